This is an optimization exercise on Yosys and OpenROAD, whose aim is a short achievable clock period and few clock cycles, not a production implementation.
Where RTL was checked, it was by simulation tests only, not by an equivalence proof against the original.
The runs stand in the order in which they began. Some may have run side by side, so a run need not build on the results above it, and the first need not be the original design.
The series may have gaps, and a smaller design here may also do less where the tests do not look.
Function not checked in run 2: the RTL went through the layout flow alone.

**design/flow/config.mk**
```make
export PLATFORM = sky130hd
export DESIGN_NAME = TourLogic
export DESIGN_NICKNAME = TourLogic
export VERILOG_FILES = /design/flow/design.v
export SDC_FILE = /design/flow/constraint.sdc
export NUM_CORES = 4
export LEC_CHECK = 0
export CAP_MARGIN = 20
export CORE_MARGIN = 2
export CORE_UTILIZATION = 40
export SLEW_MARGIN = 20
```
**design/flow/constraint.sdc**
```tcl
create_clock -name core_clock -period 10.0 [get_ports {clk}]
set_input_delay 2.0000 -clock core_clock [delete_from_list [all_inputs] [get_ports {clk}]]
set_output_delay 2.0000 -clock core_clock [all_outputs]
set_load 0.01 [all_outputs]
```
**design/flow/run.sh**
```bash
#!/bin/bash
# synth_recipe.tcl (not shown) runs the flow's synth.tcl, then flattens the netlist and writes it again
# the make line also repeats each setting of config.mk as NAME=value (left out here)
make -C /OpenROAD-flow-scripts/flow DESIGN_CONFIG=/design/flow/config.mk WORK_HOME=/design/flow/orfs CLKGATE_MAP_FILE= SYNTH_SCRIPT=/design/flow/synth_recipe.tcl finish
```
**design/flow/design.v**
```verilog
module TourLogic(clk,rst_n,x_start,y_start,go,done,indx,move);
  input clk,rst_n;
  input [2:0] x_start, y_start;
  input logic go;
  input [4:0] indx;
  output logic done;
  output logic [7:0] move;
  logic        busy;           
  logic [24:0] vis;            
  logic [24:0] cur;            
  logic [4:0]  depth;          
  logic [7:0]  mask;           
  logic [7:0]  stk [0:23];     
  assign done = busy & (depth == 5'd24);
  assign move = stk[5'd23 - indx];
  wire [24:0] unv = ~vis;
  logic [24:0] f0, f1, f2;
  wire cz1 = ~(unv[7]) & ~(unv[11]);
  wire co1 = (~(unv[7]) & (unv[11])) | ((unv[7]) & ~(unv[11]));
  wire ct1 = (~(unv[7]) & 1'b0) | ((unv[7]) & (unv[11])) | (1'b0 & ~(unv[11]));
  assign f0[0] = cz1; assign f1[0] = co1; assign f2[0] = ct1;
  wire cz2 = ~(unv[8]) & ~(unv[10]);
  wire co2 = (~(unv[8]) & (unv[10])) | ((unv[8]) & ~(unv[10]));
  wire ct2 = (~(unv[8]) & 1'b0) | ((unv[8]) & (unv[10])) | (1'b0 & ~(unv[10]));
  wire cz3 = cz2 & ~(unv[12]);
  wire co3 = (cz2 & (unv[12])) | (co2 & ~(unv[12]));
  wire ct3 = (cz2 & 1'b0) | (co2 & (unv[12])) | (ct2 & ~(unv[12]));
  assign f0[1] = cz3; assign f1[1] = co3; assign f2[1] = ct3;
  wire cz4 = ~(unv[9]) & ~(unv[5]);
  wire co4 = (~(unv[9]) & (unv[5])) | ((unv[9]) & ~(unv[5]));
  wire ct4 = (~(unv[9]) & 1'b0) | ((unv[9]) & (unv[5])) | (1'b0 & ~(unv[5]));
  wire cz5 = ~(unv[11]) & ~(unv[13]);
  wire co5 = (~(unv[11]) & (unv[13])) | ((unv[11]) & ~(unv[13]));
  wire ct5 = (~(unv[11]) & 1'b0) | ((unv[11]) & (unv[13])) | (1'b0 & ~(unv[13]));
  wire cz6 = cz4 & cz5;
  wire co6 = (cz4 & co5) | (co4 & cz5);
  wire ct6 = (cz4 & ct5) | (co4 & co5) | (ct4 & cz5);
  assign f0[2] = cz6; assign f1[2] = co6; assign f2[2] = ct6;
  wire cz7 = ~(unv[6]) & ~(unv[12]);
  wire co7 = (~(unv[6]) & (unv[12])) | ((unv[6]) & ~(unv[12]));
  wire ct7 = (~(unv[6]) & 1'b0) | ((unv[6]) & (unv[12])) | (1'b0 & ~(unv[12]));
  wire cz8 = cz7 & ~(unv[14]);
  wire co8 = (cz7 & (unv[14])) | (co7 & ~(unv[14]));
  wire ct8 = (cz7 & 1'b0) | (co7 & (unv[14])) | (ct7 & ~(unv[14]));
  assign f0[3] = cz8; assign f1[3] = co8; assign f2[3] = ct8;
  wire cz9 = ~(unv[7]) & ~(unv[13]);
  wire co9 = (~(unv[7]) & (unv[13])) | ((unv[7]) & ~(unv[13]));
  wire ct9 = (~(unv[7]) & 1'b0) | ((unv[7]) & (unv[13])) | (1'b0 & ~(unv[13]));
  assign f0[4] = cz9; assign f1[4] = co9; assign f2[4] = ct9;
  wire cz10 = ~(unv[12]) & ~(unv[2]);
  wire co10 = (~(unv[12]) & (unv[2])) | ((unv[12]) & ~(unv[2]));
  wire ct10 = (~(unv[12]) & 1'b0) | ((unv[12]) & (unv[2])) | (1'b0 & ~(unv[2]));
  wire cz11 = cz10 & ~(unv[16]);
  wire co11 = (cz10 & (unv[16])) | (co10 & ~(unv[16]));
  wire ct11 = (cz10 & 1'b0) | (co10 & (unv[16])) | (ct10 & ~(unv[16]));
  assign f0[5] = cz11; assign f1[5] = co11; assign f2[5] = ct11;
  wire cz12 = ~(unv[13]) & ~(unv[3]);
  wire co12 = (~(unv[13]) & (unv[3])) | ((unv[13]) & ~(unv[3]));
  wire ct12 = (~(unv[13]) & 1'b0) | ((unv[13]) & (unv[3])) | (1'b0 & ~(unv[3]));
  wire cz13 = ~(unv[15]) & ~(unv[17]);
  wire co13 = (~(unv[15]) & (unv[17])) | ((unv[15]) & ~(unv[17]));
  wire ct13 = (~(unv[15]) & 1'b0) | ((unv[15]) & (unv[17])) | (1'b0 & ~(unv[17]));
  wire cz14 = cz12 & cz13;
  wire co14 = (cz12 & co13) | (co12 & cz13);
  wire ct14 = (cz12 & ct13) | (co12 & co13) | (ct12 & cz13);
  assign f0[6] = cz14; assign f1[6] = co14; assign f2[6] = ct14;
  wire cz15 = ~(unv[14]) & ~(unv[4]);
  wire co15 = (~(unv[14]) & (unv[4])) | ((unv[14]) & ~(unv[4]));
  wire ct15 = (~(unv[14]) & 1'b0) | ((unv[14]) & (unv[4])) | (1'b0 & ~(unv[4]));
  wire cz16 = ~(unv[0]) & ~(unv[10]);
  wire co16 = (~(unv[0]) & (unv[10])) | ((unv[0]) & ~(unv[10]));
  wire ct16 = (~(unv[0]) & 1'b0) | ((unv[0]) & (unv[10])) | (1'b0 & ~(unv[10]));
  wire cz17 = ~(unv[16]) & ~(unv[18]);
  wire co17 = (~(unv[16]) & (unv[18])) | ((unv[16]) & ~(unv[18]));
  wire ct17 = (~(unv[16]) & 1'b0) | ((unv[16]) & (unv[18])) | (1'b0 & ~(unv[18]));
  wire cz18 = cz15 & cz16;
  wire co18 = (cz15 & co16) | (co15 & cz16);
  wire ct18 = (cz15 & ct16) | (co15 & co16) | (ct15 & cz16);
  wire cz19 = cz18 & cz17;
  wire co19 = (cz18 & co17) | (co18 & cz17);
  wire ct19 = (cz18 & ct17) | (co18 & co17) | (ct18 & cz17);
  assign f0[7] = cz19; assign f1[7] = co19; assign f2[7] = ct19;
  wire cz20 = ~(unv[1]) & ~(unv[11]);
  wire co20 = (~(unv[1]) & (unv[11])) | ((unv[1]) & ~(unv[11]));
  wire ct20 = (~(unv[1]) & 1'b0) | ((unv[1]) & (unv[11])) | (1'b0 & ~(unv[11]));
  wire cz21 = ~(unv[17]) & ~(unv[19]);
  wire co21 = (~(unv[17]) & (unv[19])) | ((unv[17]) & ~(unv[19]));
  wire ct21 = (~(unv[17]) & 1'b0) | ((unv[17]) & (unv[19])) | (1'b0 & ~(unv[19]));
  wire cz22 = cz20 & cz21;
  wire co22 = (cz20 & co21) | (co20 & cz21);
  wire ct22 = (cz20 & ct21) | (co20 & co21) | (ct20 & cz21);
  assign f0[8] = cz22; assign f1[8] = co22; assign f2[8] = ct22;
  wire cz23 = ~(unv[2]) & ~(unv[12]);
  wire co23 = (~(unv[2]) & (unv[12])) | ((unv[2]) & ~(unv[12]));
  wire ct23 = (~(unv[2]) & 1'b0) | ((unv[2]) & (unv[12])) | (1'b0 & ~(unv[12]));
  wire cz24 = cz23 & ~(unv[18]);
  wire co24 = (cz23 & (unv[18])) | (co23 & ~(unv[18]));
  wire ct24 = (cz23 & 1'b0) | (co23 & (unv[18])) | (ct23 & ~(unv[18]));
  assign f0[9] = cz24; assign f1[9] = co24; assign f2[9] = ct24;
  wire cz25 = ~(unv[17]) & ~(unv[7]);
  wire co25 = (~(unv[17]) & (unv[7])) | ((unv[17]) & ~(unv[7]));
  wire ct25 = (~(unv[17]) & 1'b0) | ((unv[17]) & (unv[7])) | (1'b0 & ~(unv[7]));
  wire cz26 = ~(unv[1]) & ~(unv[21]);
  wire co26 = (~(unv[1]) & (unv[21])) | ((unv[1]) & ~(unv[21]));
  wire ct26 = (~(unv[1]) & 1'b0) | ((unv[1]) & (unv[21])) | (1'b0 & ~(unv[21]));
  wire cz27 = cz25 & cz26;
  wire co27 = (cz25 & co26) | (co25 & cz26);
  wire ct27 = (cz25 & ct26) | (co25 & co26) | (ct25 & cz26);
  assign f0[10] = cz27; assign f1[10] = co27; assign f2[10] = ct27;
  wire cz28 = ~(unv[18]) & ~(unv[8]);
  wire co28 = (~(unv[18]) & (unv[8])) | ((unv[18]) & ~(unv[8]));
  wire ct28 = (~(unv[18]) & 1'b0) | ((unv[18]) & (unv[8])) | (1'b0 & ~(unv[8]));
  wire cz29 = ~(unv[2]) & ~(unv[0]);
  wire co29 = (~(unv[2]) & (unv[0])) | ((unv[2]) & ~(unv[0]));
  wire ct29 = (~(unv[2]) & 1'b0) | ((unv[2]) & (unv[0])) | (1'b0 & ~(unv[0]));
  wire cz30 = ~(unv[20]) & ~(unv[22]);
  wire co30 = (~(unv[20]) & (unv[22])) | ((unv[20]) & ~(unv[22]));
  wire ct30 = (~(unv[20]) & 1'b0) | ((unv[20]) & (unv[22])) | (1'b0 & ~(unv[22]));
  wire cz31 = cz28 & cz29;
  wire co31 = (cz28 & co29) | (co28 & cz29);
  wire ct31 = (cz28 & ct29) | (co28 & co29) | (ct28 & cz29);
  wire cz32 = cz31 & cz30;
  wire co32 = (cz31 & co30) | (co31 & cz30);
  wire ct32 = (cz31 & ct30) | (co31 & co30) | (ct31 & cz30);
  assign f0[11] = cz32; assign f1[11] = co32; assign f2[11] = ct32;
  wire cz33 = ~(unv[19]) & ~(unv[9]);
  wire co33 = (~(unv[19]) & (unv[9])) | ((unv[19]) & ~(unv[9]));
  wire ct33 = (~(unv[19]) & 1'b0) | ((unv[19]) & (unv[9])) | (1'b0 & ~(unv[9]));
  wire cz34 = ~(unv[3]) & ~(unv[1]);
  wire co34 = (~(unv[3]) & (unv[1])) | ((unv[3]) & ~(unv[1]));
  wire ct34 = (~(unv[3]) & 1'b0) | ((unv[3]) & (unv[1])) | (1'b0 & ~(unv[1]));
  wire cz35 = ~(unv[5]) & ~(unv[15]);
  wire co35 = (~(unv[5]) & (unv[15])) | ((unv[5]) & ~(unv[15]));
  wire ct35 = (~(unv[5]) & 1'b0) | ((unv[5]) & (unv[15])) | (1'b0 & ~(unv[15]));
  wire cz36 = ~(unv[21]) & ~(unv[23]);
  wire co36 = (~(unv[21]) & (unv[23])) | ((unv[21]) & ~(unv[23]));
  wire ct36 = (~(unv[21]) & 1'b0) | ((unv[21]) & (unv[23])) | (1'b0 & ~(unv[23]));
  wire cz37 = cz33 & cz34;
  wire co37 = (cz33 & co34) | (co33 & cz34);
  wire ct37 = (cz33 & ct34) | (co33 & co34) | (ct33 & cz34);
  wire cz38 = cz35 & cz36;
  wire co38 = (cz35 & co36) | (co35 & cz36);
  wire ct38 = (cz35 & ct36) | (co35 & co36) | (ct35 & cz36);
  wire cz39 = cz37 & cz38;
  wire co39 = (cz37 & co38) | (co37 & cz38);
  wire ct39 = (cz37 & ct38) | (co37 & co38) | (ct37 & cz38);
  assign f0[12] = cz39; assign f1[12] = co39; assign f2[12] = ct39;
  wire cz40 = ~(unv[4]) & ~(unv[2]);
  wire co40 = (~(unv[4]) & (unv[2])) | ((unv[4]) & ~(unv[2]));
  wire ct40 = (~(unv[4]) & 1'b0) | ((unv[4]) & (unv[2])) | (1'b0 & ~(unv[2]));
  wire cz41 = ~(unv[6]) & ~(unv[16]);
  wire co41 = (~(unv[6]) & (unv[16])) | ((unv[6]) & ~(unv[16]));
  wire ct41 = (~(unv[6]) & 1'b0) | ((unv[6]) & (unv[16])) | (1'b0 & ~(unv[16]));
  wire cz42 = ~(unv[22]) & ~(unv[24]);
  wire co42 = (~(unv[22]) & (unv[24])) | ((unv[22]) & ~(unv[24]));
  wire ct42 = (~(unv[22]) & 1'b0) | ((unv[22]) & (unv[24])) | (1'b0 & ~(unv[24]));
  wire cz43 = cz40 & cz41;
  wire co43 = (cz40 & co41) | (co40 & cz41);
  wire ct43 = (cz40 & ct41) | (co40 & co41) | (ct40 & cz41);
  wire cz44 = cz43 & cz42;
  wire co44 = (cz43 & co42) | (co43 & cz42);
  wire ct44 = (cz43 & ct42) | (co43 & co42) | (ct43 & cz42);
  assign f0[13] = cz44; assign f1[13] = co44; assign f2[13] = ct44;
  wire cz45 = ~(unv[3]) & ~(unv[7]);
  wire co45 = (~(unv[3]) & (unv[7])) | ((unv[3]) & ~(unv[7]));
  wire ct45 = (~(unv[3]) & 1'b0) | ((unv[3]) & (unv[7])) | (1'b0 & ~(unv[7]));
  wire cz46 = ~(unv[17]) & ~(unv[23]);
  wire co46 = (~(unv[17]) & (unv[23])) | ((unv[17]) & ~(unv[23]));
  wire ct46 = (~(unv[17]) & 1'b0) | ((unv[17]) & (unv[23])) | (1'b0 & ~(unv[23]));
  wire cz47 = cz45 & cz46;
  wire co47 = (cz45 & co46) | (co45 & cz46);
  wire ct47 = (cz45 & ct46) | (co45 & co46) | (ct45 & cz46);
  assign f0[14] = cz47; assign f1[14] = co47; assign f2[14] = ct47;
  wire cz48 = ~(unv[22]) & ~(unv[12]);
  wire co48 = (~(unv[22]) & (unv[12])) | ((unv[22]) & ~(unv[12]));
  wire ct48 = (~(unv[22]) & 1'b0) | ((unv[22]) & (unv[12])) | (1'b0 & ~(unv[12]));
  wire cz49 = cz48 & ~(unv[6]);
  wire co49 = (cz48 & (unv[6])) | (co48 & ~(unv[6]));
  wire ct49 = (cz48 & 1'b0) | (co48 & (unv[6])) | (ct48 & ~(unv[6]));
  assign f0[15] = cz49; assign f1[15] = co49; assign f2[15] = ct49;
  wire cz50 = ~(unv[23]) & ~(unv[13]);
  wire co50 = (~(unv[23]) & (unv[13])) | ((unv[23]) & ~(unv[13]));
  wire ct50 = (~(unv[23]) & 1'b0) | ((unv[23]) & (unv[13])) | (1'b0 & ~(unv[13]));
  wire cz51 = ~(unv[7]) & ~(unv[5]);
  wire co51 = (~(unv[7]) & (unv[5])) | ((unv[7]) & ~(unv[5]));
  wire ct51 = (~(unv[7]) & 1'b0) | ((unv[7]) & (unv[5])) | (1'b0 & ~(unv[5]));
  wire cz52 = cz50 & cz51;
  wire co52 = (cz50 & co51) | (co50 & cz51);
  wire ct52 = (cz50 & ct51) | (co50 & co51) | (ct50 & cz51);
  assign f0[16] = cz52; assign f1[16] = co52; assign f2[16] = ct52;
  wire cz53 = ~(unv[24]) & ~(unv[14]);
  wire co53 = (~(unv[24]) & (unv[14])) | ((unv[24]) & ~(unv[14]));
  wire ct53 = (~(unv[24]) & 1'b0) | ((unv[24]) & (unv[14])) | (1'b0 & ~(unv[14]));
  wire cz54 = ~(unv[8]) & ~(unv[6]);
  wire co54 = (~(unv[8]) & (unv[6])) | ((unv[8]) & ~(unv[6]));
  wire ct54 = (~(unv[8]) & 1'b0) | ((unv[8]) & (unv[6])) | (1'b0 & ~(unv[6]));
  wire cz55 = ~(unv[10]) & ~(unv[20]);
  wire co55 = (~(unv[10]) & (unv[20])) | ((unv[10]) & ~(unv[20]));
  wire ct55 = (~(unv[10]) & 1'b0) | ((unv[10]) & (unv[20])) | (1'b0 & ~(unv[20]));
  wire cz56 = cz53 & cz54;
  wire co56 = (cz53 & co54) | (co53 & cz54);
  wire ct56 = (cz53 & ct54) | (co53 & co54) | (ct53 & cz54);
  wire cz57 = cz56 & cz55;
  wire co57 = (cz56 & co55) | (co56 & cz55);
  wire ct57 = (cz56 & ct55) | (co56 & co55) | (ct56 & cz55);
  assign f0[17] = cz57; assign f1[17] = co57; assign f2[17] = ct57;
  wire cz58 = ~(unv[9]) & ~(unv[7]);
  wire co58 = (~(unv[9]) & (unv[7])) | ((unv[9]) & ~(unv[7]));
  wire ct58 = (~(unv[9]) & 1'b0) | ((unv[9]) & (unv[7])) | (1'b0 & ~(unv[7]));
  wire cz59 = ~(unv[11]) & ~(unv[21]);
  wire co59 = (~(unv[11]) & (unv[21])) | ((unv[11]) & ~(unv[21]));
  wire ct59 = (~(unv[11]) & 1'b0) | ((unv[11]) & (unv[21])) | (1'b0 & ~(unv[21]));
  wire cz60 = cz58 & cz59;
  wire co60 = (cz58 & co59) | (co58 & cz59);
  wire ct60 = (cz58 & ct59) | (co58 & co59) | (ct58 & cz59);
  assign f0[18] = cz60; assign f1[18] = co60; assign f2[18] = ct60;
  wire cz61 = ~(unv[8]) & ~(unv[12]);
  wire co61 = (~(unv[8]) & (unv[12])) | ((unv[8]) & ~(unv[12]));
  wire ct61 = (~(unv[8]) & 1'b0) | ((unv[8]) & (unv[12])) | (1'b0 & ~(unv[12]));
  wire cz62 = cz61 & ~(unv[22]);
  wire co62 = (cz61 & (unv[22])) | (co61 & ~(unv[22]));
  wire ct62 = (cz61 & 1'b0) | (co61 & (unv[22])) | (ct61 & ~(unv[22]));
  assign f0[19] = cz62; assign f1[19] = co62; assign f2[19] = ct62;
  wire cz63 = ~(unv[17]) & ~(unv[11]);
  wire co63 = (~(unv[17]) & (unv[11])) | ((unv[17]) & ~(unv[11]));
  wire ct63 = (~(unv[17]) & 1'b0) | ((unv[17]) & (unv[11])) | (1'b0 & ~(unv[11]));
  assign f0[20] = cz63; assign f1[20] = co63; assign f2[20] = ct63;
  wire cz64 = ~(unv[18]) & ~(unv[12]);
  wire co64 = (~(unv[18]) & (unv[12])) | ((unv[18]) & ~(unv[12]));
  wire ct64 = (~(unv[18]) & 1'b0) | ((unv[18]) & (unv[12])) | (1'b0 & ~(unv[12]));
  wire cz65 = cz64 & ~(unv[10]);
  wire co65 = (cz64 & (unv[10])) | (co64 & ~(unv[10]));
  wire ct65 = (cz64 & 1'b0) | (co64 & (unv[10])) | (ct64 & ~(unv[10]));
  assign f0[21] = cz65; assign f1[21] = co65; assign f2[21] = ct65;
  wire cz66 = ~(unv[19]) & ~(unv[13]);
  wire co66 = (~(unv[19]) & (unv[13])) | ((unv[19]) & ~(unv[13]));
  wire ct66 = (~(unv[19]) & 1'b0) | ((unv[19]) & (unv[13])) | (1'b0 & ~(unv[13]));
  wire cz67 = ~(unv[11]) & ~(unv[15]);
  wire co67 = (~(unv[11]) & (unv[15])) | ((unv[11]) & ~(unv[15]));
  wire ct67 = (~(unv[11]) & 1'b0) | ((unv[11]) & (unv[15])) | (1'b0 & ~(unv[15]));
  wire cz68 = cz66 & cz67;
  wire co68 = (cz66 & co67) | (co66 & cz67);
  wire ct68 = (cz66 & ct67) | (co66 & co67) | (ct66 & cz67);
  assign f0[22] = cz68; assign f1[22] = co68; assign f2[22] = ct68;
  wire cz69 = ~(unv[14]) & ~(unv[12]);
  wire co69 = (~(unv[14]) & (unv[12])) | ((unv[14]) & ~(unv[12]));
  wire ct69 = (~(unv[14]) & 1'b0) | ((unv[14]) & (unv[12])) | (1'b0 & ~(unv[12]));
  wire cz70 = cz69 & ~(unv[16]);
  wire co70 = (cz69 & (unv[16])) | (co69 & ~(unv[16]));
  wire ct70 = (cz69 & 1'b0) | (co69 & (unv[16])) | (ct69 & ~(unv[16]));
  assign f0[23] = cz70; assign f1[23] = co70; assign f2[23] = ct70;
  wire cz71 = ~(unv[13]) & ~(unv[17]);
  wire co71 = (~(unv[13]) & (unv[17])) | ((unv[13]) & ~(unv[17]));
  wire ct71 = (~(unv[13]) & 1'b0) | ((unv[13]) & (unv[17])) | (1'b0 & ~(unv[17]));
  assign f0[24] = cz71; assign f1[24] = co71; assign f2[24] = ct71;
  wire [24:0] A  = unv & (f0 | f1);    
  wire [24:0] Zg = unv & f0;           
  wire [24:0] U1 = unv & f1;
  wire [24:0] U2 = unv & f2;
  wire cz72 = ~(A[0]) & ~(A[1]);
  wire co72 = (~(A[0]) & (A[1])) | ((A[0]) & ~(A[1]));
  wire ct72 = (~(A[0]) & 1'b0) | ((A[0]) & (A[1])) | (1'b0 & ~(A[1]));
  wire cz73 = ~(A[2]) & ~(A[3]);
  wire co73 = (~(A[2]) & (A[3])) | ((A[2]) & ~(A[3]));
  wire ct73 = (~(A[2]) & 1'b0) | ((A[2]) & (A[3])) | (1'b0 & ~(A[3]));
  wire cz74 = ~(A[4]) & ~(A[5]);
  wire co74 = (~(A[4]) & (A[5])) | ((A[4]) & ~(A[5]));
  wire ct74 = (~(A[4]) & 1'b0) | ((A[4]) & (A[5])) | (1'b0 & ~(A[5]));
  wire cz75 = ~(A[6]) & ~(A[7]);
  wire co75 = (~(A[6]) & (A[7])) | ((A[6]) & ~(A[7]));
  wire ct75 = (~(A[6]) & 1'b0) | ((A[6]) & (A[7])) | (1'b0 & ~(A[7]));
  wire cz76 = ~(A[8]) & ~(A[9]);
  wire co76 = (~(A[8]) & (A[9])) | ((A[8]) & ~(A[9]));
  wire ct76 = (~(A[8]) & 1'b0) | ((A[8]) & (A[9])) | (1'b0 & ~(A[9]));
  wire cz77 = ~(A[10]) & ~(A[11]);
  wire co77 = (~(A[10]) & (A[11])) | ((A[10]) & ~(A[11]));
  wire ct77 = (~(A[10]) & 1'b0) | ((A[10]) & (A[11])) | (1'b0 & ~(A[11]));
  wire cz78 = ~(A[12]) & ~(A[13]);
  wire co78 = (~(A[12]) & (A[13])) | ((A[12]) & ~(A[13]));
  wire ct78 = (~(A[12]) & 1'b0) | ((A[12]) & (A[13])) | (1'b0 & ~(A[13]));
  wire cz79 = ~(A[14]) & ~(A[15]);
  wire co79 = (~(A[14]) & (A[15])) | ((A[14]) & ~(A[15]));
  wire ct79 = (~(A[14]) & 1'b0) | ((A[14]) & (A[15])) | (1'b0 & ~(A[15]));
  wire cz80 = ~(A[16]) & ~(A[17]);
  wire co80 = (~(A[16]) & (A[17])) | ((A[16]) & ~(A[17]));
  wire ct80 = (~(A[16]) & 1'b0) | ((A[16]) & (A[17])) | (1'b0 & ~(A[17]));
  wire cz81 = ~(A[18]) & ~(A[19]);
  wire co81 = (~(A[18]) & (A[19])) | ((A[18]) & ~(A[19]));
  wire ct81 = (~(A[18]) & 1'b0) | ((A[18]) & (A[19])) | (1'b0 & ~(A[19]));
  wire cz82 = ~(A[20]) & ~(A[21]);
  wire co82 = (~(A[20]) & (A[21])) | ((A[20]) & ~(A[21]));
  wire ct82 = (~(A[20]) & 1'b0) | ((A[20]) & (A[21])) | (1'b0 & ~(A[21]));
  wire cz83 = ~(A[22]) & ~(A[23]);
  wire co83 = (~(A[22]) & (A[23])) | ((A[22]) & ~(A[23]));
  wire ct83 = (~(A[22]) & 1'b0) | ((A[22]) & (A[23])) | (1'b0 & ~(A[23]));
  wire cz84 = cz72 & cz73;
  wire co84 = (cz72 & co73) | (co72 & cz73);
  wire ct84 = (cz72 & ct73) | (co72 & co73) | (ct72 & cz73);
  wire cz85 = cz74 & cz75;
  wire co85 = (cz74 & co75) | (co74 & cz75);
  wire ct85 = (cz74 & ct75) | (co74 & co75) | (ct74 & cz75);
  wire cz86 = cz76 & cz77;
  wire co86 = (cz76 & co77) | (co76 & cz77);
  wire ct86 = (cz76 & ct77) | (co76 & co77) | (ct76 & cz77);
  wire cz87 = cz78 & cz79;
  wire co87 = (cz78 & co79) | (co78 & cz79);
  wire ct87 = (cz78 & ct79) | (co78 & co79) | (ct78 & cz79);
  wire cz88 = cz80 & cz81;
  wire co88 = (cz80 & co81) | (co80 & cz81);
  wire ct88 = (cz80 & ct81) | (co80 & co81) | (ct80 & cz81);
  wire cz89 = cz82 & cz83;
  wire co89 = (cz82 & co83) | (co82 & cz83);
  wire ct89 = (cz82 & ct83) | (co82 & co83) | (ct82 & cz83);
  wire cz90 = cz84 & cz85;
  wire co90 = (cz84 & co85) | (co84 & cz85);
  wire ct90 = (cz84 & ct85) | (co84 & co85) | (ct84 & cz85);
  wire cz91 = cz86 & cz87;
  wire co91 = (cz86 & co87) | (co86 & cz87);
  wire ct91 = (cz86 & ct87) | (co86 & co87) | (ct86 & cz87);
  wire cz92 = cz88 & cz89;
  wire co92 = (cz88 & co89) | (co88 & cz89);
  wire ct92 = (cz88 & ct89) | (co88 & co89) | (ct88 & cz89);
  wire cz93 = cz90 & cz91;
  wire co93 = (cz90 & co91) | (co90 & cz91);
  wire ct93 = (cz90 & ct91) | (co90 & co91) | (ct90 & cz91);
  wire cz94 = cz92 & ~(A[24]);
  wire co94 = (cz92 & (A[24])) | (co92 & ~(A[24]));
  wire ct94 = (cz92 & 1'b0) | (co92 & (A[24])) | (ct92 & ~(A[24]));
  wire cz95 = cz93 & cz94;
  wire co95 = (cz93 & co94) | (co93 & cz94);
  wire ct95 = (cz93 & ct94) | (co93 & co94) | (ct93 & cz94);
  wire cz96 = ~(Zg[0]) & ~(Zg[1]);
  wire co96 = (~(Zg[0]) & (Zg[1])) | ((Zg[0]) & ~(Zg[1]));
  wire ct96 = (~(Zg[0]) & 1'b0) | ((Zg[0]) & (Zg[1])) | (1'b0 & ~(Zg[1]));
  wire cz97 = ~(Zg[2]) & ~(Zg[3]);
  wire co97 = (~(Zg[2]) & (Zg[3])) | ((Zg[2]) & ~(Zg[3]));
  wire ct97 = (~(Zg[2]) & 1'b0) | ((Zg[2]) & (Zg[3])) | (1'b0 & ~(Zg[3]));
  wire cz98 = ~(Zg[4]) & ~(Zg[5]);
  wire co98 = (~(Zg[4]) & (Zg[5])) | ((Zg[4]) & ~(Zg[5]));
  wire ct98 = (~(Zg[4]) & 1'b0) | ((Zg[4]) & (Zg[5])) | (1'b0 & ~(Zg[5]));
  wire cz99 = ~(Zg[6]) & ~(Zg[7]);
  wire co99 = (~(Zg[6]) & (Zg[7])) | ((Zg[6]) & ~(Zg[7]));
  wire ct99 = (~(Zg[6]) & 1'b0) | ((Zg[6]) & (Zg[7])) | (1'b0 & ~(Zg[7]));
  wire cz100 = ~(Zg[8]) & ~(Zg[9]);
  wire co100 = (~(Zg[8]) & (Zg[9])) | ((Zg[8]) & ~(Zg[9]));
  wire ct100 = (~(Zg[8]) & 1'b0) | ((Zg[8]) & (Zg[9])) | (1'b0 & ~(Zg[9]));
  wire cz101 = ~(Zg[10]) & ~(Zg[11]);
  wire co101 = (~(Zg[10]) & (Zg[11])) | ((Zg[10]) & ~(Zg[11]));
  wire ct101 = (~(Zg[10]) & 1'b0) | ((Zg[10]) & (Zg[11])) | (1'b0 & ~(Zg[11]));
  wire cz102 = ~(Zg[12]) & ~(Zg[13]);
  wire co102 = (~(Zg[12]) & (Zg[13])) | ((Zg[12]) & ~(Zg[13]));
  wire ct102 = (~(Zg[12]) & 1'b0) | ((Zg[12]) & (Zg[13])) | (1'b0 & ~(Zg[13]));
  wire cz103 = ~(Zg[14]) & ~(Zg[15]);
  wire co103 = (~(Zg[14]) & (Zg[15])) | ((Zg[14]) & ~(Zg[15]));
  wire ct103 = (~(Zg[14]) & 1'b0) | ((Zg[14]) & (Zg[15])) | (1'b0 & ~(Zg[15]));
  wire cz104 = ~(Zg[16]) & ~(Zg[17]);
  wire co104 = (~(Zg[16]) & (Zg[17])) | ((Zg[16]) & ~(Zg[17]));
  wire ct104 = (~(Zg[16]) & 1'b0) | ((Zg[16]) & (Zg[17])) | (1'b0 & ~(Zg[17]));
  wire cz105 = ~(Zg[18]) & ~(Zg[19]);
  wire co105 = (~(Zg[18]) & (Zg[19])) | ((Zg[18]) & ~(Zg[19]));
  wire ct105 = (~(Zg[18]) & 1'b0) | ((Zg[18]) & (Zg[19])) | (1'b0 & ~(Zg[19]));
  wire cz106 = ~(Zg[20]) & ~(Zg[21]);
  wire co106 = (~(Zg[20]) & (Zg[21])) | ((Zg[20]) & ~(Zg[21]));
  wire ct106 = (~(Zg[20]) & 1'b0) | ((Zg[20]) & (Zg[21])) | (1'b0 & ~(Zg[21]));
  wire cz107 = ~(Zg[22]) & ~(Zg[23]);
  wire co107 = (~(Zg[22]) & (Zg[23])) | ((Zg[22]) & ~(Zg[23]));
  wire ct107 = (~(Zg[22]) & 1'b0) | ((Zg[22]) & (Zg[23])) | (1'b0 & ~(Zg[23]));
  wire cz108 = cz96 & cz97;
  wire co108 = (cz96 & co97) | (co96 & cz97);
  wire ct108 = (cz96 & ct97) | (co96 & co97) | (ct96 & cz97);
  wire cz109 = cz98 & cz99;
  wire co109 = (cz98 & co99) | (co98 & cz99);
  wire ct109 = (cz98 & ct99) | (co98 & co99) | (ct98 & cz99);
  wire cz110 = cz100 & cz101;
  wire co110 = (cz100 & co101) | (co100 & cz101);
  wire ct110 = (cz100 & ct101) | (co100 & co101) | (ct100 & cz101);
  wire cz111 = cz102 & cz103;
  wire co111 = (cz102 & co103) | (co102 & cz103);
  wire ct111 = (cz102 & ct103) | (co102 & co103) | (ct102 & cz103);
  wire cz112 = cz104 & cz105;
  wire co112 = (cz104 & co105) | (co104 & cz105);
  wire ct112 = (cz104 & ct105) | (co104 & co105) | (ct104 & cz105);
  wire cz113 = cz106 & cz107;
  wire co113 = (cz106 & co107) | (co106 & cz107);
  wire ct113 = (cz106 & ct107) | (co106 & co107) | (ct106 & cz107);
  wire cz114 = cz108 & cz109;
  wire co114 = (cz108 & co109) | (co108 & cz109);
  wire ct114 = (cz108 & ct109) | (co108 & co109) | (ct108 & cz109);
  wire cz115 = cz110 & cz111;
  wire co115 = (cz110 & co111) | (co110 & cz111);
  wire ct115 = (cz110 & ct111) | (co110 & co111) | (ct110 & cz111);
  wire cz116 = cz112 & cz113;
  wire co116 = (cz112 & co113) | (co112 & cz113);
  wire ct116 = (cz112 & ct113) | (co112 & co113) | (ct112 & cz113);
  wire cz117 = cz114 & cz115;
  wire co117 = (cz114 & co115) | (co114 & cz115);
  wire ct117 = (cz114 & ct115) | (co114 & co115) | (ct114 & cz115);
  wire cz118 = cz116 & ~(Zg[24]);
  wire co118 = (cz116 & (Zg[24])) | (co116 & ~(Zg[24]));
  wire ct118 = (cz116 & 1'b0) | (co116 & (Zg[24])) | (ct116 & ~(Zg[24]));
  wire cz119 = cz117 & cz118;
  wire co119 = (cz117 & co118) | (co117 & cz118);
  wire ct119 = (cz117 & ct118) | (co117 & co118) | (ct117 & cz118);
  wire a0 = cz95, a1 = co95, a2 = ct95;
  wire z0 = cz119, z1 = co119;
  wire rem0 = (depth == 5'd23);
  wire rem1 = (depth == 5'd22);
  logic [24:0] ok;
  wire cz120 = ~(U2[7]) & ~(U2[11]);
  wire co120 = (~(U2[7]) & (U2[11])) | ((U2[7]) & ~(U2[11]));
  wire ct120 = (~(U2[7]) & 1'b0) | ((U2[7]) & (U2[11])) | (1'b0 & ~(U2[11]));
  wire ble1_0 = cz120 | co120;
  wire ble2_0 = cz120 | co120 | ct120;
  wire zo0 = ~(z0 | (z1 & Zg[0]));
  wire an0_0 = a0 | (a1 & A[0]);
  wire an1_0 = (a1 & ~A[0]) | (a2 & A[0]);
  wire r2_0 = ~zo0 & ~(U1[7] | U1[11]) & ~f0[0] & ((an0_0 & ble2_0) | (an1_0 & ble1_0));
  assign ok[0] = unv[0] & (rem0 | (rem1 & ~zo0) | (~rem0 & ~rem1 & r2_0));
  wire cz121 = ~(U2[8]) & ~(U2[10]);
  wire co121 = (~(U2[8]) & (U2[10])) | ((U2[8]) & ~(U2[10]));
  wire ct121 = (~(U2[8]) & 1'b0) | ((U2[8]) & (U2[10])) | (1'b0 & ~(U2[10]));
  wire cz122 = cz121 & ~(U2[12]);
  wire co122 = (cz121 & (U2[12])) | (co121 & ~(U2[12]));
  wire ct122 = (cz121 & 1'b0) | (co121 & (U2[12])) | (ct121 & ~(U2[12]));
  wire ble1_1 = cz122 | co122;
  wire ble2_1 = cz122 | co122 | ct122;
  wire zo1 = ~(z0 | (z1 & Zg[1]));
  wire an0_1 = a0 | (a1 & A[1]);
  wire an1_1 = (a1 & ~A[1]) | (a2 & A[1]);
  wire r2_1 = ~zo1 & ~(U1[8] | U1[10] | U1[12]) & ~f0[1] & ((an0_1 & ble2_1) | (an1_1 & ble1_1));
  assign ok[1] = unv[1] & (rem0 | (rem1 & ~zo1) | (~rem0 & ~rem1 & r2_1));
  wire cz123 = ~(U2[9]) & ~(U2[5]);
  wire co123 = (~(U2[9]) & (U2[5])) | ((U2[9]) & ~(U2[5]));
  wire ct123 = (~(U2[9]) & 1'b0) | ((U2[9]) & (U2[5])) | (1'b0 & ~(U2[5]));
  wire cz124 = ~(U2[11]) & ~(U2[13]);
  wire co124 = (~(U2[11]) & (U2[13])) | ((U2[11]) & ~(U2[13]));
  wire ct124 = (~(U2[11]) & 1'b0) | ((U2[11]) & (U2[13])) | (1'b0 & ~(U2[13]));
  wire cz125 = cz123 & cz124;
  wire co125 = (cz123 & co124) | (co123 & cz124);
  wire ct125 = (cz123 & ct124) | (co123 & co124) | (ct123 & cz124);
  wire ble1_2 = cz125 | co125;
  wire ble2_2 = cz125 | co125 | ct125;
  wire zo2 = ~(z0 | (z1 & Zg[2]));
  wire an0_2 = a0 | (a1 & A[2]);
  wire an1_2 = (a1 & ~A[2]) | (a2 & A[2]);
  wire r2_2 = ~zo2 & ~(U1[9] | U1[5] | U1[11] | U1[13]) & ~f0[2] & ((an0_2 & ble2_2) | (an1_2 & ble1_2));
  assign ok[2] = unv[2] & (rem0 | (rem1 & ~zo2) | (~rem0 & ~rem1 & r2_2));
  wire cz126 = ~(U2[6]) & ~(U2[12]);
  wire co126 = (~(U2[6]) & (U2[12])) | ((U2[6]) & ~(U2[12]));
  wire ct126 = (~(U2[6]) & 1'b0) | ((U2[6]) & (U2[12])) | (1'b0 & ~(U2[12]));
  wire cz127 = cz126 & ~(U2[14]);
  wire co127 = (cz126 & (U2[14])) | (co126 & ~(U2[14]));
  wire ct127 = (cz126 & 1'b0) | (co126 & (U2[14])) | (ct126 & ~(U2[14]));
  wire ble1_3 = cz127 | co127;
  wire ble2_3 = cz127 | co127 | ct127;
  wire zo3 = ~(z0 | (z1 & Zg[3]));
  wire an0_3 = a0 | (a1 & A[3]);
  wire an1_3 = (a1 & ~A[3]) | (a2 & A[3]);
  wire r2_3 = ~zo3 & ~(U1[6] | U1[12] | U1[14]) & ~f0[3] & ((an0_3 & ble2_3) | (an1_3 & ble1_3));
  assign ok[3] = unv[3] & (rem0 | (rem1 & ~zo3) | (~rem0 & ~rem1 & r2_3));
  wire cz128 = ~(U2[7]) & ~(U2[13]);
  wire co128 = (~(U2[7]) & (U2[13])) | ((U2[7]) & ~(U2[13]));
  wire ct128 = (~(U2[7]) & 1'b0) | ((U2[7]) & (U2[13])) | (1'b0 & ~(U2[13]));
  wire ble1_4 = cz128 | co128;
  wire ble2_4 = cz128 | co128 | ct128;
  wire zo4 = ~(z0 | (z1 & Zg[4]));
  wire an0_4 = a0 | (a1 & A[4]);
  wire an1_4 = (a1 & ~A[4]) | (a2 & A[4]);
  wire r2_4 = ~zo4 & ~(U1[7] | U1[13]) & ~f0[4] & ((an0_4 & ble2_4) | (an1_4 & ble1_4));
  assign ok[4] = unv[4] & (rem0 | (rem1 & ~zo4) | (~rem0 & ~rem1 & r2_4));
  wire cz129 = ~(U2[12]) & ~(U2[2]);
  wire co129 = (~(U2[12]) & (U2[2])) | ((U2[12]) & ~(U2[2]));
  wire ct129 = (~(U2[12]) & 1'b0) | ((U2[12]) & (U2[2])) | (1'b0 & ~(U2[2]));
  wire cz130 = cz129 & ~(U2[16]);
  wire co130 = (cz129 & (U2[16])) | (co129 & ~(U2[16]));
  wire ct130 = (cz129 & 1'b0) | (co129 & (U2[16])) | (ct129 & ~(U2[16]));
  wire ble1_5 = cz130 | co130;
  wire ble2_5 = cz130 | co130 | ct130;
  wire zo5 = ~(z0 | (z1 & Zg[5]));
  wire an0_5 = a0 | (a1 & A[5]);
  wire an1_5 = (a1 & ~A[5]) | (a2 & A[5]);
  wire r2_5 = ~zo5 & ~(U1[12] | U1[2] | U1[16]) & ~f0[5] & ((an0_5 & ble2_5) | (an1_5 & ble1_5));
  assign ok[5] = unv[5] & (rem0 | (rem1 & ~zo5) | (~rem0 & ~rem1 & r2_5));
  wire cz131 = ~(U2[13]) & ~(U2[3]);
  wire co131 = (~(U2[13]) & (U2[3])) | ((U2[13]) & ~(U2[3]));
  wire ct131 = (~(U2[13]) & 1'b0) | ((U2[13]) & (U2[3])) | (1'b0 & ~(U2[3]));
  wire cz132 = ~(U2[15]) & ~(U2[17]);
  wire co132 = (~(U2[15]) & (U2[17])) | ((U2[15]) & ~(U2[17]));
  wire ct132 = (~(U2[15]) & 1'b0) | ((U2[15]) & (U2[17])) | (1'b0 & ~(U2[17]));
  wire cz133 = cz131 & cz132;
  wire co133 = (cz131 & co132) | (co131 & cz132);
  wire ct133 = (cz131 & ct132) | (co131 & co132) | (ct131 & cz132);
  wire ble1_6 = cz133 | co133;
  wire ble2_6 = cz133 | co133 | ct133;
  wire zo6 = ~(z0 | (z1 & Zg[6]));
  wire an0_6 = a0 | (a1 & A[6]);
  wire an1_6 = (a1 & ~A[6]) | (a2 & A[6]);
  wire r2_6 = ~zo6 & ~(U1[13] | U1[3] | U1[15] | U1[17]) & ~f0[6] & ((an0_6 & ble2_6) | (an1_6 & ble1_6));
  assign ok[6] = unv[6] & (rem0 | (rem1 & ~zo6) | (~rem0 & ~rem1 & r2_6));
  wire cz134 = ~(U2[14]) & ~(U2[4]);
  wire co134 = (~(U2[14]) & (U2[4])) | ((U2[14]) & ~(U2[4]));
  wire ct134 = (~(U2[14]) & 1'b0) | ((U2[14]) & (U2[4])) | (1'b0 & ~(U2[4]));
  wire cz135 = ~(U2[0]) & ~(U2[10]);
  wire co135 = (~(U2[0]) & (U2[10])) | ((U2[0]) & ~(U2[10]));
  wire ct135 = (~(U2[0]) & 1'b0) | ((U2[0]) & (U2[10])) | (1'b0 & ~(U2[10]));
  wire cz136 = ~(U2[16]) & ~(U2[18]);
  wire co136 = (~(U2[16]) & (U2[18])) | ((U2[16]) & ~(U2[18]));
  wire ct136 = (~(U2[16]) & 1'b0) | ((U2[16]) & (U2[18])) | (1'b0 & ~(U2[18]));
  wire cz137 = cz134 & cz135;
  wire co137 = (cz134 & co135) | (co134 & cz135);
  wire ct137 = (cz134 & ct135) | (co134 & co135) | (ct134 & cz135);
  wire cz138 = cz137 & cz136;
  wire co138 = (cz137 & co136) | (co137 & cz136);
  wire ct138 = (cz137 & ct136) | (co137 & co136) | (ct137 & cz136);
  wire ble1_7 = cz138 | co138;
  wire ble2_7 = cz138 | co138 | ct138;
  wire zo7 = ~(z0 | (z1 & Zg[7]));
  wire an0_7 = a0 | (a1 & A[7]);
  wire an1_7 = (a1 & ~A[7]) | (a2 & A[7]);
  wire r2_7 = ~zo7 & ~(U1[14] | U1[4] | U1[0] | U1[10] | U1[16] | U1[18]) & ~f0[7] & ((an0_7 & ble2_7) | (an1_7 & ble1_7));
  assign ok[7] = unv[7] & (rem0 | (rem1 & ~zo7) | (~rem0 & ~rem1 & r2_7));
  wire cz139 = ~(U2[1]) & ~(U2[11]);
  wire co139 = (~(U2[1]) & (U2[11])) | ((U2[1]) & ~(U2[11]));
  wire ct139 = (~(U2[1]) & 1'b0) | ((U2[1]) & (U2[11])) | (1'b0 & ~(U2[11]));
  wire cz140 = ~(U2[17]) & ~(U2[19]);
  wire co140 = (~(U2[17]) & (U2[19])) | ((U2[17]) & ~(U2[19]));
  wire ct140 = (~(U2[17]) & 1'b0) | ((U2[17]) & (U2[19])) | (1'b0 & ~(U2[19]));
  wire cz141 = cz139 & cz140;
  wire co141 = (cz139 & co140) | (co139 & cz140);
  wire ct141 = (cz139 & ct140) | (co139 & co140) | (ct139 & cz140);
  wire ble1_8 = cz141 | co141;
  wire ble2_8 = cz141 | co141 | ct141;
  wire zo8 = ~(z0 | (z1 & Zg[8]));
  wire an0_8 = a0 | (a1 & A[8]);
  wire an1_8 = (a1 & ~A[8]) | (a2 & A[8]);
  wire r2_8 = ~zo8 & ~(U1[1] | U1[11] | U1[17] | U1[19]) & ~f0[8] & ((an0_8 & ble2_8) | (an1_8 & ble1_8));
  assign ok[8] = unv[8] & (rem0 | (rem1 & ~zo8) | (~rem0 & ~rem1 & r2_8));
  wire cz142 = ~(U2[2]) & ~(U2[12]);
  wire co142 = (~(U2[2]) & (U2[12])) | ((U2[2]) & ~(U2[12]));
  wire ct142 = (~(U2[2]) & 1'b0) | ((U2[2]) & (U2[12])) | (1'b0 & ~(U2[12]));
  wire cz143 = cz142 & ~(U2[18]);
  wire co143 = (cz142 & (U2[18])) | (co142 & ~(U2[18]));
  wire ct143 = (cz142 & 1'b0) | (co142 & (U2[18])) | (ct142 & ~(U2[18]));
  wire ble1_9 = cz143 | co143;
  wire ble2_9 = cz143 | co143 | ct143;
  wire zo9 = ~(z0 | (z1 & Zg[9]));
  wire an0_9 = a0 | (a1 & A[9]);
  wire an1_9 = (a1 & ~A[9]) | (a2 & A[9]);
  wire r2_9 = ~zo9 & ~(U1[2] | U1[12] | U1[18]) & ~f0[9] & ((an0_9 & ble2_9) | (an1_9 & ble1_9));
  assign ok[9] = unv[9] & (rem0 | (rem1 & ~zo9) | (~rem0 & ~rem1 & r2_9));
  wire cz144 = ~(U2[17]) & ~(U2[7]);
  wire co144 = (~(U2[17]) & (U2[7])) | ((U2[17]) & ~(U2[7]));
  wire ct144 = (~(U2[17]) & 1'b0) | ((U2[17]) & (U2[7])) | (1'b0 & ~(U2[7]));
  wire cz145 = ~(U2[1]) & ~(U2[21]);
  wire co145 = (~(U2[1]) & (U2[21])) | ((U2[1]) & ~(U2[21]));
  wire ct145 = (~(U2[1]) & 1'b0) | ((U2[1]) & (U2[21])) | (1'b0 & ~(U2[21]));
  wire cz146 = cz144 & cz145;
  wire co146 = (cz144 & co145) | (co144 & cz145);
  wire ct146 = (cz144 & ct145) | (co144 & co145) | (ct144 & cz145);
  wire ble1_10 = cz146 | co146;
  wire ble2_10 = cz146 | co146 | ct146;
  wire zo10 = ~(z0 | (z1 & Zg[10]));
  wire an0_10 = a0 | (a1 & A[10]);
  wire an1_10 = (a1 & ~A[10]) | (a2 & A[10]);
  wire r2_10 = ~zo10 & ~(U1[17] | U1[7] | U1[1] | U1[21]) & ~f0[10] & ((an0_10 & ble2_10) | (an1_10 & ble1_10));
  assign ok[10] = unv[10] & (rem0 | (rem1 & ~zo10) | (~rem0 & ~rem1 & r2_10));
  wire cz147 = ~(U2[18]) & ~(U2[8]);
  wire co147 = (~(U2[18]) & (U2[8])) | ((U2[18]) & ~(U2[8]));
  wire ct147 = (~(U2[18]) & 1'b0) | ((U2[18]) & (U2[8])) | (1'b0 & ~(U2[8]));
  wire cz148 = ~(U2[2]) & ~(U2[0]);
  wire co148 = (~(U2[2]) & (U2[0])) | ((U2[2]) & ~(U2[0]));
  wire ct148 = (~(U2[2]) & 1'b0) | ((U2[2]) & (U2[0])) | (1'b0 & ~(U2[0]));
  wire cz149 = ~(U2[20]) & ~(U2[22]);
  wire co149 = (~(U2[20]) & (U2[22])) | ((U2[20]) & ~(U2[22]));
  wire ct149 = (~(U2[20]) & 1'b0) | ((U2[20]) & (U2[22])) | (1'b0 & ~(U2[22]));
  wire cz150 = cz147 & cz148;
  wire co150 = (cz147 & co148) | (co147 & cz148);
  wire ct150 = (cz147 & ct148) | (co147 & co148) | (ct147 & cz148);
  wire cz151 = cz150 & cz149;
  wire co151 = (cz150 & co149) | (co150 & cz149);
  wire ct151 = (cz150 & ct149) | (co150 & co149) | (ct150 & cz149);
  wire ble1_11 = cz151 | co151;
  wire ble2_11 = cz151 | co151 | ct151;
  wire zo11 = ~(z0 | (z1 & Zg[11]));
  wire an0_11 = a0 | (a1 & A[11]);
  wire an1_11 = (a1 & ~A[11]) | (a2 & A[11]);
  wire r2_11 = ~zo11 & ~(U1[18] | U1[8] | U1[2] | U1[0] | U1[20] | U1[22]) & ~f0[11] & ((an0_11 & ble2_11) | (an1_11 & ble1_11));
  assign ok[11] = unv[11] & (rem0 | (rem1 & ~zo11) | (~rem0 & ~rem1 & r2_11));
  wire cz152 = ~(U2[19]) & ~(U2[9]);
  wire co152 = (~(U2[19]) & (U2[9])) | ((U2[19]) & ~(U2[9]));
  wire ct152 = (~(U2[19]) & 1'b0) | ((U2[19]) & (U2[9])) | (1'b0 & ~(U2[9]));
  wire cz153 = ~(U2[3]) & ~(U2[1]);
  wire co153 = (~(U2[3]) & (U2[1])) | ((U2[3]) & ~(U2[1]));
  wire ct153 = (~(U2[3]) & 1'b0) | ((U2[3]) & (U2[1])) | (1'b0 & ~(U2[1]));
  wire cz154 = ~(U2[5]) & ~(U2[15]);
  wire co154 = (~(U2[5]) & (U2[15])) | ((U2[5]) & ~(U2[15]));
  wire ct154 = (~(U2[5]) & 1'b0) | ((U2[5]) & (U2[15])) | (1'b0 & ~(U2[15]));
  wire cz155 = ~(U2[21]) & ~(U2[23]);
  wire co155 = (~(U2[21]) & (U2[23])) | ((U2[21]) & ~(U2[23]));
  wire ct155 = (~(U2[21]) & 1'b0) | ((U2[21]) & (U2[23])) | (1'b0 & ~(U2[23]));
  wire cz156 = cz152 & cz153;
  wire co156 = (cz152 & co153) | (co152 & cz153);
  wire ct156 = (cz152 & ct153) | (co152 & co153) | (ct152 & cz153);
  wire cz157 = cz154 & cz155;
  wire co157 = (cz154 & co155) | (co154 & cz155);
  wire ct157 = (cz154 & ct155) | (co154 & co155) | (ct154 & cz155);
  wire cz158 = cz156 & cz157;
  wire co158 = (cz156 & co157) | (co156 & cz157);
  wire ct158 = (cz156 & ct157) | (co156 & co157) | (ct156 & cz157);
  wire ble1_12 = cz158 | co158;
  wire ble2_12 = cz158 | co158 | ct158;
  wire zo12 = ~(z0 | (z1 & Zg[12]));
  wire an0_12 = a0 | (a1 & A[12]);
  wire an1_12 = (a1 & ~A[12]) | (a2 & A[12]);
  wire r2_12 = ~zo12 & ~(U1[19] | U1[9] | U1[3] | U1[1] | U1[5] | U1[15] | U1[21] | U1[23]) & ~f0[12] & ((an0_12 & ble2_12) | (an1_12 & ble1_12));
  assign ok[12] = unv[12] & (rem0 | (rem1 & ~zo12) | (~rem0 & ~rem1 & r2_12));
  wire cz159 = ~(U2[4]) & ~(U2[2]);
  wire co159 = (~(U2[4]) & (U2[2])) | ((U2[4]) & ~(U2[2]));
  wire ct159 = (~(U2[4]) & 1'b0) | ((U2[4]) & (U2[2])) | (1'b0 & ~(U2[2]));
  wire cz160 = ~(U2[6]) & ~(U2[16]);
  wire co160 = (~(U2[6]) & (U2[16])) | ((U2[6]) & ~(U2[16]));
  wire ct160 = (~(U2[6]) & 1'b0) | ((U2[6]) & (U2[16])) | (1'b0 & ~(U2[16]));
  wire cz161 = ~(U2[22]) & ~(U2[24]);
  wire co161 = (~(U2[22]) & (U2[24])) | ((U2[22]) & ~(U2[24]));
  wire ct161 = (~(U2[22]) & 1'b0) | ((U2[22]) & (U2[24])) | (1'b0 & ~(U2[24]));
  wire cz162 = cz159 & cz160;
  wire co162 = (cz159 & co160) | (co159 & cz160);
  wire ct162 = (cz159 & ct160) | (co159 & co160) | (ct159 & cz160);
  wire cz163 = cz162 & cz161;
  wire co163 = (cz162 & co161) | (co162 & cz161);
  wire ct163 = (cz162 & ct161) | (co162 & co161) | (ct162 & cz161);
  wire ble1_13 = cz163 | co163;
  wire ble2_13 = cz163 | co163 | ct163;
  wire zo13 = ~(z0 | (z1 & Zg[13]));
  wire an0_13 = a0 | (a1 & A[13]);
  wire an1_13 = (a1 & ~A[13]) | (a2 & A[13]);
  wire r2_13 = ~zo13 & ~(U1[4] | U1[2] | U1[6] | U1[16] | U1[22] | U1[24]) & ~f0[13] & ((an0_13 & ble2_13) | (an1_13 & ble1_13));
  assign ok[13] = unv[13] & (rem0 | (rem1 & ~zo13) | (~rem0 & ~rem1 & r2_13));
  wire cz164 = ~(U2[3]) & ~(U2[7]);
  wire co164 = (~(U2[3]) & (U2[7])) | ((U2[3]) & ~(U2[7]));
  wire ct164 = (~(U2[3]) & 1'b0) | ((U2[3]) & (U2[7])) | (1'b0 & ~(U2[7]));
  wire cz165 = ~(U2[17]) & ~(U2[23]);
  wire co165 = (~(U2[17]) & (U2[23])) | ((U2[17]) & ~(U2[23]));
  wire ct165 = (~(U2[17]) & 1'b0) | ((U2[17]) & (U2[23])) | (1'b0 & ~(U2[23]));
  wire cz166 = cz164 & cz165;
  wire co166 = (cz164 & co165) | (co164 & cz165);
  wire ct166 = (cz164 & ct165) | (co164 & co165) | (ct164 & cz165);
  wire ble1_14 = cz166 | co166;
  wire ble2_14 = cz166 | co166 | ct166;
  wire zo14 = ~(z0 | (z1 & Zg[14]));
  wire an0_14 = a0 | (a1 & A[14]);
  wire an1_14 = (a1 & ~A[14]) | (a2 & A[14]);
  wire r2_14 = ~zo14 & ~(U1[3] | U1[7] | U1[17] | U1[23]) & ~f0[14] & ((an0_14 & ble2_14) | (an1_14 & ble1_14));
  assign ok[14] = unv[14] & (rem0 | (rem1 & ~zo14) | (~rem0 & ~rem1 & r2_14));
  wire cz167 = ~(U2[22]) & ~(U2[12]);
  wire co167 = (~(U2[22]) & (U2[12])) | ((U2[22]) & ~(U2[12]));
  wire ct167 = (~(U2[22]) & 1'b0) | ((U2[22]) & (U2[12])) | (1'b0 & ~(U2[12]));
  wire cz168 = cz167 & ~(U2[6]);
  wire co168 = (cz167 & (U2[6])) | (co167 & ~(U2[6]));
  wire ct168 = (cz167 & 1'b0) | (co167 & (U2[6])) | (ct167 & ~(U2[6]));
  wire ble1_15 = cz168 | co168;
  wire ble2_15 = cz168 | co168 | ct168;
  wire zo15 = ~(z0 | (z1 & Zg[15]));
  wire an0_15 = a0 | (a1 & A[15]);
  wire an1_15 = (a1 & ~A[15]) | (a2 & A[15]);
  wire r2_15 = ~zo15 & ~(U1[22] | U1[12] | U1[6]) & ~f0[15] & ((an0_15 & ble2_15) | (an1_15 & ble1_15));
  assign ok[15] = unv[15] & (rem0 | (rem1 & ~zo15) | (~rem0 & ~rem1 & r2_15));
  wire cz169 = ~(U2[23]) & ~(U2[13]);
  wire co169 = (~(U2[23]) & (U2[13])) | ((U2[23]) & ~(U2[13]));
  wire ct169 = (~(U2[23]) & 1'b0) | ((U2[23]) & (U2[13])) | (1'b0 & ~(U2[13]));
  wire cz170 = ~(U2[7]) & ~(U2[5]);
  wire co170 = (~(U2[7]) & (U2[5])) | ((U2[7]) & ~(U2[5]));
  wire ct170 = (~(U2[7]) & 1'b0) | ((U2[7]) & (U2[5])) | (1'b0 & ~(U2[5]));
  wire cz171 = cz169 & cz170;
  wire co171 = (cz169 & co170) | (co169 & cz170);
  wire ct171 = (cz169 & ct170) | (co169 & co170) | (ct169 & cz170);
  wire ble1_16 = cz171 | co171;
  wire ble2_16 = cz171 | co171 | ct171;
  wire zo16 = ~(z0 | (z1 & Zg[16]));
  wire an0_16 = a0 | (a1 & A[16]);
  wire an1_16 = (a1 & ~A[16]) | (a2 & A[16]);
  wire r2_16 = ~zo16 & ~(U1[23] | U1[13] | U1[7] | U1[5]) & ~f0[16] & ((an0_16 & ble2_16) | (an1_16 & ble1_16));
  assign ok[16] = unv[16] & (rem0 | (rem1 & ~zo16) | (~rem0 & ~rem1 & r2_16));
  wire cz172 = ~(U2[24]) & ~(U2[14]);
  wire co172 = (~(U2[24]) & (U2[14])) | ((U2[24]) & ~(U2[14]));
  wire ct172 = (~(U2[24]) & 1'b0) | ((U2[24]) & (U2[14])) | (1'b0 & ~(U2[14]));
  wire cz173 = ~(U2[8]) & ~(U2[6]);
  wire co173 = (~(U2[8]) & (U2[6])) | ((U2[8]) & ~(U2[6]));
  wire ct173 = (~(U2[8]) & 1'b0) | ((U2[8]) & (U2[6])) | (1'b0 & ~(U2[6]));
  wire cz174 = ~(U2[10]) & ~(U2[20]);
  wire co174 = (~(U2[10]) & (U2[20])) | ((U2[10]) & ~(U2[20]));
  wire ct174 = (~(U2[10]) & 1'b0) | ((U2[10]) & (U2[20])) | (1'b0 & ~(U2[20]));
  wire cz175 = cz172 & cz173;
  wire co175 = (cz172 & co173) | (co172 & cz173);
  wire ct175 = (cz172 & ct173) | (co172 & co173) | (ct172 & cz173);
  wire cz176 = cz175 & cz174;
  wire co176 = (cz175 & co174) | (co175 & cz174);
  wire ct176 = (cz175 & ct174) | (co175 & co174) | (ct175 & cz174);
  wire ble1_17 = cz176 | co176;
  wire ble2_17 = cz176 | co176 | ct176;
  wire zo17 = ~(z0 | (z1 & Zg[17]));
  wire an0_17 = a0 | (a1 & A[17]);
  wire an1_17 = (a1 & ~A[17]) | (a2 & A[17]);
  wire r2_17 = ~zo17 & ~(U1[24] | U1[14] | U1[8] | U1[6] | U1[10] | U1[20]) & ~f0[17] & ((an0_17 & ble2_17) | (an1_17 & ble1_17));
  assign ok[17] = unv[17] & (rem0 | (rem1 & ~zo17) | (~rem0 & ~rem1 & r2_17));
  wire cz177 = ~(U2[9]) & ~(U2[7]);
  wire co177 = (~(U2[9]) & (U2[7])) | ((U2[9]) & ~(U2[7]));
  wire ct177 = (~(U2[9]) & 1'b0) | ((U2[9]) & (U2[7])) | (1'b0 & ~(U2[7]));
  wire cz178 = ~(U2[11]) & ~(U2[21]);
  wire co178 = (~(U2[11]) & (U2[21])) | ((U2[11]) & ~(U2[21]));
  wire ct178 = (~(U2[11]) & 1'b0) | ((U2[11]) & (U2[21])) | (1'b0 & ~(U2[21]));
  wire cz179 = cz177 & cz178;
  wire co179 = (cz177 & co178) | (co177 & cz178);
  wire ct179 = (cz177 & ct178) | (co177 & co178) | (ct177 & cz178);
  wire ble1_18 = cz179 | co179;
  wire ble2_18 = cz179 | co179 | ct179;
  wire zo18 = ~(z0 | (z1 & Zg[18]));
  wire an0_18 = a0 | (a1 & A[18]);
  wire an1_18 = (a1 & ~A[18]) | (a2 & A[18]);
  wire r2_18 = ~zo18 & ~(U1[9] | U1[7] | U1[11] | U1[21]) & ~f0[18] & ((an0_18 & ble2_18) | (an1_18 & ble1_18));
  assign ok[18] = unv[18] & (rem0 | (rem1 & ~zo18) | (~rem0 & ~rem1 & r2_18));
  wire cz180 = ~(U2[8]) & ~(U2[12]);
  wire co180 = (~(U2[8]) & (U2[12])) | ((U2[8]) & ~(U2[12]));
  wire ct180 = (~(U2[8]) & 1'b0) | ((U2[8]) & (U2[12])) | (1'b0 & ~(U2[12]));
  wire cz181 = cz180 & ~(U2[22]);
  wire co181 = (cz180 & (U2[22])) | (co180 & ~(U2[22]));
  wire ct181 = (cz180 & 1'b0) | (co180 & (U2[22])) | (ct180 & ~(U2[22]));
  wire ble1_19 = cz181 | co181;
  wire ble2_19 = cz181 | co181 | ct181;
  wire zo19 = ~(z0 | (z1 & Zg[19]));
  wire an0_19 = a0 | (a1 & A[19]);
  wire an1_19 = (a1 & ~A[19]) | (a2 & A[19]);
  wire r2_19 = ~zo19 & ~(U1[8] | U1[12] | U1[22]) & ~f0[19] & ((an0_19 & ble2_19) | (an1_19 & ble1_19));
  assign ok[19] = unv[19] & (rem0 | (rem1 & ~zo19) | (~rem0 & ~rem1 & r2_19));
  wire cz182 = ~(U2[17]) & ~(U2[11]);
  wire co182 = (~(U2[17]) & (U2[11])) | ((U2[17]) & ~(U2[11]));
  wire ct182 = (~(U2[17]) & 1'b0) | ((U2[17]) & (U2[11])) | (1'b0 & ~(U2[11]));
  wire ble1_20 = cz182 | co182;
  wire ble2_20 = cz182 | co182 | ct182;
  wire zo20 = ~(z0 | (z1 & Zg[20]));
  wire an0_20 = a0 | (a1 & A[20]);
  wire an1_20 = (a1 & ~A[20]) | (a2 & A[20]);
  wire r2_20 = ~zo20 & ~(U1[17] | U1[11]) & ~f0[20] & ((an0_20 & ble2_20) | (an1_20 & ble1_20));
  assign ok[20] = unv[20] & (rem0 | (rem1 & ~zo20) | (~rem0 & ~rem1 & r2_20));
  wire cz183 = ~(U2[18]) & ~(U2[12]);
  wire co183 = (~(U2[18]) & (U2[12])) | ((U2[18]) & ~(U2[12]));
  wire ct183 = (~(U2[18]) & 1'b0) | ((U2[18]) & (U2[12])) | (1'b0 & ~(U2[12]));
  wire cz184 = cz183 & ~(U2[10]);
  wire co184 = (cz183 & (U2[10])) | (co183 & ~(U2[10]));
  wire ct184 = (cz183 & 1'b0) | (co183 & (U2[10])) | (ct183 & ~(U2[10]));
  wire ble1_21 = cz184 | co184;
  wire ble2_21 = cz184 | co184 | ct184;
  wire zo21 = ~(z0 | (z1 & Zg[21]));
  wire an0_21 = a0 | (a1 & A[21]);
  wire an1_21 = (a1 & ~A[21]) | (a2 & A[21]);
  wire r2_21 = ~zo21 & ~(U1[18] | U1[12] | U1[10]) & ~f0[21] & ((an0_21 & ble2_21) | (an1_21 & ble1_21));
  assign ok[21] = unv[21] & (rem0 | (rem1 & ~zo21) | (~rem0 & ~rem1 & r2_21));
  wire cz185 = ~(U2[19]) & ~(U2[13]);
  wire co185 = (~(U2[19]) & (U2[13])) | ((U2[19]) & ~(U2[13]));
  wire ct185 = (~(U2[19]) & 1'b0) | ((U2[19]) & (U2[13])) | (1'b0 & ~(U2[13]));
  wire cz186 = ~(U2[11]) & ~(U2[15]);
  wire co186 = (~(U2[11]) & (U2[15])) | ((U2[11]) & ~(U2[15]));
  wire ct186 = (~(U2[11]) & 1'b0) | ((U2[11]) & (U2[15])) | (1'b0 & ~(U2[15]));
  wire cz187 = cz185 & cz186;
  wire co187 = (cz185 & co186) | (co185 & cz186);
  wire ct187 = (cz185 & ct186) | (co185 & co186) | (ct185 & cz186);
  wire ble1_22 = cz187 | co187;
  wire ble2_22 = cz187 | co187 | ct187;
  wire zo22 = ~(z0 | (z1 & Zg[22]));
  wire an0_22 = a0 | (a1 & A[22]);
  wire an1_22 = (a1 & ~A[22]) | (a2 & A[22]);
  wire r2_22 = ~zo22 & ~(U1[19] | U1[13] | U1[11] | U1[15]) & ~f0[22] & ((an0_22 & ble2_22) | (an1_22 & ble1_22));
  assign ok[22] = unv[22] & (rem0 | (rem1 & ~zo22) | (~rem0 & ~rem1 & r2_22));
  wire cz188 = ~(U2[14]) & ~(U2[12]);
  wire co188 = (~(U2[14]) & (U2[12])) | ((U2[14]) & ~(U2[12]));
  wire ct188 = (~(U2[14]) & 1'b0) | ((U2[14]) & (U2[12])) | (1'b0 & ~(U2[12]));
  wire cz189 = cz188 & ~(U2[16]);
  wire co189 = (cz188 & (U2[16])) | (co188 & ~(U2[16]));
  wire ct189 = (cz188 & 1'b0) | (co188 & (U2[16])) | (ct188 & ~(U2[16]));
  wire ble1_23 = cz189 | co189;
  wire ble2_23 = cz189 | co189 | ct189;
  wire zo23 = ~(z0 | (z1 & Zg[23]));
  wire an0_23 = a0 | (a1 & A[23]);
  wire an1_23 = (a1 & ~A[23]) | (a2 & A[23]);
  wire r2_23 = ~zo23 & ~(U1[14] | U1[12] | U1[16]) & ~f0[23] & ((an0_23 & ble2_23) | (an1_23 & ble1_23));
  assign ok[23] = unv[23] & (rem0 | (rem1 & ~zo23) | (~rem0 & ~rem1 & r2_23));
  wire cz190 = ~(U2[13]) & ~(U2[17]);
  wire co190 = (~(U2[13]) & (U2[17])) | ((U2[13]) & ~(U2[17]));
  wire ct190 = (~(U2[13]) & 1'b0) | ((U2[13]) & (U2[17])) | (1'b0 & ~(U2[17]));
  wire ble1_24 = cz190 | co190;
  wire ble2_24 = cz190 | co190 | ct190;
  wire zo24 = ~(z0 | (z1 & Zg[24]));
  wire an0_24 = a0 | (a1 & A[24]);
  wire an1_24 = (a1 & ~A[24]) | (a2 & A[24]);
  wire r2_24 = ~zo24 & ~(U1[13] | U1[17]) & ~f0[24] & ((an0_24 & ble2_24) | (an1_24 & ble1_24));
  assign ok[24] = unv[24] & (rem0 | (rem1 & ~zo24) | (~rem0 & ~rem1 & r2_24));
  logic [7:0] valid;
  assign valid[0] = mask[0] & ((cur[0] & ok[7]) | (cur[1] & ok[8]) | (cur[2] & ok[9]) | (cur[5] & ok[12]) | (cur[6] & ok[13]) | (cur[7] & ok[14]) | (cur[10] & ok[17]) | (cur[11] & ok[18]) | (cur[12] & ok[19]) | (cur[15] & ok[22]) | (cur[16] & ok[23]) | (cur[17] & ok[24]));
  assign valid[1] = mask[1] & ((cur[5] & ok[2]) | (cur[6] & ok[3]) | (cur[7] & ok[4]) | (cur[10] & ok[7]) | (cur[11] & ok[8]) | (cur[12] & ok[9]) | (cur[15] & ok[12]) | (cur[16] & ok[13]) | (cur[17] & ok[14]) | (cur[20] & ok[17]) | (cur[21] & ok[18]) | (cur[22] & ok[19]));
  assign valid[2] = mask[2] & ((cur[10] & ok[1]) | (cur[11] & ok[2]) | (cur[12] & ok[3]) | (cur[13] & ok[4]) | (cur[15] & ok[6]) | (cur[16] & ok[7]) | (cur[17] & ok[8]) | (cur[18] & ok[9]) | (cur[20] & ok[11]) | (cur[21] & ok[12]) | (cur[22] & ok[13]) | (cur[23] & ok[14]));
  assign valid[3] = mask[3] & ((cur[11] & ok[0]) | (cur[12] & ok[1]) | (cur[13] & ok[2]) | (cur[14] & ok[3]) | (cur[16] & ok[5]) | (cur[17] & ok[6]) | (cur[18] & ok[7]) | (cur[19] & ok[8]) | (cur[21] & ok[10]) | (cur[22] & ok[11]) | (cur[23] & ok[12]) | (cur[24] & ok[13]));
  assign valid[4] = mask[4] & ((cur[7] & ok[0]) | (cur[8] & ok[1]) | (cur[9] & ok[2]) | (cur[12] & ok[5]) | (cur[13] & ok[6]) | (cur[14] & ok[7]) | (cur[17] & ok[10]) | (cur[18] & ok[11]) | (cur[19] & ok[12]) | (cur[22] & ok[15]) | (cur[23] & ok[16]) | (cur[24] & ok[17]));
  assign valid[5] = mask[5] & ((cur[2] & ok[5]) | (cur[3] & ok[6]) | (cur[4] & ok[7]) | (cur[7] & ok[10]) | (cur[8] & ok[11]) | (cur[9] & ok[12]) | (cur[12] & ok[15]) | (cur[13] & ok[16]) | (cur[14] & ok[17]) | (cur[17] & ok[20]) | (cur[18] & ok[21]) | (cur[19] & ok[22]));
  assign valid[6] = mask[6] & ((cur[1] & ok[10]) | (cur[2] & ok[11]) | (cur[3] & ok[12]) | (cur[4] & ok[13]) | (cur[6] & ok[15]) | (cur[7] & ok[16]) | (cur[8] & ok[17]) | (cur[9] & ok[18]) | (cur[11] & ok[20]) | (cur[12] & ok[21]) | (cur[13] & ok[22]) | (cur[14] & ok[23]));
  assign valid[7] = mask[7] & ((cur[0] & ok[11]) | (cur[1] & ok[12]) | (cur[2] & ok[13]) | (cur[3] & ok[14]) | (cur[5] & ok[16]) | (cur[6] & ok[17]) | (cur[7] & ok[18]) | (cur[8] & ok[19]) | (cur[10] & ok[21]) | (cur[11] & ok[22]) | (cur[12] & ok[23]) | (cur[13] & ok[24]));
  wire [7:0] sel = valid & ~(valid - 8'd1);    
  wire       adv = |valid;
  logic [24:0] ncur;    
  logic [24:0] par;     
  wire  [7:0] t = stk[0];
  assign ncur[0] = (cur[7] & sel[4]) | (cur[11] & sel[3]);
  assign ncur[1] = (cur[8] & sel[4]) | (cur[10] & sel[2]) | (cur[12] & sel[3]);
  assign ncur[2] = (cur[5] & sel[1]) | (cur[9] & sel[4]) | (cur[11] & sel[2]) | (cur[13] & sel[3]);
  assign ncur[3] = (cur[6] & sel[1]) | (cur[12] & sel[2]) | (cur[14] & sel[3]);
  assign ncur[4] = (cur[7] & sel[1]) | (cur[13] & sel[2]);
  assign ncur[5] = (cur[2] & sel[5]) | (cur[12] & sel[4]) | (cur[16] & sel[3]);
  assign ncur[6] = (cur[3] & sel[5]) | (cur[13] & sel[4]) | (cur[15] & sel[2]) | (cur[17] & sel[3]);
  assign ncur[7] = (cur[0] & sel[0]) | (cur[4] & sel[5]) | (cur[10] & sel[1]) | (cur[14] & sel[4]) | (cur[16] & sel[2]) | (cur[18] & sel[3]);
  assign ncur[8] = (cur[1] & sel[0]) | (cur[11] & sel[1]) | (cur[17] & sel[2]) | (cur[19] & sel[3]);
  assign ncur[9] = (cur[2] & sel[0]) | (cur[12] & sel[1]) | (cur[18] & sel[2]);
  assign ncur[10] = (cur[1] & sel[6]) | (cur[7] & sel[5]) | (cur[17] & sel[4]) | (cur[21] & sel[3]);
  assign ncur[11] = (cur[0] & sel[7]) | (cur[2] & sel[6]) | (cur[8] & sel[5]) | (cur[18] & sel[4]) | (cur[20] & sel[2]) | (cur[22] & sel[3]);
  assign ncur[12] = (cur[1] & sel[7]) | (cur[3] & sel[6]) | (cur[5] & sel[0]) | (cur[9] & sel[5]) | (cur[15] & sel[1]) | (cur[19] & sel[4]) | (cur[21] & sel[2]) | (cur[23] & sel[3]);
  assign ncur[13] = (cur[2] & sel[7]) | (cur[4] & sel[6]) | (cur[6] & sel[0]) | (cur[16] & sel[1]) | (cur[22] & sel[2]) | (cur[24] & sel[3]);
  assign ncur[14] = (cur[3] & sel[7]) | (cur[7] & sel[0]) | (cur[17] & sel[1]) | (cur[23] & sel[2]);
  assign ncur[15] = (cur[6] & sel[6]) | (cur[12] & sel[5]) | (cur[22] & sel[4]);
  assign ncur[16] = (cur[5] & sel[7]) | (cur[7] & sel[6]) | (cur[13] & sel[5]) | (cur[23] & sel[4]);
  assign ncur[17] = (cur[6] & sel[7]) | (cur[8] & sel[6]) | (cur[10] & sel[0]) | (cur[14] & sel[5]) | (cur[20] & sel[1]) | (cur[24] & sel[4]);
  assign ncur[18] = (cur[7] & sel[7]) | (cur[9] & sel[6]) | (cur[11] & sel[0]) | (cur[21] & sel[1]);
  assign ncur[19] = (cur[8] & sel[7]) | (cur[12] & sel[0]) | (cur[22] & sel[1]);
  assign ncur[20] = (cur[11] & sel[6]) | (cur[17] & sel[5]);
  assign ncur[21] = (cur[10] & sel[7]) | (cur[12] & sel[6]) | (cur[18] & sel[5]);
  assign ncur[22] = (cur[11] & sel[7]) | (cur[13] & sel[6]) | (cur[15] & sel[0]) | (cur[19] & sel[5]);
  assign ncur[23] = (cur[12] & sel[7]) | (cur[14] & sel[6]) | (cur[16] & sel[0]);
  assign ncur[24] = (cur[13] & sel[7]) | (cur[17] & sel[0]);
  assign par[0] = (t[0] & cur[7]) | (t[7] & cur[11]);
  assign par[1] = (t[0] & cur[8]) | (t[6] & cur[10]) | (t[7] & cur[12]);
  assign par[2] = (t[0] & cur[9]) | (t[5] & cur[5]) | (t[6] & cur[11]) | (t[7] & cur[13]);
  assign par[3] = (t[5] & cur[6]) | (t[6] & cur[12]) | (t[7] & cur[14]);
  assign par[4] = (t[5] & cur[7]) | (t[6] & cur[13]);
  assign par[5] = (t[0] & cur[12]) | (t[1] & cur[2]) | (t[7] & cur[16]);
  assign par[6] = (t[0] & cur[13]) | (t[1] & cur[3]) | (t[6] & cur[15]) | (t[7] & cur[17]);
  assign par[7] = (t[0] & cur[14]) | (t[1] & cur[4]) | (t[4] & cur[0]) | (t[5] & cur[10]) | (t[6] & cur[16]) | (t[7] & cur[18]);
  assign par[8] = (t[4] & cur[1]) | (t[5] & cur[11]) | (t[6] & cur[17]) | (t[7] & cur[19]);
  assign par[9] = (t[4] & cur[2]) | (t[5] & cur[12]) | (t[6] & cur[18]);
  assign par[10] = (t[0] & cur[17]) | (t[1] & cur[7]) | (t[2] & cur[1]) | (t[7] & cur[21]);
  assign par[11] = (t[0] & cur[18]) | (t[1] & cur[8]) | (t[2] & cur[2]) | (t[3] & cur[0]) | (t[6] & cur[20]) | (t[7] & cur[22]);
  assign par[12] = (t[0] & cur[19]) | (t[1] & cur[9]) | (t[2] & cur[3]) | (t[3] & cur[1]) | (t[4] & cur[5]) | (t[5] & cur[15]) | (t[6] & cur[21]) | (t[7] & cur[23]);
  assign par[13] = (t[2] & cur[4]) | (t[3] & cur[2]) | (t[4] & cur[6]) | (t[5] & cur[16]) | (t[6] & cur[22]) | (t[7] & cur[24]);
  assign par[14] = (t[3] & cur[3]) | (t[4] & cur[7]) | (t[5] & cur[17]) | (t[6] & cur[23]);
  assign par[15] = (t[0] & cur[22]) | (t[1] & cur[12]) | (t[2] & cur[6]);
  assign par[16] = (t[0] & cur[23]) | (t[1] & cur[13]) | (t[2] & cur[7]) | (t[3] & cur[5]);
  assign par[17] = (t[0] & cur[24]) | (t[1] & cur[14]) | (t[2] & cur[8]) | (t[3] & cur[6]) | (t[4] & cur[10]) | (t[5] & cur[20]);
  assign par[18] = (t[2] & cur[9]) | (t[3] & cur[7]) | (t[4] & cur[11]) | (t[5] & cur[21]);
  assign par[19] = (t[3] & cur[8]) | (t[4] & cur[12]) | (t[5] & cur[22]);
  assign par[20] = (t[1] & cur[17]) | (t[2] & cur[11]);
  assign par[21] = (t[1] & cur[18]) | (t[2] & cur[12]) | (t[3] & cur[10]);
  assign par[22] = (t[1] & cur[19]) | (t[2] & cur[13]) | (t[3] & cur[11]) | (t[4] & cur[15]);
  assign par[23] = (t[2] & cur[14]) | (t[3] & cur[12]) | (t[4] & cur[16]);
  assign par[24] = (t[3] & cur[13]) | (t[4] & cur[17]);
  wire [7:0] after = {|t[6:0], |t[5:0], |t[4:0], |t[3:0], |t[2:0], |t[1:0], t[0], 1'b0};
  wire [2:0] xs = x_start, ys = y_start;
  wire [4:0] sidx = xs * 3'd5 + ys;
  wire [24:0] s1h = 25'd1 << sidx;
  always_ff @(posedge clk, negedge rst_n)
    if (!rst_n) busy <= 1'b0;
    else if (!busy) busy <= go;
    else if (done) busy <= 1'b0;
  always_ff @(posedge clk) begin
    if (!busy) begin
      if (go) begin
        vis   <= s1h;
        cur   <= s1h;
        depth <= 5'd0;
        mask  <= 8'hff;
      end
    end else if (!done) begin
      if (adv) begin
        vis   <= vis | ncur;
        cur   <= ncur;
        depth <= depth + 5'd1;
        mask  <= 8'hff;
        stk[0] <= sel;
        for (int i = 1; i < 24; i++) stk[i] <= stk[i-1];
      end else begin
        vis   <= vis & ~cur;
        cur   <= par;
        depth <= depth - 5'd1;
        mask  <= after;
        for (int i = 0; i < 23; i++) stk[i] <= stk[i+1];
        stk[23] <= 8'h00;
      end
    end
  end
endmodule
```
==> results of run 1 <==
cell families after synthesis:
family,synth area share (%)
AO/OA/AOI/OAI,25.4
XOR/XNOR,0.275
adder cells (fa/ha/maj),12.3
buffers and inverters,4.48
flip-flops,34.4
multiplexers,9.70
AND/OR/NAND/NOR,13.4
per-layer routing:
layer / vias to the layer above / share of wire [%] / track usage, %
met1: 10700 / 41 / 46.3
met5: - / 0 / 0
met2: 1543 / 43 / 49.8
li1: 9057 / - / -
met3: 355 / 11 / 6.80
met4: 0 / 5.4 / 15.7
stage by stage:
stage | std cells | setup WS [ps] | instance area (um2) | utilization, % | hold WS, ps
5_1_grt | 3039 | 771 | 24400 | 44.3 | 594
3_5_place_dp | 2989 | 1560 | 23500 | 42.7 | 573
4_1_cts | 3037 | 1510 | 24400 | 44.2 | 582
3_3_place_gp | 2989 | 1420 | 23500 | 42.7 | 561
6_report | 3039 | 1070 | 24400 | 44.3 | 579
2_1_floorplan | 2271 | 413 | 22300 | - | 541
worst min-delay path by stage:
stage	from	slack [ps]	cells past startpoint	end
finish	stk[23][5]$_SDFFCE_PP0P_	580	1	stk[22][5]$_DFFE_PP_
global route	stk[13][4]$_DFFE_PP_	590	1	stk[12][4]$_DFFE_PP_
CTS	stk[12][1]$_DFFE_PP_	580	1	stk[11][1]$_DFFE_PP_
detailed placement	stk[23][5]$_SDFFCE_PP0P_	570	1	stk[22][5]$_DFFE_PP_
global placement	stk[2][4]$_DFFE_PP_	560	1	stk[1][4]$_DFFE_PP_
floorplan	stk[1][1]$_DFFE_PP_	540	1	stk[0][1]$_DFFE_PP_
sequential cells by signal, indices dropped and copies added (netlist names):
| name | flops |
|---|---|
| mask | 8 |
| busy | 1 |
| stk | 192 |
| vis | 25 |
| depth | 5 |
| cur | 25 |
placed cells by master (no fill, tap or decap), types with 14 or more instances in the layout:
master / instances
sky130_fd_sc_hd__and2_1: 27
sky130_fd_sc_hd__o21ai_0: 79
sky130_fd_sc_hd__nor3_1: 25
sky130_fd_sc_hd__o31ai_1: 16
sky130_fd_sc_hd__o211ai_1: 53
sky130_fd_sc_hd__a221oi_1: 52
sky130_fd_sc_hd__ha_1: 215
sky130_fd_sc_hd__mux2i_1: 18
sky130_fd_sc_hd__nand2_1: 154
sky130_fd_sc_hd__a2111oi_0: 16
sky130_fd_sc_hd__a22o_1: 54
sky130_fd_sc_hd__a222oi_1: 41
sky130_fd_sc_hd__o221ai_1: 16
sky130_fd_sc_hd__a211oi_1: 22
sky130_fd_sc_hd__nor4_1: 23
sky130_fd_sc_hd__edfxtp_1: 255
sky130_fd_sc_hd__mux2_1: 100
sky130_fd_sc_hd__a31oi_1: 14
sky130_fd_sc_hd__o22ai_1: 25
sky130_fd_sc_hd__mux2_2: 76
sky130_fd_sc_hd__o21ai_1: 15
sky130_fd_sc_hd__nand4_1: 42
sky130_fd_sc_hd__nand3_1: 64
sky130_fd_sc_hd__inv_1: 124
sky130_fd_sc_hd__a21oi_1: 97
sky130_fd_sc_hd__clkdlybuf4s50_1: 22
sky130_fd_sc_hd__a22oi_1: 83
sky130_fd_sc_hd__nor2_1: 140
sky130_fd_sc_hd__or2_2: 26
sky130_fd_sc_hd__buf_4: 65
sky130_fd_sc_hd__a21o_1: 21
sky130_fd_sc_hd__clkbuf_16: 26
layout make-up:
type,count,area (um2),share of cell area [%]
clock buffer,29,662,2.71
clock inverter,19,200,0.821
inverter,124,465,1.91
multi-input combinational,1772,13700,56.1
sequential,256,7680,31.5
tap,748,936,3.84
timing repair buffer,91,767,3.14
worst max-delay path, delay by kind of cell, from the launching register on:
kind / cells / cell delay (ps)
xor+xnor: 2 / 320
flops: 1 / 840
buf+inv: 6 / 1470
fa+ha+maj: 3 / 1080
compound gates: 10 / 3460
simple gates: 7 / 1470
==> parameters.txt, run 1 <==
Parameter                              Value

Yosys
  Cell count after synthesis ... 2271
  Most common flop cell mapped by yosys ... sky130_fd_sc_hd__edfxtp_1
  Number of register bits inferred by synthesis ... 256
  Portion of the post-synthesis area used by sequential elements ... 34.4%
  Most area-hungry cell type in the Yosys netlist ... sky130_fd_sc_hd__edfxtp_1
  Number of enable flip-flop cells after synthesis ... 255
  Dominant cell by count in the synthesized netlist ... sky130_fd_sc_hd__edfxtp_1
  Async S/R FF share, synth ... 0.391%
  Top cells by instance count after synthesis ... 255 x sky130_fd_sc_hd__edfxtp_1, 215 x sky130_fd_sc_hd__ha_1, 154 x sky130_fd_sc_hd__nand2_1, 145 x sky130_fd_sc_hd__nor2_1, 124 x sky130_fd_sc_hd__inv_1
  YS warnings ... 2
  Number of distinct library cells after synthesis ... 97
  Top area cells in the synthesized netlist ... sky130_fd_sc_hd__edfxtp_1 34%, sky130_fd_sc_hd__ha_1 12%, sky130_fd_sc_hd__mux2_1 5.0%, sky130_fd_sc_hd__mux2_2 3.8%, sky130_fd_sc_hd__a22oi_1 2.8%
  Share of the synthesized area in the top cell type ... 34.3%
  Average instance area after synthesis ... 9.82 um2
  Synth Cell Area ... 22300 um2

Finish
  Diodes inserted ... 0
  Final #Nets ... 2502
  P&R area growth vs syn ... 9.40%
  Share of post-route cells with drive strength above 1 ... 10.9%
  Count of filler cells inserted in the layout ... 5345

Setup path
  Critical path capture point ... depth[4]$_SDFFCE_PN0P_
  Cell repeated most along the worst path ... sky130_fd_sc_hd__nor2_1
  Critical R2R Launch ... vis[2]$_DFFE_PP_
  Data arrival time of the critical path ... 9230 ps
  Data required time at the worst endpoint ... 10300 ps
  Startpoint types ... flop
  Library cell contributing the largest single delay on the critical path ... sky130_fd_sc_hd__a221oi_1
  Longest individual stage delay on the worst path ... 1000 ps
  Internal reg-to-reg setup slack ... 1070 ps
  Critical path type ... flop to flop
  Depth of the worst register-to-register path ... 28
  CP endpoint kind ... flop
  Critical path launch point ... vis[2]$_DFFE_PP_
  Capture point of the worst reg-to-reg path ... depth[4]$_SDFFCE_PN0P_
  Worst-path maximum fanout ... 14

Route
  Via count normalized by instance count ... 7.11
  First-pass iteration count of the detailed router ... 9
  Detailed-route DRC error count ... 0
  Wirelength per Cell ... 32.5 um
  Vias ... 21600
  Total Routed Length ... 98700 um
  Number of DRC markers in iteration 0 ... 3367
  Routed Antenna Nets ... 0

STA
  Worst-margin pin slew ... 1330 ps
  Final setup viols ... 0
  Share of the clock period used by the worst path after layout ... 89.3%
  Peak Freq ... 112 MHz
  Total count of hold-check failures in the final report ... 0
  Setup Skew ... 30.2 ps
  Unrepaired setup endpoints after global routing ... no
  Fin. max-slew vios ... 0
  Summed negative setup slack over all endpoints ... 0 ps
  Worst-case headroom to the max-slew limit ... 11.3%
  Post-route minimum period ... 8930 ps

Clock network
  Buffers from clock root to sink, at most ... 3
  Cts bufs inserted ... 26
  Post-CTS repair timing setup buffer count ... 0
  # clock sinks ... 256
  Clock tree from TritonCTS ... built
  Hold buffers post-CTS ... 0
  Buffer type at the clock tree root ... sky130_fd_sc_hd__clkbuf_16
  Post-cts gate resize count ... 0
  Clock edge transition at the registers on the reported setup and hold paths ... 70 ps
  H-Tree Level Count ... 1
  Source-to-sink clock delay at the later pin of the worst-skew pair ... 580 ps

Min path
  Kind of path behind the tightest hold check ... flop to flop

GRT
  Number of antenna violations at the first check in global routing ... 0
  Number of global-route vias before repair ... 20400
  Wire length of the first global-routing pass ... 141000 um
  Pin count of the biggest net entering global routing ... 207
  Tot GR Track Use ... 33.4%
  Overflow left after global routing ... 0

Floorplanning
  Ports placed on the boundary ... 23
  Die width ... 240 um
  Placement row count ... 86
  Die ar. ... 57700 um2
  Die extent in y ... 240 um
  Core Footprint ... 55100 um2
  Effective utilization at floorplan ... 40.5%

Job
  Maximum Capacitance Violations ... 0

Placement
  Routability congestion estimate from global placement ... 1.07
  HPWL Detailed ... 72600 um
  Port Buffers ... 22

Outcome
  Status ... complete, no violations
Testbench counts, summed over its fixed seeds: cycles 3,993.
Power of run 1 is left out: the tool's default activity adds up to more than one toggle a clock period on the data nets, which glitch-free logic cannot reach.
==> run 2: too many edits to list; what changed since run 1 <==
design/flow/design.v: 895 -> 2893 lines; modules unchanged: 0
  TourLogic: edited, 895 -> 2893 lines, shown in part
==> module TourLogic as of run 2, first 34 of 2893 lines <==
module TourLogic(clk,rst_n,x_start,y_start,go,done,indx,move);
  input clk,rst_n;
  input [2:0] x_start, y_start;
  input logic go;
  input [4:0] indx;
  output logic done;
  output logic [7:0] move;
  logic        busy;           
  logic [24:0] vis;            
  logic [24:0] cur;            
  logic [4:0]  depth;          
  logic [7:0]  mask;           
  logic [7:0]  stk [0:23];     
  assign done = busy & (depth == 5'd24);
  assign move = stk[5'd23 - indx];
  wire [24:0] unv = ~vis;
  logic [24:0] F1, F2, F3;
  assign F1[0] = (~(unv[7]) & (unv[11])) | ((unv[7]) & ~(unv[11]));
  assign F2[0] = (~(unv[7]) & 1'b0) | ((unv[7]) & (unv[11])) | (1'b0 & ~(unv[11]));
  assign F3[0] = ((unv[7]) & 1'b0) | (1'b0 & (unv[11])) | (~(unv[7]) & ~~(unv[11]) & ~(unv[11]) & ~1'b0) | (~~(unv[7]) & ~(unv[7]) & ~1'b0 & ~(unv[11]));
  wire cz1 = ~(unv[10]) & ~(unv[12]);
  wire co1 = (~(unv[10]) & (unv[12])) | ((unv[10]) & ~(unv[12]));
  wire ct1 = (~(unv[10]) & 1'b0) | ((unv[10]) & (unv[12])) | (1'b0 & ~(unv[12]));
  assign F1[1] = (~(unv[8]) & co1) | ((unv[8]) & cz1);
  assign F2[1] = (~(unv[8]) & ct1) | ((unv[8]) & co1) | (1'b0 & cz1);
  assign F3[1] = ((unv[8]) & ct1) | (1'b0 & co1) | (~(unv[8]) & ~cz1 & ~co1 & ~ct1) | (~~(unv[8]) & ~(unv[8]) & ~1'b0 & cz1);
  wire cz2 = ~(unv[9]) & ~(unv[5]);
  wire co2 = (~(unv[9]) & (unv[5])) | ((unv[9]) & ~(unv[5]));
  wire ct2 = (~(unv[9]) & 1'b0) | ((unv[9]) & (unv[5])) | (1'b0 & ~(unv[5]));
  wire cz3 = ~(unv[11]) & ~(unv[13]);
  wire co3 = (~(unv[11]) & (unv[13])) | ((unv[11]) & ~(unv[13]));
  wire ct3 = (~(unv[11]) & 1'b0) | ((unv[11]) & (unv[13])) | (1'b0 & ~(unv[13]));
  assign F1[2] = (cz2 & co3) | (co2 & cz3);
  assign F2[2] = (cz2 & ct3) | (co2 & co3) | (ct2 & cz3);
--- a/design/flow/config.mk
+++ b/design/flow/config.mk
@@ -7,2 +7,3 @@
 export LEC_CHECK = 0
+export ABC_CLOCK_PERIOD_IN_PS = 4000
 export CAP_MARGIN = 20
@@ -10,2 +11,3 @@
 export CORE_UTILIZATION = 40
+export SETUP_SLACK_MARGIN = 5
 export SLEW_MARGIN = 20
==> run 2 against run 1 <==
The flow now stops in global routing; area after synthesis up 80%; synthesized cell count rose to 2.5 times the previous value.
==> parameters.txt, run 2 <==
Parameter                              Value

Yosys
  Top area cells in the synthesized netlist ... sky130_fd_sc_hd__edfxtp_1 19%, sky130_fd_sc_hd__nand2_1 10%, sky130_fd_sc_hd__ha_1 8.1%, sky130_fd_sc_hd__nor2_1 4.9%, sky130_fd_sc_hd__a31oi_1 4.8% (was sky130_fd_sc_hd__edfxtp_1 34%, sky130_fd_sc_hd__ha_1 12%, sky130_fd_sc_hd__mux2_1 5.0%, sky130_fd_sc_hd__mux2_2 3.8%, sky130_fd_sc_hd__a22oi_1 2.8%)
  Synth Cell Area ... 40000 um2 (was 22300 um2)
  Top cells by instance count after synthesis ... 1115 x sky130_fd_sc_hd__nand2_1, 523 x sky130_fd_sc_hd__nor2_1, 353 x sky130_fd_sc_hd__clkbuf_1, 339 x sky130_fd_sc_hd__a21oi_1, 309 x sky130_fd_sc_hd__a31oi_1 (was 255 x sky130_fd_sc_hd__edfxtp_1, 215 x sky130_fd_sc_hd__ha_1, 154 x sky130_fd_sc_hd__nand2_1, 145 x sky130_fd_sc_hd__nor2_1, 124 x sky130_fd_sc_hd__inv_1)
  Most area-hungry cell type in the Yosys netlist ... sky130_fd_sc_hd__edfxtp_1 (unchanged)
  Cell count after synthesis ... 5734 (was 2271)
  Portion of the post-synthesis area used by sequential elements ... 19.2% (was 34.4%)
  Number of distinct library cells after synthesis ... 112 (was 97)
  YS warnings ... 2 (unchanged)
  Async S/R FF share, synth ... 0.391% (unchanged)
  Share of the synthesized area in the top cell type ... 19.1% (was 34.3%)
  Number of enable flip-flop cells after synthesis ... 255 (unchanged)
  Average instance area after synthesis ... 6.98 um2 (was 9.82 um2)
  Dominant cell by count in the synthesized netlist ... sky130_fd_sc_hd__nand2_1 (was sky130_fd_sc_hd__edfxtp_1)
  Most common flop cell mapped by yosys ... sky130_fd_sc_hd__edfxtp_1 (unchanged)
  Number of register bits inferred by synthesis ... 256 (unchanged)

Outcome
  Stage where the flow stopped ... global routing
  Status ... stopped before the end (was complete, no violations)
  Error Message ... [ERROR GRT-0232] Routing congestion too high. Check the congestion heatmap in the GUI.

Placement
  HPWL Detailed ... 240000 um (was 72600 um)
  Number of placed cells counting well taps ... 7142 (was 2989)
  Port Buffers ... 22 (unchanged)
  Routability congestion estimate from global placement ... 1.22 (was 1.07)

STA
  Worst Endpoint after GRT Repair ... depth[4]$_SDFFCE_PN0P_/D
  Kind of pin the worst path terminates on ... sequential cell input

Clock network
  Hold buffers post-CTS ... 0 (unchanged)
  Buffers from clock root to sink, at most ... 3 (unchanged)
  Buffer type at the clock tree root ... sky130_fd_sc_hd__clkbuf_16 (unchanged)
  H-Tree Level Count ... 1 (unchanged)
  Cts bufs inserted ... 26 (unchanged)
  # clock sinks ... 256 (unchanged)

GRT
  Pin count of the biggest net entering global routing ... 208

Floorplanning
  Placement row count ... 116 (was 86)
  Effective utilization at floorplan ... 40.2% (was 40.5%)
  Die extent in y ... 320 um (was 240 um)
  Ports placed on the boundary ... 23 (unchanged)
  Die width ... 320 um (was 240 um)
## run 2: cell families after synthesis
kind of cell	count (synthesis)	synth area share [%]
buffers and inverters	605	6.09
muxes	56	1.46
AOI/OAI and AO/OA	2082	37.2
and+or+nand+nor	2474	27.9
DFF	256	19.2
adders and majority gates	258	8.06
xor gates and xnor gates	3	0.0656
## run 2: through the flow
step	hold slack, ps	worst slack, ps	instance area (um2)
floorplan	568	2900	40900
global placement	607	-98.6	45100
detailed placement	623	138	45200
CTS	665	2400	54100
## run 2: how the worst max path moves through the flow
| stage | slack [ps] | end | cells past startpoint | start |
|---|---|---|---|---|
| after detailed placement | 140 | vis[20]$_DFFE_PP_ | 24 | vis[19]$_DFFE_PP_ |
| after CTS | 2400 | stk[11][4]$_DFFE_PP_ | 33 | vis[17]$_DFFE_PP_ |
| after floorplan | 2900 | mask[7]$_SDFFCE_PP1P_ | 30 | vis[14]$_DFFE_PP_ |
| after global placement | -100 | vis[23]$_DFFE_PP_ | 30 | vis[19]$_DFFE_PP_ |
## run 2: what timing repair did
action	in CTS
setup buffers	321
pin swaps	278
setup endpoints to repair	263
gates cloned	50
resized for setup	919
==> inputs of run 3 (changes only) <==
==> design/flow/design.v: back to that of run 1 <==
==> run 3 against run 2 <==
Now clean on timing, DRC and antenna; synthesized cell count down 60%; area after synthesis down 44%.
==> parameters.txt, run 3 <==
Parameter                              Value

Yosys
  Synth Cell Area ... 22300 um2 (was 40000 um2)
  YS warnings ... 2 (unchanged)
  Top area cells in the synthesized netlist ... sky130_fd_sc_hd__edfxtp_1 34%, sky130_fd_sc_hd__ha_1 12%, sky130_fd_sc_hd__mux2_1 5.0%, sky130_fd_sc_hd__mux2_2 3.8%, sky130_fd_sc_hd__a22oi_1 2.8% (was sky130_fd_sc_hd__edfxtp_1 19%, sky130_fd_sc_hd__nand2_1 10%, sky130_fd_sc_hd__ha_1 8.1%, sky130_fd_sc_hd__nor2_1 4.9%, sky130_fd_sc_hd__a31oi_1 4.8%)
  Cell count after synthesis ... 2271 (was 5734)
  Portion of the post-synthesis area used by sequential elements ... 34.4% (was 19.2%)
  Number of register bits inferred by synthesis ... 256 (unchanged)
  Share of synthesized area spent on multiplexers ... 9.70% (was 1.46%)
  Area fraction in compound gates after synthesis ... 25.4% (was 37.2%)
  Async S/R FF share, synth ... 0.391% (unchanged)
  Average instance area after synthesis ... 9.82 um2 (was 6.98 um2)
  Top cells by instance count after synthesis ... 255 x sky130_fd_sc_hd__edfxtp_1, 215 x sky130_fd_sc_hd__ha_1, 154 x sky130_fd_sc_hd__nand2_1, 145 x sky130_fd_sc_hd__nor2_1, 124 x sky130_fd_sc_hd__inv_1 (was 1115 x sky130_fd_sc_hd__nand2_1, 523 x sky130_fd_sc_hd__nor2_1, 353 x sky130_fd_sc_hd__clkbuf_1, 339 x sky130_fd_sc_hd__a21oi_1, 309 x sky130_fd_sc_hd__a31oi_1)
  Number of enable flip-flop cells after synthesis ... 255 (unchanged)
  Dominant cell by count in the synthesized netlist ... sky130_fd_sc_hd__edfxtp_1 (was sky130_fd_sc_hd__nand2_1)
  Adder-cell area share of the yosys netlist ... 12.3% (was 8.06%)
  Number of distinct library cells after synthesis ... 97 (was 112)
  Most common flop cell mapped by yosys ... sky130_fd_sc_hd__edfxtp_1 (unchanged)
  Share of the synthesized area in the top cell type ... 34.3% (was 19.1%)
  Share of synthesized cell area in and, or, nand and nor gates ... 13.4% (was 27.9%)
  Main combinational cell family by area after synthesis ... compound AO/OA/AOI/OAI gates (unchanged)
  Parity-gate share of the synthesized area counting xor and xnor cells ... 0.275% (was 0.0656%)
  Most area-hungry cell type in the Yosys netlist ... sky130_fd_sc_hd__edfxtp_1 (unchanged)

Min path
  Launch instance of the worst min-delay path ... stk[23][4]$_SDFFCE_PP0P_
  Worst Hold End ... stk[22][4]$_DFFE_PP_
  Kind of path behind the tightest hold check ... flop to flop
  Worst Hold Path Cells ... 1

Route
  Total Routed Length ... 115000 um
  Detailed-route DRC error count ... 0
  Wirelength per Cell ... 33.9 um
  Number of DRC markers in iteration 0 ... 4062
  Vias ... 24100
  First-pass iteration count of the detailed router ... 9
  Routed Antenna Nets ... 0
  Via count normalized by instance count ... 7.10

Floorplanning
  Core Footprint ... 55100 um2
  Placement row count ... 86 (was 116)
  Die ar. ... 57700 um2
  Die width ... 240 um (was 320 um)
  Effective utilization at floorplan ... 40.5% (was 40.2%)
  Ports placed on the boundary ... 23 (unchanged)
  Die extent in y ... 240 um (was 320 um)

Setup path
  Worst-path maximum fanout ... 13
  CP endpoint kind ... flop
  Data arrival time of the critical path ... 6800 ps
  Data required time at the worst endpoint ... 10290 ps
  Critical R2R Launch ... vis[21]$_DFFE_PP_
  Internal reg-to-reg setup slack ... 3490 ps
  Critical path type ... flop to flop
  Depth of the worst register-to-register path ... 29
  Library cell contributing the largest single delay on the critical path ... sky130_fd_sc_hd__a21oi_4
  Longest individual stage delay on the worst path ... 440 ps
  Capture point of the worst reg-to-reg path ... vis[22]$_DFFE_PP_
  Startpoint types ... flop

Placement
  Routability congestion estimate from global placement ... 1.09 (was 1.22)
  Placed cell areas ... 24100 um2 (was 45200 um2)
  HPWL Detailed ... 74600 um (was 240000 um)
  Port Buffers ... 22 (unchanged)

Finish
  Final core area utilization ... 55.6%
  Final #Nets ... 2853
  Share of post-route cells with drive strength above 1 ... 36.3%
  P&R area growth vs syn ... 37.5%
  Top Registers ... stk: 192 flops, cur: 25 flops, vis: 25 flops
  Most common library cell in the layout ignoring fill and taps ... sky130_fd_sc_hd__buf_4
  Count of filler cells inserted in the layout ... 4780
  Summed area of non-filler cells in the final layout ... 30700 um2
  Largest register FFs ... 192
  Register ranked first by flip-flop count ... stk
  Most frequent cells in the layout ... 291 x sky130_fd_sc_hd__buf_4, 255 x sky130_fd_sc_hd__edfxtp_1, 174 x sky130_fd_sc_hd__ha_1

STA
  Worst-case headroom to the max-slew limit ... 21.8%
  Worst-margin pin slew ... 1160 ps
  Share of the clock period used by the worst path after layout ... 65.1%
  Total count of hold-check failures in the final report ... 0
  Peak Freq ... 154 MHz
  Post-route minimum period ... 6510 ps
  Fin. max-slew vios ... 0
  Final setup viols ... 0
  Summed negative setup slack over all endpoints ... 0 ps
  Unrepaired setup endpoints after global routing ... yes
  Setup Skew ... 16.2 ps

Outcome
  Status ... complete, no violations (was stopped before the end)

Clock network
  Buffers from clock root to sink, at most ... 3 (unchanged)
  Source-to-sink clock delay at the later pin of the worst-skew pair ... 580 ps
  Hold buffers post-CTS ... 0 (unchanged)
  # clock sinks ... 256 (unchanged)
  Buffer type at the clock tree root ... sky130_fd_sc_hd__clkbuf_16 (unchanged)
  Clock tree from TritonCTS ... built
  Clock edge transition at the registers on the reported setup and hold paths ... 70 ps
  Cts bufs inserted ... 27 (was 26)
  H-Tree Level Count ... 1 (unchanged)

GRT
  Met1 demand-to-capacity share in global routing ... 50.8%
  Tot GR Track Use ... 37.6%
  GR Util met3 ... 8.60%
  Pin count of the biggest net entering global routing ... 193
  Met2 Use GR ... 55.9%
  Number of antenna violations at the first check in global routing ... 1
  Wire length of the first global-routing pass ... 158000 um
  Overflow left after global routing ... 0
  Most congested layer reported by global routing ... met2
  Number of global-route vias before repair ... 22700

Job
  Maximum Capacitance Violations ... 0
## run 3: changes by cell type after synthesis, moves of 57 or more
cell,previous run,this run
sky130_fd_sc_hd__buf_2,75,18
sky130_fd_sc_hd__nor2_1,523,145
sky130_fd_sc_hd__o21ai_0,241,79
sky130_fd_sc_hd__a211oi_1,88,22
sky130_fd_sc_hd__nand3_1,221,65
sky130_fd_sc_hd__a21oi_1,339,97
sky130_fd_sc_hd__nand2_1,1115,154
sky130_fd_sc_hd__mux2_2,19,76
sky130_fd_sc_hd__mux2_1,0,100
sky130_fd_sc_hd__clkbuf_1,353,75
sky130_fd_sc_hd__a22oi_1,144,83
sky130_fd_sc_hd__nor3_1,138,25
sky130_fd_sc_hd__nand4_1,121,42
sky130_fd_sc_hd__a31oi_1,309,14
## run 3: what timing repair did
action | 4_1_cts | 5_1_grt
cloned | 9 | 17
hold endpoints to repair | 0 | 0
buffers inserted | 279 | 55
gates resized for setup | 494 | 78
setup endpoints to repair | 262 | 262
pin swaps | 159 | 63
## run 3: cell families (layout without fill, tap and decap cells)
| family | Yosys count | after routing |
|---|---|---|
| AO/OA/AOI/OAI | 753 | 753 |
| XOR/XNOR | 7 | 7 |
| adder cells (fa/ha/maj) | 218 | 218 |
| buffers and inverters | 243 | 612 |
| flip-flops | 256 | 256 |
| multiplexers | 194 | 194 |
| other | 0 | 1 |
| AND/OR/NAND/NOR | 600 | 603 |
## run 3: area by class of cell
type	instances	area [um2]	share of cell area, %
well taps	748	936	3.05
clock inverters	17	125	0.408
diodes	1	2.50	0.00816
repair buffers	438	4440	14.5
clock buffers	33	698	2.28
flip-flops and latches	256	7680	25.1
inverters	124	561	1.83
multi-input cells	1775	16200	52.9
## run 3: metrics by stage
step | hold WS, ps | setup WS (ps) | std cells
after floorplan | 541 | 4070 | 2271
after global placement | 561 | 1460 | 2981
after detailed placement | 568 | 1510 | 2981
after CTS | 583 | 3720 | 3319
after global routing | 615 | 3400 | 3391
final | 581 | 3490 | 3392
## run 3: worst max-delay path by stage
stage	to	start	cells after the start
2_1_floorplan	depth[4]$_SDFFCE_PN0P_	vis[12]$_DFFE_PP_	29
3_3_place_gp	depth[4]$_SDFFCE_PN0P_	vis[11]$_DFFE_PP_	26
3_5_place_dp	depth[4]$_SDFFCE_PN0P_	vis[11]$_DFFE_PP_	26
4_1_cts	mask[7]$_SDFFCE_PP1P_	vis[16]$_DFFE_PP_	23
5_1_grt	vis[22]$_DFFE_PP_	vis[21]$_DFFE_PP_	29
6_report	vis[22]$_DFFE_PP_	vis[21]$_DFFE_PP_	29
## run 3: layer usage
layer	vias up	part of all wire [%]
met5	-	0.0070
met4	2	6.9
met3	545	12
met2	1925	42
met1	11800	39
li1	9834	-
## run 3: worst max-delay path: cells and delay by family, from the launching register on
kind / cells / cell delay [ps]
AO/OA/AOI/OAI: 9 / 2350
buffers and inverters: 12 / 2010
AND/OR/NAND/NOR: 6 / 880
adder cells (fa/ha/maj): 2 / 570
flip-flops: 1 / 400
Testbench counts for the RTL of run 3, summed over its fixed seeds: cycles 3,993.
Power of run 3 is left out for the same reason.
==> inputs of run 4 (changes only) <==
==> design/flow/design.v (replaced) <==
module TourLogic(clk,rst_n,x_start,y_start,go,done,indx,move);
  input clk,rst_n;
  input [2:0] x_start, y_start;
  input logic go;
  input [4:0] indx;
  output logic done;
  output logic [7:0] move;
  logic        busy;           
  logic [24:0] vis;            
  logic [24:0] cur;            
  logic [4:0]  depth;          
  logic [7:0]  mask;           
  logic [7:0]  stk [0:23];     
  logic [2:0]  acls;           
  logic [2:0]  acstk [0:23];   
  logic [2:0] nc0;    
  logic [3:0] nc1;    
  logic [4:0] nc2;    
  logic [3:0] nc3;    
  logic [2:0] nc4;    
  logic [3:0] nc5;    
  logic [4:0] nc6;    
  logic [6:0] nc7;    
  logic [4:0] nc8;    
  logic [3:0] nc9;    
  logic [4:0] nc10;    
  logic [6:0] nc11;    
  logic [8:0] nc12;    
  logic [6:0] nc13;    
  logic [4:0] nc14;    
  logic [3:0] nc15;    
  logic [4:0] nc16;    
  logic [6:0] nc17;    
  logic [4:0] nc18;    
  logic [3:0] nc19;    
  logic [2:0] nc20;    
  logic [3:0] nc21;    
  logic [4:0] nc22;    
  logic [3:0] nc23;    
  logic [2:0] nc24;    
  assign done = busy & (depth == 5'd24);
  assign move = stk[indx];
  wire [24:0] unv = ~vis;
  logic [24:0] A, U2, U3;    
  assign A[0] = unv[0] & nc0[1]; assign U2[0] = unv[0] & nc0[2]; assign U3[0] = 1'b0;
  assign A[1] = unv[1] & nc1[1]; assign U2[1] = unv[1] & nc1[2]; assign U3[1] = unv[1] & nc1[3];
  assign A[2] = unv[2] & nc2[1]; assign U2[2] = unv[2] & nc2[2]; assign U3[2] = unv[2] & nc2[3];
  assign A[3] = unv[3] & nc3[1]; assign U2[3] = unv[3] & nc3[2]; assign U3[3] = unv[3] & nc3[3];
  assign A[4] = unv[4] & nc4[1]; assign U2[4] = unv[4] & nc4[2]; assign U3[4] = 1'b0;
  assign A[5] = unv[5] & nc5[1]; assign U2[5] = unv[5] & nc5[2]; assign U3[5] = unv[5] & nc5[3];
  assign A[6] = unv[6] & nc6[1]; assign U2[6] = unv[6] & nc6[2]; assign U3[6] = unv[6] & nc6[3];
  assign A[7] = unv[7] & nc7[1]; assign U2[7] = unv[7] & nc7[2]; assign U3[7] = unv[7] & nc7[3];
  assign A[8] = unv[8] & nc8[1]; assign U2[8] = unv[8] & nc8[2]; assign U3[8] = unv[8] & nc8[3];
  assign A[9] = unv[9] & nc9[1]; assign U2[9] = unv[9] & nc9[2]; assign U3[9] = unv[9] & nc9[3];
  assign A[10] = unv[10] & nc10[1]; assign U2[10] = unv[10] & nc10[2]; assign U3[10] = unv[10] & nc10[3];
  assign A[11] = unv[11] & nc11[1]; assign U2[11] = unv[11] & nc11[2]; assign U3[11] = unv[11] & nc11[3];
  assign A[12] = unv[12] & nc12[1]; assign U2[12] = unv[12] & nc12[2]; assign U3[12] = unv[12] & nc12[3];
  assign A[13] = unv[13] & nc13[1]; assign U2[13] = unv[13] & nc13[2]; assign U3[13] = unv[13] & nc13[3];
  assign A[14] = unv[14] & nc14[1]; assign U2[14] = unv[14] & nc14[2]; assign U3[14] = unv[14] & nc14[3];
  assign A[15] = unv[15] & nc15[1]; assign U2[15] = unv[15] & nc15[2]; assign U3[15] = unv[15] & nc15[3];
  assign A[16] = unv[16] & nc16[1]; assign U2[16] = unv[16] & nc16[2]; assign U3[16] = unv[16] & nc16[3];
  assign A[17] = unv[17] & nc17[1]; assign U2[17] = unv[17] & nc17[2]; assign U3[17] = unv[17] & nc17[3];
  assign A[18] = unv[18] & nc18[1]; assign U2[18] = unv[18] & nc18[2]; assign U3[18] = unv[18] & nc18[3];
  assign A[19] = unv[19] & nc19[1]; assign U2[19] = unv[19] & nc19[2]; assign U3[19] = unv[19] & nc19[3];
  assign A[20] = unv[20] & nc20[1]; assign U2[20] = unv[20] & nc20[2]; assign U3[20] = 1'b0;
  assign A[21] = unv[21] & nc21[1]; assign U2[21] = unv[21] & nc21[2]; assign U3[21] = unv[21] & nc21[3];
  assign A[22] = unv[22] & nc22[1]; assign U2[22] = unv[22] & nc22[2]; assign U3[22] = unv[22] & nc22[3];
  assign A[23] = unv[23] & nc23[1]; assign U2[23] = unv[23] & nc23[2]; assign U3[23] = unv[23] & nc23[3];
  assign A[24] = unv[24] & nc24[1]; assign U2[24] = unv[24] & nc24[2]; assign U3[24] = 1'b0;
  wire a0 = acls[0], a1 = acls[1], a2 = acls[2];
  wire d_lt21 = (depth < 5'd21);    
  wire d_lt22 = (depth < 5'd22);    
  logic [24:0] ok1, G;
  logic [24:0] c0, c1, c2;          
  wire cz1 = ~U2[7] & ~U2[11];
  wire co1 = (~U2[7] & U2[11]) | (U2[7] & ~U2[11]);
  wire ct1 = (~U2[7] & 1'b0) | (U2[7] & U2[11]) | (1'b0 & ~U2[11]);
  wire an0_0 = a0 | (a1 & A[0]);
  wire an1_0 = (a1 & ~A[0]) | (a2 & A[0]);
  wire an2_0 = a2 & ~A[0];
  wire r1_0 = ~(A[7] | A[11]) & ((an0_0 & (cz1 | co1 | ct1)) | (an1_0 & (cz1 | co1)));
  assign ok1[0] = unv[0] & (~d_lt22 | r1_0);
  assign c0[0] = an0_0 & cz1;
  assign c1[0] = (an0_0 & co1) | (an1_0 & cz1);
  assign c2[0] = (an0_0 & ct1) | (an1_0 & co1) | (an2_0 & cz1);
  wire cz2 = ~U2[8] & ~U2[10];
  wire co2 = (~U2[8] & U2[10]) | (U2[8] & ~U2[10]);
  wire ct2 = (~U2[8] & 1'b0) | (U2[8] & U2[10]) | (1'b0 & ~U2[10]);
  wire cz3 = cz2 & ~U2[12];
  wire co3 = (cz2 & U2[12]) | (co2 & ~U2[12]);
  wire ct3 = (cz2 & 1'b0) | (co2 & U2[12]) | (ct2 & ~U2[12]);
  wire an0_1 = a0 | (a1 & A[1]);
  wire an1_1 = (a1 & ~A[1]) | (a2 & A[1]);
  wire an2_1 = a2 & ~A[1];
  wire r1_1 = ~(A[8] | A[10] | A[12]) & ((an0_1 & (cz3 | co3 | ct3)) | (an1_1 & (cz3 | co3)));
  assign ok1[1] = unv[1] & (~d_lt22 | r1_1);
  assign c0[1] = an0_1 & cz3;
  assign c1[1] = (an0_1 & co3) | (an1_1 & cz3);
  assign c2[1] = (an0_1 & ct3) | (an1_1 & co3) | (an2_1 & cz3);
  wire cz4 = ~U2[9] & ~U2[5];
  wire co4 = (~U2[9] & U2[5]) | (U2[9] & ~U2[5]);
  wire ct4 = (~U2[9] & 1'b0) | (U2[9] & U2[5]) | (1'b0 & ~U2[5]);
  wire cz5 = ~U2[11] & ~U2[13];
  wire co5 = (~U2[11] & U2[13]) | (U2[11] & ~U2[13]);
  wire ct5 = (~U2[11] & 1'b0) | (U2[11] & U2[13]) | (1'b0 & ~U2[13]);
  wire cz6 = cz4 & cz5;
  wire co6 = (cz4 & co5) | (co4 & cz5);
  wire ct6 = (cz4 & ct5) | (co4 & co5) | (ct4 & cz5);
  wire an0_2 = a0 | (a1 & A[2]);
  wire an1_2 = (a1 & ~A[2]) | (a2 & A[2]);
  wire an2_2 = a2 & ~A[2];
  wire r1_2 = ~(A[9] | A[5] | A[11] | A[13]) & ((an0_2 & (cz6 | co6 | ct6)) | (an1_2 & (cz6 | co6)));
  assign ok1[2] = unv[2] & (~d_lt22 | r1_2);
  assign c0[2] = an0_2 & cz6;
  assign c1[2] = (an0_2 & co6) | (an1_2 & cz6);
  assign c2[2] = (an0_2 & ct6) | (an1_2 & co6) | (an2_2 & cz6);
  wire cz7 = ~U2[6] & ~U2[12];
  wire co7 = (~U2[6] & U2[12]) | (U2[6] & ~U2[12]);
  wire ct7 = (~U2[6] & 1'b0) | (U2[6] & U2[12]) | (1'b0 & ~U2[12]);
  wire cz8 = cz7 & ~U2[14];
  wire co8 = (cz7 & U2[14]) | (co7 & ~U2[14]);
  wire ct8 = (cz7 & 1'b0) | (co7 & U2[14]) | (ct7 & ~U2[14]);
  wire an0_3 = a0 | (a1 & A[3]);
  wire an1_3 = (a1 & ~A[3]) | (a2 & A[3]);
  wire an2_3 = a2 & ~A[3];
  wire r1_3 = ~(A[6] | A[12] | A[14]) & ((an0_3 & (cz8 | co8 | ct8)) | (an1_3 & (cz8 | co8)));
  assign ok1[3] = unv[3] & (~d_lt22 | r1_3);
  assign c0[3] = an0_3 & cz8;
  assign c1[3] = (an0_3 & co8) | (an1_3 & cz8);
  assign c2[3] = (an0_3 & ct8) | (an1_3 & co8) | (an2_3 & cz8);
  wire cz9 = ~U2[7] & ~U2[13];
  wire co9 = (~U2[7] & U2[13]) | (U2[7] & ~U2[13]);
  wire ct9 = (~U2[7] & 1'b0) | (U2[7] & U2[13]) | (1'b0 & ~U2[13]);
  wire an0_4 = a0 | (a1 & A[4]);
  wire an1_4 = (a1 & ~A[4]) | (a2 & A[4]);
  wire an2_4 = a2 & ~A[4];
  wire r1_4 = ~(A[7] | A[13]) & ((an0_4 & (cz9 | co9 | ct9)) | (an1_4 & (cz9 | co9)));
  assign ok1[4] = unv[4] & (~d_lt22 | r1_4);
  assign c0[4] = an0_4 & cz9;
  assign c1[4] = (an0_4 & co9) | (an1_4 & cz9);
  assign c2[4] = (an0_4 & ct9) | (an1_4 & co9) | (an2_4 & cz9);
  wire cz10 = ~U2[12] & ~U2[2];
  wire co10 = (~U2[12] & U2[2]) | (U2[12] & ~U2[2]);
  wire ct10 = (~U2[12] & 1'b0) | (U2[12] & U2[2]) | (1'b0 & ~U2[2]);
  wire cz11 = cz10 & ~U2[16];
  wire co11 = (cz10 & U2[16]) | (co10 & ~U2[16]);
  wire ct11 = (cz10 & 1'b0) | (co10 & U2[16]) | (ct10 & ~U2[16]);
  wire an0_5 = a0 | (a1 & A[5]);
  wire an1_5 = (a1 & ~A[5]) | (a2 & A[5]);
  wire an2_5 = a2 & ~A[5];
  wire r1_5 = ~(A[12] | A[2] | A[16]) & ((an0_5 & (cz11 | co11 | ct11)) | (an1_5 & (cz11 | co11)));
  assign ok1[5] = unv[5] & (~d_lt22 | r1_5);
  assign c0[5] = an0_5 & cz11;
  assign c1[5] = (an0_5 & co11) | (an1_5 & cz11);
  assign c2[5] = (an0_5 & ct11) | (an1_5 & co11) | (an2_5 & cz11);
  wire cz12 = ~U2[13] & ~U2[3];
  wire co12 = (~U2[13] & U2[3]) | (U2[13] & ~U2[3]);
  wire ct12 = (~U2[13] & 1'b0) | (U2[13] & U2[3]) | (1'b0 & ~U2[3]);
  wire cz13 = ~U2[15] & ~U2[17];
  wire co13 = (~U2[15] & U2[17]) | (U2[15] & ~U2[17]);
  wire ct13 = (~U2[15] & 1'b0) | (U2[15] & U2[17]) | (1'b0 & ~U2[17]);
  wire cz14 = cz12 & cz13;
  wire co14 = (cz12 & co13) | (co12 & cz13);
  wire ct14 = (cz12 & ct13) | (co12 & co13) | (ct12 & cz13);
  wire an0_6 = a0 | (a1 & A[6]);
  wire an1_6 = (a1 & ~A[6]) | (a2 & A[6]);
  wire an2_6 = a2 & ~A[6];
  wire r1_6 = ~(A[13] | A[3] | A[15] | A[17]) & ((an0_6 & (cz14 | co14 | ct14)) | (an1_6 & (cz14 | co14)));
  assign ok1[6] = unv[6] & (~d_lt22 | r1_6);
  assign c0[6] = an0_6 & cz14;
  assign c1[6] = (an0_6 & co14) | (an1_6 & cz14);
  assign c2[6] = (an0_6 & ct14) | (an1_6 & co14) | (an2_6 & cz14);
  wire cz15 = ~U2[14] & ~U2[4];
  wire co15 = (~U2[14] & U2[4]) | (U2[14] & ~U2[4]);
  wire ct15 = (~U2[14] & 1'b0) | (U2[14] & U2[4]) | (1'b0 & ~U2[4]);
  wire cz16 = ~U2[0] & ~U2[10];
  wire co16 = (~U2[0] & U2[10]) | (U2[0] & ~U2[10]);
  wire ct16 = (~U2[0] & 1'b0) | (U2[0] & U2[10]) | (1'b0 & ~U2[10]);
  wire cz17 = ~U2[16] & ~U2[18];
  wire co17 = (~U2[16] & U2[18]) | (U2[16] & ~U2[18]);
  wire ct17 = (~U2[16] & 1'b0) | (U2[16] & U2[18]) | (1'b0 & ~U2[18]);
  wire cz18 = cz15 & cz16;
  wire co18 = (cz15 & co16) | (co15 & cz16);
  wire ct18 = (cz15 & ct16) | (co15 & co16) | (ct15 & cz16);
  wire cz19 = cz18 & cz17;
  wire co19 = (cz18 & co17) | (co18 & cz17);
  wire ct19 = (cz18 & ct17) | (co18 & co17) | (ct18 & cz17);
  wire an0_7 = a0 | (a1 & A[7]);
  wire an1_7 = (a1 & ~A[7]) | (a2 & A[7]);
  wire an2_7 = a2 & ~A[7];
  wire r1_7 = ~(A[14] | A[4] | A[0] | A[10] | A[16] | A[18]) & ((an0_7 & (cz19 | co19 | ct19)) | (an1_7 & (cz19 | co19)));
  assign ok1[7] = unv[7] & (~d_lt22 | r1_7);
  assign c0[7] = an0_7 & cz19;
  assign c1[7] = (an0_7 & co19) | (an1_7 & cz19);
  assign c2[7] = (an0_7 & ct19) | (an1_7 & co19) | (an2_7 & cz19);
  wire cz20 = ~U2[1] & ~U2[11];
  wire co20 = (~U2[1] & U2[11]) | (U2[1] & ~U2[11]);
  wire ct20 = (~U2[1] & 1'b0) | (U2[1] & U2[11]) | (1'b0 & ~U2[11]);
  wire cz21 = ~U2[17] & ~U2[19];
  wire co21 = (~U2[17] & U2[19]) | (U2[17] & ~U2[19]);
  wire ct21 = (~U2[17] & 1'b0) | (U2[17] & U2[19]) | (1'b0 & ~U2[19]);
  wire cz22 = cz20 & cz21;
  wire co22 = (cz20 & co21) | (co20 & cz21);
  wire ct22 = (cz20 & ct21) | (co20 & co21) | (ct20 & cz21);
  wire an0_8 = a0 | (a1 & A[8]);
  wire an1_8 = (a1 & ~A[8]) | (a2 & A[8]);
  wire an2_8 = a2 & ~A[8];
  wire r1_8 = ~(A[1] | A[11] | A[17] | A[19]) & ((an0_8 & (cz22 | co22 | ct22)) | (an1_8 & (cz22 | co22)));
  assign ok1[8] = unv[8] & (~d_lt22 | r1_8);
  assign c0[8] = an0_8 & cz22;
  assign c1[8] = (an0_8 & co22) | (an1_8 & cz22);
  assign c2[8] = (an0_8 & ct22) | (an1_8 & co22) | (an2_8 & cz22);
  wire cz23 = ~U2[2] & ~U2[12];
  wire co23 = (~U2[2] & U2[12]) | (U2[2] & ~U2[12]);
  wire ct23 = (~U2[2] & 1'b0) | (U2[2] & U2[12]) | (1'b0 & ~U2[12]);
  wire cz24 = cz23 & ~U2[18];
  wire co24 = (cz23 & U2[18]) | (co23 & ~U2[18]);
  wire ct24 = (cz23 & 1'b0) | (co23 & U2[18]) | (ct23 & ~U2[18]);
  wire an0_9 = a0 | (a1 & A[9]);
  wire an1_9 = (a1 & ~A[9]) | (a2 & A[9]);
  wire an2_9 = a2 & ~A[9];
  wire r1_9 = ~(A[2] | A[12] | A[18]) & ((an0_9 & (cz24 | co24 | ct24)) | (an1_9 & (cz24 | co24)));
  assign ok1[9] = unv[9] & (~d_lt22 | r1_9);
  assign c0[9] = an0_9 & cz24;
  assign c1[9] = (an0_9 & co24) | (an1_9 & cz24);
  assign c2[9] = (an0_9 & ct24) | (an1_9 & co24) | (an2_9 & cz24);
  wire cz25 = ~U2[17] & ~U2[7];
  wire co25 = (~U2[17] & U2[7]) | (U2[17] & ~U2[7]);
  wire ct25 = (~U2[17] & 1'b0) | (U2[17] & U2[7]) | (1'b0 & ~U2[7]);
  wire cz26 = ~U2[1] & ~U2[21];
  wire co26 = (~U2[1] & U2[21]) | (U2[1] & ~U2[21]);
  wire ct26 = (~U2[1] & 1'b0) | (U2[1] & U2[21]) | (1'b0 & ~U2[21]);
  wire cz27 = cz25 & cz26;
  wire co27 = (cz25 & co26) | (co25 & cz26);
  wire ct27 = (cz25 & ct26) | (co25 & co26) | (ct25 & cz26);
  wire an0_10 = a0 | (a1 & A[10]);
  wire an1_10 = (a1 & ~A[10]) | (a2 & A[10]);
  wire an2_10 = a2 & ~A[10];
  wire r1_10 = ~(A[17] | A[7] | A[1] | A[21]) & ((an0_10 & (cz27 | co27 | ct27)) | (an1_10 & (cz27 | co27)));
  assign ok1[10] = unv[10] & (~d_lt22 | r1_10);
  assign c0[10] = an0_10 & cz27;
  assign c1[10] = (an0_10 & co27) | (an1_10 & cz27);
  assign c2[10] = (an0_10 & ct27) | (an1_10 & co27) | (an2_10 & cz27);
  wire cz28 = ~U2[18] & ~U2[8];
  wire co28 = (~U2[18] & U2[8]) | (U2[18] & ~U2[8]);
  wire ct28 = (~U2[18] & 1'b0) | (U2[18] & U2[8]) | (1'b0 & ~U2[8]);
  wire cz29 = ~U2[2] & ~U2[0];
  wire co29 = (~U2[2] & U2[0]) | (U2[2] & ~U2[0]);
  wire ct29 = (~U2[2] & 1'b0) | (U2[2] & U2[0]) | (1'b0 & ~U2[0]);
  wire cz30 = ~U2[20] & ~U2[22];
  wire co30 = (~U2[20] & U2[22]) | (U2[20] & ~U2[22]);
  wire ct30 = (~U2[20] & 1'b0) | (U2[20] & U2[22]) | (1'b0 & ~U2[22]);
  wire cz31 = cz28 & cz29;
  wire co31 = (cz28 & co29) | (co28 & cz29);
  wire ct31 = (cz28 & ct29) | (co28 & co29) | (ct28 & cz29);
  wire cz32 = cz31 & cz30;
  wire co32 = (cz31 & co30) | (co31 & cz30);
  wire ct32 = (cz31 & ct30) | (co31 & co30) | (ct31 & cz30);
  wire an0_11 = a0 | (a1 & A[11]);
  wire an1_11 = (a1 & ~A[11]) | (a2 & A[11]);
  wire an2_11 = a2 & ~A[11];
  wire r1_11 = ~(A[18] | A[8] | A[2] | A[0] | A[20] | A[22]) & ((an0_11 & (cz32 | co32 | ct32)) | (an1_11 & (cz32 | co32)));
  assign ok1[11] = unv[11] & (~d_lt22 | r1_11);
  assign c0[11] = an0_11 & cz32;
  assign c1[11] = (an0_11 & co32) | (an1_11 & cz32);
  assign c2[11] = (an0_11 & ct32) | (an1_11 & co32) | (an2_11 & cz32);
  wire cz33 = ~U2[19] & ~U2[9];
  wire co33 = (~U2[19] & U2[9]) | (U2[19] & ~U2[9]);
  wire ct33 = (~U2[19] & 1'b0) | (U2[19] & U2[9]) | (1'b0 & ~U2[9]);
  wire cz34 = ~U2[3] & ~U2[1];
  wire co34 = (~U2[3] & U2[1]) | (U2[3] & ~U2[1]);
  wire ct34 = (~U2[3] & 1'b0) | (U2[3] & U2[1]) | (1'b0 & ~U2[1]);
  wire cz35 = ~U2[5] & ~U2[15];
  wire co35 = (~U2[5] & U2[15]) | (U2[5] & ~U2[15]);
  wire ct35 = (~U2[5] & 1'b0) | (U2[5] & U2[15]) | (1'b0 & ~U2[15]);
  wire cz36 = ~U2[21] & ~U2[23];
  wire co36 = (~U2[21] & U2[23]) | (U2[21] & ~U2[23]);
  wire ct36 = (~U2[21] & 1'b0) | (U2[21] & U2[23]) | (1'b0 & ~U2[23]);
  wire cz37 = cz33 & cz34;
  wire co37 = (cz33 & co34) | (co33 & cz34);
  wire ct37 = (cz33 & ct34) | (co33 & co34) | (ct33 & cz34);
  wire cz38 = cz35 & cz36;
  wire co38 = (cz35 & co36) | (co35 & cz36);
  wire ct38 = (cz35 & ct36) | (co35 & co36) | (ct35 & cz36);
  wire cz39 = cz37 & cz38;
  wire co39 = (cz37 & co38) | (co37 & cz38);
  wire ct39 = (cz37 & ct38) | (co37 & co38) | (ct37 & cz38);
  wire an0_12 = a0 | (a1 & A[12]);
  wire an1_12 = (a1 & ~A[12]) | (a2 & A[12]);
  wire an2_12 = a2 & ~A[12];
  wire r1_12 = ~(A[19] | A[9] | A[3] | A[1] | A[5] | A[15] | A[21] | A[23]) & ((an0_12 & (cz39 | co39 | ct39)) | (an1_12 & (cz39 | co39)));
  assign ok1[12] = unv[12] & (~d_lt22 | r1_12);
  assign c0[12] = an0_12 & cz39;
  assign c1[12] = (an0_12 & co39) | (an1_12 & cz39);
  assign c2[12] = (an0_12 & ct39) | (an1_12 & co39) | (an2_12 & cz39);
  wire cz40 = ~U2[4] & ~U2[2];
  wire co40 = (~U2[4] & U2[2]) | (U2[4] & ~U2[2]);
  wire ct40 = (~U2[4] & 1'b0) | (U2[4] & U2[2]) | (1'b0 & ~U2[2]);
  wire cz41 = ~U2[6] & ~U2[16];
  wire co41 = (~U2[6] & U2[16]) | (U2[6] & ~U2[16]);
  wire ct41 = (~U2[6] & 1'b0) | (U2[6] & U2[16]) | (1'b0 & ~U2[16]);
  wire cz42 = ~U2[22] & ~U2[24];
  wire co42 = (~U2[22] & U2[24]) | (U2[22] & ~U2[24]);
  wire ct42 = (~U2[22] & 1'b0) | (U2[22] & U2[24]) | (1'b0 & ~U2[24]);
  wire cz43 = cz40 & cz41;
  wire co43 = (cz40 & co41) | (co40 & cz41);
  wire ct43 = (cz40 & ct41) | (co40 & co41) | (ct40 & cz41);
  wire cz44 = cz43 & cz42;
  wire co44 = (cz43 & co42) | (co43 & cz42);
  wire ct44 = (cz43 & ct42) | (co43 & co42) | (ct43 & cz42);
  wire an0_13 = a0 | (a1 & A[13]);
  wire an1_13 = (a1 & ~A[13]) | (a2 & A[13]);
  wire an2_13 = a2 & ~A[13];
  wire r1_13 = ~(A[4] | A[2] | A[6] | A[16] | A[22] | A[24]) & ((an0_13 & (cz44 | co44 | ct44)) | (an1_13 & (cz44 | co44)));
  assign ok1[13] = unv[13] & (~d_lt22 | r1_13);
  assign c0[13] = an0_13 & cz44;
  assign c1[13] = (an0_13 & co44) | (an1_13 & cz44);
  assign c2[13] = (an0_13 & ct44) | (an1_13 & co44) | (an2_13 & cz44);
  wire cz45 = ~U2[3] & ~U2[7];
  wire co45 = (~U2[3] & U2[7]) | (U2[3] & ~U2[7]);
  wire ct45 = (~U2[3] & 1'b0) | (U2[3] & U2[7]) | (1'b0 & ~U2[7]);
  wire cz46 = ~U2[17] & ~U2[23];
  wire co46 = (~U2[17] & U2[23]) | (U2[17] & ~U2[23]);
  wire ct46 = (~U2[17] & 1'b0) | (U2[17] & U2[23]) | (1'b0 & ~U2[23]);
  wire cz47 = cz45 & cz46;
  wire co47 = (cz45 & co46) | (co45 & cz46);
  wire ct47 = (cz45 & ct46) | (co45 & co46) | (ct45 & cz46);
  wire an0_14 = a0 | (a1 & A[14]);
  wire an1_14 = (a1 & ~A[14]) | (a2 & A[14]);
  wire an2_14 = a2 & ~A[14];
  wire r1_14 = ~(A[3] | A[7] | A[17] | A[23]) & ((an0_14 & (cz47 | co47 | ct47)) | (an1_14 & (cz47 | co47)));
  assign ok1[14] = unv[14] & (~d_lt22 | r1_14);
  assign c0[14] = an0_14 & cz47;
  assign c1[14] = (an0_14 & co47) | (an1_14 & cz47);
  assign c2[14] = (an0_14 & ct47) | (an1_14 & co47) | (an2_14 & cz47);
  wire cz48 = ~U2[22] & ~U2[12];
  wire co48 = (~U2[22] & U2[12]) | (U2[22] & ~U2[12]);
  wire ct48 = (~U2[22] & 1'b0) | (U2[22] & U2[12]) | (1'b0 & ~U2[12]);
  wire cz49 = cz48 & ~U2[6];
  wire co49 = (cz48 & U2[6]) | (co48 & ~U2[6]);
  wire ct49 = (cz48 & 1'b0) | (co48 & U2[6]) | (ct48 & ~U2[6]);
  wire an0_15 = a0 | (a1 & A[15]);
  wire an1_15 = (a1 & ~A[15]) | (a2 & A[15]);
  wire an2_15 = a2 & ~A[15];
  wire r1_15 = ~(A[22] | A[12] | A[6]) & ((an0_15 & (cz49 | co49 | ct49)) | (an1_15 & (cz49 | co49)));
  assign ok1[15] = unv[15] & (~d_lt22 | r1_15);
  assign c0[15] = an0_15 & cz49;
  assign c1[15] = (an0_15 & co49) | (an1_15 & cz49);
  assign c2[15] = (an0_15 & ct49) | (an1_15 & co49) | (an2_15 & cz49);
  wire cz50 = ~U2[23] & ~U2[13];
  wire co50 = (~U2[23] & U2[13]) | (U2[23] & ~U2[13]);
  wire ct50 = (~U2[23] & 1'b0) | (U2[23] & U2[13]) | (1'b0 & ~U2[13]);
  wire cz51 = ~U2[7] & ~U2[5];
  wire co51 = (~U2[7] & U2[5]) | (U2[7] & ~U2[5]);
  wire ct51 = (~U2[7] & 1'b0) | (U2[7] & U2[5]) | (1'b0 & ~U2[5]);
  wire cz52 = cz50 & cz51;
  wire co52 = (cz50 & co51) | (co50 & cz51);
  wire ct52 = (cz50 & ct51) | (co50 & co51) | (ct50 & cz51);
  wire an0_16 = a0 | (a1 & A[16]);
  wire an1_16 = (a1 & ~A[16]) | (a2 & A[16]);
  wire an2_16 = a2 & ~A[16];
  wire r1_16 = ~(A[23] | A[13] | A[7] | A[5]) & ((an0_16 & (cz52 | co52 | ct52)) | (an1_16 & (cz52 | co52)));
  assign ok1[16] = unv[16] & (~d_lt22 | r1_16);
  assign c0[16] = an0_16 & cz52;
  assign c1[16] = (an0_16 & co52) | (an1_16 & cz52);
  assign c2[16] = (an0_16 & ct52) | (an1_16 & co52) | (an2_16 & cz52);
  wire cz53 = ~U2[24] & ~U2[14];
  wire co53 = (~U2[24] & U2[14]) | (U2[24] & ~U2[14]);
  wire ct53 = (~U2[24] & 1'b0) | (U2[24] & U2[14]) | (1'b0 & ~U2[14]);
  wire cz54 = ~U2[8] & ~U2[6];
  wire co54 = (~U2[8] & U2[6]) | (U2[8] & ~U2[6]);
  wire ct54 = (~U2[8] & 1'b0) | (U2[8] & U2[6]) | (1'b0 & ~U2[6]);
  wire cz55 = ~U2[10] & ~U2[20];
  wire co55 = (~U2[10] & U2[20]) | (U2[10] & ~U2[20]);
  wire ct55 = (~U2[10] & 1'b0) | (U2[10] & U2[20]) | (1'b0 & ~U2[20]);
  wire cz56 = cz53 & cz54;
  wire co56 = (cz53 & co54) | (co53 & cz54);
  wire ct56 = (cz53 & ct54) | (co53 & co54) | (ct53 & cz54);
  wire cz57 = cz56 & cz55;
  wire co57 = (cz56 & co55) | (co56 & cz55);
  wire ct57 = (cz56 & ct55) | (co56 & co55) | (ct56 & cz55);
  wire an0_17 = a0 | (a1 & A[17]);
  wire an1_17 = (a1 & ~A[17]) | (a2 & A[17]);
  wire an2_17 = a2 & ~A[17];
  wire r1_17 = ~(A[24] | A[14] | A[8] | A[6] | A[10] | A[20]) & ((an0_17 & (cz57 | co57 | ct57)) | (an1_17 & (cz57 | co57)));
  assign ok1[17] = unv[17] & (~d_lt22 | r1_17);
  assign c0[17] = an0_17 & cz57;
  assign c1[17] = (an0_17 & co57) | (an1_17 & cz57);
  assign c2[17] = (an0_17 & ct57) | (an1_17 & co57) | (an2_17 & cz57);
  wire cz58 = ~U2[9] & ~U2[7];
  wire co58 = (~U2[9] & U2[7]) | (U2[9] & ~U2[7]);
  wire ct58 = (~U2[9] & 1'b0) | (U2[9] & U2[7]) | (1'b0 & ~U2[7]);
  wire cz59 = ~U2[11] & ~U2[21];
  wire co59 = (~U2[11] & U2[21]) | (U2[11] & ~U2[21]);
  wire ct59 = (~U2[11] & 1'b0) | (U2[11] & U2[21]) | (1'b0 & ~U2[21]);
  wire cz60 = cz58 & cz59;
  wire co60 = (cz58 & co59) | (co58 & cz59);
  wire ct60 = (cz58 & ct59) | (co58 & co59) | (ct58 & cz59);
  wire an0_18 = a0 | (a1 & A[18]);
  wire an1_18 = (a1 & ~A[18]) | (a2 & A[18]);
  wire an2_18 = a2 & ~A[18];
  wire r1_18 = ~(A[9] | A[7] | A[11] | A[21]) & ((an0_18 & (cz60 | co60 | ct60)) | (an1_18 & (cz60 | co60)));
  assign ok1[18] = unv[18] & (~d_lt22 | r1_18);
  assign c0[18] = an0_18 & cz60;
  assign c1[18] = (an0_18 & co60) | (an1_18 & cz60);
  assign c2[18] = (an0_18 & ct60) | (an1_18 & co60) | (an2_18 & cz60);
  wire cz61 = ~U2[8] & ~U2[12];
  wire co61 = (~U2[8] & U2[12]) | (U2[8] & ~U2[12]);
  wire ct61 = (~U2[8] & 1'b0) | (U2[8] & U2[12]) | (1'b0 & ~U2[12]);
  wire cz62 = cz61 & ~U2[22];
  wire co62 = (cz61 & U2[22]) | (co61 & ~U2[22]);
  wire ct62 = (cz61 & 1'b0) | (co61 & U2[22]) | (ct61 & ~U2[22]);
  wire an0_19 = a0 | (a1 & A[19]);
  wire an1_19 = (a1 & ~A[19]) | (a2 & A[19]);
  wire an2_19 = a2 & ~A[19];
  wire r1_19 = ~(A[8] | A[12] | A[22]) & ((an0_19 & (cz62 | co62 | ct62)) | (an1_19 & (cz62 | co62)));
  assign ok1[19] = unv[19] & (~d_lt22 | r1_19);
  assign c0[19] = an0_19 & cz62;
  assign c1[19] = (an0_19 & co62) | (an1_19 & cz62);
  assign c2[19] = (an0_19 & ct62) | (an1_19 & co62) | (an2_19 & cz62);
  wire cz63 = ~U2[17] & ~U2[11];
  wire co63 = (~U2[17] & U2[11]) | (U2[17] & ~U2[11]);
  wire ct63 = (~U2[17] & 1'b0) | (U2[17] & U2[11]) | (1'b0 & ~U2[11]);
  wire an0_20 = a0 | (a1 & A[20]);
  wire an1_20 = (a1 & ~A[20]) | (a2 & A[20]);
  wire an2_20 = a2 & ~A[20];
  wire r1_20 = ~(A[17] | A[11]) & ((an0_20 & (cz63 | co63 | ct63)) | (an1_20 & (cz63 | co63)));
  assign ok1[20] = unv[20] & (~d_lt22 | r1_20);
  assign c0[20] = an0_20 & cz63;
  assign c1[20] = (an0_20 & co63) | (an1_20 & cz63);
  assign c2[20] = (an0_20 & ct63) | (an1_20 & co63) | (an2_20 & cz63);
  wire cz64 = ~U2[18] & ~U2[12];
  wire co64 = (~U2[18] & U2[12]) | (U2[18] & ~U2[12]);
  wire ct64 = (~U2[18] & 1'b0) | (U2[18] & U2[12]) | (1'b0 & ~U2[12]);
  wire cz65 = cz64 & ~U2[10];
  wire co65 = (cz64 & U2[10]) | (co64 & ~U2[10]);
  wire ct65 = (cz64 & 1'b0) | (co64 & U2[10]) | (ct64 & ~U2[10]);
  wire an0_21 = a0 | (a1 & A[21]);
  wire an1_21 = (a1 & ~A[21]) | (a2 & A[21]);
  wire an2_21 = a2 & ~A[21];
  wire r1_21 = ~(A[18] | A[12] | A[10]) & ((an0_21 & (cz65 | co65 | ct65)) | (an1_21 & (cz65 | co65)));
  assign ok1[21] = unv[21] & (~d_lt22 | r1_21);
  assign c0[21] = an0_21 & cz65;
  assign c1[21] = (an0_21 & co65) | (an1_21 & cz65);
  assign c2[21] = (an0_21 & ct65) | (an1_21 & co65) | (an2_21 & cz65);
  wire cz66 = ~U2[19] & ~U2[13];
  wire co66 = (~U2[19] & U2[13]) | (U2[19] & ~U2[13]);
  wire ct66 = (~U2[19] & 1'b0) | (U2[19] & U2[13]) | (1'b0 & ~U2[13]);
  wire cz67 = ~U2[11] & ~U2[15];
  wire co67 = (~U2[11] & U2[15]) | (U2[11] & ~U2[15]);
  wire ct67 = (~U2[11] & 1'b0) | (U2[11] & U2[15]) | (1'b0 & ~U2[15]);
  wire cz68 = cz66 & cz67;
  wire co68 = (cz66 & co67) | (co66 & cz67);
  wire ct68 = (cz66 & ct67) | (co66 & co67) | (ct66 & cz67);
  wire an0_22 = a0 | (a1 & A[22]);
  wire an1_22 = (a1 & ~A[22]) | (a2 & A[22]);
  wire an2_22 = a2 & ~A[22];
  wire r1_22 = ~(A[19] | A[13] | A[11] | A[15]) & ((an0_22 & (cz68 | co68 | ct68)) | (an1_22 & (cz68 | co68)));
  assign ok1[22] = unv[22] & (~d_lt22 | r1_22);
  assign c0[22] = an0_22 & cz68;
  assign c1[22] = (an0_22 & co68) | (an1_22 & cz68);
  assign c2[22] = (an0_22 & ct68) | (an1_22 & co68) | (an2_22 & cz68);
  wire cz69 = ~U2[14] & ~U2[12];
  wire co69 = (~U2[14] & U2[12]) | (U2[14] & ~U2[12]);
  wire ct69 = (~U2[14] & 1'b0) | (U2[14] & U2[12]) | (1'b0 & ~U2[12]);
  wire cz70 = cz69 & ~U2[16];
  wire co70 = (cz69 & U2[16]) | (co69 & ~U2[16]);
  wire ct70 = (cz69 & 1'b0) | (co69 & U2[16]) | (ct69 & ~U2[16]);
  wire an0_23 = a0 | (a1 & A[23]);
  wire an1_23 = (a1 & ~A[23]) | (a2 & A[23]);
  wire an2_23 = a2 & ~A[23];
  wire r1_23 = ~(A[14] | A[12] | A[16]) & ((an0_23 & (cz70 | co70 | ct70)) | (an1_23 & (cz70 | co70)));
  assign ok1[23] = unv[23] & (~d_lt22 | r1_23);
  assign c0[23] = an0_23 & cz70;
  assign c1[23] = (an0_23 & co70) | (an1_23 & cz70);
  assign c2[23] = (an0_23 & ct70) | (an1_23 & co70) | (an2_23 & cz70);
  wire cz71 = ~U2[13] & ~U2[17];
  wire co71 = (~U2[13] & U2[17]) | (U2[13] & ~U2[17]);
  wire ct71 = (~U2[13] & 1'b0) | (U2[13] & U2[17]) | (1'b0 & ~U2[17]);
  wire an0_24 = a0 | (a1 & A[24]);
  wire an1_24 = (a1 & ~A[24]) | (a2 & A[24]);
  wire an2_24 = a2 & ~A[24];
  wire r1_24 = ~(A[13] | A[17]) & ((an0_24 & (cz71 | co71 | ct71)) | (an1_24 & (cz71 | co71)));
  assign ok1[24] = unv[24] & (~d_lt22 | r1_24);
  assign c0[24] = an0_24 & cz71;
  assign c1[24] = (an0_24 & co71) | (an1_24 & cz71);
  assign c2[24] = (an0_24 & ct71) | (an1_24 & co71) | (an2_24 & cz71);
  assign G = ok1;
  logic [7:0] valid, sel;
  assign valid[0] = mask[0] & ((cur[0] & G[7]) | (cur[1] & G[8]) | (cur[2] & G[9]) | (cur[5] & G[12]) | (cur[6] & G[13]) | (cur[7] & G[14]) | (cur[10] & G[17]) | (cur[11] & G[18]) | (cur[12] & G[19]) | (cur[15] & G[22]) | (cur[16] & G[23]) | (cur[17] & G[24]));
  assign valid[1] = mask[1] & ((cur[5] & G[2]) | (cur[6] & G[3]) | (cur[7] & G[4]) | (cur[10] & G[7]) | (cur[11] & G[8]) | (cur[12] & G[9]) | (cur[15] & G[12]) | (cur[16] & G[13]) | (cur[17] & G[14]) | (cur[20] & G[17]) | (cur[21] & G[18]) | (cur[22] & G[19]));
  assign valid[2] = mask[2] & ((cur[10] & G[1]) | (cur[11] & G[2]) | (cur[12] & G[3]) | (cur[13] & G[4]) | (cur[15] & G[6]) | (cur[16] & G[7]) | (cur[17] & G[8]) | (cur[18] & G[9]) | (cur[20] & G[11]) | (cur[21] & G[12]) | (cur[22] & G[13]) | (cur[23] & G[14]));
  assign valid[3] = mask[3] & ((cur[11] & G[0]) | (cur[12] & G[1]) | (cur[13] & G[2]) | (cur[14] & G[3]) | (cur[16] & G[5]) | (cur[17] & G[6]) | (cur[18] & G[7]) | (cur[19] & G[8]) | (cur[21] & G[10]) | (cur[22] & G[11]) | (cur[23] & G[12]) | (cur[24] & G[13]));
  assign valid[4] = mask[4] & ((cur[7] & G[0]) | (cur[8] & G[1]) | (cur[9] & G[2]) | (cur[12] & G[5]) | (cur[13] & G[6]) | (cur[14] & G[7]) | (cur[17] & G[10]) | (cur[18] & G[11]) | (cur[19] & G[12]) | (cur[22] & G[15]) | (cur[23] & G[16]) | (cur[24] & G[17]));
  assign valid[5] = mask[5] & ((cur[2] & G[5]) | (cur[3] & G[6]) | (cur[4] & G[7]) | (cur[7] & G[10]) | (cur[8] & G[11]) | (cur[9] & G[12]) | (cur[12] & G[15]) | (cur[13] & G[16]) | (cur[14] & G[17]) | (cur[17] & G[20]) | (cur[18] & G[21]) | (cur[19] & G[22]));
  assign valid[6] = mask[6] & ((cur[1] & G[10]) | (cur[2] & G[11]) | (cur[3] & G[12]) | (cur[4] & G[13]) | (cur[6] & G[15]) | (cur[7] & G[16]) | (cur[8] & G[17]) | (cur[9] & G[18]) | (cur[11] & G[20]) | (cur[12] & G[21]) | (cur[13] & G[22]) | (cur[14] & G[23]));
  assign valid[7] = mask[7] & ((cur[0] & G[11]) | (cur[1] & G[12]) | (cur[2] & G[13]) | (cur[3] & G[14]) | (cur[5] & G[16]) | (cur[6] & G[17]) | (cur[7] & G[18]) | (cur[8] & G[19]) | (cur[10] & G[21]) | (cur[11] & G[22]) | (cur[12] & G[23]) | (cur[13] & G[24]));
  assign sel[0] = valid[0];
  assign sel[1] = valid[1] & ~valid[0];
  assign sel[2] = valid[2] & ~valid[0] & ~valid[1];
  assign sel[3] = valid[3] & ~valid[0] & ~valid[1] & ~valid[2];
  assign sel[4] = valid[4] & ~valid[0] & ~valid[1] & ~valid[2] & ~valid[3];
  assign sel[5] = valid[5] & ~valid[0] & ~valid[1] & ~valid[2] & ~valid[3] & ~valid[4];
  assign sel[6] = valid[6] & ~valid[0] & ~valid[1] & ~valid[2] & ~valid[3] & ~valid[4] & ~valid[5];
  assign sel[7] = valid[7] & ~valid[0] & ~valid[1] & ~valid[2] & ~valid[3] & ~valid[4] & ~valid[5] & ~valid[6];
  wire adv = |valid;
  logic [24:0] n1h, d1;
  assign n1h[0] = ((cur[7] & sel[4]) | (cur[11] & sel[3]));
  assign n1h[1] = ((cur[8] & sel[4]) | (cur[10] & sel[2]) | (cur[12] & sel[3]));
  assign n1h[2] = ((cur[5] & sel[1]) | (cur[9] & sel[4]) | (cur[11] & sel[2]) | (cur[13] & sel[3]));
  assign n1h[3] = ((cur[6] & sel[1]) | (cur[12] & sel[2]) | (cur[14] & sel[3]));
  assign n1h[4] = ((cur[7] & sel[1]) | (cur[13] & sel[2]));
  assign n1h[5] = ((cur[2] & sel[5]) | (cur[12] & sel[4]) | (cur[16] & sel[3]));
  assign n1h[6] = ((cur[3] & sel[5]) | (cur[13] & sel[4]) | (cur[15] & sel[2]) | (cur[17] & sel[3]));
  assign n1h[7] = ((cur[0] & sel[0]) | (cur[4] & sel[5]) | (cur[10] & sel[1]) | (cur[14] & sel[4]) | (cur[16] & sel[2]) | (cur[18] & sel[3]));
  assign n1h[8] = ((cur[1] & sel[0]) | (cur[11] & sel[1]) | (cur[17] & sel[2]) | (cur[19] & sel[3]));
  assign n1h[9] = ((cur[2] & sel[0]) | (cur[12] & sel[1]) | (cur[18] & sel[2]));
  assign n1h[10] = ((cur[1] & sel[6]) | (cur[7] & sel[5]) | (cur[17] & sel[4]) | (cur[21] & sel[3]));
  assign n1h[11] = ((cur[0] & sel[7]) | (cur[2] & sel[6]) | (cur[8] & sel[5]) | (cur[18] & sel[4]) | (cur[20] & sel[2]) | (cur[22] & sel[3]));
  assign n1h[12] = ((cur[1] & sel[7]) | (cur[3] & sel[6]) | (cur[5] & sel[0]) | (cur[9] & sel[5]) | (cur[15] & sel[1]) | (cur[19] & sel[4]) | (cur[21] & sel[2]) | (cur[23] & sel[3]));
  assign n1h[13] = ((cur[2] & sel[7]) | (cur[4] & sel[6]) | (cur[6] & sel[0]) | (cur[16] & sel[1]) | (cur[22] & sel[2]) | (cur[24] & sel[3]));
  assign n1h[14] = ((cur[3] & sel[7]) | (cur[7] & sel[0]) | (cur[17] & sel[1]) | (cur[23] & sel[2]));
  assign n1h[15] = ((cur[6] & sel[6]) | (cur[12] & sel[5]) | (cur[22] & sel[4]));
  assign n1h[16] = ((cur[5] & sel[7]) | (cur[7] & sel[6]) | (cur[13] & sel[5]) | (cur[23] & sel[4]));
  assign n1h[17] = ((cur[6] & sel[7]) | (cur[8] & sel[6]) | (cur[10] & sel[0]) | (cur[14] & sel[5]) | (cur[20] & sel[1]) | (cur[24] & sel[4]));
  assign n1h[18] = ((cur[7] & sel[7]) | (cur[9] & sel[6]) | (cur[11] & sel[0]) | (cur[21] & sel[1]));
  assign n1h[19] = ((cur[8] & sel[7]) | (cur[12] & sel[0]) | (cur[22] & sel[1]));
  assign n1h[20] = ((cur[11] & sel[6]) | (cur[17] & sel[5]));
  assign n1h[21] = ((cur[10] & sel[7]) | (cur[12] & sel[6]) | (cur[18] & sel[5]));
  assign n1h[22] = ((cur[11] & sel[7]) | (cur[13] & sel[6]) | (cur[15] & sel[0]) | (cur[19] & sel[5]));
  assign n1h[23] = ((cur[12] & sel[7]) | (cur[14] & sel[6]) | (cur[16] & sel[0]));
  assign n1h[24] = ((cur[13] & sel[7]) | (cur[17] & sel[0]));
  assign d1[0] = (n1h[7] | n1h[11]);
  assign d1[1] = (n1h[8] | n1h[10] | n1h[12]);
  assign d1[2] = (n1h[9] | n1h[5] | n1h[11] | n1h[13]);
  assign d1[3] = (n1h[6] | n1h[12] | n1h[14]);
  assign d1[4] = (n1h[7] | n1h[13]);
  assign d1[5] = (n1h[12] | n1h[2] | n1h[16]);
  assign d1[6] = (n1h[13] | n1h[3] | n1h[15] | n1h[17]);
  assign d1[7] = (n1h[14] | n1h[4] | n1h[0] | n1h[10] | n1h[16] | n1h[18]);
  assign d1[8] = (n1h[1] | n1h[11] | n1h[17] | n1h[19]);
  assign d1[9] = (n1h[2] | n1h[12] | n1h[18]);
  assign d1[10] = (n1h[17] | n1h[7] | n1h[1] | n1h[21]);
  assign d1[11] = (n1h[18] | n1h[8] | n1h[2] | n1h[0] | n1h[20] | n1h[22]);
  assign d1[12] = (n1h[19] | n1h[9] | n1h[3] | n1h[1] | n1h[5] | n1h[15] | n1h[21] | n1h[23]);
  assign d1[13] = (n1h[4] | n1h[2] | n1h[6] | n1h[16] | n1h[22] | n1h[24]);
  assign d1[14] = (n1h[3] | n1h[7] | n1h[17] | n1h[23]);
  assign d1[15] = (n1h[22] | n1h[12] | n1h[6]);
  assign d1[16] = (n1h[23] | n1h[13] | n1h[7] | n1h[5]);
  assign d1[17] = (n1h[24] | n1h[14] | n1h[8] | n1h[6] | n1h[10] | n1h[20]);
  assign d1[18] = (n1h[9] | n1h[7] | n1h[11] | n1h[21]);
  assign d1[19] = (n1h[8] | n1h[12] | n1h[22]);
  assign d1[20] = (n1h[17] | n1h[11]);
  assign d1[21] = (n1h[18] | n1h[12] | n1h[10]);
  assign d1[22] = (n1h[19] | n1h[13] | n1h[11] | n1h[15]);
  assign d1[23] = (n1h[14] | n1h[12] | n1h[16]);
  assign d1[24] = (n1h[13] | n1h[17]);
  wire [2:0] ac1 = ({3{n1h[0]}} & {c2[0], c1[0], c0[0]}) | ({3{n1h[1]}} & {c2[1], c1[1], c0[1]}) | ({3{n1h[2]}} & {c2[2], c1[2], c0[2]}) | ({3{n1h[3]}} & {c2[3], c1[3], c0[3]}) | ({3{n1h[4]}} & {c2[4], c1[4], c0[4]}) | ({3{n1h[5]}} & {c2[5], c1[5], c0[5]}) | ({3{n1h[6]}} & {c2[6], c1[6], c0[6]}) | ({3{n1h[7]}} & {c2[7], c1[7], c0[7]}) | ({3{n1h[8]}} & {c2[8], c1[8], c0[8]}) | ({3{n1h[9]}} & {c2[9], c1[9], c0[9]}) | ({3{n1h[10]}} & {c2[10], c1[10], c0[10]}) | ({3{n1h[11]}} & {c2[11], c1[11], c0[11]}) | ({3{n1h[12]}} & {c2[12], c1[12], c0[12]}) | ({3{n1h[13]}} & {c2[13], c1[13], c0[13]}) | ({3{n1h[14]}} & {c2[14], c1[14], c0[14]}) | ({3{n1h[15]}} & {c2[15], c1[15], c0[15]}) | ({3{n1h[16]}} & {c2[16], c1[16], c0[16]}) | ({3{n1h[17]}} & {c2[17], c1[17], c0[17]}) | ({3{n1h[18]}} & {c2[18], c1[18], c0[18]}) | ({3{n1h[19]}} & {c2[19], c1[19], c0[19]}) | ({3{n1h[20]}} & {c2[20], c1[20], c0[20]}) | ({3{n1h[21]}} & {c2[21], c1[21], c0[21]}) | ({3{n1h[22]}} & {c2[22], c1[22], c0[22]}) | ({3{n1h[23]}} & {c2[23], c1[23], c0[23]}) | ({3{n1h[24]}} & {c2[24], c1[24], c0[24]});
  wire [4:0] dm1 = depth - 5'd1;
  wire [7:0] t = stk[dm1];
  logic [24:0] par, up;
  assign par[0] = ((t[0] & cur[7]) | (t[7] & cur[11]));
  assign up[0] = (cur[7] | cur[11]);
  assign par[1] = ((t[0] & cur[8]) | (t[6] & cur[10]) | (t[7] & cur[12]));
  assign up[1] = (cur[8] | cur[10] | cur[12]);
  assign par[2] = ((t[0] & cur[9]) | (t[5] & cur[5]) | (t[6] & cur[11]) | (t[7] & cur[13]));
  assign up[2] = (cur[9] | cur[5] | cur[11] | cur[13]);
  assign par[3] = ((t[5] & cur[6]) | (t[6] & cur[12]) | (t[7] & cur[14]));
  assign up[3] = (cur[6] | cur[12] | cur[14]);
  assign par[4] = ((t[5] & cur[7]) | (t[6] & cur[13]));
  assign up[4] = (cur[7] | cur[13]);
  assign par[5] = ((t[0] & cur[12]) | (t[1] & cur[2]) | (t[7] & cur[16]));
  assign up[5] = (cur[12] | cur[2] | cur[16]);
  assign par[6] = ((t[0] & cur[13]) | (t[1] & cur[3]) | (t[6] & cur[15]) | (t[7] & cur[17]));
  assign up[6] = (cur[13] | cur[3] | cur[15] | cur[17]);
  assign par[7] = ((t[0] & cur[14]) | (t[1] & cur[4]) | (t[4] & cur[0]) | (t[5] & cur[10]) | (t[6] & cur[16]) | (t[7] & cur[18]));
  assign up[7] = (cur[14] | cur[4] | cur[0] | cur[10] | cur[16] | cur[18]);
  assign par[8] = ((t[4] & cur[1]) | (t[5] & cur[11]) | (t[6] & cur[17]) | (t[7] & cur[19]));
  assign up[8] = (cur[1] | cur[11] | cur[17] | cur[19]);
  assign par[9] = ((t[4] & cur[2]) | (t[5] & cur[12]) | (t[6] & cur[18]));
  assign up[9] = (cur[2] | cur[12] | cur[18]);
  assign par[10] = ((t[0] & cur[17]) | (t[1] & cur[7]) | (t[2] & cur[1]) | (t[7] & cur[21]));
  assign up[10] = (cur[17] | cur[7] | cur[1] | cur[21]);
  assign par[11] = ((t[0] & cur[18]) | (t[1] & cur[8]) | (t[2] & cur[2]) | (t[3] & cur[0]) | (t[6] & cur[20]) | (t[7] & cur[22]));
  assign up[11] = (cur[18] | cur[8] | cur[2] | cur[0] | cur[20] | cur[22]);
  assign par[12] = ((t[0] & cur[19]) | (t[1] & cur[9]) | (t[2] & cur[3]) | (t[3] & cur[1]) | (t[4] & cur[5]) | (t[5] & cur[15]) | (t[6] & cur[21]) | (t[7] & cur[23]));
  assign up[12] = (cur[19] | cur[9] | cur[3] | cur[1] | cur[5] | cur[15] | cur[21] | cur[23]);
  assign par[13] = ((t[2] & cur[4]) | (t[3] & cur[2]) | (t[4] & cur[6]) | (t[5] & cur[16]) | (t[6] & cur[22]) | (t[7] & cur[24]));
  assign up[13] = (cur[4] | cur[2] | cur[6] | cur[16] | cur[22] | cur[24]);
  assign par[14] = ((t[3] & cur[3]) | (t[4] & cur[7]) | (t[5] & cur[17]) | (t[6] & cur[23]));
  assign up[14] = (cur[3] | cur[7] | cur[17] | cur[23]);
  assign par[15] = ((t[0] & cur[22]) | (t[1] & cur[12]) | (t[2] & cur[6]));
  assign up[15] = (cur[22] | cur[12] | cur[6]);
  assign par[16] = ((t[0] & cur[23]) | (t[1] & cur[13]) | (t[2] & cur[7]) | (t[3] & cur[5]));
  assign up[16] = (cur[23] | cur[13] | cur[7] | cur[5]);
  assign par[17] = ((t[0] & cur[24]) | (t[1] & cur[14]) | (t[2] & cur[8]) | (t[3] & cur[6]) | (t[4] & cur[10]) | (t[5] & cur[20]));
  assign up[17] = (cur[24] | cur[14] | cur[8] | cur[6] | cur[10] | cur[20]);
  assign par[18] = ((t[2] & cur[9]) | (t[3] & cur[7]) | (t[4] & cur[11]) | (t[5] & cur[21]));
  assign up[18] = (cur[9] | cur[7] | cur[11] | cur[21]);
  assign par[19] = ((t[3] & cur[8]) | (t[4] & cur[12]) | (t[5] & cur[22]));
  assign up[19] = (cur[8] | cur[12] | cur[22]);
  assign par[20] = ((t[1] & cur[17]) | (t[2] & cur[11]));
  assign up[20] = (cur[17] | cur[11]);
  assign par[21] = ((t[1] & cur[18]) | (t[2] & cur[12]) | (t[3] & cur[10]));
  assign up[21] = (cur[18] | cur[12] | cur[10]);
  assign par[22] = ((t[1] & cur[19]) | (t[2] & cur[13]) | (t[3] & cur[11]) | (t[4] & cur[15]));
  assign up[22] = (cur[19] | cur[13] | cur[11] | cur[15]);
  assign par[23] = ((t[2] & cur[14]) | (t[3] & cur[12]) | (t[4] & cur[16]));
  assign up[23] = (cur[14] | cur[12] | cur[16]);
  assign par[24] = ((t[3] & cur[13]) | (t[4] & cur[17]));
  assign up[24] = (cur[13] | cur[17]);
  wire [7:0] after = {|t[6:0], |t[5:0], |t[4:0], |t[3:0], |t[2:0], |t[1:0], t[0], 1'b0};
  logic [24:0] s1h, s1n;    
  always_comb
    for (int i = 0; i < 5; i++)
      for (int j = 0; j < 5; j++)
        s1h[i*5+j] = (x_start == i) && (y_start == j);
  assign s1n[0] = (s1h[7] | s1h[11]);
  assign s1n[1] = (s1h[8] | s1h[10] | s1h[12]);
  assign s1n[2] = (s1h[9] | s1h[5] | s1h[11] | s1h[13]);
  assign s1n[3] = (s1h[6] | s1h[12] | s1h[14]);
  assign s1n[4] = (s1h[7] | s1h[13]);
  assign s1n[5] = (s1h[12] | s1h[2] | s1h[16]);
  assign s1n[6] = (s1h[13] | s1h[3] | s1h[15] | s1h[17]);
  assign s1n[7] = (s1h[14] | s1h[4] | s1h[0] | s1h[10] | s1h[16] | s1h[18]);
  assign s1n[8] = (s1h[1] | s1h[11] | s1h[17] | s1h[19]);
  assign s1n[9] = (s1h[2] | s1h[12] | s1h[18]);
  assign s1n[10] = (s1h[17] | s1h[7] | s1h[1] | s1h[21]);
  assign s1n[11] = (s1h[18] | s1h[8] | s1h[2] | s1h[0] | s1h[20] | s1h[22]);
  assign s1n[12] = (s1h[19] | s1h[9] | s1h[3] | s1h[1] | s1h[5] | s1h[15] | s1h[21] | s1h[23]);
  assign s1n[13] = (s1h[4] | s1h[2] | s1h[6] | s1h[16] | s1h[22] | s1h[24]);
  assign s1n[14] = (s1h[3] | s1h[7] | s1h[17] | s1h[23]);
  assign s1n[15] = (s1h[22] | s1h[12] | s1h[6]);
  assign s1n[16] = (s1h[23] | s1h[13] | s1h[7] | s1h[5]);
  assign s1n[17] = (s1h[24] | s1h[14] | s1h[8] | s1h[6] | s1h[10] | s1h[20]);
  assign s1n[18] = (s1h[9] | s1h[7] | s1h[11] | s1h[21]);
  assign s1n[19] = (s1h[8] | s1h[12] | s1h[22]);
  assign s1n[20] = (s1h[17] | s1h[11]);
  assign s1n[21] = (s1h[18] | s1h[12] | s1h[10]);
  assign s1n[22] = (s1h[19] | s1h[13] | s1h[11] | s1h[15]);
  assign s1n[23] = (s1h[14] | s1h[12] | s1h[16]);
  assign s1n[24] = (s1h[13] | s1h[17]);
  wire cz72 = ~s1n[0] & ~s1n[4];
  wire co72 = (~s1n[0] & s1n[4]) | (s1n[0] & ~s1n[4]);
  wire ct72 = (~s1n[0] & 1'b0) | (s1n[0] & s1n[4]) | (1'b0 & ~s1n[4]);
  wire cz73 = ~s1n[20] & ~s1n[24];
  wire co73 = (~s1n[20] & s1n[24]) | (s1n[20] & ~s1n[24]);
  wire ct73 = (~s1n[20] & 1'b0) | (s1n[20] & s1n[24]) | (1'b0 & ~s1n[24]);
  wire cz74 = cz72 & cz73;
  wire co74 = (cz72 & co73) | (co72 & cz73);
  wire ct74 = (cz72 & ct73) | (co72 & co73) | (ct72 & cz73);
  wire [2:0] acl0 = {ct74, co74, cz74};
  always_ff @(posedge clk, negedge rst_n)
    if (!rst_n) busy <= 1'b0;
    else if (!busy) busy <= go;
    else if (done) busy <= 1'b0;
  wire init = !busy & go;
  wire step = busy & !done;
  always_ff @(posedge clk) begin
    if (init) begin
      vis   <= s1h;
      cur   <= s1h;
      depth <= 5'd0;
      mask  <= 8'hff;
      acls  <= acl0;
    end else if (step) begin
      if (adv) begin
        mask <= 8'hff;
        vis   <= vis | n1h;
        cur   <= n1h;
        depth <= depth + 5'd1;
        acls  <= ac1;
        stk[depth] <= sel;
        acstk[depth] <= acls;
      end else begin
        vis   <= vis & ~cur;
        cur   <= par;
        depth <= dm1;
        mask  <= after;
        acls  <= acstk[dm1];
      end
    end
  end
  always_ff @(posedge clk) begin
    if (init) begin
      nc0 <= s1n[0] ? 3'd2 : 3'd4;
      nc1 <= s1n[1] ? 4'd4 : 4'd8;
      nc2 <= s1n[2] ? 5'd8 : 5'd16;
      nc3 <= s1n[3] ? 4'd4 : 4'd8;
      nc4 <= s1n[4] ? 3'd2 : 3'd4;
      nc5 <= s1n[5] ? 4'd4 : 4'd8;
      nc6 <= s1n[6] ? 5'd8 : 5'd16;
      nc7 <= s1n[7] ? 7'd32 : 7'd64;
      nc8 <= s1n[8] ? 5'd8 : 5'd16;
      nc9 <= s1n[9] ? 4'd4 : 4'd8;
      nc10 <= s1n[10] ? 5'd8 : 5'd16;
      nc11 <= s1n[11] ? 7'd32 : 7'd64;
      nc12 <= s1n[12] ? 9'd128 : 9'd256;
      nc13 <= s1n[13] ? 7'd32 : 7'd64;
      nc14 <= s1n[14] ? 5'd8 : 5'd16;
      nc15 <= s1n[15] ? 4'd4 : 4'd8;
      nc16 <= s1n[16] ? 5'd8 : 5'd16;
      nc17 <= s1n[17] ? 7'd32 : 7'd64;
      nc18 <= s1n[18] ? 5'd8 : 5'd16;
      nc19 <= s1n[19] ? 4'd4 : 4'd8;
      nc20 <= s1n[20] ? 3'd2 : 3'd4;
      nc21 <= s1n[21] ? 4'd4 : 4'd8;
      nc22 <= s1n[22] ? 5'd8 : 5'd16;
      nc23 <= s1n[23] ? 4'd4 : 4'd8;
      nc24 <= s1n[24] ? 3'd2 : 3'd4;
    end else if (step) begin
      if (adv) begin
        if (d1[0]) nc0 <= nc0 >> 1;
        if (d1[1]) nc1 <= nc1 >> 1;
        if (d1[2]) nc2 <= nc2 >> 1;
        if (d1[3]) nc3 <= nc3 >> 1;
        if (d1[4]) nc4 <= nc4 >> 1;
        if (d1[5]) nc5 <= nc5 >> 1;
        if (d1[6]) nc6 <= nc6 >> 1;
        if (d1[7]) nc7 <= nc7 >> 1;
        if (d1[8]) nc8 <= nc8 >> 1;
        if (d1[9]) nc9 <= nc9 >> 1;
        if (d1[10]) nc10 <= nc10 >> 1;
        if (d1[11]) nc11 <= nc11 >> 1;
        if (d1[12]) nc12 <= nc12 >> 1;
        if (d1[13]) nc13 <= nc13 >> 1;
        if (d1[14]) nc14 <= nc14 >> 1;
        if (d1[15]) nc15 <= nc15 >> 1;
        if (d1[16]) nc16 <= nc16 >> 1;
        if (d1[17]) nc17 <= nc17 >> 1;
        if (d1[18]) nc18 <= nc18 >> 1;
        if (d1[19]) nc19 <= nc19 >> 1;
        if (d1[20]) nc20 <= nc20 >> 1;
        if (d1[21]) nc21 <= nc21 >> 1;
        if (d1[22]) nc22 <= nc22 >> 1;
        if (d1[23]) nc23 <= nc23 >> 1;
        if (d1[24]) nc24 <= nc24 >> 1;
      end else begin
        if (up[0]) nc0 <= nc0 << 1;
        if (up[1]) nc1 <= nc1 << 1;
        if (up[2]) nc2 <= nc2 << 1;
        if (up[3]) nc3 <= nc3 << 1;
        if (up[4]) nc4 <= nc4 << 1;
        if (up[5]) nc5 <= nc5 << 1;
        if (up[6]) nc6 <= nc6 << 1;
        if (up[7]) nc7 <= nc7 << 1;
        if (up[8]) nc8 <= nc8 << 1;
        if (up[9]) nc9 <= nc9 << 1;
        if (up[10]) nc10 <= nc10 << 1;
        if (up[11]) nc11 <= nc11 << 1;
        if (up[12]) nc12 <= nc12 << 1;
        if (up[13]) nc13 <= nc13 << 1;
        if (up[14]) nc14 <= nc14 << 1;
        if (up[15]) nc15 <= nc15 << 1;
        if (up[16]) nc16 <= nc16 << 1;
        if (up[17]) nc17 <= nc17 << 1;
        if (up[18]) nc18 <= nc18 << 1;
        if (up[19]) nc19 <= nc19 << 1;
        if (up[20]) nc20 <= nc20 << 1;
        if (up[21]) nc21 <= nc21 << 1;
        if (up[22]) nc22 <= nc22 << 1;
        if (up[23]) nc23 <= nc23 << 1;
        if (up[24]) nc24 <= nc24 << 1;
      end
    end
  end
endmodule
--- a/design/flow/config.mk
+++ b/design/flow/config.mk
@@ -10,3 +10,3 @@
 export CORE_MARGIN = 2
-export CORE_UTILIZATION = 40
+export CORE_UTILIZATION = 35
 export SETUP_SLACK_MARGIN = 5
==> run 4 against run 3 <==
Still clean on timing, DRC and antenna; final cell count up 18%; core utilization down 11 points; critical path depth up 13; die area up 47%; global-route usage down 5.7 points; first-iteration DRC count up 0.91%; area after synthesis up 29%; clock skew up 33 ps; sequential share of layout area up 12 points; fmax up 11%; routed wire length up 23%; critical path type unchanged; largest cell class unchanged; highest routed layer unchanged.
==> parameters.txt, run 4 <==
Parameter                              Value

Finish
  Largest register FFs ... 192 (unchanged)
  Most common library cell in the layout ignoring fill and taps ... sky130_fd_sc_hd__edfxtp_1 (was sky130_fd_sc_hd__buf_4)
  Count of filler cells inserted in the layout ... 7413 (was 4780)
  Register cell area after layout ... 13400 um2 (was 7680 um2)
  Share of post-route cells with drive strength above 1 ... 29.8% (was 36.3%)
  Final #Nets ... 2989 (was 2853)
  Count of non-filler cells in the finished layout ... 4012 (was 3392)
  Register ranked first by flip-flop count ... stk (unchanged)
  Summed area of non-filler cells in the final layout ... 36400 um2 (was 30700 um2)
  P&R area growth vs syn ... 26.3% (was 37.5%)
  Final core area utilization ... 44.5% (was 55.6%)
  Multi-input logic area ... 15900 um2 (was 16200 um2)
  Most frequent cells in the layout ... 438 x sky130_fd_sc_hd__edfxtp_1, 373 x sky130_fd_sc_hd__nand2_1, 250 x sky130_fd_sc_hd__buf_4 (was 291 x sky130_fd_sc_hd__buf_4, 255 x sky130_fd_sc_hd__edfxtp_1, 174 x sky130_fd_sc_hd__ha_1)
  Top Registers ... stk: 192 flops, acstk: 72 flops (was stk: 192 flops, cur: 25 flops, vis: 25 flops)

Setup path
  CP endpoint kind ... flop (unchanged)
  Depth of the worst register-to-register path ... 42 (was 29)
  Critical path type ... flop to flop (unchanged)
  Data arrival time of the critical path ... 6280 ps (was 6800 ps)
  Data required time at the worst endpoint ... 10440 ps (was 10290 ps)
  Cell repeated most along the worst path ... sky130_fd_sc_hd__buf_6
  Kind of cell adding the most delay to the critical path ... buffers and inverters (was compound AO/OA/AOI/OAI gates)
  Critical Path Stages ... 42 (was 29)
  Critical path buffer and inverter count ... 34 (was 12)
  Library cell contributing the largest single delay on the critical path ... sky130_fd_sc_hd__edfxtp_1 (was sky130_fd_sc_hd__a21oi_4)
  Startpoint types ... flop (unchanged)
  Worst-path maximum fanout ... 4 (was 13)
  Longest individual stage delay on the worst path ... 510 ps (was 440 ps)

Min path
  Kind of path behind the tightest hold check ... flop to flop (unchanged)
  Worst Hold Path Cells ... 1 (unchanged)

Route
  First-pass iteration count of the detailed router ... 11 (was 9)
  Vias ... 27200 (was 24100)
  Total Routed Length ... 141000 um (was 115000 um)
  Via count normalized by instance count ... 6.78 (was 7.10)
  Routed Antenna Nets ... 0 (unchanged)
  Wirelength per Cell ... 35.2 um (was 33.9 um)
  Detailed-route DRC error count ... 0 (unchanged)
  Number of DRC markers in iteration 0 ... 4099 (was 4062)

Clock network
  Clock tree from TritonCTS ... built (unchanged)
  Cts bufs inserted ... 47 (was 27)
  H-Tree Level Count ... 2 (was 1)
  # clock sinks ... 452 (was 256)
  Clock edge transition at the registers on the reported setup and hold paths ... 60 ps (was 70 ps)
  Buffers from clock root to sink, at most ... 3 (unchanged)
  Source-to-sink clock delay at the later pin of the worst-skew pair ... 640 ps (was 580 ps)
  Buffer type at the clock tree root ... sky130_fd_sc_hd__clkbuf_16 (unchanged)

STA
  Unrepaired setup endpoints after global routing ... yes (unchanged)
  Peak Freq ... 171 MHz (was 154 MHz)
  Worst-margin pin slew ... 1190 ps (was 1160 ps)
  Worst-case headroom to the max-slew limit ... 20.2% (was 21.8%)
  Share of the clock period used by the worst path after layout ... 58.4% (was 65.1%)
  Setup Skew ... 49.4 ps (was 16.2 ps)
  Final setup viols ... 0 (unchanged)
  Post-route minimum period ... 5840 ps (was 6510 ps)
  Total count of hold-check failures in the final report ... 0 (unchanged)
  Summed negative setup slack over all endpoints ... 0 ps (unchanged)
  Fin. max-slew vios ... 0 (unchanged)

GRT
  Overflow left after global routing ... 0 (unchanged)
  Number of global-route vias before repair ... 25100 (was 22700)
  Number of antenna violations at the first check in global routing ... 4 (was 1)
  Tot GR Track Use ... 32.0% (was 37.6%)
  Wire length of the first global-routing pass ... 193000 um (was 158000 um)
  Pin count of the biggest net entering global routing ... 78 (was 193)

Yosys
  Most common flop cell mapped by yosys ... sky130_fd_sc_hd__edfxtp_1 (unchanged)
  Share of the synthesized area in the top cell type ... 45.6% (was 34.3%)
  Synth Cell Area ... 28800 um2 (was 22300 um2)
  Cell count after synthesis ... 2675 (was 2271)
  Number of enable flip-flop cells after synthesis ... 438 (was 255)
  Number of register bits inferred by synthesis ... 452 (was 256)
  Async S/R FF share, synth ... 0.221% (was 0.391%)
  YS warnings ... 1 (was 2)
  Top area cells in the synthesized netlist ... sky130_fd_sc_hd__edfxtp_1 46%, sky130_fd_sc_hd__mux4_2 10%, sky130_fd_sc_hd__nand2_1 5.1%, sky130_fd_sc_hd__a21oi_1 4.0%, sky130_fd_sc_hd__ha_1 3.2% (was sky130_fd_sc_hd__edfxtp_1 34%, sky130_fd_sc_hd__ha_1 12%, sky130_fd_sc_hd__mux2_1 5.0%, sky130_fd_sc_hd__mux2_2 3.8%, sky130_fd_sc_hd__a22oi_1 2.8%)
  Top cells by instance count after synthesis ... 438 x sky130_fd_sc_hd__edfxtp_1, 389 x sky130_fd_sc_hd__nand2_1, 229 x sky130_fd_sc_hd__a21oi_1, 161 x sky130_fd_sc_hd__nor2_1, 146 x sky130_fd_sc_hd__clkbuf_1 (was 255 x sky130_fd_sc_hd__edfxtp_1, 215 x sky130_fd_sc_hd__ha_1, 154 x sky130_fd_sc_hd__nand2_1, 145 x sky130_fd_sc_hd__nor2_1, 124 x sky130_fd_sc_hd__inv_1)
  Dominant cell by count in the synthesized netlist ... sky130_fd_sc_hd__edfxtp_1 (unchanged)
  Most area-hungry cell type in the Yosys netlist ... sky130_fd_sc_hd__edfxtp_1 (unchanged)
  Number of distinct library cells after synthesis ... 112 (was 97)
  Portion of the post-synthesis area used by sequential elements ... 46.6% (was 34.4%)
  Average instance area after synthesis ... 10.8 um2 (was 9.82 um2)

Floorplanning
  Core Footprint ... 81800 um2 (was 55100 um2)
  Effective utilization at floorplan ... 35.2% (was 40.5%)
  Die ar. ... 84700 um2 (was 57700 um2)
  Die width ... 291 um (was 240 um)
  Ports placed on the boundary ... 23 (unchanged)
  Die extent in y ... 291 um (was 240 um)
  Placement row count ... 105 (was 86)

Placement
  Routability congestion estimate from global placement ... 1.05 (was 1.09)
  Placed cell areas ... 30400 um2 (was 24100 um2)
  Number of placed cells counting well taps ... 3649 (was 2981)
  HPWL Detailed ... 93500 um (was 74600 um)
  Port Buffers ... 22 (unchanged)

Job
  Maximum Capacitance Violations ... 0 (unchanged)

Outcome
  Status ... complete, no violations (unchanged)
-- run 4: final cells by class --
type | count | share of cell area, %
multi-input cells | 1950 | 43.6
clock buffers | 55 | 3.37
well taps | 1070 | 3.68
inverters | 67 | 0.821
flip-flops and latches | 452 | 36.9
repair buffers | 382 | 10.6
diodes | 2 | 0.0137
repair inverters | 1 | 0.0241
clock inverters | 33 | 0.931
-- run 4: metrics by stage --
step	hold slack, ps	worst slack (ps)
finish	553	4160
global route	579	4150
CTS	559	4370
detailed placement	537	2360
global placement	534	2510
floorplan	440	4610
-- run 4: kinds of logic after synthesis --
family | Yosys count | synth area share (%)
muxes | 186 | 12.3
buffers and inverters | 281 | 4.04
and+or+nand+nor | 900 | 14.9
DFF | 452 | 46.6
AOI/OAI and AO/OA | 769 | 18.5
xor gates and xnor gates | 12 | 0.365
adders and majority gates | 75 | 3.25
-- run 4: worst paths after layout --
| check | endpoint | slack (ps) | startpoint |
|---|---|---|---|
| min in group asynchronous | busy$_DFF_PN0_ | 1600 | rst_n |
| max in group asynchronous | busy$_DFF_PN0_ | 8230 | rst_n |
| setup / recovery | acls[2]$_DFFE_PP_ | 4160 | nc17[2]$_SDFFCE_PP0P_ |
| hold reg to reg | nc13[6]$_DFFE_PP_ | 550 | nc13[5]$_DFFE_PP_ |
| hold / removal | nc13[6]$_DFFE_PP_ | 550 | nc13[5]$_DFFE_PP_ |
| setup reg to reg | acls[2]$_DFFE_PP_ | 4160 | nc17[2]$_SDFFCE_PP0P_ |
-- run 4: per-layer routing --
layer | share of wire (%) | wire (um) | vias to the layer above | GRT usage (%)
met1 | 39 | 54900 | 13500 | 43.9
li1 | - | - | 10900 | -
met3 | 13 | 18300 | 510 | 8.70
met4 | 6.6 | 9260 | 8 | 16.5
met2 | 42 | 58700 | 2245 | 46.1
met5 | 0.042 | 60 | - | 0
-- run 4: worst reg2reg max path, delay by kind of cell (launching register included) --
| family | cells | cell delay (ps) |
|---|---|---|
| and+or+nand+nor | 2 | 490 |
| buffers and inverters | 34 | 3660 |
| AOI/OAI and AO/OA | 5 | 750 |
| DFF | 1 | 510 |
| adders and majority gates | 1 | 270 |
-- run 4: repair_timing --
item | CTS | global route
hold buffers | 0 | 0
buffers inserted | 181 | 68
pin swaps | 76 | 56
setup endpoints to repair | 747 | 516
gates resized for setup | 332 | 147
gates cloned | 19 | 5
Testbench counts for the RTL of run 4, summed over its fixed seeds: cycles 3,993.
Power of run 4 is left out for the same reason.
==> inputs of run 5 (changes only) <==
--- a/design/flow/design.v
+++ b/design/flow/design.v
@@ -70,3 +70,2 @@
   wire a0 = acls[0], a1 = acls[1], a2 = acls[2];
-  wire d_lt21 = (depth < 5'd21);    
   wire d_lt22 = (depth < 5'd22);    
@@ -506,54 +505,429 @@
   wire adv = |valid;
-  logic [24:0] n1h, d1;
-  assign n1h[0] = ((cur[7] & sel[4]) | (cur[11] & sel[3]));
-  assign n1h[1] = ((cur[8] & sel[4]) | (cur[10] & sel[2]) | (cur[12] & sel[3]));
-  assign n1h[2] = ((cur[5] & sel[1]) | (cur[9] & sel[4]) | (cur[11] & sel[2]) | (cur[13] & sel[3]));
-  assign n1h[3] = ((cur[6] & sel[1]) | (cur[12] & sel[2]) | (cur[14] & sel[3]));
-  assign n1h[4] = ((cur[7] & sel[1]) | (cur[13] & sel[2]));
-  assign n1h[5] = ((cur[2] & sel[5]) | (cur[12] & sel[4]) | (cur[16] & sel[3]));
-  assign n1h[6] = ((cur[3] & sel[5]) | (cur[13] & sel[4]) | (cur[15] & sel[2]) | (cur[17] & sel[3]));
-  assign n1h[7] = ((cur[0] & sel[0]) | (cur[4] & sel[5]) | (cur[10] & sel[1]) | (cur[14] & sel[4]) | (cur[16] & sel[2]) | (cur[18] & sel[3]));
-  assign n1h[8] = ((cur[1] & sel[0]) | (cur[11] & sel[1]) | (cur[17] & sel[2]) | (cur[19] & sel[3]));
-  assign n1h[9] = ((cur[2] & sel[0]) | (cur[12] & sel[1]) | (cur[18] & sel[2]));
-  assign n1h[10] = ((cur[1] & sel[6]) | (cur[7] & sel[5]) | (cur[17] & sel[4]) | (cur[21] & sel[3]));
-  assign n1h[11] = ((cur[0] & sel[7]) | (cur[2] & sel[6]) | (cur[8] & sel[5]) | (cur[18] & sel[4]) | (cur[20] & sel[2]) | (cur[22] & sel[3]));
-  assign n1h[12] = ((cur[1] & sel[7]) | (cur[3] & sel[6]) | (cur[5] & sel[0]) | (cur[9] & sel[5]) | (cur[15] & sel[1]) | (cur[19] & sel[4]) | (cur[21] & sel[2]) | (cur[23] & sel[3]));
-  assign n1h[13] = ((cur[2] & sel[7]) | (cur[4] & sel[6]) | (cur[6] & sel[0]) | (cur[16] & sel[1]) | (cur[22] & sel[2]) | (cur[24] & sel[3]));
-  assign n1h[14] = ((cur[3] & sel[7]) | (cur[7] & sel[0]) | (cur[17] & sel[1]) | (cur[23] & sel[2]));
-  assign n1h[15] = ((cur[6] & sel[6]) | (cur[12] & sel[5]) | (cur[22] & sel[4]));
-  assign n1h[16] = ((cur[5] & sel[7]) | (cur[7] & sel[6]) | (cur[13] & sel[5]) | (cur[23] & sel[4]));
-  assign n1h[17] = ((cur[6] & sel[7]) | (cur[8] & sel[6]) | (cur[10] & sel[0]) | (cur[14] & sel[5]) | (cur[20] & sel[1]) | (cur[24] & sel[4]));
-  assign n1h[18] = ((cur[7] & sel[7]) | (cur[9] & sel[6]) | (cur[11] & sel[0]) | (cur[21] & sel[1]));
-  assign n1h[19] = ((cur[8] & sel[7]) | (cur[12] & sel[0]) | (cur[22] & sel[1]));
-  assign n1h[20] = ((cur[11] & sel[6]) | (cur[17] & sel[5]));
-  assign n1h[21] = ((cur[10] & sel[7]) | (cur[12] & sel[6]) | (cur[18] & sel[5]));
-  assign n1h[22] = ((cur[11] & sel[7]) | (cur[13] & sel[6]) | (cur[15] & sel[0]) | (cur[19] & sel[5]));
-  assign n1h[23] = ((cur[12] & sel[7]) | (cur[14] & sel[6]) | (cur[16] & sel[0]));
-  assign n1h[24] = ((cur[13] & sel[7]) | (cur[17] & sel[0]));
-  assign d1[0] = (n1h[7] | n1h[11]);
-  assign d1[1] = (n1h[8] | n1h[10] | n1h[12]);
-  assign d1[2] = (n1h[9] | n1h[5] | n1h[11] | n1h[13]);
-  assign d1[3] = (n1h[6] | n1h[12] | n1h[14]);
-  assign d1[4] = (n1h[7] | n1h[13]);
-  assign d1[5] = (n1h[12] | n1h[2] | n1h[16]);
-  assign d1[6] = (n1h[13] | n1h[3] | n1h[15] | n1h[17]);
-  assign d1[7] = (n1h[14] | n1h[4] | n1h[0] | n1h[10] | n1h[16] | n1h[18]);
-  assign d1[8] = (n1h[1] | n1h[11] | n1h[17] | n1h[19]);
-  assign d1[9] = (n1h[2] | n1h[12] | n1h[18]);
-  assign d1[10] = (n1h[17] | n1h[7] | n1h[1] | n1h[21]);
-  assign d1[11] = (n1h[18] | n1h[8] | n1h[2] | n1h[0] | n1h[20] | n1h[22]);
-  assign d1[12] = (n1h[19] | n1h[9] | n1h[3] | n1h[1] | n1h[5] | n1h[15] | n1h[21] | n1h[23]);
-  assign d1[13] = (n1h[4] | n1h[2] | n1h[6] | n1h[16] | n1h[22] | n1h[24]);
-  assign d1[14] = (n1h[3] | n1h[7] | n1h[17] | n1h[23]);
-  assign d1[15] = (n1h[22] | n1h[12] | n1h[6]);
-  assign d1[16] = (n1h[23] | n1h[13] | n1h[7] | n1h[5]);
-  assign d1[17] = (n1h[24] | n1h[14] | n1h[8] | n1h[6] | n1h[10] | n1h[20]);
-  assign d1[18] = (n1h[9] | n1h[7] | n1h[11] | n1h[21]);
-  assign d1[19] = (n1h[8] | n1h[12] | n1h[22]);
-  assign d1[20] = (n1h[17] | n1h[11]);
-  assign d1[21] = (n1h[18] | n1h[12] | n1h[10]);
-  assign d1[22] = (n1h[19] | n1h[13] | n1h[11] | n1h[15]);
-  assign d1[23] = (n1h[14] | n1h[12] | n1h[16]);
-  assign d1[24] = (n1h[13] | n1h[17]);
-  wire [2:0] ac1 = ({3{n1h[0]}} & {c2[0], c1[0], c0[0]}) | ({3{n1h[1]}} & {c2[1], c1[1], c0[1]}) | ({3{n1h[2]}} & {c2[2], c1[2], c0[2]}) | ({3{n1h[3]}} & {c2[3], c1[3], c0[3]}) | ({3{n1h[4]}} & {c2[4], c1[4], c0[4]}) | ({3{n1h[5]}} & {c2[5], c1[5], c0[5]}) | ({3{n1h[6]}} & {c2[6], c1[6], c0[6]}) | ({3{n1h[7]}} & {c2[7], c1[7], c0[7]}) | ({3{n1h[8]}} & {c2[8], c1[8], c0[8]}) | ({3{n1h[9]}} & {c2[9], c1[9], c0[9]}) | ({3{n1h[10]}} & {c2[10], c1[10], c0[10]}) | ({3{n1h[11]}} & {c2[11], c1[11], c0[11]}) | ({3{n1h[12]}} & {c2[12], c1[12], c0[12]}) | ({3{n1h[13]}} & {c2[13], c1[13], c0[13]}) | ({3{n1h[14]}} & {c2[14], c1[14], c0[14]}) | ({3{n1h[15]}} & {c2[15], c1[15], c0[15]}) | ({3{n1h[16]}} & {c2[16], c1[16], c0[16]}) | ({3{n1h[17]}} & {c2[17], c1[17], c0[17]}) | ({3{n1h[18]}} & {c2[18], c1[18], c0[18]}) | ({3{n1h[19]}} & {c2[19], c1[19], c0[19]}) | ({3{n1h[20]}} & {c2[20], c1[20], c0[20]}) | ({3{n1h[21]}} & {c2[21], c1[21], c0[21]}) | ({3{n1h[22]}} & {c2[22], c1[22], c0[22]}) | ({3{n1h[23]}} & {c2[23], c1[23], c0[23]}) | ({3{n1h[24]}} & {c2[24], c1[24], c0[24]});
+  logic [24:0] N1_0, D1_0;
+  logic [2:0] C1_0;
+  assign N1_0[0] = 1'b0;
+  assign D1_0[0] = (cur[0]);
+  assign N1_0[1] = 1'b0;
+  assign D1_0[1] = (cur[1] | cur[5]);
+  assign N1_0[2] = 1'b0;
+  assign D1_0[2] = (cur[2] | cur[6]);
+  assign N1_0[3] = 1'b0;
+  assign D1_0[3] = (cur[5] | cur[7]);
+  assign N1_0[4] = 1'b0;
+  assign D1_0[4] = (cur[0] | cur[6]);
+  assign N1_0[5] = 1'b0;
+  assign D1_0[5] = (cur[5]);
+  assign N1_0[6] = 1'b0;
+  assign D1_0[6] = (cur[6] | cur[10]);
+  assign N1_0[7] = (cur[0]);
+  assign D1_0[7] = (cur[7] | cur[11]);
+  assign N1_0[8] = (cur[1]);
+  assign D1_0[8] = (cur[10] | cur[12]);
+  assign N1_0[9] = (cur[2]);
+  assign D1_0[9] = (cur[5] | cur[11]);
+  assign N1_0[10] = 1'b0;
+  assign D1_0[10] = (cur[0] | cur[10]);
+  assign N1_0[11] = 1'b0;
+  assign D1_0[11] = (cur[1] | cur[11] | cur[15]);
+  assign N1_0[12] = (cur[5]);
+  assign D1_0[12] = (cur[2] | cur[12] | cur[16]);
+  assign N1_0[13] = (cur[6]);
+  assign D1_0[13] = (cur[15] | cur[17]);
+  assign N1_0[14] = (cur[7]);
+  assign D1_0[14] = (cur[0] | cur[10] | cur[16]);
+  assign N1_0[15] = 1'b0;
+  assign D1_0[15] = (cur[5] | cur[15]);
+  assign N1_0[16] = 1'b0;
+  assign D1_0[16] = (cur[0] | cur[6] | cur[16]);
+  assign N1_0[17] = (cur[10]);
+  assign D1_0[17] = (cur[1] | cur[7] | cur[17]);
+  assign N1_0[18] = (cur[11]);
+  assign D1_0[18] = (cur[0] | cur[2]);
+  assign N1_0[19] = (cur[12]);
+  assign D1_0[19] = (cur[1] | cur[5] | cur[15]);
+  assign N1_0[20] = 1'b0;
+  assign D1_0[20] = (cur[10]);
+  assign N1_0[21] = 1'b0;
+  assign D1_0[21] = (cur[5] | cur[11]);
+  assign N1_0[22] = (cur[15]);
+  assign D1_0[22] = (cur[6] | cur[12]);
+  assign N1_0[23] = (cur[16]);
+  assign D1_0[23] = (cur[5] | cur[7]);
+  assign N1_0[24] = (cur[17]);
+  assign D1_0[24] = (cur[6] | cur[10]);
+  assign C1_0 = ({3{cur[0]}} & {c2[7], c1[7], c0[7]}) | ({3{cur[1]}} & {c2[8], c1[8], c0[8]}) | ({3{cur[2]}} & {c2[9], c1[9], c0[9]}) | ({3{cur[5]}} & {c2[12], c1[12], c0[12]}) | ({3{cur[6]}} & {c2[13], c1[13], c0[13]}) | ({3{cur[7]}} & {c2[14], c1[14], c0[14]}) | ({3{cur[10]}} & {c2[17], c1[17], c0[17]}) | ({3{cur[11]}} & {c2[18], c1[18], c0[18]}) | ({3{cur[12]}} & {c2[19], c1[19], c0[19]}) | ({3{cur[15]}} & {c2[22], c1[22], c0[22]}) | ({3{cur[16]}} & {c2[23], c1[23], c0[23]}) | ({3{cur[17]}} & {c2[24], c1[24], c0[24]});
+  logic [24:0] N1_1, D1_1;
+  logic [2:0] C1_1;
+  assign N1_1[0] = 1'b0;
+  assign D1_1[0] = (cur[10]);
+  assign N1_1[1] = 1'b0;
+  assign D1_1[1] = (cur[11] | cur[15]);
+  assign N1_1[2] = (cur[5]);
+  assign D1_1[2] = (cur[12] | cur[16]);
+  assign N1_1[3] = (cur[6]);
+  assign D1_1[3] = (cur[15] | cur[17]);
+  assign N1_1[4] = (cur[7]);
+  assign D1_1[4] = (cur[10] | cur[16]);
+  assign N1_1[5] = 1'b0;
+  assign D1_1[5] = (cur[5] | cur[15]);
+  assign N1_1[6] = 1'b0;
+  assign D1_1[6] = (cur[6] | cur[16] | cur[20]);
+  assign N1_1[7] = (cur[10]);
+  assign D1_1[7] = (cur[7] | cur[17] | cur[21]);
+  assign N1_1[8] = (cur[11]);
+  assign D1_1[8] = (cur[20] | cur[22]);
+  assign N1_1[9] = (cur[12]);
+  assign D1_1[9] = (cur[5] | cur[15] | cur[21]);
+  assign N1_1[10] = 1'b0;
+  assign D1_1[10] = (cur[10] | cur[20]);
+  assign N1_1[11] = 1'b0;
+  assign D1_1[11] = (cur[5] | cur[11] | cur[21]);
+  assign N1_1[12] = (cur[15]);
+  assign D1_1[12] = (cur[6] | cur[12] | cur[22]);
+  assign N1_1[13] = (cur[16]);
+  assign D1_1[13] = (cur[5] | cur[7]);
+  assign N1_1[14] = (cur[17]);
+  assign D1_1[14] = (cur[6] | cur[10] | cur[20]);
+  assign N1_1[15] = 1'b0;
+  assign D1_1[15] = (cur[15]);
+  assign N1_1[16] = 1'b0;
+  assign D1_1[16] = (cur[10] | cur[16]);
+  assign N1_1[17] = (cur[20]);
+  assign D1_1[17] = (cur[11] | cur[17]);
+  assign N1_1[18] = (cur[21]);
+  assign D1_1[18] = (cur[10] | cur[12]);
+  assign N1_1[19] = (cur[22]);
+  assign D1_1[19] = (cur[11] | cur[15]);
+  assign N1_1[20] = 1'b0;
+  assign D1_1[20] = (cur[20]);
+  assign N1_1[21] = 1'b0;
+  assign D1_1[21] = (cur[15] | cur[21]);
+  assign N1_1[22] = 1'b0;
+  assign D1_1[22] = (cur[16] | cur[22]);
+  assign N1_1[23] = 1'b0;
+  assign D1_1[23] = (cur[15] | cur[17]);
+  assign N1_1[24] = 1'b0;
+  assign D1_1[24] = (cur[16] | cur[20]);
+  assign C1_1 = ({3{cur[5]}} & {c2[2], c1[2], c0[2]}) | ({3{cur[6]}} & {c2[3], c1[3], c0[3]}) | ({3{cur[7]}} & {c2[4], c1[4], c0[4]}) | ({3{cur[10]}} & {c2[7], c1[7], c0[7]}) | ({3{cur[11]}} & {c2[8], c1[8], c0[8]}) | ({3{cur[12]}} & {c2[9], c1[9], c0[9]}) | ({3{cur[15]}} & {c2[12], c1[12], c0[12]}) | ({3{cur[16]}} & {c2[13], c1[13], c0[13]}) | ({3{cur[17]}} & {c2[14], c1[14], c0[14]}) | ({3{cur[20]}} & {c2[17], c1[17], c0[17]}) | ({3{cur[21]}} & {c2[18], c1[18], c0[18]}) | ({3{cur[22]}} & {c2[19], c1[19], c0[19]});
+  logic [24:0] N1_2, D1_2;
+  logic [2:0] C1_2;
+  assign N1_2[0] = 1'b0;
+  assign D1_2[0] = (cur[16] | cur[20]);
+  assign N1_2[1] = (cur[10]);
+  assign D1_2[1] = (cur[17] | cur[21]);
+  assign N1_2[2] = (cur[11]);
+  assign D1_2[2] = (cur[18] | cur[20] | cur[22]);
+  assign N1_2[3] = (cur[12]);
+  assign D1_2[3] = (cur[15] | cur[21] | cur[23]);
+  assign N1_2[4] = (cur[13]);
+  assign D1_2[4] = (cur[16] | cur[22]);
+  assign N1_2[5] = 1'b0;
+  assign D1_2[5] = (cur[11] | cur[21]);
+  assign N1_2[6] = (cur[15]);
+  assign D1_2[6] = (cur[12] | cur[22]);
+  assign N1_2[7] = (cur[16]);
+  assign D1_2[7] = (cur[13] | cur[23]);
+  assign N1_2[8] = (cur[17]);
+  assign D1_2[8] = (cur[10] | cur[20]);
+  assign N1_2[9] = (cur[18]);
+  assign D1_2[9] = (cur[11] | cur[21]);
+  assign N1_2[10] = 1'b0;
+  assign D1_2[10] = (cur[10] | cur[16]);
+  assign N1_2[11] = (cur[20]);
+  assign D1_2[11] = (cur[11] | cur[17]);
+  assign N1_2[12] = (cur[21]);
+  assign D1_2[12] = (cur[10] | cur[12] | cur[18]);
+  assign N1_2[13] = (cur[22]);
+  assign D1_2[13] = (cur[11] | cur[13] | cur[15]);
+  assign N1_2[14] = (cur[23]);
+  assign D1_2[14] = (cur[12] | cur[16]);
+  assign N1_2[15] = 1'b0;
+  assign D1_2[15] = (cur[15] | cur[21]);
+  assign N1_2[16] = 1'b0;
+  assign D1_2[16] = (cur[16] | cur[22]);
+  assign N1_2[17] = 1'b0;
+  assign D1_2[17] = (cur[15] | cur[17] | cur[23]);
+  assign N1_2[18] = 1'b0;
+  assign D1_2[18] = (cur[16] | cur[18] | cur[20]);
+  assign N1_2[19] = 1'b0;
+  assign D1_2[19] = (cur[17] | cur[21]);
+  assign N1_2[20] = 1'b0;
+  assign D1_2[20] = (cur[20]);
+  assign N1_2[21] = 1'b0;
+  assign D1_2[21] = (cur[21]);
+  assign N1_2[22] = 1'b0;
+  assign D1_2[22] = (cur[20] | cur[22]);
+  assign N1_2[23] = 1'b0;
+  assign D1_2[23] = (cur[21] | cur[23]);
+  assign N1_2[24] = 1'b0;
+  assign D1_2[24] = (cur[22]);
+  assign C1_2 = ({3{cur[10]}} & {c2[1], c1[1], c0[1]}) | ({3{cur[11]}} & {c2[2], c1[2], c0[2]}) | ({3{cur[12]}} & {c2[3], c1[3], c0[3]}) | ({3{cur[13]}} & {c2[4], c1[4], c0[4]}) | ({3{cur[15]}} & {c2[6], c1[6], c0[6]}) | ({3{cur[16]}} & {c2[7], c1[7], c0[7]}) | ({3{cur[17]}} & {c2[8], c1[8], c0[8]}) | ({3{cur[18]}} & {c2[9], c1[9], c0[9]}) | ({3{cur[20]}} & {c2[11], c1[11], c0[11]}) | ({3{cur[21]}} & {c2[12], c1[12], c0[12]}) | ({3{cur[22]}} & {c2[13], c1[13], c0[13]}) | ({3{cur[23]}} & {c2[14], c1[14], c0[14]});
+  logic [24:0] N1_3, D1_3;
+  logic [2:0] C1_3;
+  assign N1_3[0] = (cur[11]);
+  assign D1_3[0] = (cur[18] | cur[22]);
+  assign N1_3[1] = (cur[12]);
+  assign D1_3[1] = (cur[19] | cur[21] | cur[23]);
+  assign N1_3[2] = (cur[13]);
+  assign D1_3[2] = (cur[16] | cur[22] | cur[24]);
+  assign N1_3[3] = (cur[14]);
+  assign D1_3[3] = (cur[17] | cur[23]);
+  assign N1_3[4] = 1'b0;
+  assign D1_3[4] = (cur[18] | cur[24]);
+  assign N1_3[5] = (cur[16]);
+  assign D1_3[5] = (cur[13] | cur[23]);
+  assign N1_3[6] = (cur[17]);
+  assign D1_3[6] = (cur[14] | cur[24]);
+  assign N1_3[7] = (cur[18]);
+  assign D1_3[7] = (cur[11] | cur[21]);
+  assign N1_3[8] = (cur[19]);
+  assign D1_3[8] = (cur[12] | cur[22]);
+  assign N1_3[9] = 1'b0;
+  assign D1_3[9] = (cur[13] | cur[23]);
+  assign N1_3[10] = (cur[21]);
+  assign D1_3[10] = (cur[12] | cur[18]);
+  assign N1_3[11] = (cur[22]);
+  assign D1_3[11] = (cur[11] | cur[13] | cur[19]);
+  assign N1_3[12] = (cur[23]);
+  assign D1_3[12] = (cur[12] | cur[14] | cur[16]);
+  assign N1_3[13] = (cur[24]);
+  assign D1_3[13] = (cur[13] | cur[17]);
+  assign N1_3[14] = 1'b0;
+  assign D1_3[14] = (cur[14] | cur[18]);
+  assign N1_3[15] = 1'b0;
+  assign D1_3[15] = (cur[17] | cur[23]);
+  assign N1_3[16] = 1'b0;
+  assign D1_3[16] = (cur[16] | cur[18] | cur[24]);
+  assign N1_3[17] = 1'b0;
+  assign D1_3[17] = (cur[17] | cur[19] | cur[21]);
+  assign N1_3[18] = 1'b0;
+  assign D1_3[18] = (cur[18] | cur[22]);
+  assign N1_3[19] = 1'b0;
+  assign D1_3[19] = (cur[19] | cur[23]);
+  assign N1_3[20] = 1'b0;
+  assign D1_3[20] = (cur[22]);
+  assign N1_3[21] = 1'b0;
+  assign D1_3[21] = (cur[21] | cur[23]);
+  assign N1_3[22] = 1'b0;
+  assign D1_3[22] = (cur[22] | cur[24]);
+  assign N1_3[23] = 1'b0;
+  assign D1_3[23] = (cur[23]);
+  assign N1_3[24] = 1'b0;
+  assign D1_3[24] = (cur[24]);
+  assign C1_3 = ({3{cur[11]}} & {c2[0], c1[0], c0[0]}) | ({3{cur[12]}} & {c2[1], c1[1], c0[1]}) | ({3{cur[13]}} & {c2[2], c1[2], c0[2]}) | ({3{cur[14]}} & {c2[3], c1[3], c0[3]}) | ({3{cur[16]}} & {c2[5], c1[5], c0[5]}) | ({3{cur[17]}} & {c2[6], c1[6], c0[6]}) | ({3{cur[18]}} & {c2[7], c1[7], c0[7]}) | ({3{cur[19]}} & {c2[8], c1[8], c0[8]}) | ({3{cur[21]}} & {c2[10], c1[10], c0[10]}) | ({3{cur[22]}} & {c2[11], c1[11], c0[11]}) | ({3{cur[23]}} & {c2[12], c1[12], c0[12]}) | ({3{cur[24]}} & {c2[13], c1[13], c0[13]});
+  logic [24:0] N1_4, D1_4;
+  logic [2:0] C1_4;
+  assign N1_4[0] = (cur[7]);
+  assign D1_4[0] = (cur[14] | cur[18]);
+  assign N1_4[1] = (cur[8]);
+  assign D1_4[1] = (cur[17] | cur[19]);
+  assign N1_4[2] = (cur[9]);
+  assign D1_4[2] = (cur[12] | cur[18]);
+  assign N1_4[3] = 1'b0;
+  assign D1_4[3] = (cur[13] | cur[19]);
+  assign N1_4[4] = 1'b0;
+  assign D1_4[4] = (cur[14]);
+  assign N1_4[5] = (cur[12]);
+  assign D1_4[5] = (cur[9] | cur[19] | cur[23]);
+  assign N1_4[6] = (cur[13]);
+  assign D1_4[6] = (cur[22] | cur[24]);
+  assign N1_4[7] = (cur[14]);
+  assign D1_4[7] = (cur[7] | cur[17] | cur[23]);
+  assign N1_4[8] = 1'b0;
+  assign D1_4[8] = (cur[8] | cur[18] | cur[24]);
+  assign N1_4[9] = 1'b0;
+  assign D1_4[9] = (cur[9] | cur[19]);
+  assign N1_4[10] = (cur[17]);
+  assign D1_4[10] = (cur[8] | cur[14] | cur[24]);
+  assign N1_4[11] = (cur[18]);
+  assign D1_4[11] = (cur[7] | cur[9]);
+  assign N1_4[12] = (cur[19]);
+  assign D1_4[12] = (cur[8] | cur[12] | cur[22]);
+  assign N1_4[13] = 1'b0;
+  assign D1_4[13] = (cur[9] | cur[13] | cur[23]);
+  assign N1_4[14] = 1'b0;
+  assign D1_4[14] = (cur[14] | cur[24]);
+  assign N1_4[15] = (cur[22]);
+  assign D1_4[15] = (cur[13] | cur[19]);
+  assign N1_4[16] = (cur[23]);
+  assign D1_4[16] = (cur[12] | cur[14]);
+  assign N1_4[17] = (cur[24]);
+  assign D1_4[17] = (cur[13] | cur[17]);
+  assign N1_4[18] = 1'b0;
+  assign D1_4[18] = (cur[14] | cur[18]);
+  assign N1_4[19] = 1'b0;
+  assign D1_4[19] = (cur[19]);
+  assign N1_4[20] = 1'b0;
+  assign D1_4[20] = (cur[18] | cur[24]);
+  assign N1_4[21] = 1'b0;
+  assign D1_4[21] = (cur[17] | cur[19]);
+  assign N1_4[22] = 1'b0;
+  assign D1_4[22] = (cur[18] | cur[22]);
+  assign N1_4[23] = 1'b0;
+  assign D1_4[23] = (cur[19] | cur[23]);
+  assign N1_4[24] = 1'b0;
+  assign D1_4[24] = (cur[24]);
+  assign C1_4 = ({3{cur[7]}} & {c2[0], c1[0], c0[0]}) | ({3{cur[8]}} & {c2[1], c1[1], c0[1]}) | ({3{cur[9]}} & {c2[2], c1[2], c0[2]}) | ({3{cur[12]}} & {c2[5], c1[5], c0[5]}) | ({3{cur[13]}} & {c2[6], c1[6], c0[6]}) | ({3{cur[14]}} & {c2[7], c1[7], c0[7]}) | ({3{cur[17]}} & {c2[10], c1[10], c0[10]}) | ({3{cur[18]}} & {c2[11], c1[11], c0[11]}) | ({3{cur[19]}} & {c2[12], c1[12], c0[12]}) | ({3{cur[22]}} & {c2[15], c1[15], c0[15]}) | ({3{cur[23]}} & {c2[16], c1[16], c0[16]}) | ({3{cur[24]}} & {c2[17], c1[17], c0[17]});
+  logic [24:0] N1_5, D1_5;
+  logic [2:0] C1_5;
+  assign N1_5[0] = 1'b0;
+  assign D1_5[0] = (cur[4] | cur[8]);
+  assign N1_5[1] = 1'b0;
+  assign D1_5[1] = (cur[7] | cur[9]);
+  assign N1_5[2] = 1'b0;
+  assign D1_5[2] = (cur[2] | cur[8]);
+  assign N1_5[3] = 1'b0;
+  assign D1_5[3] = (cur[3] | cur[9]);
+  assign N1_5[4] = 1'b0;
+  assign D1_5[4] = (cur[4]);
+  assign N1_5[5] = (cur[2]);
+  assign D1_5[5] = (cur[9] | cur[13]);
+  assign N1_5[6] = (cur[3]);
+  assign D1_5[6] = (cur[12] | cur[14]);
+  assign N1_5[7] = (cur[4]);
+  assign D1_5[7] = (cur[7] | cur[13]);
+  assign N1_5[8] = 1'b0;
+  assign D1_5[8] = (cur[8] | cur[14]);
+  assign N1_5[9] = 1'b0;
+  assign D1_5[9] = (cur[9]);
+  assign N1_5[10] = (cur[7]);
+  assign D1_5[10] = (cur[4] | cur[14] | cur[18]);
+  assign N1_5[11] = (cur[8]);
+  assign D1_5[11] = (cur[17] | cur[19]);
+  assign N1_5[12] = (cur[9]);
+  assign D1_5[12] = (cur[2] | cur[12] | cur[18]);
+  assign N1_5[13] = 1'b0;
+  assign D1_5[13] = (cur[3] | cur[13] | cur[19]);
+  assign N1_5[14] = 1'b0;
+  assign D1_5[14] = (cur[4] | cur[14]);
+  assign N1_5[15] = (cur[12]);
+  assign D1_5[15] = (cur[3] | cur[9] | cur[19]);
+  assign N1_5[16] = (cur[13]);
+  assign D1_5[16] = (cur[2] | cur[4]);
+  assign N1_5[17] = (cur[14]);
+  assign D1_5[17] = (cur[3] | cur[7] | cur[17]);
+  assign N1_5[18] = 1'b0;
+  assign D1_5[18] = (cur[4] | cur[8] | cur[18]);
+  assign N1_5[19] = 1'b0;
+  assign D1_5[19] = (cur[9] | cur[19]);
+  assign N1_5[20] = (cur[17]);
+  assign D1_5[20] = (cur[8] | cur[14]);
+  assign N1_5[21] = (cur[18]);
+  assign D1_5[21] = (cur[7] | cur[9]);
+  assign N1_5[22] = (cur[19]);
+  assign D1_5[22] = (cur[8] | cur[12]);
+  assign N1_5[23] = 1'b0;
+  assign D1_5[23] = (cur[9] | cur[13]);
+  assign N1_5[24] = 1'b0;
+  assign D1_5[24] = (cur[14]);
+  assign C1_5 = ({3{cur[2]}} & {c2[5], c1[5], c0[5]}) | ({3{cur[3]}} & {c2[6], c1[6], c0[6]}) | ({3{cur[4]}} & {c2[7], c1[7], c0[7]}) | ({3{cur[7]}} & {c2[10], c1[10], c0[10]}) | ({3{cur[8]}} & {c2[11], c1[11], c0[11]}) | ({3{cur[9]}} & {c2[12], c1[12], c0[12]}) | ({3{cur[12]}} & {c2[15], c1[15], c0[15]}) | ({3{cur[13]}} & {c2[16], c1[16], c0[16]}) | ({3{cur[14]}} & {c2[17], c1[17], c0[17]}) | ({3{cur[17]}} & {c2[20], c1[20], c0[20]}) | ({3{cur[18]}} & {c2[21], c1[21], c0[21]}) | ({3{cur[19]}} & {c2[22], c1[22], c0[22]});
+  logic [24:0] N1_6, D1_6;
+  logic [2:0] C1_6;
+  assign N1_6[0] = 1'b0;
+  assign D1_6[0] = (cur[2]);
+  assign N1_6[1] = 1'b0;
+  assign D1_6[1] = (cur[1] | cur[3]);
+  assign N1_6[2] = 1'b0;
+  assign D1_6[2] = (cur[2] | cur[4]);
+  assign N1_6[3] = 1'b0;
+  assign D1_6[3] = (cur[3]);
+  assign N1_6[4] = 1'b0;
+  assign D1_6[4] = (cur[4]);
+  assign N1_6[5] = 1'b0;
+  assign D1_6[5] = (cur[3] | cur[7]);
+  assign N1_6[6] = 1'b0;
+  assign D1_6[6] = (cur[4] | cur[6] | cur[8]);
+  assign N1_6[7] = 1'b0;
+  assign D1_6[7] = (cur[1] | cur[7] | cur[9]);
+  assign N1_6[8] = 1'b0;
+  assign D1_6[8] = (cur[2] | cur[8]);
+  assign N1_6[9] = 1'b0;
+  assign D1_6[9] = (cur[3] | cur[9]);
+  assign N1_6[10] = (cur[1]);
+  assign D1_6[10] = (cur[8] | cur[12]);
+  assign N1_6[11] = (cur[2]);
+  assign D1_6[11] = (cur[9] | cur[11] | cur[13]);
+  assign N1_6[12] = (cur[3]);
+  assign D1_6[12] = (cur[6] | cur[12] | cur[14]);
+  assign N1_6[13] = (cur[4]);
+  assign D1_6[13] = (cur[7] | cur[13]);
+  assign N1_6[14] = 1'b0;
+  assign D1_6[14] = (cur[8] | cur[14]);
+  assign N1_6[15] = (cur[6]);
+  assign D1_6[15] = (cur[3] | cur[13]);
+  assign N1_6[16] = (cur[7]);
+  assign D1_6[16] = (cur[4] | cur[14]);
+  assign N1_6[17] = (cur[8]);
+  assign D1_6[17] = (cur[1] | cur[11]);
+  assign N1_6[18] = (cur[9]);
+  assign D1_6[18] = (cur[2] | cur[12]);
+  assign N1_6[19] = 1'b0;
+  assign D1_6[19] = (cur[3] | cur[13]);
+  assign N1_6[20] = (cur[11]);
+  assign D1_6[20] = (cur[2] | cur[8]);
+  assign N1_6[21] = (cur[12]);
+  assign D1_6[21] = (cur[1] | cur[3] | cur[9]);
+  assign N1_6[22] = (cur[13]);
+  assign D1_6[22] = (cur[2] | cur[4] | cur[6]);
+  assign N1_6[23] = (cur[14]);
+  assign D1_6[23] = (cur[3] | cur[7]);
+  assign N1_6[24] = 1'b0;
+  assign D1_6[24] = (cur[4] | cur[8]);
+  assign C1_6 = ({3{cur[1]}} & {c2[10], c1[10], c0[10]}) | ({3{cur[2]}} & {c2[11], c1[11], c0[11]}) | ({3{cur[3]}} & {c2[12], c1[12], c0[12]}) | ({3{cur[4]}} & {c2[13], c1[13], c0[13]}) | ({3{cur[6]}} & {c2[15], c1[15], c0[15]}) | ({3{cur[7]}} & {c2[16], c1[16], c0[16]}) | ({3{cur[8]}} & {c2[17], c1[17], c0[17]}) | ({3{cur[9]}} & {c2[18], c1[18], c0[18]}) | ({3{cur[11]}} & {c2[20], c1[20], c0[20]}) | ({3{cur[12]}} & {c2[21], c1[21], c0[21]}) | ({3{cur[13]}} & {c2[22], c1[22], c0[22]}) | ({3{cur[14]}} & {c2[23], c1[23], c0[23]});
+  logic [24:0] N1_7, D1_7;
+  logic [2:0] C1_7;
+  assign N1_7[0] = 1'b0;
+  assign D1_7[0] = (cur[0]);
+  assign N1_7[1] = 1'b0;
+  assign D1_7[1] = (cur[1]);
+  assign N1_7[2] = 1'b0;
+  assign D1_7[2] = (cur[0] | cur[2]);
+  assign N1_7[3] = 1'b0;
+  assign D1_7[3] = (cur[1] | cur[3]);
+  assign N1_7[4] = 1'b0;
+  assign D1_7[4] = (cur[2]);
+  assign N1_7[5] = 1'b0;
+  assign D1_7[5] = (cur[1] | cur[5]);
+  assign N1_7[6] = 1'b0;
+  assign D1_7[6] = (cur[2] | cur[6]);
+  assign N1_7[7] = 1'b0;
+  assign D1_7[7] = (cur[3] | cur[5] | cur[7]);
+  assign N1_7[8] = 1'b0;
+  assign D1_7[8] = (cur[0] | cur[6] | cur[8]);
+  assign N1_7[9] = 1'b0;
+  assign D1_7[9] = (cur[1] | cur[7]);
+  assign N1_7[10] = 1'b0;
+  assign D1_7[10] = (cur[6] | cur[10]);
+  assign N1_7[11] = (cur[0]);
+  assign D1_7[11] = (cur[7] | cur[11]);
+  assign N1_7[12] = (cur[1]);
+  assign D1_7[12] = (cur[8] | cur[10] | cur[12]);
+  assign N1_7[13] = (cur[2]);
+  assign D1_7[13] = (cur[5] | cur[11] | cur[13]);
+  assign N1_7[14] = (cur[3]);
+  assign D1_7[14] = (cur[6] | cur[12]);
+  assign N1_7[15] = 1'b0;
+  assign D1_7[15] = (cur[1] | cur[11]);
+  assign N1_7[16] = (cur[5]);
+  assign D1_7[16] = (cur[2] | cur[12]);
+  assign N1_7[17] = (cur[6]);
+  assign D1_7[17] = (cur[3] | cur[13]);
+  assign N1_7[18] = (cur[7]);
+  assign D1_7[18] = (cur[0] | cur[10]);
+  assign N1_7[19] = (cur[8]);
+  assign D1_7[19] = (cur[1] | cur[11]);
+  assign N1_7[20] = 1'b0;
+  assign D1_7[20] = (cur[0] | cur[6]);
+  assign N1_7[21] = (cur[10]);
+  assign D1_7[21] = (cur[1] | cur[7]);
+  assign N1_7[22] = (cur[11]);
+  assign D1_7[22] = (cur[0] | cur[2] | cur[8]);
+  assign N1_7[23] = (cur[12]);
+  assign D1_7[23] = (cur[1] | cur[3] | cur[5]);
+  assign N1_7[24] = (cur[13]);
+  assign D1_7[24] = (cur[2] | cur[6]);
+  assign C1_7 = ({3{cur[0]}} & {c2[11], c1[11], c0[11]}) | ({3{cur[1]}} & {c2[12], c1[12], c0[12]}) | ({3{cur[2]}} & {c2[13], c1[13], c0[13]}) | ({3{cur[3]}} & {c2[14], c1[14], c0[14]}) | ({3{cur[5]}} & {c2[16], c1[16], c0[16]}) | ({3{cur[6]}} & {c2[17], c1[17], c0[17]}) | ({3{cur[7]}} & {c2[18], c1[18], c0[18]}) | ({3{cur[8]}} & {c2[19], c1[19], c0[19]}) | ({3{cur[10]}} & {c2[21], c1[21], c0[21]}) | ({3{cur[11]}} & {c2[22], c1[22], c0[22]}) | ({3{cur[12]}} & {c2[23], c1[23], c0[23]}) | ({3{cur[13]}} & {c2[24], c1[24], c0[24]});
+  wire [24:0] n1h = ({25{sel[0]}} & N1_0) | ({25{sel[1]}} & N1_1) | ({25{sel[2]}} & N1_2) | ({25{sel[3]}} & N1_3) | ({25{sel[4]}} & N1_4) | ({25{sel[5]}} & N1_5) | ({25{sel[6]}} & N1_6) | ({25{sel[7]}} & N1_7);    
+  wire [24:0] d1  = ({25{sel[0]}} & D1_0) | ({25{sel[1]}} & D1_1) | ({25{sel[2]}} & D1_2) | ({25{sel[3]}} & D1_3) | ({25{sel[4]}} & D1_4) | ({25{sel[5]}} & D1_5) | ({25{sel[6]}} & D1_6) | ({25{sel[7]}} & D1_7);    
+  wire [2:0]  ac1 = ({3{sel[0]}} & C1_0) | ({3{sel[1]}} & C1_1) | ({3{sel[2]}} & C1_2) | ({3{sel[3]}} & C1_3) | ({3{sel[4]}} & C1_4) | ({3{sel[5]}} & C1_5) | ({3{sel[6]}} & C1_6) | ({3{sel[7]}} & C1_7);
   wire [4:0] dm1 = depth - 5'd1;
==> run 5 against run 4 <==
Die area rose by 8.5%; non-clock buffer count rose by 126; hold slack got worse by 4.4 ps; global-route usage increased by 1.1 points; core utilization up 2.0 points; clock skew down 21 ps; sequential share of layout area down 4.3 points; critical endpoint is now move[0]; critical path depth is 35 lower; design area increased by 13%; register-to-register slack improved by 260 ps; flip-flop and latch count unchanged; routed wire length rose by 16%.
==> parameters.txt, run 5 <==
Parameter                              Value

Route
  Routed Antenna Nets ... 0 (unchanged)
  Vias ... 32900 (was 27200)
  First-pass iteration count of the detailed router ... 17 (was 11)
  Wirelength per Cell ... 35.9 um (was 35.2 um)
  Via count normalized by instance count ... 7.21 (was 6.78)
  Total Routed Length ... 164000 um (was 141000 um)
  Detailed-route DRC error count ... 0 (unchanged)
  Number of DRC markers in iteration 0 ... 6775 (was 4099)

Setup path
  Library cell contributing the largest single delay on the critical path ... sky130_fd_sc_hd__mux4_2 (was sky130_fd_sc_hd__edfxtp_1)
  CP cell instances ... buf_12 -> bufbuf_16 -> mux4_2 -> mux4_2 -> nor2_1 -> a21oi_2 -> buf_2
  Longest individual stage delay on the worst path ... 500 ps (was 510 ps)
  Cell repeated most along the worst path ... sky130_fd_sc_hd__mux4_2 (was sky130_fd_sc_hd__buf_6)
  Critical path buffer and inverter count ... 3 (was 34)
  Critical path type ... input port to primary output (was flop to flop)
  CP endpoint kind ... primary output (was flop)
  Data arrival time of the critical path ... 3600 ps (was 6280 ps)
  Worst-path maximum fanout ... 5 (was 4)
  Kind of cell adding the most delay to the critical path ... multiplexers (was buffers and inverters)
  Data required time at the worst endpoint ... 8000 ps (was 10440 ps)
  Startpoint types ... input port (was flop)

Clock network
  H-Tree Level Count ... 2 (unchanged)
  Buffers from clock root to sink, at most ... 3 (unchanged)
  Cts bufs inserted ... 44 (was 47)
  Clock edge transition at the registers on the reported setup and hold paths ... 60 ps (about the same)
  Clock tree from TritonCTS ... built (unchanged)
  # clock sinks ... 452 (unchanged)
  Buffer type at the clock tree root ... sky130_fd_sc_hd__clkbuf_16 (unchanged)
  Hold buffers post-CTS ... 0 (unchanged)
  Source-to-sink clock delay at the later pin of the worst-skew pair ... 620 ps (was 640 ps)

Floorplanning
  Ports placed on the boundary ... 23 (unchanged)
  Die extent in y ... 303 um (was 291 um)
  Core Footprint ... 88500 um2 (was 81800 um2)
  Die width ... 303 um (was 291 um)
  Effective utilization at floorplan ... 35.4% (was 35.2%)
  Die ar. ... 91900 um2 (was 84700 um2)
  Placement row count ... 109 (was 105)

Finish
  Final #Nets ... 3432 (was 2989)
  Register cell area after layout ... 13400 um2 (about the same)
  Register ranked first by flip-flop count ... stk (unchanged)
  Most frequent cells in the layout ... 438 x sky130_fd_sc_hd__edfxtp_1, 366 x sky130_fd_sc_hd__nand2_1, 312 x sky130_fd_sc_hd__buf_4 (was 438 x sky130_fd_sc_hd__edfxtp_1, 373 x sky130_fd_sc_hd__nand2_1, 250 x sky130_fd_sc_hd__buf_4)
  P&R area growth vs syn ... 31.5% (was 26.3%)
  Count of filler cells inserted in the layout ... 7813 (was 7413)
  Most common library cell in the layout ignoring fill and taps ... sky130_fd_sc_hd__edfxtp_1 (unchanged)
  Largest register FFs ... 192 (unchanged)
  Share of post-route cells with drive strength above 1 ... 32.1% (was 29.8%)
  Top Registers ... stk: 192 flops, acstk: 72 flops (unchanged)
  Multi-input logic area ... 18900 um2 (was 15900 um2)

Placement
  HPWL Detailed ... 99600 um (was 93500 um)
  Port Buffers ... 22 (unchanged)
  Routability congestion estimate from global placement ... 1.12 (was 1.05)

Yosys
  Area fraction in compound gates after synthesis ... 22.1% (was 18.5%)
  Number of register bits inferred by synthesis ... 452 (unchanged)
  Main combinational cell family by area after synthesis ... compound AO/OA/AOI/OAI gates (unchanged)
  Parity-gate share of the synthesized area counting xor and xnor cells ... 0.496% (was 0.365%)
  Average instance area after synthesis ... 10.2 um2 (was 10.8 um2)
  Number of enable flip-flop cells after synthesis ... 438 (unchanged)
  Async S/R FF share, synth ... 0.221% (unchanged)
  Top area cells in the synthesized netlist ... sky130_fd_sc_hd__edfxtp_1 42%, sky130_fd_sc_hd__mux4_2 9.6%, sky130_fd_sc_hd__nand2_1 4.6%, sky130_fd_sc_hd__a21oi_1 3.5%, sky130_fd_sc_hd__nor2_1 2.3% (was sky130_fd_sc_hd__edfxtp_1 46%, sky130_fd_sc_hd__mux4_2 10%, sky130_fd_sc_hd__nand2_1 5.1%, sky130_fd_sc_hd__a21oi_1 4.0%, sky130_fd_sc_hd__ha_1 3.2%)
  Share of synthesized cell area in and, or, nand and nor gates ... 16.2% (was 14.9%)
  YS warnings ... 1 (unchanged)
  Number of distinct library cells after synthesis ... 107 (was 112)
  Portion of the post-synthesis area used by sequential elements ... 42.9% (was 46.6%)
  Share of synthesized area spent on multiplexers ... 11.2% (was 12.3%)
  Share of the synthesized area in the top cell type ... 42.0% (was 45.6%)
  Dominant cell by count in the synthesized netlist ... sky130_fd_sc_hd__edfxtp_1 (unchanged)
  Synth Cell Area ... 31300 um2 (was 28800 um2)
  Top cells by instance count after synthesis ... 438 x sky130_fd_sc_hd__edfxtp_1, 382 x sky130_fd_sc_hd__nand2_1, 217 x sky130_fd_sc_hd__a21oi_1, 196 x sky130_fd_sc_hd__nor2_1, 180 x sky130_fd_sc_hd__clkbuf_1 (was 438 x sky130_fd_sc_hd__edfxtp_1, 389 x sky130_fd_sc_hd__nand2_1, 229 x sky130_fd_sc_hd__a21oi_1, 161 x sky130_fd_sc_hd__nor2_1, 146 x sky130_fd_sc_hd__clkbuf_1)
  Most area-hungry cell type in the Yosys netlist ... sky130_fd_sc_hd__edfxtp_1 (unchanged)
  Most common flop cell mapped by yosys ... sky130_fd_sc_hd__edfxtp_1 (unchanged)
  Cell count after synthesis ... 3074 (was 2675)
  Adder-cell area share of the yosys netlist ... 2.28% (was 3.25%)

STA
  Worst-margin pin slew ... 1220 ps (was 1190 ps)
  Share of the clock period used by the worst path after layout ... 56.0% (was 58.4%)
  Total count of hold-check failures in the final report ... 0 (unchanged)
  Final setup viols ... 0 (unchanged)
  Setup Skew ... 28.5 ps (was 49.4 ps)
  Peak Freq ... 179 MHz (was 171 MHz)
  Fin. max-slew vios ... 0 (unchanged)
  Unrepaired setup endpoints after global routing ... yes (unchanged)
  Post-route minimum period ... 5600 ps (was 5840 ps)
  Worst-case headroom to the max-slew limit ... 18.2% (was 20.2%)
  Summed negative setup slack over all endpoints ... 0 ps (unchanged)

GRT
  Wire length of the first global-routing pass ... 218000 um (was 193000 um)
  Number of global-route vias before repair ... 29000 (was 25100)
  Overflow left after global routing ... 0 (unchanged)
  Number of antenna violations at the first check in global routing ... 10 (was 4)
  Pin count of the biggest net entering global routing ... 95 (was 78)
  Tot GR Track Use ... 33.1% (was 32.0%)

Outcome
  Status ... complete, no violations (unchanged)

Job
  Maximum Capacitance Violations ... 0 (unchanged)

Min path
  Kind of path behind the tightest hold check ... flop to flop (unchanged)
-- run 5: logic make-up after synthesis --
logic type	Yosys count
flip-flops	452
buffers and inverters	358
multiplexers	184
XOR/XNOR	16
AO/OA/AOI/OAI	967
AND/OR/NAND/NOR	1040
adder cells (fa/ha/maj)	57
-- run 5: worst paths after layout --
path	depth (start not counted)	end	from	slack (ps)
setup / recovery	7	move[0]	indx[0]	4400
hold reg to reg	2	mask[7]$_SDFFE_PP1P_	mask[7]$_SDFFE_PP1P_	550
setup reg to reg	17	cur[12]$_DFFE_PP_	vis[24]$_DFFE_PP_	4420
hold / removal	2	mask[7]$_SDFFE_PP1P_	mask[7]$_SDFFE_PP1P_	550
max in group asynchronous	1	busy$_DFF_PN0_	rst_n	8260
min in group asynchronous	1	busy$_DFF_PN0_	rst_n	1580
-- run 5: per-layer routing --
layer / track usage [%] / vias up / share of wire (%)
met5: 0 / - / 0.19
met4: 19.4 / 12 / 8.8
met3: 13.8 / 894 / 16
met2: 45.4 / 3265 / 39
met1: 43.3 / 15900 / 36
li1: - / 12800 / -
-- run 5: repair_timing --
action | in CTS | in global routing
cloned | 18 | 31
pin swaps | 68 | 130
buffers inserted | 190 | 138
endpoints found under the setup margin | 771 | 569
resized for setup | 333 | 385
-- run 5: layout make-up --
| cell class | count | share of cell area, % |
|---|---|---|
| antenna | 6 | 0.0365 |
| clock buffer | 46 | 2.69 |
| clock inverter | 36 | 1.06 |
| inverter | 84 | 0.990 |
| multi-input combinational | 2270 | 45.9 |
| sequential | 452 | 32.6 |
| tap | 1165 | 3.54 |
| timing repair buffer | 508 | 13.2 |
| timing repair inverter | 1 | 0.0213 |
-- run 5: through the flow --
stage                     worst slack [ps]  utilization, %  hold slack, ps  cell area, um2  std cells
after floorplan                       4620               -             452           31400       3074
after global placement                2350            37.1             512           32900       4102
after detailed placement              2060            37.1             517           32900       4102
after CTS                             4420            42.8             533           37900       4392
after global routing                  4300            46.5             575           41200       4563
final                                 4400            46.5             549           41200       4568
-- run 5: worst min-delay path, delay by kind of cell, from the launching register on --
family,cells,cell delay [ps]
AO/OA/AOI/OAI,1,120
buffers and inverters,1,80
flip-flops,1,310
Testbench counts for the RTL of run 5, summed over its fixed seeds: cycles 3,993.
Power of run 5 is left out for the same reason.
==> inputs of run 6 (changes only) <==
--- a/design/flow/design.v
+++ b/design/flow/design.v
@@ -70,2 +70,3 @@
   wire a0 = acls[0], a1 = acls[1], a2 = acls[2];
+  wire d_lt21 = (depth < 5'd21);    
   wire d_lt22 = (depth < 5'd22);    
@@ -486,3 +487,1132 @@
   assign c2[24] = (an0_24 & ct71) | (an1_24 & co71) | (an2_24 & cz71);
-  assign G = ok1;
+  wire cz72 = ~U2[4] & ~U2[10];
+  wire co72 = (~U2[4] & U2[10]) | (U2[4] & ~U2[10]);
+  wire ct72 = (~U2[4] & 1'b0) | (U2[4] & U2[10]) | (1'b0 & ~U2[10]);
+  wire cz73 = ~U2[14] & ~U2[16];
+  wire co73 = (~U2[14] & U2[16]) | (U2[14] & ~U2[16]);
+  wire ct73 = (~U2[14] & 1'b0) | (U2[14] & U2[16]) | (1'b0 & ~U2[16]);
+  wire cz74 = cz72 & cz73;
+  wire co74 = (cz72 & co73) | (co72 & cz73);
+  wire ct74 = (cz72 & ct73) | (co72 & co73) | (ct72 & cz73);
+  wire cz75 = cz74 & ~U2[18];
+  wire co75 = (cz74 & U2[18]) | (co74 & ~U2[18]);
+  wire ct75 = (cz74 & 1'b0) | (co74 & U2[18]) | (ct74 & ~U2[18]);
+  wire in_0_0 = A[7] | U2[7];
+  wire e0_0_0 = c0[0] | (c1[0] & in_0_0);
+  wire e1_0_0 = (c1[0] & ~in_0_0) | (c2[0] & in_0_0);
+  wire ok2_0_0 = unv[7] & (~d_lt21 | (~(A[4] | A[10] | A[14] | A[16] | A[18]) & ((e0_0_0 & (cz75 | co75 | ct75)) | (e1_0_0 & (cz75 | co75)))));
+  wire cz76 = ~U2[2] & ~U2[8];
+  wire co76 = (~U2[2] & U2[8]) | (U2[2] & ~U2[8]);
+  wire ct76 = (~U2[2] & 1'b0) | (U2[2] & U2[8]) | (1'b0 & ~U2[8]);
+  wire cz77 = ~U2[18] & ~U2[20];
+  wire co77 = (~U2[18] & U2[20]) | (U2[18] & ~U2[20]);
+  wire ct77 = (~U2[18] & 1'b0) | (U2[18] & U2[20]) | (1'b0 & ~U2[20]);
+  wire cz78 = cz76 & cz77;
+  wire co78 = (cz76 & co77) | (co76 & cz77);
+  wire ct78 = (cz76 & ct77) | (co76 & co77) | (ct76 & cz77);
+  wire cz79 = cz78 & ~U2[22];
+  wire co79 = (cz78 & U2[22]) | (co78 & ~U2[22]);
+  wire ct79 = (cz78 & 1'b0) | (co78 & U2[22]) | (ct78 & ~U2[22]);
+  wire in_0_7 = A[11] | U2[11];
+  wire e0_0_7 = c0[0] | (c1[0] & in_0_7);
+  wire e1_0_7 = (c1[0] & ~in_0_7) | (c2[0] & in_0_7);
+  wire ok2_0_7 = unv[11] & (~d_lt21 | (~(A[2] | A[8] | A[18] | A[20] | A[22]) & ((e0_0_7 & (cz79 | co79 | ct79)) | (e1_0_7 & (cz79 | co79)))));
+  wire [7:0] v2_0 = {ok2_0_7, 1'b0, 1'b0, 1'b0, 1'b0, 1'b0, 1'b0, ok2_0_0};
+  assign G[0] = ok1[0] & (~d_lt22 | (|v2_0));
+  wire cz80 = ~U2[11] & ~U2[17];
+  wire co80 = (~U2[11] & U2[17]) | (U2[11] & ~U2[17]);
+  wire ct80 = (~U2[11] & 1'b0) | (U2[11] & U2[17]) | (1'b0 & ~U2[17]);
+  wire cz81 = cz80 & ~U2[19];
+  wire co81 = (cz80 & U2[19]) | (co80 & ~U2[19]);
+  wire ct81 = (cz80 & 1'b0) | (co80 & U2[19]) | (ct80 & ~U2[19]);
+  wire in_1_0 = A[8] | U2[8];
+  wire e0_1_0 = c0[1] | (c1[1] & in_1_0);
+  wire e1_1_0 = (c1[1] & ~in_1_0) | (c2[1] & in_1_0);
+  wire ok2_1_0 = unv[8] & (~d_lt21 | (~(A[11] | A[17] | A[19]) & ((e0_1_0 & (cz81 | co81 | ct81)) | (e1_1_0 & (cz81 | co81)))));
+  wire cz82 = ~U2[7] & ~U2[17];
+  wire co82 = (~U2[7] & U2[17]) | (U2[7] & ~U2[17]);
+  wire ct82 = (~U2[7] & 1'b0) | (U2[7] & U2[17]) | (1'b0 & ~U2[17]);
+  wire cz83 = cz82 & ~U2[21];
+  wire co83 = (cz82 & U2[21]) | (co82 & ~U2[21]);
+  wire ct83 = (cz82 & 1'b0) | (co82 & U2[21]) | (ct82 & ~U2[21]);
+  wire in_1_6 = A[10] | U2[10];
+  wire e0_1_6 = c0[1] | (c1[1] & in_1_6);
+  wire e1_1_6 = (c1[1] & ~in_1_6) | (c2[1] & in_1_6);
+  wire ok2_1_6 = unv[10] & (~d_lt21 | (~(A[7] | A[17] | A[21]) & ((e0_1_6 & (cz83 | co83 | ct83)) | (e1_1_6 & (cz83 | co83)))));
+  wire cz84 = ~U2[3] & ~U2[5];
+  wire co84 = (~U2[3] & U2[5]) | (U2[3] & ~U2[5]);
+  wire ct84 = (~U2[3] & 1'b0) | (U2[3] & U2[5]) | (1'b0 & ~U2[5]);
+  wire cz85 = ~U2[9] & ~U2[15];
+  wire co85 = (~U2[9] & U2[15]) | (U2[9] & ~U2[15]);
+  wire ct85 = (~U2[9] & 1'b0) | (U2[9] & U2[15]) | (1'b0 & ~U2[15]);
+  wire cz86 = ~U2[19] & ~U2[21];
+  wire co86 = (~U2[19] & U2[21]) | (U2[19] & ~U2[21]);
+  wire ct86 = (~U2[19] & 1'b0) | (U2[19] & U2[21]) | (1'b0 & ~U2[21]);
+  wire cz87 = cz84 & cz85;
+  wire co87 = (cz84 & co85) | (co84 & cz85);
+  wire ct87 = (cz84 & ct85) | (co84 & co85) | (ct84 & cz85);
+  wire cz88 = cz86 & ~U2[23];
+  wire co88 = (cz86 & U2[23]) | (co86 & ~U2[23]);
+  wire ct88 = (cz86 & 1'b0) | (co86 & U2[23]) | (ct86 & ~U2[23]);
+  wire cz89 = cz87 & cz88;
+  wire co89 = (cz87 & co88) | (co87 & cz88);
+  wire ct89 = (cz87 & ct88) | (co87 & co88) | (ct87 & cz88);
+  wire in_1_7 = A[12] | U2[12];
+  wire e0_1_7 = c0[1] | (c1[1] & in_1_7);
+  wire e1_1_7 = (c1[1] & ~in_1_7) | (c2[1] & in_1_7);
+  wire ok2_1_7 = unv[12] & (~d_lt21 | (~(A[3] | A[5] | A[9] | A[15] | A[19] | A[21] | A[23]) & ((e0_1_7 & (cz89 | co89 | ct89)) | (e1_1_7 & (cz89 | co89)))));
+  wire [7:0] v2_1 = {ok2_1_7, ok2_1_6, 1'b0, 1'b0, 1'b0, 1'b0, 1'b0, ok2_1_0};
+  assign G[1] = ok1[1] & (~d_lt22 | (|v2_1));
+  wire cz90 = ~U2[12] & ~U2[18];
+  wire co90 = (~U2[12] & U2[18]) | (U2[12] & ~U2[18]);
+  wire ct90 = (~U2[12] & 1'b0) | (U2[12] & U2[18]) | (1'b0 & ~U2[18]);
+  wire in_2_0 = A[9] | U2[9];
+  wire e0_2_0 = c0[2] | (c1[2] & in_2_0);
+  wire e1_2_0 = (c1[2] & ~in_2_0) | (c2[2] & in_2_0);
+  wire ok2_2_0 = unv[9] & (~d_lt21 | (~(A[12] | A[18]) & ((e0_2_0 & (cz90 | co90 | ct90)) | (e1_2_0 & (cz90 | co90)))));
+  wire cz91 = ~U2[12] & ~U2[16];
+  wire co91 = (~U2[12] & U2[16]) | (U2[12] & ~U2[16]);
+  wire ct91 = (~U2[12] & 1'b0) | (U2[12] & U2[16]) | (1'b0 & ~U2[16]);
+  wire in_2_5 = A[5] | U2[5];
+  wire e0_2_5 = c0[2] | (c1[2] & in_2_5);
+  wire e1_2_5 = (c1[2] & ~in_2_5) | (c2[2] & in_2_5);
+  wire ok2_2_5 = unv[5] & (~d_lt21 | (~(A[12] | A[16]) & ((e0_2_5 & (cz91 | co91 | ct91)) | (e1_2_5 & (cz91 | co91)))));
+  wire cz92 = ~U2[0] & ~U2[8];
+  wire co92 = (~U2[0] & U2[8]) | (U2[0] & ~U2[8]);
+  wire ct92 = (~U2[0] & 1'b0) | (U2[0] & U2[8]) | (1'b0 & ~U2[8]);
+  wire cz93 = ~U2[18] & ~U2[20];
+  wire co93 = (~U2[18] & U2[20]) | (U2[18] & ~U2[20]);
+  wire ct93 = (~U2[18] & 1'b0) | (U2[18] & U2[20]) | (1'b0 & ~U2[20]);
+  wire cz94 = cz92 & cz93;
+  wire co94 = (cz92 & co93) | (co92 & cz93);
+  wire ct94 = (cz92 & ct93) | (co92 & co93) | (ct92 & cz93);
+  wire cz95 = cz94 & ~U2[22];
+  wire co95 = (cz94 & U2[22]) | (co94 & ~U2[22]);
+  wire ct95 = (cz94 & 1'b0) | (co94 & U2[22]) | (ct94 & ~U2[22]);
+  wire in_2_6 = A[11] | U2[11];
+  wire e0_2_6 = c0[2] | (c1[2] & in_2_6);
+  wire e1_2_6 = (c1[2] & ~in_2_6) | (c2[2] & in_2_6);
+  wire ok2_2_6 = unv[11] & (~d_lt21 | (~(A[0] | A[8] | A[18] | A[20] | A[22]) & ((e0_2_6 & (cz95 | co95 | ct95)) | (e1_2_6 & (cz95 | co95)))));
+  wire cz96 = ~U2[4] & ~U2[6];
+  wire co96 = (~U2[4] & U2[6]) | (U2[4] & ~U2[6]);
+  wire ct96 = (~U2[4] & 1'b0) | (U2[4] & U2[6]) | (1'b0 & ~U2[6]);
+  wire cz97 = ~U2[16] & ~U2[22];
+  wire co97 = (~U2[16] & U2[22]) | (U2[16] & ~U2[22]);
+  wire ct97 = (~U2[16] & 1'b0) | (U2[16] & U2[22]) | (1'b0 & ~U2[22]);
+  wire cz98 = cz96 & cz97;
+  wire co98 = (cz96 & co97) | (co96 & cz97);
+  wire ct98 = (cz96 & ct97) | (co96 & co97) | (ct96 & cz97);
+  wire cz99 = cz98 & ~U2[24];
+  wire co99 = (cz98 & U2[24]) | (co98 & ~U2[24]);
+  wire ct99 = (cz98 & 1'b0) | (co98 & U2[24]) | (ct98 & ~U2[24]);
+  wire in_2_7 = A[13] | U2[13];
+  wire e0_2_7 = c0[2] | (c1[2] & in_2_7);
+  wire e1_2_7 = (c1[2] & ~in_2_7) | (c2[2] & in_2_7);
+  wire ok2_2_7 = unv[13] & (~d_lt21 | (~(A[4] | A[6] | A[16] | A[22] | A[24]) & ((e0_2_7 & (cz99 | co99 | ct99)) | (e1_2_7 & (cz99 | co99)))));
+  wire [7:0] v2_2 = {ok2_2_7, ok2_2_6, ok2_2_5, 1'b0, 1'b0, 1'b0, 1'b0, ok2_2_0};
+  assign G[2] = ok1[2] & (~d_lt22 | (|v2_2));
+  wire cz100 = ~U2[13] & ~U2[15];
+  wire co100 = (~U2[13] & U2[15]) | (U2[13] & ~U2[15]);
+  wire ct100 = (~U2[13] & 1'b0) | (U2[13] & U2[15]) | (1'b0 & ~U2[15]);
+  wire cz101 = cz100 & ~U2[17];
+  wire co101 = (cz100 & U2[17]) | (co100 & ~U2[17]);
+  wire ct101 = (cz100 & 1'b0) | (co100 & U2[17]) | (ct100 & ~U2[17]);
+  wire in_3_5 = A[6] | U2[6];
+  wire e0_3_5 = c0[3] | (c1[3] & in_3_5);
+  wire e1_3_5 = (c1[3] & ~in_3_5) | (c2[3] & in_3_5);
+  wire ok2_3_5 = unv[6] & (~d_lt21 | (~(A[13] | A[15] | A[17]) & ((e0_3_5 & (cz101 | co101 | ct101)) | (e1_3_5 & (cz101 | co101)))));
+  wire cz102 = ~U2[1] & ~U2[5];
+  wire co102 = (~U2[1] & U2[5]) | (U2[1] & ~U2[5]);
+  wire ct102 = (~U2[1] & 1'b0) | (U2[1] & U2[5]) | (1'b0 & ~U2[5]);
+  wire cz103 = ~U2[9] & ~U2[15];
+  wire co103 = (~U2[9] & U2[15]) | (U2[9] & ~U2[15]);
+  wire ct103 = (~U2[9] & 1'b0) | (U2[9] & U2[15]) | (1'b0 & ~U2[15]);
+  wire cz104 = ~U2[19] & ~U2[21];
+  wire co104 = (~U2[19] & U2[21]) | (U2[19] & ~U2[21]);
+  wire ct104 = (~U2[19] & 1'b0) | (U2[19] & U2[21]) | (1'b0 & ~U2[21]);
+  wire cz105 = cz102 & cz103;
+  wire co105 = (cz102 & co103) | (co102 & cz103);
+  wire ct105 = (cz102 & ct103) | (co102 & co103) | (ct102 & cz103);
+  wire cz106 = cz104 & ~U2[23];
+  wire co106 = (cz104 & U2[23]) | (co104 & ~U2[23]);
+  wire ct106 = (cz104 & 1'b0) | (co104 & U2[23]) | (ct104 & ~U2[23]);
+  wire cz107 = cz105 & cz106;
+  wire co107 = (cz105 & co106) | (co105 & cz106);
+  wire ct107 = (cz105 & ct106) | (co105 & co106) | (ct105 & cz106);
+  wire in_3_6 = A[12] | U2[12];
+  wire e0_3_6 = c0[3] | (c1[3] & in_3_6);
+  wire e1_3_6 = (c1[3] & ~in_3_6) | (c2[3] & in_3_6);
+  wire ok2_3_6 = unv[12] & (~d_lt21 | (~(A[1] | A[5] | A[9] | A[15] | A[19] | A[21] | A[23]) & ((e0_3_6 & (cz107 | co107 | ct107)) | (e1_3_6 & (cz107 | co107)))));
+  wire cz108 = ~U2[7] & ~U2[17];
+  wire co108 = (~U2[7] & U2[17]) | (U2[7] & ~U2[17]);
+  wire ct108 = (~U2[7] & 1'b0) | (U2[7] & U2[17]) | (1'b0 & ~U2[17]);
+  wire cz109 = cz108 & ~U2[23];
+  wire co109 = (cz108 & U2[23]) | (co108 & ~U2[23]);
+  wire ct109 = (cz108 & 1'b0) | (co108 & U2[23]) | (ct108 & ~U2[23]);
+  wire in_3_7 = A[14] | U2[14];
+  wire e0_3_7 = c0[3] | (c1[3] & in_3_7);
+  wire e1_3_7 = (c1[3] & ~in_3_7) | (c2[3] & in_3_7);
+  wire ok2_3_7 = unv[14] & (~d_lt21 | (~(A[7] | A[17] | A[23]) & ((e0_3_7 & (cz109 | co109 | ct109)) | (e1_3_7 & (cz109 | co109)))));
+  wire [7:0] v2_3 = {ok2_3_7, ok2_3_6, ok2_3_5, 1'b0, 1'b0, 1'b0, 1'b0, 1'b0};
+  assign G[3] = ok1[3] & (~d_lt22 | (|v2_3));
+  wire cz110 = ~U2[0] & ~U2[10];
+  wire co110 = (~U2[0] & U2[10]) | (U2[0] & ~U2[10]);
+  wire ct110 = (~U2[0] & 1'b0) | (U2[0] & U2[10]) | (1'b0 & ~U2[10]);
+  wire cz111 = ~U2[14] & ~U2[16];
+  wire co111 = (~U2[14] & U2[16]) | (U2[14] & ~U2[16]);
+  wire ct111 = (~U2[14] & 1'b0) | (U2[14] & U2[16]) | (1'b0 & ~U2[16]);
+  wire cz112 = cz110 & cz111;
+  wire co112 = (cz110 & co111) | (co110 & cz111);
+  wire ct112 = (cz110 & ct111) | (co110 & co111) | (ct110 & cz111);
+  wire cz113 = cz112 & ~U2[18];
+  wire co113 = (cz112 & U2[18]) | (co112 & ~U2[18]);
+  wire ct113 = (cz112 & 1'b0) | (co112 & U2[18]) | (ct112 & ~U2[18]);
+  wire in_4_5 = A[7] | U2[7];
+  wire e0_4_5 = c0[4] | (c1[4] & in_4_5);
+  wire e1_4_5 = (c1[4] & ~in_4_5) | (c2[4] & in_4_5);
+  wire ok2_4_5 = unv[7] & (~d_lt21 | (~(A[0] | A[10] | A[14] | A[16] | A[18]) & ((e0_4_5 & (cz113 | co113 | ct113)) | (e1_4_5 & (cz113 | co113)))));
+  wire cz114 = ~U2[2] & ~U2[6];
+  wire co114 = (~U2[2] & U2[6]) | (U2[2] & ~U2[6]);
+  wire ct114 = (~U2[2] & 1'b0) | (U2[2] & U2[6]) | (1'b0 & ~U2[6]);
+  wire cz115 = ~U2[16] & ~U2[22];
+  wire co115 = (~U2[16] & U2[22]) | (U2[16] & ~U2[22]);
+  wire ct115 = (~U2[16] & 1'b0) | (U2[16] & U2[22]) | (1'b0 & ~U2[22]);
+  wire cz116 = cz114 & cz115;
+  wire co116 = (cz114 & co115) | (co114 & cz115);
+  wire ct116 = (cz114 & ct115) | (co114 & co115) | (ct114 & cz115);
+  wire cz117 = cz116 & ~U2[24];
+  wire co117 = (cz116 & U2[24]) | (co116 & ~U2[24]);
+  wire ct117 = (cz116 & 1'b0) | (co116 & U2[24]) | (ct116 & ~U2[24]);
+  wire in_4_6 = A[13] | U2[13];
+  wire e0_4_6 = c0[4] | (c1[4] & in_4_6);
+  wire e1_4_6 = (c1[4] & ~in_4_6) | (c2[4] & in_4_6);
+  wire ok2_4_6 = unv[13] & (~d_lt21 | (~(A[2] | A[6] | A[16] | A[22] | A[24]) & ((e0_4_6 & (cz117 | co117 | ct117)) | (e1_4_6 & (cz117 | co117)))));
+  wire [7:0] v2_4 = {1'b0, ok2_4_6, ok2_4_5, 1'b0, 1'b0, 1'b0, 1'b0, 1'b0};
+  assign G[4] = ok1[4] & (~d_lt22 | (|v2_4));
+  wire cz118 = ~U2[1] & ~U2[3];
+  wire co118 = (~U2[1] & U2[3]) | (U2[1] & ~U2[3]);
+  wire ct118 = (~U2[1] & 1'b0) | (U2[1] & U2[3]) | (1'b0 & ~U2[3]);
+  wire cz119 = ~U2[9] & ~U2[15];
+  wire co119 = (~U2[9] & U2[15]) | (U2[9] & ~U2[15]);
+  wire ct119 = (~U2[9] & 1'b0) | (U2[9] & U2[15]) | (1'b0 & ~U2[15]);
+  wire cz120 = ~U2[19] & ~U2[21];
+  wire co120 = (~U2[19] & U2[21]) | (U2[19] & ~U2[21]);
+  wire ct120 = (~U2[19] & 1'b0) | (U2[19] & U2[21]) | (1'b0 & ~U2[21]);
+  wire cz121 = cz118 & cz119;
+  wire co121 = (cz118 & co119) | (co118 & cz119);
+  wire ct121 = (cz118 & ct119) | (co118 & co119) | (ct118 & cz119);
+  wire cz122 = cz120 & ~U2[23];
+  wire co122 = (cz120 & U2[23]) | (co120 & ~U2[23]);
+  wire ct122 = (cz120 & 1'b0) | (co120 & U2[23]) | (ct120 & ~U2[23]);
+  wire cz123 = cz121 & cz122;
+  wire co123 = (cz121 & co122) | (co121 & cz122);
+  wire ct123 = (cz121 & ct122) | (co121 & co122) | (ct121 & cz122);
+  wire in_5_0 = A[12] | U2[12];
+  wire e0_5_0 = c0[5] | (c1[5] & in_5_0);
+  wire e1_5_0 = (c1[5] & ~in_5_0) | (c2[5] & in_5_0);
+  wire ok2_5_0 = unv[12] & (~d_lt21 | (~(A[1] | A[3] | A[9] | A[15] | A[19] | A[21] | A[23]) & ((e0_5_0 & (cz123 | co123 | ct123)) | (e1_5_0 & (cz123 | co123)))));
+  wire cz124 = ~U2[9] & ~U2[11];
+  wire co124 = (~U2[9] & U2[11]) | (U2[9] & ~U2[11]);
+  wire ct124 = (~U2[9] & 1'b0) | (U2[9] & U2[11]) | (1'b0 & ~U2[11]);
+  wire cz125 = cz124 & ~U2[13];
+  wire co125 = (cz124 & U2[13]) | (co124 & ~U2[13]);
+  wire ct125 = (cz124 & 1'b0) | (co124 & U2[13]) | (ct124 & ~U2[13]);
+  wire in_5_1 = A[2] | U2[2];
+  wire e0_5_1 = c0[5] | (c1[5] & in_5_1);
+  wire e1_5_1 = (c1[5] & ~in_5_1) | (c2[5] & in_5_1);
+  wire ok2_5_1 = unv[2] & (~d_lt21 | (~(A[9] | A[11] | A[13]) & ((e0_5_1 & (cz125 | co125 | ct125)) | (e1_5_1 & (cz125 | co125)))));
+  wire cz126 = ~U2[7] & ~U2[13];
+  wire co126 = (~U2[7] & U2[13]) | (U2[7] & ~U2[13]);
+  wire ct126 = (~U2[7] & 1'b0) | (U2[7] & U2[13]) | (1'b0 & ~U2[13]);
+  wire cz127 = cz126 & ~U2[23];
+  wire co127 = (cz126 & U2[23]) | (co126 & ~U2[23]);
+  wire ct127 = (cz126 & 1'b0) | (co126 & U2[23]) | (ct126 & ~U2[23]);
+  wire in_5_7 = A[16] | U2[16];
+  wire e0_5_7 = c0[5] | (c1[5] & in_5_7);
+  wire e1_5_7 = (c1[5] & ~in_5_7) | (c2[5] & in_5_7);
+  wire ok2_5_7 = unv[16] & (~d_lt21 | (~(A[7] | A[13] | A[23]) & ((e0_5_7 & (cz127 | co127 | ct127)) | (e1_5_7 & (cz127 | co127)))));
+  wire [7:0] v2_5 = {ok2_5_7, 1'b0, 1'b0, 1'b0, 1'b0, 1'b0, ok2_5_1, ok2_5_0};
+  assign G[5] = ok1[5] & (~d_lt22 | (|v2_5));
+  wire cz128 = ~U2[2] & ~U2[4];
+  wire co128 = (~U2[2] & U2[4]) | (U2[2] & ~U2[4]);
+  wire ct128 = (~U2[2] & 1'b0) | (U2[2] & U2[4]) | (1'b0 & ~U2[4]);
+  wire cz129 = ~U2[16] & ~U2[22];
+  wire co129 = (~U2[16] & U2[22]) | (U2[16] & ~U2[22]);
+  wire ct129 = (~U2[16] & 1'b0) | (U2[16] & U2[22]) | (1'b0 & ~U2[22]);
+  wire cz130 = cz128 & cz129;
+  wire co130 = (cz128 & co129) | (co128 & cz129);
+  wire ct130 = (cz128 & ct129) | (co128 & co129) | (ct128 & cz129);
+  wire cz131 = cz130 & ~U2[24];
+  wire co131 = (cz130 & U2[24]) | (co130 & ~U2[24]);
+  wire ct131 = (cz130 & 1'b0) | (co130 & U2[24]) | (ct130 & ~U2[24]);
+  wire in_6_0 = A[13] | U2[13];
+  wire e0_6_0 = c0[6] | (c1[6] & in_6_0);
+  wire e1_6_0 = (c1[6] & ~in_6_0) | (c2[6] & in_6_0);
+  wire ok2_6_0 = unv[13] & (~d_lt21 | (~(A[2] | A[4] | A[16] | A[22] | A[24]) & ((e0_6_0 & (cz131 | co131 | ct131)) | (e1_6_0 & (cz131 | co131)))));
+  wire cz132 = ~U2[12] & ~U2[14];
+  wire co132 = (~U2[12] & U2[14]) | (U2[12] & ~U2[14]);
+  wire ct132 = (~U2[12] & 1'b0) | (U2[12] & U2[14]) | (1'b0 & ~U2[14]);
+  wire in_6_1 = A[3] | U2[3];
+  wire e0_6_1 = c0[6] | (c1[6] & in_6_1);
+  wire e1_6_1 = (c1[6] & ~in_6_1) | (c2[6] & in_6_1);
+  wire ok2_6_1 = unv[3] & (~d_lt21 | (~(A[12] | A[14]) & ((e0_6_1 & (cz132 | co132 | ct132)) | (e1_6_1 & (cz132 | co132)))));
+  wire cz133 = ~U2[12] & ~U2[22];
+  wire co133 = (~U2[12] & U2[22]) | (U2[12] & ~U2[22]);
+  wire ct133 = (~U2[12] & 1'b0) | (U2[12] & U2[22]) | (1'b0 & ~U2[22]);
+  wire in_6_6 = A[15] | U2[15];
+  wire e0_6_6 = c0[6] | (c1[6] & in_6_6);
+  wire e1_6_6 = (c1[6] & ~in_6_6) | (c2[6] & in_6_6);
+  wire ok2_6_6 = unv[15] & (~d_lt21 | (~(A[12] | A[22]) & ((e0_6_6 & (cz133 | co133 | ct133)) | (e1_6_6 & (cz133 | co133)))));
+  wire cz134 = ~U2[8] & ~U2[10];
+  wire co134 = (~U2[8] & U2[10]) | (U2[8] & ~U2[10]);
+  wire ct134 = (~U2[8] & 1'b0) | (U2[8] & U2[10]) | (1'b0 & ~U2[10]);
+  wire cz135 = ~U2[14] & ~U2[20];
+  wire co135 = (~U2[14] & U2[20]) | (U2[14] & ~U2[20]);
+  wire ct135 = (~U2[14] & 1'b0) | (U2[14] & U2[20]) | (1'b0 & ~U2[20]);
+  wire cz136 = cz134 & cz135;
+  wire co136 = (cz134 & co135) | (co134 & cz135);
+  wire ct136 = (cz134 & ct135) | (co134 & co135) | (ct134 & cz135);
+  wire cz137 = cz136 & ~U2[24];
+  wire co137 = (cz136 & U2[24]) | (co136 & ~U2[24]);
+  wire ct137 = (cz136 & 1'b0) | (co136 & U2[24]) | (ct136 & ~U2[24]);
+  wire in_6_7 = A[17] | U2[17];
+  wire e0_6_7 = c0[6] | (c1[6] & in_6_7);
+  wire e1_6_7 = (c1[6] & ~in_6_7) | (c2[6] & in_6_7);
+  wire ok2_6_7 = unv[17] & (~d_lt21 | (~(A[8] | A[10] | A[14] | A[20] | A[24]) & ((e0_6_7 & (cz137 | co137 | ct137)) | (e1_6_7 & (cz137 | co137)))));
+  wire [7:0] v2_6 = {ok2_6_7, ok2_6_6, 1'b0, 1'b0, 1'b0, 1'b0, ok2_6_1, ok2_6_0};
+  assign G[6] = ok1[6] & (~d_lt22 | (|v2_6));
+  wire cz138 = ~U2[3] & ~U2[17];
+  wire co138 = (~U2[3] & U2[17]) | (U2[3] & ~U2[17]);
+  wire ct138 = (~U2[3] & 1'b0) | (U2[3] & U2[17]) | (1'b0 & ~U2[17]);
+  wire cz139 = cz138 & ~U2[23];
+  wire co139 = (cz138 & U2[23]) | (co138 & ~U2[23]);
+  wire ct139 = (cz138 & 1'b0) | (co138 & U2[23]) | (ct138 & ~U2[23]);
+  wire in_7_0 = A[14] | U2[14];
+  wire e0_7_0 = c0[7] | (c1[7] & in_7_0);
+  wire e1_7_0 = (c1[7] & ~in_7_0) | (c2[7] & in_7_0);
+  wire ok2_7_0 = unv[14] & (~d_lt21 | (~(A[3] | A[17] | A[23]) & ((e0_7_0 & (cz139 | co139 | ct139)) | (e1_7_0 & (cz139 | co139)))));
+  wire in_7_1 = A[4] | U2[4];
+  wire e0_7_1 = c0[7] | (c1[7] & in_7_1);
+  wire e1_7_1 = (c1[7] & ~in_7_1) | (c2[7] & in_7_1);
+  wire ok2_7_1 = unv[4] & (~d_lt21 | (~(A[13]) & ((e0_7_1 & (~U2[13] | U2[13] | 1'b0)) | (e1_7_1 & (~U2[13] | U2[13])))));
+  wire in_7_4 = A[0] | U2[0];
+  wire e0_7_4 = c0[7] | (c1[7] & in_7_4);
+  wire e1_7_4 = (c1[7] & ~in_7_4) | (c2[7] & in_7_4);
+  wire ok2_7_4 = unv[0] & (~d_lt21 | (~(A[11]) & ((e0_7_4 & (~U2[11] | U2[11] | 1'b0)) | (e1_7_4 & (~U2[11] | U2[11])))));
+  wire cz140 = ~U2[1] & ~U2[17];
+  wire co140 = (~U2[1] & U2[17]) | (U2[1] & ~U2[17]);
+  wire ct140 = (~U2[1] & 1'b0) | (U2[1] & U2[17]) | (1'b0 & ~U2[17]);
+  wire cz141 = cz140 & ~U2[21];
+  wire co141 = (cz140 & U2[21]) | (co140 & ~U2[21]);
+  wire ct141 = (cz140 & 1'b0) | (co140 & U2[21]) | (ct140 & ~U2[21]);
+  wire in_7_5 = A[10] | U2[10];
+  wire e0_7_5 = c0[7] | (c1[7] & in_7_5);
+  wire e1_7_5 = (c1[7] & ~in_7_5) | (c2[7] & in_7_5);
+  wire ok2_7_5 = unv[10] & (~d_lt21 | (~(A[1] | A[17] | A[21]) & ((e0_7_5 & (cz141 | co141 | ct141)) | (e1_7_5 & (cz141 | co141)))));
+  wire cz142 = ~U2[5] & ~U2[13];
+  wire co142 = (~U2[5] & U2[13]) | (U2[5] & ~U2[13]);
+  wire ct142 = (~U2[5] & 1'b0) | (U2[5] & U2[13]) | (1'b0 & ~U2[13]);
+  wire cz143 = cz142 & ~U2[23];
+  wire co143 = (cz142 & U2[23]) | (co142 & ~U2[23]);
+  wire ct143 = (cz142 & 1'b0) | (co142 & U2[23]) | (ct142 & ~U2[23]);
+  wire in_7_6 = A[16] | U2[16];
+  wire e0_7_6 = c0[7] | (c1[7] & in_7_6);
+  wire e1_7_6 = (c1[7] & ~in_7_6) | (c2[7] & in_7_6);
+  wire ok2_7_6 = unv[16] & (~d_lt21 | (~(A[5] | A[13] | A[23]) & ((e0_7_6 & (cz143 | co143 | ct143)) | (e1_7_6 & (cz143 | co143)))));
+  wire cz144 = ~U2[9] & ~U2[11];
+  wire co144 = (~U2[9] & U2[11]) | (U2[9] & ~U2[11]);
+  wire ct144 = (~U2[9] & 1'b0) | (U2[9] & U2[11]) | (1'b0 & ~U2[11]);
+  wire cz145 = cz144 & ~U2[21];
+  wire co145 = (cz144 & U2[21]) | (co144 & ~U2[21]);
+  wire ct145 = (cz144 & 1'b0) | (co144 & U2[21]) | (ct144 & ~U2[21]);
+  wire in_7_7 = A[18] | U2[18];
+  wire e0_7_7 = c0[7] | (c1[7] & in_7_7);
+  wire e1_7_7 = (c1[7] & ~in_7_7) | (c2[7] & in_7_7);
+  wire ok2_7_7 = unv[18] & (~d_lt21 | (~(A[9] | A[11] | A[21]) & ((e0_7_7 & (cz145 | co145 | ct145)) | (e1_7_7 & (cz145 | co145)))));
+  wire [7:0] v2_7 = {ok2_7_7, ok2_7_6, ok2_7_5, ok2_7_4, 1'b0, 1'b0, ok2_7_1, ok2_7_0};
+  assign G[7] = ok1[7] & (~d_lt22 | (|v2_7));
+  wire cz146 = ~U2[10] & ~U2[12];
+  wire co146 = (~U2[10] & U2[12]) | (U2[10] & ~U2[12]);
+  wire ct146 = (~U2[10] & 1'b0) | (U2[10] & U2[12]) | (1'b0 & ~U2[12]);
+  wire in_8_4 = A[1] | U2[1];
+  wire e0_8_4 = c0[8] | (c1[8] & in_8_4);
+  wire e1_8_4 = (c1[8] & ~in_8_4) | (c2[8] & in_8_4);
+  wire ok2_8_4 = unv[1] & (~d_lt21 | (~(A[10] | A[12]) & ((e0_8_4 & (cz146 | co146 | ct146)) | (e1_8_4 & (cz146 | co146)))));
+  wire cz147 = ~U2[0] & ~U2[2];
+  wire co147 = (~U2[0] & U2[2]) | (U2[0] & ~U2[2]);
+  wire ct147 = (~U2[0] & 1'b0) | (U2[0] & U2[2]) | (1'b0 & ~U2[2]);
+  wire cz148 = ~U2[18] & ~U2[20];
+  wire co148 = (~U2[18] & U2[20]) | (U2[18] & ~U2[20]);
+  wire ct148 = (~U2[18] & 1'b0) | (U2[18] & U2[20]) | (1'b0 & ~U2[20]);
+  wire cz149 = cz147 & cz148;
+  wire co149 = (cz147 & co148) | (co147 & cz148);
+  wire ct149 = (cz147 & ct148) | (co147 & co148) | (ct147 & cz148);
+  wire cz150 = cz149 & ~U2[22];
+  wire co150 = (cz149 & U2[22]) | (co149 & ~U2[22]);
+  wire ct150 = (cz149 & 1'b0) | (co149 & U2[22]) | (ct149 & ~U2[22]);
+  wire in_8_5 = A[11] | U2[11];
+  wire e0_8_5 = c0[8] | (c1[8] & in_8_5);
+  wire e1_8_5 = (c1[8] & ~in_8_5) | (c2[8] & in_8_5);
+  wire ok2_8_5 = unv[11] & (~d_lt21 | (~(A[0] | A[2] | A[18] | A[20] | A[22]) & ((e0_8_5 & (cz150 | co150 | ct150)) | (e1_8_5 & (cz150 | co150)))));
+  wire cz151 = ~U2[6] & ~U2[10];
+  wire co151 = (~U2[6] & U2[10]) | (U2[6] & ~U2[10]);
+  wire ct151 = (~U2[6] & 1'b0) | (U2[6] & U2[10]) | (1'b0 & ~U2[10]);
+  wire cz152 = ~U2[14] & ~U2[20];
+  wire co152 = (~U2[14] & U2[20]) | (U2[14] & ~U2[20]);
+  wire ct152 = (~U2[14] & 1'b0) | (U2[14] & U2[20]) | (1'b0 & ~U2[20]);
+  wire cz153 = cz151 & cz152;
+  wire co153 = (cz151 & co152) | (co151 & cz152);
+  wire ct153 = (cz151 & ct152) | (co151 & co152) | (ct151 & cz152);
+  wire cz154 = cz153 & ~U2[24];
+  wire co154 = (cz153 & U2[24]) | (co153 & ~U2[24]);
+  wire ct154 = (cz153 & 1'b0) | (co153 & U2[24]) | (ct153 & ~U2[24]);
+  wire in_8_6 = A[17] | U2[17];
+  wire e0_8_6 = c0[8] | (c1[8] & in_8_6);
+  wire e1_8_6 = (c1[8] & ~in_8_6) | (c2[8] & in_8_6);
+  wire ok2_8_6 = unv[17] & (~d_lt21 | (~(A[6] | A[10] | A[14] | A[20] | A[24]) & ((e0_8_6 & (cz154 | co154 | ct154)) | (e1_8_6 & (cz154 | co154)))));
+  wire cz155 = ~U2[12] & ~U2[22];
+  wire co155 = (~U2[12] & U2[22]) | (U2[12] & ~U2[22]);
+  wire ct155 = (~U2[12] & 1'b0) | (U2[12] & U2[22]) | (1'b0 & ~U2[22]);
+  wire in_8_7 = A[19] | U2[19];
+  wire e0_8_7 = c0[8] | (c1[8] & in_8_7);
+  wire e1_8_7 = (c1[8] & ~in_8_7) | (c2[8] & in_8_7);
+  wire ok2_8_7 = unv[19] & (~d_lt21 | (~(A[12] | A[22]) & ((e0_8_7 & (cz155 | co155 | ct155)) | (e1_8_7 & (cz155 | co155)))));
+  wire [7:0] v2_8 = {ok2_8_7, ok2_8_6, ok2_8_5, ok2_8_4, 1'b0, 1'b0, 1'b0, 1'b0};
+  assign G[8] = ok1[8] & (~d_lt22 | (|v2_8));
+  wire cz156 = ~U2[5] & ~U2[11];
+  wire co156 = (~U2[5] & U2[11]) | (U2[5] & ~U2[11]);
+  wire ct156 = (~U2[5] & 1'b0) | (U2[5] & U2[11]) | (1'b0 & ~U2[11]);
+  wire cz157 = cz156 & ~U2[13];
+  wire co157 = (cz156 & U2[13]) | (co156 & ~U2[13]);
+  wire ct157 = (cz156 & 1'b0) | (co156 & U2[13]) | (ct156 & ~U2[13]);
+  wire in_9_4 = A[2] | U2[2];
+  wire e0_9_4 = c0[9] | (c1[9] & in_9_4);
+  wire e1_9_4 = (c1[9] & ~in_9_4) | (c2[9] & in_9_4);
+  wire ok2_9_4 = unv[2] & (~d_lt21 | (~(A[5] | A[11] | A[13]) & ((e0_9_4 & (cz157 | co157 | ct157)) | (e1_9_4 & (cz157 | co157)))));
+  wire cz158 = ~U2[1] & ~U2[3];
+  wire co158 = (~U2[1] & U2[3]) | (U2[1] & ~U2[3]);
+  wire ct158 = (~U2[1] & 1'b0) | (U2[1] & U2[3]) | (1'b0 & ~U2[3]);
+  wire cz159 = ~U2[5] & ~U2[15];
+  wire co159 = (~U2[5] & U2[15]) | (U2[5] & ~U2[15]);
+  wire ct159 = (~U2[5] & 1'b0) | (U2[5] & U2[15]) | (1'b0 & ~U2[15]);
+  wire cz160 = ~U2[19] & ~U2[21];
+  wire co160 = (~U2[19] & U2[21]) | (U2[19] & ~U2[21]);
+  wire ct160 = (~U2[19] & 1'b0) | (U2[19] & U2[21]) | (1'b0 & ~U2[21]);
+  wire cz161 = cz158 & cz159;
+  wire co161 = (cz158 & co159) | (co158 & cz159);
+  wire ct161 = (cz158 & ct159) | (co158 & co159) | (ct158 & cz159);
+  wire cz162 = cz160 & ~U2[23];
+  wire co162 = (cz160 & U2[23]) | (co160 & ~U2[23]);
+  wire ct162 = (cz160 & 1'b0) | (co160 & U2[23]) | (ct160 & ~U2[23]);
+  wire cz163 = cz161 & cz162;
+  wire co163 = (cz161 & co162) | (co161 & cz162);
+  wire ct163 = (cz161 & ct162) | (co161 & co162) | (ct161 & cz162);
+  wire in_9_5 = A[12] | U2[12];
+  wire e0_9_5 = c0[9] | (c1[9] & in_9_5);
+  wire e1_9_5 = (c1[9] & ~in_9_5) | (c2[9] & in_9_5);
+  wire ok2_9_5 = unv[12] & (~d_lt21 | (~(A[1] | A[3] | A[5] | A[15] | A[19] | A[21] | A[23]) & ((e0_9_5 & (cz163 | co163 | ct163)) | (e1_9_5 & (cz163 | co163)))));
+  wire cz164 = ~U2[7] & ~U2[11];
+  wire co164 = (~U2[7] & U2[11]) | (U2[7] & ~U2[11]);
+  wire ct164 = (~U2[7] & 1'b0) | (U2[7] & U2[11]) | (1'b0 & ~U2[11]);
+  wire cz165 = cz164 & ~U2[21];
+  wire co165 = (cz164 & U2[21]) | (co164 & ~U2[21]);
+  wire ct165 = (cz164 & 1'b0) | (co164 & U2[21]) | (ct164 & ~U2[21]);
+  wire in_9_6 = A[18] | U2[18];
+  wire e0_9_6 = c0[9] | (c1[9] & in_9_6);
+  wire e1_9_6 = (c1[9] & ~in_9_6) | (c2[9] & in_9_6);
+  wire ok2_9_6 = unv[18] & (~d_lt21 | (~(A[7] | A[11] | A[21]) & ((e0_9_6 & (cz165 | co165 | ct165)) | (e1_9_6 & (cz165 | co165)))));
+  wire [7:0] v2_9 = {1'b0, ok2_9_6, ok2_9_5, ok2_9_4, 1'b0, 1'b0, 1'b0, 1'b0};
+  assign G[9] = ok1[9] & (~d_lt22 | (|v2_9));
+  wire cz166 = ~U2[6] & ~U2[8];
+  wire co166 = (~U2[6] & U2[8]) | (U2[6] & ~U2[8]);
+  wire ct166 = (~U2[6] & 1'b0) | (U2[6] & U2[8]) | (1'b0 & ~U2[8]);
+  wire cz167 = ~U2[14] & ~U2[20];
+  wire co167 = (~U2[14] & U2[20]) | (U2[14] & ~U2[20]);
+  wire ct167 = (~U2[14] & 1'b0) | (U2[14] & U2[20]) | (1'b0 & ~U2[20]);
+  wire cz168 = cz166 & cz167;
+  wire co168 = (cz166 & co167) | (co166 & cz167);
+  wire ct168 = (cz166 & ct167) | (co166 & co167) | (ct166 & cz167);
+  wire cz169 = cz168 & ~U2[24];
+  wire co169 = (cz168 & U2[24]) | (co168 & ~U2[24]);
+  wire ct169 = (cz168 & 1'b0) | (co168 & U2[24]) | (ct168 & ~U2[24]);
+  wire in_10_0 = A[17] | U2[17];
+  wire e0_10_0 = c0[10] | (c1[10] & in_10_0);
+  wire e1_10_0 = (c1[10] & ~in_10_0) | (c2[10] & in_10_0);
+  wire ok2_10_0 = unv[17] & (~d_lt21 | (~(A[6] | A[8] | A[14] | A[20] | A[24]) & ((e0_10_0 & (cz169 | co169 | ct169)) | (e1_10_0 & (cz169 | co169)))));
+  wire cz170 = ~U2[0] & ~U2[4];
+  wire co170 = (~U2[0] & U2[4]) | (U2[0] & ~U2[4]);
+  wire ct170 = (~U2[0] & 1'b0) | (U2[0] & U2[4]) | (1'b0 & ~U2[4]);
+  wire cz171 = ~U2[14] & ~U2[16];
+  wire co171 = (~U2[14] & U2[16]) | (U2[14] & ~U2[16]);
+  wire ct171 = (~U2[14] & 1'b0) | (U2[14] & U2[16]) | (1'b0 & ~U2[16]);
+  wire cz172 = cz170 & cz171;
+  wire co172 = (cz170 & co171) | (co170 & cz171);
+  wire ct172 = (cz170 & ct171) | (co170 & co171) | (ct170 & cz171);
+  wire cz173 = cz172 & ~U2[18];
+  wire co173 = (cz172 & U2[18]) | (co172 & ~U2[18]);
+  wire ct173 = (cz172 & 1'b0) | (co172 & U2[18]) | (ct172 & ~U2[18]);
+  wire in_10_1 = A[7] | U2[7];
+  wire e0_10_1 = c0[10] | (c1[10] & in_10_1);
+  wire e1_10_1 = (c1[10] & ~in_10_1) | (c2[10] & in_10_1);
+  wire ok2_10_1 = unv[7] & (~d_lt21 | (~(A[0] | A[4] | A[14] | A[16] | A[18]) & ((e0_10_1 & (cz173 | co173 | ct173)) | (e1_10_1 & (cz173 | co173)))));
+  wire cz174 = ~U2[8] & ~U2[12];
+  wire co174 = (~U2[8] & U2[12]) | (U2[8] & ~U2[12]);
+  wire ct174 = (~U2[8] & 1'b0) | (U2[8] & U2[12]) | (1'b0 & ~U2[12]);
+  wire in_10_2 = A[1] | U2[1];
+  wire e0_10_2 = c0[10] | (c1[10] & in_10_2);
+  wire e1_10_2 = (c1[10] & ~in_10_2) | (c2[10] & in_10_2);
+  wire ok2_10_2 = unv[1] & (~d_lt21 | (~(A[8] | A[12]) & ((e0_10_2 & (cz174 | co174 | ct174)) | (e1_10_2 & (cz174 | co174)))));
+  wire cz175 = ~U2[12] & ~U2[18];
+  wire co175 = (~U2[12] & U2[18]) | (U2[12] & ~U2[18]);
+  wire ct175 = (~U2[12] & 1'b0) | (U2[12] & U2[18]) | (1'b0 & ~U2[18]);
+  wire in_10_7 = A[21] | U2[21];
+  wire e0_10_7 = c0[10] | (c1[10] & in_10_7);
+  wire e1_10_7 = (c1[10] & ~in_10_7) | (c2[10] & in_10_7);
+  wire ok2_10_7 = unv[21] & (~d_lt21 | (~(A[12] | A[18]) & ((e0_10_7 & (cz175 | co175 | ct175)) | (e1_10_7 & (cz175 | co175)))));
+  wire [7:0] v2_10 = {ok2_10_7, 1'b0, 1'b0, 1'b0, 1'b0, ok2_10_2, ok2_10_1, ok2_10_0};
+  assign G[10] = ok1[10] & (~d_lt22 | (|v2_10));
+  wire cz176 = ~U2[7] & ~U2[9];
+  wire co176 = (~U2[7] & U2[9]) | (U2[7] & ~U2[9]);
+  wire ct176 = (~U2[7] & 1'b0) | (U2[7] & U2[9]) | (1'b0 & ~U2[9]);
+  wire cz177 = cz176 & ~U2[21];
+  wire co177 = (cz176 & U2[21]) | (co176 & ~U2[21]);
+  wire ct177 = (cz176 & 1'b0) | (co176 & U2[21]) | (ct176 & ~U2[21]);
+  wire in_11_0 = A[18] | U2[18];
+  wire e0_11_0 = c0[11] | (c1[11] & in_11_0);
+  wire e1_11_0 = (c1[11] & ~in_11_0) | (c2[11] & in_11_0);
+  wire ok2_11_0 = unv[18] & (~d_lt21 | (~(A[7] | A[9] | A[21]) & ((e0_11_0 & (cz177 | co177 | ct177)) | (e1_11_0 & (cz177 | co177)))));
+  wire cz178 = ~U2[1] & ~U2[17];
+  wire co178 = (~U2[1] & U2[17]) | (U2[1] & ~U2[17]);
+  wire ct178 = (~U2[1] & 1'b0) | (U2[1] & U2[17]) | (1'b0 & ~U2[17]);
+  wire cz179 = cz178 & ~U2[19];
+  wire co179 = (cz178 & U2[19]) | (co178 & ~U2[19]);
+  wire ct179 = (cz178 & 1'b0) | (co178 & U2[19]) | (ct178 & ~U2[19]);
+  wire in_11_1 = A[8] | U2[8];
+  wire e0_11_1 = c0[11] | (c1[11] & in_11_1);
+  wire e1_11_1 = (c1[11] & ~in_11_1) | (c2[11] & in_11_1);
+  wire ok2_11_1 = unv[8] & (~d_lt21 | (~(A[1] | A[17] | A[19]) & ((e0_11_1 & (cz179 | co179 | ct179)) | (e1_11_1 & (cz179 | co179)))));
+  wire cz180 = ~U2[5] & ~U2[9];
+  wire co180 = (~U2[5] & U2[9]) | (U2[5] & ~U2[9]);
+  wire ct180 = (~U2[5] & 1'b0) | (U2[5] & U2[9]) | (1'b0 & ~U2[9]);
+  wire cz181 = cz180 & ~U2[13];
+  wire co181 = (cz180 & U2[13]) | (co180 & ~U2[13]);
+  wire ct181 = (cz180 & 1'b0) | (co180 & U2[13]) | (ct180 & ~U2[13]);
+  wire in_11_2 = A[2] | U2[2];
+  wire e0_11_2 = c0[11] | (c1[11] & in_11_2);
+  wire e1_11_2 = (c1[11] & ~in_11_2) | (c2[11] & in_11_2);
+  wire ok2_11_2 = unv[2] & (~d_lt21 | (~(A[5] | A[9] | A[13]) & ((e0_11_2 & (cz181 | co181 | ct181)) | (e1_11_2 & (cz181 | co181)))));
+  wire in_11_3 = A[0] | U2[0];
+  wire e0_11_3 = c0[11] | (c1[11] & in_11_3);
+  wire e1_11_3 = (c1[11] & ~in_11_3) | (c2[11] & in_11_3);
+  wire ok2_11_3 = unv[0] & (~d_lt21 | (~(A[7]) & ((e0_11_3 & (~U2[7] | U2[7] | 1'b0)) | (e1_11_3 & (~U2[7] | U2[7])))));
+  wire in_11_6 = A[20] | U2[20];
+  wire e0_11_6 = c0[11] | (c1[11] & in_11_6);
+  wire e1_11_6 = (c1[11] & ~in_11_6) | (c2[11] & in_11_6);
+  wire ok2_11_6 = unv[20] & (~d_lt21 | (~(A[17]) & ((e0_11_6 & (~U2[17] | U2[17] | 1'b0)) | (e1_11_6 & (~U2[17] | U2[17])))));
+  wire cz182 = ~U2[13] & ~U2[15];
+  wire co182 = (~U2[13] & U2[15]) | (U2[13] & ~U2[15]);
+  wire ct182 = (~U2[13] & 1'b0) | (U2[13] & U2[15]) | (1'b0 & ~U2[15]);
+  wire cz183 = cz182 & ~U2[19];
+  wire co183 = (cz182 & U2[19]) | (co182 & ~U2[19]);
+  wire ct183 = (cz182 & 1'b0) | (co182 & U2[19]) | (ct182 & ~U2[19]);
+  wire in_11_7 = A[22] | U2[22];
+  wire e0_11_7 = c0[11] | (c1[11] & in_11_7);
+  wire e1_11_7 = (c1[11] & ~in_11_7) | (c2[11] & in_11_7);
+  wire ok2_11_7 = unv[22] & (~d_lt21 | (~(A[13] | A[15] | A[19]) & ((e0_11_7 & (cz183 | co183 | ct183)) | (e1_11_7 & (cz183 | co183)))));
+  wire [7:0] v2_11 = {ok2_11_7, ok2_11_6, 1'b0, 1'b0, ok2_11_3, ok2_11_2, ok2_11_1, ok2_11_0};
+  assign G[11] = ok1[11] & (~d_lt22 | (|v2_11));
+  wire cz184 = ~U2[8] & ~U2[22];
+  wire co184 = (~U2[8] & U2[22]) | (U2[8] & ~U2[22]);
+  wire ct184 = (~U2[8] & 1'b0) | (U2[8] & U2[22]) | (1'b0 & ~U2[22]);
+  wire in_12_0 = A[19] | U2[19];
+  wire e0_12_0 = c0[12] | (c1[12] & in_12_0);
+  wire e1_12_0 = (c1[12] & ~in_12_0) | (c2[12] & in_12_0);
+  wire ok2_12_0 = unv[19] & (~d_lt21 | (~(A[8] | A[22]) & ((e0_12_0 & (cz184 | co184 | ct184)) | (e1_12_0 & (cz184 | co184)))));
+  wire cz185 = ~U2[2] & ~U2[18];
+  wire co185 = (~U2[2] & U2[18]) | (U2[2] & ~U2[18]);
+  wire ct185 = (~U2[2] & 1'b0) | (U2[2] & U2[18]) | (1'b0 & ~U2[18]);
+  wire in_12_1 = A[9] | U2[9];
+  wire e0_12_1 = c0[12] | (c1[12] & in_12_1);
+  wire e1_12_1 = (c1[12] & ~in_12_1) | (c2[12] & in_12_1);
+  wire ok2_12_1 = unv[9] & (~d_lt21 | (~(A[2] | A[18]) & ((e0_12_1 & (cz185 | co185 | ct185)) | (e1_12_1 & (cz185 | co185)))));
+  wire cz186 = ~U2[6] & ~U2[14];
+  wire co186 = (~U2[6] & U2[14]) | (U2[6] & ~U2[14]);
+  wire ct186 = (~U2[6] & 1'b0) | (U2[6] & U2[14]) | (1'b0 & ~U2[14]);
+  wire in_12_2 = A[3] | U2[3];
+  wire e0_12_2 = c0[12] | (c1[12] & in_12_2);
+  wire e1_12_2 = (c1[12] & ~in_12_2) | (c2[12] & in_12_2);
+  wire ok2_12_2 = unv[3] & (~d_lt21 | (~(A[6] | A[14]) & ((e0_12_2 & (cz186 | co186 | ct186)) | (e1_12_2 & (cz186 | co186)))));
+  wire cz187 = ~U2[8] & ~U2[10];
+  wire co187 = (~U2[8] & U2[10]) | (U2[8] & ~U2[10]);
+  wire ct187 = (~U2[8] & 1'b0) | (U2[8] & U2[10]) | (1'b0 & ~U2[10]);
+  wire in_12_3 = A[1] | U2[1];
+  wire e0_12_3 = c0[12] | (c1[12] & in_12_3);
+  wire e1_12_3 = (c1[12] & ~in_12_3) | (c2[12] & in_12_3);
+  wire ok2_12_3 = unv[1] & (~d_lt21 | (~(A[8] | A[10]) & ((e0_12_3 & (cz187 | co187 | ct187)) | (e1_12_3 & (cz187 | co187)))));
+  wire cz188 = ~U2[2] & ~U2[16];
+  wire co188 = (~U2[2] & U2[16]) | (U2[2] & ~U2[16]);
+  wire ct188 = (~U2[2] & 1'b0) | (U2[2] & U2[16]) | (1'b0 & ~U2[16]);
+  wire in_12_4 = A[5] | U2[5];
+  wire e0_12_4 = c0[12] | (c1[12] & in_12_4);
+  wire e1_12_4 = (c1[12] & ~in_12_4) | (c2[12] & in_12_4);
+  wire ok2_12_4 = unv[5] & (~d_lt21 | (~(A[2] | A[16]) & ((e0_12_4 & (cz188 | co188 | ct188)) | (e1_12_4 & (cz188 | co188)))));
+  wire cz189 = ~U2[6] & ~U2[22];
+  wire co189 = (~U2[6] & U2[22]) | (U2[6] & ~U2[22]);
+  wire ct189 = (~U2[6] & 1'b0) | (U2[6] & U2[22]) | (1'b0 & ~U2[22]);
+  wire in_12_5 = A[15] | U2[15];
+  wire e0_12_5 = c0[12] | (c1[12] & in_12_5);
+  wire e1_12_5 = (c1[12] & ~in_12_5) | (c2[12] & in_12_5);
+  wire ok2_12_5 = unv[15] & (~d_lt21 | (~(A[6] | A[22]) & ((e0_12_5 & (cz189 | co189 | ct189)) | (e1_12_5 & (cz189 | co189)))));
+  wire cz190 = ~U2[10] & ~U2[18];
+  wire co190 = (~U2[10] & U2[18]) | (U2[10] & ~U2[18]);
+  wire ct190 = (~U2[10] & 1'b0) | (U2[10] & U2[18]) | (1'b0 & ~U2[18]);
+  wire in_12_6 = A[21] | U2[21];
+  wire e0_12_6 = c0[12] | (c1[12] & in_12_6);
+  wire e1_12_6 = (c1[12] & ~in_12_6) | (c2[12] & in_12_6);
+  wire ok2_12_6 = unv[21] & (~d_lt21 | (~(A[10] | A[18]) & ((e0_12_6 & (cz190 | co190 | ct190)) | (e1_12_6 & (cz190 | co190)))));
+  wire cz191 = ~U2[14] & ~U2[16];
+  wire co191 = (~U2[14] & U2[16]) | (U2[14] & ~U2[16]);
+  wire ct191 = (~U2[14] & 1'b0) | (U2[14] & U2[16]) | (1'b0 & ~U2[16]);
+  wire in_12_7 = A[23] | U2[23];
+  wire e0_12_7 = c0[12] | (c1[12] & in_12_7);
+  wire e1_12_7 = (c1[12] & ~in_12_7) | (c2[12] & in_12_7);
+  wire ok2_12_7 = unv[23] & (~d_lt21 | (~(A[14] | A[16]) & ((e0_12_7 & (cz191 | co191 | ct191)) | (e1_12_7 & (cz191 | co191)))));
+  wire [7:0] v2_12 = {ok2_12_7, ok2_12_6, ok2_12_5, ok2_12_4, ok2_12_3, ok2_12_2, ok2_12_1, ok2_12_0};
+  assign G[12] = ok1[12] & (~d_lt22 | (|v2_12));
+  wire in_13_2 = A[4] | U2[4];
+  wire e0_13_2 = c0[13] | (c1[13] & in_13_2);
+  wire e1_13_2 = (c1[13] & ~in_13_2) | (c2[13] & in_13_2);
+  wire ok2_13_2 = unv[4] & (~d_lt21 | (~(A[7]) & ((e0_13_2 & (~U2[7] | U2[7] | 1'b0)) | (e1_13_2 & (~U2[7] | U2[7])))));
+  wire cz192 = ~U2[5] & ~U2[9];
+  wire co192 = (~U2[5] & U2[9]) | (U2[5] & ~U2[9]);
+  wire ct192 = (~U2[5] & 1'b0) | (U2[5] & U2[9]) | (1'b0 & ~U2[9]);
+  wire cz193 = cz192 & ~U2[11];
+  wire co193 = (cz192 & U2[11]) | (co192 & ~U2[11]);
+  wire ct193 = (cz192 & 1'b0) | (co192 & U2[11]) | (ct192 & ~U2[11]);
+  wire in_13_3 = A[2] | U2[2];
+  wire e0_13_3 = c0[13] | (c1[13] & in_13_3);
+  wire e1_13_3 = (c1[13] & ~in_13_3) | (c2[13] & in_13_3);
+  wire ok2_13_3 = unv[2] & (~d_lt21 | (~(A[5] | A[9] | A[11]) & ((e0_13_3 & (cz193 | co193 | ct193)) | (e1_13_3 & (cz193 | co193)))));
+  wire cz194 = ~U2[3] & ~U2[15];
+  wire co194 = (~U2[3] & U2[15]) | (U2[3] & ~U2[15]);
+  wire ct194 = (~U2[3] & 1'b0) | (U2[3] & U2[15]) | (1'b0 & ~U2[15]);
+  wire cz195 = cz194 & ~U2[17];
+  wire co195 = (cz194 & U2[17]) | (co194 & ~U2[17]);
+  wire ct195 = (cz194 & 1'b0) | (co194 & U2[17]) | (ct194 & ~U2[17]);
+  wire in_13_4 = A[6] | U2[6];
+  wire e0_13_4 = c0[13] | (c1[13] & in_13_4);
+  wire e1_13_4 = (c1[13] & ~in_13_4) | (c2[13] & in_13_4);
+  wire ok2_13_4 = unv[6] & (~d_lt21 | (~(A[3] | A[15] | A[17]) & ((e0_13_4 & (cz195 | co195 | ct195)) | (e1_13_4 & (cz195 | co195)))));
+  wire cz196 = ~U2[5] & ~U2[7];
+  wire co196 = (~U2[5] & U2[7]) | (U2[5] & ~U2[7]);
+  wire ct196 = (~U2[5] & 1'b0) | (U2[5] & U2[7]) | (1'b0 & ~U2[7]);
+  wire cz197 = cz196 & ~U2[23];
+  wire co197 = (cz196 & U2[23]) | (co196 & ~U2[23]);
+  wire ct197 = (cz196 & 1'b0) | (co196 & U2[23]) | (ct196 & ~U2[23]);
+  wire in_13_5 = A[16] | U2[16];
+  wire e0_13_5 = c0[13] | (c1[13] & in_13_5);
+  wire e1_13_5 = (c1[13] & ~in_13_5) | (c2[13] & in_13_5);
+  wire ok2_13_5 = unv[16] & (~d_lt21 | (~(A[5] | A[7] | A[23]) & ((e0_13_5 & (cz197 | co197 | ct197)) | (e1_13_5 & (cz197 | co197)))));
+  wire cz198 = ~U2[11] & ~U2[15];
+  wire co198 = (~U2[11] & U2[15]) | (U2[11] & ~U2[15]);
+  wire ct198 = (~U2[11] & 1'b0) | (U2[11] & U2[15]) | (1'b0 & ~U2[15]);
+  wire cz199 = cz198 & ~U2[19];
+  wire co199 = (cz198 & U2[19]) | (co198 & ~U2[19]);
+  wire ct199 = (cz198 & 1'b0) | (co198 & U2[19]) | (ct198 & ~U2[19]);
+  wire in_13_6 = A[22] | U2[22];
+  wire e0_13_6 = c0[13] | (c1[13] & in_13_6);
+  wire e1_13_6 = (c1[13] & ~in_13_6) | (c2[13] & in_13_6);
+  wire ok2_13_6 = unv[22] & (~d_lt21 | (~(A[11] | A[15] | A[19]) & ((e0_13_6 & (cz199 | co199 | ct199)) | (e1_13_6 & (cz199 | co199)))));
+  wire in_13_7 = A[24] | U2[24];
+  wire e0_13_7 = c0[13] | (c1[13] & in_13_7);
+  wire e1_13_7 = (c1[13] & ~in_13_7) | (c2[13] & in_13_7);
+  wire ok2_13_7 = unv[24] & (~d_lt21 | (~(A[17]) & ((e0_13_7 & (~U2[17] | U2[17] | 1'b0)) | (e1_13_7 & (~U2[17] | U2[17])))));
+  wire [7:0] v2_13 = {ok2_13_7, ok2_13_6, ok2_13_5, ok2_13_4, ok2_13_3, ok2_13_2, 1'b0, 1'b0};
+  assign G[13] = ok1[13] & (~d_lt22 | (|v2_13));
+  wire cz200 = ~U2[6] & ~U2[12];
+  wire co200 = (~U2[6] & U2[12]) | (U2[6] & ~U2[12]);
+  wire ct200 = (~U2[6] & 1'b0) | (U2[6] & U2[12]) | (1'b0 & ~U2[12]);
+  wire in_14_3 = A[3] | U2[3];
+  wire e0_14_3 = c0[14] | (c1[14] & in_14_3);
+  wire e1_14_3 = (c1[14] & ~in_14_3) | (c2[14] & in_14_3);
+  wire ok2_14_3 = unv[3] & (~d_lt21 | (~(A[6] | A[12]) & ((e0_14_3 & (cz200 | co200 | ct200)) | (e1_14_3 & (cz200 | co200)))));
+  wire cz201 = ~U2[0] & ~U2[4];
+  wire co201 = (~U2[0] & U2[4]) | (U2[0] & ~U2[4]);
+  wire ct201 = (~U2[0] & 1'b0) | (U2[0] & U2[4]) | (1'b0 & ~U2[4]);
+  wire cz202 = ~U2[10] & ~U2[16];
+  wire co202 = (~U2[10] & U2[16]) | (U2[10] & ~U2[16]);
+  wire ct202 = (~U2[10] & 1'b0) | (U2[10] & U2[16]) | (1'b0 & ~U2[16]);
+  wire cz203 = cz201 & cz202;
+  wire co203 = (cz201 & co202) | (co201 & cz202);
+  wire ct203 = (cz201 & ct202) | (co201 & co202) | (ct201 & cz202);
+  wire cz204 = cz203 & ~U2[18];
+  wire co204 = (cz203 & U2[18]) | (co203 & ~U2[18]);
+  wire ct204 = (cz203 & 1'b0) | (co203 & U2[18]) | (ct203 & ~U2[18]);
+  wire in_14_4 = A[7] | U2[7];
+  wire e0_14_4 = c0[14] | (c1[14] & in_14_4);
+  wire e1_14_4 = (c1[14] & ~in_14_4) | (c2[14] & in_14_4);
+  wire ok2_14_4 = unv[7] & (~d_lt21 | (~(A[0] | A[4] | A[10] | A[16] | A[18]) & ((e0_14_4 & (cz204 | co204 | ct204)) | (e1_14_4 & (cz204 | co204)))));
+  wire cz205 = ~U2[6] & ~U2[8];
+  wire co205 = (~U2[6] & U2[8]) | (U2[6] & ~U2[8]);
+  wire ct205 = (~U2[6] & 1'b0) | (U2[6] & U2[8]) | (1'b0 & ~U2[8]);
+  wire cz206 = ~U2[10] & ~U2[20];
+  wire co206 = (~U2[10] & U2[20]) | (U2[10] & ~U2[20]);
+  wire ct206 = (~U2[10] & 1'b0) | (U2[10] & U2[20]) | (1'b0 & ~U2[20]);
+  wire cz207 = cz205 & cz206;
+  wire co207 = (cz205 & co206) | (co205 & cz206);
+  wire ct207 = (cz205 & ct206) | (co205 & co206) | (ct205 & cz206);
+  wire cz208 = cz207 & ~U2[24];
+  wire co208 = (cz207 & U2[24]) | (co207 & ~U2[24]);
+  wire ct208 = (cz207 & 1'b0) | (co207 & U2[24]) | (ct207 & ~U2[24]);
+  wire in_14_5 = A[17] | U2[17];
+  wire e0_14_5 = c0[14] | (c1[14] & in_14_5);
+  wire e1_14_5 = (c1[14] & ~in_14_5) | (c2[14] & in_14_5);
+  wire ok2_14_5 = unv[17] & (~d_lt21 | (~(A[6] | A[8] | A[10] | A[20] | A[24]) & ((e0_14_5 & (cz208 | co208 | ct208)) | (e1_14_5 & (cz208 | co208)))));
+  wire cz209 = ~U2[12] & ~U2[16];
+  wire co209 = (~U2[12] & U2[16]) | (U2[12] & ~U2[16]);
+  wire ct209 = (~U2[12] & 1'b0) | (U2[12] & U2[16]) | (1'b0 & ~U2[16]);
+  wire in_14_6 = A[23] | U2[23];
+  wire e0_14_6 = c0[14] | (c1[14] & in_14_6);
+  wire e1_14_6 = (c1[14] & ~in_14_6) | (c2[14] & in_14_6);
+  wire ok2_14_6 = unv[23] & (~d_lt21 | (~(A[12] | A[16]) & ((e0_14_6 & (cz209 | co209 | ct209)) | (e1_14_6 & (cz209 | co209)))));
+  wire [7:0] v2_14 = {1'b0, ok2_14_6, ok2_14_5, ok2_14_4, ok2_14_3, 1'b0, 1'b0, 1'b0};
+  assign G[14] = ok1[14] & (~d_lt22 | (|v2_14));
+  wire cz210 = ~U2[11] & ~U2[13];
+  wire co210 = (~U2[11] & U2[13]) | (U2[11] & ~U2[13]);
+  wire ct210 = (~U2[11] & 1'b0) | (U2[11] & U2[13]) | (1'b0 & ~U2[13]);
+  wire cz211 = cz210 & ~U2[19];
+  wire co211 = (cz210 & U2[19]) | (co210 & ~U2[19]);
+  wire ct211 = (cz210 & 1'b0) | (co210 & U2[19]) | (ct210 & ~U2[19]);
+  wire in_15_0 = A[22] | U2[22];
+  wire e0_15_0 = c0[15] | (c1[15] & in_15_0);
+  wire e1_15_0 = (c1[15] & ~in_15_0) | (c2[15] & in_15_0);
+  wire ok2_15_0 = unv[22] & (~d_lt21 | (~(A[11] | A[13] | A[19]) & ((e0_15_0 & (cz211 | co211 | ct211)) | (e1_15_0 & (cz211 | co211)))));
+  wire cz212 = ~U2[1] & ~U2[3];
+  wire co212 = (~U2[1] & U2[3]) | (U2[1] & ~U2[3]);
+  wire ct212 = (~U2[1] & 1'b0) | (U2[1] & U2[3]) | (1'b0 & ~U2[3]);
+  wire cz213 = ~U2[5] & ~U2[9];
+  wire co213 = (~U2[5] & U2[9]) | (U2[5] & ~U2[9]);
+  wire ct213 = (~U2[5] & 1'b0) | (U2[5] & U2[9]) | (1'b0 & ~U2[9]);
+  wire cz214 = ~U2[19] & ~U2[21];
+  wire co214 = (~U2[19] & U2[21]) | (U2[19] & ~U2[21]);
+  wire ct214 = (~U2[19] & 1'b0) | (U2[19] & U2[21]) | (1'b0 & ~U2[21]);
+  wire cz215 = cz212 & cz213;
+  wire co215 = (cz212 & co213) | (co212 & cz213);
+  wire ct215 = (cz212 & ct213) | (co212 & co213) | (ct212 & cz213);
+  wire cz216 = cz214 & ~U2[23];
+  wire co216 = (cz214 & U2[23]) | (co214 & ~U2[23]);
+  wire ct216 = (cz214 & 1'b0) | (co214 & U2[23]) | (ct214 & ~U2[23]);
+  wire cz217 = cz215 & cz216;
+  wire co217 = (cz215 & co216) | (co215 & cz216);
+  wire ct217 = (cz215 & ct216) | (co215 & co216) | (ct215 & cz216);
+  wire in_15_1 = A[12] | U2[12];
+  wire e0_15_1 = c0[15] | (c1[15] & in_15_1);
+  wire e1_15_1 = (c1[15] & ~in_15_1) | (c2[15] & in_15_1);
+  wire ok2_15_1 = unv[12] & (~d_lt21 | (~(A[1] | A[3] | A[5] | A[9] | A[19] | A[21] | A[23]) & ((e0_15_1 & (cz217 | co217 | ct217)) | (e1_15_1 & (cz217 | co217)))));
+  wire cz218 = ~U2[3] & ~U2[13];
+  wire co218 = (~U2[3] & U2[13]) | (U2[3] & ~U2[13]);
+  wire ct218 = (~U2[3] & 1'b0) | (U2[3] & U2[13]) | (1'b0 & ~U2[13]);
+  wire cz219 = cz218 & ~U2[17];
+  wire co219 = (cz218 & U2[17]) | (co218 & ~U2[17]);
+  wire ct219 = (cz218 & 1'b0) | (co218 & U2[17]) | (ct218 & ~U2[17]);
+  wire in_15_2 = A[6] | U2[6];
+  wire e0_15_2 = c0[15] | (c1[15] & in_15_2);
+  wire e1_15_2 = (c1[15] & ~in_15_2) | (c2[15] & in_15_2);
+  wire ok2_15_2 = unv[6] & (~d_lt21 | (~(A[3] | A[13] | A[17]) & ((e0_15_2 & (cz219 | co219 | ct219)) | (e1_15_2 & (cz219 | co219)))));
+  wire [7:0] v2_15 = {1'b0, 1'b0, 1'b0, 1'b0, 1'b0, ok2_15_2, ok2_15_1, ok2_15_0};
+  assign G[15] = ok1[15] & (~d_lt22 | (|v2_15));
+  wire cz220 = ~U2[12] & ~U2[14];
+  wire co220 = (~U2[12] & U2[14]) | (U2[12] & ~U2[14]);
+  wire ct220 = (~U2[12] & 1'b0) | (U2[12] & U2[14]) | (1'b0 & ~U2[14]);
+  wire in_16_0 = A[23] | U2[23];
+  wire e0_16_0 = c0[16] | (c1[16] & in_16_0);
+  wire e1_16_0 = (c1[16] & ~in_16_0) | (c2[16] & in_16_0);
+  wire ok2_16_0 = unv[23] & (~d_lt21 | (~(A[12] | A[14]) & ((e0_16_0 & (cz220 | co220 | ct220)) | (e1_16_0 & (cz220 | co220)))));
+  wire cz221 = ~U2[2] & ~U2[4];
+  wire co221 = (~U2[2] & U2[4]) | (U2[2] & ~U2[4]);
+  wire ct221 = (~U2[2] & 1'b0) | (U2[2] & U2[4]) | (1'b0 & ~U2[4]);
+  wire cz222 = ~U2[6] & ~U2[22];
+  wire co222 = (~U2[6] & U2[22]) | (U2[6] & ~U2[22]);
+  wire ct222 = (~U2[6] & 1'b0) | (U2[6] & U2[22]) | (1'b0 & ~U2[22]);
+  wire cz223 = cz221 & cz222;
+  wire co223 = (cz221 & co222) | (co221 & cz222);
+  wire ct223 = (cz221 & ct222) | (co221 & co222) | (ct221 & cz222);
+  wire cz224 = cz223 & ~U2[24];
+  wire co224 = (cz223 & U2[24]) | (co223 & ~U2[24]);
+  wire ct224 = (cz223 & 1'b0) | (co223 & U2[24]) | (ct223 & ~U2[24]);
+  wire in_16_1 = A[13] | U2[13];
+  wire e0_16_1 = c0[16] | (c1[16] & in_16_1);
+  wire e1_16_1 = (c1[16] & ~in_16_1) | (c2[16] & in_16_1);
+  wire ok2_16_1 = unv[13] & (~d_lt21 | (~(A[2] | A[4] | A[6] | A[22] | A[24]) & ((e0_16_1 & (cz224 | co224 | ct224)) | (e1_16_1 & (cz224 | co224)))));
+  wire cz225 = ~U2[0] & ~U2[4];
+  wire co225 = (~U2[0] & U2[4]) | (U2[0] & ~U2[4]);
+  wire ct225 = (~U2[0] & 1'b0) | (U2[0] & U2[4]) | (1'b0 & ~U2[4]);
+  wire cz226 = ~U2[10] & ~U2[14];
+  wire co226 = (~U2[10] & U2[14]) | (U2[10] & ~U2[14]);
+  wire ct226 = (~U2[10] & 1'b0) | (U2[10] & U2[14]) | (1'b0 & ~U2[14]);
+  wire cz227 = cz225 & cz226;
+  wire co227 = (cz225 & co226) | (co225 & cz226);
+  wire ct227 = (cz225 & ct226) | (co225 & co226) | (ct225 & cz226);
+  wire cz228 = cz227 & ~U2[18];
+  wire co228 = (cz227 & U2[18]) | (co227 & ~U2[18]);
+  wire ct228 = (cz227 & 1'b0) | (co227 & U2[18]) | (ct227 & ~U2[18]);
+  wire in_16_2 = A[7] | U2[7];
+  wire e0_16_2 = c0[16] | (c1[16] & in_16_2);
+  wire e1_16_2 = (c1[16] & ~in_16_2) | (c2[16] & in_16_2);
+  wire ok2_16_2 = unv[7] & (~d_lt21 | (~(A[0] | A[4] | A[10] | A[14] | A[18]) & ((e0_16_2 & (cz228 | co228 | ct228)) | (e1_16_2 & (cz228 | co228)))));
+  wire cz229 = ~U2[2] & ~U2[12];
+  wire co229 = (~U2[2] & U2[12]) | (U2[2] & ~U2[12]);
+  wire ct229 = (~U2[2] & 1'b0) | (U2[2] & U2[12]) | (1'b0 & ~U2[12]);
+  wire in_16_3 = A[5] | U2[5];
+  wire e0_16_3 = c0[16] | (c1[16] & in_16_3);
+  wire e1_16_3 = (c1[16] & ~in_16_3) | (c2[16] & in_16_3);
+  wire ok2_16_3 = unv[5] & (~d_lt21 | (~(A[2] | A[12]) & ((e0_16_3 & (cz229 | co229 | ct229)) | (e1_16_3 & (cz229 | co229)))));
+  wire [7:0] v2_16 = {1'b0, 1'b0, 1'b0, 1'b0, ok2_16_3, ok2_16_2, ok2_16_1, ok2_16_0};
+  assign G[16] = ok1[16] & (~d_lt22 | (|v2_16));
+  wire in_17_0 = A[24] | U2[24];
+  wire e0_17_0 = c0[17] | (c1[17] & in_17_0);
+  wire e1_17_0 = (c1[17] & ~in_17_0) | (c2[17] & in_17_0);
+  wire ok2_17_0 = unv[24] & (~d_lt21 | (~(A[13]) & ((e0_17_0 & (~U2[13] | U2[13] | 1'b0)) | (e1_17_0 & (~U2[13] | U2[13])))));
+  wire cz230 = ~U2[3] & ~U2[7];
+  wire co230 = (~U2[3] & U2[7]) | (U2[3] & ~U2[7]);
+  wire ct230 = (~U2[3] & 1'b0) | (U2[3] & U2[7]) | (1'b0 & ~U2[7]);
+  wire cz231 = cz230 & ~U2[23];
+  wire co231 = (cz230 & U2[23]) | (co230 & ~U2[23]);
+  wire ct231 = (cz230 & 1'b0) | (co230 & U2[23]) | (ct230 & ~U2[23]);
+  wire in_17_1 = A[14] | U2[14];
+  wire e0_17_1 = c0[17] | (c1[17] & in_17_1);
+  wire e1_17_1 = (c1[17] & ~in_17_1) | (c2[17] & in_17_1);
+  wire ok2_17_1 = unv[14] & (~d_lt21 | (~(A[3] | A[7] | A[23]) & ((e0_17_1 & (cz231 | co231 | ct231)) | (e1_17_1 & (cz231 | co231)))));
+  wire cz232 = ~U2[1] & ~U2[11];
+  wire co232 = (~U2[1] & U2[11]) | (U2[1] & ~U2[11]);
+  wire ct232 = (~U2[1] & 1'b0) | (U2[1] & U2[11]) | (1'b0 & ~U2[11]);
+  wire cz233 = cz232 & ~U2[19];
+  wire co233 = (cz232 & U2[19]) | (co232 & ~U2[19]);
+  wire ct233 = (cz232 & 1'b0) | (co232 & U2[19]) | (ct232 & ~U2[19]);
+  wire in_17_2 = A[8] | U2[8];
+  wire e0_17_2 = c0[17] | (c1[17] & in_17_2);
+  wire e1_17_2 = (c1[17] & ~in_17_2) | (c2[17] & in_17_2);
+  wire ok2_17_2 = unv[8] & (~d_lt21 | (~(A[1] | A[11] | A[19]) & ((e0_17_2 & (cz233 | co233 | ct233)) | (e1_17_2 & (cz233 | co233)))));
+  wire cz234 = ~U2[3] & ~U2[13];
+  wire co234 = (~U2[3] & U2[13]) | (U2[3] & ~U2[13]);
+  wire ct234 = (~U2[3] & 1'b0) | (U2[3] & U2[13]) | (1'b0 & ~U2[13]);
+  wire cz235 = cz234 & ~U2[15];
+  wire co235 = (cz234 & U2[15]) | (co234 & ~U2[15]);
+  wire ct235 = (cz234 & 1'b0) | (co234 & U2[15]) | (ct234 & ~U2[15]);
+  wire in_17_3 = A[6] | U2[6];
+  wire e0_17_3 = c0[17] | (c1[17] & in_17_3);
+  wire e1_17_3 = (c1[17] & ~in_17_3) | (c2[17] & in_17_3);
+  wire ok2_17_3 = unv[6] & (~d_lt21 | (~(A[3] | A[13] | A[15]) & ((e0_17_3 & (cz235 | co235 | ct235)) | (e1_17_3 & (cz235 | co235)))));
+  wire cz236 = ~U2[1] & ~U2[7];
+  wire co236 = (~U2[1] & U2[7]) | (U2[1] & ~U2[7]);
+  wire ct236 = (~U2[1] & 1'b0) | (U2[1] & U2[7]) | (1'b0 & ~U2[7]);
+  wire cz237 = cz236 & ~U2[21];
+  wire co237 = (cz236 & U2[21]) | (co236 & ~U2[21]);
+  wire ct237 = (cz236 & 1'b0) | (co236 & U2[21]) | (ct236 & ~U2[21]);
+  wire in_17_4 = A[10] | U2[10];
+  wire e0_17_4 = c0[17] | (c1[17] & in_17_4);
+  wire e1_17_4 = (c1[17] & ~in_17_4) | (c2[17] & in_17_4);
+  wire ok2_17_4 = unv[10] & (~d_lt21 | (~(A[1] | A[7] | A[21]) & ((e0_17_4 & (cz237 | co237 | ct237)) | (e1_17_4 & (cz237 | co237)))));
+  wire in_17_5 = A[20] | U2[20];
+  wire e0_17_5 = c0[17] | (c1[17] & in_17_5);
+  wire e1_17_5 = (c1[17] & ~in_17_5) | (c2[17] & in_17_5);
+  wire ok2_17_5 = unv[20] & (~d_lt21 | (~(A[11]) & ((e0_17_5 & (~U2[11] | U2[11] | 1'b0)) | (e1_17_5 & (~U2[11] | U2[11])))));
+  wire [7:0] v2_17 = {1'b0, 1'b0, ok2_17_5, ok2_17_4, ok2_17_3, ok2_17_2, ok2_17_1, ok2_17_0};
+  assign G[17] = ok1[17] & (~d_lt22 | (|v2_17));
+  wire cz238 = ~U2[2] & ~U2[12];
+  wire co238 = (~U2[2] & U2[12]) | (U2[2] & ~U2[12]);
+  wire ct238 = (~U2[2] & 1'b0) | (U2[2] & U2[12]) | (1'b0 & ~U2[12]);
+  wire in_18_2 = A[9] | U2[9];
+  wire e0_18_2 = c0[18] | (c1[18] & in_18_2);
+  wire e1_18_2 = (c1[18] & ~in_18_2) | (c2[18] & in_18_2);
+  wire ok2_18_2 = unv[9] & (~d_lt21 | (~(A[2] | A[12]) & ((e0_18_2 & (cz238 | co238 | ct238)) | (e1_18_2 & (cz238 | co238)))));
+  wire cz239 = ~U2[0] & ~U2[4];
+  wire co239 = (~U2[0] & U2[4]) | (U2[0] & ~U2[4]);
+  wire ct239 = (~U2[0] & 1'b0) | (U2[0] & U2[4]) | (1'b0 & ~U2[4]);
+  wire cz240 = ~U2[10] & ~U2[14];
+  wire co240 = (~U2[10] & U2[14]) | (U2[10] & ~U2[14]);
+  wire ct240 = (~U2[10] & 1'b0) | (U2[10] & U2[14]) | (1'b0 & ~U2[14]);
+  wire cz241 = cz239 & cz240;
+  wire co241 = (cz239 & co240) | (co239 & cz240);
+  wire ct241 = (cz239 & ct240) | (co239 & co240) | (ct239 & cz240);
+  wire cz242 = cz241 & ~U2[16];
+  wire co242 = (cz241 & U2[16]) | (co241 & ~U2[16]);
+  wire ct242 = (cz241 & 1'b0) | (co241 & U2[16]) | (ct241 & ~U2[16]);
+  wire in_18_3 = A[7] | U2[7];
+  wire e0_18_3 = c0[18] | (c1[18] & in_18_3);
+  wire e1_18_3 = (c1[18] & ~in_18_3) | (c2[18] & in_18_3);
+  wire ok2_18_3 = unv[7] & (~d_lt21 | (~(A[0] | A[4] | A[10] | A[14] | A[16]) & ((e0_18_3 & (cz242 | co242 | ct242)) | (e1_18_3 & (cz242 | co242)))));
+  wire cz243 = ~U2[0] & ~U2[2];
+  wire co243 = (~U2[0] & U2[2]) | (U2[0] & ~U2[2]);
+  wire ct243 = (~U2[0] & 1'b0) | (U2[0] & U2[2]) | (1'b0 & ~U2[2]);
+  wire cz244 = ~U2[8] & ~U2[20];
+  wire co244 = (~U2[8] & U2[20]) | (U2[8] & ~U2[20]);
+  wire ct244 = (~U2[8] & 1'b0) | (U2[8] & U2[20]) | (1'b0 & ~U2[20]);
+  wire cz245 = cz243 & cz244;
+  wire co245 = (cz243 & co244) | (co243 & cz244);
+  wire ct245 = (cz243 & ct244) | (co243 & co244) | (ct243 & cz244);
+  wire cz246 = cz245 & ~U2[22];
+  wire co246 = (cz245 & U2[22]) | (co245 & ~U2[22]);
+  wire ct246 = (cz245 & 1'b0) | (co245 & U2[22]) | (ct245 & ~U2[22]);
+  wire in_18_4 = A[11] | U2[11];
+  wire e0_18_4 = c0[18] | (c1[18] & in_18_4);
+  wire e1_18_4 = (c1[18] & ~in_18_4) | (c2[18] & in_18_4);
+  wire ok2_18_4 = unv[11] & (~d_lt21 | (~(A[0] | A[2] | A[8] | A[20] | A[22]) & ((e0_18_4 & (cz246 | co246 | ct246)) | (e1_18_4 & (cz246 | co246)))));
+  wire cz247 = ~U2[10] & ~U2[12];
+  wire co247 = (~U2[10] & U2[12]) | (U2[10] & ~U2[12]);
+  wire ct247 = (~U2[10] & 1'b0) | (U2[10] & U2[12]) | (1'b0 & ~U2[12]);
+  wire in_18_5 = A[21] | U2[21];
+  wire e0_18_5 = c0[18] | (c1[18] & in_18_5);
+  wire e1_18_5 = (c1[18] & ~in_18_5) | (c2[18] & in_18_5);
+  wire ok2_18_5 = unv[21] & (~d_lt21 | (~(A[10] | A[12]) & ((e0_18_5 & (cz247 | co247 | ct247)) | (e1_18_5 & (cz247 | co247)))));
+  wire [7:0] v2_18 = {1'b0, 1'b0, ok2_18_5, ok2_18_4, ok2_18_3, ok2_18_2, 1'b0, 1'b0};
+  assign G[18] = ok1[18] & (~d_lt22 | (|v2_18));
+  wire cz248 = ~U2[1] & ~U2[11];
+  wire co248 = (~U2[1] & U2[11]) | (U2[1] & ~U2[11]);
+  wire ct248 = (~U2[1] & 1'b0) | (U2[1] & U2[11]) | (1'b0 & ~U2[11]);
+  wire cz249 = cz248 & ~U2[17];
+  wire co249 = (cz248 & U2[17]) | (co248 & ~U2[17]);
+  wire ct249 = (cz248 & 1'b0) | (co248 & U2[17]) | (ct248 & ~U2[17]);
+  wire in_19_3 = A[8] | U2[8];
+  wire e0_19_3 = c0[19] | (c1[19] & in_19_3);
+  wire e1_19_3 = (c1[19] & ~in_19_3) | (c2[19] & in_19_3);
+  wire ok2_19_3 = unv[8] & (~d_lt21 | (~(A[1] | A[11] | A[17]) & ((e0_19_3 & (cz249 | co249 | ct249)) | (e1_19_3 & (cz249 | co249)))));
+  wire cz250 = ~U2[1] & ~U2[3];
+  wire co250 = (~U2[1] & U2[3]) | (U2[1] & ~U2[3]);
+  wire ct250 = (~U2[1] & 1'b0) | (U2[1] & U2[3]) | (1'b0 & ~U2[3]);
+  wire cz251 = ~U2[5] & ~U2[9];
+  wire co251 = (~U2[5] & U2[9]) | (U2[5] & ~U2[9]);
+  wire ct251 = (~U2[5] & 1'b0) | (U2[5] & U2[9]) | (1'b0 & ~U2[9]);
+  wire cz252 = ~U2[15] & ~U2[21];
+  wire co252 = (~U2[15] & U2[21]) | (U2[15] & ~U2[21]);
+  wire ct252 = (~U2[15] & 1'b0) | (U2[15] & U2[21]) | (1'b0 & ~U2[21]);
+  wire cz253 = cz250 & cz251;
+  wire co253 = (cz250 & co251) | (co250 & cz251);
+  wire ct253 = (cz250 & ct251) | (co250 & co251) | (ct250 & cz251);
+  wire cz254 = cz252 & ~U2[23];
+  wire co254 = (cz252 & U2[23]) | (co252 & ~U2[23]);
+  wire ct254 = (cz252 & 1'b0) | (co252 & U2[23]) | (ct252 & ~U2[23]);
+  wire cz255 = cz253 & cz254;
+  wire co255 = (cz253 & co254) | (co253 & cz254);
+  wire ct255 = (cz253 & ct254) | (co253 & co254) | (ct253 & cz254);
+  wire in_19_4 = A[12] | U2[12];
+  wire e0_19_4 = c0[19] | (c1[19] & in_19_4);
+  wire e1_19_4 = (c1[19] & ~in_19_4) | (c2[19] & in_19_4);
+  wire ok2_19_4 = unv[12] & (~d_lt21 | (~(A[1] | A[3] | A[5] | A[9] | A[15] | A[21] | A[23]) & ((e0_19_4 & (cz255 | co255 | ct255)) | (e1_19_4 & (cz255 | co255)))));
+  wire cz256 = ~U2[11] & ~U2[13];
+  wire co256 = (~U2[11] & U2[13]) | (U2[11] & ~U2[13]);
+  wire ct256 = (~U2[11] & 1'b0) | (U2[11] & U2[13]) | (1'b0 & ~U2[13]);
+  wire cz257 = cz256 & ~U2[15];
+  wire co257 = (cz256 & U2[15]) | (co256 & ~U2[15]);
+  wire ct257 = (cz256 & 1'b0) | (co256 & U2[15]) | (ct256 & ~U2[15]);
+  wire in_19_5 = A[22] | U2[22];
+  wire e0_19_5 = c0[19] | (c1[19] & in_19_5);
+  wire e1_19_5 = (c1[19] & ~in_19_5) | (c2[19] & in_19_5);
+  wire ok2_19_5 = unv[22] & (~d_lt21 | (~(A[11] | A[13] | A[15]) & ((e0_19_5 & (cz257 | co257 | ct257)) | (e1_19_5 & (cz257 | co257)))));
+  wire [7:0] v2_19 = {1'b0, 1'b0, ok2_19_5, ok2_19_4, ok2_19_3, 1'b0, 1'b0, 1'b0};
+  assign G[19] = ok1[19] & (~d_lt22 | (|v2_19));
+  wire cz258 = ~U2[6] & ~U2[8];
+  wire co258 = (~U2[6] & U2[8]) | (U2[6] & ~U2[8]);
+  wire ct258 = (~U2[6] & 1'b0) | (U2[6] & U2[8]) | (1'b0 & ~U2[8]);
+  wire cz259 = ~U2[10] & ~U2[14];
+  wire co259 = (~U2[10] & U2[14]) | (U2[10] & ~U2[14]);
+  wire ct259 = (~U2[10] & 1'b0) | (U2[10] & U2[14]) | (1'b0 & ~U2[14]);
+  wire cz260 = cz258 & cz259;
+  wire co260 = (cz258 & co259) | (co258 & cz259);
+  wire ct260 = (cz258 & ct259) | (co258 & co259) | (ct258 & cz259);
+  wire cz261 = cz260 & ~U2[24];
+  wire co261 = (cz260 & U2[24]) | (co260 & ~U2[24]);
+  wire ct261 = (cz260 & 1'b0) | (co260 & U2[24]) | (ct260 & ~U2[24]);
+  wire in_20_1 = A[17] | U2[17];
+  wire e0_20_1 = c0[20] | (c1[20] & in_20_1);
+  wire e1_20_1 = (c1[20] & ~in_20_1) | (c2[20] & in_20_1);
+  wire ok2_20_1 = unv[17] & (~d_lt21 | (~(A[6] | A[8] | A[10] | A[14] | A[24]) & ((e0_20_1 & (cz261 | co261 | ct261)) | (e1_20_1 & (cz261 | co261)))));
+  wire cz262 = ~U2[0] & ~U2[2];
+  wire co262 = (~U2[0] & U2[2]) | (U2[0] & ~U2[2]);
+  wire ct262 = (~U2[0] & 1'b0) | (U2[0] & U2[2]) | (1'b0 & ~U2[2]);
+  wire cz263 = ~U2[8] & ~U2[18];
+  wire co263 = (~U2[8] & U2[18]) | (U2[8] & ~U2[18]);
+  wire ct263 = (~U2[8] & 1'b0) | (U2[8] & U2[18]) | (1'b0 & ~U2[18]);
+  wire cz264 = cz262 & cz263;
+  wire co264 = (cz262 & co263) | (co262 & cz263);
+  wire ct264 = (cz262 & ct263) | (co262 & co263) | (ct262 & cz263);
+  wire cz265 = cz264 & ~U2[22];
+  wire co265 = (cz264 & U2[22]) | (co264 & ~U2[22]);
+  wire ct265 = (cz264 & 1'b0) | (co264 & U2[22]) | (ct264 & ~U2[22]);
+  wire in_20_2 = A[11] | U2[11];
+  wire e0_20_2 = c0[20] | (c1[20] & in_20_2);
+  wire e1_20_2 = (c1[20] & ~in_20_2) | (c2[20] & in_20_2);
+  wire ok2_20_2 = unv[11] & (~d_lt21 | (~(A[0] | A[2] | A[8] | A[18] | A[22]) & ((e0_20_2 & (cz265 | co265 | ct265)) | (e1_20_2 & (cz265 | co265)))));
+  wire [7:0] v2_20 = {1'b0, 1'b0, 1'b0, 1'b0, 1'b0, ok2_20_2, ok2_20_1, 1'b0};
+  assign G[20] = ok1[20] & (~d_lt22 | (|v2_20));
+  wire cz266 = ~U2[7] & ~U2[9];
+  wire co266 = (~U2[7] & U2[9]) | (U2[7] & ~U2[9]);
+  wire ct266 = (~U2[7] & 1'b0) | (U2[7] & U2[9]) | (1'b0 & ~U2[9]);
+  wire cz267 = cz266 & ~U2[11];
+  wire co267 = (cz266 & U2[11]) | (co266 & ~U2[11]);
+  wire ct267 = (cz266 & 1'b0) | (co266 & U2[11]) | (ct266 & ~U2[11]);
+  wire in_21_1 = A[18] | U2[18];
+  wire e0_21_1 = c0[21] | (c1[21] & in_21_1);
+  wire e1_21_1 = (c1[21] & ~in_21_1) | (c2[21] & in_21_1);
+  wire ok2_21_1 = unv[18] & (~d_lt21 | (~(A[7] | A[9] | A[11]) & ((e0_21_1 & (cz267 | co267 | ct267)) | (e1_21_1 & (cz267 | co267)))));
+  wire cz268 = ~U2[1] & ~U2[3];
+  wire co268 = (~U2[1] & U2[3]) | (U2[1] & ~U2[3]);
+  wire ct268 = (~U2[1] & 1'b0) | (U2[1] & U2[3]) | (1'b0 & ~U2[3]);
+  wire cz269 = ~U2[5] & ~U2[9];
+  wire co269 = (~U2[5] & U2[9]) | (U2[5] & ~U2[9]);
+  wire ct269 = (~U2[5] & 1'b0) | (U2[5] & U2[9]) | (1'b0 & ~U2[9]);
+  wire cz270 = ~U2[15] & ~U2[19];
+  wire co270 = (~U2[15] & U2[19]) | (U2[15] & ~U2[19]);
+  wire ct270 = (~U2[15] & 1'b0) | (U2[15] & U2[19]) | (1'b0 & ~U2[19]);
+  wire cz271 = cz268 & cz269;
+  wire co271 = (cz268 & co269) | (co268 & cz269);
+  wire ct271 = (cz268 & ct269) | (co268 & co269) | (ct268 & cz269);
+  wire cz272 = cz270 & ~U2[23];
+  wire co272 = (cz270 & U2[23]) | (co270 & ~U2[23]);
+  wire ct272 = (cz270 & 1'b0) | (co270 & U2[23]) | (ct270 & ~U2[23]);
+  wire cz273 = cz271 & cz272;
+  wire co273 = (cz271 & co272) | (co271 & cz272);
+  wire ct273 = (cz271 & ct272) | (co271 & co272) | (ct271 & cz272);
+  wire in_21_2 = A[12] | U2[12];
+  wire e0_21_2 = c0[21] | (c1[21] & in_21_2);
+  wire e1_21_2 = (c1[21] & ~in_21_2) | (c2[21] & in_21_2);
+  wire ok2_21_2 = unv[12] & (~d_lt21 | (~(A[1] | A[3] | A[5] | A[9] | A[15] | A[19] | A[23]) & ((e0_21_2 & (cz273 | co273 | ct273)) | (e1_21_2 & (cz273 | co273)))));
+  wire cz274 = ~U2[1] & ~U2[7];
+  wire co274 = (~U2[1] & U2[7]) | (U2[1] & ~U2[7]);
+  wire ct274 = (~U2[1] & 1'b0) | (U2[1] & U2[7]) | (1'b0 & ~U2[7]);
+  wire cz275 = cz274 & ~U2[17];
+  wire co275 = (cz274 & U2[17]) | (co274 & ~U2[17]);
+  wire ct275 = (cz274 & 1'b0) | (co274 & U2[17]) | (ct274 & ~U2[17]);
+  wire in_21_3 = A[10] | U2[10];
+  wire e0_21_3 = c0[21] | (c1[21] & in_21_3);
+  wire e1_21_3 = (c1[21] & ~in_21_3) | (c2[21] & in_21_3);
+  wire ok2_21_3 = unv[10] & (~d_lt21 | (~(A[1] | A[7] | A[17]) & ((e0_21_3 & (cz275 | co275 | ct275)) | (e1_21_3 & (cz275 | co275)))));
+  wire [7:0] v2_21 = {1'b0, 1'b0, 1'b0, 1'b0, ok2_21_3, ok2_21_2, ok2_21_1, 1'b0};
+  assign G[21] = ok1[21] & (~d_lt22 | (|v2_21));
+  wire cz276 = ~U2[8] & ~U2[12];
+  wire co276 = (~U2[8] & U2[12]) | (U2[8] & ~U2[12]);
+  wire ct276 = (~U2[8] & 1'b0) | (U2[8] & U2[12]) | (1'b0 & ~U2[12]);
+  wire in_22_1 = A[19] | U2[19];
+  wire e0_22_1 = c0[22] | (c1[22] & in_22_1);
+  wire e1_22_1 = (c1[22] & ~in_22_1) | (c2[22] & in_22_1);
+  wire ok2_22_1 = unv[19] & (~d_lt21 | (~(A[8] | A[12]) & ((e0_22_1 & (cz276 | co276 | ct276)) | (e1_22_1 & (cz276 | co276)))));
+  wire cz277 = ~U2[2] & ~U2[4];
+  wire co277 = (~U2[2] & U2[4]) | (U2[2] & ~U2[4]);
+  wire ct277 = (~U2[2] & 1'b0) | (U2[2] & U2[4]) | (1'b0 & ~U2[4]);
+  wire cz278 = ~U2[6] & ~U2[16];
+  wire co278 = (~U2[6] & U2[16]) | (U2[6] & ~U2[16]);
+  wire ct278 = (~U2[6] & 1'b0) | (U2[6] & U2[16]) | (1'b0 & ~U2[16]);
+  wire cz279 = cz277 & cz278;
+  wire co279 = (cz277 & co278) | (co277 & cz278);
+  wire ct279 = (cz277 & ct278) | (co277 & co278) | (ct277 & cz278);
+  wire cz280 = cz279 & ~U2[24];
+  wire co280 = (cz279 & U2[24]) | (co279 & ~U2[24]);
+  wire ct280 = (cz279 & 1'b0) | (co279 & U2[24]) | (ct279 & ~U2[24]);
+  wire in_22_2 = A[13] | U2[13];
+  wire e0_22_2 = c0[22] | (c1[22] & in_22_2);
+  wire e1_22_2 = (c1[22] & ~in_22_2) | (c2[22] & in_22_2);
+  wire ok2_22_2 = unv[13] & (~d_lt21 | (~(A[2] | A[4] | A[6] | A[16] | A[24]) & ((e0_22_2 & (cz280 | co280 | ct280)) | (e1_22_2 & (cz280 | co280)))));
+  wire cz281 = ~U2[0] & ~U2[2];
+  wire co281 = (~U2[0] & U2[2]) | (U2[0] & ~U2[2]);
+  wire ct281 = (~U2[0] & 1'b0) | (U2[0] & U2[2]) | (1'b0 & ~U2[2]);
+  wire cz282 = ~U2[8] & ~U2[18];
+  wire co282 = (~U2[8] & U2[18]) | (U2[8] & ~U2[18]);
+  wire ct282 = (~U2[8] & 1'b0) | (U2[8] & U2[18]) | (1'b0 & ~U2[18]);
+  wire cz283 = cz281 & cz282;
+  wire co283 = (cz281 & co282) | (co281 & cz282);
+  wire ct283 = (cz281 & ct282) | (co281 & co282) | (ct281 & cz282);
+  wire cz284 = cz283 & ~U2[20];
+  wire co284 = (cz283 & U2[20]) | (co283 & ~U2[20]);
+  wire ct284 = (cz283 & 1'b0) | (co283 & U2[20]) | (ct283 & ~U2[20]);
+  wire in_22_3 = A[11] | U2[11];
+  wire e0_22_3 = c0[22] | (c1[22] & in_22_3);
+  wire e1_22_3 = (c1[22] & ~in_22_3) | (c2[22] & in_22_3);
+  wire ok2_22_3 = unv[11] & (~d_lt21 | (~(A[0] | A[2] | A[8] | A[18] | A[20]) & ((e0_22_3 & (cz284 | co284 | ct284)) | (e1_22_3 & (cz284 | co284)))));
+  wire cz285 = ~U2[6] & ~U2[12];
+  wire co285 = (~U2[6] & U2[12]) | (U2[6] & ~U2[12]);
+  wire ct285 = (~U2[6] & 1'b0) | (U2[6] & U2[12]) | (1'b0 & ~U2[12]);
+  wire in_22_4 = A[15] | U2[15];
+  wire e0_22_4 = c0[22] | (c1[22] & in_22_4);
+  wire e1_22_4 = (c1[22] & ~in_22_4) | (c2[22] & in_22_4);
+  wire ok2_22_4 = unv[15] & (~d_lt21 | (~(A[6] | A[12]) & ((e0_22_4 & (cz285 | co285 | ct285)) | (e1_22_4 & (cz285 | co285)))));
+  wire [7:0] v2_22 = {1'b0, 1'b0, 1'b0, ok2_22_4, ok2_22_3, ok2_22_2, ok2_22_1, 1'b0};
+  assign G[22] = ok1[22] & (~d_lt22 | (|v2_22));
+  wire cz286 = ~U2[3] & ~U2[7];
+  wire co286 = (~U2[3] & U2[7]) | (U2[3] & ~U2[7]);
+  wire ct286 = (~U2[3] & 1'b0) | (U2[3] & U2[7]) | (1'b0 & ~U2[7]);
+  wire cz287 = cz286 & ~U2[17];
+  wire co287 = (cz286 & U2[17]) | (co286 & ~U2[17]);
+  wire ct287 = (cz286 & 1'b0) | (co286 & U2[17]) | (ct286 & ~U2[17]);
+  wire in_23_2 = A[14] | U2[14];
+  wire e0_23_2 = c0[23] | (c1[23] & in_23_2);
+  wire e1_23_2 = (c1[23] & ~in_23_2) | (c2[23] & in_23_2);
+  wire ok2_23_2 = unv[14] & (~d_lt21 | (~(A[3] | A[7] | A[17]) & ((e0_23_2 & (cz287 | co287 | ct287)) | (e1_23_2 & (cz287 | co287)))));
+  wire cz288 = ~U2[1] & ~U2[3];
+  wire co288 = (~U2[1] & U2[3]) | (U2[1] & ~U2[3]);
+  wire ct288 = (~U2[1] & 1'b0) | (U2[1] & U2[3]) | (1'b0 & ~U2[3]);
+  wire cz289 = ~U2[5] & ~U2[9];
+  wire co289 = (~U2[5] & U2[9]) | (U2[5] & ~U2[9]);
+  wire ct289 = (~U2[5] & 1'b0) | (U2[5] & U2[9]) | (1'b0 & ~U2[9]);
+  wire cz290 = ~U2[15] & ~U2[19];
+  wire co290 = (~U2[15] & U2[19]) | (U2[15] & ~U2[19]);
+  wire ct290 = (~U2[15] & 1'b0) | (U2[15] & U2[19]) | (1'b0 & ~U2[19]);
+  wire cz291 = cz288 & cz289;
+  wire co291 = (cz288 & co289) | (co288 & cz289);
+  wire ct291 = (cz288 & ct289) | (co288 & co289) | (ct288 & cz289);
+  wire cz292 = cz290 & ~U2[21];
+  wire co292 = (cz290 & U2[21]) | (co290 & ~U2[21]);
+  wire ct292 = (cz290 & 1'b0) | (co290 & U2[21]) | (ct290 & ~U2[21]);
+  wire cz293 = cz291 & cz292;
+  wire co293 = (cz291 & co292) | (co291 & cz292);
+  wire ct293 = (cz291 & ct292) | (co291 & co292) | (ct291 & cz292);
+  wire in_23_3 = A[12] | U2[12];
+  wire e0_23_3 = c0[23] | (c1[23] & in_23_3);
+  wire e1_23_3 = (c1[23] & ~in_23_3) | (c2[23] & in_23_3);
+  wire ok2_23_3 = unv[12] & (~d_lt21 | (~(A[1] | A[3] | A[5] | A[9] | A[15] | A[19] | A[21]) & ((e0_23_3 & (cz293 | co293 | ct293)) | (e1_23_3 & (cz293 | co293)))));
+  wire cz294 = ~U2[5] & ~U2[7];
+  wire co294 = (~U2[5] & U2[7]) | (U2[5] & ~U2[7]);
+  wire ct294 = (~U2[5] & 1'b0) | (U2[5] & U2[7]) | (1'b0 & ~U2[7]);
+  wire cz295 = cz294 & ~U2[13];
+  wire co295 = (cz294 & U2[13]) | (co294 & ~U2[13]);
+  wire ct295 = (cz294 & 1'b0) | (co294 & U2[13]) | (ct294 & ~U2[13]);
+  wire in_23_4 = A[16] | U2[16];
+  wire e0_23_4 = c0[23] | (c1[23] & in_23_4);
+  wire e1_23_4 = (c1[23] & ~in_23_4) | (c2[23] & in_23_4);
+  wire ok2_23_4 = unv[16] & (~d_lt21 | (~(A[5] | A[7] | A[13]) & ((e0_23_4 & (cz295 | co295 | ct295)) | (e1_23_4 & (cz295 | co295)))));
+  wire [7:0] v2_23 = {1'b0, 1'b0, 1'b0, ok2_23_4, ok2_23_3, ok2_23_2, 1'b0, 1'b0};
+  assign G[23] = ok1[23] & (~d_lt22 | (|v2_23));
+  wire cz296 = ~U2[2] & ~U2[4];
+  wire co296 = (~U2[2] & U2[4]) | (U2[2] & ~U2[4]);
+  wire ct296 = (~U2[2] & 1'b0) | (U2[2] & U2[4]) | (1'b0 & ~U2[4]);
+  wire cz297 = ~U2[6] & ~U2[16];
+  wire co297 = (~U2[6] & U2[16]) | (U2[6] & ~U2[16]);
+  wire ct297 = (~U2[6] & 1'b0) | (U2[6] & U2[16]) | (1'b0 & ~U2[16]);
+  wire cz298 = cz296 & cz297;
+  wire co298 = (cz296 & co297) | (co296 & cz297);
+  wire ct298 = (cz296 & ct297) | (co296 & co297) | (ct296 & cz297);
+  wire cz299 = cz298 & ~U2[22];
+  wire co299 = (cz298 & U2[22]) | (co298 & ~U2[22]);
+  wire ct299 = (cz298 & 1'b0) | (co298 & U2[22]) | (ct298 & ~U2[22]);
+  wire in_24_3 = A[13] | U2[13];
+  wire e0_24_3 = c0[24] | (c1[24] & in_24_3);
+  wire e1_24_3 = (c1[24] & ~in_24_3) | (c2[24] & in_24_3);
+  wire ok2_24_3 = unv[13] & (~d_lt21 | (~(A[2] | A[4] | A[6] | A[16] | A[22]) & ((e0_24_3 & (cz299 | co299 | ct299)) | (e1_24_3 & (cz299 | co299)))));
+  wire cz300 = ~U2[6] & ~U2[8];
+  wire co300 = (~U2[6] & U2[8]) | (U2[6] & ~U2[8]);
+  wire ct300 = (~U2[6] & 1'b0) | (U2[6] & U2[8]) | (1'b0 & ~U2[8]);
+  wire cz301 = ~U2[10] & ~U2[14];
+  wire co301 = (~U2[10] & U2[14]) | (U2[10] & ~U2[14]);
+  wire ct301 = (~U2[10] & 1'b0) | (U2[10] & U2[14]) | (1'b0 & ~U2[14]);
+  wire cz302 = cz300 & cz301;
+  wire co302 = (cz300 & co301) | (co300 & cz301);
+  wire ct302 = (cz300 & ct301) | (co300 & co301) | (ct300 & cz301);
+  wire cz303 = cz302 & ~U2[20];
+  wire co303 = (cz302 & U2[20]) | (co302 & ~U2[20]);
+  wire ct303 = (cz302 & 1'b0) | (co302 & U2[20]) | (ct302 & ~U2[20]);
+  wire in_24_4 = A[17] | U2[17];
+  wire e0_24_4 = c0[24] | (c1[24] & in_24_4);
+  wire e1_24_4 = (c1[24] & ~in_24_4) | (c2[24] & in_24_4);
+  wire ok2_24_4 = unv[17] & (~d_lt21 | (~(A[6] | A[8] | A[10] | A[14] | A[20]) & ((e0_24_4 & (cz303 | co303 | ct303)) | (e1_24_4 & (cz303 | co303)))));
+  wire [7:0] v2_24 = {1'b0, 1'b0, 1'b0, ok2_24_4, ok2_24_3, 1'b0, 1'b0, 1'b0};
+  assign G[24] = ok1[24] & (~d_lt22 | (|v2_24));
   logic [7:0] valid, sel;
@@ -1016,12 +2146,12 @@
   assign s1n[24] = (s1h[13] | s1h[17]);
-  wire cz72 = ~s1n[0] & ~s1n[4];
-  wire co72 = (~s1n[0] & s1n[4]) | (s1n[0] & ~s1n[4]);
-  wire ct72 = (~s1n[0] & 1'b0) | (s1n[0] & s1n[4]) | (1'b0 & ~s1n[4]);
-  wire cz73 = ~s1n[20] & ~s1n[24];
-  wire co73 = (~s1n[20] & s1n[24]) | (s1n[20] & ~s1n[24]);
-  wire ct73 = (~s1n[20] & 1'b0) | (s1n[20] & s1n[24]) | (1'b0 & ~s1n[24]);
-  wire cz74 = cz72 & cz73;
-  wire co74 = (cz72 & co73) | (co72 & cz73);
-  wire ct74 = (cz72 & ct73) | (co72 & co73) | (ct72 & cz73);
-  wire [2:0] acl0 = {ct74, co74, cz74};
+  wire cz304 = ~s1n[0] & ~s1n[4];
+  wire co304 = (~s1n[0] & s1n[4]) | (s1n[0] & ~s1n[4]);
+  wire ct304 = (~s1n[0] & 1'b0) | (s1n[0] & s1n[4]) | (1'b0 & ~s1n[4]);
+  wire cz305 = ~s1n[20] & ~s1n[24];
+  wire co305 = (~s1n[20] & s1n[24]) | (s1n[20] & ~s1n[24]);
+  wire ct305 = (~s1n[20] & 1'b0) | (s1n[20] & s1n[24]) | (1'b0 & ~s1n[24]);
+  wire cz306 = cz304 & cz305;
+  wire co306 = (cz304 & co305) | (co304 & cz305);
+  wire ct306 = (cz304 & ct305) | (co304 & co305) | (ct304 & cz305);
+  wire [2:0] acl0 = {ct306, co306, cz306};
   always_ff @(posedge clk, negedge rst_n)
--- a/design/flow/config.mk
+++ b/design/flow/config.mk
@@ -10,3 +10,4 @@
 export CORE_MARGIN = 2
-export CORE_UTILIZATION = 35
+export CORE_UTILIZATION = 25
+export PLACE_DENSITY = 0.45
 export SETUP_SLACK_MARGIN = 5
==> run 6 against run 5 <==
Largest cell class unchanged; flip-flop and latch count is the same; routed wire length grew 71%; clock skew grew 19 ps; synthesized cell count grew 44%.
==> parameters.txt, run 6 <==
Parameter                              Value

Placement
  Port Buffers ... 22 (unchanged)
  HPWL Detailed ... 182000 um (was 99600 um)
  Routability congestion estimate from global placement ... 1.09 (was 1.12)

GRT
  Number of global-route vias before repair ... 43900 (was 29000)
  Number of antenna violations at the first check in global routing ... 18 (was 10)
  Most congested layer reported by global routing ... met2 (unchanged)
  Overflow left after global routing ... 0 (unchanged)
  GR Util met3 ... 12.7% (was 13.8%)
  Pin count of the biggest net entering global routing ... 71 (was 95)
  Met1 demand-to-capacity share in global routing ... 40.5% (was 43.3%)
  Met2 Use GR ... 45.5% (was 45.4%)
  Tot GR Track Use ... 32.6% (was 33.1%)
  Wire length of the first global-routing pass ... 371000 um (was 218000 um)

Yosys
  YS warnings ... 1 (unchanged)
  Cell count after synthesis ... 4421 (was 3074)
  Top area cells in the synthesized netlist ... sky130_fd_sc_hd__edfxtp_1 33%, sky130_fd_sc_hd__mux4_2 7.6%, sky130_fd_sc_hd__a21oi_1 4.5%, sky130_fd_sc_hd__nand2_1 4.2%, sky130_fd_sc_hd__o21ai_0 3.4% (was sky130_fd_sc_hd__edfxtp_1 42%, sky130_fd_sc_hd__mux4_2 9.6%, sky130_fd_sc_hd__nand2_1 4.6%, sky130_fd_sc_hd__a21oi_1 3.5%, sky130_fd_sc_hd__nor2_1 2.3%)
  Async S/R FF share, synth ... 0.221% (unchanged)
  Number of register bits inferred by synthesis ... 452 (unchanged)
  Most area-hungry cell type in the Yosys netlist ... sky130_fd_sc_hd__edfxtp_1 (unchanged)
  Portion of the post-synthesis area used by sequential elements ... 34.0% (was 42.9%)
  Average instance area after synthesis ... 8.94 um2 (was 10.2 um2)
  Synth Cell Area ... 39500 um2 (was 31300 um2)
  Most common flop cell mapped by yosys ... sky130_fd_sc_hd__edfxtp_1 (unchanged)
  Top cells by instance count after synthesis ... 445 x sky130_fd_sc_hd__nand2_1, 438 x sky130_fd_sc_hd__edfxtp_1, 352 x sky130_fd_sc_hd__a21oi_1, 312 x sky130_fd_sc_hd__nor2_1, 286 x sky130_fd_sc_hd__clkbuf_1 (was 438 x sky130_fd_sc_hd__edfxtp_1, 382 x sky130_fd_sc_hd__nand2_1, 217 x sky130_fd_sc_hd__a21oi_1, 196 x sky130_fd_sc_hd__nor2_1, 180 x sky130_fd_sc_hd__clkbuf_1)
  Share of the synthesized area in the top cell type ... 33.3% (was 42.0%)
  Number of distinct library cells after synthesis ... 117 (was 107)
  Dominant cell by count in the synthesized netlist ... sky130_fd_sc_hd__nand2_1 (was sky130_fd_sc_hd__edfxtp_1)
  Number of enable flip-flop cells after synthesis ... 438 (unchanged)

STA
  Setup Skew ... 47.9 ps (was 28.5 ps)
  Post-route minimum period ... 6150 ps (was 5600 ps)
  Peak Freq ... 163 MHz (was 179 MHz)
  Unrepaired setup endpoints after global routing ... yes (unchanged)
  Final setup viols ... 0 (unchanged)
  Worst-margin pin slew ... 1350 ps (was 1220 ps)
  Fin. max-slew vios ... 0 (unchanged)
  Share of the clock period used by the worst path after layout ... 61.5% (was 56.0%)
  Total count of hold-check failures in the final report ... 0 (unchanged)
  Summed negative setup slack over all endpoints ... 0 ps (unchanged)
  Worst-case headroom to the max-slew limit ... 10.3% (was 18.2%)

Floorplanning
  Ports placed on the boundary ... 23 (unchanged)
  Die width ... 402 um (was 303 um)
  Die extent in y ... 402 um (was 303 um)
  Placement row count ... 145 (was 109)
  Core Footprint ... 157000 um2 (was 88500 um2)
  Effective utilization at floorplan ... 25.2% (was 35.4%)
  Die ar. ... 161000 um2 (was 91900 um2)

Finish
  Final #Nets ... 4969 (was 3432)
  Register ranked first by flip-flop count ... stk (unchanged)
  Most common library cell in the layout ignoring fill and taps ... sky130_fd_sc_hd__buf_4 (was sky130_fd_sc_hd__edfxtp_1)
  P&R area growth vs syn ... 44.7% (was 31.5%)
  Most frequent cells in the layout ... 461 x sky130_fd_sc_hd__buf_4, 438 x sky130_fd_sc_hd__edfxtp_1, 316 x sky130_fd_sc_hd__nand2_1 (was 438 x sky130_fd_sc_hd__edfxtp_1, 366 x sky130_fd_sc_hd__nand2_1, 312 x sky130_fd_sc_hd__buf_4)
  Share of post-route cells with drive strength above 1 ... 38.8% (was 32.1%)
  Largest register FFs ... 192 (unchanged)
  Top Registers ... stk: 192 flops, acstk: 72 flops (unchanged)

Route
  Number of DRC markers in iteration 0 ... 9362 (was 6775)
  Routed Antenna Nets ... 0 (unchanged)
  Via count normalized by instance count ... 6.89 (was 7.21)
  Vias ... 48000 (was 32900)
  Total Routed Length ... 280000 um (was 164000 um)
  Wirelength per Cell ... 40.3 um (was 35.9 um)
  Detailed-route DRC error count ... 0 (unchanged)
  First-pass iteration count of the detailed router ... 17 (unchanged)

Setup path
  Longest individual stage delay on the worst path ... 740 ps (was 500 ps)
  Critical path type ... flop to flop (was input port to primary output)
  Worst-path maximum fanout ... 70 (was 5)
  Cell repeated most along the worst path ... sky130_fd_sc_hd__buf_6 (was sky130_fd_sc_hd__mux4_2)
  Startpoint types ... flop (was input port)
  CP endpoint kind ... flop (was primary output)
  Library cell contributing the largest single delay on the critical path ... sky130_fd_sc_hd__a2111oi_4 (was sky130_fd_sc_hd__mux4_2)
  Data arrival time of the critical path ... 6510 ps (was 3600 ps)
  Critical path buffer and inverter count ... 5 (was 3)
  Internal reg-to-reg setup slack ... 3850 ps (was 4420 ps)
  CP cell instances ... buf_12 -> or2_4 -> a21oi_1 -> o221ai_4 -> o31ai_4 -> nand4_1 -> a2111oi_4 -> buf_4 -> nor3b_4 -> a221oi_2 -> nand4_1 -> buf_6 -> o41ai_4 -> nor2_4 -> nand3_4 -> buf_6 -> o21ai_4 -> a2111oi_4 -> a21oi_2 -> buf_6 (was buf_12 -> bufbuf_16 -> mux4_2 -> mux4_2 -> nor2_1 -> a21oi_2 -> buf_2)
  Data required time at the worst endpoint ... 10360 ps (was 8000 ps)
  Kind of cell adding the most delay to the critical path ... compound AO/OA/AOI/OAI gates (was multiplexers)

Job
  Maximum Capacitance Violations ... 0 (unchanged)

Clock network
  Clock edge transition at the registers on the reported setup and hold paths ... 60 ps (about the same)
  H-Tree Level Count ... 2 (unchanged)
  Hold buffers post-CTS ... 0 (unchanged)
  Buffer type at the clock tree root ... sky130_fd_sc_hd__clkbuf_16 (unchanged)
  Cts bufs inserted ... 44 (unchanged)
  Clock tree from TritonCTS ... built (unchanged)
  Source-to-sink clock delay at the later pin of the worst-skew pair ... 640 ps (was 620 ps)
  Buffers from clock root to sink, at most ... 3 (unchanged)
  # clock sinks ... 452 (unchanged)

Min path
  Kind of path behind the tightest hold check ... flop to flop (unchanged)

Outcome
  Status ... complete, no violations (unchanged)
run 6: cell types whose count changed after synthesis, sizes merged, moves of 37 or more:
cell	change
a211oi	+48
a21oi	+135
a22oi	+51
and2	+38
buf	+53
clkbuf	+106
ha	+40
inv	+37
nand2	+65
nand3	+59
nor2	+117
nor3	+63
o21ai	+157
o22ai	+47
run 6: final timing paths:
check                      depth (start not counted)                   from               endpoint
setup / recovery                                  20      acls[0]$_DFFE_PP_       nc7[5]$_DFFE_PP_
hold / removal                                     2  depth[0]$_SDFFE_PP0P_  depth[0]$_SDFFE_PP0P_
setup reg to reg                                  20      acls[0]$_DFFE_PP_       nc7[5]$_DFFE_PP_
hold reg to reg                                    2  depth[0]$_SDFFE_PP0P_  depth[0]$_SDFFE_PP0P_
max in group asynchronous                          1                  rst_n         busy$_DFF_PN0_
min in group asynchronous                          1                  rst_n         busy$_DFF_PN0_
run 6: through the flow:
step	utilization [%]	setup WS (ps)	instances	hold WS [ps]	area, um2
2_1_floorplan	-	4720	4421	431	40600
3_3_place_gp	27.5	1610	6291	527	43100
3_5_place_dp	27.5	1560	6291	534	43100
4_1_cts	34.4	4280	6820	558	53900
5_1_grt	36.5	3980	6948	599	57200
6_report	36.5	3850	6959	566	57200
run 6: cell type report:
type / instances / area [um2]
inverter: 120 / 612
antenna: 11 / 27.5
clock buffer: 53 / 1130
tap: 2058 / 2570
clock inverter: 25 / 304
timing repair inverter: 2 / 17.5
multi-input combinational: 3419 / 29500
fill: 15400 / 99400
timing repair buffer: 819 / 9610
sequential: 452 / 13400
run 6: layer usage:
metal | part of all wire [%] | wire [um]
met5 | 0.017 | 49
met4 | 9.4 | 26300
met3 | 15 | 41600
met2 | 39 | 111000
met1 | 36 | 102000
run 6: what timing repair did:
item | in CTS | in global routing
cloned | 64 | 14
resized for setup | 1105 | 431
setup endpoints to repair | 771 | 747
setup buffers | 387 | 114
pin swaps | 325 | 194
run 6: logic make-up (layout without fill, tap and decap cells):
| group | count (synthesis) | count (layout) | synth area share [%] |
|---|---|---|---|
| buffers and inverters | 553 | 1019 | 5.75 |
| multiplexers | 197 | 197 | 9.22 |
| other | 0 | 11 | 0 |
| AO/OA/AOI/OAI | 1657 | 1657 | 29.5 |
| adder cells (fa/ha/maj) | 112 | 112 | 3.46 |
| flip-flops | 452 | 452 | 34.0 |
| XOR/XNOR | 18 | 18 | 0.399 |
| AND/OR/NAND/NOR | 1432 | 1435 | 17.7 |
run 6: worst reg2reg max path, delay by kind of cell, from the launching register on:
| family | cells | cell delay, ps |
|---|---|---|
| AO/OA/AOI/OAI | 9 | 3040 |
| buffers and inverters | 5 | 900 |
| flip-flops | 1 | 450 |
| AND/OR/NAND/NOR | 6 | 1510 |
Testbench counts for the RTL of run 6, summed over its fixed seeds: cycles 3,615.
Power of run 6 is left out for the same reason.
==> inputs of run 7 (changes only) <==
--- a/design/flow/design.v
+++ b/design/flow/design.v
@@ -41,30 +41,39 @@
   assign done = busy & (depth == 5'd24);
-  assign move = stk[indx];
+  logic [3:0] rlo;
+  logic [5:0] rhi;
+  always_comb begin
+    for (int l = 0; l < 4; l++) rlo[l] = (indx[1:0] == l);
+    for (int h = 0; h < 6; h++) rhi[h] = (indx[4:2] == h);
+    move = 8'h00;
+    for (int h = 0; h < 6; h++)
+      move = move | ({8{rhi[h]}} & (({8{rlo[0]}} & stk[4*h]) | ({8{rlo[1]}} & stk[4*h+1]) |
+                                    ({8{rlo[2]}} & stk[4*h+2]) | ({8{rlo[3]}} & stk[4*h+3])));
+  end
   wire [24:0] unv = ~vis;
   logic [24:0] A, U2, U3;    
-  assign A[0] = unv[0] & nc0[1]; assign U2[0] = unv[0] & nc0[2]; assign U3[0] = 1'b0;
-  assign A[1] = unv[1] & nc1[1]; assign U2[1] = unv[1] & nc1[2]; assign U3[1] = unv[1] & nc1[3];
-  assign A[2] = unv[2] & nc2[1]; assign U2[2] = unv[2] & nc2[2]; assign U3[2] = unv[2] & nc2[3];
-  assign A[3] = unv[3] & nc3[1]; assign U2[3] = unv[3] & nc3[2]; assign U3[3] = unv[3] & nc3[3];
-  assign A[4] = unv[4] & nc4[1]; assign U2[4] = unv[4] & nc4[2]; assign U3[4] = 1'b0;
-  assign A[5] = unv[5] & nc5[1]; assign U2[5] = unv[5] & nc5[2]; assign U3[5] = unv[5] & nc5[3];
-  assign A[6] = unv[6] & nc6[1]; assign U2[6] = unv[6] & nc6[2]; assign U3[6] = unv[6] & nc6[3];
-  assign A[7] = unv[7] & nc7[1]; assign U2[7] = unv[7] & nc7[2]; assign U3[7] = unv[7] & nc7[3];
-  assign A[8] = unv[8] & nc8[1]; assign U2[8] = unv[8] & nc8[2]; assign U3[8] = unv[8] & nc8[3];
-  assign A[9] = unv[9] & nc9[1]; assign U2[9] = unv[9] & nc9[2]; assign U3[9] = unv[9] & nc9[3];
-  assign A[10] = unv[10] & nc10[1]; assign U2[10] = unv[10] & nc10[2]; assign U3[10] = unv[10] & nc10[3];
-  assign A[11] = unv[11] & nc11[1]; assign U2[11] = unv[11] & nc11[2]; assign U3[11] = unv[11] & nc11[3];
-  assign A[12] = unv[12] & nc12[1]; assign U2[12] = unv[12] & nc12[2]; assign U3[12] = unv[12] & nc12[3];
-  assign A[13] = unv[13] & nc13[1]; assign U2[13] = unv[13] & nc13[2]; assign U3[13] = unv[13] & nc13[3];
-  assign A[14] = unv[14] & nc14[1]; assign U2[14] = unv[14] & nc14[2]; assign U3[14] = unv[14] & nc14[3];
-  assign A[15] = unv[15] & nc15[1]; assign U2[15] = unv[15] & nc15[2]; assign U3[15] = unv[15] & nc15[3];
-  assign A[16] = unv[16] & nc16[1]; assign U2[16] = unv[16] & nc16[2]; assign U3[16] = unv[16] & nc16[3];
-  assign A[17] = unv[17] & nc17[1]; assign U2[17] = unv[17] & nc17[2]; assign U3[17] = unv[17] & nc17[3];
-  assign A[18] = unv[18] & nc18[1]; assign U2[18] = unv[18] & nc18[2]; assign U3[18] = unv[18] & nc18[3];
-  assign A[19] = unv[19] & nc19[1]; assign U2[19] = unv[19] & nc19[2]; assign U3[19] = unv[19] & nc19[3];
-  assign A[20] = unv[20] & nc20[1]; assign U2[20] = unv[20] & nc20[2]; assign U3[20] = 1'b0;
-  assign A[21] = unv[21] & nc21[1]; assign U2[21] = unv[21] & nc21[2]; assign U3[21] = unv[21] & nc21[3];
-  assign A[22] = unv[22] & nc22[1]; assign U2[22] = unv[22] & nc22[2]; assign U3[22] = unv[22] & nc22[3];
-  assign A[23] = unv[23] & nc23[1]; assign U2[23] = unv[23] & nc23[2]; assign U3[23] = unv[23] & nc23[3];
-  assign A[24] = unv[24] & nc24[1]; assign U2[24] = unv[24] & nc24[2]; assign U3[24] = 1'b0;
+  assign A[0] = nc0[1]; assign U2[0] = nc0[2]; assign U3[0] = 1'b0;
+  assign A[1] = nc1[1]; assign U2[1] = nc1[2]; assign U3[1] = nc1[3];
+  assign A[2] = nc2[1]; assign U2[2] = nc2[2]; assign U3[2] = nc2[3];
+  assign A[3] = nc3[1]; assign U2[3] = nc3[2]; assign U3[3] = nc3[3];
+  assign A[4] = nc4[1]; assign U2[4] = nc4[2]; assign U3[4] = 1'b0;
+  assign A[5] = nc5[1]; assign U2[5] = nc5[2]; assign U3[5] = nc5[3];
+  assign A[6] = nc6[1]; assign U2[6] = nc6[2]; assign U3[6] = nc6[3];
+  assign A[7] = nc7[1]; assign U2[7] = nc7[2]; assign U3[7] = nc7[3];
+  assign A[8] = nc8[1]; assign U2[8] = nc8[2]; assign U3[8] = nc8[3];
+  assign A[9] = nc9[1]; assign U2[9] = nc9[2]; assign U3[9] = nc9[3];
+  assign A[10] = nc10[1]; assign U2[10] = nc10[2]; assign U3[10] = nc10[3];
+  assign A[11] = nc11[1]; assign U2[11] = nc11[2]; assign U3[11] = nc11[3];
+  assign A[12] = nc12[1]; assign U2[12] = nc12[2]; assign U3[12] = nc12[3];
+  assign A[13] = nc13[1]; assign U2[13] = nc13[2]; assign U3[13] = nc13[3];
+  assign A[14] = nc14[1]; assign U2[14] = nc14[2]; assign U3[14] = nc14[3];
+  assign A[15] = nc15[1]; assign U2[15] = nc15[2]; assign U3[15] = nc15[3];
+  assign A[16] = nc16[1]; assign U2[16] = nc16[2]; assign U3[16] = nc16[3];
+  assign A[17] = nc17[1]; assign U2[17] = nc17[2]; assign U3[17] = nc17[3];
+  assign A[18] = nc18[1]; assign U2[18] = nc18[2]; assign U3[18] = nc18[3];
+  assign A[19] = nc19[1]; assign U2[19] = nc19[2]; assign U3[19] = nc19[3];
+  assign A[20] = nc20[1]; assign U2[20] = nc20[2]; assign U3[20] = 1'b0;
+  assign A[21] = nc21[1]; assign U2[21] = nc21[2]; assign U3[21] = nc21[3];
+  assign A[22] = nc22[1]; assign U2[22] = nc22[2]; assign U3[22] = nc22[3];
+  assign A[23] = nc23[1]; assign U2[23] = nc23[2]; assign U3[23] = nc23[3];
+  assign A[24] = nc24[1]; assign U2[24] = nc24[2]; assign U3[24] = 1'b0;
   wire a0 = acls[0], a1 = acls[1], a2 = acls[2];
@@ -2187,82 +2196,132 @@
   end
+  wire [3:0] fs0 = {3'd0, unv[7]} + {3'd0, unv[11]};
+  wire [2:0] fc0 = 3'd1 << fs0;    
+  wire [3:0] fs1 = {3'd0, unv[8]} + {3'd0, unv[10]} + {3'd0, unv[12]};
+  wire [3:0] fc1 = 4'd1 << fs1;    
+  wire [3:0] fs2 = {3'd0, unv[9]} + {3'd0, unv[5]} + {3'd0, unv[11]} + {3'd0, unv[13]};
+  wire [4:0] fc2 = 5'd1 << fs2;    
+  wire [3:0] fs3 = {3'd0, unv[6]} + {3'd0, unv[12]} + {3'd0, unv[14]};
+  wire [3:0] fc3 = 4'd1 << fs3;    
+  wire [3:0] fs4 = {3'd0, unv[7]} + {3'd0, unv[13]};
+  wire [2:0] fc4 = 3'd1 << fs4;    
+  wire [3:0] fs5 = {3'd0, unv[12]} + {3'd0, unv[2]} + {3'd0, unv[16]};
+  wire [3:0] fc5 = 4'd1 << fs5;    
+  wire [3:0] fs6 = {3'd0, unv[13]} + {3'd0, unv[3]} + {3'd0, unv[15]} + {3'd0, unv[17]};
+  wire [4:0] fc6 = 5'd1 << fs6;    
+  wire [3:0] fs7 = {3'd0, unv[14]} + {3'd0, unv[4]} + {3'd0, unv[0]} + {3'd0, unv[10]} + {3'd0, unv[16]} + {3'd0, unv[18]};
+  wire [6:0] fc7 = 7'd1 << fs7;    
+  wire [3:0] fs8 = {3'd0, unv[1]} + {3'd0, unv[11]} + {3'd0, unv[17]} + {3'd0, unv[19]};
+  wire [4:0] fc8 = 5'd1 << fs8;    
+  wire [3:0] fs9 = {3'd0, unv[2]} + {3'd0, unv[12]} + {3'd0, unv[18]};
+  wire [3:0] fc9 = 4'd1 << fs9;    
+  wire [3:0] fs10 = {3'd0, unv[17]} + {3'd0, unv[7]} + {3'd0, unv[1]} + {3'd0, unv[21]};
+  wire [4:0] fc10 = 5'd1 << fs10;    
+  wire [3:0] fs11 = {3'd0, unv[18]} + {3'd0, unv[8]} + {3'd0, unv[2]} + {3'd0, unv[0]} + {3'd0, unv[20]} + {3'd0, unv[22]};
+  wire [6:0] fc11 = 7'd1 << fs11;    
+  wire [3:0] fs12 = {3'd0, unv[19]} + {3'd0, unv[9]} + {3'd0, unv[3]} + {3'd0, unv[1]} + {3'd0, unv[5]} + {3'd0, unv[15]} + {3'd0, unv[21]} + {3'd0, unv[23]};
+  wire [8:0] fc12 = 9'd1 << fs12;    
+  wire [3:0] fs13 = {3'd0, unv[4]} + {3'd0, unv[2]} + {3'd0, unv[6]} + {3'd0, unv[16]} + {3'd0, unv[22]} + {3'd0, unv[24]};
+  wire [6:0] fc13 = 7'd1 << fs13;    
+  wire [3:0] fs14 = {3'd0, unv[3]} + {3'd0, unv[7]} + {3'd0, unv[17]} + {3'd0, unv[23]};
+  wire [4:0] fc14 = 5'd1 << fs14;    
+  wire [3:0] fs15 = {3'd0, unv[22]} + {3'd0, unv[12]} + {3'd0, unv[6]};
+  wire [3:0] fc15 = 4'd1 << fs15;    
+  wire [3:0] fs16 = {3'd0, unv[23]} + {3'd0, unv[13]} + {3'd0, unv[7]} + {3'd0, unv[5]};
+  wire [4:0] fc16 = 5'd1 << fs16;    
+  wire [3:0] fs17 = {3'd0, unv[24]} + {3'd0, unv[14]} + {3'd0, unv[8]} + {3'd0, unv[6]} + {3'd0, unv[10]} + {3'd0, unv[20]};
+  wire [6:0] fc17 = 7'd1 << fs17;    
+  wire [3:0] fs18 = {3'd0, unv[9]} + {3'd0, unv[7]} + {3'd0, unv[11]} + {3'd0, unv[21]};
+  wire [4:0] fc18 = 5'd1 << fs18;    
+  wire [3:0] fs19 = {3'd0, unv[8]} + {3'd0, unv[12]} + {3'd0, unv[22]};
+  wire [3:0] fc19 = 4'd1 << fs19;    
+  wire [3:0] fs20 = {3'd0, unv[17]} + {3'd0, unv[11]};
+  wire [2:0] fc20 = 3'd1 << fs20;    
+  wire [3:0] fs21 = {3'd0, unv[18]} + {3'd0, unv[12]} + {3'd0, unv[10]};
+  wire [3:0] fc21 = 4'd1 << fs21;    
+  wire [3:0] fs22 = {3'd0, unv[19]} + {3'd0, unv[13]} + {3'd0, unv[11]} + {3'd0, unv[15]};
+  wire [4:0] fc22 = 5'd1 << fs22;    
+  wire [3:0] fs23 = {3'd0, unv[14]} + {3'd0, unv[12]} + {3'd0, unv[16]};
+  wire [3:0] fc23 = 4'd1 << fs23;    
+  wire [3:0] fs24 = {3'd0, unv[13]} + {3'd0, unv[17]};
+  wire [2:0] fc24 = 3'd1 << fs24;    
   always_ff @(posedge clk) begin
     if (init) begin
-      nc0 <= s1n[0] ? 3'd2 : 3'd4;
-      nc1 <= s1n[1] ? 4'd4 : 4'd8;
-      nc2 <= s1n[2] ? 5'd8 : 5'd16;
-      nc3 <= s1n[3] ? 4'd4 : 4'd8;
-      nc4 <= s1n[4] ? 3'd2 : 3'd4;
-      nc5 <= s1n[5] ? 4'd4 : 4'd8;
-      nc6 <= s1n[6] ? 5'd8 : 5'd16;
-      nc7 <= s1n[7] ? 7'd32 : 7'd64;
-      nc8 <= s1n[8] ? 5'd8 : 5'd16;
-      nc9 <= s1n[9] ? 4'd4 : 4'd8;
-      nc10 <= s1n[10] ? 5'd8 : 5'd16;
-      nc11 <= s1n[11] ? 7'd32 : 7'd64;
-      nc12 <= s1n[12] ? 9'd128 : 9'd256;
-      nc13 <= s1n[13] ? 7'd32 : 7'd64;
-      nc14 <= s1n[14] ? 5'd8 : 5'd16;
-      nc15 <= s1n[15] ? 4'd4 : 4'd8;
-      nc16 <= s1n[16] ? 5'd8 : 5'd16;
-      nc17 <= s1n[17] ? 7'd32 : 7'd64;
-      nc18 <= s1n[18] ? 5'd8 : 5'd16;
-      nc19 <= s1n[19] ? 4'd4 : 4'd8;
-      nc20 <= s1n[20] ? 3'd2 : 3'd4;
-      nc21 <= s1n[21] ? 4'd4 : 4'd8;
-      nc22 <= s1n[22] ? 5'd8 : 5'd16;
-      nc23 <= s1n[23] ? 4'd4 : 4'd8;
-      nc24 <= s1n[24] ? 3'd2 : 3'd4;
+      nc0 <= s1h[0] ? 3'd0 : s1n[0] ? 3'd2 : 3'd4;
+      nc1 <= s1h[1] ? 4'd0 : s1n[1] ? 4'd4 : 4'd8;
+      nc2 <= s1h[2] ? 5'd0 : s1n[2] ? 5'd8 : 5'd16;
+      nc3 <= s1h[3] ? 4'd0 : s1n[3] ? 4'd4 : 4'd8;
+      nc4 <= s1h[4] ? 3'd0 : s1n[4] ? 3'd2 : 3'd4;
+      nc5 <= s1h[5] ? 4'd0 : s1n[5] ? 4'd4 : 4'd8;
+      nc6 <= s1h[6] ? 5'd0 : s1n[6] ? 5'd8 : 5'd16;
+      nc7 <= s1h[7] ? 7'd0 : s1n[7] ? 7'd32 : 7'd64;
+      nc8 <= s1h[8] ? 5'd0 : s1n[8] ? 5'd8 : 5'd16;
+      nc9 <= s1h[9] ? 4'd0 : s1n[9] ? 4'd4 : 4'd8;
+      nc10 <= s1h[10] ? 5'd0 : s1n[10] ? 5'd8 : 5'd16;
+      nc11 <= s1h[11] ? 7'd0 : s1n[11] ? 7'd32 : 7'd64;
+      nc12 <= s1h[12] ? 9'd0 : s1n[12] ? 9'd128 : 9'd256;
+      nc13 <= s1h[13] ? 7'd0 : s1n[13] ? 7'd32 : 7'd64;
+      nc14 <= s1h[14] ? 5'd0 : s1n[14] ? 5'd8 : 5'd16;
+      nc15 <= s1h[15] ? 4'd0 : s1n[15] ? 4'd4 : 4'd8;
+      nc16 <= s1h[16] ? 5'd0 : s1n[16] ? 5'd8 : 5'd16;
+      nc17 <= s1h[17] ? 7'd0 : s1n[17] ? 7'd32 : 7'd64;
+      nc18 <= s1h[18] ? 5'd0 : s1n[18] ? 5'd8 : 5'd16;
+      nc19 <= s1h[19] ? 4'd0 : s1n[19] ? 4'd4 : 4'd8;
+      nc20 <= s1h[20] ? 3'd0 : s1n[20] ? 3'd2 : 3'd4;
+      nc21 <= s1h[21] ? 4'd0 : s1n[21] ? 4'd4 : 4'd8;
+      nc22 <= s1h[22] ? 5'd0 : s1n[22] ? 5'd8 : 5'd16;
+      nc23 <= s1h[23] ? 4'd0 : s1n[23] ? 4'd4 : 4'd8;
+      nc24 <= s1h[24] ? 3'd0 : s1n[24] ? 3'd2 : 3'd4;
     end else if (step) begin
       if (adv) begin
-        if (d1[0]) nc0 <= nc0 >> 1;
-        if (d1[1]) nc1 <= nc1 >> 1;
-        if (d1[2]) nc2 <= nc2 >> 1;
-        if (d1[3]) nc3 <= nc3 >> 1;
-        if (d1[4]) nc4 <= nc4 >> 1;
-        if (d1[5]) nc5 <= nc5 >> 1;
-        if (d1[6]) nc6 <= nc6 >> 1;
-        if (d1[7]) nc7 <= nc7 >> 1;
-        if (d1[8]) nc8 <= nc8 >> 1;
-        if (d1[9]) nc9 <= nc9 >> 1;
-        if (d1[10]) nc10 <= nc10 >> 1;
-        if (d1[11]) nc11 <= nc11 >> 1;
-        if (d1[12]) nc12 <= nc12 >> 1;
-        if (d1[13]) nc13 <= nc13 >> 1;
-        if (d1[14]) nc14 <= nc14 >> 1;
-        if (d1[15]) nc15 <= nc15 >> 1;
-        if (d1[16]) nc16 <= nc16 >> 1;
-        if (d1[17]) nc17 <= nc17 >> 1;
-        if (d1[18]) nc18 <= nc18 >> 1;
-        if (d1[19]) nc19 <= nc19 >> 1;
-        if (d1[20]) nc20 <= nc20 >> 1;
-        if (d1[21]) nc21 <= nc21 >> 1;
-        if (d1[22]) nc22 <= nc22 >> 1;
-        if (d1[23]) nc23 <= nc23 >> 1;
-        if (d1[24]) nc24 <= nc24 >> 1;
+        if (n1h[0]) nc0 <= 3'd0; else if (d1[0]) nc0 <= nc0 >> 1;
+        if (n1h[1]) nc1 <= 4'd0; else if (d1[1]) nc1 <= nc1 >> 1;
+        if (n1h[2]) nc2 <= 5'd0; else if (d1[2]) nc2 <= nc2 >> 1;
+        if (n1h[3]) nc3 <= 4'd0; else if (d1[3]) nc3 <= nc3 >> 1;
+        if (n1h[4]) nc4 <= 3'd0; else if (d1[4]) nc4 <= nc4 >> 1;
+        if (n1h[5]) nc5 <= 4'd0; else if (d1[5]) nc5 <= nc5 >> 1;
+        if (n1h[6]) nc6 <= 5'd0; else if (d1[6]) nc6 <= nc6 >> 1;
+        if (n1h[7]) nc7 <= 7'd0; else if (d1[7]) nc7 <= nc7 >> 1;
+        if (n1h[8]) nc8 <= 5'd0; else if (d1[8]) nc8 <= nc8 >> 1;
+        if (n1h[9]) nc9 <= 4'd0; else if (d1[9]) nc9 <= nc9 >> 1;
+        if (n1h[10]) nc10 <= 5'd0; else if (d1[10]) nc10 <= nc10 >> 1;
+        if (n1h[11]) nc11 <= 7'd0; else if (d1[11]) nc11 <= nc11 >> 1;
+        if (n1h[12]) nc12 <= 9'd0; else if (d1[12]) nc12 <= nc12 >> 1;
+        if (n1h[13]) nc13 <= 7'd0; else if (d1[13]) nc13 <= nc13 >> 1;
+        if (n1h[14]) nc14 <= 5'd0; else if (d1[14]) nc14 <= nc14 >> 1;
+        if (n1h[15]) nc15 <= 4'd0; else if (d1[15]) nc15 <= nc15 >> 1;
+        if (n1h[16]) nc16 <= 5'd0; else if (d1[16]) nc16 <= nc16 >> 1;
+        if (n1h[17]) nc17 <= 7'd0; else if (d1[17]) nc17 <= nc17 >> 1;
+        if (n1h[18]) nc18 <= 5'd0; else if (d1[18]) nc18 <= nc18 >> 1;
+        if (n1h[19]) nc19 <= 4'd0; else if (d1[19]) nc19 <= nc19 >> 1;
+        if (n1h[20]) nc20 <= 3'd0; else if (d1[20]) nc20 <= nc20 >> 1;
+        if (n1h[21]) nc21 <= 4'd0; else if (d1[21]) nc21 <= nc21 >> 1;
+        if (n1h[22]) nc22 <= 5'd0; else if (d1[22]) nc22 <= nc22 >> 1;
+        if (n1h[23]) nc23 <= 4'd0; else if (d1[23]) nc23 <= nc23 >> 1;
+        if (n1h[24]) nc24 <= 3'd0; else if (d1[24]) nc24 <= nc24 >> 1;
       end else begin
-        if (up[0]) nc0 <= nc0 << 1;
-        if (up[1]) nc1 <= nc1 << 1;
-        if (up[2]) nc2 <= nc2 << 1;
-        if (up[3]) nc3 <= nc3 << 1;
-        if (up[4]) nc4 <= nc4 << 1;
-        if (up[5]) nc5 <= nc5 << 1;
-        if (up[6]) nc6 <= nc6 << 1;
-        if (up[7]) nc7 <= nc7 << 1;
-        if (up[8]) nc8 <= nc8 << 1;
-        if (up[9]) nc9 <= nc9 << 1;
-        if (up[10]) nc10 <= nc10 << 1;
-        if (up[11]) nc11 <= nc11 << 1;
-        if (up[12]) nc12 <= nc12 << 1;
-        if (up[13]) nc13 <= nc13 << 1;
-        if (up[14]) nc14 <= nc14 << 1;
-        if (up[15]) nc15 <= nc15 << 1;
-        if (up[16]) nc16 <= nc16 << 1;
-        if (up[17]) nc17 <= nc17 << 1;
-        if (up[18]) nc18 <= nc18 << 1;
-        if (up[19]) nc19 <= nc19 << 1;
-        if (up[20]) nc20 <= nc20 << 1;
-        if (up[21]) nc21 <= nc21 << 1;
-        if (up[22]) nc22 <= nc22 << 1;
-        if (up[23]) nc23 <= nc23 << 1;
-        if (up[24]) nc24 <= nc24 << 1;
+        if (cur[0]) nc0 <= fc0; else if (up[0]) nc0 <= nc0 << 1;
+        if (cur[1]) nc1 <= fc1; else if (up[1]) nc1 <= nc1 << 1;
+        if (cur[2]) nc2 <= fc2; else if (up[2]) nc2 <= nc2 << 1;
+        if (cur[3]) nc3 <= fc3; else if (up[3]) nc3 <= nc3 << 1;
+        if (cur[4]) nc4 <= fc4; else if (up[4]) nc4 <= nc4 << 1;
+        if (cur[5]) nc5 <= fc5; else if (up[5]) nc5 <= nc5 << 1;
+        if (cur[6]) nc6 <= fc6; else if (up[6]) nc6 <= nc6 << 1;
+        if (cur[7]) nc7 <= fc7; else if (up[7]) nc7 <= nc7 << 1;
+        if (cur[8]) nc8 <= fc8; else if (up[8]) nc8 <= nc8 << 1;
+        if (cur[9]) nc9 <= fc9; else if (up[9]) nc9 <= nc9 << 1;
+        if (cur[10]) nc10 <= fc10; else if (up[10]) nc10 <= nc10 << 1;
+        if (cur[11]) nc11 <= fc11; else if (up[11]) nc11 <= nc11 << 1;
+        if (cur[12]) nc12 <= fc12; else if (up[12]) nc12 <= nc12 << 1;
+        if (cur[13]) nc13 <= fc13; else if (up[13]) nc13 <= nc13 << 1;
+        if (cur[14]) nc14 <= fc14; else if (up[14]) nc14 <= nc14 << 1;
+        if (cur[15]) nc15 <= fc15; else if (up[15]) nc15 <= nc15 << 1;
+        if (cur[16]) nc16 <= fc16; else if (up[16]) nc16 <= nc16 << 1;
+        if (cur[17]) nc17 <= fc17; else if (up[17]) nc17 <= nc17 << 1;
+        if (cur[18]) nc18 <= fc18; else if (up[18]) nc18 <= nc18 << 1;
+        if (cur[19]) nc19 <= fc19; else if (up[19]) nc19 <= nc19 << 1;
+        if (cur[20]) nc20 <= fc20; else if (up[20]) nc20 <= nc20 << 1;
+        if (cur[21]) nc21 <= fc21; else if (up[21]) nc21 <= nc21 << 1;
+        if (cur[22]) nc22 <= fc22; else if (up[22]) nc22 <= nc22 << 1;
+        if (cur[23]) nc23 <= fc23; else if (up[23]) nc23 <= nc23 << 1;
+        if (cur[24]) nc24 <= fc24; else if (up[24]) nc24 <= nc24 << 1;
       end
==> run 7 against run 6 <==
Hold slack worse by 50 ps; critical endpoint is now cur[7]$_DFFE_PP_; non-clock buffer count increased by 144; first-iteration DRC count is 0.95% lower; synthesized cell count grew 4.1%.
==> parameters.txt, run 7 <==
Parameter                              Value

STA
  Unrepaired setup endpoints after global routing ... yes (unchanged)
  Final setup margin ... 3980 ps (was 3850 ps)
  Fin. max-slew vios ... 0 (unchanged)
  Worst-margin pin slew ... 1260 ps (was 1350 ps)
  Summed negative setup slack over all endpoints ... 0 ps (unchanged)
  Setup Skew ... 76.1 ps (was 47.9 ps)
  Worst-case headroom to the max-slew limit ... 15.9% (was 10.3%)
  Peak Freq ... 166 MHz (was 163 MHz)
  Total count of hold-check failures in the final report ... 0 (unchanged)
  Post-route minimum period ... 6020 ps (was 6150 ps)
  Share of the clock period used by the worst path after layout ... 60.2% (was 61.5%)
  Final setup viols ... 0 (unchanged)

Outcome
  Status ... complete, no violations (unchanged)

Yosys
  Average instance area after synthesis ... 9.52 um2 (was 8.94 um2)
  Top cells by instance count after synthesis ... 502 x sky130_fd_sc_hd__edfxtp_1, 360 x sky130_fd_sc_hd__nor2_1, 323 x sky130_fd_sc_hd__a21oi_1, 323 x sky130_fd_sc_hd__clkbuf_1, 317 x sky130_fd_sc_hd__nand2_1 (was 445 x sky130_fd_sc_hd__nand2_1, 438 x sky130_fd_sc_hd__edfxtp_1, 352 x sky130_fd_sc_hd__a21oi_1, 312 x sky130_fd_sc_hd__nor2_1, 286 x sky130_fd_sc_hd__clkbuf_1)
  Number of enable flip-flop cells after synthesis ... 502 (was 438)
  Cell count after synthesis ... 4604 (was 4421)
  Dominant cell by count in the synthesized netlist ... sky130_fd_sc_hd__edfxtp_1 (was sky130_fd_sc_hd__nand2_1)
  Top area cells in the synthesized netlist ... sky130_fd_sc_hd__edfxtp_1 34%, sky130_fd_sc_hd__mux4_2 7.7%, sky130_fd_sc_hd__ha_1 5.5%, sky130_fd_sc_hd__a21oi_1 3.7%, sky130_fd_sc_hd__nor2_1 3.1% (was sky130_fd_sc_hd__edfxtp_1 33%, sky130_fd_sc_hd__mux4_2 7.6%, sky130_fd_sc_hd__a21oi_1 4.5%, sky130_fd_sc_hd__nand2_1 4.2%, sky130_fd_sc_hd__o21ai_0 3.4%)
  Portion of the post-synthesis area used by sequential elements ... 35.0% (was 34.0%)
  Area fraction in compound gates after synthesis ... 27.8% (was 29.5%)
  Adder-cell area share of the yosys netlist ... 7.02% (was 3.46%)
  Share of the synthesized area in the top cell type ... 34.4% (was 33.3%)
  Synth Cell Area ... 43800 um2 (was 39500 um2)
  YS warnings ... 1 (unchanged)
  Number of register bits inferred by synthesis ... 516 (was 452)
  Main combinational cell family by area after synthesis ... compound AO/OA/AOI/OAI gates (unchanged)
  Number of distinct library cells after synthesis ... 101 (was 117)
  Most common flop cell mapped by yosys ... sky130_fd_sc_hd__edfxtp_1 (unchanged)
  Most area-hungry cell type in the Yosys netlist ... sky130_fd_sc_hd__edfxtp_1 (unchanged)
  Share of synthesized cell area in and, or, nand and nor gates ... 15.4% (was 17.7%)
  Share of synthesized area spent on multiplexers ... 9.86% (was 9.22%)
  Async S/R FF share, synth ... 0.194% (was 0.221%)
  Parity-gate share of the synthesized area counting xor and xnor cells ... 0.120% (was 0.399%)

Route
  Vias ... 51600 (was 48000)
  Routed Antenna Nets ... 0 (unchanged)
  Total Routed Length ... 330000 um (was 280000 um)
  Detailed-route DRC error count ... 0 (unchanged)
  Number of DRC markers in iteration 0 ... 9273 (was 9362)
  Wirelength per Cell ... 43.3 um (was 40.3 um)
  First-pass iteration count of the detailed router ... 9 (was 17)
  Via count normalized by instance count ... 6.76 (was 6.89)

Setup path
  CP endpoint kind ... flop (unchanged)
  Worst-path maximum fanout ... 6 (was 70)
  Data arrival time of the critical path ... 6610 ps (was 6510 ps)
  Data required time at the worst endpoint ... 10590 ps (was 10360 ps)
  Startpoint types ... flop (unchanged)
  Critical path type ... flop to flop (unchanged)
  Library cell contributing the largest single delay on the critical path ... sky130_fd_sc_hd__edfxtp_1 (was sky130_fd_sc_hd__a2111oi_4)
  Longest individual stage delay on the worst path ... 530 ps (was 740 ps)
  Cell repeated most along the worst path ... sky130_fd_sc_hd__buf_4 (was sky130_fd_sc_hd__buf_6)

Floorplanning
  Effective utilization at floorplan ... 25.2% (about the same)
  Die extent in y ... 423 um (was 402 um)
  Die ar. ... 179000 um2 (was 161000 um2)
  Ports placed on the boundary ... 23 (unchanged)
  Placement row count ... 153 (was 145)
  Core Footprint ... 174000 um2 (was 157000 um2)
  Die width ... 423 um (was 402 um)

GRT
  Tot GR Track Use ... 35.3% (was 32.6%)
  Wire length of the first global-routing pass ... 434000 um (was 371000 um)
  Number of global-route vias before repair ... 47500 (was 43900)
  Number of antenna violations at the first check in global routing ... 35 (was 18)
  Overflow left after global routing ... 0 (unchanged)
  Pin count of the biggest net entering global routing ... 49 (was 71)

Finish
  Summed area of non-filler cells in the final layout ... 64700 um2 (was 57200 um2)
  Multi-input logic area ... 32200 um2 (was 29500 um2)
  Largest register FFs ... 256 (was 192)
  Share of post-route cells with drive strength above 1 ... 38.8% (about the same)
  P&R area growth vs syn ... 47.6% (was 44.7%)
  Count of filler cells inserted in the layout ... 16900 (was 15400)
  Most common library cell in the layout ignoring fill and taps ... sky130_fd_sc_hd__buf_4 (unchanged)
  Top Registers ... stk: 256 flops, acstk: 72 flops (was stk: 192 flops, acstk: 72 flops)
  Final #Nets ... 5478 (was 4969)
  Register cell area after layout ... 15400 um2 (was 13400 um2)
  Most frequent cells in the layout ... 519 x sky130_fd_sc_hd__buf_4, 502 x sky130_fd_sc_hd__edfxtp_1, 281 x sky130_fd_sc_hd__nor2_1 (was 461 x sky130_fd_sc_hd__buf_4, 438 x sky130_fd_sc_hd__edfxtp_1, 316 x sky130_fd_sc_hd__nand2_1)
  Register ranked first by flip-flop count ... stk (unchanged)

Clock network
  Clock edge transition at the registers on the reported setup and hold paths ... 60 ps (about the same)
  Buffers from clock root to sink, at most ... 3 (unchanged)
  Source-to-sink clock delay at the later pin of the worst-skew pair ... 730 ps (was 640 ps)
  H-Tree Level Count ... 2 (unchanged)
  Clock tree from TritonCTS ... built (unchanged)
  # clock sinks ... 516 (was 452)
  Buffer type at the clock tree root ... sky130_fd_sc_hd__clkbuf_16 (unchanged)
  Cts bufs inserted ... 60 (was 44)

Placement
  Port Buffers ... 22 (unchanged)
  Setup slack after placement ... 1430 ps (was 1560 ps)
  Routability congestion estimate from global placement ... 1.07 (was 1.09)
  Placed cell areas ... 48500 um2 (was 43100 um2)
  HPWL Detailed ... 219000 um (was 182000 um)

Min path
  Kind of path behind the tightest hold check ... flop to flop (unchanged)

Job
  Maximum Capacitance Violations ... 0 (unchanged)
## run 7: metal layers
metal	global-route usage, %	wire [um]	vias to the layer above
li1	-	-	19900
met1	43.9	123000	25800
met2	49.2	132000	4500
met3	13.4	45100	1328
met4	26.3	30600	14
met5	0.323	107	-
## run 7: cell families after synthesis
| group | Yosys count |
|---|---|
| mux | 242 |
| simple gates | 1341 |
| fa+ha+maj | 227 |
| flops | 516 |
| compound gates | 1723 |
| xor+xnor | 6 |
| other cells | 1 |
| buf+inv | 548 |
## run 7: final timing paths
check | depth (start not counted) | startpoint | slack [ps] | endpoint
max reg2reg | 27 | nc7[2]$_SDFFCE_PP0P_ | 3980 | cur[7]$_DFFE_PP_
max in group asynchronous | 1 | rst_n | 8280 | busy$_DFF_PN0_
max | 27 | nc7[2]$_SDFFCE_PP0P_ | 3980 | cur[7]$_DFFE_PP_
min reg2reg | 1 | mask[7]$_SDFFE_PP1P_ | 520 | mask[7]$_SDFFE_PP1P_
min | 1 | mask[7]$_SDFFE_PP1P_ | 520 | mask[7]$_SDFFE_PP1P_
min in group asynchronous | 1 | rst_n | 1540 | busy$_DFF_PN0_
## run 7: timing repair
| action | 4_1_cts | 5_1_grt |
|---|---|---|
| pin swaps | 296 | 179 |
| buffers inserted | 478 | 126 |
| cloned | 75 | 8 |
| hold buffers | 0 | 0 |
| endpoints found under the setup margin | 892 | 846 |
| gates resized for setup | 1112 | 340 |
## run 7: area by class of cell
| cell class | instances | share of cell area [%] |
|---|---|---|
| Multi-Input combinational cell | 3556 | 49.7 |
| Sequential cell | 516 | 23.7 |
| Timing Repair Buffer | 963 | 17.7 |
| Tap cell | 2325 | 4.50 |
| Clock buffer | 70 | 2.38 |
| Inverter | 135 | 1.10 |
| Clock inverter | 39 | 0.669 |
| Timing Repair inverter | 6 | 0.128 |
| Antenna cell | 20 | 0.0774 |
## run 7: critical path, delay by kind of cell (launching register included)
family / cells / cell delay [ps]
flip-flops: 1 / 530
AND/OR/NAND/NOR: 4 / 580
adder cells (fa/ha/maj): 1 / 230
AO/OA/AOI/OAI: 9 / 2420
buffers and inverters: 13 / 2070
## run 7: metrics by stage
| step | std cells | hold WS (ps) | utilization (%) |
|---|---|---|---|
| floorplan | 4611 | 440 | - |
| global placement | 6814 | 485 | 27.8 |
| detailed placement | 6814 | 476 | 27.8 |
| CTS | 7476 | 520 | 35.4 |
| global route | 7612 | 532 | 37.2 |
| finish | 7630 | 516 | 37.2 |
Testbench counts for the RTL of run 7, summed over its fixed seeds: cycles 3,615.
Power of run 7 is left out for the same reason.
==> inputs of run 8 (changes only) <==
==> design/flow/design.v: back to that of run 6 <==
--- a/design/flow/config.mk
+++ b/design/flow/config.mk
@@ -10,4 +10,4 @@
 export CORE_MARGIN = 2
-export CORE_UTILIZATION = 25
-export PLACE_DENSITY = 0.45
+export CORE_UTILIZATION = 22
+export PLACE_DENSITY = 0.4
 export SETUP_SLACK_MARGIN = 5
==> run 8 against run 7 <==
Via count shrank 7.2%; flip-flop and latch count shrank 64; clock skew shrank 27 ps; core utilization shrank 4.3 points; die area grew 2.4%; worst setup slack lost 40 ps; routed wire length shrank 11%; design area shrank 9.3%; highest routed layer unchanged.
==> parameters.txt, run 8 <==
Parameter                              Value

Outcome
  Status ... complete, no violations (unchanged)

Finish
  Summed area of non-filler cells in the final layout ... 58700 um2 (was 64700 um2)
  Final #Nets ... 5049 (was 5478)
  Most common library cell in the layout ignoring fill and taps ... sky130_fd_sc_hd__buf_4 (unchanged)
  P&R area growth vs syn ... 48.5% (was 47.6%)
  Share of post-route cells with drive strength above 1 ... 39.9% (was 38.8%)
  Top Registers ... stk: 192 flops, acstk: 72 flops (was stk: 256 flops, acstk: 72 flops)
  Count of filler cells inserted in the layout ... 18100 (was 16900)
  Register ranked first by flip-flop count ... stk (unchanged)
  Largest register FFs ... 192 (was 256)
  Most frequent cells in the layout ... 492 x sky130_fd_sc_hd__buf_4, 438 x sky130_fd_sc_hd__edfxtp_1, 314 x sky130_fd_sc_hd__nand2_1 (was 519 x sky130_fd_sc_hd__buf_4, 502 x sky130_fd_sc_hd__edfxtp_1, 281 x sky130_fd_sc_hd__nor2_1)

GRT
  Wire length of the first global-routing pass ... 388000 um (was 434000 um)
  Overflow left after global routing ... 0 (unchanged)
  Pin count of the biggest net entering global routing ... 113 (was 49)
  Number of global-route vias before repair ... 43900 (was 47500)
  Tot GR Track Use ... 30.2% (was 35.3%)
  Number of antenna violations at the first check in global routing ... 20 (was 35)

Setup path
  Data arrival time of the critical path ... 6430 ps (was 6610 ps)
  Critical path type ... flop to flop (unchanged)
  Startpoint types ... flop (unchanged)
  Worst-path maximum fanout ... 6 (unchanged)
  CP endpoint kind ... flop (unchanged)
  Data required time at the worst endpoint ... 10370 ps (was 10590 ps)

Placement
  Placed cell areas ... 43600 um2 (was 48500 um2)
  Routability congestion estimate from global placement ... 1.10 (was 1.07)
  HPWL Detailed ... 195000 um (was 219000 um)
  Port Buffers ... 22 (unchanged)

Route
  Number of DRC markers in iteration 0 ... 7948 (was 9273)
  Routed Antenna Nets ... 0 (unchanged)
  Vias ... 47900 (was 51600)
  Wirelength per Cell ... 40.1 um (was 43.3 um)
  Detailed-route DRC error count ... 0 (unchanged)
  Via count normalized by instance count ... 6.52 (was 6.76)
  First-pass iteration count of the detailed router ... 13 (was 9)
  Total Routed Length ... 294000 um (was 330000 um)

Floorplanning
  Die width ... 428 um (was 423 um)
  Placement row count ... 155 (was 153)
  Effective utilization at floorplan ... 22.1% (was 25.2%)
  Ports placed on the boundary ... 23 (unchanged)
  Die extent in y ... 428 um (was 423 um)
  Die ar. ... 183000 um2 (was 179000 um2)
  Core Footprint ... 178000 um2 (was 174000 um2)

Yosys
  Share of synthesized cell area in and, or, nand and nor gates ... 17.7% (was 15.4%)
  Cell count after synthesis ... 4421 (was 4604)
  Most common flop cell mapped by yosys ... sky130_fd_sc_hd__edfxtp_1 (unchanged)
  Adder-cell area share of the yosys netlist ... 3.46% (was 7.02%)
  Area fraction in compound gates after synthesis ... 29.5% (was 27.8%)
  Dominant cell by count in the synthesized netlist ... sky130_fd_sc_hd__nand2_1 (was sky130_fd_sc_hd__edfxtp_1)
  Top area cells in the synthesized netlist ... sky130_fd_sc_hd__edfxtp_1 33%, sky130_fd_sc_hd__mux4_2 7.6%, sky130_fd_sc_hd__a21oi_1 4.5%, sky130_fd_sc_hd__nand2_1 4.2%, sky130_fd_sc_hd__o21ai_0 3.4% (was sky130_fd_sc_hd__edfxtp_1 34%, sky130_fd_sc_hd__mux4_2 7.7%, sky130_fd_sc_hd__ha_1 5.5%, sky130_fd_sc_hd__a21oi_1 3.7%, sky130_fd_sc_hd__nor2_1 3.1%)
  Synth Cell Area ... 39500 um2 (was 43800 um2)
  Share of the synthesized area in the top cell type ... 33.3% (was 34.4%)
  Main combinational cell family by area after synthesis ... compound AO/OA/AOI/OAI gates (unchanged)
  Parity-gate share of the synthesized area counting xor and xnor cells ... 0.399% (was 0.120%)
  Number of register bits inferred by synthesis ... 452 (was 516)
  Number of enable flip-flop cells after synthesis ... 438 (was 502)
  Async S/R FF share, synth ... 0.221% (was 0.194%)
  Top cells by instance count after synthesis ... 445 x sky130_fd_sc_hd__nand2_1, 438 x sky130_fd_sc_hd__edfxtp_1, 352 x sky130_fd_sc_hd__a21oi_1, 312 x sky130_fd_sc_hd__nor2_1, 286 x sky130_fd_sc_hd__clkbuf_1 (was 502 x sky130_fd_sc_hd__edfxtp_1, 360 x sky130_fd_sc_hd__nor2_1, 323 x sky130_fd_sc_hd__a21oi_1, 323 x sky130_fd_sc_hd__clkbuf_1, 317 x sky130_fd_sc_hd__nand2_1)
  Share of synthesized area spent on multiplexers ... 9.22% (was 9.86%)
  Number of distinct library cells after synthesis ... 117 (was 101)
  Most area-hungry cell type in the Yosys netlist ... sky130_fd_sc_hd__edfxtp_1 (unchanged)
  YS warnings ... 1 (unchanged)
  Portion of the post-synthesis area used by sequential elements ... 34.0% (was 35.0%)
  Average instance area after synthesis ... 8.94 um2 (was 9.52 um2)

STA
  Unrepaired setup endpoints after global routing ... yes (unchanged)
  Peak Freq ... 165 MHz (was 166 MHz)
  Summed negative setup slack over all endpoints ... 0 ps (unchanged)
  Fin. max-slew vios ... 0 (unchanged)
  Share of the clock period used by the worst path after layout ... 60.6% (was 60.2%)
  Post-Route Hold Slack ... 569 ps (was 516 ps)
  Final setup viols ... 0 (unchanged)
  Total count of hold-check failures in the final report ... 0 (unchanged)
  Post-route minimum period ... 6060 ps (was 6020 ps)
  Setup Skew ... 48.7 ps (was 76.1 ps)
  Worst-case headroom to the max-slew limit ... 10.8% (was 15.9%)
  Worst-margin pin slew ... 1340 ps (was 1260 ps)

Clock network
  H-Tree Level Count ... 2 (unchanged)
  Buffer type at the clock tree root ... sky130_fd_sc_hd__clkbuf_16 (unchanged)
  Clock edge transition at the registers on the reported setup and hold paths ... 70 ps (was 60 ps)
  Source-to-sink clock delay at the later pin of the worst-skew pair ... 650 ps (was 730 ps)
  # clock sinks ... 452 (was 516)
  Buffers from clock root to sink, at most ... 3 (unchanged)
  Hold buffers post-CTS ... 0 (unchanged)
  Clock tree from TritonCTS ... built (unchanged)
  Cts bufs inserted ... 43 (was 60)

Job
  Maximum Capacitance Violations ... 0 (unchanged)

Min path
  Kind of path behind the tightest hold check ... flop to flop (unchanged)
-- run 8: cell types whose count changed in the layout (fill, tap and decap cells not counted), moves of 30 or more --
cell	before	now
sky130_fd_sc_hd__a21oi_2	51	93
sky130_fd_sc_hd__fa_1	32	0
sky130_fd_sc_hd__nand3_1	94	128
sky130_fd_sc_hd__ha_1	155	55
sky130_fd_sc_hd__nand2_1	280	314
sky130_fd_sc_hd__a22oi_1	136	104
sky130_fd_sc_hd__nand2_4	11	81
sky130_fd_sc_hd__nor3_1	71	101
sky130_fd_sc_hd__edfxtp_1	502	438
-- run 8: per-stage QoR --
stage	setup WS [ps]	instances	utilization [%]
2_1_floorplan	4720	4421	-
3_3_place_gp	1210	6600	24.4
3_5_place_dp	1830	6602	24.4
4_1_cts	4220	7202	31.1
5_1_grt	4080	7327	32.9
6_report	3940	7339	32.9
-- run 8: layout make-up --
cell class / count / area, um2 / share of cell area (%)
Timing Repair Buffer: 899 / 10700 / 18.2
Clock inverter: 29 / 390 / 0.665
Tap cell: 2355 / 2950 / 5.02
Antenna cell: 14 / 35.0 / 0.0597
Sequential cell: 452 / 13400 / 22.9
Clock buffer: 48 / 1090 / 1.87
Multi-Input combinational cell: 3421 / 29400 / 50.2
Timing Repair inverter: 1 / 7.51 / 0.0128
Inverter: 120 / 599 / 1.02
-- run 8: repair_timing --
item | CTS | global route
gates cloned | 67 | 15
resized for setup | 1129 | 427
endpoints found under the hold margin | 0 | 0
buffers inserted | 456 | 107
pin swaps | 321 | 224
endpoints found under the setup margin | 772 | 747
-- run 8: metal layers --
layer / vias to the layer above / track usage, % / share of wire, %
met5: - / 0 / 0.085
met4: 14 / 19.6 / 8.5
met3: 1125 / 11.4 / 14
met2: 3930 / 42.7 / 40
met1: 24000 / 38.2 / 38
li1: 18700 / - / -
-- run 8: kinds of logic after synthesis --
kind of cell,after synthesis
buffers and inverters,553
AO/OA/AOI/OAI,1657
AND/OR/NAND/NOR,1432
multiplexers,197
XOR/XNOR,18
flip-flops,452
adder cells (fa/ha/maj),112
-- run 8: final timing paths --
path	start	to	slack (ps)	depth (start not counted)
min in group asynchronous	rst_n	busy$_DFF_PN0_	1490	1
max in group asynchronous	rst_n	busy$_DFF_PN0_	8410	1
min reg2reg	nc8[3]$_DFFE_PP_	nc8[4]$_DFFE_PP_	570	1
max	nc1[2]$_DFFE_PP_	nc2[1]$_SDFFCE_PP0P_	3940	17
max reg2reg	nc1[2]$_DFFE_PP_	nc2[1]$_SDFFCE_PP0P_	3940	17
min	nc8[3]$_DFFE_PP_	nc8[4]$_DFFE_PP_	570	1
-- run 8: critical path, cell delays in order (launching register included) --
cell and delay, ps:
sky130_fd_sc_hd__edfxtp_1 510, sky130_fd_sc_hd__buf_4 220, sky130_fd_sc_hd__o21bai_1 1020, sky130_fd_sc_hd__nor3_1 160, sky130_fd_sc_hd__or4_4 610, sky130_fd_sc_hd__a2111oi_4 380
sky130_fd_sc_hd__a311oi_4 150, sky130_fd_sc_hd__buf_12 190, sky130_fd_sc_hd__buf_4 150, sky130_fd_sc_hd__and2_1 180, sky130_fd_sc_hd__o41ai_4 450, sky130_fd_sc_hd__buf_4 210
sky130_fd_sc_hd__nand4_4 220, sky130_fd_sc_hd__a2111o_1 500, sky130_fd_sc_hd__nand3_4 180, sky130_fd_sc_hd__nor3_1 120, sky130_fd_sc_hd__a221oi_4 320, sky130_fd_sc_hd__buf_12 170
Testbench counts for the RTL of run 8, summed over its fixed seeds: cycles 3,615.
Power of run 8 is left out for the same reason.
==> inputs of run 9 (changes only) <==
==> design/flow/design.v: back to that of run 7 <==
==> run 9 against run 8 <==
Hold slack got worse by 20 ps; largest cell class unchanged; area after synthesis rose by 11%; die area is 11% higher; critical path depth is 9 higher; critical endpoint is now nc6[3]$_DFFE_PP_; via count up 5.2%.
==> parameters.txt, run 9 <==
Parameter                              Value

GRT
  Number of antenna violations at the first check in global routing ... 24 (was 20)
  Overflow left after global routing ... 0 (unchanged)
  Tot GR Track Use ... 29.2% (was 30.2%)
  Wire length of the first global-routing pass ... 414000 um (was 388000 um)
  Pin count of the biggest net entering global routing ... 51 (was 113)
  Number of global-route vias before repair ... 46200 (was 43900)

Finish
  Most common library cell in the layout ignoring fill and taps ... sky130_fd_sc_hd__edfxtp_1 (was sky130_fd_sc_hd__buf_4)
  Share of post-route cells with drive strength above 1 ... 36.5% (was 39.9%)
  Largest register FFs ... 256 (was 192)
  Top Registers ... stk: 256 flops, acstk: 72 flops (was stk: 192 flops, acstk: 72 flops)
  Register ranked first by flip-flop count ... stk (unchanged)
  Final #Nets ... 5376 (was 5049)
  P&R area growth vs syn ... 44.3% (was 48.5%)
  Most frequent cells in the layout ... 502 x sky130_fd_sc_hd__edfxtp_1, 457 x sky130_fd_sc_hd__buf_4, 282 x sky130_fd_sc_hd__nand2_1 (was 492 x sky130_fd_sc_hd__buf_4, 438 x sky130_fd_sc_hd__edfxtp_1, 314 x sky130_fd_sc_hd__nand2_1)
  Count of non-filler cells in the finished layout ... 7839 (was 7339)

STA
  Share of the clock period used by the worst path after layout ... 59.3% (was 60.6%)
  Worst-case headroom to the max-slew limit ... 15.1% (was 10.8%)
  Final setup margin ... 4070 ps (was 3940 ps)
  Fin. max-slew vios ... 0 (unchanged)
  Unrepaired setup endpoints after global routing ... yes (unchanged)
  Worst-margin pin slew ... 1270 ps (was 1340 ps)
  Peak Freq ... 169 MHz (was 165 MHz)
  Setup Skew ... 47.5 ps (was 48.7 ps)
  Summed negative setup slack over all endpoints ... 0 ps (unchanged)
  Final setup viols ... 0 (unchanged)
  Post-route minimum period ... 5930 ps (was 6060 ps)
  Total count of hold-check failures in the final report ... 0 (unchanged)
  Post-Route Hold Slack ... 549 ps (was 569 ps)

Setup path
  Internal reg-to-reg setup slack ... 4070 ps (was 3940 ps)
  Library cell contributing the largest single delay on the critical path ... sky130_fd_sc_hd__edfxtp_1 (was sky130_fd_sc_hd__o21bai_1)
  Critical R2R Launch ... nc20[2]$_DFFE_PP_ (was nc1[2]$_DFFE_PP_)
  Data required time at the worst endpoint ... 10350 ps (was 10370 ps)
  Longest individual stage delay on the worst path ... 510 ps (was 1020 ps)
  Startpoint types ... flop (unchanged)
  Critical path buffer and inverter count ... 11 (was 5)
  Critical path capture point ... nc6[3]$_DFFE_PP_ (was nc2[1]$_SDFFCE_PP0P_)
  Capture point of the worst reg-to-reg path ... nc6[3]$_DFFE_PP_ (was nc2[1]$_SDFFCE_PP0P_)
  Worst-path maximum fanout ... 7 (was 6)
  Critical path launch point ... nc20[2]$_DFFE_PP_ (was nc1[2]$_DFFE_PP_)
  Depth of the worst register-to-register path ... 26 (was 17)
  Critical Path Stages ... 26 (was 17)
  CP endpoint kind ... flop (unchanged)
  Data arrival time of the critical path ... 6280 ps (was 6430 ps)
  Kind of cell adding the most delay to the critical path ... compound AO/OA/AOI/OAI gates (unchanged)
  Critical path type ... flop to flop (unchanged)

Clock network
  Cts bufs inserted ... 53 (was 43)
  Clock edge transition at the registers on the reported setup and hold paths ... 70 ps (about the same)
  Source-to-sink clock delay at the later pin of the worst-skew pair ... 680 ps (was 650 ps)
  # clock sinks ... 516 (was 452)
  Buffer type at the clock tree root ... sky130_fd_sc_hd__clkbuf_16 (unchanged)
  Clock tree from TritonCTS ... built (unchanged)
  H-Tree Level Count ... 2 (unchanged)
  Buffers from clock root to sink, at most ... 3 (unchanged)

Yosys
  Most common flop cell mapped by yosys ... sky130_fd_sc_hd__edfxtp_1 (unchanged)
  Dominant cell by count in the synthesized netlist ... sky130_fd_sc_hd__edfxtp_1 (was sky130_fd_sc_hd__nand2_1)
  Number of enable flip-flop cells after synthesis ... 502 (was 438)
  Top cells by instance count after synthesis ... 502 x sky130_fd_sc_hd__edfxtp_1, 360 x sky130_fd_sc_hd__nor2_1, 323 x sky130_fd_sc_hd__a21oi_1, 323 x sky130_fd_sc_hd__clkbuf_1, 317 x sky130_fd_sc_hd__nand2_1 (was 445 x sky130_fd_sc_hd__nand2_1, 438 x sky130_fd_sc_hd__edfxtp_1, 352 x sky130_fd_sc_hd__a21oi_1, 312 x sky130_fd_sc_hd__nor2_1, 286 x sky130_fd_sc_hd__clkbuf_1)
  Synth Cell Area ... 43800 um2 (was 39500 um2)
  Adder-cell area share of the yosys netlist ... 7.02% (was 3.46%)
  Async S/R FF share, synth ... 0.194% (was 0.221%)
  Portion of the post-synthesis area used by sequential elements ... 35.0% (was 34.0%)
  Cell count after synthesis ... 4604 (was 4421)
  Average instance area after synthesis ... 9.52 um2 (was 8.94 um2)
  Most area-hungry cell type in the Yosys netlist ... sky130_fd_sc_hd__edfxtp_1 (unchanged)
  Main combinational cell family by area after synthesis ... compound AO/OA/AOI/OAI gates (unchanged)
  Share of synthesized cell area in and, or, nand and nor gates ... 15.4% (was 17.7%)
  Parity-gate share of the synthesized area counting xor and xnor cells ... 0.120% (was 0.399%)
  Area fraction in compound gates after synthesis ... 27.8% (was 29.5%)
  Share of synthesized area spent on multiplexers ... 9.86% (was 9.22%)
  Top area cells in the synthesized netlist ... sky130_fd_sc_hd__edfxtp_1 34%, sky130_fd_sc_hd__mux4_2 7.7%, sky130_fd_sc_hd__ha_1 5.5%, sky130_fd_sc_hd__a21oi_1 3.7%, sky130_fd_sc_hd__nor2_1 3.1% (was sky130_fd_sc_hd__edfxtp_1 33%, sky130_fd_sc_hd__mux4_2 7.6%, sky130_fd_sc_hd__a21oi_1 4.5%, sky130_fd_sc_hd__nand2_1 4.2%, sky130_fd_sc_hd__o21ai_0 3.4%)
  Share of the synthesized area in the top cell type ... 34.4% (was 33.3%)
  Number of distinct library cells after synthesis ... 101 (was 117)
  YS warnings ... 1 (unchanged)
  Number of register bits inferred by synthesis ... 516 (was 452)

Route
  Total length of routed met3 wires ... 40900 um (was 40000 um)
  Number of DRC markers in iteration 0 ... 7712 (was 7948)
  Uppermost signal routing layer after detailed routing ... met5 (unchanged)
  First-pass iteration count of the detailed router ... 12 (was 13)
  Routed Antenna Nets ... 0 (unchanged)
  Total Routed Length ... 313000 um (was 294000 um)
  Vias ... 50300 (was 47900)
  Routed metal-1 wirelength ... 120000 um (was 111000 um)
  Via count normalized by instance count ... 6.42 (was 6.52)
  Detailed-route DRC error count ... 0 (unchanged)
  Met2 wire len ... 125000 um (was 118000 um)
  Wirelength per Cell ... 39.9 um (was 40.1 um)

Placement
  Number of placed cells counting well taps ... 7091 (was 6602)
  HPWL Detailed ... 207000 um (was 195000 um)
  Routability congestion estimate from global placement ... 1.07 (was 1.10)
  Setup slack after placement ... 1770 ps (was 1830 ps)
  Port Buffers ... 22 (unchanged)

Floorplanning
  Ports placed on the boundary ... 23 (unchanged)
  Die ar. ... 203000 um2 (was 183000 um2)
  Placement row count ... 163 (was 155)
  Die extent in y ... 450 um (was 428 um)
  Effective utilization at floorplan ... 22.2% (was 22.1%)
  Die width ... 450 um (was 428 um)
  Core Footprint ... 198000 um2 (was 178000 um2)

Job
  Maximum Capacitance Violations ... 0 (unchanged)

Outcome
  Status ... complete, no violations (unchanged)

Min path
  Kind of path behind the tightest hold check ... flop to flop (unchanged)
-- run 9: worst min-delay path by stage --
| stage | from | to | cells after the start |
|---|---|---|---|
| 2_1_floorplan | mask[7]$_SDFFE_PP1P_ | mask[7]$_SDFFE_PP1P_ | 1 |
| 5_1_grt | mask[7]$_SDFFE_PP1P_ | mask[7]$_SDFFE_PP1P_ | 1 |
| 3_3_place_gp | mask[7]$_SDFFE_PP1P_ | mask[7]$_SDFFE_PP1P_ | 1 |
| 4_1_cts | mask[7]$_SDFFE_PP1P_ | mask[7]$_SDFFE_PP1P_ | 1 |
| 3_5_place_dp | mask[7]$_SDFFE_PP1P_ | mask[7]$_SDFFE_PP1P_ | 1 |
| 6_report | mask[7]$_SDFFE_PP1P_ | mask[7]$_SDFFE_PP1P_ | 1 |
-- run 9: routing by layer --
metal / global-route usage [%] / vias up
li1: - / 19700
met1: 37.4 / 25400
met2: 40.9 / 4041
met3: 10.8 / 1211
met4: 19.0 / 14
met5: 0.0237 / -
-- run 9: cells by family (layout without fill, tap and decap cells) --
group           Yosys count  count (layout)
buf+inv                 548            1110
fa+ha+maj               227             227
xor+xnor                  6               6
mux                     242             242
flops                   516             516
simple gates           1341            1349
compound gates         1723            1723
other cells               1              26
-- run 9: stage by stage --
step	util, %	area (um2)
finish	32.0	63300
CTS	30.4	60100
global placement	24.6	48600
global route	32.0	63200
detailed placement	24.6	48600
floorplan	-	45200
-- run 9: what timing repair did --
| item | in CTS | in global routing |
|---|---|---|
| resized for setup | 963 | 358 |
| gates cloned | 58 | 16 |
| setup buffers | 420 | 135 |
| hold endpoints to repair | 0 | 0 |
| pin swaps | 244 | 197 |
| hold buffers | 0 | 0 |
| setup endpoints to repair | 892 | 859 |
-- run 9: layout make-up --
| type | instances | area, um2 |
|---|---|---|
| fill | 20000 | 134000 |
| multi-input combinational | 3555 | 31500 |
| sequential | 516 | 15400 |
| timing repair buffer | 871 | 10500 |
| tap | 2640 | 3300 |
| clock buffer | 64 | 1370 |
| inverter | 135 | 703 |
| clock inverter | 36 | 438 |
| timing repair inverter | 4 | 50.0 |
| antenna | 18 | 45.0 |
Testbench counts for the RTL of run 9, summed over its fixed seeds: cycles 3,615.
Power of run 9 is left out for the same reason.

afterwards: timing with drivers on the ports:
No port has a modelled driver above. Below, the same layouts with a new extraction and two added sets of constraints.
Step 1: set_driving_cell puts a clkbuf_16 on clk and a buf_2 on each other input, an assumption about the parent block.
Step 2 moves the port delays by t, midway between the first and last clock arrival at a register: inputs arrive t later, outputs are due t later. That takes back most of the time a late clock gives input paths.
Three values: ideal, step 1, step 2; two values: the first two.
| run | shift t [ns] | setup WS [ns] | worst setup path after step 2 |
|---|---|---|---|
| run 1 | 0.619 | 1.072 / 1.072 / 1.072 | register to register |
| run 3 | 0.626 | 3.492 / 3.492 / 3.492 | register to register |
| run 4 | 0.677 | 4.163 / 3.915 / 3.915 | input to output |
| run 5 | 0.669 | 4.398 / 3.981 / 3.981 | input to output |
| run 6 | 0.669 | 3.848 / 3.848 / 3.848 | register to register |
| run 7 | 0.769 | 3.981 / 3.981 / 3.690 | input to register |
| run 8 | 0.685 | 3.941 / 3.941 / 3.905 | input to register |
| run 9 | 0.728 | 4.074 / 4.074 / 3.908 | input to register |
After both steps setup and hold are still met in every run listed. For run 5, which loses most, drivers alone change the setup slack by -0.417 ns; drivers and shift together by -0.417 ns.
